What follows belongs to an exercise in optimizing a design on an open flow for small area; a production flow would make more cautious choices.
Function was checked by simulation only, so behaviour that the tests miss may differ from the original.
Order is by start time. A run may have started before the one above it ended, and the first run may already hold edits.
The series may have gaps, and a smaller design here may also do less where the tests do not look.
Power and IR drop assume default switching activity.

<file path="flow/config.mk">
export PLATFORM = sky130hd
export DESIGN_NAME = KSmod_32_latency_5
export DESIGN_NICKNAME = KSmod_32_latency_5
export VERILOG_FILES = /design/flow/design.v
export SDC_FILE = /design/flow/constraint.sdc
export NUM_CORES = 4
export LEC_CHECK = 0
export CAP_MARGIN = 20
export CORE_MARGIN = 2
export CORE_UTILIZATION = 40
export SLEW_MARGIN = 20
</file>
<file path="flow/constraint.sdc">
create_clock -name core_clock -period 5.0 [get_ports {clk}]
set_input_delay 1.0000 -clock core_clock [delete_from_list [all_inputs] [get_ports {clk}]]
set_output_delay 1.0000 -clock core_clock [all_outputs]
set_load 0.01 [all_outputs]
</file>
<file path="flow/design.v">
module xor_module (
    input   x_share0,
    input   x_share1,
    input   y_share0,
    input   y_share1,
    output  z_share0,
    output  z_share1
);
    assign z_share0 = x_share0 ^ y_share0;
    assign z_share1 = x_share1 ^ y_share1;
endmodule
module reg_module (
    input   clk,
    input   input_share0,
    input   input_share1,
    output reg  output_share0,
    output reg  output_share1
);
    always @(posedge clk) begin
        output_share0 <= input_share0;
        output_share1 <= input_share1;
    end
endmodule
module reg_27bits (
    input clk,
    input  [26:0] input_share0,
    output [26:0] output_share0
);
    reg [26:0] reg_share0;
    always @(posedge clk) begin
        reg_share0 <= input_share0;
    end
    assign output_share0 = reg_share0;
endmodule
module and_module (
    input   clk,
    input   x_share0,
    input   x_share1,
    input   y_share0,
    input   y_share1,
    input   rnd,
    output  z_share0,
    output  z_share1
);
    reg t0,t1,t2,t3;
    always @(posedge clk) begin
        t0 <= x_share0 & y_share0;
        t1 <= (x_share0 & y_share1) ^ rnd;
        t2 <= (x_share1 & y_share0) ^ rnd;
        t3 <= x_share1 & y_share1;
    end
    assign z_share0 = t0 ^ t1;
    assign z_share1 = t2 ^ t3;
endmodule
`timescale 1ns / 1ps
module KSmod_32_latency_5 (
  input           clk,
  input  [63:0] share0_in,
  input  [63:0] share1_in,
  input  [26:0] rand_bit_share0,
  input  [26:0] rand_bit_share1,
  output [31:0] o_share0,
  output [31:0] o_share1
);
  wire   [26:0] stage2_share0, stage3_share0, stage4_share0, stage5_share0, stage6_share0;
  reg_27bits rand_stage1 (.clk(clk), .input_share0(rand_bit_share0), .output_share0(stage2_share0));
  reg_27bits rand_stage2 (.clk(clk), .input_share0(stage2_share0), .output_share0(stage3_share0));
  reg_27bits rand_stage3 (.clk(clk), .input_share0(stage3_share0), .output_share0(stage4_share0));
  reg_27bits rand_stage4 (.clk(clk), .input_share0(stage4_share0), .output_share0(stage5_share0));
  reg_27bits rand_stage5 (.clk(clk), .input_share0(stage5_share0), .output_share0(stage6_share0));
  xor_module u_xor_P0_1_d0 (.x_share0(share0_in[1]), .x_share1(share1_in[1]), .y_share0(share0_in[33]), .y_share1(share1_in[33]), .z_share0(d0_P0_1_s0), .z_share1(d0_P0_1_s1));
  xor_module u_xor_P0_10_d0 (.x_share0(share0_in[10]), .x_share1(share1_in[10]), .y_share0(share0_in[42]), .y_share1(share1_in[42]), .z_share0(d0_P0_10_s0), .z_share1(d0_P0_10_s1));
  xor_module u_xor_P0_11_d0 (.x_share0(share0_in[11]), .x_share1(share1_in[11]), .y_share0(share0_in[43]), .y_share1(share1_in[43]), .z_share0(d0_P0_11_s0), .z_share1(d0_P0_11_s1));
  xor_module u_xor_P0_12_d0 (.x_share0(share0_in[12]), .x_share1(share1_in[12]), .y_share0(share0_in[44]), .y_share1(share1_in[44]), .z_share0(d0_P0_12_s0), .z_share1(d0_P0_12_s1));
  xor_module u_xor_P0_13_d0 (.x_share0(share0_in[13]), .x_share1(share1_in[13]), .y_share0(share0_in[45]), .y_share1(share1_in[45]), .z_share0(d0_P0_13_s0), .z_share1(d0_P0_13_s1));
  xor_module u_xor_P0_14_d0 (.x_share0(share0_in[14]), .x_share1(share1_in[14]), .y_share0(share0_in[46]), .y_share1(share1_in[46]), .z_share0(d0_P0_14_s0), .z_share1(d0_P0_14_s1));
  xor_module u_xor_P0_15_d0 (.x_share0(share0_in[15]), .x_share1(share1_in[15]), .y_share0(share0_in[47]), .y_share1(share1_in[47]), .z_share0(d0_P0_15_s0), .z_share1(d0_P0_15_s1));
  xor_module u_xor_P0_16_d0 (.x_share0(share0_in[16]), .x_share1(share1_in[16]), .y_share0(share0_in[48]), .y_share1(share1_in[48]), .z_share0(d0_P0_16_s0), .z_share1(d0_P0_16_s1));
  xor_module u_xor_P0_17_d0 (.x_share0(share0_in[17]), .x_share1(share1_in[17]), .y_share0(share0_in[49]), .y_share1(share1_in[49]), .z_share0(d0_P0_17_s0), .z_share1(d0_P0_17_s1));
  xor_module u_xor_P0_18_d0 (.x_share0(share0_in[18]), .x_share1(share1_in[18]), .y_share0(share0_in[50]), .y_share1(share1_in[50]), .z_share0(d0_P0_18_s0), .z_share1(d0_P0_18_s1));
  xor_module u_xor_P0_19_d0 (.x_share0(share0_in[19]), .x_share1(share1_in[19]), .y_share0(share0_in[51]), .y_share1(share1_in[51]), .z_share0(d0_P0_19_s0), .z_share1(d0_P0_19_s1));
  xor_module u_xor_P0_2_d0 (.x_share0(share0_in[2]), .x_share1(share1_in[2]), .y_share0(share0_in[34]), .y_share1(share1_in[34]), .z_share0(d0_P0_2_s0), .z_share1(d0_P0_2_s1));
  xor_module u_xor_P0_20_d0 (.x_share0(share0_in[20]), .x_share1(share1_in[20]), .y_share0(share0_in[52]), .y_share1(share1_in[52]), .z_share0(d0_P0_20_s0), .z_share1(d0_P0_20_s1));
  xor_module u_xor_P0_21_d0 (.x_share0(share0_in[21]), .x_share1(share1_in[21]), .y_share0(share0_in[53]), .y_share1(share1_in[53]), .z_share0(d0_P0_21_s0), .z_share1(d0_P0_21_s1));
  xor_module u_xor_P0_22_d0 (.x_share0(share0_in[22]), .x_share1(share1_in[22]), .y_share0(share0_in[54]), .y_share1(share1_in[54]), .z_share0(d0_P0_22_s0), .z_share1(d0_P0_22_s1));
  xor_module u_xor_P0_23_d0 (.x_share0(share0_in[23]), .x_share1(share1_in[23]), .y_share0(share0_in[55]), .y_share1(share1_in[55]), .z_share0(d0_P0_23_s0), .z_share1(d0_P0_23_s1));
  xor_module u_xor_P0_24_d0 (.x_share0(share0_in[24]), .x_share1(share1_in[24]), .y_share0(share0_in[56]), .y_share1(share1_in[56]), .z_share0(d0_P0_24_s0), .z_share1(d0_P0_24_s1));
  xor_module u_xor_P0_25_d0 (.x_share0(share0_in[25]), .x_share1(share1_in[25]), .y_share0(share0_in[57]), .y_share1(share1_in[57]), .z_share0(d0_P0_25_s0), .z_share1(d0_P0_25_s1));
  xor_module u_xor_P0_26_d0 (.x_share0(share0_in[26]), .x_share1(share1_in[26]), .y_share0(share0_in[58]), .y_share1(share1_in[58]), .z_share0(d0_P0_26_s0), .z_share1(d0_P0_26_s1));
  xor_module u_xor_P0_27_d0 (.x_share0(share0_in[27]), .x_share1(share1_in[27]), .y_share0(share0_in[59]), .y_share1(share1_in[59]), .z_share0(d0_P0_27_s0), .z_share1(d0_P0_27_s1));
  xor_module u_xor_P0_28_d0 (.x_share0(share0_in[28]), .x_share1(share1_in[28]), .y_share0(share0_in[60]), .y_share1(share1_in[60]), .z_share0(d0_P0_28_s0), .z_share1(d0_P0_28_s1));
  xor_module u_xor_P0_29_d0 (.x_share0(share0_in[29]), .x_share1(share1_in[29]), .y_share0(share0_in[61]), .y_share1(share1_in[61]), .z_share0(d0_P0_29_s0), .z_share1(d0_P0_29_s1));
  xor_module u_xor_P0_3_d0 (.x_share0(share0_in[3]), .x_share1(share1_in[3]), .y_share0(share0_in[35]), .y_share1(share1_in[35]), .z_share0(d0_P0_3_s0), .z_share1(d0_P0_3_s1));
  xor_module u_xor_P0_30_d0 (.x_share0(share0_in[30]), .x_share1(share1_in[30]), .y_share0(share0_in[62]), .y_share1(share1_in[62]), .z_share0(d0_P0_30_s0), .z_share1(d0_P0_30_s1));
  xor_module u_xor_P0_31_d0 (.x_share0(share0_in[31]), .x_share1(share1_in[31]), .y_share0(share0_in[63]), .y_share1(share1_in[63]), .z_share0(d0_P0_31_s0), .z_share1(d0_P0_31_s1));
  xor_module u_xor_P0_4_d0 (.x_share0(share0_in[4]), .x_share1(share1_in[4]), .y_share0(share0_in[36]), .y_share1(share1_in[36]), .z_share0(d0_P0_4_s0), .z_share1(d0_P0_4_s1));
  xor_module u_xor_P0_5_d0 (.x_share0(share0_in[5]), .x_share1(share1_in[5]), .y_share0(share0_in[37]), .y_share1(share1_in[37]), .z_share0(d0_P0_5_s0), .z_share1(d0_P0_5_s1));
  xor_module u_xor_P0_6_d0 (.x_share0(share0_in[6]), .x_share1(share1_in[6]), .y_share0(share0_in[38]), .y_share1(share1_in[38]), .z_share0(d0_P0_6_s0), .z_share1(d0_P0_6_s1));
  xor_module u_xor_P0_7_d0 (.x_share0(share0_in[7]), .x_share1(share1_in[7]), .y_share0(share0_in[39]), .y_share1(share1_in[39]), .z_share0(d0_P0_7_s0), .z_share1(d0_P0_7_s1));
  xor_module u_xor_P0_8_d0 (.x_share0(share0_in[8]), .x_share1(share1_in[8]), .y_share0(share0_in[40]), .y_share1(share1_in[40]), .z_share0(d0_P0_8_s0), .z_share1(d0_P0_8_s1));
  xor_module u_xor_P0_9_d0 (.x_share0(share0_in[9]), .x_share1(share1_in[9]), .y_share0(share0_in[41]), .y_share1(share1_in[41]), .z_share0(d0_P0_9_s0), .z_share1(d0_P0_9_s1));
  xor_module u_xor_o0_d0 (.x_share0(share0_in[0]), .x_share1(share1_in[0]), .y_share0(share0_in[32]), .y_share1(share1_in[32]), .z_share0(d0_o0_s0), .z_share1(d0_o0_s1));
  reg_module u_reg_P0_1_d1 (.clk(clk), .input_share0(d0_P0_1_s0), .input_share1(d0_P0_1_s1), .output_share0(d1_P0_1_s0), .output_share1(d1_P0_1_s1));
  reg_module u_reg_P0_10_d1 (.clk(clk), .input_share0(d0_P0_10_s0), .input_share1(d0_P0_10_s1), .output_share0(d1_P0_10_s0), .output_share1(d1_P0_10_s1));
  reg_module u_reg_P0_11_d1 (.clk(clk), .input_share0(d0_P0_11_s0), .input_share1(d0_P0_11_s1), .output_share0(d1_P0_11_s0), .output_share1(d1_P0_11_s1));
  reg_module u_reg_P0_12_d1 (.clk(clk), .input_share0(d0_P0_12_s0), .input_share1(d0_P0_12_s1), .output_share0(d1_P0_12_s0), .output_share1(d1_P0_12_s1));
  reg_module u_reg_P0_13_d1 (.clk(clk), .input_share0(d0_P0_13_s0), .input_share1(d0_P0_13_s1), .output_share0(d1_P0_13_s0), .output_share1(d1_P0_13_s1));
  reg_module u_reg_P0_14_d1 (.clk(clk), .input_share0(d0_P0_14_s0), .input_share1(d0_P0_14_s1), .output_share0(d1_P0_14_s0), .output_share1(d1_P0_14_s1));
  reg_module u_reg_P0_15_d1 (.clk(clk), .input_share0(d0_P0_15_s0), .input_share1(d0_P0_15_s1), .output_share0(d1_P0_15_s0), .output_share1(d1_P0_15_s1));
  reg_module u_reg_P0_16_d1 (.clk(clk), .input_share0(d0_P0_16_s0), .input_share1(d0_P0_16_s1), .output_share0(d1_P0_16_s0), .output_share1(d1_P0_16_s1));
  reg_module u_reg_P0_17_d1 (.clk(clk), .input_share0(d0_P0_17_s0), .input_share1(d0_P0_17_s1), .output_share0(d1_P0_17_s0), .output_share1(d1_P0_17_s1));
  reg_module u_reg_P0_18_d1 (.clk(clk), .input_share0(d0_P0_18_s0), .input_share1(d0_P0_18_s1), .output_share0(d1_P0_18_s0), .output_share1(d1_P0_18_s1));
  reg_module u_reg_P0_19_d1 (.clk(clk), .input_share0(d0_P0_19_s0), .input_share1(d0_P0_19_s1), .output_share0(d1_P0_19_s0), .output_share1(d1_P0_19_s1));
  reg_module u_reg_P0_2_d1 (.clk(clk), .input_share0(d0_P0_2_s0), .input_share1(d0_P0_2_s1), .output_share0(d1_P0_2_s0), .output_share1(d1_P0_2_s1));
  reg_module u_reg_P0_20_d1 (.clk(clk), .input_share0(d0_P0_20_s0), .input_share1(d0_P0_20_s1), .output_share0(d1_P0_20_s0), .output_share1(d1_P0_20_s1));
  reg_module u_reg_P0_21_d1 (.clk(clk), .input_share0(d0_P0_21_s0), .input_share1(d0_P0_21_s1), .output_share0(d1_P0_21_s0), .output_share1(d1_P0_21_s1));
  reg_module u_reg_P0_22_d1 (.clk(clk), .input_share0(d0_P0_22_s0), .input_share1(d0_P0_22_s1), .output_share0(d1_P0_22_s0), .output_share1(d1_P0_22_s1));
  reg_module u_reg_P0_23_d1 (.clk(clk), .input_share0(d0_P0_23_s0), .input_share1(d0_P0_23_s1), .output_share0(d1_P0_23_s0), .output_share1(d1_P0_23_s1));
  reg_module u_reg_P0_24_d1 (.clk(clk), .input_share0(d0_P0_24_s0), .input_share1(d0_P0_24_s1), .output_share0(d1_P0_24_s0), .output_share1(d1_P0_24_s1));
  reg_module u_reg_P0_25_d1 (.clk(clk), .input_share0(d0_P0_25_s0), .input_share1(d0_P0_25_s1), .output_share0(d1_P0_25_s0), .output_share1(d1_P0_25_s1));
  reg_module u_reg_P0_26_d1 (.clk(clk), .input_share0(d0_P0_26_s0), .input_share1(d0_P0_26_s1), .output_share0(d1_P0_26_s0), .output_share1(d1_P0_26_s1));
  reg_module u_reg_P0_27_d1 (.clk(clk), .input_share0(d0_P0_27_s0), .input_share1(d0_P0_27_s1), .output_share0(d1_P0_27_s0), .output_share1(d1_P0_27_s1));
  reg_module u_reg_P0_28_d1 (.clk(clk), .input_share0(d0_P0_28_s0), .input_share1(d0_P0_28_s1), .output_share0(d1_P0_28_s0), .output_share1(d1_P0_28_s1));
  reg_module u_reg_P0_29_d1 (.clk(clk), .input_share0(d0_P0_29_s0), .input_share1(d0_P0_29_s1), .output_share0(d1_P0_29_s0), .output_share1(d1_P0_29_s1));
  reg_module u_reg_P0_3_d1 (.clk(clk), .input_share0(d0_P0_3_s0), .input_share1(d0_P0_3_s1), .output_share0(d1_P0_3_s0), .output_share1(d1_P0_3_s1));
  reg_module u_reg_P0_30_d1 (.clk(clk), .input_share0(d0_P0_30_s0), .input_share1(d0_P0_30_s1), .output_share0(d1_P0_30_s0), .output_share1(d1_P0_30_s1));
  reg_module u_reg_P0_31_d1 (.clk(clk), .input_share0(d0_P0_31_s0), .input_share1(d0_P0_31_s1), .output_share0(d1_P0_31_s0), .output_share1(d1_P0_31_s1));
  reg_module u_reg_P0_4_d1 (.clk(clk), .input_share0(d0_P0_4_s0), .input_share1(d0_P0_4_s1), .output_share0(d1_P0_4_s0), .output_share1(d1_P0_4_s1));
  reg_module u_reg_P0_5_d1 (.clk(clk), .input_share0(d0_P0_5_s0), .input_share1(d0_P0_5_s1), .output_share0(d1_P0_5_s0), .output_share1(d1_P0_5_s1));
  reg_module u_reg_P0_6_d1 (.clk(clk), .input_share0(d0_P0_6_s0), .input_share1(d0_P0_6_s1), .output_share0(d1_P0_6_s0), .output_share1(d1_P0_6_s1));
  reg_module u_reg_P0_7_d1 (.clk(clk), .input_share0(d0_P0_7_s0), .input_share1(d0_P0_7_s1), .output_share0(d1_P0_7_s0), .output_share1(d1_P0_7_s1));
  reg_module u_reg_P0_8_d1 (.clk(clk), .input_share0(d0_P0_8_s0), .input_share1(d0_P0_8_s1), .output_share0(d1_P0_8_s0), .output_share1(d1_P0_8_s1));
  reg_module u_reg_P0_9_d1 (.clk(clk), .input_share0(d0_P0_9_s0), .input_share1(d0_P0_9_s1), .output_share0(d1_P0_9_s0), .output_share1(d1_P0_9_s1));
  and_module u_and_G0_0_d1 (.clk(clk), .x_share0(share0_in[0]), .x_share1(share1_in[0]), .y_share0(share0_in[32]), .y_share1(share1_in[32]), .rnd(r_G0_0), .z_share0(d1_G0_0_s0), .z_share1(d1_G0_0_s1));
  assign r_G0_0 = rand_bit_share0[1];
  and_module u_and_G0_1_d1 (.clk(clk), .x_share0(share0_in[1]), .x_share1(share1_in[1]), .y_share0(share0_in[33]), .y_share1(share1_in[33]), .rnd(r_G0_1), .z_share0(d1_G0_1_s0), .z_share1(d1_G0_1_s1));
  assign r_G0_1 = rand_bit_share0[0];
  and_module u_and_G0_10_d1 (.clk(clk), .x_share0(share0_in[10]), .x_share1(share1_in[10]), .y_share0(share0_in[42]), .y_share1(share1_in[42]), .rnd(r_G0_10), .z_share0(d1_G0_10_s0), .z_share1(d1_G0_10_s1));
  assign r_G0_10 = rand_bit_share0[4];
  and_module u_and_G0_11_d1 (.clk(clk), .x_share0(share0_in[11]), .x_share1(share1_in[11]), .y_share0(share0_in[43]), .y_share1(share1_in[43]), .rnd(r_G0_11), .z_share0(d1_G0_11_s0), .z_share1(d1_G0_11_s1));
  assign r_G0_11 = rand_bit_share0[2];
  and_module u_and_G0_12_d1 (.clk(clk), .x_share0(share0_in[12]), .x_share1(share1_in[12]), .y_share0(share0_in[44]), .y_share1(share1_in[44]), .rnd(r_G0_12), .z_share0(d1_G0_12_s0), .z_share1(d1_G0_12_s1));
  assign r_G0_12 = rand_bit_share0[9];
  and_module u_and_G0_13_d1 (.clk(clk), .x_share0(share0_in[13]), .x_share1(share1_in[13]), .y_share0(share0_in[45]), .y_share1(share1_in[45]), .rnd(r_G0_13), .z_share0(d1_G0_13_s0), .z_share1(d1_G0_13_s1));
  assign r_G0_13 = rand_bit_share0[0];
  and_module u_and_G0_14_d1 (.clk(clk), .x_share0(share0_in[14]), .x_share1(share1_in[14]), .y_share0(share0_in[46]), .y_share1(share1_in[46]), .rnd(r_G0_14), .z_share0(d1_G0_14_s0), .z_share1(d1_G0_14_s1));
  assign r_G0_14 = rand_bit_share0[19];
  and_module u_and_G0_15_d1 (.clk(clk), .x_share0(share0_in[15]), .x_share1(share1_in[15]), .y_share0(share0_in[47]), .y_share1(share1_in[47]), .rnd(r_G0_15), .z_share0(d1_G0_15_s0), .z_share1(d1_G0_15_s1));
  assign r_G0_15 = rand_bit_share0[1];
  and_module u_and_G0_16_d1 (.clk(clk), .x_share0(share0_in[16]), .x_share1(share1_in[16]), .y_share0(share0_in[48]), .y_share1(share1_in[48]), .rnd(r_G0_16), .z_share0(d1_G0_16_s0), .z_share1(d1_G0_16_s1));
  assign r_G0_16 = rand_bit_share0[4];
  and_module u_and_G0_17_d1 (.clk(clk), .x_share0(share0_in[17]), .x_share1(share1_in[17]), .y_share0(share0_in[49]), .y_share1(share1_in[49]), .rnd(r_G0_17), .z_share0(d1_G0_17_s0), .z_share1(d1_G0_17_s1));
  assign r_G0_17 = rand_bit_share0[2];
  and_module u_and_G0_18_d1 (.clk(clk), .x_share0(share0_in[18]), .x_share1(share1_in[18]), .y_share0(share0_in[50]), .y_share1(share1_in[50]), .rnd(r_G0_18), .z_share0(d1_G0_18_s0), .z_share1(d1_G0_18_s1));
  assign r_G0_18 = rand_bit_share0[5];
  and_module u_and_G0_19_d1 (.clk(clk), .x_share0(share0_in[19]), .x_share1(share1_in[19]), .y_share0(share0_in[51]), .y_share1(share1_in[51]), .rnd(r_G0_19), .z_share0(d1_G0_19_s0), .z_share1(d1_G0_19_s1));
  assign r_G0_19 = rand_bit_share0[0];
  and_module u_and_G0_2_d1 (.clk(clk), .x_share0(share0_in[2]), .x_share1(share1_in[2]), .y_share0(share0_in[34]), .y_share1(share1_in[34]), .rnd(r_G0_2), .z_share0(d1_G0_2_s0), .z_share1(d1_G0_2_s1));
  assign r_G0_2 = rand_bit_share0[10];
  and_module u_and_G0_20_d1 (.clk(clk), .x_share0(share0_in[20]), .x_share1(share1_in[20]), .y_share0(share0_in[52]), .y_share1(share1_in[52]), .rnd(r_G0_20), .z_share0(d1_G0_20_s0), .z_share1(d1_G0_20_s1));
  assign r_G0_20 = rand_bit_share0[3];
  and_module u_and_G0_21_d1 (.clk(clk), .x_share0(share0_in[21]), .x_share1(share1_in[21]), .y_share0(share0_in[53]), .y_share1(share1_in[53]), .rnd(r_G0_21), .z_share0(d1_G0_21_s0), .z_share1(d1_G0_21_s1));
  assign r_G0_21 = rand_bit_share0[5];
  and_module u_and_G0_22_d1 (.clk(clk), .x_share0(share0_in[22]), .x_share1(share1_in[22]), .y_share0(share0_in[54]), .y_share1(share1_in[54]), .rnd(r_G0_22), .z_share0(d1_G0_22_s0), .z_share1(d1_G0_22_s1));
  assign r_G0_22 = rand_bit_share0[1];
  and_module u_and_G0_23_d1 (.clk(clk), .x_share0(share0_in[23]), .x_share1(share1_in[23]), .y_share0(share0_in[55]), .y_share1(share1_in[55]), .rnd(r_G0_23), .z_share0(d1_G0_23_s0), .z_share1(d1_G0_23_s1));
  assign r_G0_23 = rand_bit_share0[3];
  and_module u_and_G0_24_d1 (.clk(clk), .x_share0(share0_in[24]), .x_share1(share1_in[24]), .y_share0(share0_in[56]), .y_share1(share1_in[56]), .rnd(r_G0_24), .z_share0(d1_G0_24_s0), .z_share1(d1_G0_24_s1));
  assign r_G0_24 = rand_bit_share0[2];
  and_module u_and_G0_25_d1 (.clk(clk), .x_share0(share0_in[25]), .x_share1(share1_in[25]), .y_share0(share0_in[57]), .y_share1(share1_in[57]), .rnd(r_G0_25), .z_share0(d1_G0_25_s0), .z_share1(d1_G0_25_s1));
  assign r_G0_25 = rand_bit_share0[0];
  and_module u_and_G0_26_d1 (.clk(clk), .x_share0(share0_in[26]), .x_share1(share1_in[26]), .y_share0(share0_in[58]), .y_share1(share1_in[58]), .rnd(r_G0_26), .z_share0(d1_G0_26_s0), .z_share1(d1_G0_26_s1));
  assign r_G0_26 = rand_bit_share0[9];
  and_module u_and_G0_27_d1 (.clk(clk), .x_share0(share0_in[27]), .x_share1(share1_in[27]), .y_share0(share0_in[59]), .y_share1(share1_in[59]), .rnd(r_G0_27), .z_share0(d1_G0_27_s0), .z_share1(d1_G0_27_s1));
  assign r_G0_27 = rand_bit_share0[1];
  and_module u_and_G0_28_d1 (.clk(clk), .x_share0(share0_in[28]), .x_share1(share1_in[28]), .y_share0(share0_in[60]), .y_share1(share1_in[60]), .rnd(r_G0_28), .z_share0(d1_G0_28_s0), .z_share1(d1_G0_28_s1));
  assign r_G0_28 = rand_bit_share0[4];
  and_module u_and_G0_29_d1 (.clk(clk), .x_share0(share0_in[29]), .x_share1(share1_in[29]), .y_share0(share0_in[61]), .y_share1(share1_in[61]), .rnd(r_G0_29), .z_share0(d1_G0_29_s0), .z_share1(d1_G0_29_s1));
  assign r_G0_29 = rand_bit_share0[2];
  and_module u_and_G0_3_d1 (.clk(clk), .x_share0(share0_in[3]), .x_share1(share1_in[3]), .y_share0(share0_in[35]), .y_share1(share1_in[35]), .rnd(r_G0_3), .z_share0(d1_G0_3_s0), .z_share1(d1_G0_3_s1));
  assign r_G0_3 = rand_bit_share0[1];
  and_module u_and_G0_30_d1 (.clk(clk), .x_share0(share0_in[30]), .x_share1(share1_in[30]), .y_share0(share0_in[62]), .y_share1(share1_in[62]), .rnd(r_G0_30), .z_share0(d1_G0_30_s0), .z_share1(d1_G0_30_s1));
  assign r_G0_30 = rand_bit_share0[3];
  and_module u_and_G0_31_d1 (.clk(clk), .x_share0(share0_in[31]), .x_share1(share1_in[31]), .y_share0(share0_in[63]), .y_share1(share1_in[63]), .rnd(r_G0_31), .z_share0(d1_G0_31_s0), .z_share1(d1_G0_31_s1));
  assign r_G0_31 = rand_bit_share0[0];
  and_module u_and_G0_4_d1 (.clk(clk), .x_share0(share0_in[4]), .x_share1(share1_in[4]), .y_share0(share0_in[36]), .y_share1(share1_in[36]), .rnd(r_G0_4), .z_share0(d1_G0_4_s0), .z_share1(d1_G0_4_s1));
  assign r_G0_4 = rand_bit_share0[4];
  and_module u_and_G0_5_d1 (.clk(clk), .x_share0(share0_in[5]), .x_share1(share1_in[5]), .y_share0(share0_in[37]), .y_share1(share1_in[37]), .rnd(r_G0_5), .z_share0(d1_G0_5_s0), .z_share1(d1_G0_5_s1));
  assign r_G0_5 = rand_bit_share0[2];
  and_module u_and_G0_6_d1 (.clk(clk), .x_share0(share0_in[6]), .x_share1(share1_in[6]), .y_share0(share0_in[38]), .y_share1(share1_in[38]), .rnd(r_G0_6), .z_share0(d1_G0_6_s0), .z_share1(d1_G0_6_s1));
  assign r_G0_6 = rand_bit_share0[5];
  and_module u_and_G0_7_d1 (.clk(clk), .x_share0(share0_in[7]), .x_share1(share1_in[7]), .y_share0(share0_in[39]), .y_share1(share1_in[39]), .rnd(r_G0_7), .z_share0(d1_G0_7_s0), .z_share1(d1_G0_7_s1));
  assign r_G0_7 = rand_bit_share0[0];
  and_module u_and_G0_8_d1 (.clk(clk), .x_share0(share0_in[8]), .x_share1(share1_in[8]), .y_share0(share0_in[40]), .y_share1(share1_in[40]), .rnd(r_G0_8), .z_share0(d1_G0_8_s0), .z_share1(d1_G0_8_s1));
  assign r_G0_8 = rand_bit_share0[11];
  and_module u_and_G0_9_d1 (.clk(clk), .x_share0(share0_in[9]), .x_share1(share1_in[9]), .y_share0(share0_in[41]), .y_share1(share1_in[41]), .rnd(r_G0_9), .z_share0(d1_G0_9_s0), .z_share1(d1_G0_9_s1));
  assign r_G0_9 = rand_bit_share0[1];
  and_module u_and_P1_10_d1 (.clk(clk), .x_share0(d0_P0_10_s0), .x_share1(d0_P0_10_s1), .y_share0(d0_P0_9_s0), .y_share1(d0_P0_9_s1), .rnd(r_P1_10), .z_share0(d1_P1_10_s0), .z_share1(d1_P1_10_s1));
  assign r_P1_10 = rand_bit_share0[1];
  and_module u_and_P1_11_d1 (.clk(clk), .x_share0(d0_P0_11_s0), .x_share1(d0_P0_11_s1), .y_share0(d0_P0_10_s0), .y_share1(d0_P0_10_s1), .rnd(r_P1_11), .z_share0(d1_P1_11_s0), .z_share1(d1_P1_11_s1));
  assign r_P1_11 = rand_bit_share0[7];
  and_module u_and_P1_12_d1 (.clk(clk), .x_share0(d0_P0_12_s0), .x_share1(d0_P0_12_s1), .y_share0(d0_P0_11_s0), .y_share1(d0_P0_11_s1), .rnd(r_P1_12), .z_share0(d1_P1_12_s0), .z_share1(d1_P1_12_s1));
  assign r_P1_12 = rand_bit_share0[2];
  and_module u_and_P1_13_d1 (.clk(clk), .x_share0(d0_P0_13_s0), .x_share1(d0_P0_13_s1), .y_share0(d0_P0_12_s0), .y_share1(d0_P0_12_s1), .rnd(r_P1_13), .z_share0(d1_P1_13_s0), .z_share1(d1_P1_13_s1));
  assign r_P1_13 = rand_bit_share0[6];
  and_module u_and_P1_14_d1 (.clk(clk), .x_share0(d0_P0_14_s0), .x_share1(d0_P0_14_s1), .y_share0(d0_P0_13_s0), .y_share1(d0_P0_13_s1), .rnd(r_P1_14), .z_share0(d1_P1_14_s0), .z_share1(d1_P1_14_s1));
  assign r_P1_14 = rand_bit_share0[0];
  and_module u_and_P1_15_d1 (.clk(clk), .x_share0(d0_P0_15_s0), .x_share1(d0_P0_15_s1), .y_share0(d0_P0_14_s0), .y_share1(d0_P0_14_s1), .rnd(r_P1_15), .z_share0(d1_P1_15_s0), .z_share1(d1_P1_15_s1));
  assign r_P1_15 = rand_bit_share0[8];
  and_module u_and_P1_16_d1 (.clk(clk), .x_share0(d0_P0_16_s0), .x_share1(d0_P0_16_s1), .y_share0(d0_P0_15_s0), .y_share1(d0_P0_15_s1), .rnd(r_P1_16), .z_share0(d1_P1_16_s0), .z_share1(d1_P1_16_s1));
  assign r_P1_16 = rand_bit_share0[5];
  and_module u_and_P1_17_d1 (.clk(clk), .x_share0(d0_P0_17_s0), .x_share1(d0_P0_17_s1), .y_share0(d0_P0_16_s0), .y_share1(d0_P0_16_s1), .rnd(r_P1_17), .z_share0(d1_P1_17_s0), .z_share1(d1_P1_17_s1));
  assign r_P1_17 = rand_bit_share0[3];
  and_module u_and_P1_18_d1 (.clk(clk), .x_share0(d0_P0_18_s0), .x_share1(d0_P0_18_s1), .y_share0(d0_P0_17_s0), .y_share1(d0_P0_17_s1), .rnd(r_P1_18), .z_share0(d1_P1_18_s0), .z_share1(d1_P1_18_s1));
  assign r_P1_18 = rand_bit_share0[3];
  and_module u_and_P1_19_d1 (.clk(clk), .x_share0(d0_P0_19_s0), .x_share1(d0_P0_19_s1), .y_share0(d0_P0_18_s0), .y_share1(d0_P0_18_s1), .rnd(r_P1_19), .z_share0(d1_P1_19_s0), .z_share1(d1_P1_19_s1));
  assign r_P1_19 = rand_bit_share0[5];
  and_module u_and_P1_2_d1 (.clk(clk), .x_share0(d0_P0_2_s0), .x_share1(d0_P0_2_s1), .y_share0(d0_P0_1_s0), .y_share1(d0_P0_1_s1), .rnd(r_P1_2), .z_share0(d1_P1_2_s0), .z_share1(d1_P1_2_s1));
  assign r_P1_2 = rand_bit_share0[2];
  and_module u_and_P1_20_d1 (.clk(clk), .x_share0(d0_P0_20_s0), .x_share1(d0_P0_20_s1), .y_share0(d0_P0_19_s0), .y_share1(d0_P0_19_s1), .rnd(r_P1_20), .z_share0(d1_P1_20_s0), .z_share1(d1_P1_20_s1));
  assign r_P1_20 = rand_bit_share0[1];
  and_module u_and_P1_21_d1 (.clk(clk), .x_share0(d0_P0_21_s0), .x_share1(d0_P0_21_s1), .y_share0(d0_P0_20_s0), .y_share1(d0_P0_20_s1), .rnd(r_P1_21), .z_share0(d1_P1_21_s0), .z_share1(d1_P1_21_s1));
  assign r_P1_21 = rand_bit_share0[7];
  and_module u_and_P1_22_d1 (.clk(clk), .x_share0(d0_P0_22_s0), .x_share1(d0_P0_22_s1), .y_share0(d0_P0_21_s0), .y_share1(d0_P0_21_s1), .rnd(r_P1_22), .z_share0(d1_P1_22_s0), .z_share1(d1_P1_22_s1));
  assign r_P1_22 = rand_bit_share0[2];
  and_module u_and_P1_23_d1 (.clk(clk), .x_share0(d0_P0_23_s0), .x_share1(d0_P0_23_s1), .y_share0(d0_P0_22_s0), .y_share1(d0_P0_22_s1), .rnd(r_P1_23), .z_share0(d1_P1_23_s0), .z_share1(d1_P1_23_s1));
  assign r_P1_23 = rand_bit_share0[6];
  and_module u_and_P1_24_d1 (.clk(clk), .x_share0(d0_P0_24_s0), .x_share1(d0_P0_24_s1), .y_share0(d0_P0_23_s0), .y_share1(d0_P0_23_s1), .rnd(r_P1_24), .z_share0(d1_P1_24_s0), .z_share1(d1_P1_24_s1));
  assign r_P1_24 = rand_bit_share0[0];
  and_module u_and_P1_25_d1 (.clk(clk), .x_share0(d0_P0_25_s0), .x_share1(d0_P0_25_s1), .y_share0(d0_P0_24_s0), .y_share1(d0_P0_24_s1), .rnd(r_P1_25), .z_share0(d1_P1_25_s0), .z_share1(d1_P1_25_s1));
  assign r_P1_25 = rand_bit_share0[8];
  and_module u_and_P1_26_d1 (.clk(clk), .x_share0(d0_P0_26_s0), .x_share1(d0_P0_26_s1), .y_share0(d0_P0_25_s0), .y_share1(d0_P0_25_s1), .rnd(r_P1_26), .z_share0(d1_P1_26_s0), .z_share1(d1_P1_26_s1));
  assign r_P1_26 = rand_bit_share0[12];
  and_module u_and_P1_27_d1 (.clk(clk), .x_share0(d0_P0_27_s0), .x_share1(d0_P0_27_s1), .y_share0(d0_P0_26_s0), .y_share1(d0_P0_26_s1), .rnd(r_P1_27), .z_share0(d1_P1_27_s0), .z_share1(d1_P1_27_s1));
  assign r_P1_27 = rand_bit_share0[9];
  and_module u_and_P1_28_d1 (.clk(clk), .x_share0(d0_P0_28_s0), .x_share1(d0_P0_28_s1), .y_share0(d0_P0_27_s0), .y_share1(d0_P0_27_s1), .rnd(r_P1_28), .z_share0(d1_P1_28_s0), .z_share1(d1_P1_28_s1));
  assign r_P1_28 = rand_bit_share0[8];
  and_module u_and_P1_29_d1 (.clk(clk), .x_share0(d0_P0_29_s0), .x_share1(d0_P0_29_s1), .y_share0(d0_P0_28_s0), .y_share1(d0_P0_28_s1), .rnd(r_P1_29), .z_share0(d1_P1_29_s0), .z_share1(d1_P1_29_s1));
  assign r_P1_29 = rand_bit_share0[4];
  and_module u_and_P1_3_d1 (.clk(clk), .x_share0(d0_P0_3_s0), .x_share1(d0_P0_3_s1), .y_share0(d0_P0_2_s0), .y_share1(d0_P0_2_s1), .rnd(r_P1_3), .z_share0(d1_P1_3_s0), .z_share1(d1_P1_3_s1));
  assign r_P1_3 = rand_bit_share0[15];
  and_module u_and_P1_30_d1 (.clk(clk), .x_share0(d0_P0_30_s0), .x_share1(d0_P0_30_s1), .y_share0(d0_P0_29_s0), .y_share1(d0_P0_29_s1), .rnd(r_P1_30), .z_share0(d1_P1_30_s0), .z_share1(d1_P1_30_s1));
  assign r_P1_30 = rand_bit_share0[17];
  and_module u_and_P1_31_d1 (.clk(clk), .x_share0(d0_P0_31_s0), .x_share1(d0_P0_31_s1), .y_share0(d0_P0_30_s0), .y_share1(d0_P0_30_s1), .rnd(r_P1_31), .z_share0(d1_P1_31_s0), .z_share1(d1_P1_31_s1));
  assign r_P1_31 = rand_bit_share0[14];
  and_module u_and_P1_4_d1 (.clk(clk), .x_share0(d0_P0_4_s0), .x_share1(d0_P0_4_s1), .y_share0(d0_P0_3_s0), .y_share1(d0_P0_3_s1), .rnd(r_P1_4), .z_share0(d1_P1_4_s0), .z_share1(d1_P1_4_s1));
  assign r_P1_4 = rand_bit_share0[7];
  and_module u_and_P1_5_d1 (.clk(clk), .x_share0(d0_P0_5_s0), .x_share1(d0_P0_5_s1), .y_share0(d0_P0_4_s0), .y_share1(d0_P0_4_s1), .rnd(r_P1_5), .z_share0(d1_P1_5_s0), .z_share1(d1_P1_5_s1));
  assign r_P1_5 = rand_bit_share0[14];
  and_module u_and_P1_6_d1 (.clk(clk), .x_share0(d0_P0_6_s0), .x_share1(d0_P0_6_s1), .y_share0(d0_P0_5_s0), .y_share1(d0_P0_5_s1), .rnd(r_P1_6), .z_share0(d1_P1_6_s0), .z_share1(d1_P1_6_s1));
  assign r_P1_6 = rand_bit_share0[11];
  and_module u_and_P1_7_d1 (.clk(clk), .x_share0(d0_P0_7_s0), .x_share1(d0_P0_7_s1), .y_share0(d0_P0_6_s0), .y_share1(d0_P0_6_s1), .rnd(r_P1_7), .z_share0(d1_P1_7_s0), .z_share1(d1_P1_7_s1));
  assign r_P1_7 = rand_bit_share0[12];
  and_module u_and_P1_8_d1 (.clk(clk), .x_share0(d0_P0_8_s0), .x_share1(d0_P0_8_s1), .y_share0(d0_P0_7_s0), .y_share1(d0_P0_7_s1), .rnd(r_P1_8), .z_share0(d1_P1_8_s0), .z_share1(d1_P1_8_s1));
  assign r_P1_8 = rand_bit_share0[3];
  and_module u_and_P1_9_d1 (.clk(clk), .x_share0(d0_P0_9_s0), .x_share1(d0_P0_9_s1), .y_share0(d0_P0_8_s0), .y_share1(d0_P0_8_s1), .rnd(r_P1_9), .z_share0(d1_P1_9_s0), .z_share1(d1_P1_9_s1));
  assign r_P1_9 = rand_bit_share0[9];
  xor_module u_xor_o1_d1 (.x_share0(d1_P0_1_s0), .x_share1(d1_P0_1_s1), .y_share0(d1_G0_0_s0), .y_share1(d1_G0_0_s1), .z_share0(d1_o1_s0), .z_share1(d1_o1_s1));
  reg_module u_reg_G0_0_d2 (.clk(clk), .input_share0(d1_G0_0_s0), .input_share1(d1_G0_0_s1), .output_share0(d2_G0_0_s0), .output_share1(d2_G0_0_s1));
  reg_module u_reg_G0_1_d2 (.clk(clk), .input_share0(d1_G0_1_s0), .input_share1(d1_G0_1_s1), .output_share0(d2_G0_1_s0), .output_share1(d2_G0_1_s1));
  reg_module u_reg_G0_10_d2 (.clk(clk), .input_share0(d1_G0_10_s0), .input_share1(d1_G0_10_s1), .output_share0(d2_G0_10_s0), .output_share1(d2_G0_10_s1));
  reg_module u_reg_G0_11_d2 (.clk(clk), .input_share0(d1_G0_11_s0), .input_share1(d1_G0_11_s1), .output_share0(d2_G0_11_s0), .output_share1(d2_G0_11_s1));
  reg_module u_reg_G0_12_d2 (.clk(clk), .input_share0(d1_G0_12_s0), .input_share1(d1_G0_12_s1), .output_share0(d2_G0_12_s0), .output_share1(d2_G0_12_s1));
  reg_module u_reg_G0_13_d2 (.clk(clk), .input_share0(d1_G0_13_s0), .input_share1(d1_G0_13_s1), .output_share0(d2_G0_13_s0), .output_share1(d2_G0_13_s1));
  reg_module u_reg_G0_14_d2 (.clk(clk), .input_share0(d1_G0_14_s0), .input_share1(d1_G0_14_s1), .output_share0(d2_G0_14_s0), .output_share1(d2_G0_14_s1));
  reg_module u_reg_G0_15_d2 (.clk(clk), .input_share0(d1_G0_15_s0), .input_share1(d1_G0_15_s1), .output_share0(d2_G0_15_s0), .output_share1(d2_G0_15_s1));
  reg_module u_reg_G0_16_d2 (.clk(clk), .input_share0(d1_G0_16_s0), .input_share1(d1_G0_16_s1), .output_share0(d2_G0_16_s0), .output_share1(d2_G0_16_s1));
  reg_module u_reg_G0_17_d2 (.clk(clk), .input_share0(d1_G0_17_s0), .input_share1(d1_G0_17_s1), .output_share0(d2_G0_17_s0), .output_share1(d2_G0_17_s1));
  reg_module u_reg_G0_18_d2 (.clk(clk), .input_share0(d1_G0_18_s0), .input_share1(d1_G0_18_s1), .output_share0(d2_G0_18_s0), .output_share1(d2_G0_18_s1));
  reg_module u_reg_G0_19_d2 (.clk(clk), .input_share0(d1_G0_19_s0), .input_share1(d1_G0_19_s1), .output_share0(d2_G0_19_s0), .output_share1(d2_G0_19_s1));
  reg_module u_reg_G0_2_d2 (.clk(clk), .input_share0(d1_G0_2_s0), .input_share1(d1_G0_2_s1), .output_share0(d2_G0_2_s0), .output_share1(d2_G0_2_s1));
  reg_module u_reg_G0_20_d2 (.clk(clk), .input_share0(d1_G0_20_s0), .input_share1(d1_G0_20_s1), .output_share0(d2_G0_20_s0), .output_share1(d2_G0_20_s1));
  reg_module u_reg_G0_21_d2 (.clk(clk), .input_share0(d1_G0_21_s0), .input_share1(d1_G0_21_s1), .output_share0(d2_G0_21_s0), .output_share1(d2_G0_21_s1));
  reg_module u_reg_G0_22_d2 (.clk(clk), .input_share0(d1_G0_22_s0), .input_share1(d1_G0_22_s1), .output_share0(d2_G0_22_s0), .output_share1(d2_G0_22_s1));
  reg_module u_reg_G0_23_d2 (.clk(clk), .input_share0(d1_G0_23_s0), .input_share1(d1_G0_23_s1), .output_share0(d2_G0_23_s0), .output_share1(d2_G0_23_s1));
  reg_module u_reg_G0_24_d2 (.clk(clk), .input_share0(d1_G0_24_s0), .input_share1(d1_G0_24_s1), .output_share0(d2_G0_24_s0), .output_share1(d2_G0_24_s1));
  reg_module u_reg_G0_25_d2 (.clk(clk), .input_share0(d1_G0_25_s0), .input_share1(d1_G0_25_s1), .output_share0(d2_G0_25_s0), .output_share1(d2_G0_25_s1));
  reg_module u_reg_G0_26_d2 (.clk(clk), .input_share0(d1_G0_26_s0), .input_share1(d1_G0_26_s1), .output_share0(d2_G0_26_s0), .output_share1(d2_G0_26_s1));
  reg_module u_reg_G0_27_d2 (.clk(clk), .input_share0(d1_G0_27_s0), .input_share1(d1_G0_27_s1), .output_share0(d2_G0_27_s0), .output_share1(d2_G0_27_s1));
  reg_module u_reg_G0_28_d2 (.clk(clk), .input_share0(d1_G0_28_s0), .input_share1(d1_G0_28_s1), .output_share0(d2_G0_28_s0), .output_share1(d2_G0_28_s1));
  reg_module u_reg_G0_29_d2 (.clk(clk), .input_share0(d1_G0_29_s0), .input_share1(d1_G0_29_s1), .output_share0(d2_G0_29_s0), .output_share1(d2_G0_29_s1));
  reg_module u_reg_G0_3_d2 (.clk(clk), .input_share0(d1_G0_3_s0), .input_share1(d1_G0_3_s1), .output_share0(d2_G0_3_s0), .output_share1(d2_G0_3_s1));
  reg_module u_reg_G0_30_d2 (.clk(clk), .input_share0(d1_G0_30_s0), .input_share1(d1_G0_30_s1), .output_share0(d2_G0_30_s0), .output_share1(d2_G0_30_s1));
  reg_module u_reg_G0_31_d2 (.clk(clk), .input_share0(d1_G0_31_s0), .input_share1(d1_G0_31_s1), .output_share0(d2_G0_31_s0), .output_share1(d2_G0_31_s1));
  reg_module u_reg_G0_4_d2 (.clk(clk), .input_share0(d1_G0_4_s0), .input_share1(d1_G0_4_s1), .output_share0(d2_G0_4_s0), .output_share1(d2_G0_4_s1));
  reg_module u_reg_G0_5_d2 (.clk(clk), .input_share0(d1_G0_5_s0), .input_share1(d1_G0_5_s1), .output_share0(d2_G0_5_s0), .output_share1(d2_G0_5_s1));
  reg_module u_reg_G0_6_d2 (.clk(clk), .input_share0(d1_G0_6_s0), .input_share1(d1_G0_6_s1), .output_share0(d2_G0_6_s0), .output_share1(d2_G0_6_s1));
  reg_module u_reg_G0_7_d2 (.clk(clk), .input_share0(d1_G0_7_s0), .input_share1(d1_G0_7_s1), .output_share0(d2_G0_7_s0), .output_share1(d2_G0_7_s1));
  reg_module u_reg_G0_8_d2 (.clk(clk), .input_share0(d1_G0_8_s0), .input_share1(d1_G0_8_s1), .output_share0(d2_G0_8_s0), .output_share1(d2_G0_8_s1));
  reg_module u_reg_G0_9_d2 (.clk(clk), .input_share0(d1_G0_9_s0), .input_share1(d1_G0_9_s1), .output_share0(d2_G0_9_s0), .output_share1(d2_G0_9_s1));
  reg_module u_reg_P0_10_d2 (.clk(clk), .input_share0(d1_P0_10_s0), .input_share1(d1_P0_10_s1), .output_share0(d2_P0_10_s0), .output_share1(d2_P0_10_s1));
  reg_module u_reg_P0_11_d2 (.clk(clk), .input_share0(d1_P0_11_s0), .input_share1(d1_P0_11_s1), .output_share0(d2_P0_11_s0), .output_share1(d2_P0_11_s1));
  reg_module u_reg_P0_12_d2 (.clk(clk), .input_share0(d1_P0_12_s0), .input_share1(d1_P0_12_s1), .output_share0(d2_P0_12_s0), .output_share1(d2_P0_12_s1));
  reg_module u_reg_P0_13_d2 (.clk(clk), .input_share0(d1_P0_13_s0), .input_share1(d1_P0_13_s1), .output_share0(d2_P0_13_s0), .output_share1(d2_P0_13_s1));
  reg_module u_reg_P0_14_d2 (.clk(clk), .input_share0(d1_P0_14_s0), .input_share1(d1_P0_14_s1), .output_share0(d2_P0_14_s0), .output_share1(d2_P0_14_s1));
  reg_module u_reg_P0_15_d2 (.clk(clk), .input_share0(d1_P0_15_s0), .input_share1(d1_P0_15_s1), .output_share0(d2_P0_15_s0), .output_share1(d2_P0_15_s1));
  reg_module u_reg_P0_16_d2 (.clk(clk), .input_share0(d1_P0_16_s0), .input_share1(d1_P0_16_s1), .output_share0(d2_P0_16_s0), .output_share1(d2_P0_16_s1));
  reg_module u_reg_P0_17_d2 (.clk(clk), .input_share0(d1_P0_17_s0), .input_share1(d1_P0_17_s1), .output_share0(d2_P0_17_s0), .output_share1(d2_P0_17_s1));
  reg_module u_reg_P0_18_d2 (.clk(clk), .input_share0(d1_P0_18_s0), .input_share1(d1_P0_18_s1), .output_share0(d2_P0_18_s0), .output_share1(d2_P0_18_s1));
  reg_module u_reg_P0_19_d2 (.clk(clk), .input_share0(d1_P0_19_s0), .input_share1(d1_P0_19_s1), .output_share0(d2_P0_19_s0), .output_share1(d2_P0_19_s1));
  reg_module u_reg_P0_2_d2 (.clk(clk), .input_share0(d1_P0_2_s0), .input_share1(d1_P0_2_s1), .output_share0(d2_P0_2_s0), .output_share1(d2_P0_2_s1));
  reg_module u_reg_P0_20_d2 (.clk(clk), .input_share0(d1_P0_20_s0), .input_share1(d1_P0_20_s1), .output_share0(d2_P0_20_s0), .output_share1(d2_P0_20_s1));
  reg_module u_reg_P0_21_d2 (.clk(clk), .input_share0(d1_P0_21_s0), .input_share1(d1_P0_21_s1), .output_share0(d2_P0_21_s0), .output_share1(d2_P0_21_s1));
  reg_module u_reg_P0_22_d2 (.clk(clk), .input_share0(d1_P0_22_s0), .input_share1(d1_P0_22_s1), .output_share0(d2_P0_22_s0), .output_share1(d2_P0_22_s1));
  reg_module u_reg_P0_23_d2 (.clk(clk), .input_share0(d1_P0_23_s0), .input_share1(d1_P0_23_s1), .output_share0(d2_P0_23_s0), .output_share1(d2_P0_23_s1));
  reg_module u_reg_P0_24_d2 (.clk(clk), .input_share0(d1_P0_24_s0), .input_share1(d1_P0_24_s1), .output_share0(d2_P0_24_s0), .output_share1(d2_P0_24_s1));
  reg_module u_reg_P0_25_d2 (.clk(clk), .input_share0(d1_P0_25_s0), .input_share1(d1_P0_25_s1), .output_share0(d2_P0_25_s0), .output_share1(d2_P0_25_s1));
  reg_module u_reg_P0_26_d2 (.clk(clk), .input_share0(d1_P0_26_s0), .input_share1(d1_P0_26_s1), .output_share0(d2_P0_26_s0), .output_share1(d2_P0_26_s1));
  reg_module u_reg_P0_27_d2 (.clk(clk), .input_share0(d1_P0_27_s0), .input_share1(d1_P0_27_s1), .output_share0(d2_P0_27_s0), .output_share1(d2_P0_27_s1));
  reg_module u_reg_P0_28_d2 (.clk(clk), .input_share0(d1_P0_28_s0), .input_share1(d1_P0_28_s1), .output_share0(d2_P0_28_s0), .output_share1(d2_P0_28_s1));
  reg_module u_reg_P0_29_d2 (.clk(clk), .input_share0(d1_P0_29_s0), .input_share1(d1_P0_29_s1), .output_share0(d2_P0_29_s0), .output_share1(d2_P0_29_s1));
  reg_module u_reg_P0_3_d2 (.clk(clk), .input_share0(d1_P0_3_s0), .input_share1(d1_P0_3_s1), .output_share0(d2_P0_3_s0), .output_share1(d2_P0_3_s1));
  reg_module u_reg_P0_30_d2 (.clk(clk), .input_share0(d1_P0_30_s0), .input_share1(d1_P0_30_s1), .output_share0(d2_P0_30_s0), .output_share1(d2_P0_30_s1));
  reg_module u_reg_P0_31_d2 (.clk(clk), .input_share0(d1_P0_31_s0), .input_share1(d1_P0_31_s1), .output_share0(d2_P0_31_s0), .output_share1(d2_P0_31_s1));
  reg_module u_reg_P0_4_d2 (.clk(clk), .input_share0(d1_P0_4_s0), .input_share1(d1_P0_4_s1), .output_share0(d2_P0_4_s0), .output_share1(d2_P0_4_s1));
  reg_module u_reg_P0_5_d2 (.clk(clk), .input_share0(d1_P0_5_s0), .input_share1(d1_P0_5_s1), .output_share0(d2_P0_5_s0), .output_share1(d2_P0_5_s1));
  reg_module u_reg_P0_6_d2 (.clk(clk), .input_share0(d1_P0_6_s0), .input_share1(d1_P0_6_s1), .output_share0(d2_P0_6_s0), .output_share1(d2_P0_6_s1));
  reg_module u_reg_P0_7_d2 (.clk(clk), .input_share0(d1_P0_7_s0), .input_share1(d1_P0_7_s1), .output_share0(d2_P0_7_s0), .output_share1(d2_P0_7_s1));
  reg_module u_reg_P0_8_d2 (.clk(clk), .input_share0(d1_P0_8_s0), .input_share1(d1_P0_8_s1), .output_share0(d2_P0_8_s0), .output_share1(d2_P0_8_s1));
  reg_module u_reg_P0_9_d2 (.clk(clk), .input_share0(d1_P0_9_s0), .input_share1(d1_P0_9_s1), .output_share0(d2_P0_9_s0), .output_share1(d2_P0_9_s1));
  reg_module u_reg_P1_10_d2 (.clk(clk), .input_share0(d1_P1_10_s0), .input_share1(d1_P1_10_s1), .output_share0(d2_P1_10_s0), .output_share1(d2_P1_10_s1));
  reg_module u_reg_P1_11_d2 (.clk(clk), .input_share0(d1_P1_11_s0), .input_share1(d1_P1_11_s1), .output_share0(d2_P1_11_s0), .output_share1(d2_P1_11_s1));
  reg_module u_reg_P1_12_d2 (.clk(clk), .input_share0(d1_P1_12_s0), .input_share1(d1_P1_12_s1), .output_share0(d2_P1_12_s0), .output_share1(d2_P1_12_s1));
  reg_module u_reg_P1_13_d2 (.clk(clk), .input_share0(d1_P1_13_s0), .input_share1(d1_P1_13_s1), .output_share0(d2_P1_13_s0), .output_share1(d2_P1_13_s1));
  reg_module u_reg_P1_14_d2 (.clk(clk), .input_share0(d1_P1_14_s0), .input_share1(d1_P1_14_s1), .output_share0(d2_P1_14_s0), .output_share1(d2_P1_14_s1));
  reg_module u_reg_P1_15_d2 (.clk(clk), .input_share0(d1_P1_15_s0), .input_share1(d1_P1_15_s1), .output_share0(d2_P1_15_s0), .output_share1(d2_P1_15_s1));
  reg_module u_reg_P1_16_d2 (.clk(clk), .input_share0(d1_P1_16_s0), .input_share1(d1_P1_16_s1), .output_share0(d2_P1_16_s0), .output_share1(d2_P1_16_s1));
  reg_module u_reg_P1_17_d2 (.clk(clk), .input_share0(d1_P1_17_s0), .input_share1(d1_P1_17_s1), .output_share0(d2_P1_17_s0), .output_share1(d2_P1_17_s1));
  reg_module u_reg_P1_18_d2 (.clk(clk), .input_share0(d1_P1_18_s0), .input_share1(d1_P1_18_s1), .output_share0(d2_P1_18_s0), .output_share1(d2_P1_18_s1));
  reg_module u_reg_P1_19_d2 (.clk(clk), .input_share0(d1_P1_19_s0), .input_share1(d1_P1_19_s1), .output_share0(d2_P1_19_s0), .output_share1(d2_P1_19_s1));
  reg_module u_reg_P1_20_d2 (.clk(clk), .input_share0(d1_P1_20_s0), .input_share1(d1_P1_20_s1), .output_share0(d2_P1_20_s0), .output_share1(d2_P1_20_s1));
  reg_module u_reg_P1_21_d2 (.clk(clk), .input_share0(d1_P1_21_s0), .input_share1(d1_P1_21_s1), .output_share0(d2_P1_21_s0), .output_share1(d2_P1_21_s1));
  reg_module u_reg_P1_22_d2 (.clk(clk), .input_share0(d1_P1_22_s0), .input_share1(d1_P1_22_s1), .output_share0(d2_P1_22_s0), .output_share1(d2_P1_22_s1));
  reg_module u_reg_P1_23_d2 (.clk(clk), .input_share0(d1_P1_23_s0), .input_share1(d1_P1_23_s1), .output_share0(d2_P1_23_s0), .output_share1(d2_P1_23_s1));
  reg_module u_reg_P1_24_d2 (.clk(clk), .input_share0(d1_P1_24_s0), .input_share1(d1_P1_24_s1), .output_share0(d2_P1_24_s0), .output_share1(d2_P1_24_s1));
  reg_module u_reg_P1_25_d2 (.clk(clk), .input_share0(d1_P1_25_s0), .input_share1(d1_P1_25_s1), .output_share0(d2_P1_25_s0), .output_share1(d2_P1_25_s1));
  reg_module u_reg_P1_26_d2 (.clk(clk), .input_share0(d1_P1_26_s0), .input_share1(d1_P1_26_s1), .output_share0(d2_P1_26_s0), .output_share1(d2_P1_26_s1));
  reg_module u_reg_P1_27_d2 (.clk(clk), .input_share0(d1_P1_27_s0), .input_share1(d1_P1_27_s1), .output_share0(d2_P1_27_s0), .output_share1(d2_P1_27_s1));
  reg_module u_reg_P1_28_d2 (.clk(clk), .input_share0(d1_P1_28_s0), .input_share1(d1_P1_28_s1), .output_share0(d2_P1_28_s0), .output_share1(d2_P1_28_s1));
  reg_module u_reg_P1_29_d2 (.clk(clk), .input_share0(d1_P1_29_s0), .input_share1(d1_P1_29_s1), .output_share0(d2_P1_29_s0), .output_share1(d2_P1_29_s1));
  reg_module u_reg_P1_3_d2 (.clk(clk), .input_share0(d1_P1_3_s0), .input_share1(d1_P1_3_s1), .output_share0(d2_P1_3_s0), .output_share1(d2_P1_3_s1));
  reg_module u_reg_P1_30_d2 (.clk(clk), .input_share0(d1_P1_30_s0), .input_share1(d1_P1_30_s1), .output_share0(d2_P1_30_s0), .output_share1(d2_P1_30_s1));
  reg_module u_reg_P1_31_d2 (.clk(clk), .input_share0(d1_P1_31_s0), .input_share1(d1_P1_31_s1), .output_share0(d2_P1_31_s0), .output_share1(d2_P1_31_s1));
  reg_module u_reg_P1_4_d2 (.clk(clk), .input_share0(d1_P1_4_s0), .input_share1(d1_P1_4_s1), .output_share0(d2_P1_4_s0), .output_share1(d2_P1_4_s1));
  reg_module u_reg_P1_5_d2 (.clk(clk), .input_share0(d1_P1_5_s0), .input_share1(d1_P1_5_s1), .output_share0(d2_P1_5_s0), .output_share1(d2_P1_5_s1));
  reg_module u_reg_P1_6_d2 (.clk(clk), .input_share0(d1_P1_6_s0), .input_share1(d1_P1_6_s1), .output_share0(d2_P1_6_s0), .output_share1(d2_P1_6_s1));
  reg_module u_reg_P1_7_d2 (.clk(clk), .input_share0(d1_P1_7_s0), .input_share1(d1_P1_7_s1), .output_share0(d2_P1_7_s0), .output_share1(d2_P1_7_s1));
  reg_module u_reg_P1_8_d2 (.clk(clk), .input_share0(d1_P1_8_s0), .input_share1(d1_P1_8_s1), .output_share0(d2_P1_8_s0), .output_share1(d2_P1_8_s1));
  reg_module u_reg_P1_9_d2 (.clk(clk), .input_share0(d1_P1_9_s0), .input_share1(d1_P1_9_s1), .output_share0(d2_P1_9_s0), .output_share1(d2_P1_9_s1));
  xor_module u_xor_G1_1_d2 (.x_share0(d2_t0_s0), .x_share1(d2_t0_s1), .y_share0(d2_G0_1_s0), .y_share1(d2_G0_1_s1), .z_share0(d2_G1_1_s0), .z_share1(d2_G1_1_s1));
  xor_module u_xor_G1_10_d2 (.x_share0(d2_t9_s0), .x_share1(d2_t9_s1), .y_share0(d2_G0_10_s0), .y_share1(d2_G0_10_s1), .z_share0(d2_G1_10_s0), .z_share1(d2_G1_10_s1));
  xor_module u_xor_G1_11_d2 (.x_share0(d2_t10_s0), .x_share1(d2_t10_s1), .y_share0(d2_G0_11_s0), .y_share1(d2_G0_11_s1), .z_share0(d2_G1_11_s0), .z_share1(d2_G1_11_s1));
  xor_module u_xor_G1_12_d2 (.x_share0(d2_t11_s0), .x_share1(d2_t11_s1), .y_share0(d2_G0_12_s0), .y_share1(d2_G0_12_s1), .z_share0(d2_G1_12_s0), .z_share1(d2_G1_12_s1));
  xor_module u_xor_G1_13_d2 (.x_share0(d2_t12_s0), .x_share1(d2_t12_s1), .y_share0(d2_G0_13_s0), .y_share1(d2_G0_13_s1), .z_share0(d2_G1_13_s0), .z_share1(d2_G1_13_s1));
  xor_module u_xor_G1_14_d2 (.x_share0(d2_t13_s0), .x_share1(d2_t13_s1), .y_share0(d2_G0_14_s0), .y_share1(d2_G0_14_s1), .z_share0(d2_G1_14_s0), .z_share1(d2_G1_14_s1));
  xor_module u_xor_G1_15_d2 (.x_share0(d2_t14_s0), .x_share1(d2_t14_s1), .y_share0(d2_G0_15_s0), .y_share1(d2_G0_15_s1), .z_share0(d2_G1_15_s0), .z_share1(d2_G1_15_s1));
  xor_module u_xor_G1_16_d2 (.x_share0(d2_t15_s0), .x_share1(d2_t15_s1), .y_share0(d2_G0_16_s0), .y_share1(d2_G0_16_s1), .z_share0(d2_G1_16_s0), .z_share1(d2_G1_16_s1));
  xor_module u_xor_G1_17_d2 (.x_share0(d2_t16_s0), .x_share1(d2_t16_s1), .y_share0(d2_G0_17_s0), .y_share1(d2_G0_17_s1), .z_share0(d2_G1_17_s0), .z_share1(d2_G1_17_s1));
  xor_module u_xor_G1_18_d2 (.x_share0(d2_t17_s0), .x_share1(d2_t17_s1), .y_share0(d2_G0_18_s0), .y_share1(d2_G0_18_s1), .z_share0(d2_G1_18_s0), .z_share1(d2_G1_18_s1));
  xor_module u_xor_G1_19_d2 (.x_share0(d2_t18_s0), .x_share1(d2_t18_s1), .y_share0(d2_G0_19_s0), .y_share1(d2_G0_19_s1), .z_share0(d2_G1_19_s0), .z_share1(d2_G1_19_s1));
  xor_module u_xor_G1_2_d2 (.x_share0(d2_t1_s0), .x_share1(d2_t1_s1), .y_share0(d2_G0_2_s0), .y_share1(d2_G0_2_s1), .z_share0(d2_G1_2_s0), .z_share1(d2_G1_2_s1));
  xor_module u_xor_G1_20_d2 (.x_share0(d2_t19_s0), .x_share1(d2_t19_s1), .y_share0(d2_G0_20_s0), .y_share1(d2_G0_20_s1), .z_share0(d2_G1_20_s0), .z_share1(d2_G1_20_s1));
  xor_module u_xor_G1_21_d2 (.x_share0(d2_t20_s0), .x_share1(d2_t20_s1), .y_share0(d2_G0_21_s0), .y_share1(d2_G0_21_s1), .z_share0(d2_G1_21_s0), .z_share1(d2_G1_21_s1));
  xor_module u_xor_G1_22_d2 (.x_share0(d2_t21_s0), .x_share1(d2_t21_s1), .y_share0(d2_G0_22_s0), .y_share1(d2_G0_22_s1), .z_share0(d2_G1_22_s0), .z_share1(d2_G1_22_s1));
  xor_module u_xor_G1_23_d2 (.x_share0(d2_t22_s0), .x_share1(d2_t22_s1), .y_share0(d2_G0_23_s0), .y_share1(d2_G0_23_s1), .z_share0(d2_G1_23_s0), .z_share1(d2_G1_23_s1));
  xor_module u_xor_G1_24_d2 (.x_share0(d2_t23_s0), .x_share1(d2_t23_s1), .y_share0(d2_G0_24_s0), .y_share1(d2_G0_24_s1), .z_share0(d2_G1_24_s0), .z_share1(d2_G1_24_s1));
  xor_module u_xor_G1_25_d2 (.x_share0(d2_t24_s0), .x_share1(d2_t24_s1), .y_share0(d2_G0_25_s0), .y_share1(d2_G0_25_s1), .z_share0(d2_G1_25_s0), .z_share1(d2_G1_25_s1));
  xor_module u_xor_G1_26_d2 (.x_share0(d2_t25_s0), .x_share1(d2_t25_s1), .y_share0(d2_G0_26_s0), .y_share1(d2_G0_26_s1), .z_share0(d2_G1_26_s0), .z_share1(d2_G1_26_s1));
  xor_module u_xor_G1_27_d2 (.x_share0(d2_t26_s0), .x_share1(d2_t26_s1), .y_share0(d2_G0_27_s0), .y_share1(d2_G0_27_s1), .z_share0(d2_G1_27_s0), .z_share1(d2_G1_27_s1));
  xor_module u_xor_G1_28_d2 (.x_share0(d2_t27_s0), .x_share1(d2_t27_s1), .y_share0(d2_G0_28_s0), .y_share1(d2_G0_28_s1), .z_share0(d2_G1_28_s0), .z_share1(d2_G1_28_s1));
  xor_module u_xor_G1_29_d2 (.x_share0(d2_t28_s0), .x_share1(d2_t28_s1), .y_share0(d2_G0_29_s0), .y_share1(d2_G0_29_s1), .z_share0(d2_G1_29_s0), .z_share1(d2_G1_29_s1));
  xor_module u_xor_G1_3_d2 (.x_share0(d2_t2_s0), .x_share1(d2_t2_s1), .y_share0(d2_G0_3_s0), .y_share1(d2_G0_3_s1), .z_share0(d2_G1_3_s0), .z_share1(d2_G1_3_s1));
  xor_module u_xor_G1_30_d2 (.x_share0(d2_t29_s0), .x_share1(d2_t29_s1), .y_share0(d2_G0_30_s0), .y_share1(d2_G0_30_s1), .z_share0(d2_G1_30_s0), .z_share1(d2_G1_30_s1));
  xor_module u_xor_G1_31_d2 (.x_share0(d2_t30_s0), .x_share1(d2_t30_s1), .y_share0(d2_G0_31_s0), .y_share1(d2_G0_31_s1), .z_share0(d2_G1_31_s0), .z_share1(d2_G1_31_s1));
  xor_module u_xor_G1_4_d2 (.x_share0(d2_t3_s0), .x_share1(d2_t3_s1), .y_share0(d2_G0_4_s0), .y_share1(d2_G0_4_s1), .z_share0(d2_G1_4_s0), .z_share1(d2_G1_4_s1));
  xor_module u_xor_G1_5_d2 (.x_share0(d2_t4_s0), .x_share1(d2_t4_s1), .y_share0(d2_G0_5_s0), .y_share1(d2_G0_5_s1), .z_share0(d2_G1_5_s0), .z_share1(d2_G1_5_s1));
  xor_module u_xor_G1_6_d2 (.x_share0(d2_t5_s0), .x_share1(d2_t5_s1), .y_share0(d2_G0_6_s0), .y_share1(d2_G0_6_s1), .z_share0(d2_G1_6_s0), .z_share1(d2_G1_6_s1));
  xor_module u_xor_G1_7_d2 (.x_share0(d2_t6_s0), .x_share1(d2_t6_s1), .y_share0(d2_G0_7_s0), .y_share1(d2_G0_7_s1), .z_share0(d2_G1_7_s0), .z_share1(d2_G1_7_s1));
  xor_module u_xor_G1_8_d2 (.x_share0(d2_t7_s0), .x_share1(d2_t7_s1), .y_share0(d2_G0_8_s0), .y_share1(d2_G0_8_s1), .z_share0(d2_G1_8_s0), .z_share1(d2_G1_8_s1));
  xor_module u_xor_G1_9_d2 (.x_share0(d2_t8_s0), .x_share1(d2_t8_s1), .y_share0(d2_G0_9_s0), .y_share1(d2_G0_9_s1), .z_share0(d2_G1_9_s0), .z_share1(d2_G1_9_s1));
  xor_module u_xor_G2_2_d2 (.x_share0(d2_t31_s0), .x_share1(d2_t31_s1), .y_share0(d2_G1_2_s0), .y_share1(d2_G1_2_s1), .z_share0(d2_G2_2_s0), .z_share1(d2_G2_2_s1));
  and_module u_and_P2_10_d2 (.clk(clk), .x_share0(d1_P1_10_s0), .x_share1(d1_P1_10_s1), .y_share0(d1_P1_8_s0), .y_share1(d1_P1_8_s1), .rnd(r_P2_10), .z_share0(d2_P2_10_s0), .z_share1(d2_P2_10_s1));
  assign r_P2_10 = stage2_share0[17];
  and_module u_and_P2_11_d2 (.clk(clk), .x_share0(d1_P1_11_s0), .x_share1(d1_P1_11_s1), .y_share0(d1_P1_9_s0), .y_share1(d1_P1_9_s1), .rnd(r_P2_11), .z_share0(d2_P2_11_s0), .z_share1(d2_P2_11_s1));
  assign r_P2_11 = stage2_share0[20];
  and_module u_and_P2_12_d2 (.clk(clk), .x_share0(d1_P1_12_s0), .x_share1(d1_P1_12_s1), .y_share0(d1_P1_10_s0), .y_share1(d1_P1_10_s1), .rnd(r_P2_12), .z_share0(d2_P2_12_s0), .z_share1(d2_P2_12_s1));
  assign r_P2_12 = stage2_share0[14];
  and_module u_and_P2_13_d2 (.clk(clk), .x_share0(d1_P1_13_s0), .x_share1(d1_P1_13_s1), .y_share0(d1_P1_11_s0), .y_share1(d1_P1_11_s1), .rnd(r_P2_13), .z_share0(d2_P2_13_s0), .z_share1(d2_P2_13_s1));
  assign r_P2_13 = stage2_share0[15];
  and_module u_and_P2_14_d2 (.clk(clk), .x_share0(d1_P1_14_s0), .x_share1(d1_P1_14_s1), .y_share0(d1_P1_12_s0), .y_share1(d1_P1_12_s1), .rnd(r_P2_14), .z_share0(d2_P2_14_s0), .z_share1(d2_P2_14_s1));
  assign r_P2_14 = stage2_share0[7];
  and_module u_and_P2_15_d2 (.clk(clk), .x_share0(d1_P1_15_s0), .x_share1(d1_P1_15_s1), .y_share0(d1_P1_13_s0), .y_share1(d1_P1_13_s1), .rnd(r_P2_15), .z_share0(d2_P2_15_s0), .z_share1(d2_P2_15_s1));
  assign r_P2_15 = stage2_share0[18];
  and_module u_and_P2_16_d2 (.clk(clk), .x_share0(d1_P1_16_s0), .x_share1(d1_P1_16_s1), .y_share0(d1_P1_14_s0), .y_share1(d1_P1_14_s1), .rnd(r_P2_16), .z_share0(d2_P2_16_s0), .z_share1(d2_P2_16_s1));
  assign r_P2_16 = stage2_share0[23];
  and_module u_and_P2_17_d2 (.clk(clk), .x_share0(d1_P1_17_s0), .x_share1(d1_P1_17_s1), .y_share0(d1_P1_15_s0), .y_share1(d1_P1_15_s1), .rnd(r_P2_17), .z_share0(d2_P2_17_s0), .z_share1(d2_P2_17_s1));
  assign r_P2_17 = stage2_share0[16];
  and_module u_and_P2_18_d2 (.clk(clk), .x_share0(d1_P1_18_s0), .x_share1(d1_P1_18_s1), .y_share0(d1_P1_16_s0), .y_share1(d1_P1_16_s1), .rnd(r_P2_18), .z_share0(d2_P2_18_s0), .z_share1(d2_P2_18_s1));
  assign r_P2_18 = stage2_share0[8];
  and_module u_and_P2_19_d2 (.clk(clk), .x_share0(d1_P1_19_s0), .x_share1(d1_P1_19_s1), .y_share0(d1_P1_17_s0), .y_share1(d1_P1_17_s1), .rnd(r_P2_19), .z_share0(d2_P2_19_s0), .z_share1(d2_P2_19_s1));
  assign r_P2_19 = stage2_share0[13];
  and_module u_and_P2_20_d2 (.clk(clk), .x_share0(d1_P1_20_s0), .x_share1(d1_P1_20_s1), .y_share0(d1_P1_18_s0), .y_share1(d1_P1_18_s1), .rnd(r_P2_20), .z_share0(d2_P2_20_s0), .z_share1(d2_P2_20_s1));
  assign r_P2_20 = stage2_share0[13];
  and_module u_and_P2_21_d2 (.clk(clk), .x_share0(d1_P1_21_s0), .x_share1(d1_P1_21_s1), .y_share0(d1_P1_19_s0), .y_share1(d1_P1_19_s1), .rnd(r_P2_21), .z_share0(d2_P2_21_s0), .z_share1(d2_P2_21_s1));
  assign r_P2_21 = stage2_share0[17];
  and_module u_and_P2_22_d2 (.clk(clk), .x_share0(d1_P1_22_s0), .x_share1(d1_P1_22_s1), .y_share0(d1_P1_20_s0), .y_share1(d1_P1_20_s1), .rnd(r_P2_22), .z_share0(d2_P2_22_s0), .z_share1(d2_P2_22_s1));
  assign r_P2_22 = stage2_share0[10];
  and_module u_and_P2_23_d2 (.clk(clk), .x_share0(d1_P1_23_s0), .x_share1(d1_P1_23_s1), .y_share0(d1_P1_21_s0), .y_share1(d1_P1_21_s1), .rnd(r_P2_23), .z_share0(d2_P2_23_s0), .z_share1(d2_P2_23_s1));
  assign r_P2_23 = stage2_share0[11];
  and_module u_and_P2_24_d2 (.clk(clk), .x_share0(d1_P1_24_s0), .x_share1(d1_P1_24_s1), .y_share0(d1_P1_22_s0), .y_share1(d1_P1_22_s1), .rnd(r_P2_24), .z_share0(d2_P2_24_s0), .z_share1(d2_P2_24_s1));
  assign r_P2_24 = stage2_share0[18];
  and_module u_and_P2_25_d2 (.clk(clk), .x_share0(d1_P1_25_s0), .x_share1(d1_P1_25_s1), .y_share0(d1_P1_23_s0), .y_share1(d1_P1_23_s1), .rnd(r_P2_25), .z_share0(d2_P2_25_s0), .z_share1(d2_P2_25_s1));
  assign r_P2_25 = stage2_share0[18];
  and_module u_and_P2_26_d2 (.clk(clk), .x_share0(d1_P1_26_s0), .x_share1(d1_P1_26_s1), .y_share0(d1_P1_24_s0), .y_share1(d1_P1_24_s1), .rnd(r_P2_26), .z_share0(d2_P2_26_s0), .z_share1(d2_P2_26_s1));
  assign r_P2_26 = stage2_share0[15];
  and_module u_and_P2_27_d2 (.clk(clk), .x_share0(d1_P1_27_s0), .x_share1(d1_P1_27_s1), .y_share0(d1_P1_25_s0), .y_share1(d1_P1_25_s1), .rnd(r_P2_27), .z_share0(d2_P2_27_s0), .z_share1(d2_P2_27_s1));
  assign r_P2_27 = stage2_share0[10];
  and_module u_and_P2_28_d2 (.clk(clk), .x_share0(d1_P1_28_s0), .x_share1(d1_P1_28_s1), .y_share0(d1_P1_26_s0), .y_share1(d1_P1_26_s1), .rnd(r_P2_28), .z_share0(d2_P2_28_s0), .z_share1(d2_P2_28_s1));
  assign r_P2_28 = stage2_share0[19];
  and_module u_and_P2_29_d2 (.clk(clk), .x_share0(d1_P1_29_s0), .x_share1(d1_P1_29_s1), .y_share0(d1_P1_27_s0), .y_share1(d1_P1_27_s1), .rnd(r_P2_29), .z_share0(d2_P2_29_s0), .z_share1(d2_P2_29_s1));
  assign r_P2_29 = stage2_share0[21];
  and_module u_and_P2_30_d2 (.clk(clk), .x_share0(d1_P1_30_s0), .x_share1(d1_P1_30_s1), .y_share0(d1_P1_28_s0), .y_share1(d1_P1_28_s1), .rnd(r_P2_30), .z_share0(d2_P2_30_s0), .z_share1(d2_P2_30_s1));
  assign r_P2_30 = stage2_share0[18];
  and_module u_and_P2_31_d2 (.clk(clk), .x_share0(d1_P1_31_s0), .x_share1(d1_P1_31_s1), .y_share0(d1_P1_29_s0), .y_share1(d1_P1_29_s1), .rnd(r_P2_31), .z_share0(d2_P2_31_s0), .z_share1(d2_P2_31_s1));
  assign r_P2_31 = stage2_share0[20];
  and_module u_and_P2_4_d2 (.clk(clk), .x_share0(d1_P1_4_s0), .x_share1(d1_P1_4_s1), .y_share0(d1_P1_2_s0), .y_share1(d1_P1_2_s1), .rnd(r_P2_4), .z_share0(d2_P2_4_s0), .z_share1(d2_P2_4_s1));
  assign r_P2_4 = stage2_share0[0];
  and_module u_and_P2_5_d2 (.clk(clk), .x_share0(d1_P1_5_s0), .x_share1(d1_P1_5_s1), .y_share0(d1_P1_3_s0), .y_share1(d1_P1_3_s1), .rnd(r_P2_5), .z_share0(d2_P2_5_s0), .z_share1(d2_P2_5_s1));
  assign r_P2_5 = stage2_share0[8];
  and_module u_and_P2_6_d2 (.clk(clk), .x_share0(d1_P1_6_s0), .x_share1(d1_P1_6_s1), .y_share0(d1_P1_4_s0), .y_share1(d1_P1_4_s1), .rnd(r_P2_6), .z_share0(d2_P2_6_s0), .z_share1(d2_P2_6_s1));
  assign r_P2_6 = stage2_share0[12];
  and_module u_and_P2_7_d2 (.clk(clk), .x_share0(d1_P1_7_s0), .x_share1(d1_P1_7_s1), .y_share0(d1_P1_5_s0), .y_share1(d1_P1_5_s1), .rnd(r_P2_7), .z_share0(d2_P2_7_s0), .z_share1(d2_P2_7_s1));
  assign r_P2_7 = stage2_share0[2];
  and_module u_and_P2_8_d2 (.clk(clk), .x_share0(d1_P1_8_s0), .x_share1(d1_P1_8_s1), .y_share0(d1_P1_6_s0), .y_share1(d1_P1_6_s1), .rnd(r_P2_8), .z_share0(d2_P2_8_s0), .z_share1(d2_P2_8_s1));
  assign r_P2_8 = stage2_share0[9];
  and_module u_and_P2_9_d2 (.clk(clk), .x_share0(d1_P1_9_s0), .x_share1(d1_P1_9_s1), .y_share0(d1_P1_7_s0), .y_share1(d1_P1_7_s1), .rnd(r_P2_9), .z_share0(d2_P2_9_s0), .z_share1(d2_P2_9_s1));
  assign r_P2_9 = stage2_share0[11];
  xor_module u_xor_o2_d2 (.x_share0(d2_P0_2_s0), .x_share1(d2_P0_2_s1), .y_share0(d2_G1_1_s0), .y_share1(d2_G1_1_s1), .z_share0(d2_o2_s0), .z_share1(d2_o2_s1));
  xor_module u_xor_o3_d2 (.x_share0(d2_P0_3_s0), .x_share1(d2_P0_3_s1), .y_share0(d2_G2_2_s0), .y_share1(d2_G2_2_s1), .z_share0(d2_o3_s0), .z_share1(d2_o3_s1));
  and_module u_and_t0_d2 (.clk(clk), .x_share0(d1_P0_1_s0), .x_share1(d1_P0_1_s1), .y_share0(d1_G0_0_s0), .y_share1(d1_G0_0_s1), .rnd(r_t0), .z_share0(d2_t0_s0), .z_share1(d2_t0_s1));
  assign r_t0 = stage2_share0[5];
  and_module u_and_t1_d2 (.clk(clk), .x_share0(d1_P0_2_s0), .x_share1(d1_P0_2_s1), .y_share0(d1_G0_1_s0), .y_share1(d1_G0_1_s1), .rnd(r_t1), .z_share0(d2_t1_s0), .z_share1(d2_t1_s1));
  assign r_t1 = stage2_share0[20];
  and_module u_and_t10_d2 (.clk(clk), .x_share0(d1_P0_11_s0), .x_share1(d1_P0_11_s1), .y_share0(d1_G0_10_s0), .y_share1(d1_G0_10_s1), .rnd(r_t10), .z_share0(d2_t10_s0), .z_share1(d2_t10_s1));
  assign r_t10 = stage2_share0[14];
  and_module u_and_t11_d2 (.clk(clk), .x_share0(d1_P0_12_s0), .x_share1(d1_P0_12_s1), .y_share0(d1_G0_11_s0), .y_share1(d1_G0_11_s1), .rnd(r_t11), .z_share0(d2_t11_s0), .z_share1(d2_t11_s1));
  assign r_t11 = stage2_share0[10];
  and_module u_and_t12_d2 (.clk(clk), .x_share0(d1_P0_13_s0), .x_share1(d1_P0_13_s1), .y_share0(d1_G0_12_s0), .y_share1(d1_G0_12_s1), .rnd(r_t12), .z_share0(d2_t12_s0), .z_share1(d2_t12_s1));
  assign r_t12 = stage2_share0[11];
  and_module u_and_t13_d2 (.clk(clk), .x_share0(d1_P0_14_s0), .x_share1(d1_P0_14_s1), .y_share0(d1_G0_13_s0), .y_share1(d1_G0_13_s1), .rnd(r_t13), .z_share0(d2_t13_s0), .z_share1(d2_t13_s1));
  assign r_t13 = stage2_share0[20];
  and_module u_and_t14_d2 (.clk(clk), .x_share0(d1_P0_15_s0), .x_share1(d1_P0_15_s1), .y_share0(d1_G0_14_s0), .y_share1(d1_G0_14_s1), .rnd(r_t14), .z_share0(d2_t14_s0), .z_share1(d2_t14_s1));
  assign r_t14 = stage2_share0[4];
  and_module u_and_t15_d2 (.clk(clk), .x_share0(d1_P0_16_s0), .x_share1(d1_P0_16_s1), .y_share0(d1_G0_15_s0), .y_share1(d1_G0_15_s1), .rnd(r_t15), .z_share0(d2_t15_s0), .z_share1(d2_t15_s1));
  assign r_t15 = stage2_share0[6];
  and_module u_and_t16_d2 (.clk(clk), .x_share0(d1_P0_17_s0), .x_share1(d1_P0_17_s1), .y_share0(d1_G0_16_s0), .y_share1(d1_G0_16_s1), .rnd(r_t16), .z_share0(d2_t16_s0), .z_share1(d2_t16_s1));
  assign r_t16 = stage2_share0[14];
  and_module u_and_t17_d2 (.clk(clk), .x_share0(d1_P0_18_s0), .x_share1(d1_P0_18_s1), .y_share0(d1_G0_17_s0), .y_share1(d1_G0_17_s1), .rnd(r_t17), .z_share0(d2_t17_s0), .z_share1(d2_t17_s1));
  assign r_t17 = stage2_share0[11];
  and_module u_and_t18_d2 (.clk(clk), .x_share0(d1_P0_19_s0), .x_share1(d1_P0_19_s1), .y_share0(d1_G0_18_s0), .y_share1(d1_G0_18_s1), .rnd(r_t18), .z_share0(d2_t18_s0), .z_share1(d2_t18_s1));
  assign r_t18 = stage2_share0[12];
  and_module u_and_t19_d2 (.clk(clk), .x_share0(d1_P0_20_s0), .x_share1(d1_P0_20_s1), .y_share0(d1_G0_19_s0), .y_share1(d1_G0_19_s1), .rnd(r_t19), .z_share0(d2_t19_s0), .z_share1(d2_t19_s1));
  assign r_t19 = stage2_share0[16];
  and_module u_and_t2_d2 (.clk(clk), .x_share0(d1_P0_3_s0), .x_share1(d1_P0_3_s1), .y_share0(d1_G0_2_s0), .y_share1(d1_G0_2_s1), .rnd(r_t2), .z_share0(d2_t2_s0), .z_share1(d2_t2_s1));
  assign r_t2 = stage2_share0[4];
  and_module u_and_t20_d2 (.clk(clk), .x_share0(d1_P0_21_s0), .x_share1(d1_P0_21_s1), .y_share0(d1_G0_20_s0), .y_share1(d1_G0_20_s1), .rnd(r_t20), .z_share0(d2_t20_s0), .z_share1(d2_t20_s1));
  assign r_t20 = stage2_share0[1];
  and_module u_and_t21_d2 (.clk(clk), .x_share0(d1_P0_22_s0), .x_share1(d1_P0_22_s1), .y_share0(d1_G0_21_s0), .y_share1(d1_G0_21_s1), .rnd(r_t21), .z_share0(d2_t21_s0), .z_share1(d2_t21_s1));
  assign r_t21 = stage2_share0[4];
  and_module u_and_t22_d2 (.clk(clk), .x_share0(d1_P0_23_s0), .x_share1(d1_P0_23_s1), .y_share0(d1_G0_22_s0), .y_share1(d1_G0_22_s1), .rnd(r_t22), .z_share0(d2_t22_s0), .z_share1(d2_t22_s1));
  assign r_t22 = stage2_share0[7];
  and_module u_and_t23_d2 (.clk(clk), .x_share0(d1_P0_24_s0), .x_share1(d1_P0_24_s1), .y_share0(d1_G0_23_s0), .y_share1(d1_G0_23_s1), .rnd(r_t23), .z_share0(d2_t23_s0), .z_share1(d2_t23_s1));
  assign r_t23 = stage2_share0[14];
  and_module u_and_t24_d2 (.clk(clk), .x_share0(d1_P0_25_s0), .x_share1(d1_P0_25_s1), .y_share0(d1_G0_24_s0), .y_share1(d1_G0_24_s1), .rnd(r_t24), .z_share0(d2_t24_s0), .z_share1(d2_t24_s1));
  assign r_t24 = stage2_share0[6];
  and_module u_and_t25_d2 (.clk(clk), .x_share0(d1_P0_26_s0), .x_share1(d1_P0_26_s1), .y_share0(d1_G0_25_s0), .y_share1(d1_G0_25_s1), .rnd(r_t25), .z_share0(d2_t25_s0), .z_share1(d2_t25_s1));
  assign r_t25 = stage2_share0[10];
  and_module u_and_t26_d2 (.clk(clk), .x_share0(d1_P0_27_s0), .x_share1(d1_P0_27_s1), .y_share0(d1_G0_26_s0), .y_share1(d1_G0_26_s1), .rnd(r_t26), .z_share0(d2_t26_s0), .z_share1(d2_t26_s1));
  assign r_t26 = stage2_share0[15];
  and_module u_and_t27_d2 (.clk(clk), .x_share0(d1_P0_28_s0), .x_share1(d1_P0_28_s1), .y_share0(d1_G0_27_s0), .y_share1(d1_G0_27_s1), .rnd(r_t27), .z_share0(d2_t27_s0), .z_share1(d2_t27_s1));
  assign r_t27 = stage2_share0[7];
  and_module u_and_t28_d2 (.clk(clk), .x_share0(d1_P0_29_s0), .x_share1(d1_P0_29_s1), .y_share0(d1_G0_28_s0), .y_share1(d1_G0_28_s1), .rnd(r_t28), .z_share0(d2_t28_s0), .z_share1(d2_t28_s1));
  assign r_t28 = stage2_share0[12];
  and_module u_and_t29_d2 (.clk(clk), .x_share0(d1_P0_30_s0), .x_share1(d1_P0_30_s1), .y_share0(d1_G0_29_s0), .y_share1(d1_G0_29_s1), .rnd(r_t29), .z_share0(d2_t29_s0), .z_share1(d2_t29_s1));
  assign r_t29 = stage2_share0[5];
  and_module u_and_t3_d2 (.clk(clk), .x_share0(d1_P0_4_s0), .x_share1(d1_P0_4_s1), .y_share0(d1_G0_3_s0), .y_share1(d1_G0_3_s1), .rnd(r_t3), .z_share0(d2_t3_s0), .z_share1(d2_t3_s1));
  assign r_t3 = stage2_share0[6];
  and_module u_and_t30_d2 (.clk(clk), .x_share0(d1_P0_31_s0), .x_share1(d1_P0_31_s1), .y_share0(d1_G0_30_s0), .y_share1(d1_G0_30_s1), .rnd(r_t30), .z_share0(d2_t30_s0), .z_share1(d2_t30_s1));
  assign r_t30 = stage2_share0[16];
  and_module u_and_t31_d2 (.clk(clk), .x_share0(d1_P1_2_s0), .x_share1(d1_P1_2_s1), .y_share0(d1_G0_0_s0), .y_share1(d1_G0_0_s1), .rnd(r_t31), .z_share0(d2_t31_s0), .z_share1(d2_t31_s1));
  assign r_t31 = stage2_share0[21];
  and_module u_and_t4_d2 (.clk(clk), .x_share0(d1_P0_5_s0), .x_share1(d1_P0_5_s1), .y_share0(d1_G0_4_s0), .y_share1(d1_G0_4_s1), .rnd(r_t4), .z_share0(d2_t4_s0), .z_share1(d2_t4_s1));
  assign r_t4 = stage2_share0[13];
  and_module u_and_t5_d2 (.clk(clk), .x_share0(d1_P0_6_s0), .x_share1(d1_P0_6_s1), .y_share0(d1_G0_5_s0), .y_share1(d1_G0_5_s1), .rnd(r_t5), .z_share0(d2_t5_s0), .z_share1(d2_t5_s1));
  assign r_t5 = stage2_share0[13];
  and_module u_and_t6_d2 (.clk(clk), .x_share0(d1_P0_7_s0), .x_share1(d1_P0_7_s1), .y_share0(d1_G0_6_s0), .y_share1(d1_G0_6_s1), .rnd(r_t6), .z_share0(d2_t6_s0), .z_share1(d2_t6_s1));
  assign r_t6 = stage2_share0[16];
  and_module u_and_t7_d2 (.clk(clk), .x_share0(d1_P0_8_s0), .x_share1(d1_P0_8_s1), .y_share0(d1_G0_7_s0), .y_share1(d1_G0_7_s1), .rnd(r_t7), .z_share0(d2_t7_s0), .z_share1(d2_t7_s1));
  assign r_t7 = stage2_share0[12];
  and_module u_and_t8_d2 (.clk(clk), .x_share0(d1_P0_9_s0), .x_share1(d1_P0_9_s1), .y_share0(d1_G0_8_s0), .y_share1(d1_G0_8_s1), .rnd(r_t8), .z_share0(d2_t8_s0), .z_share1(d2_t8_s1));
  assign r_t8 = stage2_share0[10];
  and_module u_and_t9_d2 (.clk(clk), .x_share0(d1_P0_10_s0), .x_share1(d1_P0_10_s1), .y_share0(d1_G0_9_s0), .y_share1(d1_G0_9_s1), .rnd(r_t9), .z_share0(d2_t9_s0), .z_share1(d2_t9_s1));
  assign r_t9 = stage2_share0[6];
  reg_module u_reg_G0_0_d3 (.clk(clk), .input_share0(d2_G0_0_s0), .input_share1(d2_G0_0_s1), .output_share0(d3_G0_0_s0), .output_share1(d3_G0_0_s1));
  reg_module u_reg_G1_1_d3 (.clk(clk), .input_share0(d2_G1_1_s0), .input_share1(d2_G1_1_s1), .output_share0(d3_G1_1_s0), .output_share1(d3_G1_1_s1));
  reg_module u_reg_G1_10_d3 (.clk(clk), .input_share0(d2_G1_10_s0), .input_share1(d2_G1_10_s1), .output_share0(d3_G1_10_s0), .output_share1(d3_G1_10_s1));
  reg_module u_reg_G1_11_d3 (.clk(clk), .input_share0(d2_G1_11_s0), .input_share1(d2_G1_11_s1), .output_share0(d3_G1_11_s0), .output_share1(d3_G1_11_s1));
  reg_module u_reg_G1_12_d3 (.clk(clk), .input_share0(d2_G1_12_s0), .input_share1(d2_G1_12_s1), .output_share0(d3_G1_12_s0), .output_share1(d3_G1_12_s1));
  reg_module u_reg_G1_13_d3 (.clk(clk), .input_share0(d2_G1_13_s0), .input_share1(d2_G1_13_s1), .output_share0(d3_G1_13_s0), .output_share1(d3_G1_13_s1));
  reg_module u_reg_G1_14_d3 (.clk(clk), .input_share0(d2_G1_14_s0), .input_share1(d2_G1_14_s1), .output_share0(d3_G1_14_s0), .output_share1(d3_G1_14_s1));
  reg_module u_reg_G1_15_d3 (.clk(clk), .input_share0(d2_G1_15_s0), .input_share1(d2_G1_15_s1), .output_share0(d3_G1_15_s0), .output_share1(d3_G1_15_s1));
  reg_module u_reg_G1_16_d3 (.clk(clk), .input_share0(d2_G1_16_s0), .input_share1(d2_G1_16_s1), .output_share0(d3_G1_16_s0), .output_share1(d3_G1_16_s1));
  reg_module u_reg_G1_17_d3 (.clk(clk), .input_share0(d2_G1_17_s0), .input_share1(d2_G1_17_s1), .output_share0(d3_G1_17_s0), .output_share1(d3_G1_17_s1));
  reg_module u_reg_G1_18_d3 (.clk(clk), .input_share0(d2_G1_18_s0), .input_share1(d2_G1_18_s1), .output_share0(d3_G1_18_s0), .output_share1(d3_G1_18_s1));
  reg_module u_reg_G1_19_d3 (.clk(clk), .input_share0(d2_G1_19_s0), .input_share1(d2_G1_19_s1), .output_share0(d3_G1_19_s0), .output_share1(d3_G1_19_s1));
  reg_module u_reg_G1_20_d3 (.clk(clk), .input_share0(d2_G1_20_s0), .input_share1(d2_G1_20_s1), .output_share0(d3_G1_20_s0), .output_share1(d3_G1_20_s1));
  reg_module u_reg_G1_21_d3 (.clk(clk), .input_share0(d2_G1_21_s0), .input_share1(d2_G1_21_s1), .output_share0(d3_G1_21_s0), .output_share1(d3_G1_21_s1));
  reg_module u_reg_G1_22_d3 (.clk(clk), .input_share0(d2_G1_22_s0), .input_share1(d2_G1_22_s1), .output_share0(d3_G1_22_s0), .output_share1(d3_G1_22_s1));
  reg_module u_reg_G1_23_d3 (.clk(clk), .input_share0(d2_G1_23_s0), .input_share1(d2_G1_23_s1), .output_share0(d3_G1_23_s0), .output_share1(d3_G1_23_s1));
  reg_module u_reg_G1_24_d3 (.clk(clk), .input_share0(d2_G1_24_s0), .input_share1(d2_G1_24_s1), .output_share0(d3_G1_24_s0), .output_share1(d3_G1_24_s1));
  reg_module u_reg_G1_25_d3 (.clk(clk), .input_share0(d2_G1_25_s0), .input_share1(d2_G1_25_s1), .output_share0(d3_G1_25_s0), .output_share1(d3_G1_25_s1));
  reg_module u_reg_G1_26_d3 (.clk(clk), .input_share0(d2_G1_26_s0), .input_share1(d2_G1_26_s1), .output_share0(d3_G1_26_s0), .output_share1(d3_G1_26_s1));
  reg_module u_reg_G1_27_d3 (.clk(clk), .input_share0(d2_G1_27_s0), .input_share1(d2_G1_27_s1), .output_share0(d3_G1_27_s0), .output_share1(d3_G1_27_s1));
  reg_module u_reg_G1_28_d3 (.clk(clk), .input_share0(d2_G1_28_s0), .input_share1(d2_G1_28_s1), .output_share0(d3_G1_28_s0), .output_share1(d3_G1_28_s1));
  reg_module u_reg_G1_29_d3 (.clk(clk), .input_share0(d2_G1_29_s0), .input_share1(d2_G1_29_s1), .output_share0(d3_G1_29_s0), .output_share1(d3_G1_29_s1));
  reg_module u_reg_G1_3_d3 (.clk(clk), .input_share0(d2_G1_3_s0), .input_share1(d2_G1_3_s1), .output_share0(d3_G1_3_s0), .output_share1(d3_G1_3_s1));
  reg_module u_reg_G1_30_d3 (.clk(clk), .input_share0(d2_G1_30_s0), .input_share1(d2_G1_30_s1), .output_share0(d3_G1_30_s0), .output_share1(d3_G1_30_s1));
  reg_module u_reg_G1_31_d3 (.clk(clk), .input_share0(d2_G1_31_s0), .input_share1(d2_G1_31_s1), .output_share0(d3_G1_31_s0), .output_share1(d3_G1_31_s1));
  reg_module u_reg_G1_4_d3 (.clk(clk), .input_share0(d2_G1_4_s0), .input_share1(d2_G1_4_s1), .output_share0(d3_G1_4_s0), .output_share1(d3_G1_4_s1));
  reg_module u_reg_G1_5_d3 (.clk(clk), .input_share0(d2_G1_5_s0), .input_share1(d2_G1_5_s1), .output_share0(d3_G1_5_s0), .output_share1(d3_G1_5_s1));
  reg_module u_reg_G1_6_d3 (.clk(clk), .input_share0(d2_G1_6_s0), .input_share1(d2_G1_6_s1), .output_share0(d3_G1_6_s0), .output_share1(d3_G1_6_s1));
  reg_module u_reg_G1_7_d3 (.clk(clk), .input_share0(d2_G1_7_s0), .input_share1(d2_G1_7_s1), .output_share0(d3_G1_7_s0), .output_share1(d3_G1_7_s1));
  reg_module u_reg_G1_8_d3 (.clk(clk), .input_share0(d2_G1_8_s0), .input_share1(d2_G1_8_s1), .output_share0(d3_G1_8_s0), .output_share1(d3_G1_8_s1));
  reg_module u_reg_G1_9_d3 (.clk(clk), .input_share0(d2_G1_9_s0), .input_share1(d2_G1_9_s1), .output_share0(d3_G1_9_s0), .output_share1(d3_G1_9_s1));
  reg_module u_reg_G2_2_d3 (.clk(clk), .input_share0(d2_G2_2_s0), .input_share1(d2_G2_2_s1), .output_share0(d3_G2_2_s0), .output_share1(d3_G2_2_s1));
  reg_module u_reg_P0_10_d3 (.clk(clk), .input_share0(d2_P0_10_s0), .input_share1(d2_P0_10_s1), .output_share0(d3_P0_10_s0), .output_share1(d3_P0_10_s1));
  reg_module u_reg_P0_11_d3 (.clk(clk), .input_share0(d2_P0_11_s0), .input_share1(d2_P0_11_s1), .output_share0(d3_P0_11_s0), .output_share1(d3_P0_11_s1));
  reg_module u_reg_P0_12_d3 (.clk(clk), .input_share0(d2_P0_12_s0), .input_share1(d2_P0_12_s1), .output_share0(d3_P0_12_s0), .output_share1(d3_P0_12_s1));
  reg_module u_reg_P0_13_d3 (.clk(clk), .input_share0(d2_P0_13_s0), .input_share1(d2_P0_13_s1), .output_share0(d3_P0_13_s0), .output_share1(d3_P0_13_s1));
  reg_module u_reg_P0_14_d3 (.clk(clk), .input_share0(d2_P0_14_s0), .input_share1(d2_P0_14_s1), .output_share0(d3_P0_14_s0), .output_share1(d3_P0_14_s1));
  reg_module u_reg_P0_15_d3 (.clk(clk), .input_share0(d2_P0_15_s0), .input_share1(d2_P0_15_s1), .output_share0(d3_P0_15_s0), .output_share1(d3_P0_15_s1));
  reg_module u_reg_P0_16_d3 (.clk(clk), .input_share0(d2_P0_16_s0), .input_share1(d2_P0_16_s1), .output_share0(d3_P0_16_s0), .output_share1(d3_P0_16_s1));
  reg_module u_reg_P0_17_d3 (.clk(clk), .input_share0(d2_P0_17_s0), .input_share1(d2_P0_17_s1), .output_share0(d3_P0_17_s0), .output_share1(d3_P0_17_s1));
  reg_module u_reg_P0_18_d3 (.clk(clk), .input_share0(d2_P0_18_s0), .input_share1(d2_P0_18_s1), .output_share0(d3_P0_18_s0), .output_share1(d3_P0_18_s1));
  reg_module u_reg_P0_19_d3 (.clk(clk), .input_share0(d2_P0_19_s0), .input_share1(d2_P0_19_s1), .output_share0(d3_P0_19_s0), .output_share1(d3_P0_19_s1));
  reg_module u_reg_P0_20_d3 (.clk(clk), .input_share0(d2_P0_20_s0), .input_share1(d2_P0_20_s1), .output_share0(d3_P0_20_s0), .output_share1(d3_P0_20_s1));
  reg_module u_reg_P0_21_d3 (.clk(clk), .input_share0(d2_P0_21_s0), .input_share1(d2_P0_21_s1), .output_share0(d3_P0_21_s0), .output_share1(d3_P0_21_s1));
  reg_module u_reg_P0_22_d3 (.clk(clk), .input_share0(d2_P0_22_s0), .input_share1(d2_P0_22_s1), .output_share0(d3_P0_22_s0), .output_share1(d3_P0_22_s1));
  reg_module u_reg_P0_23_d3 (.clk(clk), .input_share0(d2_P0_23_s0), .input_share1(d2_P0_23_s1), .output_share0(d3_P0_23_s0), .output_share1(d3_P0_23_s1));
  reg_module u_reg_P0_24_d3 (.clk(clk), .input_share0(d2_P0_24_s0), .input_share1(d2_P0_24_s1), .output_share0(d3_P0_24_s0), .output_share1(d3_P0_24_s1));
  reg_module u_reg_P0_25_d3 (.clk(clk), .input_share0(d2_P0_25_s0), .input_share1(d2_P0_25_s1), .output_share0(d3_P0_25_s0), .output_share1(d3_P0_25_s1));
  reg_module u_reg_P0_26_d3 (.clk(clk), .input_share0(d2_P0_26_s0), .input_share1(d2_P0_26_s1), .output_share0(d3_P0_26_s0), .output_share1(d3_P0_26_s1));
  reg_module u_reg_P0_27_d3 (.clk(clk), .input_share0(d2_P0_27_s0), .input_share1(d2_P0_27_s1), .output_share0(d3_P0_27_s0), .output_share1(d3_P0_27_s1));
  reg_module u_reg_P0_28_d3 (.clk(clk), .input_share0(d2_P0_28_s0), .input_share1(d2_P0_28_s1), .output_share0(d3_P0_28_s0), .output_share1(d3_P0_28_s1));
  reg_module u_reg_P0_29_d3 (.clk(clk), .input_share0(d2_P0_29_s0), .input_share1(d2_P0_29_s1), .output_share0(d3_P0_29_s0), .output_share1(d3_P0_29_s1));
  reg_module u_reg_P0_30_d3 (.clk(clk), .input_share0(d2_P0_30_s0), .input_share1(d2_P0_30_s1), .output_share0(d3_P0_30_s0), .output_share1(d3_P0_30_s1));
  reg_module u_reg_P0_31_d3 (.clk(clk), .input_share0(d2_P0_31_s0), .input_share1(d2_P0_31_s1), .output_share0(d3_P0_31_s0), .output_share1(d3_P0_31_s1));
  reg_module u_reg_P0_4_d3 (.clk(clk), .input_share0(d2_P0_4_s0), .input_share1(d2_P0_4_s1), .output_share0(d3_P0_4_s0), .output_share1(d3_P0_4_s1));
  reg_module u_reg_P0_5_d3 (.clk(clk), .input_share0(d2_P0_5_s0), .input_share1(d2_P0_5_s1), .output_share0(d3_P0_5_s0), .output_share1(d3_P0_5_s1));
  reg_module u_reg_P0_6_d3 (.clk(clk), .input_share0(d2_P0_6_s0), .input_share1(d2_P0_6_s1), .output_share0(d3_P0_6_s0), .output_share1(d3_P0_6_s1));
  reg_module u_reg_P0_7_d3 (.clk(clk), .input_share0(d2_P0_7_s0), .input_share1(d2_P0_7_s1), .output_share0(d3_P0_7_s0), .output_share1(d3_P0_7_s1));
  reg_module u_reg_P0_8_d3 (.clk(clk), .input_share0(d2_P0_8_s0), .input_share1(d2_P0_8_s1), .output_share0(d3_P0_8_s0), .output_share1(d3_P0_8_s1));
  reg_module u_reg_P0_9_d3 (.clk(clk), .input_share0(d2_P0_9_s0), .input_share1(d2_P0_9_s1), .output_share0(d3_P0_9_s0), .output_share1(d3_P0_9_s1));
  reg_module u_reg_P2_10_d3 (.clk(clk), .input_share0(d2_P2_10_s0), .input_share1(d2_P2_10_s1), .output_share0(d3_P2_10_s0), .output_share1(d3_P2_10_s1));
  reg_module u_reg_P2_11_d3 (.clk(clk), .input_share0(d2_P2_11_s0), .input_share1(d2_P2_11_s1), .output_share0(d3_P2_11_s0), .output_share1(d3_P2_11_s1));
  reg_module u_reg_P2_12_d3 (.clk(clk), .input_share0(d2_P2_12_s0), .input_share1(d2_P2_12_s1), .output_share0(d3_P2_12_s0), .output_share1(d3_P2_12_s1));
  reg_module u_reg_P2_13_d3 (.clk(clk), .input_share0(d2_P2_13_s0), .input_share1(d2_P2_13_s1), .output_share0(d3_P2_13_s0), .output_share1(d3_P2_13_s1));
  reg_module u_reg_P2_14_d3 (.clk(clk), .input_share0(d2_P2_14_s0), .input_share1(d2_P2_14_s1), .output_share0(d3_P2_14_s0), .output_share1(d3_P2_14_s1));
  reg_module u_reg_P2_15_d3 (.clk(clk), .input_share0(d2_P2_15_s0), .input_share1(d2_P2_15_s1), .output_share0(d3_P2_15_s0), .output_share1(d3_P2_15_s1));
  reg_module u_reg_P2_16_d3 (.clk(clk), .input_share0(d2_P2_16_s0), .input_share1(d2_P2_16_s1), .output_share0(d3_P2_16_s0), .output_share1(d3_P2_16_s1));
  reg_module u_reg_P2_17_d3 (.clk(clk), .input_share0(d2_P2_17_s0), .input_share1(d2_P2_17_s1), .output_share0(d3_P2_17_s0), .output_share1(d3_P2_17_s1));
  reg_module u_reg_P2_18_d3 (.clk(clk), .input_share0(d2_P2_18_s0), .input_share1(d2_P2_18_s1), .output_share0(d3_P2_18_s0), .output_share1(d3_P2_18_s1));
  reg_module u_reg_P2_19_d3 (.clk(clk), .input_share0(d2_P2_19_s0), .input_share1(d2_P2_19_s1), .output_share0(d3_P2_19_s0), .output_share1(d3_P2_19_s1));
  reg_module u_reg_P2_20_d3 (.clk(clk), .input_share0(d2_P2_20_s0), .input_share1(d2_P2_20_s1), .output_share0(d3_P2_20_s0), .output_share1(d3_P2_20_s1));
  reg_module u_reg_P2_21_d3 (.clk(clk), .input_share0(d2_P2_21_s0), .input_share1(d2_P2_21_s1), .output_share0(d3_P2_21_s0), .output_share1(d3_P2_21_s1));
  reg_module u_reg_P2_22_d3 (.clk(clk), .input_share0(d2_P2_22_s0), .input_share1(d2_P2_22_s1), .output_share0(d3_P2_22_s0), .output_share1(d3_P2_22_s1));
  reg_module u_reg_P2_23_d3 (.clk(clk), .input_share0(d2_P2_23_s0), .input_share1(d2_P2_23_s1), .output_share0(d3_P2_23_s0), .output_share1(d3_P2_23_s1));
  reg_module u_reg_P2_24_d3 (.clk(clk), .input_share0(d2_P2_24_s0), .input_share1(d2_P2_24_s1), .output_share0(d3_P2_24_s0), .output_share1(d3_P2_24_s1));
  reg_module u_reg_P2_25_d3 (.clk(clk), .input_share0(d2_P2_25_s0), .input_share1(d2_P2_25_s1), .output_share0(d3_P2_25_s0), .output_share1(d3_P2_25_s1));
  reg_module u_reg_P2_26_d3 (.clk(clk), .input_share0(d2_P2_26_s0), .input_share1(d2_P2_26_s1), .output_share0(d3_P2_26_s0), .output_share1(d3_P2_26_s1));
  reg_module u_reg_P2_27_d3 (.clk(clk), .input_share0(d2_P2_27_s0), .input_share1(d2_P2_27_s1), .output_share0(d3_P2_27_s0), .output_share1(d3_P2_27_s1));
  reg_module u_reg_P2_28_d3 (.clk(clk), .input_share0(d2_P2_28_s0), .input_share1(d2_P2_28_s1), .output_share0(d3_P2_28_s0), .output_share1(d3_P2_28_s1));
  reg_module u_reg_P2_29_d3 (.clk(clk), .input_share0(d2_P2_29_s0), .input_share1(d2_P2_29_s1), .output_share0(d3_P2_29_s0), .output_share1(d3_P2_29_s1));
  reg_module u_reg_P2_30_d3 (.clk(clk), .input_share0(d2_P2_30_s0), .input_share1(d2_P2_30_s1), .output_share0(d3_P2_30_s0), .output_share1(d3_P2_30_s1));
  reg_module u_reg_P2_31_d3 (.clk(clk), .input_share0(d2_P2_31_s0), .input_share1(d2_P2_31_s1), .output_share0(d3_P2_31_s0), .output_share1(d3_P2_31_s1));
  reg_module u_reg_P2_7_d3 (.clk(clk), .input_share0(d2_P2_7_s0), .input_share1(d2_P2_7_s1), .output_share0(d3_P2_7_s0), .output_share1(d3_P2_7_s1));
  reg_module u_reg_P2_8_d3 (.clk(clk), .input_share0(d2_P2_8_s0), .input_share1(d2_P2_8_s1), .output_share0(d3_P2_8_s0), .output_share1(d3_P2_8_s1));
  reg_module u_reg_P2_9_d3 (.clk(clk), .input_share0(d2_P2_9_s0), .input_share1(d2_P2_9_s1), .output_share0(d3_P2_9_s0), .output_share1(d3_P2_9_s1));
  xor_module u_xor_G2_10_d3 (.x_share0(d3_t39_s0), .x_share1(d3_t39_s1), .y_share0(d3_G1_10_s0), .y_share1(d3_G1_10_s1), .z_share0(d3_G2_10_s0), .z_share1(d3_G2_10_s1));
  xor_module u_xor_G2_11_d3 (.x_share0(d3_t40_s0), .x_share1(d3_t40_s1), .y_share0(d3_G1_11_s0), .y_share1(d3_G1_11_s1), .z_share0(d3_G2_11_s0), .z_share1(d3_G2_11_s1));
  xor_module u_xor_G2_12_d3 (.x_share0(d3_t41_s0), .x_share1(d3_t41_s1), .y_share0(d3_G1_12_s0), .y_share1(d3_G1_12_s1), .z_share0(d3_G2_12_s0), .z_share1(d3_G2_12_s1));
  xor_module u_xor_G2_13_d3 (.x_share0(d3_t42_s0), .x_share1(d3_t42_s1), .y_share0(d3_G1_13_s0), .y_share1(d3_G1_13_s1), .z_share0(d3_G2_13_s0), .z_share1(d3_G2_13_s1));
  xor_module u_xor_G2_14_d3 (.x_share0(d3_t43_s0), .x_share1(d3_t43_s1), .y_share0(d3_G1_14_s0), .y_share1(d3_G1_14_s1), .z_share0(d3_G2_14_s0), .z_share1(d3_G2_14_s1));
  xor_module u_xor_G2_15_d3 (.x_share0(d3_t44_s0), .x_share1(d3_t44_s1), .y_share0(d3_G1_15_s0), .y_share1(d3_G1_15_s1), .z_share0(d3_G2_15_s0), .z_share1(d3_G2_15_s1));
  xor_module u_xor_G2_16_d3 (.x_share0(d3_t45_s0), .x_share1(d3_t45_s1), .y_share0(d3_G1_16_s0), .y_share1(d3_G1_16_s1), .z_share0(d3_G2_16_s0), .z_share1(d3_G2_16_s1));
  xor_module u_xor_G2_17_d3 (.x_share0(d3_t46_s0), .x_share1(d3_t46_s1), .y_share0(d3_G1_17_s0), .y_share1(d3_G1_17_s1), .z_share0(d3_G2_17_s0), .z_share1(d3_G2_17_s1));
  xor_module u_xor_G2_18_d3 (.x_share0(d3_t47_s0), .x_share1(d3_t47_s1), .y_share0(d3_G1_18_s0), .y_share1(d3_G1_18_s1), .z_share0(d3_G2_18_s0), .z_share1(d3_G2_18_s1));
  xor_module u_xor_G2_19_d3 (.x_share0(d3_t48_s0), .x_share1(d3_t48_s1), .y_share0(d3_G1_19_s0), .y_share1(d3_G1_19_s1), .z_share0(d3_G2_19_s0), .z_share1(d3_G2_19_s1));
  xor_module u_xor_G2_20_d3 (.x_share0(d3_t49_s0), .x_share1(d3_t49_s1), .y_share0(d3_G1_20_s0), .y_share1(d3_G1_20_s1), .z_share0(d3_G2_20_s0), .z_share1(d3_G2_20_s1));
  xor_module u_xor_G2_21_d3 (.x_share0(d3_t50_s0), .x_share1(d3_t50_s1), .y_share0(d3_G1_21_s0), .y_share1(d3_G1_21_s1), .z_share0(d3_G2_21_s0), .z_share1(d3_G2_21_s1));
  xor_module u_xor_G2_22_d3 (.x_share0(d3_t51_s0), .x_share1(d3_t51_s1), .y_share0(d3_G1_22_s0), .y_share1(d3_G1_22_s1), .z_share0(d3_G2_22_s0), .z_share1(d3_G2_22_s1));
  xor_module u_xor_G2_23_d3 (.x_share0(d3_t52_s0), .x_share1(d3_t52_s1), .y_share0(d3_G1_23_s0), .y_share1(d3_G1_23_s1), .z_share0(d3_G2_23_s0), .z_share1(d3_G2_23_s1));
  xor_module u_xor_G2_24_d3 (.x_share0(d3_t53_s0), .x_share1(d3_t53_s1), .y_share0(d3_G1_24_s0), .y_share1(d3_G1_24_s1), .z_share0(d3_G2_24_s0), .z_share1(d3_G2_24_s1));
  xor_module u_xor_G2_25_d3 (.x_share0(d3_t54_s0), .x_share1(d3_t54_s1), .y_share0(d3_G1_25_s0), .y_share1(d3_G1_25_s1), .z_share0(d3_G2_25_s0), .z_share1(d3_G2_25_s1));
  xor_module u_xor_G2_26_d3 (.x_share0(d3_t55_s0), .x_share1(d3_t55_s1), .y_share0(d3_G1_26_s0), .y_share1(d3_G1_26_s1), .z_share0(d3_G2_26_s0), .z_share1(d3_G2_26_s1));
  xor_module u_xor_G2_27_d3 (.x_share0(d3_t56_s0), .x_share1(d3_t56_s1), .y_share0(d3_G1_27_s0), .y_share1(d3_G1_27_s1), .z_share0(d3_G2_27_s0), .z_share1(d3_G2_27_s1));
  xor_module u_xor_G2_28_d3 (.x_share0(d3_t57_s0), .x_share1(d3_t57_s1), .y_share0(d3_G1_28_s0), .y_share1(d3_G1_28_s1), .z_share0(d3_G2_28_s0), .z_share1(d3_G2_28_s1));
  xor_module u_xor_G2_29_d3 (.x_share0(d3_t58_s0), .x_share1(d3_t58_s1), .y_share0(d3_G1_29_s0), .y_share1(d3_G1_29_s1), .z_share0(d3_G2_29_s0), .z_share1(d3_G2_29_s1));
  xor_module u_xor_G2_3_d3 (.x_share0(d3_t32_s0), .x_share1(d3_t32_s1), .y_share0(d3_G1_3_s0), .y_share1(d3_G1_3_s1), .z_share0(d3_G2_3_s0), .z_share1(d3_G2_3_s1));
  xor_module u_xor_G2_30_d3 (.x_share0(d3_t59_s0), .x_share1(d3_t59_s1), .y_share0(d3_G1_30_s0), .y_share1(d3_G1_30_s1), .z_share0(d3_G2_30_s0), .z_share1(d3_G2_30_s1));
  xor_module u_xor_G2_31_d3 (.x_share0(d3_t60_s0), .x_share1(d3_t60_s1), .y_share0(d3_G1_31_s0), .y_share1(d3_G1_31_s1), .z_share0(d3_G2_31_s0), .z_share1(d3_G2_31_s1));
  xor_module u_xor_G2_4_d3 (.x_share0(d3_t33_s0), .x_share1(d3_t33_s1), .y_share0(d3_G1_4_s0), .y_share1(d3_G1_4_s1), .z_share0(d3_G2_4_s0), .z_share1(d3_G2_4_s1));
  xor_module u_xor_G2_5_d3 (.x_share0(d3_t34_s0), .x_share1(d3_t34_s1), .y_share0(d3_G1_5_s0), .y_share1(d3_G1_5_s1), .z_share0(d3_G2_5_s0), .z_share1(d3_G2_5_s1));
  xor_module u_xor_G2_6_d3 (.x_share0(d3_t35_s0), .x_share1(d3_t35_s1), .y_share0(d3_G1_6_s0), .y_share1(d3_G1_6_s1), .z_share0(d3_G2_6_s0), .z_share1(d3_G2_6_s1));
  xor_module u_xor_G2_7_d3 (.x_share0(d3_t36_s0), .x_share1(d3_t36_s1), .y_share0(d3_G1_7_s0), .y_share1(d3_G1_7_s1), .z_share0(d3_G2_7_s0), .z_share1(d3_G2_7_s1));
  xor_module u_xor_G2_8_d3 (.x_share0(d3_t37_s0), .x_share1(d3_t37_s1), .y_share0(d3_G1_8_s0), .y_share1(d3_G1_8_s1), .z_share0(d3_G2_8_s0), .z_share1(d3_G2_8_s1));
  xor_module u_xor_G2_9_d3 (.x_share0(d3_t38_s0), .x_share1(d3_t38_s1), .y_share0(d3_G1_9_s0), .y_share1(d3_G1_9_s1), .z_share0(d3_G2_9_s0), .z_share1(d3_G2_9_s1));
  xor_module u_xor_G3_4_d3 (.x_share0(d3_t61_s0), .x_share1(d3_t61_s1), .y_share0(d3_G2_4_s0), .y_share1(d3_G2_4_s1), .z_share0(d3_G3_4_s0), .z_share1(d3_G3_4_s1));
  xor_module u_xor_G3_5_d3 (.x_share0(d3_t62_s0), .x_share1(d3_t62_s1), .y_share0(d3_G2_5_s0), .y_share1(d3_G2_5_s1), .z_share0(d3_G3_5_s0), .z_share1(d3_G3_5_s1));
  xor_module u_xor_G3_6_d3 (.x_share0(d3_t63_s0), .x_share1(d3_t63_s1), .y_share0(d3_G2_6_s0), .y_share1(d3_G2_6_s1), .z_share0(d3_G3_6_s0), .z_share1(d3_G3_6_s1));
  and_module u_and_P3_10_d3 (.clk(clk), .x_share0(d2_P2_10_s0), .x_share1(d2_P2_10_s1), .y_share0(d2_P2_6_s0), .y_share1(d2_P2_6_s1), .rnd(r_P3_10), .z_share0(d3_P3_10_s0), .z_share1(d3_P3_10_s1));
  assign r_P3_10 = stage3_share0[22];
  and_module u_and_P3_11_d3 (.clk(clk), .x_share0(d2_P2_11_s0), .x_share1(d2_P2_11_s1), .y_share0(d2_P2_7_s0), .y_share1(d2_P2_7_s1), .rnd(r_P3_11), .z_share0(d3_P3_11_s0), .z_share1(d3_P3_11_s1));
  assign r_P3_11 = stage3_share0[6];
  and_module u_and_P3_12_d3 (.clk(clk), .x_share0(d2_P2_12_s0), .x_share1(d2_P2_12_s1), .y_share0(d2_P2_8_s0), .y_share1(d2_P2_8_s1), .rnd(r_P3_12), .z_share0(d3_P3_12_s0), .z_share1(d3_P3_12_s1));
  assign r_P3_12 = stage3_share0[18];
  and_module u_and_P3_13_d3 (.clk(clk), .x_share0(d2_P2_13_s0), .x_share1(d2_P2_13_s1), .y_share0(d2_P2_9_s0), .y_share1(d2_P2_9_s1), .rnd(r_P3_13), .z_share0(d3_P3_13_s0), .z_share1(d3_P3_13_s1));
  assign r_P3_13 = stage3_share0[18];
  and_module u_and_P3_14_d3 (.clk(clk), .x_share0(d2_P2_14_s0), .x_share1(d2_P2_14_s1), .y_share0(d2_P2_10_s0), .y_share1(d2_P2_10_s1), .rnd(r_P3_14), .z_share0(d3_P3_14_s0), .z_share1(d3_P3_14_s1));
  assign r_P3_14 = stage3_share0[9];
  and_module u_and_P3_15_d3 (.clk(clk), .x_share0(d2_P2_15_s0), .x_share1(d2_P2_15_s1), .y_share0(d2_P2_11_s0), .y_share1(d2_P2_11_s1), .rnd(r_P3_15), .z_share0(d3_P3_15_s0), .z_share1(d3_P3_15_s1));
  assign r_P3_15 = stage3_share0[3];
  and_module u_and_P3_16_d3 (.clk(clk), .x_share0(d2_P2_16_s0), .x_share1(d2_P2_16_s1), .y_share0(d2_P2_12_s0), .y_share1(d2_P2_12_s1), .rnd(r_P3_16), .z_share0(d3_P3_16_s0), .z_share1(d3_P3_16_s1));
  assign r_P3_16 = stage3_share0[10];
  and_module u_and_P3_17_d3 (.clk(clk), .x_share0(d2_P2_17_s0), .x_share1(d2_P2_17_s1), .y_share0(d2_P2_13_s0), .y_share1(d2_P2_13_s1), .rnd(r_P3_17), .z_share0(d3_P3_17_s0), .z_share1(d3_P3_17_s1));
  assign r_P3_17 = stage3_share0[20];
  and_module u_and_P3_18_d3 (.clk(clk), .x_share0(d2_P2_18_s0), .x_share1(d2_P2_18_s1), .y_share0(d2_P2_14_s0), .y_share1(d2_P2_14_s1), .rnd(r_P3_18), .z_share0(d3_P3_18_s0), .z_share1(d3_P3_18_s1));
  assign r_P3_18 = stage3_share0[9];
  and_module u_and_P3_19_d3 (.clk(clk), .x_share0(d2_P2_19_s0), .x_share1(d2_P2_19_s1), .y_share0(d2_P2_15_s0), .y_share1(d2_P2_15_s1), .rnd(r_P3_19), .z_share0(d3_P3_19_s0), .z_share1(d3_P3_19_s1));
  assign r_P3_19 = stage3_share0[22];
  and_module u_and_P3_20_d3 (.clk(clk), .x_share0(d2_P2_20_s0), .x_share1(d2_P2_20_s1), .y_share0(d2_P2_16_s0), .y_share1(d2_P2_16_s1), .rnd(r_P3_20), .z_share0(d3_P3_20_s0), .z_share1(d3_P3_20_s1));
  assign r_P3_20 = stage3_share0[21];
  and_module u_and_P3_21_d3 (.clk(clk), .x_share0(d2_P2_21_s0), .x_share1(d2_P2_21_s1), .y_share0(d2_P2_17_s0), .y_share1(d2_P2_17_s1), .rnd(r_P3_21), .z_share0(d3_P3_21_s0), .z_share1(d3_P3_21_s1));
  assign r_P3_21 = stage3_share0[23];
  and_module u_and_P3_22_d3 (.clk(clk), .x_share0(d2_P2_22_s0), .x_share1(d2_P2_22_s1), .y_share0(d2_P2_18_s0), .y_share1(d2_P2_18_s1), .rnd(r_P3_22), .z_share0(d3_P3_22_s0), .z_share1(d3_P3_22_s1));
  assign r_P3_22 = stage3_share0[23];
  and_module u_and_P3_23_d3 (.clk(clk), .x_share0(d2_P2_23_s0), .x_share1(d2_P2_23_s1), .y_share0(d2_P2_19_s0), .y_share1(d2_P2_19_s1), .rnd(r_P3_23), .z_share0(d3_P3_23_s0), .z_share1(d3_P3_23_s1));
  assign r_P3_23 = stage3_share0[17];
  and_module u_and_P3_24_d3 (.clk(clk), .x_share0(d2_P2_24_s0), .x_share1(d2_P2_24_s1), .y_share0(d2_P2_20_s0), .y_share1(d2_P2_20_s1), .rnd(r_P3_24), .z_share0(d3_P3_24_s0), .z_share1(d3_P3_24_s1));
  assign r_P3_24 = stage3_share0[8];
  and_module u_and_P3_25_d3 (.clk(clk), .x_share0(d2_P2_25_s0), .x_share1(d2_P2_25_s1), .y_share0(d2_P2_21_s0), .y_share1(d2_P2_21_s1), .rnd(r_P3_25), .z_share0(d3_P3_25_s0), .z_share1(d3_P3_25_s1));
  assign r_P3_25 = stage3_share0[4];
  and_module u_and_P3_26_d3 (.clk(clk), .x_share0(d2_P2_26_s0), .x_share1(d2_P2_26_s1), .y_share0(d2_P2_22_s0), .y_share1(d2_P2_22_s1), .rnd(r_P3_26), .z_share0(d3_P3_26_s0), .z_share1(d3_P3_26_s1));
  assign r_P3_26 = stage3_share0[18];
  and_module u_and_P3_27_d3 (.clk(clk), .x_share0(d2_P2_27_s0), .x_share1(d2_P2_27_s1), .y_share0(d2_P2_23_s0), .y_share1(d2_P2_23_s1), .rnd(r_P3_27), .z_share0(d3_P3_27_s0), .z_share1(d3_P3_27_s1));
  assign r_P3_27 = stage3_share0[17];
  and_module u_and_P3_28_d3 (.clk(clk), .x_share0(d2_P2_28_s0), .x_share1(d2_P2_28_s1), .y_share0(d2_P2_24_s0), .y_share1(d2_P2_24_s1), .rnd(r_P3_28), .z_share0(d3_P3_28_s0), .z_share1(d3_P3_28_s1));
  assign r_P3_28 = stage3_share0[20];
  and_module u_and_P3_29_d3 (.clk(clk), .x_share0(d2_P2_29_s0), .x_share1(d2_P2_29_s1), .y_share0(d2_P2_25_s0), .y_share1(d2_P2_25_s1), .rnd(r_P3_29), .z_share0(d3_P3_29_s0), .z_share1(d3_P3_29_s1));
  assign r_P3_29 = stage3_share0[22];
  and_module u_and_P3_30_d3 (.clk(clk), .x_share0(d2_P2_30_s0), .x_share1(d2_P2_30_s1), .y_share0(d2_P2_26_s0), .y_share1(d2_P2_26_s1), .rnd(r_P3_30), .z_share0(d3_P3_30_s0), .z_share1(d3_P3_30_s1));
  assign r_P3_30 = stage3_share0[22];
  and_module u_and_P3_31_d3 (.clk(clk), .x_share0(d2_P2_31_s0), .x_share1(d2_P2_31_s1), .y_share0(d2_P2_27_s0), .y_share1(d2_P2_27_s1), .rnd(r_P3_31), .z_share0(d3_P3_31_s0), .z_share1(d3_P3_31_s1));
  assign r_P3_31 = stage3_share0[21];
  and_module u_and_P3_8_d3 (.clk(clk), .x_share0(d2_P2_8_s0), .x_share1(d2_P2_8_s1), .y_share0(d2_P2_4_s0), .y_share1(d2_P2_4_s1), .rnd(r_P3_8), .z_share0(d3_P3_8_s0), .z_share1(d3_P3_8_s1));
  assign r_P3_8 = stage3_share0[17];
  and_module u_and_P3_9_d3 (.clk(clk), .x_share0(d2_P2_9_s0), .x_share1(d2_P2_9_s1), .y_share0(d2_P2_5_s0), .y_share1(d2_P2_5_s1), .rnd(r_P3_9), .z_share0(d3_P3_9_s0), .z_share1(d3_P3_9_s1));
  assign r_P3_9 = stage3_share0[7];
  xor_module u_xor_o4_d3 (.x_share0(d3_P0_4_s0), .x_share1(d3_P0_4_s1), .y_share0(d3_G2_3_s0), .y_share1(d3_G2_3_s1), .z_share0(d3_o4_s0), .z_share1(d3_o4_s1));
  xor_module u_xor_o5_d3 (.x_share0(d3_P0_5_s0), .x_share1(d3_P0_5_s1), .y_share0(d3_G3_4_s0), .y_share1(d3_G3_4_s1), .z_share0(d3_o5_s0), .z_share1(d3_o5_s1));
  xor_module u_xor_o6_d3 (.x_share0(d3_P0_6_s0), .x_share1(d3_P0_6_s1), .y_share0(d3_G3_5_s0), .y_share1(d3_G3_5_s1), .z_share0(d3_o6_s0), .z_share1(d3_o6_s1));
  xor_module u_xor_o7_d3 (.x_share0(d3_P0_7_s0), .x_share1(d3_P0_7_s1), .y_share0(d3_G3_6_s0), .y_share1(d3_G3_6_s1), .z_share0(d3_o7_s0), .z_share1(d3_o7_s1));
  and_module u_and_t32_d3 (.clk(clk), .x_share0(d2_P1_3_s0), .x_share1(d2_P1_3_s1), .y_share0(d2_G1_1_s0), .y_share1(d2_G1_1_s1), .rnd(r_t32), .z_share0(d3_t32_s0), .z_share1(d3_t32_s1));
  assign r_t32 = stage3_share0[21];
  and_module u_and_t33_d3 (.clk(clk), .x_share0(d2_P1_4_s0), .x_share1(d2_P1_4_s1), .y_share0(d2_G1_2_s0), .y_share1(d2_G1_2_s1), .rnd(r_t33), .z_share0(d3_t33_s0), .z_share1(d3_t33_s1));
  assign r_t33 = stage3_share0[15];
  and_module u_and_t34_d3 (.clk(clk), .x_share0(d2_P1_5_s0), .x_share1(d2_P1_5_s1), .y_share0(d2_G1_3_s0), .y_share1(d2_G1_3_s1), .rnd(r_t34), .z_share0(d3_t34_s0), .z_share1(d3_t34_s1));
  assign r_t34 = stage3_share0[19];
  and_module u_and_t35_d3 (.clk(clk), .x_share0(d2_P1_6_s0), .x_share1(d2_P1_6_s1), .y_share0(d2_G1_4_s0), .y_share1(d2_G1_4_s1), .rnd(r_t35), .z_share0(d3_t35_s0), .z_share1(d3_t35_s1));
  assign r_t35 = stage3_share0[16];
  and_module u_and_t36_d3 (.clk(clk), .x_share0(d2_P1_7_s0), .x_share1(d2_P1_7_s1), .y_share0(d2_G1_5_s0), .y_share1(d2_G1_5_s1), .rnd(r_t36), .z_share0(d3_t36_s0), .z_share1(d3_t36_s1));
  assign r_t36 = stage3_share0[19];
  and_module u_and_t37_d3 (.clk(clk), .x_share0(d2_P1_8_s0), .x_share1(d2_P1_8_s1), .y_share0(d2_G1_6_s0), .y_share1(d2_G1_6_s1), .rnd(r_t37), .z_share0(d3_t37_s0), .z_share1(d3_t37_s1));
  assign r_t37 = stage3_share0[16];
  and_module u_and_t38_d3 (.clk(clk), .x_share0(d2_P1_9_s0), .x_share1(d2_P1_9_s1), .y_share0(d2_G1_7_s0), .y_share1(d2_G1_7_s1), .rnd(r_t38), .z_share0(d3_t38_s0), .z_share1(d3_t38_s1));
  assign r_t38 = stage3_share0[12];
  and_module u_and_t39_d3 (.clk(clk), .x_share0(d2_P1_10_s0), .x_share1(d2_P1_10_s1), .y_share0(d2_G1_8_s0), .y_share1(d2_G1_8_s1), .rnd(r_t39), .z_share0(d3_t39_s0), .z_share1(d3_t39_s1));
  assign r_t39 = stage3_share0[14];
  and_module u_and_t40_d3 (.clk(clk), .x_share0(d2_P1_11_s0), .x_share1(d2_P1_11_s1), .y_share0(d2_G1_9_s0), .y_share1(d2_G1_9_s1), .rnd(r_t40), .z_share0(d3_t40_s0), .z_share1(d3_t40_s1));
  assign r_t40 = stage3_share0[3];
  and_module u_and_t41_d3 (.clk(clk), .x_share0(d2_P1_12_s0), .x_share1(d2_P1_12_s1), .y_share0(d2_G1_10_s0), .y_share1(d2_G1_10_s1), .rnd(r_t41), .z_share0(d3_t41_s0), .z_share1(d3_t41_s1));
  assign r_t41 = stage3_share0[17];
  and_module u_and_t42_d3 (.clk(clk), .x_share0(d2_P1_13_s0), .x_share1(d2_P1_13_s1), .y_share0(d2_G1_11_s0), .y_share1(d2_G1_11_s1), .rnd(r_t42), .z_share0(d3_t42_s0), .z_share1(d3_t42_s1));
  assign r_t42 = stage3_share0[20];
  and_module u_and_t43_d3 (.clk(clk), .x_share0(d2_P1_14_s0), .x_share1(d2_P1_14_s1), .y_share0(d2_G1_12_s0), .y_share1(d2_G1_12_s1), .rnd(r_t43), .z_share0(d3_t43_s0), .z_share1(d3_t43_s1));
  assign r_t43 = stage3_share0[21];
  and_module u_and_t44_d3 (.clk(clk), .x_share0(d2_P1_15_s0), .x_share1(d2_P1_15_s1), .y_share0(d2_G1_13_s0), .y_share1(d2_G1_13_s1), .rnd(r_t44), .z_share0(d3_t44_s0), .z_share1(d3_t44_s1));
  assign r_t44 = stage3_share0[15];
  and_module u_and_t45_d3 (.clk(clk), .x_share0(d2_P1_16_s0), .x_share1(d2_P1_16_s1), .y_share0(d2_G1_14_s0), .y_share1(d2_G1_14_s1), .rnd(r_t45), .z_share0(d3_t45_s0), .z_share1(d3_t45_s1));
  assign r_t45 = stage3_share0[15];
  and_module u_and_t46_d3 (.clk(clk), .x_share0(d2_P1_17_s0), .x_share1(d2_P1_17_s1), .y_share0(d2_G1_15_s0), .y_share1(d2_G1_15_s1), .rnd(r_t46), .z_share0(d3_t46_s0), .z_share1(d3_t46_s1));
  assign r_t46 = stage3_share0[13];
  and_module u_and_t47_d3 (.clk(clk), .x_share0(d2_P1_18_s0), .x_share1(d2_P1_18_s1), .y_share0(d2_G1_16_s0), .y_share1(d2_G1_16_s1), .rnd(r_t47), .z_share0(d3_t47_s0), .z_share1(d3_t47_s1));
  assign r_t47 = stage3_share0[13];
  and_module u_and_t48_d3 (.clk(clk), .x_share0(d2_P1_19_s0), .x_share1(d2_P1_19_s1), .y_share0(d2_G1_17_s0), .y_share1(d2_G1_17_s1), .rnd(r_t48), .z_share0(d3_t48_s0), .z_share1(d3_t48_s1));
  assign r_t48 = stage3_share0[16];
  and_module u_and_t49_d3 (.clk(clk), .x_share0(d2_P1_20_s0), .x_share1(d2_P1_20_s1), .y_share0(d2_G1_18_s0), .y_share1(d2_G1_18_s1), .rnd(r_t49), .z_share0(d3_t49_s0), .z_share1(d3_t49_s1));
  assign r_t49 = stage3_share0[12];
  and_module u_and_t50_d3 (.clk(clk), .x_share0(d2_P1_21_s0), .x_share1(d2_P1_21_s1), .y_share0(d2_G1_19_s0), .y_share1(d2_G1_19_s1), .rnd(r_t50), .z_share0(d3_t50_s0), .z_share1(d3_t50_s1));
  assign r_t50 = stage3_share0[9];
  and_module u_and_t51_d3 (.clk(clk), .x_share0(d2_P1_22_s0), .x_share1(d2_P1_22_s1), .y_share0(d2_G1_20_s0), .y_share1(d2_G1_20_s1), .rnd(r_t51), .z_share0(d3_t51_s0), .z_share1(d3_t51_s1));
  assign r_t51 = stage3_share0[6];
  and_module u_and_t52_d3 (.clk(clk), .x_share0(d2_P1_23_s0), .x_share1(d2_P1_23_s1), .y_share0(d2_G1_21_s0), .y_share1(d2_G1_21_s1), .rnd(r_t52), .z_share0(d3_t52_s0), .z_share1(d3_t52_s1));
  assign r_t52 = stage3_share0[13];
  and_module u_and_t53_d3 (.clk(clk), .x_share0(d2_P1_24_s0), .x_share1(d2_P1_24_s1), .y_share0(d2_G1_22_s0), .y_share1(d2_G1_22_s1), .rnd(r_t53), .z_share0(d3_t53_s0), .z_share1(d3_t53_s1));
  assign r_t53 = stage3_share0[10];
  and_module u_and_t54_d3 (.clk(clk), .x_share0(d2_P1_25_s0), .x_share1(d2_P1_25_s1), .y_share0(d2_G1_23_s0), .y_share1(d2_G1_23_s1), .rnd(r_t54), .z_share0(d3_t54_s0), .z_share1(d3_t54_s1));
  assign r_t54 = stage3_share0[20];
  and_module u_and_t55_d3 (.clk(clk), .x_share0(d2_P1_26_s0), .x_share1(d2_P1_26_s1), .y_share0(d2_G1_24_s0), .y_share1(d2_G1_24_s1), .rnd(r_t55), .z_share0(d3_t55_s0), .z_share1(d3_t55_s1));
  assign r_t55 = stage3_share0[20];
  and_module u_and_t56_d3 (.clk(clk), .x_share0(d2_P1_27_s0), .x_share1(d2_P1_27_s1), .y_share0(d2_G1_25_s0), .y_share1(d2_G1_25_s1), .rnd(r_t56), .z_share0(d3_t56_s0), .z_share1(d3_t56_s1));
  assign r_t56 = stage3_share0[4];
  and_module u_and_t57_d3 (.clk(clk), .x_share0(d2_P1_28_s0), .x_share1(d2_P1_28_s1), .y_share0(d2_G1_26_s0), .y_share1(d2_G1_26_s1), .rnd(r_t57), .z_share0(d3_t57_s0), .z_share1(d3_t57_s1));
  assign r_t57 = stage3_share0[15];
  and_module u_and_t58_d3 (.clk(clk), .x_share0(d2_P1_29_s0), .x_share1(d2_P1_29_s1), .y_share0(d2_G1_27_s0), .y_share1(d2_G1_27_s1), .rnd(r_t58), .z_share0(d3_t58_s0), .z_share1(d3_t58_s1));
  assign r_t58 = stage3_share0[13];
  and_module u_and_t59_d3 (.clk(clk), .x_share0(d2_P1_30_s0), .x_share1(d2_P1_30_s1), .y_share0(d2_G1_28_s0), .y_share1(d2_G1_28_s1), .rnd(r_t59), .z_share0(d3_t59_s0), .z_share1(d3_t59_s1));
  assign r_t59 = stage3_share0[11];
  and_module u_and_t60_d3 (.clk(clk), .x_share0(d2_P1_31_s0), .x_share1(d2_P1_31_s1), .y_share0(d2_G1_29_s0), .y_share1(d2_G1_29_s1), .rnd(r_t60), .z_share0(d3_t60_s0), .z_share1(d3_t60_s1));
  assign r_t60 = stage3_share0[17];
  and_module u_and_t61_d3 (.clk(clk), .x_share0(d2_P2_4_s0), .x_share1(d2_P2_4_s1), .y_share0(d2_G0_0_s0), .y_share1(d2_G0_0_s1), .rnd(r_t61), .z_share0(d3_t61_s0), .z_share1(d3_t61_s1));
  assign r_t61 = stage3_share0[24];
  and_module u_and_t62_d3 (.clk(clk), .x_share0(d2_P2_5_s0), .x_share1(d2_P2_5_s1), .y_share0(d2_G1_1_s0), .y_share1(d2_G1_1_s1), .rnd(r_t62), .z_share0(d3_t62_s0), .z_share1(d3_t62_s1));
  assign r_t62 = stage3_share0[16];
  and_module u_and_t63_d3 (.clk(clk), .x_share0(d2_P2_6_s0), .x_share1(d2_P2_6_s1), .y_share0(d2_G2_2_s0), .y_share1(d2_G2_2_s1), .rnd(r_t63), .z_share0(d3_t63_s0), .z_share1(d3_t63_s1));
  assign r_t63 = stage3_share0[3];
  reg_module u_reg_G0_0_d4 (.clk(clk), .input_share0(d3_G0_0_s0), .input_share1(d3_G0_0_s1), .output_share0(d4_G0_0_s0), .output_share1(d4_G0_0_s1));
  reg_module u_reg_G1_1_d4 (.clk(clk), .input_share0(d3_G1_1_s0), .input_share1(d3_G1_1_s1), .output_share0(d4_G1_1_s0), .output_share1(d4_G1_1_s1));
  reg_module u_reg_G2_10_d4 (.clk(clk), .input_share0(d3_G2_10_s0), .input_share1(d3_G2_10_s1), .output_share0(d4_G2_10_s0), .output_share1(d4_G2_10_s1));
  reg_module u_reg_G2_11_d4 (.clk(clk), .input_share0(d3_G2_11_s0), .input_share1(d3_G2_11_s1), .output_share0(d4_G2_11_s0), .output_share1(d4_G2_11_s1));
  reg_module u_reg_G2_12_d4 (.clk(clk), .input_share0(d3_G2_12_s0), .input_share1(d3_G2_12_s1), .output_share0(d4_G2_12_s0), .output_share1(d4_G2_12_s1));
  reg_module u_reg_G2_13_d4 (.clk(clk), .input_share0(d3_G2_13_s0), .input_share1(d3_G2_13_s1), .output_share0(d4_G2_13_s0), .output_share1(d4_G2_13_s1));
  reg_module u_reg_G2_14_d4 (.clk(clk), .input_share0(d3_G2_14_s0), .input_share1(d3_G2_14_s1), .output_share0(d4_G2_14_s0), .output_share1(d4_G2_14_s1));
  reg_module u_reg_G2_15_d4 (.clk(clk), .input_share0(d3_G2_15_s0), .input_share1(d3_G2_15_s1), .output_share0(d4_G2_15_s0), .output_share1(d4_G2_15_s1));
  reg_module u_reg_G2_16_d4 (.clk(clk), .input_share0(d3_G2_16_s0), .input_share1(d3_G2_16_s1), .output_share0(d4_G2_16_s0), .output_share1(d4_G2_16_s1));
  reg_module u_reg_G2_17_d4 (.clk(clk), .input_share0(d3_G2_17_s0), .input_share1(d3_G2_17_s1), .output_share0(d4_G2_17_s0), .output_share1(d4_G2_17_s1));
  reg_module u_reg_G2_18_d4 (.clk(clk), .input_share0(d3_G2_18_s0), .input_share1(d3_G2_18_s1), .output_share0(d4_G2_18_s0), .output_share1(d4_G2_18_s1));
  reg_module u_reg_G2_19_d4 (.clk(clk), .input_share0(d3_G2_19_s0), .input_share1(d3_G2_19_s1), .output_share0(d4_G2_19_s0), .output_share1(d4_G2_19_s1));
  reg_module u_reg_G2_2_d4 (.clk(clk), .input_share0(d3_G2_2_s0), .input_share1(d3_G2_2_s1), .output_share0(d4_G2_2_s0), .output_share1(d4_G2_2_s1));
  reg_module u_reg_G2_20_d4 (.clk(clk), .input_share0(d3_G2_20_s0), .input_share1(d3_G2_20_s1), .output_share0(d4_G2_20_s0), .output_share1(d4_G2_20_s1));
  reg_module u_reg_G2_21_d4 (.clk(clk), .input_share0(d3_G2_21_s0), .input_share1(d3_G2_21_s1), .output_share0(d4_G2_21_s0), .output_share1(d4_G2_21_s1));
  reg_module u_reg_G2_22_d4 (.clk(clk), .input_share0(d3_G2_22_s0), .input_share1(d3_G2_22_s1), .output_share0(d4_G2_22_s0), .output_share1(d4_G2_22_s1));
  reg_module u_reg_G2_23_d4 (.clk(clk), .input_share0(d3_G2_23_s0), .input_share1(d3_G2_23_s1), .output_share0(d4_G2_23_s0), .output_share1(d4_G2_23_s1));
  reg_module u_reg_G2_24_d4 (.clk(clk), .input_share0(d3_G2_24_s0), .input_share1(d3_G2_24_s1), .output_share0(d4_G2_24_s0), .output_share1(d4_G2_24_s1));
  reg_module u_reg_G2_25_d4 (.clk(clk), .input_share0(d3_G2_25_s0), .input_share1(d3_G2_25_s1), .output_share0(d4_G2_25_s0), .output_share1(d4_G2_25_s1));
  reg_module u_reg_G2_26_d4 (.clk(clk), .input_share0(d3_G2_26_s0), .input_share1(d3_G2_26_s1), .output_share0(d4_G2_26_s0), .output_share1(d4_G2_26_s1));
  reg_module u_reg_G2_27_d4 (.clk(clk), .input_share0(d3_G2_27_s0), .input_share1(d3_G2_27_s1), .output_share0(d4_G2_27_s0), .output_share1(d4_G2_27_s1));
  reg_module u_reg_G2_28_d4 (.clk(clk), .input_share0(d3_G2_28_s0), .input_share1(d3_G2_28_s1), .output_share0(d4_G2_28_s0), .output_share1(d4_G2_28_s1));
  reg_module u_reg_G2_29_d4 (.clk(clk), .input_share0(d3_G2_29_s0), .input_share1(d3_G2_29_s1), .output_share0(d4_G2_29_s0), .output_share1(d4_G2_29_s1));
  reg_module u_reg_G2_3_d4 (.clk(clk), .input_share0(d3_G2_3_s0), .input_share1(d3_G2_3_s1), .output_share0(d4_G2_3_s0), .output_share1(d4_G2_3_s1));
  reg_module u_reg_G2_30_d4 (.clk(clk), .input_share0(d3_G2_30_s0), .input_share1(d3_G2_30_s1), .output_share0(d4_G2_30_s0), .output_share1(d4_G2_30_s1));
  reg_module u_reg_G2_31_d4 (.clk(clk), .input_share0(d3_G2_31_s0), .input_share1(d3_G2_31_s1), .output_share0(d4_G2_31_s0), .output_share1(d4_G2_31_s1));
  reg_module u_reg_G2_7_d4 (.clk(clk), .input_share0(d3_G2_7_s0), .input_share1(d3_G2_7_s1), .output_share0(d4_G2_7_s0), .output_share1(d4_G2_7_s1));
  reg_module u_reg_G2_8_d4 (.clk(clk), .input_share0(d3_G2_8_s0), .input_share1(d3_G2_8_s1), .output_share0(d4_G2_8_s0), .output_share1(d4_G2_8_s1));
  reg_module u_reg_G2_9_d4 (.clk(clk), .input_share0(d3_G2_9_s0), .input_share1(d3_G2_9_s1), .output_share0(d4_G2_9_s0), .output_share1(d4_G2_9_s1));
  reg_module u_reg_G3_4_d4 (.clk(clk), .input_share0(d3_G3_4_s0), .input_share1(d3_G3_4_s1), .output_share0(d4_G3_4_s0), .output_share1(d4_G3_4_s1));
  reg_module u_reg_G3_5_d4 (.clk(clk), .input_share0(d3_G3_5_s0), .input_share1(d3_G3_5_s1), .output_share0(d4_G3_5_s0), .output_share1(d4_G3_5_s1));
  reg_module u_reg_G3_6_d4 (.clk(clk), .input_share0(d3_G3_6_s0), .input_share1(d3_G3_6_s1), .output_share0(d4_G3_6_s0), .output_share1(d4_G3_6_s1));
  reg_module u_reg_P0_10_d4 (.clk(clk), .input_share0(d3_P0_10_s0), .input_share1(d3_P0_10_s1), .output_share0(d4_P0_10_s0), .output_share1(d4_P0_10_s1));
  reg_module u_reg_P0_11_d4 (.clk(clk), .input_share0(d3_P0_11_s0), .input_share1(d3_P0_11_s1), .output_share0(d4_P0_11_s0), .output_share1(d4_P0_11_s1));
  reg_module u_reg_P0_12_d4 (.clk(clk), .input_share0(d3_P0_12_s0), .input_share1(d3_P0_12_s1), .output_share0(d4_P0_12_s0), .output_share1(d4_P0_12_s1));
  reg_module u_reg_P0_13_d4 (.clk(clk), .input_share0(d3_P0_13_s0), .input_share1(d3_P0_13_s1), .output_share0(d4_P0_13_s0), .output_share1(d4_P0_13_s1));
  reg_module u_reg_P0_14_d4 (.clk(clk), .input_share0(d3_P0_14_s0), .input_share1(d3_P0_14_s1), .output_share0(d4_P0_14_s0), .output_share1(d4_P0_14_s1));
  reg_module u_reg_P0_15_d4 (.clk(clk), .input_share0(d3_P0_15_s0), .input_share1(d3_P0_15_s1), .output_share0(d4_P0_15_s0), .output_share1(d4_P0_15_s1));
  reg_module u_reg_P0_16_d4 (.clk(clk), .input_share0(d3_P0_16_s0), .input_share1(d3_P0_16_s1), .output_share0(d4_P0_16_s0), .output_share1(d4_P0_16_s1));
  reg_module u_reg_P0_17_d4 (.clk(clk), .input_share0(d3_P0_17_s0), .input_share1(d3_P0_17_s1), .output_share0(d4_P0_17_s0), .output_share1(d4_P0_17_s1));
  reg_module u_reg_P0_18_d4 (.clk(clk), .input_share0(d3_P0_18_s0), .input_share1(d3_P0_18_s1), .output_share0(d4_P0_18_s0), .output_share1(d4_P0_18_s1));
  reg_module u_reg_P0_19_d4 (.clk(clk), .input_share0(d3_P0_19_s0), .input_share1(d3_P0_19_s1), .output_share0(d4_P0_19_s0), .output_share1(d4_P0_19_s1));
  reg_module u_reg_P0_20_d4 (.clk(clk), .input_share0(d3_P0_20_s0), .input_share1(d3_P0_20_s1), .output_share0(d4_P0_20_s0), .output_share1(d4_P0_20_s1));
  reg_module u_reg_P0_21_d4 (.clk(clk), .input_share0(d3_P0_21_s0), .input_share1(d3_P0_21_s1), .output_share0(d4_P0_21_s0), .output_share1(d4_P0_21_s1));
  reg_module u_reg_P0_22_d4 (.clk(clk), .input_share0(d3_P0_22_s0), .input_share1(d3_P0_22_s1), .output_share0(d4_P0_22_s0), .output_share1(d4_P0_22_s1));
  reg_module u_reg_P0_23_d4 (.clk(clk), .input_share0(d3_P0_23_s0), .input_share1(d3_P0_23_s1), .output_share0(d4_P0_23_s0), .output_share1(d4_P0_23_s1));
  reg_module u_reg_P0_24_d4 (.clk(clk), .input_share0(d3_P0_24_s0), .input_share1(d3_P0_24_s1), .output_share0(d4_P0_24_s0), .output_share1(d4_P0_24_s1));
  reg_module u_reg_P0_25_d4 (.clk(clk), .input_share0(d3_P0_25_s0), .input_share1(d3_P0_25_s1), .output_share0(d4_P0_25_s0), .output_share1(d4_P0_25_s1));
  reg_module u_reg_P0_26_d4 (.clk(clk), .input_share0(d3_P0_26_s0), .input_share1(d3_P0_26_s1), .output_share0(d4_P0_26_s0), .output_share1(d4_P0_26_s1));
  reg_module u_reg_P0_27_d4 (.clk(clk), .input_share0(d3_P0_27_s0), .input_share1(d3_P0_27_s1), .output_share0(d4_P0_27_s0), .output_share1(d4_P0_27_s1));
  reg_module u_reg_P0_28_d4 (.clk(clk), .input_share0(d3_P0_28_s0), .input_share1(d3_P0_28_s1), .output_share0(d4_P0_28_s0), .output_share1(d4_P0_28_s1));
  reg_module u_reg_P0_29_d4 (.clk(clk), .input_share0(d3_P0_29_s0), .input_share1(d3_P0_29_s1), .output_share0(d4_P0_29_s0), .output_share1(d4_P0_29_s1));
  reg_module u_reg_P0_30_d4 (.clk(clk), .input_share0(d3_P0_30_s0), .input_share1(d3_P0_30_s1), .output_share0(d4_P0_30_s0), .output_share1(d4_P0_30_s1));
  reg_module u_reg_P0_31_d4 (.clk(clk), .input_share0(d3_P0_31_s0), .input_share1(d3_P0_31_s1), .output_share0(d4_P0_31_s0), .output_share1(d4_P0_31_s1));
  reg_module u_reg_P0_8_d4 (.clk(clk), .input_share0(d3_P0_8_s0), .input_share1(d3_P0_8_s1), .output_share0(d4_P0_8_s0), .output_share1(d4_P0_8_s1));
  reg_module u_reg_P0_9_d4 (.clk(clk), .input_share0(d3_P0_9_s0), .input_share1(d3_P0_9_s1), .output_share0(d4_P0_9_s0), .output_share1(d4_P0_9_s1));
  reg_module u_reg_P3_15_d4 (.clk(clk), .input_share0(d3_P3_15_s0), .input_share1(d3_P3_15_s1), .output_share0(d4_P3_15_s0), .output_share1(d4_P3_15_s1));
  reg_module u_reg_P3_16_d4 (.clk(clk), .input_share0(d3_P3_16_s0), .input_share1(d3_P3_16_s1), .output_share0(d4_P3_16_s0), .output_share1(d4_P3_16_s1));
  reg_module u_reg_P3_17_d4 (.clk(clk), .input_share0(d3_P3_17_s0), .input_share1(d3_P3_17_s1), .output_share0(d4_P3_17_s0), .output_share1(d4_P3_17_s1));
  reg_module u_reg_P3_18_d4 (.clk(clk), .input_share0(d3_P3_18_s0), .input_share1(d3_P3_18_s1), .output_share0(d4_P3_18_s0), .output_share1(d4_P3_18_s1));
  reg_module u_reg_P3_19_d4 (.clk(clk), .input_share0(d3_P3_19_s0), .input_share1(d3_P3_19_s1), .output_share0(d4_P3_19_s0), .output_share1(d4_P3_19_s1));
  reg_module u_reg_P3_20_d4 (.clk(clk), .input_share0(d3_P3_20_s0), .input_share1(d3_P3_20_s1), .output_share0(d4_P3_20_s0), .output_share1(d4_P3_20_s1));
  reg_module u_reg_P3_21_d4 (.clk(clk), .input_share0(d3_P3_21_s0), .input_share1(d3_P3_21_s1), .output_share0(d4_P3_21_s0), .output_share1(d4_P3_21_s1));
  reg_module u_reg_P3_22_d4 (.clk(clk), .input_share0(d3_P3_22_s0), .input_share1(d3_P3_22_s1), .output_share0(d4_P3_22_s0), .output_share1(d4_P3_22_s1));
  reg_module u_reg_P3_23_d4 (.clk(clk), .input_share0(d3_P3_23_s0), .input_share1(d3_P3_23_s1), .output_share0(d4_P3_23_s0), .output_share1(d4_P3_23_s1));
  reg_module u_reg_P3_24_d4 (.clk(clk), .input_share0(d3_P3_24_s0), .input_share1(d3_P3_24_s1), .output_share0(d4_P3_24_s0), .output_share1(d4_P3_24_s1));
  reg_module u_reg_P3_25_d4 (.clk(clk), .input_share0(d3_P3_25_s0), .input_share1(d3_P3_25_s1), .output_share0(d4_P3_25_s0), .output_share1(d4_P3_25_s1));
  reg_module u_reg_P3_26_d4 (.clk(clk), .input_share0(d3_P3_26_s0), .input_share1(d3_P3_26_s1), .output_share0(d4_P3_26_s0), .output_share1(d4_P3_26_s1));
  reg_module u_reg_P3_27_d4 (.clk(clk), .input_share0(d3_P3_27_s0), .input_share1(d3_P3_27_s1), .output_share0(d4_P3_27_s0), .output_share1(d4_P3_27_s1));
  reg_module u_reg_P3_28_d4 (.clk(clk), .input_share0(d3_P3_28_s0), .input_share1(d3_P3_28_s1), .output_share0(d4_P3_28_s0), .output_share1(d4_P3_28_s1));
  reg_module u_reg_P3_29_d4 (.clk(clk), .input_share0(d3_P3_29_s0), .input_share1(d3_P3_29_s1), .output_share0(d4_P3_29_s0), .output_share1(d4_P3_29_s1));
  reg_module u_reg_P3_30_d4 (.clk(clk), .input_share0(d3_P3_30_s0), .input_share1(d3_P3_30_s1), .output_share0(d4_P3_30_s0), .output_share1(d4_P3_30_s1));
  reg_module u_reg_P3_31_d4 (.clk(clk), .input_share0(d3_P3_31_s0), .input_share1(d3_P3_31_s1), .output_share0(d4_P3_31_s0), .output_share1(d4_P3_31_s1));
  xor_module u_xor_G3_10_d4 (.x_share0(d4_t67_s0), .x_share1(d4_t67_s1), .y_share0(d4_G2_10_s0), .y_share1(d4_G2_10_s1), .z_share0(d4_G3_10_s0), .z_share1(d4_G3_10_s1));
  xor_module u_xor_G3_11_d4 (.x_share0(d4_t68_s0), .x_share1(d4_t68_s1), .y_share0(d4_G2_11_s0), .y_share1(d4_G2_11_s1), .z_share0(d4_G3_11_s0), .z_share1(d4_G3_11_s1));
  xor_module u_xor_G3_12_d4 (.x_share0(d4_t69_s0), .x_share1(d4_t69_s1), .y_share0(d4_G2_12_s0), .y_share1(d4_G2_12_s1), .z_share0(d4_G3_12_s0), .z_share1(d4_G3_12_s1));
  xor_module u_xor_G3_13_d4 (.x_share0(d4_t70_s0), .x_share1(d4_t70_s1), .y_share0(d4_G2_13_s0), .y_share1(d4_G2_13_s1), .z_share0(d4_G3_13_s0), .z_share1(d4_G3_13_s1));
  xor_module u_xor_G3_14_d4 (.x_share0(d4_t71_s0), .x_share1(d4_t71_s1), .y_share0(d4_G2_14_s0), .y_share1(d4_G2_14_s1), .z_share0(d4_G3_14_s0), .z_share1(d4_G3_14_s1));
  xor_module u_xor_G3_15_d4 (.x_share0(d4_t72_s0), .x_share1(d4_t72_s1), .y_share0(d4_G2_15_s0), .y_share1(d4_G2_15_s1), .z_share0(d4_G3_15_s0), .z_share1(d4_G3_15_s1));
  xor_module u_xor_G3_16_d4 (.x_share0(d4_t73_s0), .x_share1(d4_t73_s1), .y_share0(d4_G2_16_s0), .y_share1(d4_G2_16_s1), .z_share0(d4_G3_16_s0), .z_share1(d4_G3_16_s1));
  xor_module u_xor_G3_17_d4 (.x_share0(d4_t74_s0), .x_share1(d4_t74_s1), .y_share0(d4_G2_17_s0), .y_share1(d4_G2_17_s1), .z_share0(d4_G3_17_s0), .z_share1(d4_G3_17_s1));
  xor_module u_xor_G3_18_d4 (.x_share0(d4_t75_s0), .x_share1(d4_t75_s1), .y_share0(d4_G2_18_s0), .y_share1(d4_G2_18_s1), .z_share0(d4_G3_18_s0), .z_share1(d4_G3_18_s1));
  xor_module u_xor_G3_19_d4 (.x_share0(d4_t76_s0), .x_share1(d4_t76_s1), .y_share0(d4_G2_19_s0), .y_share1(d4_G2_19_s1), .z_share0(d4_G3_19_s0), .z_share1(d4_G3_19_s1));
  xor_module u_xor_G3_20_d4 (.x_share0(d4_t77_s0), .x_share1(d4_t77_s1), .y_share0(d4_G2_20_s0), .y_share1(d4_G2_20_s1), .z_share0(d4_G3_20_s0), .z_share1(d4_G3_20_s1));
  xor_module u_xor_G3_21_d4 (.x_share0(d4_t78_s0), .x_share1(d4_t78_s1), .y_share0(d4_G2_21_s0), .y_share1(d4_G2_21_s1), .z_share0(d4_G3_21_s0), .z_share1(d4_G3_21_s1));
  xor_module u_xor_G3_22_d4 (.x_share0(d4_t79_s0), .x_share1(d4_t79_s1), .y_share0(d4_G2_22_s0), .y_share1(d4_G2_22_s1), .z_share0(d4_G3_22_s0), .z_share1(d4_G3_22_s1));
  xor_module u_xor_G3_23_d4 (.x_share0(d4_t80_s0), .x_share1(d4_t80_s1), .y_share0(d4_G2_23_s0), .y_share1(d4_G2_23_s1), .z_share0(d4_G3_23_s0), .z_share1(d4_G3_23_s1));
  xor_module u_xor_G3_24_d4 (.x_share0(d4_t81_s0), .x_share1(d4_t81_s1), .y_share0(d4_G2_24_s0), .y_share1(d4_G2_24_s1), .z_share0(d4_G3_24_s0), .z_share1(d4_G3_24_s1));
  xor_module u_xor_G3_25_d4 (.x_share0(d4_t82_s0), .x_share1(d4_t82_s1), .y_share0(d4_G2_25_s0), .y_share1(d4_G2_25_s1), .z_share0(d4_G3_25_s0), .z_share1(d4_G3_25_s1));
  xor_module u_xor_G3_26_d4 (.x_share0(d4_t83_s0), .x_share1(d4_t83_s1), .y_share0(d4_G2_26_s0), .y_share1(d4_G2_26_s1), .z_share0(d4_G3_26_s0), .z_share1(d4_G3_26_s1));
  xor_module u_xor_G3_27_d4 (.x_share0(d4_t84_s0), .x_share1(d4_t84_s1), .y_share0(d4_G2_27_s0), .y_share1(d4_G2_27_s1), .z_share0(d4_G3_27_s0), .z_share1(d4_G3_27_s1));
  xor_module u_xor_G3_28_d4 (.x_share0(d4_t85_s0), .x_share1(d4_t85_s1), .y_share0(d4_G2_28_s0), .y_share1(d4_G2_28_s1), .z_share0(d4_G3_28_s0), .z_share1(d4_G3_28_s1));
  xor_module u_xor_G3_29_d4 (.x_share0(d4_t86_s0), .x_share1(d4_t86_s1), .y_share0(d4_G2_29_s0), .y_share1(d4_G2_29_s1), .z_share0(d4_G3_29_s0), .z_share1(d4_G3_29_s1));
  xor_module u_xor_G3_30_d4 (.x_share0(d4_t87_s0), .x_share1(d4_t87_s1), .y_share0(d4_G2_30_s0), .y_share1(d4_G2_30_s1), .z_share0(d4_G3_30_s0), .z_share1(d4_G3_30_s1));
  xor_module u_xor_G3_31_d4 (.x_share0(d4_t88_s0), .x_share1(d4_t88_s1), .y_share0(d4_G2_31_s0), .y_share1(d4_G2_31_s1), .z_share0(d4_G3_31_s0), .z_share1(d4_G3_31_s1));
  xor_module u_xor_G3_7_d4 (.x_share0(d4_t64_s0), .x_share1(d4_t64_s1), .y_share0(d4_G2_7_s0), .y_share1(d4_G2_7_s1), .z_share0(d4_G3_7_s0), .z_share1(d4_G3_7_s1));
  xor_module u_xor_G3_8_d4 (.x_share0(d4_t65_s0), .x_share1(d4_t65_s1), .y_share0(d4_G2_8_s0), .y_share1(d4_G2_8_s1), .z_share0(d4_G3_8_s0), .z_share1(d4_G3_8_s1));
  xor_module u_xor_G3_9_d4 (.x_share0(d4_t66_s0), .x_share1(d4_t66_s1), .y_share0(d4_G2_9_s0), .y_share1(d4_G2_9_s1), .z_share0(d4_G3_9_s0), .z_share1(d4_G3_9_s1));
  xor_module u_xor_G4_10_d4 (.x_share0(d4_t91_s0), .x_share1(d4_t91_s1), .y_share0(d4_G3_10_s0), .y_share1(d4_G3_10_s1), .z_share0(d4_G4_10_s0), .z_share1(d4_G4_10_s1));
  xor_module u_xor_G4_11_d4 (.x_share0(d4_t92_s0), .x_share1(d4_t92_s1), .y_share0(d4_G3_11_s0), .y_share1(d4_G3_11_s1), .z_share0(d4_G4_11_s0), .z_share1(d4_G4_11_s1));
  xor_module u_xor_G4_12_d4 (.x_share0(d4_t93_s0), .x_share1(d4_t93_s1), .y_share0(d4_G3_12_s0), .y_share1(d4_G3_12_s1), .z_share0(d4_G4_12_s0), .z_share1(d4_G4_12_s1));
  xor_module u_xor_G4_13_d4 (.x_share0(d4_t94_s0), .x_share1(d4_t94_s1), .y_share0(d4_G3_13_s0), .y_share1(d4_G3_13_s1), .z_share0(d4_G4_13_s0), .z_share1(d4_G4_13_s1));
  xor_module u_xor_G4_14_d4 (.x_share0(d4_t95_s0), .x_share1(d4_t95_s1), .y_share0(d4_G3_14_s0), .y_share1(d4_G3_14_s1), .z_share0(d4_G4_14_s0), .z_share1(d4_G4_14_s1));
  xor_module u_xor_G4_8_d4 (.x_share0(d4_t89_s0), .x_share1(d4_t89_s1), .y_share0(d4_G3_8_s0), .y_share1(d4_G3_8_s1), .z_share0(d4_G4_8_s0), .z_share1(d4_G4_8_s1));
  xor_module u_xor_G4_9_d4 (.x_share0(d4_t90_s0), .x_share1(d4_t90_s1), .y_share0(d4_G3_9_s0), .y_share1(d4_G3_9_s1), .z_share0(d4_G4_9_s0), .z_share1(d4_G4_9_s1));
  and_module u_and_P4_16_d4 (.clk(clk), .x_share0(d3_P3_16_s0), .x_share1(d3_P3_16_s1), .y_share0(d3_P3_8_s0), .y_share1(d3_P3_8_s1), .rnd(r_P4_16), .z_share0(d4_P4_16_s0), .z_share1(d4_P4_16_s1));
  assign r_P4_16 = stage4_share0[8];
  and_module u_and_P4_17_d4 (.clk(clk), .x_share0(d3_P3_17_s0), .x_share1(d3_P3_17_s1), .y_share0(d3_P3_9_s0), .y_share1(d3_P3_9_s1), .rnd(r_P4_17), .z_share0(d4_P4_17_s0), .z_share1(d4_P4_17_s1));
  assign r_P4_17 = stage4_share0[4];
  and_module u_and_P4_18_d4 (.clk(clk), .x_share0(d3_P3_18_s0), .x_share1(d3_P3_18_s1), .y_share0(d3_P3_10_s0), .y_share1(d3_P3_10_s1), .rnd(r_P4_18), .z_share0(d4_P4_18_s0), .z_share1(d4_P4_18_s1));
  assign r_P4_18 = stage4_share0[15];
  and_module u_and_P4_19_d4 (.clk(clk), .x_share0(d3_P3_19_s0), .x_share1(d3_P3_19_s1), .y_share0(d3_P3_11_s0), .y_share1(d3_P3_11_s1), .rnd(r_P4_19), .z_share0(d4_P4_19_s0), .z_share1(d4_P4_19_s1));
  assign r_P4_19 = stage4_share0[9];
  and_module u_and_P4_20_d4 (.clk(clk), .x_share0(d3_P3_20_s0), .x_share1(d3_P3_20_s1), .y_share0(d3_P3_12_s0), .y_share1(d3_P3_12_s1), .rnd(r_P4_20), .z_share0(d4_P4_20_s0), .z_share1(d4_P4_20_s1));
  assign r_P4_20 = stage4_share0[8];
  and_module u_and_P4_21_d4 (.clk(clk), .x_share0(d3_P3_21_s0), .x_share1(d3_P3_21_s1), .y_share0(d3_P3_13_s0), .y_share1(d3_P3_13_s1), .rnd(r_P4_21), .z_share0(d4_P4_21_s0), .z_share1(d4_P4_21_s1));
  assign r_P4_21 = stage4_share0[4];
  and_module u_and_P4_22_d4 (.clk(clk), .x_share0(d3_P3_22_s0), .x_share1(d3_P3_22_s1), .y_share0(d3_P3_14_s0), .y_share1(d3_P3_14_s1), .rnd(r_P4_22), .z_share0(d4_P4_22_s0), .z_share1(d4_P4_22_s1));
  assign r_P4_22 = stage4_share0[18];
  and_module u_and_P4_23_d4 (.clk(clk), .x_share0(d3_P3_23_s0), .x_share1(d3_P3_23_s1), .y_share0(d3_P3_15_s0), .y_share1(d3_P3_15_s1), .rnd(r_P4_23), .z_share0(d4_P4_23_s0), .z_share1(d4_P4_23_s1));
  assign r_P4_23 = stage4_share0[9];
  and_module u_and_P4_24_d4 (.clk(clk), .x_share0(d3_P3_24_s0), .x_share1(d3_P3_24_s1), .y_share0(d3_P3_16_s0), .y_share1(d3_P3_16_s1), .rnd(r_P4_24), .z_share0(d4_P4_24_s0), .z_share1(d4_P4_24_s1));
  assign r_P4_24 = stage4_share0[19];
  and_module u_and_P4_25_d4 (.clk(clk), .x_share0(d3_P3_25_s0), .x_share1(d3_P3_25_s1), .y_share0(d3_P3_17_s0), .y_share1(d3_P3_17_s1), .rnd(r_P4_25), .z_share0(d4_P4_25_s0), .z_share1(d4_P4_25_s1));
  assign r_P4_25 = stage4_share0[21];
  and_module u_and_P4_26_d4 (.clk(clk), .x_share0(d3_P3_26_s0), .x_share1(d3_P3_26_s1), .y_share0(d3_P3_18_s0), .y_share1(d3_P3_18_s1), .rnd(r_P4_26), .z_share0(d4_P4_26_s0), .z_share1(d4_P4_26_s1));
  assign r_P4_26 = stage4_share0[19];
  and_module u_and_P4_27_d4 (.clk(clk), .x_share0(d3_P3_27_s0), .x_share1(d3_P3_27_s1), .y_share0(d3_P3_19_s0), .y_share1(d3_P3_19_s1), .rnd(r_P4_27), .z_share0(d4_P4_27_s0), .z_share1(d4_P4_27_s1));
  assign r_P4_27 = stage4_share0[23];
  and_module u_and_P4_28_d4 (.clk(clk), .x_share0(d3_P3_28_s0), .x_share1(d3_P3_28_s1), .y_share0(d3_P3_20_s0), .y_share1(d3_P3_20_s1), .rnd(r_P4_28), .z_share0(d4_P4_28_s0), .z_share1(d4_P4_28_s1));
  assign r_P4_28 = stage4_share0[22];
  and_module u_and_P4_29_d4 (.clk(clk), .x_share0(d3_P3_29_s0), .x_share1(d3_P3_29_s1), .y_share0(d3_P3_21_s0), .y_share1(d3_P3_21_s1), .rnd(r_P4_29), .z_share0(d4_P4_29_s0), .z_share1(d4_P4_29_s1));
  assign r_P4_29 = stage4_share0[24];
  and_module u_and_P4_30_d4 (.clk(clk), .x_share0(d3_P3_30_s0), .x_share1(d3_P3_30_s1), .y_share0(d3_P3_22_s0), .y_share1(d3_P3_22_s1), .rnd(r_P4_30), .z_share0(d4_P4_30_s0), .z_share1(d4_P4_30_s1));
  assign r_P4_30 = stage4_share0[24];
  and_module u_and_P4_31_d4 (.clk(clk), .x_share0(d3_P3_31_s0), .x_share1(d3_P3_31_s1), .y_share0(d3_P3_23_s0), .y_share1(d3_P3_23_s1), .rnd(r_P4_31), .z_share0(d4_P4_31_s0), .z_share1(d4_P4_31_s1));
  assign r_P4_31 = stage4_share0[7];
  xor_module u_xor_o10_d4 (.x_share0(d4_P0_10_s0), .x_share1(d4_P0_10_s1), .y_share0(d4_G4_9_s0), .y_share1(d4_G4_9_s1), .z_share0(d4_o10_s0), .z_share1(d4_o10_s1));
  xor_module u_xor_o11_d4 (.x_share0(d4_P0_11_s0), .x_share1(d4_P0_11_s1), .y_share0(d4_G4_10_s0), .y_share1(d4_G4_10_s1), .z_share0(d4_o11_s0), .z_share1(d4_o11_s1));
  xor_module u_xor_o12_d4 (.x_share0(d4_P0_12_s0), .x_share1(d4_P0_12_s1), .y_share0(d4_G4_11_s0), .y_share1(d4_G4_11_s1), .z_share0(d4_o12_s0), .z_share1(d4_o12_s1));
  xor_module u_xor_o13_d4 (.x_share0(d4_P0_13_s0), .x_share1(d4_P0_13_s1), .y_share0(d4_G4_12_s0), .y_share1(d4_G4_12_s1), .z_share0(d4_o13_s0), .z_share1(d4_o13_s1));
  xor_module u_xor_o14_d4 (.x_share0(d4_P0_14_s0), .x_share1(d4_P0_14_s1), .y_share0(d4_G4_13_s0), .y_share1(d4_G4_13_s1), .z_share0(d4_o14_s0), .z_share1(d4_o14_s1));
  xor_module u_xor_o15_d4 (.x_share0(d4_P0_15_s0), .x_share1(d4_P0_15_s1), .y_share0(d4_G4_14_s0), .y_share1(d4_G4_14_s1), .z_share0(d4_o15_s0), .z_share1(d4_o15_s1));
  xor_module u_xor_o8_d4 (.x_share0(d4_P0_8_s0), .x_share1(d4_P0_8_s1), .y_share0(d4_G3_7_s0), .y_share1(d4_G3_7_s1), .z_share0(d4_o8_s0), .z_share1(d4_o8_s1));
  xor_module u_xor_o9_d4 (.x_share0(d4_P0_9_s0), .x_share1(d4_P0_9_s1), .y_share0(d4_G4_8_s0), .y_share1(d4_G4_8_s1), .z_share0(d4_o9_s0), .z_share1(d4_o9_s1));
  and_module u_and_t64_d4 (.clk(clk), .x_share0(d3_P2_7_s0), .x_share1(d3_P2_7_s1), .y_share0(d3_G2_3_s0), .y_share1(d3_G2_3_s1), .rnd(r_t64), .z_share0(d4_t64_s0), .z_share1(d4_t64_s1));
  assign r_t64 = stage4_share0[22];
  and_module u_and_t65_d4 (.clk(clk), .x_share0(d3_P2_8_s0), .x_share1(d3_P2_8_s1), .y_share0(d3_G2_4_s0), .y_share1(d3_G2_4_s1), .rnd(r_t65), .z_share0(d4_t65_s0), .z_share1(d4_t65_s1));
  assign r_t65 = stage4_share0[13];
  and_module u_and_t66_d4 (.clk(clk), .x_share0(d3_P2_9_s0), .x_share1(d3_P2_9_s1), .y_share0(d3_G2_5_s0), .y_share1(d3_G2_5_s1), .rnd(r_t66), .z_share0(d4_t66_s0), .z_share1(d4_t66_s1));
  assign r_t66 = stage4_share0[15];
  and_module u_and_t67_d4 (.clk(clk), .x_share0(d3_P2_10_s0), .x_share1(d3_P2_10_s1), .y_share0(d3_G2_6_s0), .y_share1(d3_G2_6_s1), .rnd(r_t67), .z_share0(d4_t67_s0), .z_share1(d4_t67_s1));
  assign r_t67 = stage4_share0[0];
  and_module u_and_t68_d4 (.clk(clk), .x_share0(d3_P2_11_s0), .x_share1(d3_P2_11_s1), .y_share0(d3_G2_7_s0), .y_share1(d3_G2_7_s1), .rnd(r_t68), .z_share0(d4_t68_s0), .z_share1(d4_t68_s1));
  assign r_t68 = stage4_share0[8];
  and_module u_and_t69_d4 (.clk(clk), .x_share0(d3_P2_12_s0), .x_share1(d3_P2_12_s1), .y_share0(d3_G2_8_s0), .y_share1(d3_G2_8_s1), .rnd(r_t69), .z_share0(d4_t69_s0), .z_share1(d4_t69_s1));
  assign r_t69 = stage4_share0[23];
  and_module u_and_t70_d4 (.clk(clk), .x_share0(d3_P2_13_s0), .x_share1(d3_P2_13_s1), .y_share0(d3_G2_9_s0), .y_share1(d3_G2_9_s1), .rnd(r_t70), .z_share0(d4_t70_s0), .z_share1(d4_t70_s1));
  assign r_t70 = stage4_share0[3];
  and_module u_and_t71_d4 (.clk(clk), .x_share0(d3_P2_14_s0), .x_share1(d3_P2_14_s1), .y_share0(d3_G2_10_s0), .y_share1(d3_G2_10_s1), .rnd(r_t71), .z_share0(d4_t71_s0), .z_share1(d4_t71_s1));
  assign r_t71 = stage4_share0[15];
  and_module u_and_t72_d4 (.clk(clk), .x_share0(d3_P2_15_s0), .x_share1(d3_P2_15_s1), .y_share0(d3_G2_11_s0), .y_share1(d3_G2_11_s1), .rnd(r_t72), .z_share0(d4_t72_s0), .z_share1(d4_t72_s1));
  assign r_t72 = stage4_share0[5];
  and_module u_and_t73_d4 (.clk(clk), .x_share0(d3_P2_16_s0), .x_share1(d3_P2_16_s1), .y_share0(d3_G2_12_s0), .y_share1(d3_G2_12_s1), .rnd(r_t73), .z_share0(d4_t73_s0), .z_share1(d4_t73_s1));
  assign r_t73 = stage4_share0[7];
  and_module u_and_t74_d4 (.clk(clk), .x_share0(d3_P2_17_s0), .x_share1(d3_P2_17_s1), .y_share0(d3_G2_13_s0), .y_share1(d3_G2_13_s1), .rnd(r_t74), .z_share0(d4_t74_s0), .z_share1(d4_t74_s1));
  assign r_t74 = stage4_share0[19];
  and_module u_and_t75_d4 (.clk(clk), .x_share0(d3_P2_18_s0), .x_share1(d3_P2_18_s1), .y_share0(d3_G2_14_s0), .y_share1(d3_G2_14_s1), .rnd(r_t75), .z_share0(d4_t75_s0), .z_share1(d4_t75_s1));
  assign r_t75 = stage4_share0[16];
  and_module u_and_t76_d4 (.clk(clk), .x_share0(d3_P2_19_s0), .x_share1(d3_P2_19_s1), .y_share0(d3_G2_15_s0), .y_share1(d3_G2_15_s1), .rnd(r_t76), .z_share0(d4_t76_s0), .z_share1(d4_t76_s1));
  assign r_t76 = stage4_share0[19];
  and_module u_and_t77_d4 (.clk(clk), .x_share0(d3_P2_20_s0), .x_share1(d3_P2_20_s1), .y_share0(d3_G2_16_s0), .y_share1(d3_G2_16_s1), .rnd(r_t77), .z_share0(d4_t77_s0), .z_share1(d4_t77_s1));
  assign r_t77 = stage4_share0[11];
  and_module u_and_t78_d4 (.clk(clk), .x_share0(d3_P2_21_s0), .x_share1(d3_P2_21_s1), .y_share0(d3_G2_17_s0), .y_share1(d3_G2_17_s1), .rnd(r_t78), .z_share0(d4_t78_s0), .z_share1(d4_t78_s1));
  assign r_t78 = stage4_share0[10];
  and_module u_and_t79_d4 (.clk(clk), .x_share0(d3_P2_22_s0), .x_share1(d3_P2_22_s1), .y_share0(d3_G2_18_s0), .y_share1(d3_G2_18_s1), .rnd(r_t79), .z_share0(d4_t79_s0), .z_share1(d4_t79_s1));
  assign r_t79 = stage4_share0[14];
  and_module u_and_t80_d4 (.clk(clk), .x_share0(d3_P2_23_s0), .x_share1(d3_P2_23_s1), .y_share0(d3_G2_19_s0), .y_share1(d3_G2_19_s1), .rnd(r_t80), .z_share0(d4_t80_s0), .z_share1(d4_t80_s1));
  assign r_t80 = stage4_share0[10];
  and_module u_and_t81_d4 (.clk(clk), .x_share0(d3_P2_24_s0), .x_share1(d3_P2_24_s1), .y_share0(d3_G2_20_s0), .y_share1(d3_G2_20_s1), .rnd(r_t81), .z_share0(d4_t81_s0), .z_share1(d4_t81_s1));
  assign r_t81 = stage4_share0[22];
  and_module u_and_t82_d4 (.clk(clk), .x_share0(d3_P2_25_s0), .x_share1(d3_P2_25_s1), .y_share0(d3_G2_21_s0), .y_share1(d3_G2_21_s1), .rnd(r_t82), .z_share0(d4_t82_s0), .z_share1(d4_t82_s1));
  assign r_t82 = stage4_share0[23];
  and_module u_and_t83_d4 (.clk(clk), .x_share0(d3_P2_26_s0), .x_share1(d3_P2_26_s1), .y_share0(d3_G2_22_s0), .y_share1(d3_G2_22_s1), .rnd(r_t83), .z_share0(d4_t83_s0), .z_share1(d4_t83_s1));
  assign r_t83 = stage4_share0[21];
  and_module u_and_t84_d4 (.clk(clk), .x_share0(d3_P2_27_s0), .x_share1(d3_P2_27_s1), .y_share0(d3_G2_23_s0), .y_share1(d3_G2_23_s1), .rnd(r_t84), .z_share0(d4_t84_s0), .z_share1(d4_t84_s1));
  assign r_t84 = stage4_share0[22];
  and_module u_and_t85_d4 (.clk(clk), .x_share0(d3_P2_28_s0), .x_share1(d3_P2_28_s1), .y_share0(d3_G2_24_s0), .y_share1(d3_G2_24_s1), .rnd(r_t85), .z_share0(d4_t85_s0), .z_share1(d4_t85_s1));
  assign r_t85 = stage4_share0[6];
  and_module u_and_t86_d4 (.clk(clk), .x_share0(d3_P2_29_s0), .x_share1(d3_P2_29_s1), .y_share0(d3_G2_25_s0), .y_share1(d3_G2_25_s1), .rnd(r_t86), .z_share0(d4_t86_s0), .z_share1(d4_t86_s1));
  assign r_t86 = stage4_share0[14];
  and_module u_and_t87_d4 (.clk(clk), .x_share0(d3_P2_30_s0), .x_share1(d3_P2_30_s1), .y_share0(d3_G2_26_s0), .y_share1(d3_G2_26_s1), .rnd(r_t87), .z_share0(d4_t87_s0), .z_share1(d4_t87_s1));
  assign r_t87 = stage4_share0[13];
  and_module u_and_t88_d4 (.clk(clk), .x_share0(d3_P2_31_s0), .x_share1(d3_P2_31_s1), .y_share0(d3_G2_27_s0), .y_share1(d3_G2_27_s1), .rnd(r_t88), .z_share0(d4_t88_s0), .z_share1(d4_t88_s1));
  assign r_t88 = stage4_share0[12];
  and_module u_and_t89_d4 (.clk(clk), .x_share0(d3_P3_8_s0), .x_share1(d3_P3_8_s1), .y_share0(d3_G0_0_s0), .y_share1(d3_G0_0_s1), .rnd(r_t89), .z_share0(d4_t89_s0), .z_share1(d4_t89_s1));
  assign r_t89 = stage4_share0[20];
  and_module u_and_t90_d4 (.clk(clk), .x_share0(d3_P3_9_s0), .x_share1(d3_P3_9_s1), .y_share0(d3_G1_1_s0), .y_share1(d3_G1_1_s1), .rnd(r_t90), .z_share0(d4_t90_s0), .z_share1(d4_t90_s1));
  assign r_t90 = stage4_share0[17];
  and_module u_and_t91_d4 (.clk(clk), .x_share0(d3_P3_10_s0), .x_share1(d3_P3_10_s1), .y_share0(d3_G2_2_s0), .y_share1(d3_G2_2_s1), .rnd(r_t91), .z_share0(d4_t91_s0), .z_share1(d4_t91_s1));
  assign r_t91 = stage4_share0[7];
  and_module u_and_t92_d4 (.clk(clk), .x_share0(d3_P3_11_s0), .x_share1(d3_P3_11_s1), .y_share0(d3_G2_3_s0), .y_share1(d3_G2_3_s1), .rnd(r_t92), .z_share0(d4_t92_s0), .z_share1(d4_t92_s1));
  assign r_t92 = stage4_share0[11];
  and_module u_and_t93_d4 (.clk(clk), .x_share0(d3_P3_12_s0), .x_share1(d3_P3_12_s1), .y_share0(d3_G3_4_s0), .y_share1(d3_G3_4_s1), .rnd(r_t93), .z_share0(d4_t93_s0), .z_share1(d4_t93_s1));
  assign r_t93 = stage4_share0[5];
  and_module u_and_t94_d4 (.clk(clk), .x_share0(d3_P3_13_s0), .x_share1(d3_P3_13_s1), .y_share0(d3_G3_5_s0), .y_share1(d3_G3_5_s1), .rnd(r_t94), .z_share0(d4_t94_s0), .z_share1(d4_t94_s1));
  assign r_t94 = stage4_share0[25];
  and_module u_and_t95_d4 (.clk(clk), .x_share0(d3_P3_14_s0), .x_share1(d3_P3_14_s1), .y_share0(d3_G3_6_s0), .y_share1(d3_G3_6_s1), .rnd(r_t95), .z_share0(d4_t95_s0), .z_share1(d4_t95_s1));
  assign r_t95 = stage4_share0[8];
  reg_module u_reg_G3_15_d5 (.clk(clk), .input_share0(d4_G3_15_s0), .input_share1(d4_G3_15_s1), .output_share0(d5_G3_15_s0), .output_share1(d5_G3_15_s1));
  reg_module u_reg_G3_16_d5 (.clk(clk), .input_share0(d4_G3_16_s0), .input_share1(d4_G3_16_s1), .output_share0(d5_G3_16_s0), .output_share1(d5_G3_16_s1));
  reg_module u_reg_G3_17_d5 (.clk(clk), .input_share0(d4_G3_17_s0), .input_share1(d4_G3_17_s1), .output_share0(d5_G3_17_s0), .output_share1(d5_G3_17_s1));
  reg_module u_reg_G3_18_d5 (.clk(clk), .input_share0(d4_G3_18_s0), .input_share1(d4_G3_18_s1), .output_share0(d5_G3_18_s0), .output_share1(d5_G3_18_s1));
  reg_module u_reg_G3_19_d5 (.clk(clk), .input_share0(d4_G3_19_s0), .input_share1(d4_G3_19_s1), .output_share0(d5_G3_19_s0), .output_share1(d5_G3_19_s1));
  reg_module u_reg_G3_20_d5 (.clk(clk), .input_share0(d4_G3_20_s0), .input_share1(d4_G3_20_s1), .output_share0(d5_G3_20_s0), .output_share1(d5_G3_20_s1));
  reg_module u_reg_G3_21_d5 (.clk(clk), .input_share0(d4_G3_21_s0), .input_share1(d4_G3_21_s1), .output_share0(d5_G3_21_s0), .output_share1(d5_G3_21_s1));
  reg_module u_reg_G3_22_d5 (.clk(clk), .input_share0(d4_G3_22_s0), .input_share1(d4_G3_22_s1), .output_share0(d5_G3_22_s0), .output_share1(d5_G3_22_s1));
  reg_module u_reg_G3_23_d5 (.clk(clk), .input_share0(d4_G3_23_s0), .input_share1(d4_G3_23_s1), .output_share0(d5_G3_23_s0), .output_share1(d5_G3_23_s1));
  reg_module u_reg_G3_24_d5 (.clk(clk), .input_share0(d4_G3_24_s0), .input_share1(d4_G3_24_s1), .output_share0(d5_G3_24_s0), .output_share1(d5_G3_24_s1));
  reg_module u_reg_G3_25_d5 (.clk(clk), .input_share0(d4_G3_25_s0), .input_share1(d4_G3_25_s1), .output_share0(d5_G3_25_s0), .output_share1(d5_G3_25_s1));
  reg_module u_reg_G3_26_d5 (.clk(clk), .input_share0(d4_G3_26_s0), .input_share1(d4_G3_26_s1), .output_share0(d5_G3_26_s0), .output_share1(d5_G3_26_s1));
  reg_module u_reg_G3_27_d5 (.clk(clk), .input_share0(d4_G3_27_s0), .input_share1(d4_G3_27_s1), .output_share0(d5_G3_27_s0), .output_share1(d5_G3_27_s1));
  reg_module u_reg_G3_28_d5 (.clk(clk), .input_share0(d4_G3_28_s0), .input_share1(d4_G3_28_s1), .output_share0(d5_G3_28_s0), .output_share1(d5_G3_28_s1));
  reg_module u_reg_G3_29_d5 (.clk(clk), .input_share0(d4_G3_29_s0), .input_share1(d4_G3_29_s1), .output_share0(d5_G3_29_s0), .output_share1(d5_G3_29_s1));
  reg_module u_reg_G3_30_d5 (.clk(clk), .input_share0(d4_G3_30_s0), .input_share1(d4_G3_30_s1), .output_share0(d5_G3_30_s0), .output_share1(d5_G3_30_s1));
  reg_module u_reg_G3_31_d5 (.clk(clk), .input_share0(d4_G3_31_s0), .input_share1(d4_G3_31_s1), .output_share0(d5_G3_31_s0), .output_share1(d5_G3_31_s1));
  reg_module u_reg_P0_16_d5 (.clk(clk), .input_share0(d4_P0_16_s0), .input_share1(d4_P0_16_s1), .output_share0(d5_P0_16_s0), .output_share1(d5_P0_16_s1));
  reg_module u_reg_P0_17_d5 (.clk(clk), .input_share0(d4_P0_17_s0), .input_share1(d4_P0_17_s1), .output_share0(d5_P0_17_s0), .output_share1(d5_P0_17_s1));
  reg_module u_reg_P0_18_d5 (.clk(clk), .input_share0(d4_P0_18_s0), .input_share1(d4_P0_18_s1), .output_share0(d5_P0_18_s0), .output_share1(d5_P0_18_s1));
  reg_module u_reg_P0_19_d5 (.clk(clk), .input_share0(d4_P0_19_s0), .input_share1(d4_P0_19_s1), .output_share0(d5_P0_19_s0), .output_share1(d5_P0_19_s1));
  reg_module u_reg_P0_20_d5 (.clk(clk), .input_share0(d4_P0_20_s0), .input_share1(d4_P0_20_s1), .output_share0(d5_P0_20_s0), .output_share1(d5_P0_20_s1));
  reg_module u_reg_P0_21_d5 (.clk(clk), .input_share0(d4_P0_21_s0), .input_share1(d4_P0_21_s1), .output_share0(d5_P0_21_s0), .output_share1(d5_P0_21_s1));
  reg_module u_reg_P0_22_d5 (.clk(clk), .input_share0(d4_P0_22_s0), .input_share1(d4_P0_22_s1), .output_share0(d5_P0_22_s0), .output_share1(d5_P0_22_s1));
  reg_module u_reg_P0_23_d5 (.clk(clk), .input_share0(d4_P0_23_s0), .input_share1(d4_P0_23_s1), .output_share0(d5_P0_23_s0), .output_share1(d5_P0_23_s1));
  reg_module u_reg_P0_24_d5 (.clk(clk), .input_share0(d4_P0_24_s0), .input_share1(d4_P0_24_s1), .output_share0(d5_P0_24_s0), .output_share1(d5_P0_24_s1));
  reg_module u_reg_P0_25_d5 (.clk(clk), .input_share0(d4_P0_25_s0), .input_share1(d4_P0_25_s1), .output_share0(d5_P0_25_s0), .output_share1(d5_P0_25_s1));
  reg_module u_reg_P0_26_d5 (.clk(clk), .input_share0(d4_P0_26_s0), .input_share1(d4_P0_26_s1), .output_share0(d5_P0_26_s0), .output_share1(d5_P0_26_s1));
  reg_module u_reg_P0_27_d5 (.clk(clk), .input_share0(d4_P0_27_s0), .input_share1(d4_P0_27_s1), .output_share0(d5_P0_27_s0), .output_share1(d5_P0_27_s1));
  reg_module u_reg_P0_28_d5 (.clk(clk), .input_share0(d4_P0_28_s0), .input_share1(d4_P0_28_s1), .output_share0(d5_P0_28_s0), .output_share1(d5_P0_28_s1));
  reg_module u_reg_P0_29_d5 (.clk(clk), .input_share0(d4_P0_29_s0), .input_share1(d4_P0_29_s1), .output_share0(d5_P0_29_s0), .output_share1(d5_P0_29_s1));
  reg_module u_reg_P0_30_d5 (.clk(clk), .input_share0(d4_P0_30_s0), .input_share1(d4_P0_30_s1), .output_share0(d5_P0_30_s0), .output_share1(d5_P0_30_s1));
  reg_module u_reg_P0_31_d5 (.clk(clk), .input_share0(d4_P0_31_s0), .input_share1(d4_P0_31_s1), .output_share0(d5_P0_31_s0), .output_share1(d5_P0_31_s1));
  reg_module u_reg_P4_31_d5 (.clk(clk), .input_share0(d4_P4_31_s0), .input_share1(d4_P4_31_s1), .output_share0(d5_P4_31_s0), .output_share1(d5_P4_31_s1));
  xor_module u_xor_G4_15_d5 (.x_share0(d5_t96_s0), .x_share1(d5_t96_s1), .y_share0(d5_G3_15_s0), .y_share1(d5_G3_15_s1), .z_share0(d5_G4_15_s0), .z_share1(d5_G4_15_s1));
  xor_module u_xor_G4_16_d5 (.x_share0(d5_t97_s0), .x_share1(d5_t97_s1), .y_share0(d5_G3_16_s0), .y_share1(d5_G3_16_s1), .z_share0(d5_G4_16_s0), .z_share1(d5_G4_16_s1));
  xor_module u_xor_G4_17_d5 (.x_share0(d5_t98_s0), .x_share1(d5_t98_s1), .y_share0(d5_G3_17_s0), .y_share1(d5_G3_17_s1), .z_share0(d5_G4_17_s0), .z_share1(d5_G4_17_s1));
  xor_module u_xor_G4_18_d5 (.x_share0(d5_t99_s0), .x_share1(d5_t99_s1), .y_share0(d5_G3_18_s0), .y_share1(d5_G3_18_s1), .z_share0(d5_G4_18_s0), .z_share1(d5_G4_18_s1));
  xor_module u_xor_G4_19_d5 (.x_share0(d5_t100_s0), .x_share1(d5_t100_s1), .y_share0(d5_G3_19_s0), .y_share1(d5_G3_19_s1), .z_share0(d5_G4_19_s0), .z_share1(d5_G4_19_s1));
  xor_module u_xor_G4_20_d5 (.x_share0(d5_t101_s0), .x_share1(d5_t101_s1), .y_share0(d5_G3_20_s0), .y_share1(d5_G3_20_s1), .z_share0(d5_G4_20_s0), .z_share1(d5_G4_20_s1));
  xor_module u_xor_G4_21_d5 (.x_share0(d5_t102_s0), .x_share1(d5_t102_s1), .y_share0(d5_G3_21_s0), .y_share1(d5_G3_21_s1), .z_share0(d5_G4_21_s0), .z_share1(d5_G4_21_s1));
  xor_module u_xor_G4_22_d5 (.x_share0(d5_t103_s0), .x_share1(d5_t103_s1), .y_share0(d5_G3_22_s0), .y_share1(d5_G3_22_s1), .z_share0(d5_G4_22_s0), .z_share1(d5_G4_22_s1));
  xor_module u_xor_G4_23_d5 (.x_share0(d5_t104_s0), .x_share1(d5_t104_s1), .y_share0(d5_G3_23_s0), .y_share1(d5_G3_23_s1), .z_share0(d5_G4_23_s0), .z_share1(d5_G4_23_s1));
  xor_module u_xor_G4_24_d5 (.x_share0(d5_t105_s0), .x_share1(d5_t105_s1), .y_share0(d5_G3_24_s0), .y_share1(d5_G3_24_s1), .z_share0(d5_G4_24_s0), .z_share1(d5_G4_24_s1));
  xor_module u_xor_G4_25_d5 (.x_share0(d5_t106_s0), .x_share1(d5_t106_s1), .y_share0(d5_G3_25_s0), .y_share1(d5_G3_25_s1), .z_share0(d5_G4_25_s0), .z_share1(d5_G4_25_s1));
  xor_module u_xor_G4_26_d5 (.x_share0(d5_t107_s0), .x_share1(d5_t107_s1), .y_share0(d5_G3_26_s0), .y_share1(d5_G3_26_s1), .z_share0(d5_G4_26_s0), .z_share1(d5_G4_26_s1));
  xor_module u_xor_G4_27_d5 (.x_share0(d5_t108_s0), .x_share1(d5_t108_s1), .y_share0(d5_G3_27_s0), .y_share1(d5_G3_27_s1), .z_share0(d5_G4_27_s0), .z_share1(d5_G4_27_s1));
  xor_module u_xor_G4_28_d5 (.x_share0(d5_t109_s0), .x_share1(d5_t109_s1), .y_share0(d5_G3_28_s0), .y_share1(d5_G3_28_s1), .z_share0(d5_G4_28_s0), .z_share1(d5_G4_28_s1));
  xor_module u_xor_G4_29_d5 (.x_share0(d5_t110_s0), .x_share1(d5_t110_s1), .y_share0(d5_G3_29_s0), .y_share1(d5_G3_29_s1), .z_share0(d5_G4_29_s0), .z_share1(d5_G4_29_s1));
  xor_module u_xor_G4_30_d5 (.x_share0(d5_t111_s0), .x_share1(d5_t111_s1), .y_share0(d5_G3_30_s0), .y_share1(d5_G3_30_s1), .z_share0(d5_G4_30_s0), .z_share1(d5_G4_30_s1));
  xor_module u_xor_G4_31_d5 (.x_share0(d5_t112_s0), .x_share1(d5_t112_s1), .y_share0(d5_G3_31_s0), .y_share1(d5_G3_31_s1), .z_share0(d5_G4_31_s0), .z_share1(d5_G4_31_s1));
  xor_module u_xor_G5_16_d5 (.x_share0(d5_t113_s0), .x_share1(d5_t113_s1), .y_share0(d5_G4_16_s0), .y_share1(d5_G4_16_s1), .z_share0(d5_G5_16_s0), .z_share1(d5_G5_16_s1));
  xor_module u_xor_G5_17_d5 (.x_share0(d5_t114_s0), .x_share1(d5_t114_s1), .y_share0(d5_G4_17_s0), .y_share1(d5_G4_17_s1), .z_share0(d5_G5_17_s0), .z_share1(d5_G5_17_s1));
  xor_module u_xor_G5_18_d5 (.x_share0(d5_t115_s0), .x_share1(d5_t115_s1), .y_share0(d5_G4_18_s0), .y_share1(d5_G4_18_s1), .z_share0(d5_G5_18_s0), .z_share1(d5_G5_18_s1));
  xor_module u_xor_G5_19_d5 (.x_share0(d5_t116_s0), .x_share1(d5_t116_s1), .y_share0(d5_G4_19_s0), .y_share1(d5_G4_19_s1), .z_share0(d5_G5_19_s0), .z_share1(d5_G5_19_s1));
  xor_module u_xor_G5_20_d5 (.x_share0(d5_t117_s0), .x_share1(d5_t117_s1), .y_share0(d5_G4_20_s0), .y_share1(d5_G4_20_s1), .z_share0(d5_G5_20_s0), .z_share1(d5_G5_20_s1));
  xor_module u_xor_G5_21_d5 (.x_share0(d5_t118_s0), .x_share1(d5_t118_s1), .y_share0(d5_G4_21_s0), .y_share1(d5_G4_21_s1), .z_share0(d5_G5_21_s0), .z_share1(d5_G5_21_s1));
  xor_module u_xor_G5_22_d5 (.x_share0(d5_t119_s0), .x_share1(d5_t119_s1), .y_share0(d5_G4_22_s0), .y_share1(d5_G4_22_s1), .z_share0(d5_G5_22_s0), .z_share1(d5_G5_22_s1));
  xor_module u_xor_G5_23_d5 (.x_share0(d5_t120_s0), .x_share1(d5_t120_s1), .y_share0(d5_G4_23_s0), .y_share1(d5_G4_23_s1), .z_share0(d5_G5_23_s0), .z_share1(d5_G5_23_s1));
  xor_module u_xor_G5_24_d5 (.x_share0(d5_t121_s0), .x_share1(d5_t121_s1), .y_share0(d5_G4_24_s0), .y_share1(d5_G4_24_s1), .z_share0(d5_G5_24_s0), .z_share1(d5_G5_24_s1));
  xor_module u_xor_G5_25_d5 (.x_share0(d5_t122_s0), .x_share1(d5_t122_s1), .y_share0(d5_G4_25_s0), .y_share1(d5_G4_25_s1), .z_share0(d5_G5_25_s0), .z_share1(d5_G5_25_s1));
  xor_module u_xor_G5_26_d5 (.x_share0(d5_t123_s0), .x_share1(d5_t123_s1), .y_share0(d5_G4_26_s0), .y_share1(d5_G4_26_s1), .z_share0(d5_G5_26_s0), .z_share1(d5_G5_26_s1));
  xor_module u_xor_G5_27_d5 (.x_share0(d5_t124_s0), .x_share1(d5_t124_s1), .y_share0(d5_G4_27_s0), .y_share1(d5_G4_27_s1), .z_share0(d5_G5_27_s0), .z_share1(d5_G5_27_s1));
  xor_module u_xor_G5_28_d5 (.x_share0(d5_t125_s0), .x_share1(d5_t125_s1), .y_share0(d5_G4_28_s0), .y_share1(d5_G4_28_s1), .z_share0(d5_G5_28_s0), .z_share1(d5_G5_28_s1));
  xor_module u_xor_G5_29_d5 (.x_share0(d5_t126_s0), .x_share1(d5_t126_s1), .y_share0(d5_G4_29_s0), .y_share1(d5_G4_29_s1), .z_share0(d5_G5_29_s0), .z_share1(d5_G5_29_s1));
  xor_module u_xor_G5_30_d5 (.x_share0(d5_t127_s0), .x_share1(d5_t127_s1), .y_share0(d5_G4_30_s0), .y_share1(d5_G4_30_s1), .z_share0(d5_G5_30_s0), .z_share1(d5_G5_30_s1));
  xor_module u_xor_o16_d5 (.x_share0(d5_P0_16_s0), .x_share1(d5_P0_16_s1), .y_share0(d5_G4_15_s0), .y_share1(d5_G4_15_s1), .z_share0(d5_o16_s0), .z_share1(d5_o16_s1));
  xor_module u_xor_o17_d5 (.x_share0(d5_P0_17_s0), .x_share1(d5_P0_17_s1), .y_share0(d5_G5_16_s0), .y_share1(d5_G5_16_s1), .z_share0(d5_o17_s0), .z_share1(d5_o17_s1));
  xor_module u_xor_o18_d5 (.x_share0(d5_P0_18_s0), .x_share1(d5_P0_18_s1), .y_share0(d5_G5_17_s0), .y_share1(d5_G5_17_s1), .z_share0(d5_o18_s0), .z_share1(d5_o18_s1));
  xor_module u_xor_o19_d5 (.x_share0(d5_P0_19_s0), .x_share1(d5_P0_19_s1), .y_share0(d5_G5_18_s0), .y_share1(d5_G5_18_s1), .z_share0(d5_o19_s0), .z_share1(d5_o19_s1));
  xor_module u_xor_o20_d5 (.x_share0(d5_P0_20_s0), .x_share1(d5_P0_20_s1), .y_share0(d5_G5_19_s0), .y_share1(d5_G5_19_s1), .z_share0(d5_o20_s0), .z_share1(d5_o20_s1));
  xor_module u_xor_o21_d5 (.x_share0(d5_P0_21_s0), .x_share1(d5_P0_21_s1), .y_share0(d5_G5_20_s0), .y_share1(d5_G5_20_s1), .z_share0(d5_o21_s0), .z_share1(d5_o21_s1));
  xor_module u_xor_o22_d5 (.x_share0(d5_P0_22_s0), .x_share1(d5_P0_22_s1), .y_share0(d5_G5_21_s0), .y_share1(d5_G5_21_s1), .z_share0(d5_o22_s0), .z_share1(d5_o22_s1));
  xor_module u_xor_o23_d5 (.x_share0(d5_P0_23_s0), .x_share1(d5_P0_23_s1), .y_share0(d5_G5_22_s0), .y_share1(d5_G5_22_s1), .z_share0(d5_o23_s0), .z_share1(d5_o23_s1));
  xor_module u_xor_o24_d5 (.x_share0(d5_P0_24_s0), .x_share1(d5_P0_24_s1), .y_share0(d5_G5_23_s0), .y_share1(d5_G5_23_s1), .z_share0(d5_o24_s0), .z_share1(d5_o24_s1));
  xor_module u_xor_o25_d5 (.x_share0(d5_P0_25_s0), .x_share1(d5_P0_25_s1), .y_share0(d5_G5_24_s0), .y_share1(d5_G5_24_s1), .z_share0(d5_o25_s0), .z_share1(d5_o25_s1));
  xor_module u_xor_o26_d5 (.x_share0(d5_P0_26_s0), .x_share1(d5_P0_26_s1), .y_share0(d5_G5_25_s0), .y_share1(d5_G5_25_s1), .z_share0(d5_o26_s0), .z_share1(d5_o26_s1));
  xor_module u_xor_o27_d5 (.x_share0(d5_P0_27_s0), .x_share1(d5_P0_27_s1), .y_share0(d5_G5_26_s0), .y_share1(d5_G5_26_s1), .z_share0(d5_o27_s0), .z_share1(d5_o27_s1));
  xor_module u_xor_o28_d5 (.x_share0(d5_P0_28_s0), .x_share1(d5_P0_28_s1), .y_share0(d5_G5_27_s0), .y_share1(d5_G5_27_s1), .z_share0(d5_o28_s0), .z_share1(d5_o28_s1));
  xor_module u_xor_o29_d5 (.x_share0(d5_P0_29_s0), .x_share1(d5_P0_29_s1), .y_share0(d5_G5_28_s0), .y_share1(d5_G5_28_s1), .z_share0(d5_o29_s0), .z_share1(d5_o29_s1));
  xor_module u_xor_o30_d5 (.x_share0(d5_P0_30_s0), .x_share1(d5_P0_30_s1), .y_share0(d5_G5_29_s0), .y_share1(d5_G5_29_s1), .z_share0(d5_o30_s0), .z_share1(d5_o30_s1));
  xor_module u_xor_o31_d5 (.x_share0(d5_P0_31_s0), .x_share1(d5_P0_31_s1), .y_share0(d5_G5_30_s0), .y_share1(d5_G5_30_s1), .z_share0(d5_o31_s0), .z_share1(d5_o31_s1));
  and_module u_and_t100_d5 (.clk(clk), .x_share0(d4_P3_19_s0), .x_share1(d4_P3_19_s1), .y_share0(d4_G3_11_s0), .y_share1(d4_G3_11_s1), .rnd(r_t100), .z_share0(d5_t100_s0), .z_share1(d5_t100_s1));
  assign r_t100 = stage5_share0[6];
  and_module u_and_t101_d5 (.clk(clk), .x_share0(d4_P3_20_s0), .x_share1(d4_P3_20_s1), .y_share0(d4_G3_12_s0), .y_share1(d4_G3_12_s1), .rnd(r_t101), .z_share0(d5_t101_s0), .z_share1(d5_t101_s1));
  assign r_t101 = stage5_share0[18];
  and_module u_and_t102_d5 (.clk(clk), .x_share0(d4_P3_21_s0), .x_share1(d4_P3_21_s1), .y_share0(d4_G3_13_s0), .y_share1(d4_G3_13_s1), .rnd(r_t102), .z_share0(d5_t102_s0), .z_share1(d5_t102_s1));
  assign r_t102 = stage5_share0[18];
  and_module u_and_t103_d5 (.clk(clk), .x_share0(d4_P3_22_s0), .x_share1(d4_P3_22_s1), .y_share0(d4_G3_14_s0), .y_share1(d4_G3_14_s1), .rnd(r_t103), .z_share0(d5_t103_s0), .z_share1(d5_t103_s1));
  assign r_t103 = stage5_share0[9];
  and_module u_and_t104_d5 (.clk(clk), .x_share0(d4_P3_23_s0), .x_share1(d4_P3_23_s1), .y_share0(d4_G3_15_s0), .y_share1(d4_G3_15_s1), .rnd(r_t104), .z_share0(d5_t104_s0), .z_share1(d5_t104_s1));
  assign r_t104 = stage5_share0[20];
  and_module u_and_t105_d5 (.clk(clk), .x_share0(d4_P3_24_s0), .x_share1(d4_P3_24_s1), .y_share0(d4_G3_16_s0), .y_share1(d4_G3_16_s1), .rnd(r_t105), .z_share0(d5_t105_s0), .z_share1(d5_t105_s1));
  assign r_t105 = stage5_share0[1];
  and_module u_and_t106_d5 (.clk(clk), .x_share0(d4_P3_25_s0), .x_share1(d4_P3_25_s1), .y_share0(d4_G3_17_s0), .y_share1(d4_G3_17_s1), .rnd(r_t106), .z_share0(d5_t106_s0), .z_share1(d5_t106_s1));
  assign r_t106 = stage5_share0[5];
  and_module u_and_t107_d5 (.clk(clk), .x_share0(d4_P3_26_s0), .x_share1(d4_P3_26_s1), .y_share0(d4_G3_18_s0), .y_share1(d4_G3_18_s1), .rnd(r_t107), .z_share0(d5_t107_s0), .z_share1(d5_t107_s1));
  assign r_t107 = stage5_share0[2];
  and_module u_and_t108_d5 (.clk(clk), .x_share0(d4_P3_27_s0), .x_share1(d4_P3_27_s1), .y_share0(d4_G3_19_s0), .y_share1(d4_G3_19_s1), .rnd(r_t108), .z_share0(d5_t108_s0), .z_share1(d5_t108_s1));
  assign r_t108 = stage5_share0[21];
  and_module u_and_t109_d5 (.clk(clk), .x_share0(d4_P3_28_s0), .x_share1(d4_P3_28_s1), .y_share0(d4_G3_20_s0), .y_share1(d4_G3_20_s1), .rnd(r_t109), .z_share0(d5_t109_s0), .z_share1(d5_t109_s1));
  assign r_t109 = stage5_share0[0];
  and_module u_and_t110_d5 (.clk(clk), .x_share0(d4_P3_29_s0), .x_share1(d4_P3_29_s1), .y_share0(d4_G3_21_s0), .y_share1(d4_G3_21_s1), .rnd(r_t110), .z_share0(d5_t110_s0), .z_share1(d5_t110_s1));
  assign r_t110 = stage5_share0[8];
  and_module u_and_t111_d5 (.clk(clk), .x_share0(d4_P3_30_s0), .x_share1(d4_P3_30_s1), .y_share0(d4_G3_22_s0), .y_share1(d4_G3_22_s1), .rnd(r_t111), .z_share0(d5_t111_s0), .z_share1(d5_t111_s1));
  assign r_t111 = stage5_share0[12];
  and_module u_and_t112_d5 (.clk(clk), .x_share0(d4_P3_31_s0), .x_share1(d4_P3_31_s1), .y_share0(d4_G3_23_s0), .y_share1(d4_G3_23_s1), .rnd(r_t112), .z_share0(d5_t112_s0), .z_share1(d5_t112_s1));
  assign r_t112 = stage5_share0[2];
  and_module u_and_t113_d5 (.clk(clk), .x_share0(d4_P4_16_s0), .x_share1(d4_P4_16_s1), .y_share0(d4_G0_0_s0), .y_share1(d4_G0_0_s1), .rnd(r_t113), .z_share0(d5_t113_s0), .z_share1(d5_t113_s1));
  assign r_t113 = stage5_share0[0];
  and_module u_and_t114_d5 (.clk(clk), .x_share0(d4_P4_17_s0), .x_share1(d4_P4_17_s1), .y_share0(d4_G1_1_s0), .y_share1(d4_G1_1_s1), .rnd(r_t114), .z_share0(d5_t114_s0), .z_share1(d5_t114_s1));
  assign r_t114 = stage5_share0[6];
  and_module u_and_t115_d5 (.clk(clk), .x_share0(d4_P4_18_s0), .x_share1(d4_P4_18_s1), .y_share0(d4_G2_2_s0), .y_share1(d4_G2_2_s1), .rnd(r_t115), .z_share0(d5_t115_s0), .z_share1(d5_t115_s1));
  assign r_t115 = stage5_share0[7];
  and_module u_and_t116_d5 (.clk(clk), .x_share0(d4_P4_19_s0), .x_share1(d4_P4_19_s1), .y_share0(d4_G2_3_s0), .y_share1(d4_G2_3_s1), .rnd(r_t116), .z_share0(d5_t116_s0), .z_share1(d5_t116_s1));
  assign r_t116 = stage5_share0[10];
  and_module u_and_t117_d5 (.clk(clk), .x_share0(d4_P4_20_s0), .x_share1(d4_P4_20_s1), .y_share0(d4_G3_4_s0), .y_share1(d4_G3_4_s1), .rnd(r_t117), .z_share0(d5_t117_s0), .z_share1(d5_t117_s1));
  assign r_t117 = stage5_share0[5];
  and_module u_and_t118_d5 (.clk(clk), .x_share0(d4_P4_21_s0), .x_share1(d4_P4_21_s1), .y_share0(d4_G3_5_s0), .y_share1(d4_G3_5_s1), .rnd(r_t118), .z_share0(d5_t118_s0), .z_share1(d5_t118_s1));
  assign r_t118 = stage5_share0[12];
  and_module u_and_t119_d5 (.clk(clk), .x_share0(d4_P4_22_s0), .x_share1(d4_P4_22_s1), .y_share0(d4_G3_6_s0), .y_share1(d4_G3_6_s1), .rnd(r_t119), .z_share0(d5_t119_s0), .z_share1(d5_t119_s1));
  assign r_t119 = stage5_share0[8];
  and_module u_and_t120_d5 (.clk(clk), .x_share0(d4_P4_23_s0), .x_share1(d4_P4_23_s1), .y_share0(d4_G3_7_s0), .y_share1(d4_G3_7_s1), .rnd(r_t120), .z_share0(d5_t120_s0), .z_share1(d5_t120_s1));
  assign r_t120 = stage5_share0[14];
  and_module u_and_t121_d5 (.clk(clk), .x_share0(d4_P4_24_s0), .x_share1(d4_P4_24_s1), .y_share0(d4_G4_8_s0), .y_share1(d4_G4_8_s1), .rnd(r_t121), .z_share0(d5_t121_s0), .z_share1(d5_t121_s1));
  assign r_t121 = stage5_share0[21];
  and_module u_and_t122_d5 (.clk(clk), .x_share0(d4_P4_25_s0), .x_share1(d4_P4_25_s1), .y_share0(d4_G4_9_s0), .y_share1(d4_G4_9_s1), .rnd(r_t122), .z_share0(d5_t122_s0), .z_share1(d5_t122_s1));
  assign r_t122 = stage5_share0[22];
  and_module u_and_t123_d5 (.clk(clk), .x_share0(d4_P4_26_s0), .x_share1(d4_P4_26_s1), .y_share0(d4_G4_10_s0), .y_share1(d4_G4_10_s1), .rnd(r_t123), .z_share0(d5_t123_s0), .z_share1(d5_t123_s1));
  assign r_t123 = stage5_share0[23];
  and_module u_and_t124_d5 (.clk(clk), .x_share0(d4_P4_27_s0), .x_share1(d4_P4_27_s1), .y_share0(d4_G4_11_s0), .y_share1(d4_G4_11_s1), .rnd(r_t124), .z_share0(d5_t124_s0), .z_share1(d5_t124_s1));
  assign r_t124 = stage5_share0[18];
  and_module u_and_t125_d5 (.clk(clk), .x_share0(d4_P4_28_s0), .x_share1(d4_P4_28_s1), .y_share0(d4_G4_12_s0), .y_share1(d4_G4_12_s1), .rnd(r_t125), .z_share0(d5_t125_s0), .z_share1(d5_t125_s1));
  assign r_t125 = stage5_share0[25];
  and_module u_and_t126_d5 (.clk(clk), .x_share0(d4_P4_29_s0), .x_share1(d4_P4_29_s1), .y_share0(d4_G4_13_s0), .y_share1(d4_G4_13_s1), .rnd(r_t126), .z_share0(d5_t126_s0), .z_share1(d5_t126_s1));
  assign r_t126 = stage5_share0[26];
  and_module u_and_t127_d5 (.clk(clk), .x_share0(d4_P4_30_s0), .x_share1(d4_P4_30_s1), .y_share0(d4_G4_14_s0), .y_share1(d4_G4_14_s1), .rnd(r_t127), .z_share0(d5_t127_s0), .z_share1(d5_t127_s1));
  assign r_t127 = stage5_share0[25];
  and_module u_and_t96_d5 (.clk(clk), .x_share0(d4_P3_15_s0), .x_share1(d4_P3_15_s1), .y_share0(d4_G3_7_s0), .y_share1(d4_G3_7_s1), .rnd(r_t96), .z_share0(d5_t96_s0), .z_share1(d5_t96_s1));
  assign r_t96 = stage5_share0[6];
  and_module u_and_t97_d5 (.clk(clk), .x_share0(d4_P3_16_s0), .x_share1(d4_P3_16_s1), .y_share0(d4_G3_8_s0), .y_share1(d4_G3_8_s1), .rnd(r_t97), .z_share0(d5_t97_s0), .z_share1(d5_t97_s1));
  assign r_t97 = stage5_share0[2];
  and_module u_and_t98_d5 (.clk(clk), .x_share0(d4_P3_17_s0), .x_share1(d4_P3_17_s1), .y_share0(d4_G3_9_s0), .y_share1(d4_G3_9_s1), .rnd(r_t98), .z_share0(d5_t98_s0), .z_share1(d5_t98_s1));
  assign r_t98 = stage5_share0[7];
  and_module u_and_t99_d5 (.clk(clk), .x_share0(d4_P3_18_s0), .x_share1(d4_P3_18_s1), .y_share0(d4_G3_10_s0), .y_share1(d4_G3_10_s1), .rnd(r_t99), .z_share0(d5_t99_s0), .z_share1(d5_t99_s1));
  assign r_t99 = stage5_share0[12];
  reg_module u_reg_G4_31_d6 (.clk(clk), .input_share0(d5_G4_31_s0), .input_share1(d5_G4_31_s1), .output_share0(d6_G4_31_s0), .output_share1(d6_G4_31_s1));
  xor_module u_xor_G5_31_d6 (.x_share0(d6_t128_s0), .x_share1(d6_t128_s1), .y_share0(d6_G4_31_s0), .y_share1(d6_G4_31_s1), .z_share0(d6_G5_31_s0), .z_share1(d6_G5_31_s1));
  and_module u_and_t128_d6 (.clk(clk), .x_share0(d5_P4_31_s0), .x_share1(d5_P4_31_s1), .y_share0(d5_G4_15_s0), .y_share1(d5_G4_15_s1), .rnd(r_t128), .z_share0(d6_t128_s0), .z_share1(d6_t128_s1));
  assign r_t128 = stage6_share0[9];
  assign o_share0[0] = d0_o0_s0;
  assign o_share1[0] = d0_o0_s1;
  assign o_share0[1] = d1_o1_s0;
  assign o_share1[1] = d1_o1_s1;
  assign o_share0[2] = d2_o2_s0;
  assign o_share1[2] = d2_o2_s1;
  assign o_share0[3] = d2_o3_s0;
  assign o_share1[3] = d2_o3_s1;
  assign o_share0[4] = d3_o4_s0;
  assign o_share1[4] = d3_o4_s1;
  assign o_share0[5] = d3_o5_s0;
  assign o_share1[5] = d3_o5_s1;
  assign o_share0[6] = d3_o6_s0;
  assign o_share1[6] = d3_o6_s1;
  assign o_share0[7] = d3_o7_s0;
  assign o_share1[7] = d3_o7_s1;
  assign o_share0[8] = d4_o8_s0;
  assign o_share1[8] = d4_o8_s1;
  assign o_share0[9] = d4_o9_s0;
  assign o_share1[9] = d4_o9_s1;
  assign o_share0[10] = d4_o10_s0;
  assign o_share1[10] = d4_o10_s1;
  assign o_share0[11] = d4_o11_s0;
  assign o_share1[11] = d4_o11_s1;
  assign o_share0[12] = d4_o12_s0;
  assign o_share1[12] = d4_o12_s1;
  assign o_share0[13] = d4_o13_s0;
  assign o_share1[13] = d4_o13_s1;
  assign o_share0[14] = d4_o14_s0;
  assign o_share1[14] = d4_o14_s1;
  assign o_share0[15] = d4_o15_s0;
  assign o_share1[15] = d4_o15_s1;
  assign o_share0[16] = d5_o16_s0;
  assign o_share1[16] = d5_o16_s1;
  assign o_share0[17] = d5_o17_s0;
  assign o_share1[17] = d5_o17_s1;
  assign o_share0[18] = d5_o18_s0;
  assign o_share1[18] = d5_o18_s1;
  assign o_share0[19] = d5_o19_s0;
  assign o_share1[19] = d5_o19_s1;
  assign o_share0[20] = d5_o20_s0;
  assign o_share1[20] = d5_o20_s1;
  assign o_share0[21] = d5_o21_s0;
  assign o_share1[21] = d5_o21_s1;
  assign o_share0[22] = d5_o22_s0;
  assign o_share1[22] = d5_o22_s1;
  assign o_share0[23] = d5_o23_s0;
  assign o_share1[23] = d5_o23_s1;
  assign o_share0[24] = d5_o24_s0;
  assign o_share1[24] = d5_o24_s1;
  assign o_share0[25] = d5_o25_s0;
  assign o_share1[25] = d5_o25_s1;
  assign o_share0[26] = d5_o26_s0;
  assign o_share1[26] = d5_o26_s1;
  assign o_share0[27] = d5_o27_s0;
  assign o_share1[27] = d5_o27_s1;
  assign o_share0[28] = d5_o28_s0;
  assign o_share1[28] = d5_o28_s1;
  assign o_share0[29] = d5_o29_s0;
  assign o_share1[29] = d5_o29_s1;
  assign o_share0[30] = d5_o30_s0;
  assign o_share1[30] = d5_o30_s1;
  assign o_share0[31] = d5_o31_s0;
  assign o_share1[31] = d5_o31_s1;
endmodule
</file>
<file path="flow/run.sh">
#!/bin/bash
# synth_recipe.tcl (not shown) runs the flow's synth.tcl, then flattens the netlist and writes it again
# the make line also repeats each setting of config.mk as NAME=value (left out here)
make -C /OpenROAD-flow-scripts/flow DESIGN_CONFIG=/design/flow/config.mk WORK_HOME=/design/flow/orfs CLKGATE_MAP_FILE= SYNTH_SCRIPT=/design/flow/synth_recipe.tcl finish
</file>
==> results of run 1 <==
## layout by cell type (no fill, tap or decap), drive strengths merged
| cell type | count |
|---|---|
| dfxtp | 1707 |
| xnor2 | 958 |
| nand2 | 444 |
| and2 | 380 |
| xor2 | 304 |
| clkbuf | 252 |
| clkdlybuf4s50 | 216 |
| nor2 | 80 |
| ha | 64 |
| clkinv | 35 |
| inv | 33 |
| xor3 | 14 |
| nand2b | 14 |
| buf | 11 |
| diode | 8 |
| xnor3 | 8 |
| and2b | 8 |
| bufinv | 8 |
| nor2b | 6 |
| clkinvlp | 3 |
## path summary, 6_finish.rpt
path                                    start                     endpoint  slack [ns]  cells past startpoint
setup / recovery              u_and_t34_d3.t1                  o_share0[6]        0.95                      4
hold / removal    u_reg_P0_8_d3.output_share1  u_reg_P0_8_d4.output_share1        0.31                      0
setup reg to reg              u_and_t34_d3.t1              u_and_t94_d4.t2        3.14                      4
hold reg to reg   u_reg_P0_8_d3.output_share1  u_reg_P0_8_d4.output_share1        0.31                      0
## worst max-delay path, delay by kind of cell, from the launching register on
kind | cells | cell delay, ns
xor+xnor | 3 | 1.41
buf+inv | 1 | 0.56
flops | 1 | 0.31
## metrics by stage
stage	utilization	instances	setup slack (ns)	instance area (µm²)
final	0.475	6295	0.946	61500
after global placement	0.431	5980	1.71	55800
after floorplan	-	4141	2.60	52200
after detailed placement	0.431	5980	1.70	55800
after CTS	0.474	6287	0.849	61400
after global routing	0.474	6287	0.833	61400
## synthesized netlist by cell type, drive strengths merged
| master | instances | share of area |
|---|---|---|
| xor3 | 14 | 0.0067 |
| buf | 90 | 0.011 |
| dfxtp | 1707 | 0.66 |
| inv | 24 | 0.0017 |
| ha | 64 | 0.015 |
| xor2 | 304 | 0.051 |
| xnor2 | 958 | 0.16 |
| nor2b | 6 | 0.00072 |
| nand2 | 444 | 0.032 |
| clkbuf | 40 | 0.0029 |
| and2 | 380 | 0.046 |
| xnor3 | 8 | 0.0036 |
| nor2 | 80 | 0.0068 |
| nand2b | 14 | 0.0017 |
| and2b | 8 | 0.0012 |
## power groups by stage
stage               clock, µW  combinational (µW)  sequential (µW)
floorplan                   0               12200            19500
global placement            0               17300            19900
detailed placement          0               17400            20000
CTS                     12700               17500            19700
global route            13300               18500            20100
finish                  12500               17100            19700
## layer usage
layer / part of all wire / wire, µm / vias up
met2: 0.44 / 51000 / 453
li1: - / - / 13125
met5: 0 / 0 / -
met1: 0.49 / 56900 / 11952
met4: 0.025 / 2860 / 0
met3: 0.041 / 4690 / 171
## registers in the layout, summed over array words and instances (netlist names), 18 cells and up
register and cells:
rand_stage1.reg_share0 27, rand_stage2.reg_share0 27, rand_stage3.reg_share0 27, rand_stage4.reg_share0 18
## area by class of cell
class	instances	area (µm²)
tap	1742	2180
clock buffer	252	5040
fill	11651	68000
sequential	1707	34200
timing repair buffer	227	2240
antenna	8	20.0
inverter	24	90.1
clock inverter	55	553
multi-input combinational	2280	17200
## logic make-up after synthesis
logic type | count (synthesis)
adder cells (fa/ha/maj) | 64
buffers and inverters | 154
XOR/XNOR | 1284
flip-flops | 1707
AND/OR/NAND/NOR | 932
==> notes.md, run 1 <==
status = no timing/DRC/antenna violations
largest family of logic cells by synthesized area = XOR/XNOR gates
largest net degree at the start of global routing = 18
Die Height = 365 µm
post-CTS setup buffer count = 0
vias = 25.7k
Period minus WS final = 4.05 ns
Syn Nets = 4,388
FF+latch count, synth = 1,707
largest fanout on the critical path = 4
Clock Skew = 0.0276 ns
PortBufs = 219
slowest stage cell, crit path = xnor2_2
crit path launch type = flip-flop
DIE AREA = 133,000 µm²
syn_area_per_cell = 12.6 µm²
mapped cell area = 52,200 µm²
Clock Path Buffers = 3
Hold Buf Count CTS = 0
Setup crit end kind = primary output
DP HPWL = 89,500 µm
RSZ-0062 raised after global routing = no
vias in the first global route = 24.6k
# setup viols final = 0
number of clock sinks = 1,707
RD Place Congestion = 0.800
Comb pwr share = 0.347
Syn-to-layout area delta = 17.8%
# rows = 132
antenna violations before repair = 14
Seq/Total Area, Yosys = 0.655
final hold viol count = 0
required time of the critical path = 4.00 ns
internal power = 33,300 µW
final setup TNS = 0 ns
WL final = 115,000 µm
GR Util All Layers = 0.174
critical path class = flip-flop to primary output
Starting Density = 0.403
max_cap viols = 0
crit share post-route = 0.811
Synth Area in XOR/XNOR = 0.225
Post-DRT Antenna Nets = 0
met2 Use GR = 0.270
Layout Nets = 4,654
synthesis warning total = 1,794
power share of the sequential group = 0.400
IO Pins = 247
Critical Path AT = 3.05 ns
synth unique cells = 20
grt ovf = 0
Hold WC Path Type = flip-flop to flip-flop
Leak Pwr = 0.0249 µW
CTS Buf Count = 167
met1 Use GR = 0.247
DRT iter0 DRCs = 1,139
crit-path cells = xnor3_2 -> xnor2_2 -> xnor2_1 -> clkdlybuf4s50_1
Final Slew Violations = 0
post-synthesis compound-gate area fraction = 0
vias per cell = 4.08
Rel. slew slack = 0.181
FMAX = 247 MHz
worst skew pair latency = 0.77 ns
first-pass GRT wire length = 163,000 µm
slowest stage delay, CP = 0.70 ns
Post-Synth Simple-Gate Area = 0.0881
Psw = 15,900 µW
Core Area = 129,000 µm²
CTS root buffer = clkbuf_16
Clock Power Share = 0.253
# DRC = 0
sw frac = 0.324
layout cells sized above 1 = 0.0781
Post-Synth Adder-Cell Area = 0.0154
GR Util met3 = 0.0296
TritonCTS clock tree = done
Max rail drop VDD = 403 µV
Cells after Synth = 4,141
Slew @ Worst Pin = 1.22 ns
clk slew on worst S/H paths = 0.06 ns
die width = 365 µm
Power Total = 49,300 µW
hold slack = 0.310 ns
mux cell area share after synthesis = 0
WL/cell = 18.3 µm
P per Cell Area = 802 nW/µm²
H-tree depth = 4
DR pass1 iterations = 5
GRT busiest layer = met2
post-CTS sizing = 0
==> run 2: too many edits to list; what changed since run 1 <==
flow/design.v: 1160 -> 2933 lines; modules unchanged: 4
  KSmod_32_latency_5: edited, 1105 -> 2879 lines, shown in part
  code outside the modules changed too, not shown
==> module KSmod_32_latency_5 as of run 2, first 48 of 2879 lines <==
module KSmod_32_latency_5 (
  input         clk,
  input  [63:0] share0_in,
  input  [63:0] share1_in,
  input  [26:0] rand_bit_share0,
  input  [26:0] rand_bit_share1,
  output [31:0] o_share0,
  output [31:0] o_share1
);
  reg [26:0] rnd2, rnd3, rnd4, rnd5;
  always @(posedge clk) begin
    rnd2 <= rand_bit_share0; rnd3 <= rnd2; rnd4 <= rnd3; rnd5 <= rnd4;
  end
  wire v0_0_s0 = share0_in[0];
  wire v0_0_s1 = share1_in[0];
  wire v0_1_s0 = share0_in[0] ^ share0_in[32];
  wire v0_1_s1 = share1_in[0] ^ share1_in[32];
  wire v0_2_s0 = share0_in[1];
  wire v0_2_s1 = share1_in[1];
  wire v0_3_s0 = share0_in[1] ^ share0_in[33];
  wire v0_3_s1 = share1_in[1] ^ share1_in[33];
  wire v0_4_s0 = share0_in[10];
  wire v0_4_s1 = share1_in[10];
  wire v0_5_s0 = share0_in[10] ^ share0_in[42];
  wire v0_5_s1 = share1_in[10] ^ share1_in[42];
  wire v0_6_s0 = share0_in[11];
  wire v0_6_s1 = share1_in[11];
  wire v0_7_s0 = share0_in[11] ^ share0_in[43];
  wire v0_7_s1 = share1_in[11] ^ share1_in[43];
  wire v0_8_s0 = share0_in[12];
  wire v0_8_s1 = share1_in[12];
  wire v0_9_s0 = share0_in[12] ^ share0_in[44];
  wire v0_9_s1 = share1_in[12] ^ share1_in[44];
  wire v0_10_s0 = share0_in[13];
  wire v0_10_s1 = share1_in[13];
  wire v0_11_s0 = share0_in[13] ^ share0_in[45];
  wire v0_11_s1 = share1_in[13] ^ share1_in[45];
  wire v0_12_s0 = share0_in[14];
  wire v0_12_s1 = share1_in[14];
  wire v0_13_s0 = share0_in[14] ^ share0_in[46];
  wire v0_13_s1 = share1_in[14] ^ share1_in[46];
  wire v0_14_s0 = share0_in[15];
  wire v0_14_s1 = share1_in[15];
  wire v0_15_s0 = share0_in[15] ^ share0_in[47];
  wire v0_15_s1 = share1_in[15] ^ share1_in[47];
  wire v0_16_s0 = share0_in[16];
  wire v0_16_s1 = share1_in[16];
  wire v0_17_s0 = share0_in[16] ^ share0_in[48];
==> notes.md, run 2 <==
TritonCTS clock tree = done
synth cell count leaders = dfxtp_1 (1,419), xnor2_1 (954), nand2_1 (685), xor2_1 (592), and2_1 (183)
Top FF cell, synth = dfxtp_1
Syn Nets = 4,376
Max rail drop VDD = 329 µV
DP HPWL = 90,000 µm
Layout Nets = 4,615
post-synth top area share = 0.592
crit-path cells = xnor2_1 -> xnor2_1 -> clkdlybuf4s50_1
Post-DRT Antenna Nets = 0
GR Util All Layers = 0.184
synth unique cells = 17
layout cells sized above 1 = 0.0573
most common cell after layout, fill and taps aside = dfxtp_1
FF+latch count, synth = 1,419
Core Area = 119,000 µm²
Die Height = 350 µm
status = no timing/DRC/antenna violations
Yosys top cell by area = dfxtp_1
final hold viol count = 0
slowest stage delay, CP = 0.69 ns
Seq/Total Area, Yosys = 0.592
Leak Pwr = 0.0229 µW
worst skew pair latency = 0.75 ns
DR pass1 iterations = 4
synthesis warning total = 1
final setup TNS = 0 ns
Reg area = 28,400 µm²
first-pass GRT wire length = 160,000 µm
IO Pins = 247
Post-synth ARST share = 0
DRT iter0 DRCs = 1,161
Clock Skew = 0.0281 ns
Hold WC Path Type = flip-flop to flip-flop
RD Place Congestion = 0.829
dpl cells = 5,837
required time of the critical path = 4.00 ns
syn_area_per_cell = 11.6 µm²
CTS root buffer = clkbuf_16
H-tree depth = 4
crit share post-route = 0.709
mapped cell area = 48,000 µm²
CTS Buf Count = 143
number of clock sinks = 1,419
DIE AREA = 123,000 µm²
WL/cell = 18.4 µm
vias per cell = 4.13
FMAX = 282 MHz
flop2flop setup slack = 3.28 ns
largest fanout on the critical path = 1
PortBufs = 219
Reg2Reg Depth = 3
vias = 25.2k
Starting Density = 0.401
clk slew on worst S/H paths = 0.06 ns
WL final = 112,000 µm
vias in the first global route = 24.6k
design area = 56,200 µm²
max_cap viols = 0
Top Registers = rnd2: 27 flops, rnd3: 27 flops, rnd4: 27 flops
Critical Path End = o_share1[18]
non-filler instance count after layout = 6,100
count of flip-flops with a built-in enable after synthesis = 0
P per Cell Area = 795 nW/µm²
Syn-to-layout area delta = 17.2%
area occupied by multi-input gates = 18,700 µm²
leading post-synthesis cells by cell area = dfxtp_1 (59%), xnor2_1 (17%), xor2_1 (11%)
die width = 350 µm
Hold Buf Count CTS = 0
reg2reg end = l4_65_s0
# rows = 127
critical path class = flip-flop to primary output
HP Start = rnd3[2]
placed cell areas = 51,500 µm²
grt ovf = 0
most common cell in the netlist = dfxtp_1
Critical Path Most Common Cell = xnor2_1
post-CTS setup buffer count = 0
final-layout fill cell count = 11.0k
Setup crit start = c1_t98
crit path launch type = flip-flop
Critical Path AT = 2.54 ns
commonest non-fill, non-tap cells in the layout = dfxtp_1 (1,419), xnor2_1 (954), nand2_1 (685)
Power Total = 44,700 µW
antenna violations before repair = 9
largest net degree at the start of global routing = 18
slowest stage cell, crit path = clkdlybuf4s50_1
Final Slew Violations = 0
# DRC = 0
post-CTS sizing = 0
Setup crit end kind = primary output
launch point of the worst reg-to-reg path = c0_t43
# setup viols final = 0
Clock Path Buffers = 3
Slew @ Worst Pin = 1.10 ns
RSZ-0062 raised after global routing = no
Period minus WS final = 3.54 ns
Cells after Synth = 4,131
Rel. slew slack = 0.263
## run 2: logic make-up (layout without fill, tap and decap cells)
family,after synthesis,in the layout,synth area share
xor gates and xnor gates,1568,1568,0.291
adders and majority gates,62,62,0.0162
buffers and inverters,148,500,0.0169
DFF,1419,1419,0.592
other,0,5,0
and+or+nand+nor,934,934,0.0839
## run 2: power breakdown
part	internal (µW)	switching, µW	total, µW	leakage (µW)
Sequential	15600	1930	17500	0.0119
Clock	6230	4320	10600	0.00231
Combinational	7530	9110	16600	0.00863
Total	29300	15400	44700	0.0229
## run 2: routing by layer
layer  wire length [µm]  part of all wire  up-vias  global-route usage
met5                 11          0.000098        -                   0
met4               2740             0.024        2              0.0566
met3               4110             0.037      147              0.0310
met2              49600              0.44      429               0.289
met1              55800              0.50    11628               0.259
li1                   -                 -    13001                   -
## run 2: cell type report
type | count | area share
Clock buffer | 218 | 0.0754
Timing Repair Buffer | 226 | 0.0398
Sequential cell | 1419 | 0.505
Multi-Input combinational cell | 2564 | 0.333
Clock inverter | 40 | 0.00875
Inverter | 16 | 0.00107
Antenna cell | 5 | 0.000223
Tap cell | 1612 | 0.0359
## run 2: worst max-delay path: cells and delay by family, from the launching register on
family,cells,cell delay (ns)
DFF,1,0.32
xor gates and xnor gates,2,0.80
buffers and inverters,1,0.69
## run 2: how the worst min path moves through the flow
stage | end | slack [ns] | depth (start not counted)
after floorplan | rnd3[22] | 0.31 | 0
after global placement | rnd3[3] | 0.31 | 0
after detailed placement | rnd4[2] | 0.31 | 0
after CTS | rnd5[26] | 0.33 | 0
after global routing | rnd3[25] | 0.33 | 0
final | rnd4[2] | 0.33 | 0
## run 2: per-stage QoR
stage          hold WS, ns  setup WS, ns   util
2_1_floorplan        0.310          2.60      -
4_1_cts              0.326          1.48  0.470
5_1_grt              0.335          1.44  0.470
6_report             0.325          1.46  0.470
3_3_place_gp         0.311          1.75  0.431
3_5_place_dp         0.314          1.73  0.431
--- run 3: outline of the changes from run 2 ---
flow/design.v: 2933 -> 2883 lines; modules unchanged: 4
  KSmod_32_latency_5: edited, 2879 -> 2829 lines, shown in part
==> module KSmod_32_latency_5, changes in run 3, first 22 of 2736 lines <==
@@ -201,74 +201,108 @@
   wire v0_93_s1 = share1_in[9];
-  reg c0_P1_14, c1_P1_14;
-  always @(posedge clk) begin c0_P1_14 <= (v0_13_s0 & v0_11_s1) ^ rand_bit_share0[0]; c1_P1_14 <= (v0_13_s1 & v0_11_s0) ^ rand_bit_share0[0]; end
-  reg c0_P1_18, c1_P1_18;
-  always @(posedge clk) begin c0_P1_18 <= (v0_21_s0 & v0_19_s1) ^ rand_bit_share0[3]; c1_P1_18 <= (v0_21_s1 & v0_19_s0) ^ rand_bit_share0[3]; end
+  reg c0_G0_0, c1_G0_0;
+  always @(posedge clk) begin c0_G0_0 <= (v0_0_s0 & v0_51_s1) ^ rand_bit_share0[1]; c1_G0_0 <= (v0_0_s1 & v0_51_s0) ^ rand_bit_share0[1]; end
+  reg c0_G0_1, c1_G0_1;
+  always @(posedge clk) begin c0_G0_1 <= (v0_2_s0 & v0_52_s1) ^ rand_bit_share0[0]; c1_G0_1 <= (v0_2_s1 & v0_52_s0) ^ rand_bit_share0[0]; end
+  reg c0_G0_10, c1_G0_10;
+  always @(posedge clk) begin c0_G0_10 <= (v0_4_s0 & v0_68_s1) ^ rand_bit_share0[4]; c1_G0_10 <= (v0_4_s1 & v0_68_s0) ^ rand_bit_share0[4]; end
+  reg c0_G0_11, c1_G0_11;
+  always @(posedge clk) begin c0_G0_11 <= (v0_6_s0 & v0_69_s1) ^ rand_bit_share0[2]; c1_G0_11 <= (v0_6_s1 & v0_69_s0) ^ rand_bit_share0[2]; end
+  reg c0_G0_12, c1_G0_12;
+  always @(posedge clk) begin c0_G0_12 <= (v0_8_s0 & v0_70_s1) ^ rand_bit_share0[9]; c1_G0_12 <= (v0_8_s1 & v0_70_s0) ^ rand_bit_share0[9]; end
+  reg c0_G0_13, c1_G0_13;
+  always @(posedge clk) begin c0_G0_13 <= (v0_10_s0 & v0_71_s1) ^ rand_bit_share0[0]; c1_G0_13 <= (v0_10_s1 & v0_71_s0) ^ rand_bit_share0[0]; end
+  reg c0_G0_14, c1_G0_14;
+  always @(posedge clk) begin c0_G0_14 <= (v0_12_s0 & v0_72_s1) ^ rand_bit_share0[19]; c1_G0_14 <= (v0_12_s1 & v0_72_s0) ^ rand_bit_share0[19]; end
+  reg c0_G0_15, c1_G0_15;
+  always @(posedge clk) begin c0_G0_15 <= (v0_14_s0 & v0_73_s1) ^ rand_bit_share0[1]; c1_G0_15 <= (v0_14_s1 & v0_73_s0) ^ rand_bit_share0[1]; end
--- a/flow/config.mk
+++ b/flow/config.mk
@@ -9,3 +9,3 @@
 export CORE_MARGIN = 2
-export CORE_UTILIZATION = 40
+export CORE_UTILIZATION = 65
 export SLEW_MARGIN = 20
==> notes.md, run 3 <==
status = no timing/DRC/antenna violations
syn_area_per_cell = 11.8 µm²
P per Cell Area = 786 nW/µm²
Clock Power Share = 0.243
Hold Buf Count CTS = 0
clk slew on worst S/H paths = 0.06 ns
Leak Pwr = 0.0220 µW
RSZ-0062 raised after global routing = no
critical path class = flip-flop to primary output
GR Util All Layers = 0.286
final-layout fill cell count = 4,693
required time of the critical path = 4.00 ns
dpl cells = 4,931
grt ovf = 0
Comb pwr share = 0.351
post-CTS sizing = 0
post-synthesis compound-gate area fraction = 0
DIE AREA = 72,600 µm²
final hold viol count = 0
vias = 25.1k
leading post-synthesis cells by cell area = dfxtp_1 (62%), xnor2_1 (16%), xor2_1 (9.0%)
DR pass1 iterations = 5
H-tree depth = 4
flop2flop setup slack = 3.19 ns
Slew @ Worst Pin = 1.13 ns
mapped cell area = 45,800 µm²
final setup TNS = 0 ns
Clock Skew = 0.0222 ns
synth cell count leaders = dfxtp_1 (1,423), xnor2_1 (842), nand2_1 (692), xor2_1 (472), and2_1 (182)
WL/cell = 20.1 µm
launch point of the worst reg-to-reg path = l3_80_s0
Seq/Total Area, Yosys = 0.622
hold depth = 0
most common cell in the netlist = dfxtp_1
# rows = 97
Hold WC Path Type = flip-flop to flip-flop
first-pass GRT wire length = 151,000 µm
Top FF cell, synth = dfxtp_1
# setup viols final = 0
WL final = 104,000 µm
HP Start = rnd3[5]
# DRC = 0
RD Place Congestion = 0.909
Max rail drop VDD = 620 µV
mux cell area share after synthesis = 0
Yosys top cell by area = dfxtp_1
Setup crit end kind = primary output
max_cap viols = 0
Period minus WS final = 3.69 ns
largest net degree at the start of global routing = 18
Post-Synth Adder-Cell Area = 0.0169
synthesis warning total = 1
Synth Area in XOR/XNOR = 0.257
FF+latch count, synth = 1,423
post-CTS setup buffer count = 0
die width = 270 µm
Rel. slew slack = 0.246
reg2reg end = l4_76_s0
Starting Density = 0.655
IO Pins = 247
antenna violations before repair = 16
FMAX = 271 MHz
Core Area = 69,900 µm²
TritonCTS clock tree = done
vias per cell = 4.85
Clock Path Buffers = 3
PortBufs = 219
Syn-to-layout area delta = 15.7%
commonest non-fill, non-tap cells in the layout = dfxtp_1 (1,423), xnor2_1 (842), nand2_1 (692)
Psw = 13,700 µW
Post-DRT Antenna Nets = 0
internal power = 27,900 µW
Layout Nets = 4,374
largest fanout on the critical path = 4
Top Registers = rnd2: 27 flops, rnd3: 27 flops, rnd4: 27 flops
DP HPWL = 82,800 µm
placed cell areas = 48,500 µm²
power share of the sequential group = 0.406
Die Height = 270 µm
Final Slew Violations = 0
Syn Nets = 4,142
DRT iter0 DRCs = 1,638
CTS root buffer = clkbuf_16
layout cells sized above 1 = 0.0560
crit path launch type = flip-flop
sw frac = 0.330
count of flip-flops with a built-in enable after synthesis = 0
Hold Path End = rnd4[5]
worst skew pair latency = 0.71 ns
Post-Synth Simple-Gate Area = 0.0865
design area = 53,000 µm²
synth unique cells = 14
CTS Buf Count = 136
post-synth top area share = 0.622
vias in the first global route = 24.9k
largest family of logic cells by synthesized area = XOR/XNOR gates
Reg2Reg Depth = 4
most common cell after layout, fill and taps aside = dfxtp_1
Post-synth ARST share = 0
crit share post-route = 0.739
Critical Path AT = 2.69 ns
number of clock sinks = 1,423
Cells after Synth = 3,897
non-filler instance count after layout = 5,180
[run 3: cell count changes in the layout (fill, tap and decap cells not counted), sizes merged]
| cell | before | now |
|---|---|---|
| xor2 | 603 | 472 |
| xnor2 | 959 | 858 |
| clkbuf | 218 | 210 |
| xnor3 | 6 | 0 |
| clkinvlp | 5 | 0 |
| dfxtp | 1419 | 1423 |
| inv | 21 | 18 |
| clkinv | 23 | 25 |
| and2 | 183 | 182 |
| buf | 8 | 7 |
| bufinv | 7 | 6 |
| clkdlybuf4s50 | 218 | 219 |
| diode | 5 | 6 |
| nand2 | 691 | 692 |
[run 3: area by class of cell]
type | count | area (µm²) | share of cell area
Clock inverter | 33 | 327 | 0.00616
Inverter | 16 | 60.1 | 0.00113
Multi-Input combinational cell | 2326 | 16500 | 0.311
Clock buffer | 210 | 4190 | 0.0790
Tap cell | 940 | 1180 | 0.0222
Antenna cell | 6 | 15.0 | 0.000283
Sequential cell | 1423 | 28500 | 0.537
Timing Repair Buffer | 226 | 2240 | 0.0423
[run 3: layer usage]
metal / wire (µm) / share of wire / GRT usage
met1: 47000 / 0.45 / 0.389
met2: 48200 / 0.46 / 0.464
met3: 5700 / 0.055 / 0.0464
met4: 3490 / 0.033 / 0.108
met5: 11 / 0.00011 / 0
[run 3: worst max-delay path by stage]
stage                       startpoint     endpoint  slack [ns]  depth (start not counted)
after floorplan           share0_in[0]  o_share0[0]        2.60                          2
after global placement    share0_in[0]  o_share0[0]        1.75                          3
after detailed placement  share1_in[0]  o_share1[0]        1.74                          3
after CTS                        c1_t1  o_share1[3]        1.28                          4
after global routing             c1_t1  o_share1[3]        1.24                          4
final                            c1_t1  o_share1[3]        1.31                          4
[run 3: kinds of logic after synthesis]
logic type / Yosys count
AND/OR/NAND/NOR: 934
buffers and inverters: 148
adder cells (fa/ha/maj): 62
flip-flops: 1423
XOR/XNOR: 1330
[run 3: power by group through the flow]
| stage | combinational [µW] | sequential, µW | clock [µW] |
|---|---|---|---|
| floorplan | 10600 | 16600 | 0 |
| global placement | 14300 | 17000 | 0 |
| detailed placement | 14600 | 17100 | 0 |
| CTS | 14700 | 16900 | 10200 |
| global route | 15800 | 17200 | 10700 |
| finish | 14600 | 16900 | 10100 |
[run 3: per-stage QoR]
step	hold slack, ns	power, µW	worst slack [ns]	util
5_1_grt	0.329	43600	1.24	0.758
6_report	0.325	41600	1.31	0.758
3_3_place_gp	0.311	31300	1.75	0.693
2_1_floorplan	0.310	27200	2.60	-
3_5_place_dp	0.312	31800	1.74	0.693
4_1_cts	0.324	41900	1.28	0.758
[run 3: critical path, stage by stage (launching register included)]
cell             delay [ns]
dfxtp_1                0.32
xor2_1                 0.17
xnor2_1                0.74
xnor2_1                0.20
clkdlybuf4s50_1        0.56
==> inputs of run 4 (changes only) <==
--- a/flow/config.mk
+++ b/flow/config.mk
@@ -10,2 +10,4 @@
 export CORE_UTILIZATION = 65
+export CTS_CLUSTER_DIAMETER = 60
+export CTS_CLUSTER_SIZE = 30
 export SLEW_MARGIN = 20
==> notes.md, run 4 <==
P per Cell Area = 753 nW/µm²
Layout Nets = 4,309
Syn-to-layout area delta = 11.3%
vias in the first global route = 24.1k
Top Registers = rnd2: 27 flops, rnd3: 27 flops, rnd4: 27 flops
FMAX = 273 MHz
TritonCTS clock tree = done
mux cell area share after synthesis = 0
crit share post-route = 0.732
DR pass1 iterations = 5
IO Pins = 247
most common cell in the netlist = dfxtp_1
GR Util All Layers = 0.280
DRT iter0 DRCs = 1,430
worst skew pair latency = 0.65 ns
DIE AREA = 72,600 µm²
critical path's top delay family = XOR/XNOR gates
Die Height = 270 µm
Yosys top cell by area = dfxtp_1
CTS Buf Count = 71
Period minus WS final = 3.66 ns
Hold WC Path Type = flip-flop to flip-flop
Post-Synth Adder-Cell Area = 0.0169
die width = 270 µm
final setup TNS = 0 ns
syn_area_per_cell = 11.8 µm²
vias = 24.6k
launch point of the worst reg-to-reg path = c0_t39
grt ovf = 0
Synth Area in XOR/XNOR = 0.257
Core Area = 69,900 µm²
Starting Density = 0.655
first-pass GRT wire length = 148,000 µm
Top FF cell, synth = dfxtp_1
WL final = 102,000 µm
WL/cell = 20.2 µm
Setup crit start = c1_t1
RD Place Congestion = 0.909
final-layout fill cell count = 4,950
Hold Buf Count CTS = 0
DP HPWL = 82,800 µm
PortBufs = 219
critical path class = flip-flop to primary output
Seq/Total Area, Yosys = 0.622
slowest stage delay, CP = 0.75 ns
H-tree depth = 3
Critical path buffers and inverters = 1
largest net degree at the start of global routing = 31
antenna violations before repair = 10
Post-synth ARST share = 0
Syn Nets = 4,142
crit path launch type = flip-flop
post-synth top area share = 0.622
count of flip-flops with a built-in enable after synthesis = 0
clk slew on worst S/H paths = 0.11 ns
FF+latch count, synth = 1,423
slowest stage cell, crit path = xnor2_1
HP Start = rnd3[5]
status = no timing/DRC/antenna violations
synth cell count leaders = dfxtp_1 (1,423), xnor2_1 (842), nand2_1 (692), xor2_1 (472), and2_1 (182)
mapped cell area = 45,800 µm²
post-CTS setup buffer count = 0
Max rail drop VDD = 494 µV
# DRC = 0
Clock Skew = 0.0351 ns
CTS root buffer = clkbuf_16
Leak Pwr = 0.0210 µW
Cells after Synth = 3,897
Critical Path Most Common Cell = xnor2_1
placed cell areas = 48,500 µm²
largest family of logic cells by synthesized area = XOR/XNOR gates
area occupied by multi-input gates = 16,500 µm²
synth unique cells = 14
largest fanout on the critical path = 4
# rows = 97
Rel. slew slack = 0.220
commonest non-fill, non-tap cells in the layout = dfxtp_1 (1,423), xnor2_1 (842), nand2_1 (692)
layout cells sized above 1 = 0.0362
post-CTS sizing = 0
required time of the critical path = 4.00 ns
Setup crit end kind = primary output
final hold viol count = 0
number of clock sinks = 1,423
# setup viols final = 0
Clock Path Buffers = 3
Post-Synth Simple-Gate Area = 0.0865
leading post-synthesis cells by cell area = dfxtp_1 (62%), xnor2_1 (16%), xor2_1 (9.0%)
Final Slew Violations = 0
design area = 51,000 µm²
post-synthesis compound-gate area fraction = 0
Reg area = 28,500 µm²
Slew @ Worst Pin = 1.17 ns
Critical Path AT = 2.66 ns
crit-path cells = xor2_1 -> xnor2_1 -> xnor2_1 -> clkdlybuf4s50_1
most common cell after layout, fill and taps aside = dfxtp_1
Post-DRT Antenna Nets = 0
RSZ-0062 raised after global routing = no
synthesis warning total = 1
max_cap viols = 0
vias per cell = 4.86
## run 4: cell counts after synthesis
No cell type changed its count.
## run 4: logic make-up after synthesis
logic type                 Yosys count
xor gates and xnor gates          1330
and+or+nand+nor                    934
DFF                               1423
buffers and inverters              148
adders and majority gates           62
## run 4: where the power goes
part / total, µW / leakage, µW / internal, µW / switching, µW
Clock: 7000 / 0.00123 / 3210 / 3790
Sequential: 16900 / 0.0120 / 15100 / 1750
Combinational: 14600 / 0.00781 / 6700 / 7860
## run 4: worst paths after layout
kind | endpoint | slack (ns) | depth (start not counted)
worst max-delay path | o_share1[3] | 1.34 | 4
worst min-delay path | rnd4[5] | 0.33 | 0
worst max register to register | l4_76_s0 | 3.15 | 4
worst min register to register | rnd4[5] | 0.33 | 0
## run 4: stage by stage
stage	hold slack (ns)	worst slack, ns	cells	power [µW]	util
3_3_place_gp	0.311	1.75	4931	31300	0.693
5_1_grt	0.340	1.27	5060	40400	0.730
3_5_place_dp	0.312	1.74	4931	31800	0.693
4_1_cts	0.332	1.32	5060	38600	0.730
2_1_floorplan	0.310	2.60	3897	27200	-
6_report	0.328	1.34	5063	38400	0.730
## run 4: layer usage
layer,global-route usage,vias to the layer above,share of wire
met1,0.388,11847,0.46
met3,0.0342,133,0.048
met4,0.0882,2,0.029
li1,-,12064,-
met2,0.460,537,0.46
met5,0,-,0.000098
## run 4: cell type report
type	instances	area share
multi-input combinational	2326	0.324
clock inverter	50	0.0124
clock buffer	79	0.0373
antenna	3	0.000147
inverter	16	0.00118
timing repair buffer	226	0.0440
sequential	1423	0.558
tap	940	0.0231
==> inputs of run 5 (changes only) <==
--- a/flow/config.mk
+++ b/flow/config.mk
@@ -7,2 +7,3 @@
 export LEC_CHECK = 0
+export ABC_AREA = 1
 export CAP_MARGIN = 20
@@ -10,4 +11,2 @@
 export CORE_UTILIZATION = 65
-export CTS_CLUSTER_DIAMETER = 60
-export CTS_CLUSTER_SIZE = 30
 export SLEW_MARGIN = 20
==> notes.md, run 5 <==
Leak Pwr = 0.0286 µW
Cells after Synth = 5,420
Post-synth ARST share = 0
Die Height = 282 µm
RD Place Congestion = 0.961
clk slew on worst S/H paths = 0.06 ns
FF+latch count, synth = 1,423
leading post-synthesis cells by cell area = dfxtp_1 (57%), xor2_1 (14%), nand2_1 (11%)
Hold WC Path Type = flip-flop to flip-flop
crit share post-route = 0.699
sw frac = 0.365
Power Total = 42,500 µW
critical path's top delay family = buffers and inverters
Max rail drop VDD = 343 µV
critical path class = flip-flop to primary output
mapped cell area = 50,100 µm²
die width = 282 µm
count of flip-flops with a built-in enable after synthesis = 0
Hold Buf Count CTS = 0
number of clock sinks = 1,423
Seq/Total Area, Yosys = 0.569
FMAX = 286 MHz
max_cap viols = 0
largest fanout on the critical path = 5
Clock Skew = 0.0256 ns
WL/cell = 18.2 µm
H-tree depth = 4
slowest stage cell, crit path = clkdlybuf4s50_1
most common cell in the netlist = nand2_1
synth cell count leaders = nand2_1 (1,512), dfxtp_1 (1,423), xor2_1 (820), inv_1 (714), nor2_1 (279)
Period minus WS final = 3.49 ns
Syn Nets = 5,665
crit-path cells = inv_1 -> nand2_1 -> nand3_1 -> nand2_1 -> xnor2_1 -> clkdlybuf4s50_1
post-synth top area share = 0.569
synthesis warning total = 1
layout cells sized above 1 = 0.0435
slowest stage delay, CP = 0.61 ns
Syn-to-layout area delta = 15.3%
Starting Density = 0.658
Core Area = 76,100 µm²
syn_area_per_cell = 9.24 µm²
post-CTS setup buffer count = 0
RSZ-0062 raised after global routing = no
Yosys top cell by area = dfxtp_1
final-layout fill cell count = 5,526
Comb pwr share = 0.352
grt ovf = 0
placed cell areas = 53,000 µm²
Setup crit end kind = primary output
hold slack = 0.316 ns
final hold viol count = 0
required time of the critical path = 4.00 ns
vias in the first global route = 31.0k
Rel. slew slack = 0.283
CTS root buffer = clkbuf_16
Critical Path AT = 2.49 ns
dpl cells = 6,598
status = no timing/DRC/antenna violations
Layout Nets = 5,955
Top FF cell, synth = dfxtp_1
Clock Power Share = 0.249
WL final = 125,000 µm
worst skew pair latency = 0.72 ns
CTS Buf Count = 140
Critical Path Most Common Cell = nand2_1
DRT iter0 DRCs = 2,478
vias = 32.9k
antenna violations before repair = 17
most common cell after layout, fill and taps aside = nand2_1
GR Util All Layers = 0.319
DR pass1 iterations = 6
final setup TNS = 0 ns
# DRC = 0
IO Pins = 247
# rows = 101
largest net degree at the start of global routing = 17
power share of the sequential group = 0.399
DP HPWL = 101,000 µm
commonest non-fill, non-tap cells in the layout = nand2_1 (1,512), dfxtp_1 (1,423), xor2_1 (820)
Top Registers = rnd2: 27 flops, rnd3: 27 flops, rnd4: 27 flops
P per Cell Area = 736 nW/µm²
Critical path buffers and inverters = 2
synth unique cells = 19
Final Slew Violations = 0
vias per cell = 4.80
TritonCTS clock tree = done
# setup viols final = 0
non-filler instance count after layout = 6,851
PortBufs = 219
first-pass GRT wire length = 183,000 µm
DIE AREA = 79,300 µm²
post-CTS sizing = 0
Clock Path Buffers = 3
Post-DRT Antenna Nets = 0
design area = 57,800 µm²
Slew @ Worst Pin = 1.07 ns
crit path launch type = flip-flop
Psw = 15,500 µW
internal power = 27,000 µW
## run 5: cell families after synthesis
family          after synthesis  share of synthesized area
compound gates               26                    0.00270
xor+xnor                   1086                      0.191
fa+ha+maj                    62                     0.0155
buf+inv                     818                     0.0664
flops                      1423                      0.569
simple gates               2005                      0.156
## run 5: path summary, 6_finish.rpt
path,to,cells after the start,slack (ns),from
hold / removal,rnd3[25],0,0.32,rnd2[25]
hold reg to reg,rnd3[25],0,0.32,rnd2[25]
setup / recovery,o_share1[6],6,1.51,c1_t34
setup reg to reg,c0_t64,2,3.11,rnd4[22]
## run 5: stage by stage
stage | utilization | setup WS, ns
3_3_place_gp | 0.697 | 1.77
3_5_place_dp | 0.697 | 1.75
5_1_grt | 0.759 | 1.39
6_report | 0.759 | 1.51
2_1_floorplan | - | 2.60
4_1_cts | 0.759 | 1.47
## run 5: power groups by stage
| stage | logic [µW] | registers, µW | clock network (µW) |
|---|---|---|---|
| 4_1_cts | 14900 | 16900 | 10700 |
| 2_1_floorplan | 10500 | 16600 | 0 |
| 3_5_place_dp | 14800 | 17100 | 0 |
| 3_3_place_gp | 14500 | 17000 | 0 |
| 6_report | 15000 | 16900 | 10600 |
| 5_1_grt | 16600 | 17300 | 11100 |
## run 5: final cells by class
| class | count | area [µm²] | share of cell area |
|---|---|---|---|
| Sequential cell | 1423 | 28500 | 0.493 |
| Tap cell | 1030 | 1290 | 0.0223 |
| Clock inverter | 54 | 617 | 0.0107 |
| Timing Repair Buffer | 219 | 2190 | 0.0379 |
| Antenna cell | 1 | 2.50 | 0.0000433 |
| Clock buffer | 198 | 4100 | 0.0709 |
| Inverter | 747 | 2800 | 0.0485 |
| Multi-Input combinational cell | 3179 | 18300 | 0.316 |
## run 5: per-layer routing
layer  global-route usage  share of wire  vias up
li1                     -              -    16559
met1                0.437           0.44    15082
met2                0.497           0.44     1002
met3               0.0623          0.076      231
met4                0.132          0.042        4
met5                    0        0.00022        -
==> inputs of run 6 (changes only) <==
==> flow/flow/run.sh (new file) <==
#!/bin/bash
set -euo pipefail
export BUFFER_PORTS_ARGS="-buffer_cell sky130_fd_sc_hd__buf_1"
bash standard.sh > standard.log 2>&1
==> flow/standard.sh (new file) <==
#!/bin/bash
# synth_recipe.tcl (not shown) runs the flow's synth.tcl, then flattens the netlist and writes it again
# the make line also repeats each setting of config.mk as NAME=value (left out here)
make -C /OpenROAD-flow-scripts/flow DESIGN_CONFIG=/design/flow/config.mk WORK_HOME=/design/flow/orfs CLKGATE_MAP_FILE= SYNTH_SCRIPT=/design/flow/synth_recipe.tcl "${@:-finish}"
--- a/flow/config.mk
+++ b/flow/config.mk
@@ -7,3 +7,2 @@
 export LEC_CHECK = 0
-export ABC_AREA = 1
 export CAP_MARGIN = 20
@@ -11,2 +10,4 @@
 export CORE_UTILIZATION = 65
+export CTS_CLUSTER_DIAMETER = 60
+export CTS_CLUSTER_SIZE = 30
 export SLEW_MARGIN = 20
removed: flow/run.sh
==> notes.md, run 6 <==
status = no timing/DRC/antenna violations
RD Place Congestion = 0.864
FMAX = 311 MHz
Critical Path AT = 2.22 ns
Rel. slew slack = 0.244
Syn Nets = 4,142
commonest non-fill, non-tap cells in the layout = dfxtp_1 (1,423), xnor2_1 (842), nand2_1 (692)
post-CTS sizing = 0
Hold Buf Count CTS = 0
final-layout fill cell count = 5,177
Yosys top cell by area = dfxtp_1
final setup TNS = 0 ns
die width = 270 µm
Synth Area in XOR/XNOR = 0.257
critical path class = flip-flop to primary output
WL final = 98,700 µm
Top FF cell, synth = dfxtp_1
max_cap viols = 0
DR pass1 iterations = 5
power share of the sequential group = 0.452
fin util = 0.709
Post-synth ARST share = 0
IO Pins = 247
most common cell in the netlist = dfxtp_1
grt ovf = 0
mapped cell area = 45,800 µm²
Syn-to-layout area delta = 8.11%
hold depth = 0
H-tree depth = 3
post-synth top area share = 0.622
Post-DRT Antenna Nets = 0
clk slew on worst S/H paths = 0.10 ns
DIE AREA = 72,600 µm²
crit share post-route = 0.644
# DRC = 0
# rows = 97
TritonCTS clock tree = done
required time of the critical path = 4.00 ns
design area = 49,500 µm²
synthesis warning total = 1
Slew @ Worst Pin = 1.13 ns
Top Registers = rnd2: 27 flops, rnd3: 27 flops, rnd4: 27 flops
P per Cell Area = 748 nW/µm²
synth cell count leaders = dfxtp_1 (1,423), xnor2_1 (842), nand2_1 (692), xor2_1 (472), and2_1 (182)
Final Slew Violations = 0
syn_area_per_cell = 11.8 µm²
Post-Synth Simple-Gate Area = 0.0865
number of clock sinks = 1,423
internal power = 23,800 µW
Clock Path Buffers = 3
DRT iter0 DRCs = 1,433
FF+latch count, synth = 1,423
WL/cell = 19.5 µm
sw frac = 0.357
worst skew pair latency = 0.65 ns
Comb pwr share = 0.364
Leak Pwr = 0.0204 µW
largest net degree at the start of global routing = 31
RSZ-0062 raised after global routing = no
DP HPWL = 79,300 µm
PortBufs = 219
Layout Nets = 4,308
final hold viol count = 0
Setup crit end kind = primary output
leading post-synthesis cells by cell area = dfxtp_1 (62%), xnor2_1 (16%), xor2_1 (9.0%)
# setup viols final = 0
mux cell area share after synthesis = 0
synth unique cells = 14
crit path launch type = flip-flop
GR Util All Layers = 0.272
Core Area = 69,900 µm²
non-filler instance count after layout = 5,056
CTS root buffer = clkbuf_16
placed cell areas = 47,100 µm²
most common cell after layout, fill and taps aside = dfxtp_1
Hold WC Path Type = flip-flop to flip-flop
Starting Density = 0.655
Seq/Total Area, Yosys = 0.622
vias = 23.7k
first-pass GRT wire length = 143,000 µm
hold slack = 0.330 ns
largest family of logic cells by synthesized area = XOR/XNOR gates
Clock Skew = 0.0286 ns
CTS Buf Count = 70
antenna violations before repair = 10
Max rail drop VDD = 529 µV
post-synthesis compound-gate area fraction = 0
largest fanout on the critical path = 4
vias in the first global route = 22.1k
Period minus WS final = 3.22 ns
Reg2Reg Depth = 4
Post-Synth Adder-Cell Area = 0.0169
Cells after Synth = 3,897
Psw = 13,200 µW
Die Height = 270 µm
count of flip-flops with a built-in enable after synthesis = 0
dpl cells = 4,931
Clock Power Share = 0.183
layout cells sized above 1 = 0.0341
post-CTS setup buffer count = 0
vias per cell = 4.69
run 6: worst paths after layout:
path / startpoint / end / slack (ns)
worst min register to register: l2_95_s1 / l3_58_s1 / 0.33
worst max register to register: l3_80_s0 / l4_76_s0 / 3.22
worst max-delay path: c1_t1 / o_share1[3] / 1.78
worst min-delay path: l2_95_s1 / l3_58_s1 / 0.33
run 6: logic make-up (layout without fill, tap and decap cells):
family | Yosys count | count (layout)
flops | 1423 | 1423
xor+xnor | 1330 | 1330
simple gates | 934 | 934
buf+inv | 148 | 362
fa+ha+maj | 62 | 62
other cells | 0 | 5
run 6: layout make-up:
type                       instances  area [µm²]  share of cell area
tap                              940        1180              0.0237
antenna                            5        12.5            0.000253
multi-input combinational       2326       16500               0.333
timing repair buffer             226         877              0.0177
clock inverter                    39         533              0.0108
sequential                      1423       28500               0.575
clock buffer                      81        1890              0.0381
inverter                          16        60.1             0.00121
run 6: worst max-delay path, stage by stage (launching register included):
cell and delay, ns:
dfxtp_1 0.34, xor2_1 0.17, xnor2_1 0.72, xnor2_1 0.19, buf_1 0.17
run 6: stage by stage:
step | total power, µW | setup WS [ns]
after global routing | 39100 | 1.70
after floorplan | 27200 | 2.60
after CTS | 37300 | 1.75
after global placement | 30400 | 2.47
final | 37100 | 1.78
after detailed placement | 30700 | 2.45
run 6: power groups by stage:
stage	Clock, µW	Combinational (µW)	Sequential (µW)
after floorplan	0	10600	16600
after global placement	0	13400	16900
after detailed placement	0	13600	17100
after CTS	6890	13600	16800
after global routing	7320	14700	17100
final	6800	13500	16800
run 6: per-layer routing:
layer	vias up	share of wire	GRT usage
met2	438	0.45	0.434
met5	-	0	0
met4	0	0.014	0.0528
li1	12076	-	-
met3	86	0.043	0.0261
met1	11108	0.49	0.406
==> inputs of run 7 (changes only) <==
==> flow/run.sh (new file) <==
#!/bin/bash
# synth_recipe.tcl (not shown) runs the flow's synth.tcl, then flattens the netlist and writes it again
# the make line also repeats each setting of config.mk as NAME=value (left out here)
make -C /OpenROAD-flow-scripts/flow DESIGN_CONFIG=/design/flow/config.mk WORK_HOME=/design/flow/orfs CLKGATE_MAP_FILE= SYNTH_SCRIPT=/design/flow/synth_recipe.tcl finish
--- a/flow/config.mk
+++ b/flow/config.mk
@@ -9,3 +9,3 @@
 export CORE_MARGIN = 2
-export CORE_UTILIZATION = 65
+export CORE_UTILIZATION = 80
 export CTS_CLUSTER_DIAMETER = 60
removed: flow/flow/run.sh
removed: flow/standard.sh
==> notes.md, run 7 <==
status = no timing/DRC/antenna violations
layout cells sized above 1 = 0.0267
vias per cell = 5.34
most common cell after layout, fill and taps aside = dfxtp_1
worst skew pair latency = 0.67 ns
PortBufs = 219
syn_area_per_cell = 11.8 µm²
commonest non-fill, non-tap cells in the layout = dfxtp_1 (1,423), xnor2_1 (842), nand2_1 (692)
Cells after Synth = 3,897
vias = 25.8k
WL/cell = 22.0 µm
Setup crit end kind = primary output
Post-DRT Antenna Nets = 0
Top Registers = rnd2: 27 flops, rnd3: 27 flops, rnd4: 27 flops
leading post-synthesis cells by cell area = dfxtp_1 (62%), xnor2_1 (16%), xor2_1 (9.0%)
Top FF cell, synth = dfxtp_1
Core Area = 56,500 µm²
final setup TNS = 0 ns
DP HPWL = 82,600 µm
CTS Buf Count = 57
Rel. slew slack = 0.151
setup ws final = 1.39 ns
clk slew on worst S/H paths = 0.10 ns
Syn Nets = 4,142
Final Slew Violations = 0
RSZ-0062 raised after global routing = no
mapped cell area = 45,800 µm²
dpl cells = 4,747
Clock Path Buffers = 3
GR Util met3 = 0.0432
GR Util All Layers = 0.359
Seq/Total Area, Yosys = 0.622
DR pass1 iterations = 7
TritonCTS clock tree = done
post-synth top area share = 0.622
max_cap viols = 0
# DRC = 0
RD Place Congestion = 0.896
Yosys top cell by area = dfxtp_1
critical path class = flip-flop to primary output
met1 Use GR = 0.471
synthesis warning total = 1
vias in the first global route = 26.6k
Critical Path AT = 2.61 ns
P per Cell Area = 753 nW/µm²
post-CTS sizing = 0
Starting Density = 0.811
H-tree depth = 2
post-CTS setup buffer count = 0
FF+latch count, synth = 1,423
DIE AREA = 59,200 µm²
Antenna Cells = 0
dpl ws = 1.73 ns
FMAX = 277 MHz
DRT iter0 DRCs = 1,928
largest net degree at the start of global routing = 31
final-layout fill cell count = 2,549
IO Pins = 247
# setup viols final = 0
# rows = 87
WL final = 106,000 µm
most common cell in the netlist = dfxtp_1
grt ovf = 0
required time of the critical path = 4.00 ns
Period minus WS final = 3.61 ns
crit share post-route = 0.722
Syn-to-layout area delta = 9.35%
number of clock sinks = 1,423
first-pass GRT wire length = 157,000 µm
Hold WC Path Type = flip-flop to flip-flop
CTS root buffer = clkbuf_16
non-filler instance count after layout = 4,836
GRT busiest layer = met2
synth cell count leaders = dfxtp_1 (1,423), xnor2_1 (842), nand2_1 (692), xor2_1 (472), and2_1 (182)
Clock Skew = 0.0277 ns
Max rail drop VDD = 744 µV
fin util = 0.887
Slew @ Worst Pin = 1.27 ns
Layout Nets = 4,295
count of flip-flops with a built-in enable after synthesis = 0
antenna violations before repair = 10
Post-synth ARST share = 0
Power Total = 37,700 µW
die width = 243 µm
Leak Pwr = 0.0207 µW
Die Height = 243 µm
final hold viol count = 0
met2 Use GR = 0.595
synth unique cells = 14
crit path launch type = flip-flop
Hold Buf Count CTS = 0
largest fanout on the critical path = 4
run 7: cell counts after synthesis:
No cell type changed its count.
run 7: critical path: stages, from the launching register on:
cell             delay, ns
dfxtp_1               0.34
xor2_1                0.17
xnor2_1               0.69
xnor2_1               0.19
clkdlybuf4s50_1       0.56
run 7: logic make-up after synthesis:
family | count (synthesis) | synth area share
adders and majority gates | 62 | 0.0169
buffers and inverters | 148 | 0.0181
xor gates and xnor gates | 1330 | 0.257
and+or+nand+nor | 934 | 0.0865
DFF | 1423 | 0.622
run 7: routing by layer:
layer / share of wire / up-vias / wire (µm)
met3: 0.072 / 248 / 7620
met2: 0.47 / 991 / 50200
li1: - / 12011 / -
met4: 0.054 / 0 / 5710
met1: 0.40 / 12582 / 42900
met5: 0 / - / 0
run 7: cell type report:
class,instances,area [µm²],area share
sequential,1423,28500,0.569
multi-input combinational,2326,16500,0.329
timing repair buffer,226,2240,0.0448
clock inverter,19,263,0.00524
clock buffer,70,1600,0.0319
inverter,16,60.1,0.00120
tap,756,946,0.0189
run 7: path summary, 6_finish.rpt:
path                            startpoint          end  slack, ns  cells past startpoint
worst max-delay path                 c1_t1  o_share1[3]       1.39                      4
worst min-delay path              l3_49_s1     l4_33_s1       0.33                      0
worst max register to register      c0_t38     l4_75_s0       3.27                      4
worst min register to register    l3_49_s1     l4_33_s1       0.33                      0
run 7: power breakdown:
part	switching [µW]	internal [µW]
logic	8150	6700
registers	1880	15100
clock network	3370	2530
total	13400	24300
run 7: through the flow:
stage | cell area [µm²] | hold WS (ns)
2_1_floorplan | 45800 | 0.310
3_3_place_gp | 48200 | 0.310
3_5_place_dp | 48200 | 0.312
4_1_cts | 50100 | 0.331
5_1_grt | 50100 | 0.338
6_report | 50100 | 0.334
==> inputs of run 8 (changes only) <==
==> flow/flow/run.sh (new file) <==
#!/bin/bash
set -euo pipefail
export BUFFER_PORTS_ARGS="-buffer_cell sky130_fd_sc_hd__buf_1"
bash standard.sh > standard.log 2>&1
==> flow/standard.sh (new file) <==
#!/bin/bash
# synth_recipe.tcl (not shown) runs the flow's synth.tcl, then flattens the netlist and writes it again
# the make line also repeats each setting of config.mk as NAME=value (left out here)
make -C /OpenROAD-flow-scripts/flow DESIGN_CONFIG=/design/flow/config.mk WORK_HOME=/design/flow/orfs CLKGATE_MAP_FILE= SYNTH_SCRIPT=/design/flow/synth_recipe.tcl "${@:-finish}"
removed: flow/run.sh
==> notes.md, run 8 <==
status = no timing/DRC/antenna violations
Critical path buffers and inverters = 1
critical path class = flip-flop to primary output
post-CTS sizing = 0
Syn Nets = 4,142
post-synth top area share = 0.622
clk slew on worst S/H paths = 0.10 ns
max_cap viols = 0
vias = 25.4k
PortBufs = 219
commonest non-fill, non-tap cells in the layout = dfxtp_1 (1,423), xnor2_1 (842), nand2_1 (692)
Top FF cell, synth = dfxtp_1
design area = 48,700 µm²
reg2reg end = l4_76_s1
synthesis warning total = 1
most common cell after layout, fill and taps aside = dfxtp_1
Hold Buf Count CTS = 0
Power Total = 36,500 µW
FMAX = 301 MHz
Post-DRT Antenna Nets = 0
crit path launch type = flip-flop
Layout Nets = 4,295
slowest stage cell, crit path = xnor2_1
# DRC = 0
DR pass1 iterations = 8
RD Place Congestion = 0.958
leading post-synthesis cells by cell area = dfxtp_1 (62%), xnor2_1 (16%), xor2_1 (9.0%)
Seq/Total Area, Yosys = 0.622
fin util = 0.862
WL final = 102,000 µm
IO Pins = 247
Setup crit end kind = primary output
Syn-to-layout area delta = 6.26%
grt ovf = 0
count of flip-flops with a built-in enable after synthesis = 0
Rel. slew slack = 0.258
Hold Path End = rnd4[5]
Max rail drop VDD = 544 µV
Critical Path Most Common Cell = xnor2_1
synth unique cells = 14
Top Registers = rnd2: 27 flops, rnd3: 27 flops, rnd4: 27 flops
launch point of the worst reg-to-reg path = l3_80_s1
final setup TNS = 0 ns
antenna violations before repair = 10
DIE AREA = 59,200 µm²
worst skew pair latency = 0.67 ns
non-filler instance count after layout = 4,837
Starting Density = 0.811
Reg2Reg Depth = 4
DP HPWL = 81,300 µm
vias per cell = 5.24
required time of the critical path = 4.00 ns
synth cell count leaders = dfxtp_1 (1,423), xnor2_1 (842), nand2_1 (692), xor2_1 (472), and2_1 (182)
H-tree depth = 2
CTS Buf Count = 57
placed cell areas = 46,900 µm²
post-CTS setup buffer count = 0
Yosys top cell by area = dfxtp_1
Clock Skew = 0.0276 ns
TritonCTS clock tree = done
slowest stage delay, CP = 0.80 ns
critical path's top delay family = XOR/XNOR gates
CTS root buffer = clkbuf_16
flop2flop setup slack = 3.17 ns
Cells after Synth = 3,897
crit share post-route = 0.664
vias in the first global route = 25.2k
final-layout fill cell count = 2,921
mapped cell area = 45,800 µm²
# setup viols final = 0
DRT iter0 DRCs = 2,028
Clock Path Buffers = 3
GR Util All Layers = 0.345
syn_area_per_cell = 11.8 µm²
Final Slew Violations = 0
first-pass GRT wire length = 150,000 µm
largest net degree at the start of global routing = 31
final hold viol count = 0
Hold WC Path Type = flip-flop to flip-flop
Post-synth ARST share = 0
Slew @ Worst Pin = 1.11 ns
WL/cell = 21.2 µm
layout cells sized above 1 = 0.0265
Critical Path AT = 2.32 ns
number of clock sinks = 1,423
Period minus WS final = 3.32 ns
P per Cell Area = 750 nW/µm²
die width = 243 µm
largest fanout on the critical path = 4
crit-path cells = xor2_1 -> xnor2_1 -> xnor2_1 -> buf_1
HP Start = rnd3[5]
Leak Pwr = 0.0201 µW
# rows = 87
most common cell in the netlist = dfxtp_1
Core Area = 56,500 µm²
RSZ-0062 raised after global routing = no
hold depth = 0
FF+latch count, synth = 1,423
dpl cells = 4,747
Die Height = 243 µm
## run 8: changes by cell type in the layout (fill, tap and decap cells not counted), moves of 2 or more
cell             previous run  this run
inv_6                       2         4
clkdlybuf4s50_1           219         0
clkbuf_8                    8         3
buf_1                       0       218
diode_2                     0         2
clkinvlp_4                  3         6
## run 8: logic make-up after synthesis
kind of cell / share of synthesized area
DFF: 0.622
xor gates and xnor gates: 0.257
and+or+nand+nor: 0.0865
buffers and inverters: 0.0181
adders and majority gates: 0.0169
## run 8: per-layer routing
layer | GRT usage | vias up | part of all wire
met5 | 0 | - | 0
met4 | 0.116 | 0 | 0.037
met3 | 0.0398 | 172 | 0.067
met2 | 0.574 | 816 | 0.47
met1 | 0.474 | 12373 | 0.42
li1 | - | 12008 | -
## run 8: worst reg2reg max path, cell delays in order (launching register included)
cell	delay, ns
dfxtp_1	0.34
xor2_1	0.79
nand2_1	0.23
xnor2_2	0.19
xor2_1	0.18
## run 8: report_power, final
part	switching, µW	leakage (µW)	internal [µW]
sequential	1850	0.0120	15100
combinational	8050	0.00722	5720
clock	3330	0.000868	2450
## run 8: cell type report
class | instances | area, µm² | share of cell area
Multi-Input combinational cell | 2326 | 16500 | 0.339
Timing Repair Buffer | 226 | 876 | 0.0180
Inverter | 16 | 60.1 | 0.00123
Clock inverter | 22 | 275 | 0.00565
Clock buffer | 66 | 1530 | 0.0315
Antenna cell | 2 | 5.00 | 0.000103
Sequential cell | 1423 | 28500 | 0.585
Tap cell | 756 | 946 | 0.0194
## run 8: through the flow
stage                     hold WS, ns  setup WS [ns]
after detailed placement        0.312           2.45
after floorplan                 0.310           2.60
final                           0.335           1.68
after global placement          0.310           2.47
after CTS                       0.335           1.73
after global routing            0.338           1.65
## run 8: worst max-delay path by stage
stage,end,startpoint,slack [ns],depth (start not counted)
after floorplan,o_share0[0],share0_in[0],2.60,2
after global placement,o_share1[3],c1_t1,2.47,4
after detailed placement,o_share1[3],c1_t1,2.45,4
after CTS,o_share1[3],c1_t1,1.73,4
after global routing,o_share1[3],c1_t1,1.65,4
final,o_share1[3],c1_t1,1.68,4
==> inputs of run 9 (changes only) <==
==> flow/flow/run.sh (replaced) <==
#!/bin/bash
set -euo pipefail
export BUFFER_PORTS_ARGS="-buffer_cell sky130_fd_sc_hd__buf_1"
export CTS_ARGS="-sink_clustering_enable -repair_clock_nets -sink_clustering_size 30 -sink_clustering_max_diameter 60 -dont_use_dummy_load"
bash standard.sh > standard.log 2>&1
==> notes.md, run 9 <==
status = no timing/DRC/antenna violations
Yosys top cell by area = dfxtp_1
mapped cell area = 45,800 µm²
setup ws final = 1.67 ns
design area = 48,300 µm²
final hold viol count = 0
synth unique cells = 14
Setup crit end kind = primary output
count of flip-flops with a built-in enable after synthesis = 0
required time of the critical path = 4.00 ns
Max rail drop VDD = 517 µV
largest net degree at the start of global routing = 31
most common cell after layout, fill and taps aside = dfxtp_1
FF+latch count, synth = 1,423
Layout Nets = 4,295
grt ovf = 0
final setup TNS = 0 ns
die width = 243 µm
PortBufs = 219
WL final = 102,000 µm
vias in the first global route = 25.0k
DIE AREA = 59,200 µm²
Hold Path End = rnd3[24]
non-filler instance count after layout = 4,805
post-synth top area share = 0.622
Post-DRT Antenna Nets = 0
Final Slew Violations = 0
crit path launch type = flip-flop
fin util = 0.855
H-tree depth = 2
DP HPWL = 81,300 µm
dpl cells = 4,747
leading post-synthesis cells by cell area = dfxtp_1 (62%), xnor2_1 (16%), xor2_1 (9.0%)
antenna violations before repair = 13
largest fanout on the critical path = 4
first-pass GRT wire length = 149,000 µm
worst skew pair latency = 0.66 ns
placed cell areas = 46,900 µm²
Clock Skew = 0.0337 ns
Reg2Reg Depth = 4
post-CTS sizing = 0
commonest non-fill, non-tap cells in the layout = dfxtp_1 (1,423), xnor2_1 (842), nand2_1 (692)
Seq/Total Area, Yosys = 0.622
post-CTS setup buffer count = 0
# setup viols final = 0
hold depth = 0
number of clock sinks = 1,423
Clock Path Buffers = 3
flop2flop setup slack = 3.16 ns
Critical Path AT = 2.33 ns
P per Cell Area = 743 nW/µm²
HP Start = rnd2[24]
vias = 25.2k
WL/cell = 21.2 µm
Period minus WS final = 3.33 ns
most common cell in the netlist = dfxtp_1
vias per cell = 5.25
Leak Pwr = 0.0199 µW
Rel. slew slack = 0.254
launch point of the worst reg-to-reg path = l3_80_s1
Top Registers = rnd2: 27 flops, rnd3: 27 flops, rnd4: 27 flops
Cells after Synth = 3,897
syn_area_per_cell = 11.8 µm²
Hold WC Path Type = flip-flop to flip-flop
CTS root buffer = clkbuf_16
clk slew on worst S/H paths = 0.09 ns
critical path class = flip-flop to primary output
TritonCTS clock tree = done
FMAX = 300 MHz
DRT iter0 DRCs = 1,925
Post-synth ARST share = 0
dpl ws = 2.45 ns
# DRC = 0
RSZ-0062 raised after global routing = no
Slew @ Worst Pin = 1.12 ns
Syn Nets = 4,142
Starting Density = 0.811
Top FF cell, synth = dfxtp_1
crit share post-route = 0.667
Core Area = 56,500 µm²
DR pass1 iterations = 5
Hold Buf Count CTS = 0
# rows = 87
synth cell count leaders = dfxtp_1 (1,423), xnor2_1 (842), nand2_1 (692), xor2_1 (472), and2_1 (182)
IO Pins = 247
synthesis warning total = 1
Die Height = 243 µm
layout cells sized above 1 = 0.0200
CTS Buf Count = 57
max_cap viols = 0
Syn-to-layout area delta = 5.42%
RD Place Congestion = 0.958
GR Util All Layers = 0.343
reg2reg end = l4_76_s1
[run 9: layer usage]
metal,up-vias,track usage,share of wire
met5,-,0,0.00012
met4,2,0.111,0.035
met3,161,0.0456,0.068
met2,815,0.572,0.47
met1,12285,0.467,0.42
li1,11971,-,-
[run 9: critical path, cell delays in order, from the launching register on]
cell and delay [ns]:
dfxtp_1 0.34, xor2_1 0.17, xnor2_1 0.83, xnor2_1 0.19, buf_1 0.17
[run 9: power by group]
part / switching, µW / total, µW / internal [µW]
sequential: 1820 / 16900 / 15100
clock: 3130 / 5170 / 2040
combinational: 8050 / 13800 / 5720
total: 13000 / 35900 / 22900
[run 9: final cells by class]
cell class	instances	area, µm²
multi-input combinational	2326	16500
tap	756	946
fill	3000	8190
sequential	1423	28500
timing repair buffer	226	876
antenna	1	2.50
clock buffer	57	1430
inverter	16	60.1
[run 9: worst max-delay path by stage]
stage | startpoint | endpoint | slack (ns) | depth (start not counted)
final | c1_t1 | o_share1[3] | 1.67 | 4
after global routing | c1_t1 | o_share1[3] | 1.67 | 4
after CTS | c1_t1 | o_share1[3] | 1.76 | 4
after detailed placement | c1_t1 | o_share1[3] | 2.45 | 4
after global placement | c1_t1 | o_share1[3] | 2.47 | 4
after floorplan | share0_in[0] | o_share0[0] | 2.60 | 2
[run 9: kinds of logic (layout without fill, tap and decap cells)]
family,Yosys count,after routing,synth area share
buf+inv,148,299,0.0181
flops,1423,1423,0.622
xor+xnor,1330,1330,0.257
fa+ha+maj,62,62,0.0169
simple gates,934,934,0.0865
other cells,0,1,0
[run 9: per-stage QoR]
stage	hold WS, ns	total power [µW]
after floorplan	0.310	27200
after global placement	0.310	29900
after detailed placement	0.312	30700
after CTS	0.335	35800
after global routing	0.334	37600
final	0.334	35900
## Run 10: large edit since run 9, in outline
flow/design.v: 2883 -> 3648 lines; modules unchanged: 4
  KSmod_32_latency_5: edited, 2829 -> 3594 lines, shown in part
==> module KSmod_32_latency_5, changes in run 10, first 101 of 4683 lines <==
@@ -9,2 +9,1016 @@
 );
+  wire v0_0_s0;
+  wire v0_0_s1;
+  wire v0_1_s0;
+  wire v0_1_s1;
+  wire v0_2_s0;
+  wire v0_2_s1;
+  wire v0_3_s0;
+  wire v0_3_s1;
+  wire v0_4_s0;
+  wire v0_4_s1;
+  wire v0_5_s0;
+  wire v0_5_s1;
+  wire v0_6_s0;
+  wire v0_6_s1;
+  wire v0_7_s0;
+  wire v0_7_s1;
+  wire v0_8_s0;
+  wire v0_8_s1;
+  wire v0_9_s0;
+  wire v0_9_s1;
+  wire v0_10_s0;
+  wire v0_10_s1;
+  wire v0_11_s0;
+  wire v0_11_s1;
+  wire v0_12_s0;
+  wire v0_12_s1;
+  wire v0_13_s0;
+  wire v0_13_s1;
+  wire v0_14_s0;
+  wire v0_14_s1;
+  wire v0_15_s0;
+  wire v0_15_s1;
+  wire v0_16_s0;
+  wire v0_16_s1;
+  wire v0_17_s0;
+  wire v0_17_s1;
+  wire v0_18_s0;
+  wire v0_18_s1;
+  wire v0_19_s0;
+  wire v0_19_s1;
+  wire v0_20_s0;
+  wire v0_20_s1;
+  wire v0_21_s0;
+  wire v0_21_s1;
+  wire v0_22_s0;
+  wire v0_22_s1;
+  wire v0_23_s0;
+  wire v0_23_s1;
+  wire v0_24_s0;
+  wire v0_24_s1;
+  wire v0_25_s0;
+  wire v0_25_s1;
+  wire v0_26_s0;
+  wire v0_26_s1;
+  wire v0_27_s0;
+  wire v0_27_s1;
+  wire v0_28_s0;
+  wire v0_28_s1;
+  wire v0_29_s0;
+  wire v0_29_s1;
+  wire v0_30_s0;
+  wire v0_30_s1;
+  wire v0_31_s0;
+  wire v0_31_s1;
+  wire v0_32_s0;
+  wire v0_32_s1;
+  wire v0_33_s0;
+  wire v0_33_s1;
+  wire v0_34_s0;
+  wire v0_34_s1;
+  wire v0_35_s0;
+  wire v0_35_s1;
+  wire v0_36_s0;
+  wire v0_36_s1;
+  wire v0_37_s0;
+  wire v0_37_s1;
+  wire v0_38_s0;
+  wire v0_38_s1;
+  wire v0_39_s0;
+  wire v0_39_s1;
+  wire v0_40_s0;
+  wire v0_40_s1;
+  wire v0_41_s0;
+  wire v0_41_s1;
+  wire v0_42_s0;
+  wire v0_42_s1;
+  wire v0_43_s0;
+  wire v0_43_s1;
+  wire v0_44_s0;
+  wire v0_44_s1;
+  wire v0_45_s0;
+  wire v0_45_s1;
+  wire v0_46_s0;
+  wire v0_46_s1;
+  wire v0_47_s0;
+  wire v0_47_s1;
+  wire v0_48_s0;
+  wire v0_48_s1;
+  wire v0_49_s0;
==> notes.md, run 10 <==
Top FF cell, synth = dfxtp_1
Cells after Synth = 3,725
number of clock sinks = 1,257
Rel. slew slack = 0.235
Syn Nets = 3,970
H-tree depth = 2
Setup crit start = c0_t34
most common cell after layout, fill and taps aside = dfxtp_1
Hold Buf Count CTS = 0
die width = 234 µm
Post-synth ARST share = 0
Syn-to-layout area delta = 5.36%
commonest non-fill, non-tap cells in the layout = dfxtp_1 (1,257), xnor2_1 (990), nand2_1 (906)
required time of the critical path = 4.00 ns
layout cells sized above 1 = 0.0230
post-CTS sizing = 0
DR pass1 iterations = 6
Yosys top cell by area = dfxtp_1
slowest stage cell, crit path = xnor2_2
Slew @ Worst Pin = 1.15 ns
non-filler instance count after layout = 4,556
first-pass GRT wire length = 139,000 µm
status = no timing/DRC/antenna violations
placed cell areas = 43,100 µm²
Reg2Reg Depth = 4
Final Slew Violations = 0
clk slew on worst S/H paths = 0.10 ns
Max rail drop VDD = 390 µV
# DRC = 0
critical path class = flip-flop to primary output
CTS root buffer = clkbuf_16
WL final = 95,900 µm
leading post-synthesis cells by cell area = dfxtp_1 (60%), xnor2_1 (21%), nand2_1 (8.1%)
Setup crit end kind = primary output
final hold viol count = 0
mapped cell area = 42,200 µm²
Clock Path Buffers = 3
Die Height = 234 µm
RSZ-0062 raised after global routing = no
Clock Skew = 0.0498 ns
slowest stage delay, CP = 0.60 ns
grt ovf = 0
P per Cell Area = 757 nW/µm²
antenna violations before repair = 9
FMAX = 313 MHz
# setup viols final = 0
DP HPWL = 77,700 µm
synth cell count leaders = dfxtp_1 (1,257), xnor2_1 (990), nand2_1 (906), xor2_1 (308), buf_4 (64)
Critical path buffers and inverters = 1
DIE AREA = 54,600 µm²
Critical Path AT = 2.19 ns
vias per cell = 5.33
Layout Nets = 4,111
final-layout fill cell count = 2,841
TritonCTS clock tree = done
GR Util All Layers = 0.351
crit path launch type = flip-flop
design area = 44,500 µm²
# rows = 84
largest fanout on the critical path = 4
worst skew pair latency = 0.64 ns
FF+latch count, synth = 1,257
post-synth top area share = 0.596
Period minus WS final = 3.19 ns
reg2reg end = l4_67_s1
Hold WC Path Type = flip-flop to flip-flop
crit share post-route = 0.639
Post-DRT Antenna Nets = 0
Top Registers = rnd2: 27 flops, rnd3: 27 flops, rnd4: 27 flops
launch point of the worst reg-to-reg path = l3_59_s1
synthesis warning total = 1
most common cell in the netlist = dfxtp_1
final setup TNS = 0 ns
CTS Buf Count = 53
post-CTS setup buffer count = 0
PortBufs = 219
largest net degree at the start of global routing = 31
dpl cells = 4,499
max_cap viols = 0
IO Pins = 247
flop2flop setup slack = 3.28 ns
WL/cell = 21.1 µm
critical path's top delay family = XOR/XNOR gates
Seq/Total Area, Yosys = 0.596
count of flip-flops with a built-in enable after synthesis = 0
Leak Pwr = 0.0180 µW
synth unique cells = 21
hold depth = 0
DRT iter0 DRCs = 1,604
crit-path cells = xnor2_1 -> xnor2_2 -> xor2_1 -> buf_1
RD Place Congestion = 0.909
Hold Path End = l4_29_s1
HP Start = l3_33_s1
vias in the first global route = 23.7k
syn_area_per_cell = 11.3 µm²
Starting Density = 0.807
Core Area = 52,300 µm²
vias = 24.3k
## run 10: cell count changes in the layout (fill, tap and decap cells not counted), moves of 60 or more
cell / previous run / this run
nor2_1: 60 / 0
xnor2_1: 842 / 990
dfxtp_1: 1423 / 1257
nand2_1: 692 / 906
and2_1: 182 / 25
xor2_1: 472 / 308
## run 10: layout make-up
cell class              count  area [µm²]  share of cell area
multi-input cells        2332       16300               0.366
repair buffers            222         846              0.0190
clock buffers              53        1330              0.0298
diodes                      4        10.0            0.000225
well taps                 688         861              0.0194
flip-flops and latches   1257       25200               0.566
## run 10: per-stage QoR
step	hold WS (ns)	total power (µW)	setup WS, ns	utilization
floorplan	0.310	25800	2.60	-
global placement	0.310	28400	2.49	0.824
detailed placement	0.312	29000	2.47	0.824
CTS	0.327	33700	1.82	0.850
global route	0.332	35300	1.79	0.850
finish	0.319	33700	1.81	0.850
## run 10: power breakdown
| part | switching [µW] | total, µW | internal (µW) |
|---|---|---|---|
| registers | 1980 | 15400 | 13400 |
| clock network | 2810 | 4710 | 1900 |
| logic | 7670 | 13500 | 5870 |
| total | 12500 | 33700 | 21200 |
## run 10: routing by layer
layer	vias to the layer above	GRT usage	routed length, µm	part of all wire
met5	-	0	13	0.00014
met4	2	0.130	3710	0.039
met3	195	0.0502	7570	0.079
met2	891	0.591	45300	0.47
met1	11742	0.463	39400	0.41
li1	11466	-	-	-
## run 10: worst reg2reg max path, cell delays in order, from the launching register on
cell and delay (ns):
dfxtp_1 0.35, xor2_1 0.69, nand2_1 0.21, xnor2_2 0.20, xnor2_1 0.16
## run 10: logic make-up after synthesis
kind of cell	count (synthesis)	synth area share
xor gates and xnor gates	1326	0.281
buffers and inverters	136	0.0185
and+or+nand+nor	935	0.0851
DFF	1257	0.596
AOI/OAI and AO/OA	9	0.00142
adders and majority gates	62	0.0184
## run 10: worst max-delay path by stage
stage / endpoint / cells past startpoint
2_1_floorplan: o_share0[0] / 2
5_1_grt: o_share1[6] / 4
6_report: o_share0[6] / 4
3_5_place_dp: o_share0[0] / 3
4_1_cts: o_share1[6] / 4
3_3_place_gp: o_share0[0] / 3
==> inputs of run 11 (changes only) <==
--- a/flow/config.mk
+++ b/flow/config.mk
@@ -9,3 +9,3 @@
 export CORE_MARGIN = 2
-export CORE_UTILIZATION = 80
+export CORE_UTILIZATION = 88
 export CTS_CLUSTER_DIAMETER = 60
==> notes.md, run 11 <==
status = no timing/DRC/antenna violations
FF+latch count, synth = 1,257
RSZ-0062 raised after global routing = no
grt ovf = 0
Max rail drop VDD = 448 µV
Syn Nets = 3,970
# DRC = 0
Setup crit end kind = primary output
Post-Synth Adder-Cell Area = 0.0184
setup ws final = 1.65 ns
layout cells sized above 1 = 0.0223
first-pass GRT wire length = 166,000 µm
Layout Nets = 4,109
Period minus WS final = 3.35 ns
synth unique cells = 21
P per Cell Area = 776 nW/µm²
# rows = 80
post-synthesis compound-gate area fraction = 0.00142
final-layout fill cell count = 1,539
commonest non-fill, non-tap cells in the layout = dfxtp_1 (1,257), xnor2_1 (990), nand2_1 (906)
GR Util All Layers = 0.453
RD Place Congestion = 0.951
Post-synth ARST share = 0
Final Slew Violations = 0
DIE AREA = 49,700 µm²
Starting Density = 0.888
vias in the first global route = 27.8k
post-CTS sizing = 0
Hold Buf Count CTS = 0
CTS Buf Count = 51
synth cell count leaders = dfxtp_1 (1,257), xnor2_1 (990), nand2_1 (906), xor2_1 (308), buf_4 (64)
FMAX = 299 MHz
area occupied by multi-input gates = 16,300 µm²
number of clock sinks = 1,257
crit path launch type = flip-flop
Clock Path Buffers = 3
Rel. slew slack = 0.191
post-CTS setup buffer count = 0
IO Pins = 247
antenna violations before repair = 14
Critical Path AT = 2.35 ns
final hold viol count = 0
DP HPWL = 82,500 µm
Syn-to-layout area delta = 5.02%
synthesis warning total = 1
required time of the critical path = 4.00 ns
Top FF cell, synth = dfxtp_1
TritonCTS clock tree = done
Synth Area in XOR/XNOR = 0.281
Clock Skew = 0.0404 ns
vias = 26.5k
Leak Pwr = 0.0180 µW
hold slack = 0.321 ns
Seq/Total Area, Yosys = 0.596
PortBufs = 219
dpl ws = 2.48 ns
Top Registers = rnd2: 27 flops, rnd3: 27 flops, rnd4: 27 flops
Cells after Synth = 3,725
Hold WC Path Type = flip-flop to flip-flop
Reg area = 25,200 µm²
vias per cell = 5.92
worst skew pair latency = 0.66 ns
most common cell in the netlist = dfxtp_1
DRT iter0 DRCs = 2,780
clk slew on worst S/H paths = 0.11 ns
# setup viols final = 0
Post-Synth Simple-Gate Area = 0.0851
max_cap viols = 0
Die Height = 223 µm
most common cell after layout, fill and taps aside = dfxtp_1
crit share post-route = 0.670
DR pass1 iterations = 6
CTS root buffer = clkbuf_16
critical path class = flip-flop to primary output
largest fanout on the critical path = 4
H-tree depth = 2
Post-DRT Antenna Nets = 0
largest family of logic cells by synthesized area = XOR/XNOR gates
Slew @ Worst Pin = 1.21 ns
largest net degree at the start of global routing = 31
final setup TNS = 0 ns
mux cell area share after synthesis = 0
count of flip-flops with a built-in enable after synthesis = 0
post-synth top area share = 0.596
die width = 223 µm
WL final = 113,000 µm
WL/cell = 25.2 µm
mapped cell area = 42,200 µm²
syn_area_per_cell = 11.3 µm²
Core Area = 47,500 µm²
leading post-synthesis cells by cell area = dfxtp_1 (60%), xnor2_1 (21%), nand2_1 (8.1%)
Yosys top cell by area = dfxtp_1
[run 11: cell counts after synthesis]
No cell type changed its count.
[run 11: final cells by class]
type                            instances  area share
Clock buffer                           51      0.0288
Timing Repair Buffer                  222      0.0191
Antenna cell                            4    0.000226
Tap cell                              615      0.0174
Sequential cell                      1257       0.568
Multi-Input combinational cell       2332       0.367
[run 11: path summary, 6_finish.rpt]
check	from	endpoint	slack [ns]	cells past startpoint
min	rnd3[0]	rnd4[0]	0.32	0
max reg2reg	l2_29_s1	c1_P3_9	3.19	4
min reg2reg	rnd3[0]	rnd4[0]	0.32	0
max	c1_t34	o_share1[6]	1.65	4
[run 11: layer usage]
layer | vias to the layer above | global-route usage | wire length, µm
met5 | - | 0 | 67
met4 | 10 | 0.300 | 8930
met3 | 564 | 0.105 | 12400
met2 | 1814 | 0.756 | 53200
met1 | 12694 | 0.526 | 38600
li1 | 11456 | - | -
[run 11: metrics by stage]
stage          area, µm²  total power (µW)  utilization  instances
2_1_floorplan      42200             25800            -       3725
3_3_place_gp       43000             28200        0.905       4426
3_5_place_dp       43000             29200        0.905       4426
4_1_cts            44300             34100        0.932       4477
5_1_grt            44300             35600        0.932       4478
6_report           44300             34400        0.932       4481
[run 11: cell families after synthesis]
group,count (synthesis)
AO/OA/AOI/OAI,9
buffers and inverters,136
AND/OR/NAND/NOR,935
adder cells (fa/ha/maj),62
XOR/XNOR,1326
flip-flops,1257
[run 11: where the power goes]
group	internal, µW	switching, µW
Sequential	13400	2130
Combinational	5870	8230
Clock	1840	2890
Total	21100	13300
[run 11: worst max-delay path: stages, from the launching register on]
cell and delay, ns:
dfxtp_1 0.34, xnor2_1 0.20, xnor2_2 0.70, xor2_1 0.26, buf_1 0.19
==> inputs of run 12 (changes only) <==
==> flow/flow/run.sh (replaced) <==
#!/bin/bash
set -euo pipefail
export BUFFER_PORTS_ARGS="-buffer_cell sky130_fd_sc_hd__buf_1"
export CTS_ARGS="-sink_clustering_enable -repair_clock_nets -sink_clustering_size 40 -sink_clustering_max_diameter 50 -dont_use_dummy_load"
bash standard.sh > standard.log 2>&1
--- a/flow/config.mk
+++ b/flow/config.mk
@@ -7,5 +7,6 @@
 export LEC_CHECK = 0
+export ABC_CLOCK_PERIOD_IN_PS = 20000
 export CAP_MARGIN = 20
 export CORE_MARGIN = 2
-export CORE_UTILIZATION = 88
+export CORE_UTILIZATION = 80
 export CTS_CLUSTER_DIAMETER = 60
==> notes.md, run 12 <==
status = no timing/DRC/antenna violations
Post-synth ARST share = 0
PortBufs = 219
synth unique cells = 21
vias in the first global route = 24.3k
WL/cell = 21.5 µm
required time of the critical path = 4.00 ns
Cells after Synth = 3,725
Clock Path Buffers = 3
Top Registers = rnd2: 27 flops, rnd3: 27 flops, rnd4: 27 flops
largest fanout on the critical path = 4
Die Height = 234 µm
final hold viol count = 0
IO Pins = 247
Hold WC Path Type = flip-flop to flip-flop
H-tree depth = 3
# setup viols final = 0
first-pass GRT wire length = 142,000 µm
Slew @ Worst Pin = 1.13 ns
Setup crit start = c1_t34
count of flip-flops with a built-in enable after synthesis = 0
vias per cell = 5.38
leading post-synthesis cells by cell area = dfxtp_1 (60%), xnor2_1 (21%), nand2_1 (8.1%)
post-CTS setup buffer count = 0
Period minus WS final = 3.17 ns
Leak Pwr = 0.0183 µW
launch point of the worst reg-to-reg path = l2_27_s1
DIE AREA = 54,600 µm²
FMAX = 315 MHz
synth cell count leaders = dfxtp_1 (1,257), xnor2_1 (990), nand2_1 (906), xor2_1 (308), buf_4 (64)
HP Start = l3_34_s1
crit-path cells = xnor2_1 -> xnor2_2 -> xor2_1 -> buf_1
sw frac = 0.367
most common cell in the netlist = dfxtp_1
syn_area_per_cell = 11.3 µm²
most common cell after layout, fill and taps aside = dfxtp_1
DP HPWL = 77,700 µm
Seq/Total Area, Yosys = 0.596
Top FF cell, synth = dfxtp_1
worst skew pair latency = 0.64 ns
hold slack = 0.304 ns
max_cap viols = 0
CTS Buf Count = 74
DRT iter0 DRCs = 1,704
final setup TNS = 0 ns
power share of the sequential group = 0.446
antenna violations before repair = 11
placed cell areas = 43,100 µm²
# DRC = 0
Max rail drop VDD = 381 µV
design area = 45,000 µm²
Rel. slew slack = 0.248
grt ovf = 0
fin util = 0.860
Comb pwr share = 0.392
number of clock sinks = 1,257
internal power = 22,000 µW
# rows = 84
Final Slew Violations = 0
Clock Power Share = 0.162
RD Place Congestion = 0.909
critical path class = flip-flop to primary output
Core Area = 52,300 µm²
mapped cell area = 42,200 µm²
synthesis warning total = 1
Yosys top cell by area = dfxtp_1
die width = 234 µm
layout cells sized above 1 = 0.0286
Syn Nets = 3,970
WL final = 98,700 µm
post-synth top area share = 0.596
Clock Skew = 0.0630 ns
Hold Buf Count CTS = 0
Syn-to-layout area delta = 6.64%
Psw = 12,700 µW
Critical Path AT = 2.17 ns
Layout Nets = 4,133
Setup crit end kind = primary output
clk slew on worst S/H paths = 0.09 ns
DR pass1 iterations = 7
RSZ-0062 raised after global routing = no
post-CTS sizing = 0
crit path launch type = flip-flop
P per Cell Area = 771 nW/µm²
slowest stage delay, CP = 0.57 ns
GR Util All Layers = 0.359
commonest non-fill, non-tap cells in the layout = dfxtp_1 (1,257), xnor2_1 (990), nand2_1 (906)
Post-DRT Antenna Nets = 0
final-layout fill cell count = 2,706
crit share post-route = 0.634
vias = 24.7k
TritonCTS clock tree = done
largest net degree at the start of global routing = 31
CTS root buffer = clkbuf_16
slowest stage cell, crit path = xnor2_2
FF+latch count, synth = 1,257
Starting Density = 0.807
==> run 12: cell types whose count changed in the layout (fill, tap and decap cells not counted) <==
cell	change
clkbuf_16	+23
diode_2	+2
buf_1	-1
buf_6	+1
clkbuf_2	+1
==> run 12: cell type report <==
class	instances	area (µm²)	area share
multi-input combinational	2332	16300	0.361
clock buffer	74	1850	0.0411
timing repair buffer	223	857	0.0190
tap	688	861	0.0191
antenna	6	15.0	0.000334
sequential	1257	25200	0.559
==> run 12: metal layers <==
metal  track usage  part of all wire  up-vias
met2         0.598              0.47      950
met3        0.0642             0.082      212
met1         0.463              0.40    11968
li1              -                 -    11529
met4         0.155             0.043        2
met5             0           0.00012        -
==> run 12: final timing paths <==
check	endpoint	slack [ns]	cells past startpoint
worst min register to register	l4_30_s1	0.30	0
worst max-delay path	o_share1[6]	1.83	4
worst min-delay path	l4_30_s1	0.30	0
worst max register to register	c0_P3_13	3.28	4
==> run 12: cell families (layout without fill, tap and decap cells) <==
kind of cell / Yosys count / count (layout) / share of synthesized area
xor+xnor: 1326 / 1326 / 0.281
flops: 1257 / 1257 / 0.596
simple gates: 935 / 935 / 0.0851
buf+inv: 136 / 297 / 0.0185
fa+ha+maj: 62 / 62 / 0.0184
compound gates: 9 / 9 / 0.00142
other cells: 0 / 6 / 0
==> run 12: worst max-delay path: cells and delay by family (launching register included) <==
kind	cells	cell delay, ns
xor+xnor	3	1.02
flops	1	0.34
buf+inv	1	0.18
==> run 12: stage by stage <==
| stage | setup slack [ns] | power (µW) | std cells |
|---|---|---|---|
| global placement | 2.49 | 28400 | 4499 |
| detailed placement | 2.47 | 29000 | 4499 |
| global route | 1.80 | 36300 | 4575 |
| floorplan | 2.60 | 25800 | 3725 |
| finish | 1.83 | 34700 | 4580 |
| CTS | 1.83 | 34600 | 4573 |
==> run 12: power groups by stage <==
stage / registers, µW / clock network [µW] / logic, µW
4_1_cts: 15400 / 5610 / 13600
5_1_grt: 15700 / 5990 / 14600
3_3_place_gp: 15400 / 0 / 12900
2_1_floorplan: 15000 / 0 / 10900
6_report: 15500 / 5610 / 13600
3_5_place_dp: 15600 / 0 / 13400
==> inputs of run 13 (changes only) <==
==> flow/flow/run.sh (replaced) <==
#!/bin/bash
set -euo pipefail
export BUFFER_PORTS_ARGS="-buffer_cell sky130_fd_sc_hd__buf_1"
export CTS_ARGS="-sink_clustering_enable -repair_clock_nets -sink_clustering_size 30 -sink_clustering_max_diameter 60 -dont_use_dummy_load"
bash standard.sh > standard.log 2>&1
--- a/flow/config.mk
+++ b/flow/config.mk
@@ -7,8 +7,8 @@
 export LEC_CHECK = 0
-export ABC_CLOCK_PERIOD_IN_PS = 20000
 export CAP_MARGIN = 20
 export CORE_MARGIN = 2
-export CORE_UTILIZATION = 80
+export CORE_UTILIZATION = 85
 export CTS_CLUSTER_DIAMETER = 60
 export CTS_CLUSTER_SIZE = 30
+export PLACE_DENSITY = 0.85
 export SLEW_MARGIN = 20
==> notes.md, run 13 <==
status = no timing/DRC/antenna violations
DP HPWL = 79,600 µm
Period minus WS final = 3.24 ns
FF+latch count, synth = 1,257
Rel. slew slack = 0.251
mapped cell area = 42,200 µm²
largest fanout on the critical path = 4
leading post-synthesis cells by cell area = dfxtp_1 (60%), xnor2_1 (21%), nand2_1 (8.1%)
final-layout fill cell count = 2,010
Comb pwr share = 0.405
layout cells sized above 1 = 0.0225
# setup viols final = 0
commonest non-fill, non-tap cells in the layout = dfxtp_1 (1,257), xnor2_1 (990), nand2_1 (906)
Layout Nets = 4,110
Slew @ Worst Pin = 1.12 ns
Hold Buf Count CTS = 0
Yosys top cell by area = dfxtp_1
vias per cell = 5.55
Clock Path Buffers = 3
syn_area_per_cell = 11.3 µm²
power share of the sequential group = 0.456
first-pass GRT wire length = 148,000 µm
most common cell after layout, fill and taps aside = dfxtp_1
Psw = 12,800 µW
# DRC = 0
P per Cell Area = 764 nW/µm²
flop2flop setup slack = 3.28 ns
Reg2Reg Depth = 4
max_cap viols = 0
sw frac = 0.376
fin util = 0.907
TritonCTS clock tree = done
launch point of the worst reg-to-reg path = l2_27_s0
synth cell count leaders = dfxtp_1 (1,257), xnor2_1 (990), nand2_1 (906), xor2_1 (308), buf_4 (64)
CTS Buf Count = 52
required time of the critical path = 4.00 ns
Setup crit end kind = primary output
Top Registers = rnd2: 27 flops, rnd3: 27 flops, rnd4: 27 flops
most common cell in the netlist = dfxtp_1
vias = 25.1k
Hold WC Path Type = flip-flop to flip-flop
grt ovf = 0
hold depth = 0
post-CTS setup buffer count = 0
Hold Path End = rnd4[2]
H-tree depth = 2
WL final = 102,000 µm
Core Area = 49,000 µm²
synthesis warning total = 1
Critical Path AT = 2.24 ns
post-CTS sizing = 0
setup ws final = 1.76 ns
DRT iter0 DRCs = 2,214
Max rail drop VDD = 396 µV
Seq/Total Area, Yosys = 0.596
Final Slew Violations = 0
crit share post-route = 0.647
DR pass1 iterations = 6
hold slack = 0.323 ns
Syn Nets = 3,970
RSZ-0062 raised after global routing = no
Cells after Synth = 3,725
die width = 227 µm
Leak Pwr = 0.0180 µW
# rows = 81
Syn-to-layout area delta = 5.20%
Antenna Cells = 0
clk slew on worst S/H paths = 0.10 ns
Die Height = 227 µm
RD Place Congestion = 0.979
post-synth top area share = 0.596
critical path class = flip-flop to primary output
largest net degree at the start of global routing = 31
count of flip-flops with a built-in enable after synthesis = 0
Clock Skew = 0.0332 ns
FMAX = 309 MHz
GR Util All Layers = 0.396
CTS root buffer = clkbuf_16
vias in the first global route = 25.6k
PortBufs = 219
dpl ws = 2.47 ns
IO Pins = 247
DIE AREA = 51,500 µm²
Post-synth ARST share = 0
final hold viol count = 0
Clock Power Share = 0.139
antenna violations before repair = 10
Post-DRT Antenna Nets = 0
crit path launch type = flip-flop
Starting Density = 0.862
final setup TNS = 0 ns
WL/cell = 22.5 µm
reg2reg end = c0_P3_9
Top FF cell, synth = dfxtp_1
HP Start = rnd3[2]
internal power = 21,200 µW
synth unique cells = 21
worst skew pair latency = 0.65 ns
number of clock sinks = 1,257
==> run 13: how the worst max path moves through the flow <==
stage	start	to	cells after the start
after floorplan	share0_in[0]	o_share0[0]	2
after global placement	share0_in[0]	o_share0[0]	3
after detailed placement	c0_t34	o_share0[6]	4
after CTS	c0_t34	o_share0[6]	4
after global routing	c1_t34	o_share1[6]	4
final	c0_t34	o_share0[6]	4
==> run 13: cell type report <==
cell class,count,area (µm²),area share
flip-flops and latches,1257,25200,0.567
multi-input cells,2332,16300,0.366
clock buffers,52,1300,0.0293
repair buffers,222,845,0.0190
well taps,664,831,0.0187
==> run 13: logic make-up (layout without fill, tap and decap cells) <==
logic type      count (synthesis)  count (layout)  synth area share
compound gates                  9               9           0.00142
buf+inv                       136             274            0.0185
xor+xnor                     1326            1326             0.281
fa+ha+maj                      62              62            0.0184
simple gates                  935             935            0.0851
flops                        1257            1257             0.596
==> run 13: layer usage <==
| layer | part of all wire | GRT usage | vias to the layer above | wire, µm |
|---|---|---|---|---|
| met3 | 0.092 | 0.0741 | 342 | 9380 |
| met2 | 0.47 | 0.659 | 1226 | 47500 |
| met1 | 0.37 | 0.483 | 12109 | 38000 |
| met5 | 0.00025 | 0 | - | 25 |
| met4 | 0.067 | 0.231 | 4 | 6760 |
| li1 | - | - | 11448 | - |
==> run 13: critical path, stage by stage (launching register included) <==
cell	delay, ns
dfxtp_1	0.34
xnor2_1	0.16
xnor2_2	0.61
xor2_1	0.29
buf_1	0.19
==> run 13: metrics by stage <==
stage / instances / total power, µW / instance area (µm²)
floorplan: 3725 / 25800 / 42200
global placement: 4475 / 28200 / 43100
detailed placement: 4475 / 29100 / 43100
CTS: 4527 / 33800 / 44400
global route: 4527 / 35400 / 44400
finish: 4527 / 33900 / 44400
==> run 13: power groups by stage <==
stage / registers, µW / clock network, µW / logic [µW]
floorplan: 15000 / 0 / 10900
global placement: 15400 / 0 / 12800
detailed placement: 15600 / 0 / 13400
CTS: 15500 / 4700 / 13600
global route: 15700 / 5020 / 14700
finish: 15500 / 4720 / 13700

[afterwards: timing with drivers on the ports]
No port has a modelled driver above. Below, the same layouts with a new extraction and two added sets of constraints. Step 1 sets driving cells, clkbuf_16 on the clock port and buf_2 on the other inputs (assumed; they add their load-dependent delay and slew). Step 2 also shifts input and output timing later by t, the mid clock arrival at the registers, as if the neighbouring blocks saw the same clock. a / b / c = no drivers / after step 1 / after step 2; a / b = the first two.
| run | shift t [ns] | setup WS [ns] | hold WS [ns] | pins driven straight from the clock port |
|---|---|---|---|---|
| run 1 | 0.829 | 0.946 / 0.876 / 1.705 | 0.310 / 0.310 / 0.310 | 1 |
| run 2 | 0.805 | 1.457 / 1.384 / 1.702 | 0.325 / 0.325 / 0.325 | 1 |
| run 3 | 0.764 | 1.307 / 1.237 / 1.717 | 0.325 / 0.325 / 0.325 | 1 |
| run 4 | 0.705 | 1.341 / 1.270 / 1.717 | 0.328 / 0.328 / 0.328 | 1 |
| run 5 | 0.778 | 1.506 / 1.437 / 1.708 | 0.316 / 0.316 / 0.316 | 1 |
| run 6 | 0.698 | 1.780 / 1.713 / 2.411 | 0.330 / 0.330 / 0.330 | 1 |
| run 7 | 0.724 | 1.388 / 1.322 / 1.730 | 0.334 / 0.334 / 0.334 | 1 |
| run 8 | 0.720 | 1.679 / 1.616 / 2.337 | 0.335 / 0.335 / 0.335 | 1 |
| run 9 | 0.709 | 1.667 / 1.602 / 2.311 | 0.334 / 0.334 / 0.334 | 1 |
| run 10 | 0.680 | 1.806 / 1.743 / 2.423 | 0.319 / 0.319 / 0.319 | 1 |
| run 11 | 0.701 | 1.652 / 1.589 / 2.289 | 0.321 / 0.321 / 0.321 | 1 |
| run 12 | 0.675 | 1.830 / 1.767 / 2.442 | 0.304 / 0.304 / 0.304 | 1 |
| run 13 | 0.704 | 1.763 / 1.696 / 2.400 | 0.323 / 0.323 / 0.323 | 1 |
After both steps every run listed still meets setup and hold.
